Background: an optimization exercise with open tools, aiming at small area. Do not read the settings as production practice. Function was checked by simulation only, so behaviour that the tests miss may differ from the original. The runs stand in the order in which they began. Some may have run side by side, so a run need not build on the results above it, and the first need not be the original design. The series may have gaps, and a smaller design here may also do less where the tests do not look. Power and IR drop assume default switching activity. The clock port is modelled as an ideal driver; clocking choices that lean on that would not hold on a real chip.

## config.mk

```make
export PLATFORM = sky130hd
export DESIGN_NAME = mult_mem_top
export DESIGN_NICKNAME = mult_mem_top
export VERILOG_FILES = /design/flow/design.v
export SDC_FILE = /design/flow/constraint.sdc
export NUM_CORES = 4
export LEC_CHECK = 0
export CAP_MARGIN = 20
export CORE_MARGIN = 2
export CORE_UTILIZATION = 40
export SLEW_MARGIN = 20
```

## constraint.sdc

```tcl
create_clock -name core_clock -period 4.5 [get_ports {clk}]
set_input_delay 0.9000 -clock core_clock [delete_from_list [all_inputs] [get_ports {clk}]]
set_output_delay 0.9000 -clock core_clock [all_outputs]
set_load 0.01 [all_outputs]
```

## design.v

```verilog
typedef enum logic [2:0] {
    IDLE  = 3'b000,
    WRITE = 3'b001,
    FULL =  3'b010,
    READ = 3'b011,
    DELAY = 3'b100
} state_t;
module multiplier #(    
    parameter LOGDEPTH = 6,
    parameter WIDTH = 32
) (
    input  logic                    clk, 
    input  logic                    rst,      
    input  logic                    EN_mult,  
    output logic                    EN_writeMem,  
    output logic [LOGDEPTH-1:0]     writeMem_addr,  
    input  logic [16-1:0]           mult_input0,
    input  logic [16-1:0]           mult_input1,
    (* dont_touch = "true" *) output reg [WIDTH-1:0]        writeMem_val,  
    output logic                    RDY_mult,  
    input  logic                    EN_blockRead,  
    output logic                    VALID_memVal,  
    output logic [WIDTH-1:0]        memVal_data,  
    output logic                    EN_readMem,  
    output logic [LOGDEPTH-1:0]     readMem_addr,  
    input  logic [WIDTH-1:0]        readMem_val  
);
    (* dont_touch = "true" *) state_t state, next_state;
    logic first_write;
    logic first_read;
    logic first_VALID_memVal;
    (* dont_touch = "true" *) reg [WIDTH-1: 0] product;
    logic [3:0] delay;
    logic [15:0] a_s0, b_s0;
    logic [15:0] a_s1, b_s1;   
    always_ff @(posedge clk) begin
        a_s0 <= mult_input0;
        b_s0 <= mult_input1;
    end
    logic [7:0] p00_s1, p01_s1, p02_s1, p03_s1;
    logic [7:0] p10_s1, p11_s1, p12_s1, p13_s1;
    always_ff @(posedge clk) begin
        a_s1 <= a_s0;
        b_s1 <= b_s0;
        p00_s1 <= a_s0[ 3: 0] * b_s0[ 3: 0];  
        p01_s1 <= a_s0[ 3: 0] * b_s0[ 7: 4];  
        p02_s1 <= a_s0[ 3: 0] * b_s0[11: 8];  
        p03_s1 <= a_s0[ 3: 0] * b_s0[15:12];  
        p10_s1 <= a_s0[ 7: 4] * b_s0[ 3: 0];  
        p11_s1 <= a_s0[ 7: 4] * b_s0[ 7: 4];  
        p12_s1 <= a_s0[ 7: 4] * b_s0[11: 8];  
        p13_s1 <= a_s0[ 7: 4] * b_s0[15:12];  
    end
    logic [7:0] p00, p01, p02, p03;
    logic [7:0] p10, p11, p12, p13;
    logic [7:0] p20, p21, p22, p23;
    logic [7:0] p30, p31, p32, p33;
    always_ff @(posedge clk) begin
        p00 <= p00_s1;
        p01 <= p01_s1;
        p02 <= p02_s1;
        p03 <= p03_s1;
        p10 <= p10_s1;
        p11 <= p11_s1;
        p12 <= p12_s1;
        p13 <= p13_s1;
        p20 <= a_s1[11: 8] * b_s1[ 3: 0];  
        p21 <= a_s1[11: 8] * b_s1[ 7: 4];  
        p22 <= a_s1[11: 8] * b_s1[11: 8];  
        p23 <= a_s1[11: 8] * b_s1[15:12];  
        p30 <= a_s1[15:12] * b_s1[ 3: 0];  
        p31 <= a_s1[15:12] * b_s1[ 7: 4];  
        p32 <= a_s1[15:12] * b_s1[11: 8];  
        p33 <= a_s1[15:12] * b_s1[15:12];  
    end
    logic [31:0] spp0,  spp1,  spp2,  spp3;
    logic [31:0] spp4,  spp5,  spp6,  spp7;
    logic [31:0] spp8,  spp9,  spp10, spp11;
    logic [31:0] spp12, spp13, spp14, spp15;
    logic [31:0] lvl1_0, lvl1_1, lvl1_2, lvl1_3;
    logic [31:0] lvl1_4, lvl1_5, lvl1_6, lvl1_7;
    logic [31:0] lvl2_0, lvl2_1, lvl2_2, lvl2_3;
    logic [31:0] lvl3_0, lvl3_1;
    logic [31:0] sum_comb;
    always_ff @(posedge clk) begin
        spp0  <= p00 << 0;    
        spp1  <= p01 << 4;    
        spp2  <= p02 << 8;    
        spp3  <= p03 << 12;   
        spp4  <= p10 << 4;    
        spp5  <= p11 << 8;    
        spp6  <= p12 << 12;   
        spp7  <= p13 << 16;   
        spp8  <= p20 << 8;    
        spp9  <= p21 << 12;   
        spp10 <= p22 << 16;   
        spp11 <= p23 << 20;   
        spp12 <= p30 << 12;   
        spp13 <= p31 << 16;   
        spp14 <= p32 << 20;   
        spp15 <= p33 << 24;   
    end
    always_ff @(posedge clk) begin
        lvl1_0 <= spp0  + spp1;
        lvl1_1 <= spp2  + spp3;
        lvl1_2 <= spp4  + spp5;
        lvl1_3 <= spp6  + spp7;
        lvl1_4 <= spp8  + spp9;
        lvl1_5 <= spp10 + spp11;
        lvl1_6 <= spp12 + spp13;
        lvl1_7 <= spp14 + spp15;
        lvl2_0 <= lvl1_0 + lvl1_1;
        lvl2_1 <= lvl1_2 + lvl1_3;
        lvl2_2 <= lvl1_4 + lvl1_5;
        lvl2_3 <= lvl1_6 + lvl1_7;
        lvl3_0 <= lvl2_0 + lvl2_1;
        lvl3_1 <= lvl2_2 + lvl2_3;
        sum_comb <= lvl3_0 + lvl3_1;
    end
    always_ff @(posedge clk) begin
        product <= sum_comb;
    end
    always_ff @(posedge clk) begin
        writeMem_val <= product;
    end
    always_comb begin
        memVal_data = readMem_val;   
    end
    logic                rdy_v, en_r_v, en_w_v, valid_v;
    logic [LOGDEPTH-1:0] wa_v, ra_v;
    always_ff @(posedge clk) begin
        if (rst) begin
            state = IDLE;
            next_state = IDLE;
        end
        else
            state = next_state;
        unique case (state)
            IDLE: begin
                first_write = 1'b0;  
                rdy_v = 1'b1;
                en_r_v = 1'b0;
                wa_v = 1'b0;
                en_w_v = 1'b0;
                valid_v = 1'b0; 
                delay = 4'b0;
                if (EN_mult == 1'b1) begin
                    next_state = DELAY;
                end
                else begin
                    next_state = IDLE;
                end
            end
            DELAY: begin
                if (delay > 7)
                    next_state = WRITE;
                delay = delay + 1;
            end
            WRITE: begin
                en_w_v = 1'b1;
                ra_v = 1'b0;
                valid_v = 1'b0; 
                if (wa_v < 6'd61)
                    rdy_v = 1'b1;
                else
                    rdy_v = 1'b0;
                if (wa_v <= 6'd62) begin
                    next_state = WRITE;
                    wa_v = !first_write ?  6'b0 : wa_v + 1;
                    first_write = 1'b1;
                end
                else begin
                    next_state = FULL;
                    en_w_v = 1'b0;
                    wa_v = 6'b0;
                end
            end
            FULL: begin
                rdy_v = 1'b0;
                en_w_v = 1'b0;
                wa_v = 6'b0;
                en_r_v = 1'b0;
                ra_v = 1'b0;
                first_read = 1'b0; 
                if (EN_blockRead == 1'b1) begin
                    next_state = READ;
                    en_r_v = 1'b1;
                    ra_v = 6'b0;
                end
                else 
                    next_state = FULL;
            end
            READ: begin
                if (ra_v < 6'd63) begin
                    next_state = READ;
                    en_r_v = 1'b1;
                    ra_v = ra_v + 1;
                    valid_v = 1'b1;
                    first_read = 1'b1;
                end
                else begin
                    next_state = IDLE;
                    rdy_v = 1'b1;
                    en_r_v = 1'b0;
                end
            end
            default: next_state = IDLE;
        endcase
        RDY_mult      <= rdy_v;
        EN_readMem    <= en_r_v;
        writeMem_addr <= wa_v;
        EN_writeMem   <= en_w_v;
        VALID_memVal  <= valid_v;
        readMem_addr  <= ra_v;
    end
endmodule
module registerArray #(
    parameter DEPTH = 64,
    parameter LOGDEPTH = 6,
    parameter WORDWIDTH = 16
    ) ( 
    clkA, aA, cenA, q,
    clkB, aB, cenB, d
    );
input clkA;
input clkB;
input [LOGDEPTH -1:0] aA;
input [LOGDEPTH -1:0] aB;
input cenA;
input cenB;
input [WORDWIDTH -1:0] d;
output [WORDWIDTH -1:0] q;
localparam [WORDWIDTH -1:0] ZERO_DATA = {WORDWIDTH{1'b0}};
localparam [LOGDEPTH -1:0] ZERO_ADDR = {LOGDEPTH{1'b0}};
localparam [LOGDEPTH -1:0] MAX_ADDR = {LOGDEPTH{1'b1}};
reg [WORDWIDTH -1:0] regArray [DEPTH -1:0];
reg [WORDWIDTH -1:0] rowBuffer;
always @(posedge clkA) begin
    if (~cenA) begin
        rowBuffer <= regArray[aA];
    end
end
always @(posedge clkB) begin
    if (~cenB) begin
        regArray[aB] <= d;
    end
end
assign q = rowBuffer;
endmodule: registerArray
module memory_wrapper_2port #(
    parameter DEPTH = 64,
    parameter LOGDEPTH = 6,
    parameter WIDTH = 16,
    parameter MEMTYPE = 0,
    parameter TECHNODE = 0, 
    parameter COL_MUX = 1
    ) ( 
    clkA, aA, cenA, q,
    clkB, aB, cenB, d
    );
input clkA;
input clkB;
input [LOGDEPTH -1:0] aA;
input [LOGDEPTH -1:0] aB;
input cenA;
input cenB;
input [WIDTH -1:0] d;
output [WIDTH -1:0] q;
generate
    if (MEMTYPE == 0) begin : gen_RegArr
        registerArray #( .DEPTH(DEPTH), .LOGDEPTH(LOGDEPTH), .WORDWIDTH(WIDTH)) 
            memInst ( 
                .clkA(clkA), .aA(aA), .cenA(cenA), .q(q), 
                .clkB(clkB), .aB(aB), .cenB(cenB), .d(d)
                    );
    end 
    else begin: genMemModule_Error
        $fatal("ERROR: Invalid value for parameter MEMTYPE (%d), DEPTH (%d), WIDTH (%d)", MEMTYPE, DEPTH, WIDTH);
    end
endgenerate
endmodule: memory_wrapper_2port
module mult_mem_top (
    input  logic        clk,
    input  logic        rst,
    input  logic        EN_mult,
    input  logic        EN_blockRead,
    input  logic [15:0] mult_input0,
    input  logic [15:0] mult_input1,
    output logic        RDY_mult,
    output logic        VALID_memVal,
    output logic [31:0] memVal_data
);
    logic        EN_writeMem;
    logic [5:0]  writeMem_addr;
    logic [31:0] writeMem_val;
    logic        EN_readMem;
    logic [5:0]  readMem_addr;
    logic [31:0] q;
    multiplier #(
        .WIDTH(32)
    ) multiplier_dut (
        .clk(clk),
        .rst(rst),
        .EN_mult(EN_mult),
        .EN_writeMem(EN_writeMem),
        .writeMem_addr(writeMem_addr),
        .mult_input0(mult_input0),
        .mult_input1(mult_input1),
        .writeMem_val(writeMem_val),
        .RDY_mult(RDY_mult),
        .EN_blockRead(EN_blockRead),
        .VALID_memVal(VALID_memVal),
        .memVal_data(memVal_data),
        .EN_readMem(EN_readMem),
        .readMem_addr(readMem_addr),
        .readMem_val(q)
    );
    memory_wrapper_2port #(
        .WIDTH(32)
    ) mw2p_dut (
        .clkA(clk),
        .clkB(clk),
        .aA(readMem_addr),
        .aB(writeMem_addr),
        .cenA(~EN_readMem),
        .cenB(~EN_writeMem),
        .d(writeMem_val),
        .q(q)
    );
endmodule
```

## run.sh

```bash
#!/bin/bash
# synth_recipe.tcl (not shown) runs the flow's synth.tcl, then flattens the netlist and writes it again
# the make line also repeats each setting of config.mk as NAME=value (left out here)
make -C /OpenROAD-flow-scripts/flow DESIGN_CONFIG=/design/flow/config.mk WORK_HOME=/design/flow/orfs CLKGATE_MAP_FILE= SYNTH_SCRIPT=/design/flow/synth_recipe.tcl finish
```

==> run summary, run 1 <==
status=complete, no violations; sequential-to-total area share from yosys stat=0.7258; hold depth=0; critical path type=reg2reg; DIE HEIGHT=520.3 um; Synth Instances=between 5000 and 6000; Arr. time, crit path=around 4.2 ns; Avg Inst Size Synth=19.33 um2; Relative slew margins=0.2673; CTS Buf Count=roughly 310; Crit path max-delay family=multiplexers; Final Slew Violations=0; via count=slightly above 50000; Req. time, crit path=5.14 ns; Place WS=0.9766 ns; fin area=122500 um2; Worst Skew=0.07152 ns; crit-path max FO=56; Starting Density=0.4023; GR Overflow Total=0; DRC viols=0; Final Hold Fails=0; Worst Hold Slack=around 0.29 ns; worst reg2reg endpoint=mw2p_dut.gen_RegArr.memInst.rowBuffer[8]; Setup TNS=0 ns; Final WS setup=0.9947 ns; total power=65.45 mW; Leakage=41.23 nW; hpwl dp=145500 um; vias in the first global route=52080; Buf+Inv Stages, Crit Path=3; Hold/Removal Path Class=reg2reg; Net count, final=6256; count leader, synth=edfxtp_1; final setup fails=0; Area contributors post-synth=edfxtp_1, dfxtp_1, mux4_2, ha_1, fa_1; ANT nets after route=0; Yosys top cell by area=edfxtp_1; R2R setup slack=0.99 ns; P per Cell Area=around 530 nW/um2; layout cells sized above 1=0.2137; Worst Reg2Reg Path Length in Cells=7; gr usage total=0.1773; initial antenna violation count=10; Setup Buffers After CTS=0; CP peak stage delay=between 0.5 and 0.6 ns; hold path startpoint=multiplier_dut.product[12]; CP Capture Type=register; first-pass GRT wire length=354100 um; die width=520.3 um; H-tree lvl count=5; Final period util=0.7790; Area Growth Syn to Fin=14.87%; CTS clk-pin slew, worst paths=0.06 ns; Synth Register Bits=2816; number of synthesized flops with an enable pin=2101; Async SR Flop Fraction=0; Hold-fix buffers, CTS=0; Max-Cap Viols=0; Slowest cell on crit path=mux4_2; RSZ-0062 raised after global routing=no; Hold Path Sink=multiplier_dut.writeMem_val[12]; Worst-Skew Late Latency=0.93 ns; Setup crit start kind=register; drt wl/cell=approximately 25 um; core area=265100 um2; FF-to-FF Start=multiplier_dut.readMem_addr[0]; die area=about 270000 um2; VDD IR max=0.3988 mV; Syn. warnings=2; clock root buffer=clkbuf_16; mapped cell area=around 110000 um2; Final Wtd Congestion=a little under 0.8; # rows=between 150 and 200; fillers=around 22000; min Tclk post-route=between 3 and 4 ns; fmax=roughly 290 MHz; DR iter-0 viols=approximately 4600; post-synthesis cell type count=58; CTS Buffer Depth=4; largest net degree at the start of global routing=~130; area share of the largest cell type after synthesis=0.5916; final WL=241900 um; crit-path cells=buf_4 > buf_12 > buf_12 > mux4_2 > mux4_2 > a22oi_1 > nand2_1; worst-margin pin slew=1.097 ns; vias per cell=5.349; drt pass-1 iters=5; # resized after CTS=0; # IOs=70; top_reg_cell synth=edfxtp_1; PortBufs=69; most frequent cells after synthesis=edfxtp_1, dfxtp_1, mux4_2; CTS sink cnt=2816; CTS tree=yes; area post-placement=112900 um2
-- per-stage QoR --
stage,cells,utilization
2_1_floorplan,5516,-
3_3_place_gp,9060,0.4256
3_5_place_dp,9062,0.4257
4_1_cts,9589,0.4618
5_1_grt,9590,0.4621
6_report,9590,0.4621
-- how the worst max path moves through the flow --
stage                                         start                                          end  slack (ns)  cells past startpoint
floorplan           multiplier_dut.writeMem_addr[3]  mw2p_dut.gen_RegArr.memInst.regArray[35][0]        0.89                      4
global placement     multiplier_dut.readMem_addr[0]     mw2p_dut.gen_RegArr.memInst.rowBuffer[2]        0.96                      7
detailed placement   multiplier_dut.readMem_addr[0]     mw2p_dut.gen_RegArr.memInst.rowBuffer[2]        0.98                      7
CTS                  multiplier_dut.readMem_addr[0]     mw2p_dut.gen_RegArr.memInst.rowBuffer[8]        0.95                      7
global route         multiplier_dut.readMem_addr[0]     mw2p_dut.gen_RegArr.memInst.rowBuffer[2]        0.73                      7
finish               multiplier_dut.readMem_addr[0]     mw2p_dut.gen_RegArr.memInst.rowBuffer[8]        0.99                      7
-- metal layers --
| layer | vias up | share of wire | routed length, um | GRT usage |
|---|---|---|---|---|
| li1 | 22350 | - | - | - |
| met1 | 26820 | 0.42 | 101600 | 0.2418 |
| met2 | 1728 | 0.49 | 118200 | 0.2928 |
| met3 | 391 | 0.070 | 16930 | 0.03462 |
| met4 | 2 | 0.022 | 5202 | 0.04350 |
| met5 | - | 0.000054 | 13 | 0 |
-- worst register-to-register path: stages (launching register included) --
cell and delay, ns:
edfxtp_1 0.35, buf_4 0.20, buf_12 0.39, buf_12 0.50, mux4_2 0.60, mux4_2 0.52, a22oi_1 0.55, nand2_1 0.13
-- logic make-up after synthesis --
| group | share of synthesized area |
|---|---|
| DFF | 0.7258 |
| muxes | 0.1330 |
| adders and majority gates | 0.05050 |
| and+or+nand+nor | 0.03217 |
| buffers and inverters | 0.01363 |
| xor gates and xnor gates | 0.01758 |
| AOI/OAI and AO/OA | 0.02730 |
-- flip-flops by register name (all words and copies together), names as in the netlist, 16 cells and up --
| register | flops |
|---|---|
| mw2p_dut.gen_RegArr.memInst.regArray | 2048 |
| multiplier_dut.product | 32 |
| multiplier_dut.sum_comb | 32 |
| multiplier_dut.writeMem_val | 32 |
| mw2p_dut.gen_RegArr.memInst.rowBuffer | 32 |
| multiplier_dut.lvl3_0 | 27 |
| multiplier_dut.lvl3_1 | 24 |
| multiplier_dut.lvl2_0 | 22 |
| multiplier_dut.lvl2_1 | 22 |
| multiplier_dut.lvl2_2 | 22 |
| multiplier_dut.lvl2_3 | 20 |
| multiplier_dut.a_s0 | 16 |
| multiplier_dut.b_s0 | 16 |
| multiplier_dut.b_s1 | 16 |
-- area by class of cell --
class	instances	area [um2]	share of cell area
Sequential cell	2816	77510	0.6328
Inverter	140	525.5	0.004290
Antenna cell	1	2.502	0.00002043
Multi-Input combinational cell	2364	28280	0.2308
Clock buffer	389	8292	0.06769
Timing Repair Buffer	209	2183	0.01782
Tap cell	3533	4420	0.03609
Clock inverter	138	1286	0.01050
-- placed cells by master (no fill, tap or decap), types with 17 or more instances in the layout --
cell and count:
a21o_1 60, a21oi_1 138, a22oi_1 25, and2_1 207, buf_12 35, buf_4 104
bufinv_16 19, clkbuf_1 58, clkbuf_16 313, clkbuf_8 17, clkdlybuf4s50_1 69, clkinv_1 35
clkinv_2 51, dfxtp_1 683, dfxtp_4 28, edfxtp_1 2101, fa_1 79, ha_1 304
inv_1 140, mux2i_1 31, mux4_2 616, nand2_1 135, nand2b_1 27, nand3_1 37
nand4_1 23, nor2_1 86, nor2_4 61, nor2b_1 39, o21ai_0 54, o21bai_1 30
o22ai_1 44, xnor2_1 164, xor2_1 50
-- where the power goes --
| group | total (mW) | switching (mW) | internal, mW |
|---|---|---|---|
| logic | 5.96 | 3.44 | 2.52 |
| registers | 35.6 | 3.06 | 32.5 |
| clock network | 23.9 | 9.78 | 14.1 |
| total | 65.5 | 16.3 | 49.2 |
==> inputs of run 2 (changes only) <==
==> design.v (replaced) <==
module mult_mem_top (
    input  logic        clk,
    input  logic        rst,
    input  logic        EN_mult,
    input  logic        EN_blockRead,
    input  logic [15:0] mult_input0,
    input  logic [15:0] mult_input1,
    output logic        RDY_mult,
    output logic        VALID_memVal,
    output logic [31:0] memVal_data
);
    localparam logic [1:0] S_IDLE = 2'd0, S_CAP = 2'd1, S_FULL = 2'd2, S_READ = 2'd3;
    logic [1:0]  st;
    logic [6:0]  cnt;      
    logic [2:0]  rot;      
    logic [2:0]  tsel;     
    logic [31:0] prod;
    assign prod = mult_input0 * mult_input1;
    logic idle, start, push, chain;
    assign idle  = rst || (st == S_IDLE);
    assign start = idle && EN_mult;
    assign push  = !idle && (st == S_CAP) && !cnt[6];
    assign chain = push || ((st == S_READ) && (cnt != 7'd0) && (rot == 3'd0));
    always_ff @(posedge clk) begin
        if (idle) begin
            RDY_mult     <= 1'b1;
            VALID_memVal <= 1'b0;
            cnt          <= 7'd0;
            st           <= EN_mult ? S_CAP : S_IDLE;
        end else begin
            case (st)
                S_CAP: begin
                    cnt <= cnt + 7'd1;
                    if (cnt == 7'd71) RDY_mult <= 1'b0;
                    if (cnt == 7'd73) st <= S_FULL;
                end
                S_FULL: begin
                    cnt <= 7'd0;
                    if (EN_blockRead) begin
                        st   <= S_READ;
                        tsel <= rot + 3'd1;
                    end
                end
                default: begin  
                    VALID_memVal <= 1'b1;
                    cnt <= cnt + 7'd1;
                    if (cnt == 7'd63) begin
                        RDY_mult <= 1'b1;
                        st       <= S_IDLE;
                    end
                end
            endcase
        end
    end
    always_ff @(posedge clk) begin
        if (start)      rot <= 3'd0;
        else if (!chain) rot <= rot + 3'd1;
    end
    logic [63:0][31:0] m;
    always_ff @(posedge clk) begin
        for (int g = 0; g < 8; g++) begin
            for (int j = 1; j < 8; j++)
                m[8*g+j] <= m[8*g+j-1];
        end
        m[0] <= push ? prod : m[7];
        for (int g = 1; g < 8; g++)
            m[8*g] <= chain ? m[8*g-1] : m[8*g+7];
    end
    assign memVal_data = m[{3'd7, tsel}];
endmodule
==> run 2 against run 1 <==
Against the previous run:
- routed wire length shrank 66%
- maximum frequency shrank 37%
- highest routed layer is now met4
- die area shrank 48%
- critical path type is now in2reg
- synthesized cell count shrank 35%
- area after synthesis shrank 48%
- the layout now fails its checks (negative setup slack)
- flip-flop and latch count shrank 751
==> run summary, run 2 <==
Final WS setup=-1.072 ns (was 0.9947 ns); vias per cell=4.197 (was 5.349); Yosys top cell by area=dfxtp_1 (was edfxtp_1); Req. time, crit path=5.12 ns (was 5.14 ns); mux cell area share after synthesis=0.07879 (was 0.1330); number of synthesized flops with an enable pin=5 (was 2101); Syn. warnings=1 (was 2); Synth Register Bits=2065 (was 2816); met3 WL post-DR=2737 um (was 16930 um); vias in the first global route=25660 (was 52080); fillers=11690 (was 21970); Starting Density=0.4029 (was 0.4023); PortBufs=69 (unchanged); worst-margin pin slew=0.7784 ns (was 1.097 ns); CTS sink cnt=2065 (was 2816); CTS Buf Count=173 (was 306); # IOs=70 (unchanged); drt wl/cell=13.98 um (was 25.23 um); Largest register FFs=2048 (unchanged); commonest non-fill, non-tap cell in the layout=dfxtp_1 (was edfxtp_1); area share of the largest cell type after synthesis=0.7454 (was 0.5916); Worst Skew=0.01937 ns (was 0.07152 ns); core area=137300 um2 (was 265100 um2); largest net degree at the start of global routing=61 (was 127); XOR/XNOR Fraction of Synth Area=0.005066 (was 0.01758); crit-path max FO=5 (was 56); drt pass-1 iters=7 (was 5); DRC viols=0 (unchanged); die area=141300 um2 (was 270800 um2); met2 WL=36660 um (was 118200 um); largest register by flop count=m (was mw2p_dut.gen_RegArr.memInst.regArray); H-tree lvl count=4 (was 5); sequential-to-total area share from yosys stat=0.7481 (was 0.7258); min Tclk post-route=5.572 ns (was 3.505 ns); CTS tree=yes (unchanged); Avg Inst Size Synth=15.52 um2 (was 19.33 um2); first-pass GRT wire length=135800 um (was 354100 um); most frequent cells after synthesis=dfxtp_1, mux2_2, inv_1 (was edfxtp_1, dfxtp_1, mux4_2); DR iter-0 viols=967 (was 4603); Post-Place Cells=5538 (was 9062); final setup fails=24 (was 0); die width=375.9 um (was 520.3 um); DR top layer=met4 (was met5); largest family of logic cells by synthesized area=adder cells (was multiplexers); via count=24840 (was 51290); gr usage total=0.1194 (was 0.1773); Worst-Skew Late Latency=0.74 ns (was 0.93 ns); Async SR Flop Fraction=0 (unchanged); Final Wtd Congestion=0.8259 (was 0.7948); # rows=136 (was 189); Max-Cap Viols=0 (unchanged); RSZ-0062 raised after global routing=yes (was no); critical path type=in2reg (was reg2reg); layout cells sized above 1=0.2627 (was 0.2137); Net count, final=4326 (was 6256); Final Hold Fails=0 (unchanged); CTS clk-pin slew, worst paths=0.06 ns (about the same); Adder-Cell Fraction of Synth Area=0.09575 (was 0.05050); post-synthesis simple-gate area fraction=0.03385 (was 0.03217); Relative slew margins=0.4795 (was 0.2673); ANT nets after route=0 (unchanged); count leader, synth=dfxtp_1 (was edfxtp_1); GR Overflow Total=0 (unchanged); status=complete, but fails checks (was complete, no violations); Non-Filler Instances=5918 (was 9590); wire length on met1=41530 um (was 101600 um); Arr. time, crit path=6.19 ns (was 4.15 ns); mapped cell area=55330 um2 (was 106600 um2); Final Slew Violations=0 (unchanged); most frequent cells in the layout=dfxtp_1, mux2_2, inv_1 (was edfxtp_1, dfxtp_1, mux4_2); top_reg_cell synth=dfxtp_1 (was edfxtp_1); initial antenna violation count=1 (was 10); Failed Checks=negative setup slack; Setup crit start kind=input port (was register); post-synthesis cell type count=67 (was 58); clock root buffer=clkbuf_16 (unchanged); Synth Instances=3565 (was 5516); hpwl dp=53810 um (was 145500 um); Synth Area in Compound Gates=0.01520 (was 0.02730); Area Growth Syn to Fin=21.17% (was 14.87%); DIE HEIGHT=375.9 um (was 520.3 um); Hold/Removal Path Class=reg2reg (unchanged); CP Capture Type=register (unchanged); final WL=82750 um (was 241900 um); Area contributors post-synth=dfxtp_1, fa_1, mux2_2, mux4_2, ha_1 (was edfxtp_1, dfxtp_1, mux4_2, ha_1, fa_1); CTS Buffer Depth=3 (was 4); top flop regs=m (2048), cnt (7); fmax=179.5 MHz (was 285.3 MHz); Final period util=1.238 (was 0.7790); Setup TNS=-20.43 ns (was 0 ns)
-- run 2: changes by cell type after synthesis, sizes merged, moves of 128 or more --
cell / delta
dfxtp: +1345
edfxtp: -2096
ha: -191
mux2: +257
mux4: -552
nor2: -128
xnor2: -147
-- run 2: logic make-up (layout without fill, tap and decap cells) --
logic type                 count (synthesis)  count (layout)
AOI/OAI and AO/OA                        128             128
xor gates and xnor gates                  32              32
adders and majority gates                307             307
buffers and inverters                    323             881
DFF                                     2065            2065
muxes                                    323             323
other                                      0               1
and+or+nand+nor                          387             387
-- run 2: area by class of cell --
type                       instances  area (um2)  share of cell area
antenna                            1       2.502          0.00003733
clock buffer                     257        5080             0.07577
clock inverter                    58       764.5             0.01140
inverter                         233       874.6             0.01305
multi-input combinational       1177       13500              0.2013
sequential                      2065       41390              0.6174
tap                             1794        2245             0.03348
timing repair buffer             333        3187             0.04754
-- run 2: final timing paths --
check	start	end	slack (ns)	cells after the start
setup / recovery	mult_input0[6]	m[29]	-1.07	20
hold / removal	m[33]	m[65]	0.31	0
setup reg to reg	st[0]	m[1804]	2.07	6
hold reg to reg	m[33]	m[65]	0.31	0
-- run 2: what timing repair did --
| action | in CTS | in global routing |
|---|---|---|
| gates resized for setup | 284 | 111 |
| hold buffers | 0 | 0 |
| buffers inserted | 49 | 21 |
| pin swaps | 116 | 104 |
| gates cloned | 6 | 0 |
| endpoints found under the setup margin | 26 | 24 |
-- run 2: critical path: stages --
cell     delay, ns
buf_12        0.11
buf_12        0.14
buf_6         0.11
and2_4        0.14
fa_1          0.47
fa_1          0.54
fa_1          0.58
fa_1          0.45
fa_1          0.54
inv_2         0.05
fa_1          0.56
inv_2         0.06
ha_4          0.25
buf_6         0.12
buf_4         0.15
a21o_2        0.21
a21oi_2       0.21
o22a_1        0.23
o31ai_4       0.09
mux2_4        0.29
-- run 2: metal layers --
layer | global-route usage | vias to the layer above
met2 | 0.1845 | 362
met4 | 0.04259 | 0
met1 | 0.1672 | 12080
li1 | - | 12270
met5 | 0 | -
met3 | 0.02296 | 133
-- run 2: metrics by stage --
| step | utilization | setup slack, ns | area (um2) | hold slack, ns |
|---|---|---|---|---|
| after floorplan | - | -1.412 | 55760 | 0.3096 |
| after global placement | 0.4350 | -2.274 | 59730 | 0.3097 |
| after detailed placement | 0.4350 | -2.311 | 59730 | 0.3121 |
| after CTS | 0.4858 | -0.9961 | 66710 | 0.3086 |
| after global routing | 0.4882 | -1.183 | 67040 | 0.3136 |
| final | 0.4882 | -1.072 | 67040 | 0.3112 |
Power of run 2 is not shown: the default activity estimate is doubtful for this run.
==> inputs of run 3 (changes only) <==
--- a/design.v
+++ b/design.v
@@ -1,3 +1,791 @@
+module mul_lo (input logic [15:0] a, input logic [7:0] b, output logic [23:0] l);
+    logic s1;
+    logic c2;
+    assign s1 = (a[6] & b[0]) ^ (a[5] & b[1]);
+    assign c2 = (a[6] & b[0]) & (a[5] & b[1]);
+    logic s3;
+    logic c4;
+    assign s3 = (a[7] & b[0]) ^ (a[6] & b[1]) ^ (a[5] & b[2]);
+    assign c4 = ((a[7] & b[0]) & (a[6] & b[1])) | ((a[7] & b[0]) & (a[5] & b[2])) | ((a[6] & b[1]) & (a[5] & b[2]));
+    logic s5;
+    logic c6;
+    assign s5 = (a[4] & b[3]) ^ (a[3] & b[4]);
+    assign c6 = (a[4] & b[3]) & (a[3] & b[4]);
+    logic s7;
+    logic c8;
+    assign s7 = (a[8] & b[0]) ^ (a[7] & b[1]) ^ (a[6] & b[2]);
+    assign c8 = ((a[8] & b[0]) & (a[7] & b[1])) | ((a[8] & b[0]) & (a[6] & b[2])) | ((a[7] & b[1]) & (a[6] & b[2]));
+    logic s9;
+    logic c10;
+    assign s9 = (a[5] & b[3]) ^ (a[4] & b[4]) ^ (a[3] & b[5]);
+    assign c10 = ((a[5] & b[3]) & (a[4] & b[4])) | ((a[5] & b[3]) & (a[3] & b[5])) | ((a[4] & b[4]) & (a[3] & b[5]));
+    logic s11;
+    logic c12;
+    assign s11 = (a[9] & b[0]) ^ (a[8] & b[1]) ^ (a[7] & b[2]);
+    assign c12 = ((a[9] & b[0]) & (a[8] & b[1])) | ((a[9] & b[0]) & (a[7] & b[2])) | ((a[8] & b[1]) & (a[7] & b[2]));
+    logic s13;
+    logic c14;
+    assign s13 = (a[6] & b[3]) ^ (a[5] & b[4]) ^ (a[4] & b[5]);
+    assign c14 = ((a[6] & b[3]) & (a[5] & b[4])) | ((a[6] & b[3]) & (a[4] & b[5])) | ((a[5] & b[4]) & (a[4] & b[5]));
+    logic s15;
+    logic c16;
+    assign s15 = (a[10] & b[0]) ^ (a[9] & b[1]) ^ (a[8] & b[2]);
+    assign c16 = ((a[10] & b[0]) & (a[9] & b[1])) | ((a[10] & b[0]) & (a[8] & b[2])) | ((a[9] & b[1]) & (a[8] & b[2]));
+    logic s17;
+    logic c18;
+    assign s17 = (a[7] & b[3]) ^ (a[6] & b[4]) ^ (a[5] & b[5]);
+    assign c18 = ((a[7] & b[3]) & (a[6] & b[4])) | ((a[7] & b[3]) & (a[5] & b[5])) | ((a[6] & b[4]) & (a[5] & b[5]));
+    logic s19;
+    logic c20;
+    assign s19 = (a[11] & b[0]) ^ (a[10] & b[1]) ^ (a[9] & b[2]);
+    assign c20 = ((a[11] & b[0]) & (a[10] & b[1])) | ((a[11] & b[0]) & (a[9] & b[2])) | ((a[10] & b[1]) & (a[9] & b[2]));
+    logic s21;
+    logic c22;
+    assign s21 = (a[8] & b[3]) ^ (a[7] & b[4]) ^ (a[6] & b[5]);
+    assign c22 = ((a[8] & b[3]) & (a[7] & b[4])) | ((a[8] & b[3]) & (a[6] & b[5])) | ((a[7] & b[4]) & (a[6] & b[5]));
+    logic s23;
+    logic c24;
+    assign s23 = (a[12] & b[0]) ^ (a[11] & b[1]) ^ (a[10] & b[2]);
+    assign c24 = ((a[12] & b[0]) & (a[11] & b[1])) | ((a[12] & b[0]) & (a[10] & b[2])) | ((a[11] & b[1]) & (a[10] & b[2]));
+    logic s25;
+    logic c26;
+    assign s25 = (a[9] & b[3]) ^ (a[8] & b[4]) ^ (a[7] & b[5]);
+    assign c26 = ((a[9] & b[3]) & (a[8] & b[4])) | ((a[9] & b[3]) & (a[7] & b[5])) | ((a[8] & b[4]) & (a[7] & b[5]));
+    logic s27;
+    logic c28;
+    assign s27 = (a[13] & b[0]) ^ (a[12] & b[1]) ^ (a[11] & b[2]);
+    assign c28 = ((a[13] & b[0]) & (a[12] & b[1])) | ((a[13] & b[0]) & (a[11] & b[2])) | ((a[12] & b[1]) & (a[11] & b[2]));
+    logic s29;
+    logic c30;
+    assign s29 = (a[10] & b[3]) ^ (a[9] & b[4]) ^ (a[8] & b[5]);
+    assign c30 = ((a[10] & b[3]) & (a[9] & b[4])) | ((a[10] & b[3]) & (a[8] & b[5])) | ((a[9] & b[4]) & (a[8] & b[5]));
+    logic s31;
+    logic c32;
+    assign s31 = (a[14] & b[0]) ^ (a[13] & b[1]) ^ (a[12] & b[2]);
+    assign c32 = ((a[14] & b[0]) & (a[13] & b[1])) | ((a[14] & b[0]) & (a[12] & b[2])) | ((a[13] & b[1]) & (a[12] & b[2]));
+    logic s33;
+    logic c34;
+    assign s33 = (a[11] & b[3]) ^ (a[10] & b[4]) ^ (a[9] & b[5]);
+    assign c34 = ((a[11] & b[3]) & (a[10] & b[4])) | ((a[11] & b[3]) & (a[9] & b[5])) | ((a[10] & b[4]) & (a[9] & b[5]));
+    logic s35;
+    logic c36;
+    assign s35 = (a[15] & b[0]) ^ (a[14] & b[1]) ^ (a[13] & b[2]);
+    assign c36 = ((a[15] & b[0]) & (a[14] & b[1])) | ((a[15] & b[0]) & (a[13] & b[2])) | ((a[14] & b[1]) & (a[13] & b[2]));
+    logic s37;
+    logic c38;
+    assign s37 = (a[12] & b[3]) ^ (a[11] & b[4]) ^ (a[10] & b[5]);
+    assign c38 = ((a[12] & b[3]) & (a[11] & b[4])) | ((a[12] & b[3]) & (a[10] & b[5])) | ((a[11] & b[4]) & (a[10] & b[5]));
+    logic s39;
+    logic c40;
+    assign s39 = (a[15] & b[1]) ^ (a[14] & b[2]) ^ (a[13] & b[3]);
+    assign c40 = ((a[15] & b[1]) & (a[14] & b[2])) | ((a[15] & b[1]) & (a[13] & b[3])) | ((a[14] & b[2]) & (a[13] & b[3]));
+    logic s41;
+    logic c42;
+    assign s41 = (a[12] & b[4]) ^ (a[11] & b[5]);
+    assign c42 = (a[12] & b[4]) & (a[11] & b[5]);
+    logic s43;
+    logic c44;
+    assign s43 = (a[15] & b[2]) ^ (a[14] & b[3]) ^ (a[13] & b[4]);
+    assign c44 = ((a[15] & b[2]) & (a[14] & b[3])) | ((a[15] & b[2]) & (a[13] & b[4])) | ((a[14] & b[3]) & (a[13] & b[4]));
+    logic s45;
+    logic c46;
+    assign s45 = (a[4] & b[0]) ^ (a[3] & b[1]);
+    assign c46 = (a[4] & b[0]) & (a[3] & b[1]);
+    logic s47;
+    logic c48;
+    assign s47 = (a[5] & b[0]) ^ (a[4] & b[1]) ^ (a[3] & b[2]);
+    assign c48 = ((a[5] & b[0]) & (a[4] & b[1])) | ((a[5] & b[0]) & (a[3] & b[2])) | ((a[4] & b[1]) & (a[3] & b[2]));
+    logic s49;
+    logic c50;
+    assign s49 = (a[2] & b[3]) ^ (a[1] & b[4]);
+    assign c50 = (a[2] & b[3]) & (a[1] & b[4]);
+    logic s51;
+    logic c52;
+    assign s51 = (a[4] & b[2]) ^ (a[3] & b[3]) ^ (a[2] & b[4]);
+    assign c52 = ((a[4] & b[2]) & (a[3] & b[3])) | ((a[4] & b[2]) & (a[2] & b[4])) | ((a[3] & b[3]) & (a[2] & b[4]));
+    logic s53;
+    logic c54;
+    assign s53 = (a[1] & b[5]) ^ (a[0] & b[6]) ^ s1;
+    assign c54 = ((a[1] & b[5]) & (a[0] & b[6])) | ((a[1] & b[5]) & s1) | ((a[0] & b[6]) & s1);
+    logic s55;
+    logic c56;
+    assign s55 = (a[2] & b[5]) ^ (a[1] & b[6]) ^ (a[0] & b[7]);
+    assign c56 = ((a[2] & b[5]) & (a[1] & b[6])) | ((a[2] & b[5]) & (a[0] & b[7])) | ((a[1] & b[6]) & (a[0] & b[7]));
+    logic s57;
+    logic c58;
+    assign s57 = s3 ^ s5 ^ c2;
+    assign c58 = (s3 & s5) | (s3 & c2) | (s5 & c2);
+    logic s59;
+    logic c60;
+    assign s59 = (a[2] & b[6]) ^ (a[1] & b[7]) ^ s7;
+    assign c60 = ((a[2] & b[6]) & (a[1] & b[7])) | ((a[2] & b[6]) & s7) | ((a[1] & b[7]) & s7);
+    logic s61;
+    logic c62;
+    assign s61 = s9 ^ c4 ^ c6;
+    assign c62 = (s9 & c4) | (s9 & c6) | (c4 & c6);
+    logic s63;
+    logic c64;
+    assign s63 = (a[3] & b[6]) ^ (a[2] & b[7]) ^ s11;
+    assign c64 = ((a[3] & b[6]) & (a[2] & b[7])) | ((a[3] & b[6]) & s11) | ((a[2] & b[7]) & s11);
+    logic s65;
+    logic c66;
+    assign s65 = s13 ^ c8 ^ c10;
+    assign c66 = (s13 & c8) | (s13 & c10) | (c8 & c10);
+    logic s67;
+    logic c68;
+    assign s67 = (a[4] & b[6]) ^ (a[3] & b[7]) ^ s15;
+    assign c68 = ((a[4] & b[6]) & (a[3] & b[7])) | ((a[4] & b[6]) & s15) | ((a[3] & b[7]) & s15);
+    logic s69;
+    logic c70;
+    assign s69 = s17 ^ c12 ^ c14;
+    assign c70 = (s17 & c12) | (s17 & c14) | (c12 & c14);
+    logic s71;
+    logic c72;
+    assign s71 = (a[5] & b[6]) ^ (a[4] & b[7]) ^ s19;
+    assign c72 = ((a[5] & b[6]) & (a[4] & b[7])) | ((a[5] & b[6]) & s19) | ((a[4] & b[7]) & s19);
+    logic s73;
+    logic c74;
+    assign s73 = s21 ^ c16 ^ c18;
+    assign c74 = (s21 & c16) | (s21 & c18) | (c16 & c18);
+    logic s75;
+    logic c76;
+    assign s75 = (a[6] & b[6]) ^ (a[5] & b[7]) ^ s23;
+    assign c76 = ((a[6] & b[6]) & (a[5] & b[7])) | ((a[6] & b[6]) & s23) | ((a[5] & b[7]) & s23);
+    logic s77;
+    logic c78;
+    assign s77 = s25 ^ c20 ^ c22;
+    assign c78 = (s25 & c20) | (s25 & c22) | (c20 & c22);
+    logic s79;
+    logic c80;
+    assign s79 = (a[7] & b[6]) ^ (a[6] & b[7]) ^ s27;
+    assign c80 = ((a[7] & b[6]) & (a[6] & b[7])) | ((a[7] & b[6]) & s27) | ((a[6] & b[7]) & s27);
+    logic s81;
+    logic c82;
+    assign s81 = s29 ^ c24 ^ c26;
+    assign c82 = (s29 & c24) | (s29 & c26) | (c24 & c26);
+    logic s83;
+    logic c84;
+    assign s83 = (a[8] & b[6]) ^ (a[7] & b[7]) ^ s31;
+    assign c84 = ((a[8] & b[6]) & (a[7] & b[7])) | ((a[8] & b[6]) & s31) | ((a[7] & b[7]) & s31);
+    logic s85;
+    logic c86;
+    assign s85 = s33 ^ c28 ^ c30;
+    assign c86 = (s33 & c28) | (s33 & c30) | (c28 & c30);
+    logic s87;
+    logic c88;
+    assign s87 = (a[9] & b[6]) ^ (a[8] & b[7]) ^ s35;
+    assign c88 = ((a[9] & b[6]) & (a[8] & b[7])) | ((a[9] & b[6]) & s35) | ((a[8] & b[7]) & s35);
+    logic s89;
+    logic c90;
+    assign s89 = s37 ^ c32 ^ c34;
+    assign c90 = (s37 & c32) | (s37 & c34) | (c32 & c34);
+    logic s91;
+    logic c92;
+    assign s91 = (a[10] & b[6]) ^ (a[9] & b[7]) ^ s39;
+    assign c92 = ((a[10] & b[6]) & (a[9] & b[7])) | ((a[10] & b[6]) & s39) | ((a[9] & b[7]) & s39);
+    logic s93;
+    logic c94;
+    assign s93 = s41 ^ c36 ^ c38;
+    assign c94 = (s41 & c36) | (s41 & c38) | (c36 & c38);
+    logic s95;
+    logic c96;
+    assign s95 = (a[12] & b[5]) ^ (a[11] & b[6]) ^ (a[10] & b[7]);
+    assign c96 = ((a[12] & b[5]) & (a[11] & b[6])) | ((a[12] & b[5]) & (a[10] & b[7])) | ((a[11] & b[6]) & (a[10] & b[7]));
+    logic s97;
+    logic c98;
+    assign s97 = s43 ^ c40 ^ c42;
+    assign c98 = (s43 & c40) | (s43 & c42) | (c40 & c42);
+    logic s99;
+    logic c100;
+    assign s99 = (a[15] & b[3]) ^ (a[14] & b[4]) ^ (a[13] & b[5]);
+    assign c100 = ((a[15] & b[3]) & (a[14] & b[4])) | ((a[15] & b[3]) & (a[13] & b[5])) | ((a[14] & b[4]) & (a[13] & b[5]));
+    logic s101;
+    logic c102;
+    assign s101 = (a[12] & b[6]) ^ (a[11] & b[7]) ^ c44;
+    assign c102 = ((a[12] & b[6]) & (a[11] & b[7])) | ((a[12] & b[6]) & c44) | ((a[11] & b[7]) & c44);
+    logic s103;
+    logic c104;
+    assign s103 = (a[15] & b[4]) ^ (a[14] & b[5]) ^ (a[13] & b[6]);
+    assign c104 = ((a[15] & b[4]) & (a[14] & b[5])) | ((a[15] & b[4]) & (a[13] & b[6])) | ((a[14] & b[5]) & (a[13] & b[6]));
+    logic s105;
+    logic c106;
+    assign s105 = (a[3] & b[0]) ^ (a[2] & b[1]);
+    assign c106 = (a[3] & b[0]) & (a[2] & b[1]);
+    logic s107;
+    logic c108;
+    assign s107 = (a[2] & b[2]) ^ (a[1] & b[3]) ^ (a[0] & b[4]);
+    assign c108 = ((a[2] & b[2]) & (a[1] & b[3])) | ((a[2] & b[2]) & (a[0] & b[4])) | ((a[1] & b[3]) & (a[0] & b[4]));
+    logic s109;
+    logic c110;
+    assign s109 = (a[0] & b[5]) ^ s47 ^ s49;
+    assign c110 = ((a[0] & b[5]) & s47) | ((a[0] & b[5]) & s49) | (s47 & s49);
+    logic s111;
+    logic c112;
+    assign s111 = s51 ^ s53 ^ c48;
+    assign c112 = (s51 & s53) | (s51 & c48) | (s53 & c48);
+    logic s113;
+    logic c114;
+    assign s113 = s55 ^ s57 ^ c52;
+    assign c114 = (s55 & s57) | (s55 & c52) | (s57 & c52);
+    logic s115;
+    logic c116;
+    assign s115 = s59 ^ s61 ^ c56;
+    assign c116 = (s59 & s61) | (s59 & c56) | (s61 & c56);
+    logic s117;
+    logic c118;
+    assign s117 = s63 ^ s65 ^ c60;
+    assign c118 = (s63 & s65) | (s63 & c60) | (s65 & c60);
+    logic s119;
+    logic c120;
+    assign s119 = s67 ^ s69 ^ c64;
+    assign c120 = (s67 & s69) | (s67 & c64) | (s69 & c64);
+    logic s121;
+    logic c122;
+    assign s121 = s71 ^ s73 ^ c68;
+    assign c122 = (s71 & s73) | (s71 & c68) | (s73 & c68);
+    logic s123;
+    logic c124;
+    assign s123 = s75 ^ s77 ^ c72;
+    assign c124 = (s75 & s77) | (s75 & c72) | (s77 & c72);
+    logic s125;
+    logic c126;
+    assign s125 = s79 ^ s81 ^ c76;
+    assign c126 = (s79 & s81) | (s79 & c76) | (s81 & c76);
+    logic s127;
+    logic c128;
+    assign s127 = s83 ^ s85 ^ c80;
+    assign c128 = (s83 & s85) | (s83 & c80) | (s85 & c80);
+    logic s129;
+    logic c130;
+    assign s129 = s87 ^ s89 ^ c84;
+    assign c130 = (s87 & s89) | (s87 & c84) | (s89 & c84);
+    logic s131;
+    logic c132;
+    assign s131 = s91 ^ s93 ^ c88;
+    assign c132 = (s91 & s93) | (s91 & c88) | (s93 & c88);
+    logic s133;
+    logic c134;
+    assign s133 = s95 ^ s97 ^ c92;
+    assign c134 = (s95 & s97) | (s95 & c92) | (s97 & c92);
+    logic s135;
+    logic c136;
+    assign s135 = s99 ^ s101 ^ c96;
+    assign c136 = (s99 & s101) | (s99 & c96) | (s101 & c96);
+    logic s137;
+    logic c138;
+    assign s137 = (a[12] & b[7]) ^ s103 ^ c100;
+    assign c138 = ((a[12] & b[7]) & s103) | ((a[12] & b[7]) & c100) | (s103 & c100);
+    logic s139;
+    logic c140;
+    assign s139 = (a[15] & b[5]) ^ (a[14] & b[6]) ^ (a[13] & b[7]);
+    assign c140 = ((a[15] & b[5]) & (a[14] & b[6])) | ((a[15] & b[5]) & (a[13] & b[7])) | ((a[14] & b[6]) & (a[13] & b[7]));
+    logic s141;
+    logic c142;
+    assign s141 = (a[2] & b[0]) ^ (a[1] & b[1]);
+    assign c142 = (a[2] & b[0]) & (a[1] & b[1]);
+    logic s143;
+    logic c144;
+    assign s143 = (a[1] & b[2]) ^ (a[0] & b[3]) ^ s105;
+    assign c144 = ((a[1] & b[2]) & (a[0] & b[3])) | ((a[1] & b[2]) & s105) | ((a[0] & b[3]) & s105);
+    logic s145;
+    logic c146;
+    assign s145 = s45 ^ s107 ^ c106;
+    assign c146 = (s45 & s107) | (s45 & c106) | (s107 & c106);
+    logic s147;
+    logic c148;
+    assign s147 = c46 ^ s109 ^ c108;
+    assign c148 = (c46 & s109) | (c46 & c108) | (s109 & c108);
+    logic s149;
+    logic c150;
+    assign s149 = c50 ^ s111 ^ c110;
+    assign c150 = (c50 & s111) | (c50 & c110) | (s111 & c110);
+    logic s151;
+    logic c152;
+    assign s151 = c54 ^ s113 ^ c112;
+    assign c152 = (c54 & s113) | (c54 & c112) | (s113 & c112);
+    logic s153;
+    logic c154;
+    assign s153 = c58 ^ s115 ^ c114;
+    assign c154 = (c58 & s115) | (c58 & c114) | (s115 & c114);
+    logic s155;
+    logic c156;
+    assign s155 = c62 ^ s117 ^ c116;
+    assign c156 = (c62 & s117) | (c62 & c116) | (s117 & c116);
+    logic s157;
+    logic c158;
+    assign s157 = c66 ^ s119 ^ c118;
+    assign c158 = (c66 & s119) | (c66 & c118) | (s119 & c118);
+    logic s159;
+    logic c160;
+    assign s159 = c70 ^ s121 ^ c120;
+    assign c160 = (c70 & s121) | (c70 & c120) | (s121 & c120);
+    logic s161;
+    logic c162;
+    assign s161 = c74 ^ s123 ^ c122;
+    assign c162 = (c74 & s123) | (c74 & c122) | (s123 & c122);
+    logic s163;
+    logic c164;
+    assign s163 = c78 ^ s125 ^ c124;
+    assign c164 = (c78 & s125) | (c78 & c124) | (s125 & c124);
+    logic s165;
+    logic c166;
+    assign s165 = c82 ^ s127 ^ c126;
+    assign c166 = (c82 & s127) | (c82 & c126) | (s127 & c126);
+    logic s167;
+    logic c168;
+    assign s167 = c86 ^ s129 ^ c128;
+    assign c168 = (c86 & s129) | (c86 & c128) | (s129 & c128);
+    logic s169;
+    logic c170;
+    assign s169 = c90 ^ s131 ^ c130;
+    assign c170 = (c90 & s131) | (c90 & c130) | (s131 & c130);
+    logic s171;
+    logic c172;
+    assign s171 = c94 ^ s133 ^ c132;
+    assign c172 = (c94 & s133) | (c94 & c132) | (s133 & c132);
+    logic s173;
+    logic c174;
+    assign s173 = c98 ^ s135 ^ c134;
+    assign c174 = (c98 & s135) | (c98 & c134) | (s135 & c134);
+    logic s175;
+    logic c176;
+    assign s175 = c102 ^ s137 ^ c136;
+    assign c176 = (c102 & s137) | (c102 & c136) | (s137 & c136);
+    logic s177;
+    logic c178;
+    assign s177 = c104 ^ s139 ^ c138;
+    assign c178 = (c104 & s139) | (c104 & c138) | (s139 & c138);
+    logic s179;
+    logic c180;
+    assign s179 = (a[15] & b[6]) ^ (a[14] & b[7]) ^ c140;
+    assign c180 = ((a[15] & b[6]) & (a[14] & b[7])) | ((a[15] & b[6]) & c140) | ((a[14] & b[7]) & c140);
+    assign l = {1'b0, (a[15] & b[7]), s179, s177, s175, s173, s171, s169, s167, s165, s163, s161, s159, s157, s155, s153, s151, s149, s147, s145, s143, (a[0] & b[2]), (a[1] & b[0]), (a[0] & b[0])}
+        + {1'b0, c180, c178, c176, c174, c172, c170, c168, c166, c164, c162, c160, c158, c156, c154, c152, c150, c148, c146, c144, c142, s141, (a[0] & b[1]), 1'b0};
+endmodule
+module mul_hi (input logic [15:0] a, input logic [7:0] b, input logic [23:0] l, output logic [31:0] p);
+    logic s1;
+    logic c2;
+    assign s1 = l[13] ^ (a[5] & b[0]);
+    assign c2 = l[13] & (a[5] & b[0]);
+    logic s3;
+    logic c4;
+    assign s3 = l[14] ^ (a[6] & b[0]) ^ (a[5] & b[1]);
+    assign c4 = (l[14] & (a[6] & b[0])) | (l[14] & (a[5] & b[1])) | ((a[6] & b[0]) & (a[5] & b[1]));
+    logic s5;
+    logic c6;
+    assign s5 = (a[4] & b[2]) ^ (a[3] & b[3]);
+    assign c6 = (a[4] & b[2]) & (a[3] & b[3]);
+    logic s7;
+    logic c8;
+    assign s7 = l[15] ^ (a[7] & b[0]) ^ (a[6] & b[1]);
+    assign c8 = (l[15] & (a[7] & b[0])) | (l[15] & (a[6] & b[1])) | ((a[7] & b[0]) & (a[6] & b[1]));
+    logic s9;
+    logic c10;
+    assign s9 = (a[5] & b[2]) ^ (a[4] & b[3]) ^ (a[3] & b[4]);
+    assign c10 = ((a[5] & b[2]) & (a[4] & b[3])) | ((a[5] & b[2]) & (a[3] & b[4])) | ((a[4] & b[3]) & (a[3] & b[4]));
+    logic s11;
+    logic c12;
+    assign s11 = (a[2] & b[5]) ^ (a[1] & b[6]);
+    assign c12 = (a[2] & b[5]) & (a[1] & b[6]);
+    logic s13;
+    logic c14;
+    assign s13 = l[16] ^ (a[8] & b[0]) ^ (a[7] & b[1]);
+    assign c14 = (l[16] & (a[8] & b[0])) | (l[16] & (a[7] & b[1])) | ((a[8] & b[0]) & (a[7] & b[1]));
+    logic s15;
+    logic c16;
+    assign s15 = (a[6] & b[2]) ^ (a[5] & b[3]) ^ (a[4] & b[4]);
+    assign c16 = ((a[6] & b[2]) & (a[5] & b[3])) | ((a[6] & b[2]) & (a[4] & b[4])) | ((a[5] & b[3]) & (a[4] & b[4]));
+    logic s17;
+    logic c18;
+    assign s17 = (a[3] & b[5]) ^ (a[2] & b[6]) ^ (a[1] & b[7]);
+    assign c18 = ((a[3] & b[5]) & (a[2] & b[6])) | ((a[3] & b[5]) & (a[1] & b[7])) | ((a[2] & b[6]) & (a[1] & b[7]));
+    logic s19;
+    logic c20;
+    assign s19 = l[17] ^ (a[9] & b[0]) ^ (a[8] & b[1]);
+    assign c20 = (l[17] & (a[9] & b[0])) | (l[17] & (a[8] & b[1])) | ((a[9] & b[0]) & (a[8] & b[1]));
+    logic s21;
+    logic c22;
+    assign s21 = (a[7] & b[2]) ^ (a[6] & b[3]) ^ (a[5] & b[4]);
+    assign c22 = ((a[7] & b[2]) & (a[6] & b[3])) | ((a[7] & b[2]) & (a[5] & b[4])) | ((a[6] & b[3]) & (a[5] & b[4]));
+    logic s23;
+    logic c24;
+    assign s23 = (a[4] & b[5]) ^ (a[3] & b[6]) ^ (a[2] & b[7]);
+    assign c24 = ((a[4] & b[5]) & (a[3] & b[6])) | ((a[4] & b[5]) & (a[2] & b[7])) | ((a[3] & b[6]) & (a[2] & b[7]));
+    logic s25;
+    logic c26;
+    assign s25 = l[18] ^ (a[10] & b[0]) ^ (a[9] & b[1]);
+    assign c26 = (l[18] & (a[10] & b[0])) | (l[18] & (a[9] & b[1])) | ((a[10] & b[0]) & (a[9] & b[1]));
+    logic s27;
+    logic c28;
+    assign s27 = (a[8] & b[2]) ^ (a[7] & b[3]) ^ (a[6] & b[4]);
+    assign c28 = ((a[8] & b[2]) & (a[7] & b[3])) | ((a[8] & b[2]) & (a[6] & b[4])) | ((a[7] & b[3]) & (a[6] & b[4]));
+    logic s29;
+    logic c30;
+    assign s29 = (a[5] & b[5]) ^ (a[4] & b[6]) ^ (a[3] & b[7]);
+    assign c30 = ((a[5] & b[5]) & (a[4] & b[6])) | ((a[5] & b[5]) & (a[3] & b[7])) | ((a[4] & b[6]) & (a[3] & b[7]));
+    logic s31;
+    logic c32;
+    assign s31 = l[19] ^ (a[11] & b[0]) ^ (a[10] & b[1]);
+    assign c32 = (l[19] & (a[11] & b[0])) | (l[19] & (a[10] & b[1])) | ((a[11] & b[0]) & (a[10] & b[1]));
+    logic s33;
+    logic c34;
+    assign s33 = (a[9] & b[2]) ^ (a[8] & b[3]) ^ (a[7] & b[4]);
+    assign c34 = ((a[9] & b[2]) & (a[8] & b[3])) | ((a[9] & b[2]) & (a[7] & b[4])) | ((a[8] & b[3]) & (a[7] & b[4]));
+    logic s35;
+    logic c36;
+    assign s35 = (a[6] & b[5]) ^ (a[5] & b[6]) ^ (a[4] & b[7]);
+    assign c36 = ((a[6] & b[5]) & (a[5] & b[6])) | ((a[6] & b[5]) & (a[4] & b[7])) | ((a[5] & b[6]) & (a[4] & b[7]));
+    logic s37;
+    logic c38;
+    assign s37 = l[20] ^ (a[12] & b[0]) ^ (a[11] & b[1]);
+    assign c38 = (l[20] & (a[12] & b[0])) | (l[20] & (a[11] & b[1])) | ((a[12] & b[0]) & (a[11] & b[1]));
+    logic s39;
+    logic c40;
+    assign s39 = (a[10] & b[2]) ^ (a[9] & b[3]) ^ (a[8] & b[4]);
+    assign c40 = ((a[10] & b[2]) & (a[9] & b[3])) | ((a[10] & b[2]) & (a[8] & b[4])) | ((a[9] & b[3]) & (a[8] & b[4]));
+    logic s41;
+    logic c42;
+    assign s41 = (a[7] & b[5]) ^ (a[6] & b[6]) ^ (a[5] & b[7]);
+    assign c42 = ((a[7] & b[5]) & (a[6] & b[6])) | ((a[7] & b[5]) & (a[5] & b[7])) | ((a[6] & b[6]) & (a[5] & b[7]));
+    logic s43;
+    logic c44;
+    assign s43 = l[21] ^ (a[13] & b[0]) ^ (a[12] & b[1]);
+    assign c44 = (l[21] & (a[13] & b[0])) | (l[21] & (a[12] & b[1])) | ((a[13] & b[0]) & (a[12] & b[1]));
+    logic s45;
+    logic c46;
+    assign s45 = (a[11] & b[2]) ^ (a[10] & b[3]) ^ (a[9] & b[4]);
+    assign c46 = ((a[11] & b[2]) & (a[10] & b[3])) | ((a[11] & b[2]) & (a[9] & b[4])) | ((a[10] & b[3]) & (a[9] & b[4]));
+    logic s47;
+    logic c48;
+    assign s47 = (a[8] & b[5]) ^ (a[7] & b[6]) ^ (a[6] & b[7]);
+    assign c48 = ((a[8] & b[5]) & (a[7] & b[6])) | ((a[8] & b[5]) & (a[6] & b[7])) | ((a[7] & b[6]) & (a[6] & b[7]));
+    logic s49;
+    logic c50;
+    assign s49 = l[22] ^ (a[14] & b[0]) ^ (a[13] & b[1]);
+    assign c50 = (l[22] & (a[14] & b[0])) | (l[22] & (a[13] & b[1])) | ((a[14] & b[0]) & (a[13] & b[1]));
+    logic s51;
+    logic c52;
+    assign s51 = (a[12] & b[2]) ^ (a[11] & b[3]) ^ (a[10] & b[4]);
+    assign c52 = ((a[12] & b[2]) & (a[11] & b[3])) | ((a[12] & b[2]) & (a[10] & b[4])) | ((a[11] & b[3]) & (a[10] & b[4]));
+    logic s53;
+    logic c54;
+    assign s53 = (a[9] & b[5]) ^ (a[8] & b[6]) ^ (a[7] & b[7]);
+    assign c54 = ((a[9] & b[5]) & (a[8] & b[6])) | ((a[9] & b[5]) & (a[7] & b[7])) | ((a[8] & b[6]) & (a[7] & b[7]));
+    logic s55;
+    logic c56;
+    assign s55 = l[23] ^ (a[15] & b[0]) ^ (a[14] & b[1]);
+    assign c56 = (l[23] & (a[15] & b[0])) | (l[23] & (a[14] & b[1])) | ((a[15] & b[0]) & (a[14] & b[1]));
+    logic s57;
+    logic c58;
+    assign s57 = (a[13] & b[2]) ^ (a[12] & b[3]) ^ (a[11] & b[4]);
+    assign c58 = ((a[13] & b[2]) & (a[12] & b[3])) | ((a[13] & b[2]) & (a[11] & b[4])) | ((a[12] & b[3]) & (a[11] & b[4]));
+    logic s59;
+    logic c60;
+    assign s59 = (a[10] & b[5]) ^ (a[9] & b[6]) ^ (a[8] & b[7]);
+    assign c60 = ((a[10] & b[5]) & (a[9] & b[6])) | ((a[10] & b[5]) & (a[8] & b[7])) | ((a[9] & b[6]) & (a[8] & b[7]));
+    logic s61;
+    logic c62;
+    assign s61 = (a[15] & b[1]) ^ (a[14] & b[2]) ^ (a[13] & b[3]);
+    assign c62 = ((a[15] & b[1]) & (a[14] & b[2])) | ((a[15] & b[1]) & (a[13] & b[3])) | ((a[14] & b[2]) & (a[13] & b[3]));
+    logic s63;
+    logic c64;
+    assign s63 = (a[12] & b[4]) ^ (a[11] & b[5]) ^ (a[10] & b[6]);
+    assign c64 = ((a[12] & b[4]) & (a[11] & b[5])) | ((a[12] & b[4]) & (a[10] & b[6])) | ((a[11] & b[5]) & (a[10] & b[6]));
+    logic s65;
+    logic c66;
+    assign s65 = (a[15] & b[2]) ^ (a[14] & b[3]) ^ (a[13] & b[4]);
+    assign c66 = ((a[15] & b[2]) & (a[14] & b[3])) | ((a[15] & b[2]) & (a[13] & b[4])) | ((a[14] & b[3]) & (a[13] & b[4]));
+    logic s67;
+    logic c68;
+    assign s67 = l[11] ^ (a[3] & b[0]);
+    assign c68 = l[11] & (a[3] & b[0]);
+    logic s69;
+    logic c70;
+    assign s69 = l[12] ^ (a[4] & b[0]) ^ (a[3] & b[1]);
+    assign c70 = (l[12] & (a[4] & b[0])) | (l[12] & (a[3] & b[1])) | ((a[4] & b[0]) & (a[3] & b[1]));
+    logic s71;
+    logic c72;
+    assign s71 = (a[2] & b[2]) ^ (a[1] & b[3]);
+    assign c72 = (a[2] & b[2]) & (a[1] & b[3]);
+    logic s73;
+    logic c74;
+    assign s73 = (a[4] & b[1]) ^ (a[3] & b[2]) ^ (a[2] & b[3]);
+    assign c74 = ((a[4] & b[1]) & (a[3] & b[2])) | ((a[4] & b[1]) & (a[2] & b[3])) | ((a[3] & b[2]) & (a[2] & b[3]));
+    logic s75;
+    logic c76;
+    assign s75 = (a[1] & b[4]) ^ (a[0] & b[5]) ^ s1;
+    assign c76 = ((a[1] & b[4]) & (a[0] & b[5])) | ((a[1] & b[4]) & s1) | ((a[0] & b[5]) & s1);
+    logic s77;
+    logic c78;
+    assign s77 = (a[2] & b[4]) ^ (a[1] & b[5]) ^ (a[0] & b[6]);
+    assign c78 = ((a[2] & b[4]) & (a[1] & b[5])) | ((a[2] & b[4]) & (a[0] & b[6])) | ((a[1] & b[5]) & (a[0] & b[6]));
+    logic s79;
+    logic c80;
+    assign s79 = s3 ^ s5 ^ c2;
+    assign c80 = (s3 & s5) | (s3 & c2) | (s5 & c2);
+    logic s81;
+    logic c82;
+    assign s81 = (a[0] & b[7]) ^ s7 ^ s9;
+    assign c82 = ((a[0] & b[7]) & s7) | ((a[0] & b[7]) & s9) | (s7 & s9);
+    logic s83;
+    logic c84;
+    assign s83 = s11 ^ c4 ^ c6;
+    assign c84 = (s11 & c4) | (s11 & c6) | (c4 & c6);
+    logic s85;
+    logic c86;
+    assign s85 = s13 ^ s15 ^ s17;
+    assign c86 = (s13 & s15) | (s13 & s17) | (s15 & s17);
+    logic s87;
+    logic c88;
+    assign s87 = c8 ^ c10 ^ c12;
+    assign c88 = (c8 & c10) | (c8 & c12) | (c10 & c12);
+    logic s89;
+    logic c90;
+    assign s89 = s19 ^ s21 ^ s23;
+    assign c90 = (s19 & s21) | (s19 & s23) | (s21 & s23);
+    logic s91;
+    logic c92;
+    assign s91 = c14 ^ c16 ^ c18;
+    assign c92 = (c14 & c16) | (c14 & c18) | (c16 & c18);
+    logic s93;
+    logic c94;
+    assign s93 = s25 ^ s27 ^ s29;
+    assign c94 = (s25 & s27) | (s25 & s29) | (s27 & s29);
+    logic s95;
+    logic c96;
+    assign s95 = c20 ^ c22 ^ c24;
+    assign c96 = (c20 & c22) | (c20 & c24) | (c22 & c24);
+    logic s97;
+    logic c98;
+    assign s97 = s31 ^ s33 ^ s35;
+    assign c98 = (s31 & s33) | (s31 & s35) | (s33 & s35);
+    logic s99;
+    logic c100;
+    assign s99 = c26 ^ c28 ^ c30;
+    assign c100 = (c26 & c28) | (c26 & c30) | (c28 & c30);
+    logic s101;
+    logic c102;
+    assign s101 = s37 ^ s39 ^ s41;
+    assign c102 = (s37 & s39) | (s37 & s41) | (s39 & s41);
+    logic s103;
+    logic c104;
+    assign s103 = c32 ^ c34 ^ c36;
+    assign c104 = (c32 & c34) | (c32 & c36) | (c34 & c36);
+    logic s105;
+    logic c106;
+    assign s105 = s43 ^ s45 ^ s47;
+    assign c106 = (s43 & s45) | (s43 & s47) | (s45 & s47);
+    logic s107;
+    logic c108;
+    assign s107 = c38 ^ c40 ^ c42;
+    assign c108 = (c38 & c40) | (c38 & c42) | (c40 & c42);
+    logic s109;
+    logic c110;
+    assign s109 = s49 ^ s51 ^ s53;
+    assign c110 = (s49 & s51) | (s49 & s53) | (s51 & s53);
+    logic s111;
+    logic c112;
+    assign s111 = c44 ^ c46 ^ c48;
+    assign c112 = (c44 & c46) | (c44 & c48) | (c46 & c48);
+    logic s113;
+    logic c114;
+    assign s113 = s55 ^ s57 ^ s59;
+    assign c114 = (s55 & s57) | (s55 & s59) | (s57 & s59);
+    logic s115;
+    logic c116;
+    assign s115 = c50 ^ c52 ^ c54;
+    assign c116 = (c50 & c52) | (c50 & c54) | (c52 & c54);
+    logic s117;
+    logic c118;
+    assign s117 = (a[9] & b[7]) ^ s61 ^ s63;
+    assign c118 = ((a[9] & b[7]) & s61) | ((a[9] & b[7]) & s63) | (s61 & s63);
+    logic s119;
+    logic c120;
+    assign s119 = c56 ^ c58 ^ c60;
+    assign c120 = (c56 & c58) | (c56 & c60) | (c58 & c60);
+    logic s121;
+    logic c122;
+    assign s121 = (a[12] & b[5]) ^ (a[11] & b[6]) ^ (a[10] & b[7]);
+    assign c122 = ((a[12] & b[5]) & (a[11] & b[6])) | ((a[12] & b[5]) & (a[10] & b[7])) | ((a[11] & b[6]) & (a[10] & b[7]));
+    logic s123;
+    logic c124;
+    assign s123 = s65 ^ c62 ^ c64;
+    assign c124 = (s65 & c62) | (s65 & c64) | (c62 & c64);
+    logic s125;
+    logic c126;
+    assign s125 = (a[15] & b[3]) ^ (a[14] & b[4]) ^ (a[13] & b[5]);
+    assign c126 = ((a[15] & b[3]) & (a[14] & b[4])) | ((a[15] & b[3]) & (a[13] & b[5])) | ((a[14] & b[4]) & (a[13] & b[5]));
+    logic s127;
+    logic c128;
+    assign s127 = (a[12] & b[6]) ^ (a[11] & b[7]) ^ c66;
+    assign c128 = ((a[12] & b[6]) & (a[11] & b[7])) | ((a[12] & b[6]) & c66) | ((a[11] & b[7]) & c66);
+    logic s129;
+    logic c130;
+    assign s129 = (a[15] & b[4]) ^ (a[14] & b[5]) ^ (a[13] & b[6]);
+    assign c130 = ((a[15] & b[4]) & (a[14] & b[5])) | ((a[15] & b[4]) & (a[13] & b[6])) | ((a[14] & b[5]) & (a[13] & b[6]));
+    logic s131;
+    logic c132;
+    assign s131 = l[10] ^ (a[2] & b[0]);
+    assign c132 = l[10] & (a[2] & b[0]);
+    logic s133;
+    logic c134;
+    assign s133 = (a[2] & b[1]) ^ (a[1] & b[2]) ^ (a[0] & b[3]);
+    assign c134 = ((a[2] & b[1]) & (a[1] & b[2])) | ((a[2] & b[1]) & (a[0] & b[3])) | ((a[1] & b[2]) & (a[0] & b[3]));
+    logic s135;
+    logic c136;
+    assign s135 = (a[0] & b[4]) ^ s69 ^ s71;
+    assign c136 = ((a[0] & b[4]) & s69) | ((a[0] & b[4]) & s71) | (s69 & s71);
+    logic s137;
+    logic c138;
+    assign s137 = s73 ^ s75 ^ c70;
+    assign c138 = (s73 & s75) | (s73 & c70) | (s75 & c70);
+    logic s139;
+    logic c140;
+    assign s139 = s77 ^ s79 ^ c74;
+    assign c140 = (s77 & s79) | (s77 & c74) | (s79 & c74);
+    logic s141;
+    logic c142;
+    assign s141 = s81 ^ s83 ^ c78;
+    assign c142 = (s81 & s83) | (s81 & c78) | (s83 & c78);
+    logic s143;
+    logic c144;
+    assign s143 = s85 ^ s87 ^ c82;
+    assign c144 = (s85 & s87) | (s85 & c82) | (s87 & c82);
+    logic s145;
+    logic c146;
+    assign s145 = s89 ^ s91 ^ c86;
+    assign c146 = (s89 & s91) | (s89 & c86) | (s91 & c86);
+    logic s147;
+    logic c148;
+    assign s147 = s93 ^ s95 ^ c90;
+    assign c148 = (s93 & s95) | (s93 & c90) | (s95 & c90);
+    logic s149;
+    logic c150;
+    assign s149 = s97 ^ s99 ^ c94;
+    assign c150 = (s97 & s99) | (s97 & c94) | (s99 & c94);
+    logic s151;
+    logic c152;
+    assign s151 = s101 ^ s103 ^ c98;
+    assign c152 = (s101 & s103) | (s101 & c98) | (s103 & c98);
+    logic s153;
+    logic c154;
+    assign s153 = s105 ^ s107 ^ c102;
+    assign c154 = (s105 & s107) | (s105 & c102) | (s107 & c102);
+    logic s155;
+    logic c156;
+    assign s155 = s109 ^ s111 ^ c106;
+    assign c156 = (s109 & s111) | (s109 & c106) | (s111 & c106);
+    logic s157;
+    logic c158;
+    assign s157 = s113 ^ s115 ^ c110;
+    assign c158 = (s113 & s115) | (s113 & c110) | (s115 & c110);
+    logic s159;
+    logic c160;
+    assign s159 = s117 ^ s119 ^ c114;
+    assign c160 = (s117 & s119) | (s117 & c114) | (s119 & c114);
+    logic s161;
+    logic c162;
+    assign s161 = s121 ^ s123 ^ c118;
+    assign c162 = (s121 & s123) | (s121 & c118) | (s123 & c118);
+    logic s163;
+    logic c164;
+    assign s163 = s125 ^ s127 ^ c122;
+    assign c164 = (s125 & s127) | (s125 & c122) | (s127 & c122);
+    logic s165;
+    logic c166;
+    assign s165 = (a[12] & b[7]) ^ s129 ^ c126;
+    assign c166 = ((a[12] & b[7]) & s129) | ((a[12] & b[7]) & c126) | (s129 & c126);
+    logic s167;
+    logic c168;
+    assign s167 = (a[15] & b[5]) ^ (a[14] & b[6]) ^ (a[13] & b[7]);
+    assign c168 = ((a[15] & b[5]) & (a[14] & b[6])) | ((a[15] & b[5]) & (a[13] & b[7])) | ((a[14] & b[6]) & (a[13] & b[7]));
+    logic s169;
+    logic c170;
+    assign s169 = l[9] ^ (a[1] & b[0]);
+    assign c170 = l[9] & (a[1] & b[0]);
+    logic s171;
+    logic c172;
+    assign s171 = (a[1] & b[1]) ^ (a[0] & b[2]) ^ s131;
+    assign c172 = ((a[1] & b[1]) & (a[0] & b[2])) | ((a[1] & b[1]) & s131) | ((a[0] & b[2]) & s131);
+    logic s173;
+    logic c174;
+    assign s173 = s67 ^ s133 ^ c132;
+    assign c174 = (s67 & s133) | (s67 & c132) | (s133 & c132);
+    logic s175;
+    logic c176;
+    assign s175 = c68 ^ s135 ^ c134;
+    assign c176 = (c68 & s135) | (c68 & c134) | (s135 & c134);
+    logic s177;
+    logic c178;
+    assign s177 = c72 ^ s137 ^ c136;
+    assign c178 = (c72 & s137) | (c72 & c136) | (s137 & c136);
+    logic s179;
+    logic c180;
+    assign s179 = c76 ^ s139 ^ c138;
+    assign c180 = (c76 & s139) | (c76 & c138) | (s139 & c138);
+    logic s181;
+    logic c182;
+    assign s181 = c80 ^ s141 ^ c140;
+    assign c182 = (c80 & s141) | (c80 & c140) | (s141 & c140);
+    logic s183;
+    logic c184;
+    assign s183 = c84 ^ s143 ^ c142;
+    assign c184 = (c84 & s143) | (c84 & c142) | (s143 & c142);
+    logic s185;
+    logic c186;
+    assign s185 = c88 ^ s145 ^ c144;
+    assign c186 = (c88 & s145) | (c88 & c144) | (s145 & c144);
+    logic s187;
+    logic c188;
+    assign s187 = c92 ^ s147 ^ c146;
+    assign c188 = (c92 & s147) | (c92 & c146) | (s147 & c146);
+    logic s189;
+    logic c190;
+    assign s189 = c96 ^ s149 ^ c148;
+    assign c190 = (c96 & s149) | (c96 & c148) | (s149 & c148);
+    logic s191;
+    logic c192;
+    assign s191 = c100 ^ s151 ^ c150;
+    assign c192 = (c100 & s151) | (c100 & c150) | (s151 & c150);
+    logic s193;
+    logic c194;
+    assign s193 = c104 ^ s153 ^ c152;
+    assign c194 = (c104 & s153) | (c104 & c152) | (s153 & c152);
+    logic s195;
+    logic c196;
+    assign s195 = c108 ^ s155 ^ c154;
+    assign c196 = (c108 & s155) | (c108 & c154) | (s155 & c154);
+    logic s197;
+    logic c198;
+    assign s197 = c112 ^ s157 ^ c156;
+    assign c198 = (c112 & s157) | (c112 & c156) | (s157 & c156);
+    logic s199;
+    logic c200;
+    assign s199 = c116 ^ s159 ^ c158;
+    assign c200 = (c116 & s159) | (c116 & c158) | (s159 & c158);
+    logic s201;
+    logic c202;
+    assign s201 = c120 ^ s161 ^ c160;
+    assign c202 = (c120 & s161) | (c120 & c160) | (s161 & c160);
+    logic s203;
+    logic c204;
+    assign s203 = c124 ^ s163 ^ c162;
+    assign c204 = (c124 & s163) | (c124 & c162) | (s163 & c162);
+    logic s205;
+    logic c206;
+    assign s205 = c128 ^ s165 ^ c164;
+    assign c206 = (c128 & s165) | (c128 & c164) | (s165 & c164);
+    logic s207;
+    logic c208;
+    assign s207 = c130 ^ s167 ^ c166;
+    assign c208 = (c130 & s167) | (c130 & c166) | (s167 & c166);
+    logic s209;
+    logic c210;
+    assign s209 = (a[15] & b[6]) ^ (a[14] & b[7]) ^ c168;
+    assign c210 = ((a[15] & b[6]) & (a[14] & b[7])) | ((a[15] & b[6]) & c168) | ((a[14] & b[7]) & c168);
+    assign p = {1'b0, (a[15] & b[7]), s209, s207, s205, s203, s201, s199, s197, s195, s193, s191, s189, s187, s185, s183, s181, s179, s177, s175, s173, s171, (a[0] & b[1]), l[8], l[7], l[6], l[5], l[4], l[3], l[2], l[1], l[0]}
+        + {1'b0, c210, c208, c206, c204, c202, c200, c198, c196, c194, c192, c190, c188, c186, c184, c182, c180, c178, c176, c174, c172, c170, s169, (a[0] & b[0]), 1'b0, 1'b0, 1'b0, 1'b0, 1'b0, 1'b0, 1'b0, 1'b0};
+endmodule
 module mult_mem_top (
     input  logic        clk,
     input  logic        rst,
@@ -14,8 +802,13 @@
     logic [6:0]  cnt;      
     logic [2:0]  rot;      
     logic [2:0]  tsel;     
+    logic [63:0][31:0] m;  
+    logic [23:0] lo;
+    logic [15:0] a0;
     logic [31:0] prod;
-    assign prod = mult_input0 * mult_input1;
+    logic        conv;
+    mul_lo u_lo (.a(mult_input0), .b(mult_input1[7:0]), .l(lo));
+    mul_hi u_hi (.a(a0), .b(m[0][31:24]), .l(m[0][23:0]), .p(prod));
     logic idle, start, push, chain;
     assign idle  = rst || (st == S_IDLE);
     assign start = idle && EN_mult;
@@ -56,13 +849,15 @@
         if (start)      rot <= 3'd0;
         else if (!chain) rot <= rot + 3'd1;
     end
-    logic [63:0][31:0] m;
     always_ff @(posedge clk) begin
+        a0   <= mult_input0;
+        conv <= push;
         for (int g = 0; g < 8; g++) begin
-            for (int j = 1; j < 8; j++)
+            for (int j = (g == 0) ? 2 : 1; j < 8; j++)
                 m[8*g+j] <= m[8*g+j-1];
         end
-        m[0] <= push ? prod : m[7];
+        m[0] <= push ? {mult_input1[15:8], lo} : m[7];
+        m[1] <= conv ? prod : m[0];
         for (int g = 1; g < 8; g++)
             m[8*g] <= chain ? m[8*g-1] : m[8*g+7];
     end
==> run 3 against run 2 <==
Against the previous run:
- non-clock buffer count fell by 12
- register-to-register slack got worse by 2.2 ns
- the layout still fails its checks (negative setup slack)
- routed wire length rose by 4.2%
- critical endpoint is now m[59]
==> run summary, run 3 <==
status=complete, but fails checks (unchanged); Failed Checks=negative setup slack (unchanged); area share of the largest cell type after synthesis=0.7486 (was 0.7454); post-synthesis cell type count=78 (was 67); # diodes=0 (was 1); crit-path most repeated cell=fa_1 (unchanged); CP peak stage delay=0.54 ns (was 0.58 ns); Largest register FFs=2048 (unchanged); Slowest cell on crit path=fa_1 (unchanged); final setup fails=5 (was 24); Hold-fix buffers, CTS=0 (unchanged); count leader, synth=dfxtp_1 (unchanged); clock root buffer=clkbuf_16 (unchanged); RSZ-0062 raised after global routing=yes (unchanged); Relative slew margins=0.5294 (was 0.4795); first-pass GRT wire length=138700 um (was 135800 um); CTS Buf Count=177 (was 173); number of synthesized flops with an enable pin=5 (unchanged); commonest non-fill, non-tap cell in the layout=dfxtp_1 (unchanged); most frequent cells in the layout=dfxtp_1, mux2_2, nand2_1 (was dfxtp_1, mux2_2, inv_1); initial antenna violation count=1 (unchanged); hold depth=0 (unchanged); worst-margin pin slew=0.7059 ns (was 0.7784 ns); Area contributors post-synth=dfxtp_1, fa_1, mux2_2, mux4_2, ha_1 (unchanged); fin area=67140 um2 (was 67040 um2); vias per cell=4.239 (was 4.197); drt pass-1 iters=5 (was 7); via count=25330 (was 24840); Final WS setup=-0.09648 ns (was -1.072 ns); die width=376.6 um (was 375.9 um); drt wl/cell=14.42 um (was 13.98 um); GR Overflow Total=0 (unchanged); mapped cell area=55540 um2 (was 55330 um2); CTS Buffer Depth=3 (unchanged); top flop regs=m (2048), a0 (16), cnt (7) (was m (2048), cnt (7)); Final Wtd Congestion=0.8103 (was 0.8259); gr usage total=0.1235 (was 0.1194); core area=137700 um2 (was 137300 um2); # IOs=70 (unchanged); Req. time, crit path=5.15 ns (was 5.12 ns); Arr. time, crit path=5.24 ns (was 6.19 ns); CTS sink cnt=2082 (was 2065); crit-path cells=buf_12 > buf_4 > buf_12 > buf_4 > nand2_2 > fa_1 > inv_1 > fa_1 > fa_1 > inv_1 > fa_1 > inv_2 > ha_4 > and4_4 > and3_4 > a221oi_4 > o31ai_4 > xor2_1 > mux2_4 (was buf_12 > buf_12 > buf_6 > and2_4 > fa_1 > fa_1 > fa_1 > fa_1 > fa_1 > inv_2 > fa_1 > inv_2 > ha_4 > buf_6 > buf_4 > a21o_2 > a21oi_2 > o22a_1 > o31ai_4 > mux2_4); CP Capture Type=register (unchanged); largest net degree at the start of global routing=93 (was 61); layout cells sized above 1=0.2372 (was 0.2627); Starting Density=0.4035 (was 0.4029); fillers=11730 (was 11690); hpwl dp=56400 um (was 53810 um); largest register by flop count=m (unchanged); most frequent cells after synthesis=dfxtp_1, mux2_2, nand2_1 (was dfxtp_1, mux2_2, inv_1); Final period util=1.021 (was 1.238); # rows=136 (unchanged); ANT nets after route=0 (unchanged); die area=141900 um2 (was 141300 um2); CTS clk-pin slew, worst paths=0.06 ns (about the same); final WL=86210 um (was 82750 um); Area Growth Syn to Fin=20.87% (was 21.17%); Worst-Skew Late Latency=0.77 ns (was 0.74 ns); DIE HEIGHT=376.6 um (was 375.9 um); Avg Inst Size Synth=15.33 um2 (was 15.52 um2); Yosys top cell by area=dfxtp_1 (unchanged); area post-placement=60080 um2 (was 59730 um2); DRC viols=0 (unchanged); Synth Register Bits=2082 (was 2065); sequential-to-total area share from yosys stat=0.7513 (was 0.7481); Max-Cap Viols=0 (unchanged); vias in the first global route=25940 (was 25660); Syn. warnings=1 (unchanged); crit-path max FO=4 (was 5); min Tclk post-route=4.596 ns (was 5.572 ns); PortBufs=69 (unchanged); H-tree lvl count=4 (unchanged); Final Hold Fails=0 (unchanged); top_reg_cell synth=dfxtp_1 (unchanged); DR iter-0 viols=1033 (was 967); critical path type=reg2reg (was in2reg); Worst Reg2Reg Path Length in Cells=19 (was 6); Final Slew Violations=0 (unchanged); fmax=217.6 MHz (was 179.5 MHz); CTS tree=yes (unchanged); Hold/Removal Path Class=reg2reg (unchanged); Synth Instances=3623 (was 3565); Worst Skew=0.05452 ns (was 0.01937 ns); Net count, final=4324 (was 4326); Setup crit start kind=register (was input port); Async SR Flop Fraction=0 (unchanged)
-- run 3: changes by cell type in the layout (fill, tap and decap cells not counted), moves of 15 or more --
cell	previous run	this run
and2_1	89	108
and2_4	28	11
buf_4	188	205
buf_6	63	16
ha_1	96	47
inv_1	200	185
inv_2	33	9
nand2_1	170	215
nand2_2	28	9
nor2_1	16	41
o21ai_0	9	37
-- run 3: path summary, 6_finish.rpt --
check          from  slack, ns     end
max           m[24]       -0.1   m[59]
min          m[424]       0.28  m[456]
max reg2reg   m[24]       -0.1   m[59]
min reg2reg  m[424]       0.28  m[456]
-- run 3: per-layer routing --
layer  vias up  part of all wire  track usage
met5         -                 0            0
met4         0             0.024      0.04294
met3       154             0.037      0.02607
met2       347              0.44       0.1904
met1     12240              0.50       0.1721
li1      12590                 -            -
-- run 3: timing repair --
action,4_1_cts,5_1_grt
setup endpoints to repair,28,28
resized for setup,83,96
gates cloned,2,2
buffers inserted,16,22
pin swaps,59,50
-- run 3: final cells by class --
| class | count | area [um2] | area share |
|---|---|---|---|
| repair buffers | 321 | 3018 | 0.04495 |
| clock buffers | 260 | 5071 | 0.07554 |
| flip-flops and latches | 2082 | 41750 | 0.6219 |
| inverters | 195 | 732.0 | 0.01090 |
| multi-input cells | 1260 | 13390 | 0.1994 |
| clock inverters | 65 | 932.1 | 0.01388 |
| well taps | 1794 | 2245 | 0.03343 |
-- run 3: logic make-up (layout without fill, tap and decap cells) --
kind of cell | after synthesis | after routing | synth area share
compound gates | 178 | 178 | 0.02136
xor+xnor | 30 | 30 | 0.004730
fa+ha+maj | 251 | 251 | 0.08127
buf+inv | 281 | 841 | 0.02025
flops | 2082 | 2082 | 0.7513
mux | 332 | 332 | 0.08019
simple gates | 469 | 469 | 0.04091
-- run 3: through the flow --
step | worst slack, ns | utilization | setup TNS (ns) | hold WS, ns | cells
6_report | -0.09648 | 0.4877 | -0.2981 | 0.2793 | 5977
5_1_grt | -0.2106 | 0.4877 | -1.358 | 0.2741 | 5977
4_1_cts | -0.04775 | 0.4840 | -0.1415 | 0.2711 | 5955
3_5_place_dp | -1.006 | 0.4365 | -22.45 | 0.3121 | 5613
3_3_place_gp | -0.9429 | 0.4365 | -20.98 | 0.3095 | 5613
2_1_floorplan | -0.2567 | - | -0.4144 | 0.3096 | 3623
-- run 3: worst max-delay path: cells and delay by family, from the launching register on --
family | cells | cell delay [ns]
xor+xnor | 1 | 0.18
fa+ha+maj | 5 | 2.12
simple gates | 3 | 0.39
buf+inv | 7 | 0.67
mux | 1 | 0.26
flops | 1 | 0.36
compound gates | 2 | 0.49
Power of run 3 is not shown: the default activity estimate is doubtful for this run.
==> inputs of run 4 (changes only) <==
--- a/design.v
+++ b/design.v
@@ -801,14 +801,15 @@
     logic [1:0]  st;
     logic [6:0]  cnt;      
     logic [2:0]  rot;      
-    logic [2:0]  tsel;     
+    logic [7:0]  tsel;     
     logic [63:0][31:0] m;  
     logic [23:0] lo;
     logic [15:0] a0;
     logic [31:0] prod;
     logic        conv;
     mul_lo u_lo (.a(mult_input0), .b(mult_input1[7:0]), .l(lo));
-    mul_hi u_hi (.a(a0), .b(m[0][31:24]), .l(m[0][23:0]), .p(prod));
+    logic [7:4]  b0;       
+    mul_hi u_hi (.a(a0), .b({b0[7:4], m[0][27:24]}), .l(m[0][23:0]), .p(prod));
     logic idle, start, push, chain;
     assign idle  = rst || (st == S_IDLE);
     assign start = idle && EN_mult;
@@ -831,7 +832,7 @@
                     cnt <= 7'd0;
                     if (EN_blockRead) begin
                         st   <= S_READ;
-                        tsel <= rot + 3'd1;
+                        tsel <= 8'd1 << (rot + 3'd1);
                     end
                 end
                 default: begin  
@@ -851,6 +852,7 @@
     end
     always_ff @(posedge clk) begin
         a0   <= mult_input0;
+        b0   <= mult_input1[15:12];
         conv <= push;
         for (int g = 0; g < 8; g++) begin
             for (int j = (g == 0) ? 2 : 1; j < 8; j++)
@@ -861,5 +863,9 @@
         for (int g = 1; g < 8; g++)
             m[8*g] <= chain ? m[8*g-1] : m[8*g+7];
     end
-    assign memVal_data = m[{3'd7, tsel}];
+    always_comb begin
+        memVal_data = '0;
+        for (int i = 0; i < 8; i++)
+            memVal_data = memVal_data | (m[56+i] & {32{tsel[i]}});
+    end
 endmodule
==> run 4 against run 3 <==
Against the previous run:
- still fails the layout checks on negative setup slack
- sequential share of layout area increased by 1.1 points
- non-clock buffer count decreased by 30
- synthesized cell count increased by 1.7%
==> run summary, run 4 <==
status=complete, but fails checks (unchanged); Failed Checks=negative setup slack (unchanged); DR top layer=met4 (unchanged); post-synthesis cell type count=67 (was 78); Synth Register Bits=2091 (was 2082); Relative slew margins=0.3330 (was 0.5294); first-pass GRT wire length=139900 um (was 138700 um); Hold/Removal Path Class=reg2reg (unchanged); Final WS setup=-0.02037 ns (was -0.09648 ns); Area contributors post-synth=dfxtp_1, fa_1, mux2_2, a22oi_1, ha_1 (was dfxtp_1, fa_1, mux2_2, mux4_2, ha_1); largest net degree at the start of global routing=86 (was 93); gr usage total=0.1242 (was 0.1235); min Tclk post-route=4.520 ns (was 4.596 ns); commonest non-fill, non-tap cell in the layout=dfxtp_1 (unchanged); critical path type=reg2reg (unchanged); sequential-to-total area share from yosys stat=0.7613 (was 0.7513); fmax=221.2 MHz (was 217.6 MHz); Max-Cap Viols=0 (unchanged); most frequent cells in the layout=dfxtp_1, mux2_2, nand2_1 (unchanged); met3 WL post-DR=3299 um (was 3147 um); die width=375.2 um (was 376.6 um); CTS sink cnt=2091 (was 2082); Final Hold Fails=0 (unchanged); Arr. time, crit path=5.17 ns (was 5.24 ns); CTS tree=yes (unchanged); drt wl/cell=14.39 um (was 14.42 um); Starting Density=0.4019 (was 0.4035); FF-to-FF Start=b0[5] (was m[24]); # rows=136 (unchanged); Yosys top cell by area=dfxtp_1 (unchanged); Setup crit start kind=register (unchanged); worst reg2reg endpoint=m[60] (was m[59]); worst-margin pin slew=1.000 ns (was 0.7059 ns); Final period util=1.005 (was 1.021); number of synthesized flops with an enable pin=10 (was 5); crit-path max FO=7 (was 4); largest register by flop count=m (unchanged); Final Util=0.4841 (was 0.4877); R2R setup slack=-0.02 ns (was -0.1 ns); Avg Inst Size Synth=14.97 um2 (was 15.33 um2); met2 WL=37930 um (was 37580 um); GR Overflow Total=0 (unchanged); top_reg_cell synth=dfxtp_1 (unchanged); CP Capture Type=register (unchanged); clock root buffer=clkbuf_16 (unchanged); vias in the first global route=26210 (was 25940); drt pass-1 iters=5 (unchanged); Hold-fix buffers, CTS=0 (unchanged); DRC viols=0 (unchanged); core area=137200 um2 (was 137700 um2); hpwl dp=56980 um (was 56400 um); # diodes=0 (unchanged); Net count, final=4358 (was 4324); CTS clk-pin slew, worst paths=0.06 ns (about the same); area share of the largest cell type after synthesis=0.7558 (was 0.7486); ANT nets after route=0 (unchanged); mapped cell area=55120 um2 (was 55540 um2); H-tree lvl count=4 (unchanged); hold depth=0 (unchanged); Final Slew Violations=0 (unchanged); PortBufs=69 (unchanged); DIE HEIGHT=375.2 um (was 376.6 um); via count=25770 (was 25330); count leader, synth=dfxtp_1 (unchanged); layout cells sized above 1=0.2071 (was 0.2372); vias per cell=4.293 (was 4.239); CTS Buf Count=178 (was 177); Worst Reg2Reg Path Length in Cells=17 (was 19); Largest register FFs=2048 (unchanged); initial antenna violation count=0 (was 1); # IOs=70 (unchanged); Async SR Flop Fraction=0 (unchanged); final WL=86390 um (was 86210 um); Hold Path Sink=m[1317] (was m[456]); final setup fails=3 (was 5); CTS Buffer Depth=3 (unchanged); most frequent cells after synthesis=dfxtp_1, mux2_2, nand2_1 (unchanged); DR iter-0 viols=1296 (was 1033); Worst-Skew Late Latency=0.76 ns (was 0.77 ns); wire length on met1=42770 um (was 43410 um); Req. time, crit path=5.15 ns (about the same); Area Growth Syn to Fin=20.47% (was 20.87%); Worst Skew=0.03900 ns (was 0.05452 ns); hold path startpoint=m[1285] (was m[424]); top flop regs=m (2048), a0 (16), tsel (8) (was m (2048), a0 (16), cnt (7)); Synth Instances=3683 (was 3623); RSZ-0062 raised after global routing=yes (unchanged); die area=140800 um2 (was 141900 um2); Syn. warnings=1 (unchanged); Final Wtd Congestion=0.8143 (was 0.8103)
-- run 4: per-layer routing --
layer,global-route usage,vias up
li1,-,12760
met5,0,-
met2,0.1923,432
met3,0.02548,176
met4,0.04577,0
met1,0.1721,12410
-- run 4: cell type report --
type                       count  area [um2]
sequential                  2091       42000
multi-input combinational   1308       12670
fill                       11800       70750
inverter                     198       743.2
clock inverter                63       903.4
clock buffer                 259        5273
timing repair buffer         291        2559
tap                         1794        2245
-- run 4: worst max path at each step --
stage | depth (start not counted) | to | slack, ns | from
global route | 18 | m[52] | -0.21 | b0[5]
global placement | 15 | m[18] | -0.80 | mult_input0[5]
detailed placement | 15 | m[18] | -0.89 | mult_input0[5]
floorplan | 17 | m[22] | -0.03 | mult_input1[0]
finish | 17 | m[60] | -0.02 | b0[5]
CTS | 17 | m[18] | -0.001 | mult_input1[2]
-- run 4: metrics by stage --
| step | worst slack [ns] | setup TNS, ns | hold slack, ns | cells | cell area, um2 |
|---|---|---|---|---|---|
| finish | -0.02037 | -0.05083 | 0.3055 | 6004 | 66400 |
| global route | -0.2101 | -1.451 | 0.3049 | 6004 | 66400 |
| CTS | -0.0009903 | -0.0009903 | 0.3037 | 5991 | 65980 |
| detailed placement | -0.8905 | -19.17 | 0.3121 | 5655 | 59450 |
| global placement | -0.7953 | -17.70 | 0.3096 | 5655 | 59450 |
| floorplan | -0.02915 | -0.08037 | 0.3096 | 3683 | 55470 |
-- run 4: critical path, cell delays in order (launching register included) --
cell,delay [ns]
dfxtp_4,0.35
buf_12,0.13
and2_4,0.13
fa_1,0.47
fa_1,0.49
inv_1,0.05
fa_1,0.45
fa_1,0.53
inv_2,0.05
ha_4,0.24
buf_6,0.12
a2111oi_4,0.33
o21ai_1,0.11
a21oi_1,0.13
a21o_1,0.24
nor3_2,0.07
or4_1,0.42
o311ai_2,0.09
-- run 4: kinds of logic (layout without fill, tap and decap cells) --
| group | after synthesis | after routing | share of synthesized area |
|---|---|---|---|
| buf+inv | 284 | 811 | 0.02138 |
| fa+ha+maj | 254 | 254 | 0.08258 |
| simple gates | 480 | 480 | 0.04281 |
| mux | 236 | 236 | 0.04810 |
| compound gates | 302 | 302 | 0.03811 |
| flops | 2091 | 2091 | 0.7613 |
| xor+xnor | 36 | 36 | 0.005720 |
-- run 4: what timing repair did --
action	in CTS	in global routing
pin swaps	46	59
endpoints found under the hold margin	0	0
setup buffers	14	11
gates cloned	0	4
resized for setup	70	78
setup endpoints to repair	22	29
Power of run 4 is not shown: the default activity estimate is doubtful for this run.
==> inputs of run 5 (changes only) <==
--- a/config.mk
+++ b/config.mk
@@ -7,5 +7,7 @@
 export LEC_CHECK = 0
 export CAP_MARGIN = 20
 export CORE_MARGIN = 2
-export CORE_UTILIZATION = 40
+export CORE_UTILIZATION = 65
+export CTS_BUF_LIST = sky130_fd_sc_hd__clkbuf_8
+export CTS_CLUSTER_SIZE = 30
 export SLEW_MARGIN = 20
==> run 5 against run 4 <==
Against the previous run:
- the layout still fails its checks (negative setup slack)
- worst hold slack lost 0.085 ns
- sequential share of layout area grew 1.2 points
- global-route usage grew 12 points
==> run summary, run 5 <==
status=complete, but fails checks (unchanged); Failed Checks=negative setup slack (unchanged); Relative slew margins=0.5074 (was 0.3330); Syn. warnings=1 (unchanged); final setup fails=1 (was 3); Post-Place Cells=4984 (was 5655); drt pass-1 iters=5 (unchanged); min Tclk post-route=4.501 ns (was 4.520 ns); Avg Inst Size Synth=14.97 um2 (unchanged); Worst Skew=0.1033 ns (was 0.03900 ns); drt wl/cell=18.54 um (was 14.39 um); DR top layer=met4 (unchanged); area share of the largest cell type after synthesis=0.7558 (unchanged); PortBufs=69 (unchanged); core area=83820 um2 (was 137200 um2); ANT nets after route=0 (unchanged); Setup crit start kind=register (unchanged); hpwl dp=61480 um (was 56980 um); initial antenna violation count=1 (was 0); top_reg_cell synth=dfxtp_1 (unchanged); CTS sink cnt=2091 (unchanged); via count=27080 (was 25770); Synth Instances=3683 (unchanged); # IOs=70 (unchanged); Synth Register Bits=2091 (unchanged); Final Slew Violations=0 (unchanged); post-synthesis cell type count=67 (unchanged); crit-path max FO=6 (was 7); gr usage total=0.2424 (was 0.1242); CP Capture Type=register (unchanged); fillers=4557 (was 11800); H-tree lvl count=5 (was 4); Largest register FFs=2048 (unchanged); largest register by flop count=m (unchanged); Net count, final=4464 (was 4358); largest net degree at the start of global routing=106 (was 86); Req. time, crit path=5.28 ns (was 5.15 ns); CTS Buffer Depth=4 (was 3); most frequent cells in the layout=dfxtp_1, clkbuf_8, inv_1 (was dfxtp_1, mux2_2, nand2_1); die area=87140 um2 (was 140800 um2); layout cells sized above 1=0.2229 (was 0.2071); vias in the first global route=30370 (was 26210); DIE HEIGHT=295.2 um (was 375.2 um); count leader, synth=dfxtp_1 (unchanged); mapped cell area=55120 um2 (unchanged); fmax=222.2 MHz (was 221.2 MHz); Area contributors post-synth=dfxtp_1, fa_1, mux2_2, a22oi_1, ha_1 (unchanged); met3 WL post-DR=3734 um (was 3299 um); top flop regs=m (2048), a0 (16), tsel (8) (unchanged); Final Hold Fails=0 (unchanged); Arr. time, crit path=5.28 ns (was 5.17 ns); DRC viols=0 (unchanged); final WL=102000 um (was 86390 um); worst-margin pin slew=0.7389 ns (was 1.000 ns); CTS clk-pin slew, worst paths=0.07 ns (was 0.06 ns); Max-Cap Viols=0 (unchanged); critical path type=reg2reg (unchanged); Hold/Removal Path Class=reg2reg (unchanged); die width=295.2 um (was 375.2 um); most frequent cells after synthesis=dfxtp_1, mux2_2, nand2_1 (unchanged); Place WS=-0.9764 ns (was -0.8905 ns); Worst-Skew Late Latency=0.93 ns (was 0.76 ns); Non-Filler Instances=5505 (was 6004); CTS Buf Count=301 (was 178); CTS tree=yes (unchanged); Final WS setup=-0.001160 ns (was -0.02037 ns); sequential-to-total area share from yosys stat=0.7613 (unchanged); met2 WL=51160 um (was 37930 um); Final Util=0.7769 (was 0.4841); Area Growth Syn to Fin=18.14% (was 20.47%); # rows=106 (was 136); vias per cell=4.920 (was 4.293); Yosys top cell by area=dfxtp_1 (unchanged); Starting Density=0.6576 (was 0.4019); commonest non-fill, non-tap cell in the layout=dfxtp_1 (unchanged); RSZ-0062 raised after global routing=yes (unchanged); Async SR Flop Fraction=0 (unchanged); clock root buffer=clkbuf_8 (was clkbuf_16); first-pass GRT wire length=163700 um (was 139900 um); DR iter-0 viols=1152 (was 1296); number of synthesized flops with an enable pin=10 (unchanged); Setup TNS=-0.001160 ns (was -0.05083 ns); Final Wtd Congestion=0.8359 (was 0.8143); wire length on met1=43490 um (was 42770 um); Final period util=1.000 (was 1.005); GR Overflow Total=0 (unchanged)
run 5: area by class of cell:
| class | instances | area, um2 | area share |
|---|---|---|---|
| antenna | 1 | 2.502 | 0.00003843 |
| clock buffer | 375 | 5161 | 0.07926 |
| clock inverter | 124 | 681.9 | 0.01047 |
| inverter | 198 | 743.2 | 0.01141 |
| multi-input combinational | 1308 | 12690 | 0.1950 |
| sequential | 2091 | 42000 | 0.6450 |
| tap | 1134 | 1419 | 0.02179 |
| timing repair buffer | 274 | 2412 | 0.03705 |
run 5: layer usage:
layer | vias to the layer above | global-route usage
met1 | 13300 | 0.2960
met2 | 588 | 0.4193
met5 | - | 0
li1 | 12980 | -
met3 | 217 | 0.04548
met4 | 0 | 0.1091
run 5: what timing repair did:
item                       4_1_cts  5_1_grt
cloned                           0        1
hold buffers                     0        0
setup endpoints to repair       14       26
setup buffers                   10       11
pin swaps                       41       40
gates resized for setup         66       74
run 5: cell families after synthesis:
| group | after synthesis | share of synthesized area |
|---|---|---|
| multiplexers | 236 | 0.04810 |
| buffers and inverters | 284 | 0.02138 |
| flip-flops | 2091 | 0.7613 |
| AO/OA/AOI/OAI | 302 | 0.03811 |
| adder cells (fa/ha/maj) | 254 | 0.08258 |
| AND/OR/NAND/NOR | 480 | 0.04281 |
| XOR/XNOR | 36 | 0.005720 |
run 5: critical path, cell delays in order (launching register included):
cell,delay (ns)
dfxtp_4,0.39
buf_6,0.13
buf_6,0.10
nand2_4,0.04
fa_1,0.48
inv_2,0.04
fa_1,0.47
inv_1,0.05
fa_1,0.45
fa_1,0.51
inv_2,0.05
ha_4,0.28
and4_4,0.24
nand2_4,0.05
a21oi_4,0.15
o41ai_4,0.10
buf_6,0.14
or4_1,0.53
a41oi_2,0.20
run 5: worst paths after layout:
kind / cells after the start / startpoint / slack (ns) / end
hold / removal: 0 / m[294] / 0.22 / m[326]
setup / recovery: 18 / m[24] / -0.001 / m[59]
hold reg to reg: 0 / m[294] / 0.22 / m[326]
setup reg to reg: 18 / m[24] / -0.001 / m[59]
run 5: through the flow:
step | hold slack [ns] | cell area [um2]
after floorplan | 0.3096 | 55470
after global placement | 0.3095 | 58530
final | 0.2203 | 65120
after detailed placement | 0.3121 | 58530
after global routing | 0.2132 | 65120
after CTS | 0.2171 | 64680
Power of run 5 is not shown: the default activity estimate is doubtful for this run.
==> inputs of run 6 (changes only) <==
==> design.v (replaced) <==
module mul_s0 (input logic [15:0] a, input logic [5:0] b, output logic [21:0] p);
    logic s1;
    logic c2;
    assign s1 = (a[4] & b[0]) ^ (a[3] & b[1]);
    assign c2 = (a[4] & b[0]) & (a[3] & b[1]);
    logic s3;
    logic c4;
    assign s3 = (a[5] & b[0]) ^ (a[4] & b[1]) ^ (a[3] & b[2]);
    assign c4 = ((a[5] & b[0]) & (a[4] & b[1])) | ((a[5] & b[0]) & (a[3] & b[2])) | ((a[4] & b[1]) & (a[3] & b[2]));
    logic s5;
    logic c6;
    assign s5 = (a[2] & b[3]) ^ (a[1] & b[4]);
    assign c6 = (a[2] & b[3]) & (a[1] & b[4]);
    logic s7;
    logic c8;
    assign s7 = (a[6] & b[0]) ^ (a[5] & b[1]) ^ (a[4] & b[2]);
    assign c8 = ((a[6] & b[0]) & (a[5] & b[1])) | ((a[6] & b[0]) & (a[4] & b[2])) | ((a[5] & b[1]) & (a[4] & b[2]));
    logic s9;
    logic c10;
    assign s9 = (a[3] & b[3]) ^ (a[2] & b[4]) ^ (a[1] & b[5]);
    assign c10 = ((a[3] & b[3]) & (a[2] & b[4])) | ((a[3] & b[3]) & (a[1] & b[5])) | ((a[2] & b[4]) & (a[1] & b[5]));
    logic s11;
    logic c12;
    assign s11 = (a[7] & b[0]) ^ (a[6] & b[1]) ^ (a[5] & b[2]);
    assign c12 = ((a[7] & b[0]) & (a[6] & b[1])) | ((a[7] & b[0]) & (a[5] & b[2])) | ((a[6] & b[1]) & (a[5] & b[2]));
    logic s13;
    logic c14;
    assign s13 = (a[4] & b[3]) ^ (a[3] & b[4]) ^ (a[2] & b[5]);
    assign c14 = ((a[4] & b[3]) & (a[3] & b[4])) | ((a[4] & b[3]) & (a[2] & b[5])) | ((a[3] & b[4]) & (a[2] & b[5]));
    logic s15;
    logic c16;
    assign s15 = (a[8] & b[0]) ^ (a[7] & b[1]) ^ (a[6] & b[2]);
    assign c16 = ((a[8] & b[0]) & (a[7] & b[1])) | ((a[8] & b[0]) & (a[6] & b[2])) | ((a[7] & b[1]) & (a[6] & b[2]));
    logic s17;
    logic c18;
    assign s17 = (a[5] & b[3]) ^ (a[4] & b[4]) ^ (a[3] & b[5]);
    assign c18 = ((a[5] & b[3]) & (a[4] & b[4])) | ((a[5] & b[3]) & (a[3] & b[5])) | ((a[4] & b[4]) & (a[3] & b[5]));
    logic s19;
    logic c20;
    assign s19 = (a[9] & b[0]) ^ (a[8] & b[1]) ^ (a[7] & b[2]);
    assign c20 = ((a[9] & b[0]) & (a[8] & b[1])) | ((a[9] & b[0]) & (a[7] & b[2])) | ((a[8] & b[1]) & (a[7] & b[2]));
    logic s21;
    logic c22;
    assign s21 = (a[6] & b[3]) ^ (a[5] & b[4]) ^ (a[4] & b[5]);
    assign c22 = ((a[6] & b[3]) & (a[5] & b[4])) | ((a[6] & b[3]) & (a[4] & b[5])) | ((a[5] & b[4]) & (a[4] & b[5]));
    logic s23;
    logic c24;
    assign s23 = (a[10] & b[0]) ^ (a[9] & b[1]) ^ (a[8] & b[2]);
    assign c24 = ((a[10] & b[0]) & (a[9] & b[1])) | ((a[10] & b[0]) & (a[8] & b[2])) | ((a[9] & b[1]) & (a[8] & b[2]));
    logic s25;
    logic c26;
    assign s25 = (a[7] & b[3]) ^ (a[6] & b[4]) ^ (a[5] & b[5]);
    assign c26 = ((a[7] & b[3]) & (a[6] & b[4])) | ((a[7] & b[3]) & (a[5] & b[5])) | ((a[6] & b[4]) & (a[5] & b[5]));
    logic s27;
    logic c28;
    assign s27 = (a[11] & b[0]) ^ (a[10] & b[1]) ^ (a[9] & b[2]);
    assign c28 = ((a[11] & b[0]) & (a[10] & b[1])) | ((a[11] & b[0]) & (a[9] & b[2])) | ((a[10] & b[1]) & (a[9] & b[2]));
    logic s29;
    logic c30;
    assign s29 = (a[8] & b[3]) ^ (a[7] & b[4]) ^ (a[6] & b[5]);
    assign c30 = ((a[8] & b[3]) & (a[7] & b[4])) | ((a[8] & b[3]) & (a[6] & b[5])) | ((a[7] & b[4]) & (a[6] & b[5]));
    logic s31;
    logic c32;
    assign s31 = (a[12] & b[0]) ^ (a[11] & b[1]) ^ (a[10] & b[2]);
    assign c32 = ((a[12] & b[0]) & (a[11] & b[1])) | ((a[12] & b[0]) & (a[10] & b[2])) | ((a[11] & b[1]) & (a[10] & b[2]));
    logic s33;
    logic c34;
    assign s33 = (a[9] & b[3]) ^ (a[8] & b[4]) ^ (a[7] & b[5]);
    assign c34 = ((a[9] & b[3]) & (a[8] & b[4])) | ((a[9] & b[3]) & (a[7] & b[5])) | ((a[8] & b[4]) & (a[7] & b[5]));
    logic s35;
    logic c36;
    assign s35 = (a[13] & b[0]) ^ (a[12] & b[1]) ^ (a[11] & b[2]);
    assign c36 = ((a[13] & b[0]) & (a[12] & b[1])) | ((a[13] & b[0]) & (a[11] & b[2])) | ((a[12] & b[1]) & (a[11] & b[2]));
    logic s37;
    logic c38;
    assign s37 = (a[10] & b[3]) ^ (a[9] & b[4]) ^ (a[8] & b[5]);
    assign c38 = ((a[10] & b[3]) & (a[9] & b[4])) | ((a[10] & b[3]) & (a[8] & b[5])) | ((a[9] & b[4]) & (a[8] & b[5]));
    logic s39;
    logic c40;
    assign s39 = (a[14] & b[0]) ^ (a[13] & b[1]) ^ (a[12] & b[2]);
    assign c40 = ((a[14] & b[0]) & (a[13] & b[1])) | ((a[14] & b[0]) & (a[12] & b[2])) | ((a[13] & b[1]) & (a[12] & b[2]));
    logic s41;
    logic c42;
    assign s41 = (a[11] & b[3]) ^ (a[10] & b[4]) ^ (a[9] & b[5]);
    assign c42 = ((a[11] & b[3]) & (a[10] & b[4])) | ((a[11] & b[3]) & (a[9] & b[5])) | ((a[10] & b[4]) & (a[9] & b[5]));
    logic s43;
    logic c44;
    assign s43 = (a[15] & b[0]) ^ (a[14] & b[1]) ^ (a[13] & b[2]);
    assign c44 = ((a[15] & b[0]) & (a[14] & b[1])) | ((a[15] & b[0]) & (a[13] & b[2])) | ((a[14] & b[1]) & (a[13] & b[2]));
    logic s45;
    logic c46;
    assign s45 = (a[12] & b[3]) ^ (a[11] & b[4]) ^ (a[10] & b[5]);
    assign c46 = ((a[12] & b[3]) & (a[11] & b[4])) | ((a[12] & b[3]) & (a[10] & b[5])) | ((a[11] & b[4]) & (a[10] & b[5]));
    logic s47;
    logic c48;
    assign s47 = (a[15] & b[1]) ^ (a[14] & b[2]) ^ (a[13] & b[3]);
    assign c48 = ((a[15] & b[1]) & (a[14] & b[2])) | ((a[15] & b[1]) & (a[13] & b[3])) | ((a[14] & b[2]) & (a[13] & b[3]));
    logic s49;
    logic c50;
    assign s49 = (a[12] & b[4]) ^ (a[11] & b[5]);
    assign c50 = (a[12] & b[4]) & (a[11] & b[5]);
    logic s51;
    logic c52;
    assign s51 = (a[15] & b[2]) ^ (a[14] & b[3]) ^ (a[13] & b[4]);
    assign c52 = ((a[15] & b[2]) & (a[14] & b[3])) | ((a[15] & b[2]) & (a[13] & b[4])) | ((a[14] & b[3]) & (a[13] & b[4]));
    logic s53;
    logic c54;
    assign s53 = (a[3] & b[0]) ^ (a[2] & b[1]);
    assign c54 = (a[3] & b[0]) & (a[2] & b[1]);
    logic s55;
    logic c56;
    assign s55 = (a[2] & b[2]) ^ (a[1] & b[3]) ^ (a[0] & b[4]);
    assign c56 = ((a[2] & b[2]) & (a[1] & b[3])) | ((a[2] & b[2]) & (a[0] & b[4])) | ((a[1] & b[3]) & (a[0] & b[4]));
    logic s57;
    logic c58;
    assign s57 = (a[0] & b[5]) ^ s3 ^ s5;
    assign c58 = ((a[0] & b[5]) & s3) | ((a[0] & b[5]) & s5) | (s3 & s5);
    logic s59;
    logic c60;
    assign s59 = s7 ^ s9 ^ c4;
    assign c60 = (s7 & s9) | (s7 & c4) | (s9 & c4);
    logic s61;
    logic c62;
    assign s61 = s11 ^ s13 ^ c8;
    assign c62 = (s11 & s13) | (s11 & c8) | (s13 & c8);
    logic s63;
    logic c64;
    assign s63 = s15 ^ s17 ^ c12;
    assign c64 = (s15 & s17) | (s15 & c12) | (s17 & c12);
    logic s65;
    logic c66;
    assign s65 = s19 ^ s21 ^ c16;
    assign c66 = (s19 & s21) | (s19 & c16) | (s21 & c16);
    logic s67;
    logic c68;
    assign s67 = s23 ^ s25 ^ c20;
    assign c68 = (s23 & s25) | (s23 & c20) | (s25 & c20);
    logic s69;
    logic c70;
    assign s69 = s27 ^ s29 ^ c24;
    assign c70 = (s27 & s29) | (s27 & c24) | (s29 & c24);
    logic s71;
    logic c72;
    assign s71 = s31 ^ s33 ^ c28;
    assign c72 = (s31 & s33) | (s31 & c28) | (s33 & c28);
    logic s73;
    logic c74;
    assign s73 = s35 ^ s37 ^ c32;
    assign c74 = (s35 & s37) | (s35 & c32) | (s37 & c32);
    logic s75;
    logic c76;
    assign s75 = s39 ^ s41 ^ c36;
    assign c76 = (s39 & s41) | (s39 & c36) | (s41 & c36);
    logic s77;
    logic c78;
    assign s77 = s43 ^ s45 ^ c40;
    assign c78 = (s43 & s45) | (s43 & c40) | (s45 & c40);
    logic s79;
    logic c80;
    assign s79 = s47 ^ s49 ^ c44;
    assign c80 = (s47 & s49) | (s47 & c44) | (s49 & c44);
    logic s81;
    logic c82;
    assign s81 = (a[12] & b[5]) ^ s51 ^ c48;
    assign c82 = ((a[12] & b[5]) & s51) | ((a[12] & b[5]) & c48) | (s51 & c48);
    logic s83;
    logic c84;
    assign s83 = (a[15] & b[3]) ^ (a[14] & b[4]) ^ (a[13] & b[5]);
    assign c84 = ((a[15] & b[3]) & (a[14] & b[4])) | ((a[15] & b[3]) & (a[13] & b[5])) | ((a[14] & b[4]) & (a[13] & b[5]));
    logic s85;
    logic c86;
    assign s85 = (a[2] & b[0]) ^ (a[1] & b[1]);
    assign c86 = (a[2] & b[0]) & (a[1] & b[1]);
    logic s87;
    logic c88;
    assign s87 = (a[1] & b[2]) ^ (a[0] & b[3]) ^ s53;
    assign c88 = ((a[1] & b[2]) & (a[0] & b[3])) | ((a[1] & b[2]) & s53) | ((a[0] & b[3]) & s53);
    logic s89;
    logic c90;
    assign s89 = s1 ^ s55 ^ c54;
    assign c90 = (s1 & s55) | (s1 & c54) | (s55 & c54);
    logic s91;
    logic c92;
    assign s91 = c2 ^ s57 ^ c56;
    assign c92 = (c2 & s57) | (c2 & c56) | (s57 & c56);
    logic s93;
    logic c94;
    assign s93 = c6 ^ s59 ^ c58;
    assign c94 = (c6 & s59) | (c6 & c58) | (s59 & c58);
    logic s95;
    logic c96;
    assign s95 = c10 ^ s61 ^ c60;
    assign c96 = (c10 & s61) | (c10 & c60) | (s61 & c60);
    logic s97;
    logic c98;
    assign s97 = c14 ^ s63 ^ c62;
    assign c98 = (c14 & s63) | (c14 & c62) | (s63 & c62);
    logic s99;
    logic c100;
    assign s99 = c18 ^ s65 ^ c64;
    assign c100 = (c18 & s65) | (c18 & c64) | (s65 & c64);
    logic s101;
    logic c102;
    assign s101 = c22 ^ s67 ^ c66;
    assign c102 = (c22 & s67) | (c22 & c66) | (s67 & c66);
    logic s103;
    logic c104;
    assign s103 = c26 ^ s69 ^ c68;
    assign c104 = (c26 & s69) | (c26 & c68) | (s69 & c68);
    logic s105;
    logic c106;
    assign s105 = c30 ^ s71 ^ c70;
    assign c106 = (c30 & s71) | (c30 & c70) | (s71 & c70);
    logic s107;
    logic c108;
    assign s107 = c34 ^ s73 ^ c72;
    assign c108 = (c34 & s73) | (c34 & c72) | (s73 & c72);
    logic s109;
    logic c110;
    assign s109 = c38 ^ s75 ^ c74;
    assign c110 = (c38 & s75) | (c38 & c74) | (s75 & c74);
    logic s111;
    logic c112;
    assign s111 = c42 ^ s77 ^ c76;
    assign c112 = (c42 & s77) | (c42 & c76) | (s77 & c76);
    logic s113;
    logic c114;
    assign s113 = c46 ^ s79 ^ c78;
    assign c114 = (c46 & s79) | (c46 & c78) | (s79 & c78);
    logic s115;
    logic c116;
    assign s115 = c50 ^ s81 ^ c80;
    assign c116 = (c50 & s81) | (c50 & c80) | (s81 & c80);
    logic s117;
    logic c118;
    assign s117 = c52 ^ s83 ^ c82;
    assign c118 = (c52 & s83) | (c52 & c82) | (s83 & c82);
    logic s119;
    logic c120;
    assign s119 = (a[15] & b[4]) ^ (a[14] & b[5]) ^ c84;
    assign c120 = ((a[15] & b[4]) & (a[14] & b[5])) | ((a[15] & b[4]) & c84) | ((a[14] & b[5]) & c84);
    assign p = {1'b0, (a[15] & b[5]), s119, s117, s115, s113, s111, s109, s107, s105, s103, s101, s99, s97, s95, s93, s91, s89, s87, (a[0] & b[2]), (a[1] & b[0]), (a[0] & b[0])}
        + {1'b0, c120, c118, c116, c114, c112, c110, c108, c106, c104, c102, c100, c98, c96, c94, c92, c90, c88, c86, s85, (a[0] & b[1]), 1'b0};
endmodule
module mul_s1 (input logic [15:0] a, input logic [4:0] b, input logic [21:0] l, output logic [26:0] p);
    logic s1;
    logic c2;
    assign s1 = l[9] ^ (a[3] & b[0]);
    assign c2 = l[9] & (a[3] & b[0]);
    logic s3;
    logic c4;
    assign s3 = l[10] ^ (a[4] & b[0]) ^ (a[3] & b[1]);
    assign c4 = (l[10] & (a[4] & b[0])) | (l[10] & (a[3] & b[1])) | ((a[4] & b[0]) & (a[3] & b[1]));
    logic s5;
    logic c6;
    assign s5 = (a[2] & b[2]) ^ (a[1] & b[3]);
    assign c6 = (a[2] & b[2]) & (a[1] & b[3]);
    logic s7;
    logic c8;
    assign s7 = l[11] ^ (a[5] & b[0]) ^ (a[4] & b[1]);
    assign c8 = (l[11] & (a[5] & b[0])) | (l[11] & (a[4] & b[1])) | ((a[5] & b[0]) & (a[4] & b[1]));
    logic s9;
    logic c10;
    assign s9 = (a[3] & b[2]) ^ (a[2] & b[3]) ^ (a[1] & b[4]);
    assign c10 = ((a[3] & b[2]) & (a[2] & b[3])) | ((a[3] & b[2]) & (a[1] & b[4])) | ((a[2] & b[3]) & (a[1] & b[4]));
    logic s11;
    logic c12;
    assign s11 = l[12] ^ (a[6] & b[0]) ^ (a[5] & b[1]);
    assign c12 = (l[12] & (a[6] & b[0])) | (l[12] & (a[5] & b[1])) | ((a[6] & b[0]) & (a[5] & b[1]));
    logic s13;
    logic c14;
    assign s13 = (a[4] & b[2]) ^ (a[3] & b[3]) ^ (a[2] & b[4]);
    assign c14 = ((a[4] & b[2]) & (a[3] & b[3])) | ((a[4] & b[2]) & (a[2] & b[4])) | ((a[3] & b[3]) & (a[2] & b[4]));
    logic s15;
    logic c16;
    assign s15 = l[13] ^ (a[7] & b[0]) ^ (a[6] & b[1]);
    assign c16 = (l[13] & (a[7] & b[0])) | (l[13] & (a[6] & b[1])) | ((a[7] & b[0]) & (a[6] & b[1]));
    logic s17;
    logic c18;
    assign s17 = (a[5] & b[2]) ^ (a[4] & b[3]) ^ (a[3] & b[4]);
    assign c18 = ((a[5] & b[2]) & (a[4] & b[3])) | ((a[5] & b[2]) & (a[3] & b[4])) | ((a[4] & b[3]) & (a[3] & b[4]));
    logic s19;
    logic c20;
    assign s19 = l[14] ^ (a[8] & b[0]) ^ (a[7] & b[1]);
    assign c20 = (l[14] & (a[8] & b[0])) | (l[14] & (a[7] & b[1])) | ((a[8] & b[0]) & (a[7] & b[1]));
    logic s21;
    logic c22;
    assign s21 = (a[6] & b[2]) ^ (a[5] & b[3]) ^ (a[4] & b[4]);
    assign c22 = ((a[6] & b[2]) & (a[5] & b[3])) | ((a[6] & b[2]) & (a[4] & b[4])) | ((a[5] & b[3]) & (a[4] & b[4]));
    logic s23;
    logic c24;
    assign s23 = l[15] ^ (a[9] & b[0]) ^ (a[8] & b[1]);
    assign c24 = (l[15] & (a[9] & b[0])) | (l[15] & (a[8] & b[1])) | ((a[9] & b[0]) & (a[8] & b[1]));
    logic s25;
    logic c26;
    assign s25 = (a[7] & b[2]) ^ (a[6] & b[3]) ^ (a[5] & b[4]);
    assign c26 = ((a[7] & b[2]) & (a[6] & b[3])) | ((a[7] & b[2]) & (a[5] & b[4])) | ((a[6] & b[3]) & (a[5] & b[4]));
    logic s27;
    logic c28;
    assign s27 = l[16] ^ (a[10] & b[0]) ^ (a[9] & b[1]);
    assign c28 = (l[16] & (a[10] & b[0])) | (l[16] & (a[9] & b[1])) | ((a[10] & b[0]) & (a[9] & b[1]));
    logic s29;
    logic c30;
    assign s29 = (a[8] & b[2]) ^ (a[7] & b[3]) ^ (a[6] & b[4]);
    assign c30 = ((a[8] & b[2]) & (a[7] & b[3])) | ((a[8] & b[2]) & (a[6] & b[4])) | ((a[7] & b[3]) & (a[6] & b[4]));
    logic s31;
    logic c32;
    assign s31 = l[17] ^ (a[11] & b[0]) ^ (a[10] & b[1]);
    assign c32 = (l[17] & (a[11] & b[0])) | (l[17] & (a[10] & b[1])) | ((a[11] & b[0]) & (a[10] & b[1]));
    logic s33;
    logic c34;
    assign s33 = (a[9] & b[2]) ^ (a[8] & b[3]) ^ (a[7] & b[4]);
    assign c34 = ((a[9] & b[2]) & (a[8] & b[3])) | ((a[9] & b[2]) & (a[7] & b[4])) | ((a[8] & b[3]) & (a[7] & b[4]));
    logic s35;
    logic c36;
    assign s35 = l[18] ^ (a[12] & b[0]) ^ (a[11] & b[1]);
    assign c36 = (l[18] & (a[12] & b[0])) | (l[18] & (a[11] & b[1])) | ((a[12] & b[0]) & (a[11] & b[1]));
    logic s37;
    logic c38;
    assign s37 = (a[10] & b[2]) ^ (a[9] & b[3]) ^ (a[8] & b[4]);
    assign c38 = ((a[10] & b[2]) & (a[9] & b[3])) | ((a[10] & b[2]) & (a[8] & b[4])) | ((a[9] & b[3]) & (a[8] & b[4]));
    logic s39;
    logic c40;
    assign s39 = l[19] ^ (a[13] & b[0]) ^ (a[12] & b[1]);
    assign c40 = (l[19] & (a[13] & b[0])) | (l[19] & (a[12] & b[1])) | ((a[13] & b[0]) & (a[12] & b[1]));
    logic s41;
    logic c42;
    assign s41 = (a[11] & b[2]) ^ (a[10] & b[3]) ^ (a[9] & b[4]);
    assign c42 = ((a[11] & b[2]) & (a[10] & b[3])) | ((a[11] & b[2]) & (a[9] & b[4])) | ((a[10] & b[3]) & (a[9] & b[4]));
    logic s43;
    logic c44;
    assign s43 = l[20] ^ (a[14] & b[0]) ^ (a[13] & b[1]);
    assign c44 = (l[20] & (a[14] & b[0])) | (l[20] & (a[13] & b[1])) | ((a[14] & b[0]) & (a[13] & b[1]));
    logic s45;
    logic c46;
    assign s45 = (a[12] & b[2]) ^ (a[11] & b[3]) ^ (a[10] & b[4]);
    assign c46 = ((a[12] & b[2]) & (a[11] & b[3])) | ((a[12] & b[2]) & (a[10] & b[4])) | ((a[11] & b[3]) & (a[10] & b[4]));
    logic s47;
    logic c48;
    assign s47 = l[21] ^ (a[15] & b[0]) ^ (a[14] & b[1]);
    assign c48 = (l[21] & (a[15] & b[0])) | (l[21] & (a[14] & b[1])) | ((a[15] & b[0]) & (a[14] & b[1]));
    logic s49;
    logic c50;
    assign s49 = (a[13] & b[2]) ^ (a[12] & b[3]) ^ (a[11] & b[4]);
    assign c50 = ((a[13] & b[2]) & (a[12] & b[3])) | ((a[13] & b[2]) & (a[11] & b[4])) | ((a[12] & b[3]) & (a[11] & b[4]));
    logic s51;
    logic c52;
    assign s51 = (a[15] & b[1]) ^ (a[14] & b[2]) ^ (a[13] & b[3]);
    assign c52 = ((a[15] & b[1]) & (a[14] & b[2])) | ((a[15] & b[1]) & (a[13] & b[3])) | ((a[14] & b[2]) & (a[13] & b[3]));
    logic s53;
    logic c54;
    assign s53 = l[8] ^ (a[2] & b[0]);
    assign c54 = l[8] & (a[2] & b[0]);
    logic s55;
    logic c56;
    assign s55 = (a[2] & b[1]) ^ (a[1] & b[2]) ^ (a[0] & b[3]);
    assign c56 = ((a[2] & b[1]) & (a[1] & b[2])) | ((a[2] & b[1]) & (a[0] & b[3])) | ((a[1] & b[2]) & (a[0] & b[3]));
    logic s57;
    logic c58;
    assign s57 = (a[0] & b[4]) ^ s3 ^ s5;
    assign c58 = ((a[0] & b[4]) & s3) | ((a[0] & b[4]) & s5) | (s3 & s5);
    logic s59;
    logic c60;
    assign s59 = s7 ^ s9 ^ c4;
    assign c60 = (s7 & s9) | (s7 & c4) | (s9 & c4);
    logic s61;
    logic c62;
    assign s61 = s11 ^ s13 ^ c8;
    assign c62 = (s11 & s13) | (s11 & c8) | (s13 & c8);
    logic s63;
    logic c64;
    assign s63 = s15 ^ s17 ^ c12;
    assign c64 = (s15 & s17) | (s15 & c12) | (s17 & c12);
    logic s65;
    logic c66;
    assign s65 = s19 ^ s21 ^ c16;
    assign c66 = (s19 & s21) | (s19 & c16) | (s21 & c16);
    logic s67;
    logic c68;
    assign s67 = s23 ^ s25 ^ c20;
    assign c68 = (s23 & s25) | (s23 & c20) | (s25 & c20);
    logic s69;
    logic c70;
    assign s69 = s27 ^ s29 ^ c24;
    assign c70 = (s27 & s29) | (s27 & c24) | (s29 & c24);
    logic s71;
    logic c72;
    assign s71 = s31 ^ s33 ^ c28;
    assign c72 = (s31 & s33) | (s31 & c28) | (s33 & c28);
    logic s73;
    logic c74;
    assign s73 = s35 ^ s37 ^ c32;
    assign c74 = (s35 & s37) | (s35 & c32) | (s37 & c32);
    logic s75;
    logic c76;
    assign s75 = s39 ^ s41 ^ c36;
    assign c76 = (s39 & s41) | (s39 & c36) | (s41 & c36);
    logic s77;
    logic c78;
    assign s77 = s43 ^ s45 ^ c40;
    assign c78 = (s43 & s45) | (s43 & c40) | (s45 & c40);
    logic s79;
    logic c80;
    assign s79 = s47 ^ s49 ^ c44;
    assign c80 = (s47 & s49) | (s47 & c44) | (s49 & c44);
    logic s81;
    logic c82;
    assign s81 = (a[12] & b[4]) ^ s51 ^ c48;
    assign c82 = ((a[12] & b[4]) & s51) | ((a[12] & b[4]) & c48) | (s51 & c48);
    logic s83;
    logic c84;
    assign s83 = (a[15] & b[2]) ^ (a[14] & b[3]) ^ (a[13] & b[4]);
    assign c84 = ((a[15] & b[2]) & (a[14] & b[3])) | ((a[15] & b[2]) & (a[13] & b[4])) | ((a[14] & b[3]) & (a[13] & b[4]));
    logic s85;
    logic c86;
    assign s85 = l[7] ^ (a[1] & b[0]);
    assign c86 = l[7] & (a[1] & b[0]);
    logic s87;
    logic c88;
    assign s87 = (a[1] & b[1]) ^ (a[0] & b[2]) ^ s53;
    assign c88 = ((a[1] & b[1]) & (a[0] & b[2])) | ((a[1] & b[1]) & s53) | ((a[0] & b[2]) & s53);
    logic s89;
    logic c90;
    assign s89 = s1 ^ s55 ^ c54;
    assign c90 = (s1 & s55) | (s1 & c54) | (s55 & c54);
    logic s91;
    logic c92;
    assign s91 = c2 ^ s57 ^ c56;
    assign c92 = (c2 & s57) | (c2 & c56) | (s57 & c56);
    logic s93;
    logic c94;
    assign s93 = c6 ^ s59 ^ c58;
    assign c94 = (c6 & s59) | (c6 & c58) | (s59 & c58);
    logic s95;
    logic c96;
    assign s95 = c10 ^ s61 ^ c60;
    assign c96 = (c10 & s61) | (c10 & c60) | (s61 & c60);
    logic s97;
    logic c98;
    assign s97 = c14 ^ s63 ^ c62;
    assign c98 = (c14 & s63) | (c14 & c62) | (s63 & c62);
    logic s99;
    logic c100;
    assign s99 = c18 ^ s65 ^ c64;
    assign c100 = (c18 & s65) | (c18 & c64) | (s65 & c64);
    logic s101;
    logic c102;
    assign s101 = c22 ^ s67 ^ c66;
    assign c102 = (c22 & s67) | (c22 & c66) | (s67 & c66);
    logic s103;
    logic c104;
    assign s103 = c26 ^ s69 ^ c68;
    assign c104 = (c26 & s69) | (c26 & c68) | (s69 & c68);
    logic s105;
    logic c106;
    assign s105 = c30 ^ s71 ^ c70;
    assign c106 = (c30 & s71) | (c30 & c70) | (s71 & c70);
    logic s107;
    logic c108;
    assign s107 = c34 ^ s73 ^ c72;
    assign c108 = (c34 & s73) | (c34 & c72) | (s73 & c72);
    logic s109;
    logic c110;
    assign s109 = c38 ^ s75 ^ c74;
    assign c110 = (c38 & s75) | (c38 & c74) | (s75 & c74);
    logic s111;
    logic c112;
    assign s111 = c42 ^ s77 ^ c76;
    assign c112 = (c42 & s77) | (c42 & c76) | (s77 & c76);
    logic s113;
    logic c114;
    assign s113 = c46 ^ s79 ^ c78;
    assign c114 = (c46 & s79) | (c46 & c78) | (s79 & c78);
    logic s115;
    logic c116;
    assign s115 = c50 ^ s81 ^ c80;
    assign c116 = (c50 & s81) | (c50 & c80) | (s81 & c80);
    logic s117;
    logic c118;
    assign s117 = c52 ^ s83 ^ c82;
    assign c118 = (c52 & s83) | (c52 & c82) | (s83 & c82);
    logic s119;
    logic c120;
    assign s119 = (a[15] & b[3]) ^ (a[14] & b[4]) ^ c84;
    assign c120 = ((a[15] & b[3]) & (a[14] & b[4])) | ((a[15] & b[3]) & c84) | ((a[14] & b[4]) & c84);
    assign p = {1'b0, (a[15] & b[4]), s119, s117, s115, s113, s111, s109, s107, s105, s103, s101, s99, s97, s95, s93, s91, s89, s87, (a[0] & b[1]), l[6], l[5], l[4], l[3], l[2], l[1], l[0]}
        + {1'b0, c120, c118, c116, c114, c112, c110, c108, c106, c104, c102, c100, c98, c96, c94, c92, c90, c88, c86, s85, (a[0] & b[0]), 1'b0, 1'b0, 1'b0, 1'b0, 1'b0, 1'b0};
endmodule
module mul_s2 (input logic [15:0] a, input logic [4:0] b, input logic [26:0] l, output logic [31:0] p);
    logic s1;
    logic c2;
    assign s1 = l[14] ^ (a[3] & b[0]);
    assign c2 = l[14] & (a[3] & b[0]);
    logic s3;
    logic c4;
    assign s3 = l[15] ^ (a[4] & b[0]) ^ (a[3] & b[1]);
    assign c4 = (l[15] & (a[4] & b[0])) | (l[15] & (a[3] & b[1])) | ((a[4] & b[0]) & (a[3] & b[1]));
    logic s5;
    logic c6;
    assign s5 = (a[2] & b[2]) ^ (a[1] & b[3]);
    assign c6 = (a[2] & b[2]) & (a[1] & b[3]);
    logic s7;
    logic c8;
    assign s7 = l[16] ^ (a[5] & b[0]) ^ (a[4] & b[1]);
    assign c8 = (l[16] & (a[5] & b[0])) | (l[16] & (a[4] & b[1])) | ((a[5] & b[0]) & (a[4] & b[1]));
    logic s9;
    logic c10;
    assign s9 = (a[3] & b[2]) ^ (a[2] & b[3]) ^ (a[1] & b[4]);
    assign c10 = ((a[3] & b[2]) & (a[2] & b[3])) | ((a[3] & b[2]) & (a[1] & b[4])) | ((a[2] & b[3]) & (a[1] & b[4]));
    logic s11;
    logic c12;
    assign s11 = l[17] ^ (a[6] & b[0]) ^ (a[5] & b[1]);
    assign c12 = (l[17] & (a[6] & b[0])) | (l[17] & (a[5] & b[1])) | ((a[6] & b[0]) & (a[5] & b[1]));
    logic s13;
    logic c14;
    assign s13 = (a[4] & b[2]) ^ (a[3] & b[3]) ^ (a[2] & b[4]);
    assign c14 = ((a[4] & b[2]) & (a[3] & b[3])) | ((a[4] & b[2]) & (a[2] & b[4])) | ((a[3] & b[3]) & (a[2] & b[4]));
    logic s15;
    logic c16;
    assign s15 = l[18] ^ (a[7] & b[0]) ^ (a[6] & b[1]);
    assign c16 = (l[18] & (a[7] & b[0])) | (l[18] & (a[6] & b[1])) | ((a[7] & b[0]) & (a[6] & b[1]));
    logic s17;
    logic c18;
    assign s17 = (a[5] & b[2]) ^ (a[4] & b[3]) ^ (a[3] & b[4]);
    assign c18 = ((a[5] & b[2]) & (a[4] & b[3])) | ((a[5] & b[2]) & (a[3] & b[4])) | ((a[4] & b[3]) & (a[3] & b[4]));
    logic s19;
    logic c20;
    assign s19 = l[19] ^ (a[8] & b[0]) ^ (a[7] & b[1]);
    assign c20 = (l[19] & (a[8] & b[0])) | (l[19] & (a[7] & b[1])) | ((a[8] & b[0]) & (a[7] & b[1]));
    logic s21;
    logic c22;
    assign s21 = (a[6] & b[2]) ^ (a[5] & b[3]) ^ (a[4] & b[4]);
    assign c22 = ((a[6] & b[2]) & (a[5] & b[3])) | ((a[6] & b[2]) & (a[4] & b[4])) | ((a[5] & b[3]) & (a[4] & b[4]));
    logic s23;
    logic c24;
    assign s23 = l[20] ^ (a[9] & b[0]) ^ (a[8] & b[1]);
    assign c24 = (l[20] & (a[9] & b[0])) | (l[20] & (a[8] & b[1])) | ((a[9] & b[0]) & (a[8] & b[1]));
    logic s25;
    logic c26;
    assign s25 = (a[7] & b[2]) ^ (a[6] & b[3]) ^ (a[5] & b[4]);
    assign c26 = ((a[7] & b[2]) & (a[6] & b[3])) | ((a[7] & b[2]) & (a[5] & b[4])) | ((a[6] & b[3]) & (a[5] & b[4]));
    logic s27;
    logic c28;
    assign s27 = l[21] ^ (a[10] & b[0]) ^ (a[9] & b[1]);
    assign c28 = (l[21] & (a[10] & b[0])) | (l[21] & (a[9] & b[1])) | ((a[10] & b[0]) & (a[9] & b[1]));
    logic s29;
    logic c30;
    assign s29 = (a[8] & b[2]) ^ (a[7] & b[3]) ^ (a[6] & b[4]);
    assign c30 = ((a[8] & b[2]) & (a[7] & b[3])) | ((a[8] & b[2]) & (a[6] & b[4])) | ((a[7] & b[3]) & (a[6] & b[4]));
    logic s31;
    logic c32;
    assign s31 = l[22] ^ (a[11] & b[0]) ^ (a[10] & b[1]);
    assign c32 = (l[22] & (a[11] & b[0])) | (l[22] & (a[10] & b[1])) | ((a[11] & b[0]) & (a[10] & b[1]));
    logic s33;
    logic c34;
    assign s33 = (a[9] & b[2]) ^ (a[8] & b[3]) ^ (a[7] & b[4]);
    assign c34 = ((a[9] & b[2]) & (a[8] & b[3])) | ((a[9] & b[2]) & (a[7] & b[4])) | ((a[8] & b[3]) & (a[7] & b[4]));
    logic s35;
    logic c36;
    assign s35 = l[23] ^ (a[12] & b[0]) ^ (a[11] & b[1]);
    assign c36 = (l[23] & (a[12] & b[0])) | (l[23] & (a[11] & b[1])) | ((a[12] & b[0]) & (a[11] & b[1]));
    logic s37;
    logic c38;
    assign s37 = (a[10] & b[2]) ^ (a[9] & b[3]) ^ (a[8] & b[4]);
    assign c38 = ((a[10] & b[2]) & (a[9] & b[3])) | ((a[10] & b[2]) & (a[8] & b[4])) | ((a[9] & b[3]) & (a[8] & b[4]));
    logic s39;
    logic c40;
    assign s39 = l[24] ^ (a[13] & b[0]) ^ (a[12] & b[1]);
    assign c40 = (l[24] & (a[13] & b[0])) | (l[24] & (a[12] & b[1])) | ((a[13] & b[0]) & (a[12] & b[1]));
    logic s41;
    logic c42;
    assign s41 = (a[11] & b[2]) ^ (a[10] & b[3]) ^ (a[9] & b[4]);
    assign c42 = ((a[11] & b[2]) & (a[10] & b[3])) | ((a[11] & b[2]) & (a[9] & b[4])) | ((a[10] & b[3]) & (a[9] & b[4]));
    logic s43;
    logic c44;
    assign s43 = l[25] ^ (a[14] & b[0]) ^ (a[13] & b[1]);
    assign c44 = (l[25] & (a[14] & b[0])) | (l[25] & (a[13] & b[1])) | ((a[14] & b[0]) & (a[13] & b[1]));
    logic s45;
    logic c46;
    assign s45 = (a[12] & b[2]) ^ (a[11] & b[3]) ^ (a[10] & b[4]);
    assign c46 = ((a[12] & b[2]) & (a[11] & b[3])) | ((a[12] & b[2]) & (a[10] & b[4])) | ((a[11] & b[3]) & (a[10] & b[4]));
    logic s47;
    logic c48;
    assign s47 = l[26] ^ (a[15] & b[0]) ^ (a[14] & b[1]);
    assign c48 = (l[26] & (a[15] & b[0])) | (l[26] & (a[14] & b[1])) | ((a[15] & b[0]) & (a[14] & b[1]));
    logic s49;
    logic c50;
    assign s49 = (a[13] & b[2]) ^ (a[12] & b[3]) ^ (a[11] & b[4]);
    assign c50 = ((a[13] & b[2]) & (a[12] & b[3])) | ((a[13] & b[2]) & (a[11] & b[4])) | ((a[12] & b[3]) & (a[11] & b[4]));
    logic s51;
    logic c52;
    assign s51 = (a[15] & b[1]) ^ (a[14] & b[2]) ^ (a[13] & b[3]);
    assign c52 = ((a[15] & b[1]) & (a[14] & b[2])) | ((a[15] & b[1]) & (a[13] & b[3])) | ((a[14] & b[2]) & (a[13] & b[3]));
    logic s53;
    logic c54;
    assign s53 = l[13] ^ (a[2] & b[0]);
    assign c54 = l[13] & (a[2] & b[0]);
    logic s55;
    logic c56;
    assign s55 = (a[2] & b[1]) ^ (a[1] & b[2]) ^ (a[0] & b[3]);
    assign c56 = ((a[2] & b[1]) & (a[1] & b[2])) | ((a[2] & b[1]) & (a[0] & b[3])) | ((a[1] & b[2]) & (a[0] & b[3]));
    logic s57;
    logic c58;
    assign s57 = (a[0] & b[4]) ^ s3 ^ s5;
    assign c58 = ((a[0] & b[4]) & s3) | ((a[0] & b[4]) & s5) | (s3 & s5);
    logic s59;
    logic c60;
    assign s59 = s7 ^ s9 ^ c4;
    assign c60 = (s7 & s9) | (s7 & c4) | (s9 & c4);
    logic s61;
    logic c62;
    assign s61 = s11 ^ s13 ^ c8;
    assign c62 = (s11 & s13) | (s11 & c8) | (s13 & c8);
    logic s63;
    logic c64;
    assign s63 = s15 ^ s17 ^ c12;
    assign c64 = (s15 & s17) | (s15 & c12) | (s17 & c12);
    logic s65;
    logic c66;
    assign s65 = s19 ^ s21 ^ c16;
    assign c66 = (s19 & s21) | (s19 & c16) | (s21 & c16);
    logic s67;
    logic c68;
    assign s67 = s23 ^ s25 ^ c20;
    assign c68 = (s23 & s25) | (s23 & c20) | (s25 & c20);
    logic s69;
    logic c70;
    assign s69 = s27 ^ s29 ^ c24;
    assign c70 = (s27 & s29) | (s27 & c24) | (s29 & c24);
    logic s71;
    logic c72;
    assign s71 = s31 ^ s33 ^ c28;
    assign c72 = (s31 & s33) | (s31 & c28) | (s33 & c28);
    logic s73;
    logic c74;
    assign s73 = s35 ^ s37 ^ c32;
    assign c74 = (s35 & s37) | (s35 & c32) | (s37 & c32);
    logic s75;
    logic c76;
    assign s75 = s39 ^ s41 ^ c36;
    assign c76 = (s39 & s41) | (s39 & c36) | (s41 & c36);
    logic s77;
    logic c78;
    assign s77 = s43 ^ s45 ^ c40;
    assign c78 = (s43 & s45) | (s43 & c40) | (s45 & c40);
    logic s79;
    logic c80;
    assign s79 = s47 ^ s49 ^ c44;
    assign c80 = (s47 & s49) | (s47 & c44) | (s49 & c44);
    logic s81;
    logic c82;
    assign s81 = (a[12] & b[4]) ^ s51 ^ c48;
    assign c82 = ((a[12] & b[4]) & s51) | ((a[12] & b[4]) & c48) | (s51 & c48);
    logic s83;
    logic c84;
    assign s83 = (a[15] & b[2]) ^ (a[14] & b[3]) ^ (a[13] & b[4]);
    assign c84 = ((a[15] & b[2]) & (a[14] & b[3])) | ((a[15] & b[2]) & (a[13] & b[4])) | ((a[14] & b[3]) & (a[13] & b[4]));
    logic s85;
    logic c86;
    assign s85 = l[12] ^ (a[1] & b[0]);
    assign c86 = l[12] & (a[1] & b[0]);
    logic s87;
    logic c88;
    assign s87 = (a[1] & b[1]) ^ (a[0] & b[2]) ^ s53;
    assign c88 = ((a[1] & b[1]) & (a[0] & b[2])) | ((a[1] & b[1]) & s53) | ((a[0] & b[2]) & s53);
    logic s89;
    logic c90;
    assign s89 = s1 ^ s55 ^ c54;
    assign c90 = (s1 & s55) | (s1 & c54) | (s55 & c54);
    logic s91;
    logic c92;
    assign s91 = c2 ^ s57 ^ c56;
    assign c92 = (c2 & s57) | (c2 & c56) | (s57 & c56);
    logic s93;
    logic c94;
    assign s93 = c6 ^ s59 ^ c58;
    assign c94 = (c6 & s59) | (c6 & c58) | (s59 & c58);
    logic s95;
    logic c96;
    assign s95 = c10 ^ s61 ^ c60;
    assign c96 = (c10 & s61) | (c10 & c60) | (s61 & c60);
    logic s97;
    logic c98;
    assign s97 = c14 ^ s63 ^ c62;
    assign c98 = (c14 & s63) | (c14 & c62) | (s63 & c62);
    logic s99;
    logic c100;
    assign s99 = c18 ^ s65 ^ c64;
    assign c100 = (c18 & s65) | (c18 & c64) | (s65 & c64);
    logic s101;
    logic c102;
    assign s101 = c22 ^ s67 ^ c66;
    assign c102 = (c22 & s67) | (c22 & c66) | (s67 & c66);
    logic s103;
    logic c104;
    assign s103 = c26 ^ s69 ^ c68;
    assign c104 = (c26 & s69) | (c26 & c68) | (s69 & c68);
    logic s105;
    logic c106;
    assign s105 = c30 ^ s71 ^ c70;
    assign c106 = (c30 & s71) | (c30 & c70) | (s71 & c70);
    logic s107;
    logic c108;
    assign s107 = c34 ^ s73 ^ c72;
    assign c108 = (c34 & s73) | (c34 & c72) | (s73 & c72);
    logic s109;
    logic c110;
    assign s109 = c38 ^ s75 ^ c74;
    assign c110 = (c38 & s75) | (c38 & c74) | (s75 & c74);
    logic s111;
    logic c112;
    assign s111 = c42 ^ s77 ^ c76;
    assign c112 = (c42 & s77) | (c42 & c76) | (s77 & c76);
    logic s113;
    logic c114;
    assign s113 = c46 ^ s79 ^ c78;
    assign c114 = (c46 & s79) | (c46 & c78) | (s79 & c78);
    logic s115;
    logic c116;
    assign s115 = c50 ^ s81 ^ c80;
    assign c116 = (c50 & s81) | (c50 & c80) | (s81 & c80);
    logic s117;
    logic c118;
    assign s117 = c52 ^ s83 ^ c82;
    assign c118 = (c52 & s83) | (c52 & c82) | (s83 & c82);
    logic s119;
    logic c120;
    assign s119 = (a[15] & b[3]) ^ (a[14] & b[4]) ^ c84;
    assign c120 = ((a[15] & b[3]) & (a[14] & b[4])) | ((a[15] & b[3]) & c84) | ((a[14] & b[4]) & c84);
    assign p = {1'b0, (a[15] & b[4]), s119, s117, s115, s113, s111, s109, s107, s105, s103, s101, s99, s97, s95, s93, s91, s89, s87, (a[0] & b[1]), l[11], l[10], l[9], l[8], l[7], l[6], l[5], l[4], l[3], l[2], l[1], l[0]}
        + {1'b0, c120, c118, c116, c114, c112, c110, c108, c106, c104, c102, c100, c98, c96, c94, c92, c90, c88, c86, s85, (a[0] & b[0]), 1'b0, 1'b0, 1'b0, 1'b0, 1'b0, 1'b0, 1'b0, 1'b0, 1'b0, 1'b0, 1'b0};
endmodule
module mult_mem_top (
    input  logic        clk,
    input  logic        rst,
    input  logic        EN_mult,
    input  logic        EN_blockRead,
    input  logic [15:0] mult_input0,
    input  logic [15:0] mult_input1,
    output logic        RDY_mult,
    output logic        VALID_memVal,
    output logic [31:0] memVal_data
);
    localparam logic [1:0] S_IDLE = 2'd0, S_CAP = 2'd1, S_FULL = 2'd2, S_READ = 2'd3;
    logic [1:0]  st;
    logic [6:0]  cnt;      
    logic [2:0]  rot;      
    logic [7:0]  tsel;     
    logic [63:0][31:0] m;  
    logic [21:0] l0;
    logic [26:0] l1;
    logic [31:0] prod;
    logic [15:0] a0, a1;
    logic        conv1, conv2;
    mul_s0 u_s0 (.a(mult_input0), .b(mult_input1[5:0]), .p(l0));
    mul_s1 u_s1 (.a(a0), .b(m[0][26:22]), .l(m[0][21:0]), .p(l1));
    mul_s2 u_s2 (.a(a1), .b(m[1][31:27]), .l(m[1][26:0]), .p(prod));
    logic idle, start, push, chain;
    assign idle  = rst || (st == S_IDLE);
    assign start = idle && EN_mult;
    assign push  = !idle && (st == S_CAP) && !cnt[6];
    assign chain = push || ((st == S_READ) && (cnt != 7'd0) && (rot == 3'd0));
    always_ff @(posedge clk) begin
        if (idle) begin
            RDY_mult     <= 1'b1;
            VALID_memVal <= 1'b0;
            cnt          <= 7'd0;
            st           <= EN_mult ? S_CAP : S_IDLE;
        end else begin
            case (st)
                S_CAP: begin
                    cnt <= cnt + 7'd1;
                    if (cnt == 7'd71) RDY_mult <= 1'b0;
                    if (cnt == 7'd73) st <= S_FULL;
                end
                S_FULL: begin
                    cnt <= 7'd0;
                    if (EN_blockRead) begin
                        st   <= S_READ;
                        tsel <= 8'd1 << (rot + 3'd1);
                    end
                end
                default: begin  
                    VALID_memVal <= 1'b1;
                    cnt <= cnt + 7'd1;
                    if (cnt == 7'd63) begin
                        RDY_mult <= 1'b1;
                        st       <= S_IDLE;
                    end
                end
            endcase
        end
    end
    always_ff @(posedge clk) begin
        if (start)      rot <= 3'd0;
        else if (!chain) rot <= rot + 3'd1;
    end
    always_ff @(posedge clk) begin
        a0    <= mult_input0;
        a1    <= a0;
        conv1 <= push;
        conv2 <= conv1;
        for (int g = 0; g < 8; g++) begin
            for (int j = (g == 0) ? 3 : 1; j < 8; j++)
                m[8*g+j] <= m[8*g+j-1];
        end
        m[0] <= push ? {mult_input1[15:6], l0} : m[7];
        m[1] <= conv1 ? {m[0][31:27], l1} : m[0];
        m[2] <= conv2 ? prod : m[1];
        for (int g = 1; g < 8; g++)
            m[8*g] <= chain ? m[8*g-1] : m[8*g+7];
    end
    always_comb begin
        memVal_data = '0;
        for (int i = 0; i < 8; i++)
            memVal_data = memVal_data | (m[56+i] & {32{tsel[i]}});
    end
endmodule
==> config.mk (replaced) <==
export PLATFORM = sky130hd
export DESIGN_NAME = mult_mem_top
export DESIGN_NICKNAME = mult_mem_top
export VERILOG_FILES = /design/flow/design.v
export SDC_FILE = /design/flow/constraint.sdc
export NUM_CORES = 4
export LEC_CHECK = 0
export CAP_MARGIN = 0
export CORE_MARGIN = 2
export CORE_UTILIZATION = 65
export CTS_CLUSTER_DIAMETER = 100
export CTS_CLUSTER_SIZE = 30
export SLEW_MARGIN = 0
==> run 6 against run 5 <==
Against the previous run:
- now clean on timing, DRC and antenna
- sequential share of layout area rose by 4.3 points
- routed wire length fell by 17%
- clock skew fell by 0.063 ns
- utilization fell by 5.8 points
- global-route usage fell by 4.8 points
- die area rose by 1.9%
- flip-flop and latch count rose by 13
- cell count fell by 6.2%
- maximum frequency rose by 3.3%
- worst setup slack improved by 0.14 ns
- non-clock buffer count fell by 86
- critical path depth fell by 3
==> run summary, run 6 <==
status=complete, no violations (was complete, but fails checks); Avg Inst Size Synth=14.72 um2 (was 14.97 um2); hpwl dp=58110 um (was 61480 um); crit-path max FO=8 (was 6); Req. time, crit path=5.02 ns (was 5.28 ns); drt wl/cell=16.46 um (was 18.54 um); final setup fails=0 (was 1); Largest register FFs=2048 (unchanged); clock root buffer=clkbuf_16 (was clkbuf_8); area post-placement=58980 um2 (was 58530 um2); CTS tree=yes (unchanged); VDD IR max=0.5376 mV; Yosys top cell by area=dfxtp_1 (unchanged); # rows=107 (was 106); DR iter-0 viols=1359 (was 1152); gr usage total=0.1947 (was 0.2424); via count=25710 (was 27080); Worst Reg2Reg Path Length in Cells=14 (was 18); top_reg_cell synth=dfxtp_1 (unchanged); die width=298.0 um (was 295.2 um); Hold Path Sink=m[1521] (was m[326]); worst reg2reg endpoint=m[54] (was m[59]); mapped cell area=56170 um2 (was 55120 um2); Starting Density=0.6576 (about the same); Leakage=25.91 nW; Synth Register Bits=2104 (was 2091); initial antenna violation count=1 (unchanged); first-pass GRT wire length=139600 um (was 163700 um); vias in the first global route=27220 (was 30370); sequential-to-total area share from yosys stat=0.7517 (was 0.7613); Final Hold Fails=0 (unchanged); DR top layer=met4 (unchanged); final WL=84970 um (was 102000 um); Net count, final=4295 (was 4464); die area=88780 um2 (was 87140 um2); wire length on met1=39820 um (was 43490 um); Setup crit start kind=input port (was register); Area contributors post-synth=dfxtp_1, fa_1, mux2_1, and2_1, ha_1 (was dfxtp_1, fa_1, mux2_2, a22oi_1, ha_1); CTS clk-pin slew, worst paths=0.11 ns (was 0.07 ns); FF-to-FF Start=a0[2] (was m[24]); met2 WL=39850 um (was 51160 um); commonest non-fill, non-tap cell in the layout=dfxtp_1 (unchanged); fmax=229.5 MHz (was 222.2 MHz); DIE HEIGHT=298.0 um (was 295.2 um); most frequent cells in the layout=dfxtp_1, inv_1, mux2_1, and2_1, fa_1 (was dfxtp_1, clkbuf_8, inv_1); CTS Buf Count=82 (was 301); # IOs=70 (unchanged); count leader, synth=dfxtp_1 (unchanged); core area=85410 um2 (was 83820 um2); drt pass-1 iters=5 (unchanged); Synth Instances=3816 (was 3683); Max-Cap Viols=0 (unchanged); CTS sink cnt=2104 (was 2091); Async SR Flop Fraction=0 (unchanged); hold depth=0 (unchanged); PortBufs=69 (unchanged); post-synthesis cell type count=65 (was 67); fin area=61370 um2 (was 65120 um2); area share of the largest cell type after synthesis=0.7464 (was 0.7558); critical path type=in2reg (was reg2reg); GR Overflow Total=0 (unchanged); largest net degree at the start of global routing=64 (was 106); Relative slew margins=0.4107 (was 0.5074); CP Capture Type=register (unchanged); Final Slew Violations=0 (unchanged); ANT nets after route=0 (unchanged); met3 WL post-DR=2998 um (was 3734 um); vias per cell=4.980 (was 4.920); largest register by flop count=m (unchanged); CTS Buffer Depth=3 (was 4); Syn. warnings=1 (unchanged); R2R setup slack=0.16 ns (was -0.001 ns); Final Wtd Congestion=0.8642 (was 0.8359); H-tree lvl count=3 (was 5); Worst-Skew Late Latency=0.68 ns (was 0.93 ns); Final WS setup=0.1420 ns (was -0.001160 ns); Worst Skew=0.04012 ns (was 0.1033 ns); worst-margin pin slew=0.8840 ns (was 0.7389 ns); Arr. time, crit path=4.88 ns (was 5.28 ns); Place WS=-0.6346 ns (was -0.9764 ns); fillers=5689 (was 4557); number of synthesized flops with an enable pin=10 (unchanged); Hold/Removal Path Class=reg2reg (unchanged); top flop regs=m (2048), a0 (16), a1 (16) (was m (2048), a0 (16), tsel (8)); P per Cell Area=677.1 nW/um2; most frequent cells after synthesis=dfxtp_1, inv_1, and2_1, mux2_1, fa_1 (was dfxtp_1, mux2_2, nand2_1); Final period util=0.9684 (was 1.000); DRC viols=0 (unchanged); min Tclk post-route=4.358 ns (was 4.501 ns); layout cells sized above 1=0.06645 (was 0.2229); Area Growth Syn to Fin=9.260% (was 18.14%); hold path startpoint=m[1489] (was m[294])
-- run 6: layout make-up --
type                       instances  area (um2)  share of cell area
antenna                            1       2.502          0.00004078
clock buffer                      87        2092             0.03409
clock inverter                    11       217.7            0.003548
inverter                         246       923.4             0.01505
multi-input combinational       1382       12730              0.2074
sequential                      2104       42240              0.6883
tap                             1144        1431             0.02332
timing repair buffer             188        1737             0.02830
-- run 6: kinds of logic after synthesis --
| kind of cell | after synthesis | share of synthesized area |
|---|---|---|
| flip-flops | 2104 | 0.7517 |
| AND/OR/NAND/NOR | 502 | 0.04785 |
| buffers and inverters | 330 | 0.02259 |
| AO/OA/AOI/OAI | 320 | 0.03941 |
| multiplexers | 256 | 0.05128 |
| adder cells (fa/ha/maj) | 255 | 0.07953 |
| XOR/XNOR | 49 | 0.007641 |
-- run 6: worst max-delay path by stage --
stage | start | end | slack (ns)
floorplan | mult_input1[3] | m[18] | 0.0007
global placement | mult_input1[3] | m[21] | -0.53
detailed placement | mult_input1[3] | m[21] | -0.63
CTS | m[26] | m[52] | 0.05
global route | mult_input1[0] | m[14] | -0.002
finish | mult_input1[0] | m[16] | 0.14
-- run 6: critical path, stage by stage --
cell and delay (ns):
clkdlybuf4s50_1 0.53, buf_4 0.19, nand2_1 0.08, fa_1 0.53
fa_1 0.51, fa_1 0.52, inv_1 0.04, ha_1 0.34
nand4_1 0.11, or3_1 0.37, a31oi_2 0.25, o21ai_1 0.12
o21ai_1 0.18, xnor2_1 0.14, o21ai_1 0.07
-- run 6: power by group --
group	internal, mW	total [mW]	leakage (nW)	switching [mW]
clock network	3.45	8.66	1.12	5.21
registers	20.8	21.6	17.1	0.884
logic	5.06	11.2	7.71	6.19
-- run 6: timing repair --
item,in CTS,in global routing
hold endpoints to repair,0,0
buffers inserted,0,0
endpoints found under the setup margin,13,17
gates resized for setup,5,19
hold buffers,0,0
-- run 6: routing by layer --
layer | vias up | track usage
li1 | 12600 | -
met1 | 12510 | 0.2591
met2 | 440 | 0.3296
met3 | 160 | 0.03026
met4 | 0 | 0.06102
met5 | - | 0
-- run 6: per-stage QoR --
stage,TNS (ns),std cells,hold WS [ns],utilization,power (mW)
6_report,0,5163,0.3053,0.7185,41.55
5_1_grt,-0.002491,5162,0.3193,0.7184,44.23
2_1_floorplan,0,3816,0.3096,-,29.83
4_1_cts,0,5162,0.3124,0.7176,41.86
3_5_place_dp,-7.377,5064,0.3121,0.6905,33.26
3_3_place_gp,-5.749,5064,0.3095,0.6905,32.89
==> inputs of run 7 (changes only) <==
==> flow/run.sh (new file) <==
#!/bin/bash
# The standard layout, with clock tree synthesis told not to add dummy loads.
# All tool output goes to standard.log in the work folder (ORFS also keeps
# each step's log under orfs/logs/).
set -euo pipefail
export CTS_ARGS="-sink_clustering_enable -repair_clock_nets -dont_use_dummy_load -sink_clustering_size 30 -sink_clustering_max_diameter 100"
bash standard.sh finish > standard.log 2>&1
==> standard.sh (new file) <==
#!/bin/bash
# synth_recipe.tcl (not shown) runs the flow's synth.tcl, then flattens the netlist and writes it again
# the make line also repeats each setting of config.mk as NAME=value (left out here)
make -C /OpenROAD-flow-scripts/flow DESIGN_CONFIG=/design/flow/config.mk WORK_HOME=/design/flow/orfs CLKGATE_MAP_FILE= SYNTH_SCRIPT=/design/flow/synth_recipe.tcl "${@:-finish}"
removed: run.sh
==> run 7 against run 6 <==
Against the previous run:
- cell area fell by 0.37%
- die area did not move
- largest power group unchanged
- sequential power barely moved
- total power fell by 0.95%
- utilization fell by 0.27 points
- global-route usage barely moved
- non-clock buffer count did not move
- register-to-register slack barely moved
- flip-flop and latch count did not move
- routed wire length fell by 0.14%
- count of clock-buffer cells in the layout fell by 5
- largest cell class unchanged
==> run summary, run 7 <==
mapped cell area=56170 um2 (unchanged); Setup crit start kind=register (was input port); Area contributors post-synth=dfxtp_1, fa_1, mux2_1, and2_1, ha_1 (unchanged); PortBufs=69 (unchanged); met1 GRT Util=0.2594 (was 0.2591); final setup fails=0 (unchanged); top flop regs=m (2048), a0 (16), a1 (16) (unchanged); Final Wtd Congestion=0.8642 (unchanged); via count=25630 (was 25710); status=complete, no violations (unchanged); # rows=107 (unchanged); first-pass GRT wire length=139500 um (was 139600 um); largest net degree at the start of global routing=64 (unchanged); Synth Register Bits=2104 (unchanged); Yosys top cell by area=dfxtp_1 (unchanged); Setup TNS=0 ns (unchanged); vias per cell=4.979 (was 4.980); final WL=84850 um (was 84970 um); Setup Buffers After CTS=0 (unchanged); CTS clk-pin slew, worst paths=0.10 ns (was 0.11 ns); min Tclk post-route=4.352 ns (was 4.358 ns); top_reg_cell synth=dfxtp_1 (unchanged); count leader, synth=dfxtp_1 (unchanged); CTS Buffer Depth=3 (unchanged); post-synthesis cell type count=65 (unchanged); VDD IR max=0.5356 mV (was 0.5376 mV); Starting Density=0.6576 (unchanged); DIE HEIGHT=298.0 um (unchanged); Max-Cap Viols=0 (unchanged); Async SR Flop Fraction=0 (unchanged); critical path type=reg2reg (was in2reg); hpwl dp=58110 um (unchanged); largest register by flop count=m (unchanged); Non-Filler Instances=5147 (was 5163); drt wl/cell=16.49 um (was 16.46 um); Slowest cell on crit path=dfxtp_1 (was clkdlybuf4s50_1); layout cells sized above 1=0.06397 (was 0.06645); fmax=229.8 MHz (was 229.5 MHz); Crit path max-delay family=adder cells (unchanged); Largest register FFs=2048 (unchanged); Hold/Removal Path Class=reg2reg (unchanged); gr usage total=0.1942 (was 0.1947); CTS sink cnt=2104 (unchanged); GRT Max-Usage Layer=met2 (unchanged); vias in the first global route=27160 (was 27220); most frequent cells after synthesis=dfxtp_1, inv_1, and2_1, mux2_1, fa_1 (unchanged); CTS tree=yes (unchanged); number of synthesized flops with an enable pin=10 (unchanged); die area=88780 um2 (unchanged); met3 usage=0.03026 (unchanged); Relative slew margins=0.3974 (was 0.4107); CP peak stage delay=0.58 ns (was 0.53 ns); commonest non-fill, non-tap cell in the layout=dfxtp_1 (unchanged); worst-margin pin slew=0.9039 ns (was 0.8840 ns); Final Slew Violations=0 (unchanged); Worst-Skew Late Latency=0.66 ns (was 0.68 ns); crit-path max FO=6 (was 8); Area Growth Syn to Fin=8.855% (was 9.260%); crit-path most repeated cell=fa_1; Arr. time, crit path=4.84 ns (was 4.88 ns); drt pass-1 iters=6 (was 5); CTS Buf Count=82 (unchanged); Final period util=0.9670 (was 0.9684); H-tree lvl count=3 (unchanged); P per Cell Area=673.2 nW/um2 (was 677.1 nW/um2); # IOs=70 (unchanged); die width=298.0 um (unchanged); met2 Use GR=0.3285 (was 0.3296); Buf+Inv Stages, Crit Path=3 (unchanged); Net count, final=4295 (unchanged); Req. time, crit path=4.98 ns (was 5.02 ns); Avg Inst Size Synth=14.72 um2 (unchanged); crit-path cells=and2_1 > fa_1 > inv_1 > fa_1 > fa_1 > inv_1 > ha_1 > nor2b_1 > or4_4 > a221oi_4 > buf_4 > o31ai_2 > xor2_1 > mux2_2 (was clkdlybuf4s50_1 > buf_4 > nand2_1 > fa_1 > fa_1 > fa_1 > inv_1 > ha_1 > nand4_1 > or3_1 > a31oi_2 > o21ai_1 > o21ai_1 > xnor2_1 > o21ai_1); DR iter-0 viols=1327 (was 1359); area share of the largest cell type after synthesis=0.7464 (unchanged); sequential-to-total area share from yosys stat=0.7517 (unchanged); initial antenna violation count=1 (unchanged); Post-Place Cells=5064 (unchanged); CP Capture Type=register (unchanged); core area=85410 um2 (unchanged); ANT nets after route=0 (unchanged); fillers=5720 (was 5689); most frequent cells in the layout=dfxtp_1, inv_1, mux2_1, and2_1, fa_1 (unchanged); DRC viols=0 (unchanged); GR Overflow Total=0 (unchanged); Final Hold Fails=0 (unchanged); Syn. warnings=1 (unchanged); RSZ-0062 raised after global routing=no; Worst Skew=0.1039 ns (was 0.04012 ns); Synth Instances=3816 (unchanged); Hold-fix buffers, CTS=0 (unchanged); clock root buffer=clkbuf_16 (unchanged); Leakage=25.84 nW (was 25.91 nW)
==> run 7: cell types whose count changed in the layout (fill, tap and decap cells not counted), moves of 2 or more <==
cell	previous run	this run
clkinv_8	2	0
clkdlybuf4s50_1	63	59
dlymetal6s2s_1	6	10
buf_4	108	106
clkbuf_1	4	0
buf_6	0	2
clkinv_16	4	0
inv_6	2	0
==> run 7: stage by stage <==
stage	total power, mW	utilization	setup WS, ns	area (um2)	hold slack [ns]
final	41.16	0.7158	0.1485	61140	0.2828
after floorplan	29.83	-	0.0007399	56170	0.3096
after CTS	41.45	0.7146	0.006509	61040	0.2809
after global routing	43.83	0.7158	0.005866	61140	0.2891
after global placement	32.89	0.6905	-0.5292	58980	0.3095
after detailed placement	33.26	0.6905	-0.6346	58980	0.3121
==> run 7: layout make-up <==
type	count	area, um2	area share
antenna	1	2.502	0.00004093
tap	1144	1431	0.02341
sequential	2104	42240	0.6908
timing repair buffer	188	1754	0.02869
inverter	246	923.4	0.01510
multi-input combinational	1382	12740	0.2084
clock buffer	82	2052	0.03356
==> run 7: logic make-up (layout without fill, tap and decap cells) <==
family	count (synthesis)	in the layout	synth area share
flip-flops	2104	2104	0.7517
AND/OR/NAND/NOR	502	502	0.04785
buffers and inverters	330	516	0.02259
AO/OA/AOI/OAI	320	320	0.03941
multiplexers	256	256	0.05128
adder cells (fa/ha/maj)	255	255	0.07953
XOR/XNOR	49	49	0.007641
other	0	1	0
==> run 7: report_power, final <==
group / switching [mW] / leakage (nW) / total (mW) / internal [mW]
clock network: 4.97 / 1.01 / 8.26 / 3.29
registers: 0.885 / 17.1 / 21.6 / 20.8
logic: 6.19 / 7.75 / 11.2 / 5.06
total: 12.0 / 25.8 / 41.2 / 29.1
==> run 7: final timing paths <==
kind / from / slack (ns) / cells past startpoint / to
hold reg to reg: m[714] / 0.28 / 0 / m[746]
setup reg to reg: a0[2] / 0.15 / 14 / m[54]
hold / removal: m[714] / 0.28 / 0 / m[746]
setup / recovery: a0[2] / 0.15 / 14 / m[54]
==> run 7: what timing repair did <==
action	CTS	global route
setup endpoints to repair	14	21
pin swaps	0	2
gates resized for setup	5	27
==> run 7: per-layer routing <==
layer | part of all wire | vias to the layer above | routed length, um
met5 | 0 | - | 0
met4 | 0.028 | 0 | 2368
met3 | 0.036 | 164 | 3048
met2 | 0.47 | 443 | 39570
met1 | 0.47 | 12440 | 39870
li1 | - | 12580 | -
==> inputs of run 8 (changes only) <==
==> design.v (replaced) <==
module mul_s0 (input logic [15:0] a, input logic [7:0] b, output logic [23:0] p);
    logic pp1;
    assign pp1 = a[0] & b[0];
    logic pp2;
    assign pp2 = a[1] & b[0];
    logic pp3;
    assign pp3 = a[2] & b[0];
    logic pp4;
    assign pp4 = a[3] & b[0];
    logic pp5;
    assign pp5 = a[4] & b[0];
    logic pp6;
    assign pp6 = a[5] & b[0];
    logic pp7;
    assign pp7 = a[6] & b[0];
    logic pp8;
    assign pp8 = a[7] & b[0];
    logic pp9;
    assign pp9 = a[8] & b[0];
    logic pp10;
    assign pp10 = a[9] & b[0];
    logic pp11;
    assign pp11 = a[10] & b[0];
    logic pp12;
    assign pp12 = a[11] & b[0];
    logic pp13;
    assign pp13 = a[12] & b[0];
    logic pp14;
    assign pp14 = a[13] & b[0];
    logic pp15;
    assign pp15 = a[14] & b[0];
    logic pp16;
    assign pp16 = a[15] & b[0];
    logic pp17;
    assign pp17 = a[0] & b[1];
    logic pp18;
    assign pp18 = a[1] & b[1];
    logic pp19;
    assign pp19 = a[2] & b[1];
    logic pp20;
    assign pp20 = a[3] & b[1];
    logic pp21;
    assign pp21 = a[4] & b[1];
    logic pp22;
    assign pp22 = a[5] & b[1];
    logic pp23;
    assign pp23 = a[6] & b[1];
    logic pp24;
    assign pp24 = a[7] & b[1];
    logic pp25;
    assign pp25 = a[8] & b[1];
    logic pp26;
    assign pp26 = a[9] & b[1];
    logic pp27;
    assign pp27 = a[10] & b[1];
    logic pp28;
    assign pp28 = a[11] & b[1];
    logic pp29;
    assign pp29 = a[12] & b[1];
    logic pp30;
    assign pp30 = a[13] & b[1];
    logic pp31;
    assign pp31 = a[14] & b[1];
    logic pp32;
    assign pp32 = a[15] & b[1];
    logic pp33;
    assign pp33 = a[0] & b[2];
    logic pp34;
    assign pp34 = a[1] & b[2];
    logic pp35;
    assign pp35 = a[2] & b[2];
    logic pp36;
    assign pp36 = a[3] & b[2];
    logic pp37;
    assign pp37 = a[4] & b[2];
    logic pp38;
    assign pp38 = a[5] & b[2];
    logic pp39;
    assign pp39 = a[6] & b[2];
    logic pp40;
    assign pp40 = a[7] & b[2];
    logic pp41;
    assign pp41 = a[8] & b[2];
    logic pp42;
    assign pp42 = a[9] & b[2];
    logic pp43;
    assign pp43 = a[10] & b[2];
    logic pp44;
    assign pp44 = a[11] & b[2];
    logic pp45;
    assign pp45 = a[12] & b[2];
    logic pp46;
    assign pp46 = a[13] & b[2];
    logic pp47;
    assign pp47 = a[14] & b[2];
    logic pp48;
    assign pp48 = a[15] & b[2];
    logic pp49;
    assign pp49 = a[0] & b[3];
    logic pp50;
    assign pp50 = a[1] & b[3];
    logic pp51;
    assign pp51 = a[2] & b[3];
    logic pp52;
    assign pp52 = a[3] & b[3];
    logic pp53;
    assign pp53 = a[4] & b[3];
    logic pp54;
    assign pp54 = a[5] & b[3];
    logic pp55;
    assign pp55 = a[6] & b[3];
    logic pp56;
    assign pp56 = a[7] & b[3];
    logic pp57;
    assign pp57 = a[8] & b[3];
    logic pp58;
    assign pp58 = a[9] & b[3];
    logic pp59;
    assign pp59 = a[10] & b[3];
    logic pp60;
    assign pp60 = a[11] & b[3];
    logic pp61;
    assign pp61 = a[12] & b[3];
    logic pp62;
    assign pp62 = a[13] & b[3];
    logic pp63;
    assign pp63 = a[14] & b[3];
    logic pp64;
    assign pp64 = a[15] & b[3];
    logic pp65;
    assign pp65 = a[0] & b[4];
    logic pp66;
    assign pp66 = a[1] & b[4];
    logic pp67;
    assign pp67 = a[2] & b[4];
    logic pp68;
    assign pp68 = a[3] & b[4];
    logic pp69;
    assign pp69 = a[4] & b[4];
    logic pp70;
    assign pp70 = a[5] & b[4];
    logic pp71;
    assign pp71 = a[6] & b[4];
    logic pp72;
    assign pp72 = a[7] & b[4];
    logic pp73;
    assign pp73 = a[8] & b[4];
    logic pp74;
    assign pp74 = a[9] & b[4];
    logic pp75;
    assign pp75 = a[10] & b[4];
    logic pp76;
    assign pp76 = a[11] & b[4];
    logic pp77;
    assign pp77 = a[12] & b[4];
    logic pp78;
    assign pp78 = a[13] & b[4];
    logic pp79;
    assign pp79 = a[14] & b[4];
    logic pp80;
    assign pp80 = a[15] & b[4];
    logic pp81;
    assign pp81 = a[0] & b[5];
    logic pp82;
    assign pp82 = a[1] & b[5];
    logic pp83;
    assign pp83 = a[2] & b[5];
    logic pp84;
    assign pp84 = a[3] & b[5];
    logic pp85;
    assign pp85 = a[4] & b[5];
    logic pp86;
    assign pp86 = a[5] & b[5];
    logic pp87;
    assign pp87 = a[6] & b[5];
    logic pp88;
    assign pp88 = a[7] & b[5];
    logic pp89;
    assign pp89 = a[8] & b[5];
    logic pp90;
    assign pp90 = a[9] & b[5];
    logic pp91;
    assign pp91 = a[10] & b[5];
    logic pp92;
    assign pp92 = a[11] & b[5];
    logic pp93;
    assign pp93 = a[12] & b[5];
    logic pp94;
    assign pp94 = a[13] & b[5];
    logic pp95;
    assign pp95 = a[14] & b[5];
    logic pp96;
    assign pp96 = a[15] & b[5];
    logic pp97;
    assign pp97 = a[0] & b[6];
    logic pp98;
    assign pp98 = a[1] & b[6];
    logic pp99;
    assign pp99 = a[2] & b[6];
    logic pp100;
    assign pp100 = a[3] & b[6];
    logic pp101;
    assign pp101 = a[4] & b[6];
    logic pp102;
    assign pp102 = a[5] & b[6];
    logic pp103;
    assign pp103 = a[6] & b[6];
    logic pp104;
    assign pp104 = a[7] & b[6];
    logic pp105;
    assign pp105 = a[8] & b[6];
    logic pp106;
    assign pp106 = a[9] & b[6];
    logic pp107;
    assign pp107 = a[10] & b[6];
    logic pp108;
    assign pp108 = a[11] & b[6];
    logic pp109;
    assign pp109 = a[12] & b[6];
    logic pp110;
    assign pp110 = a[13] & b[6];
    logic pp111;
    assign pp111 = a[14] & b[6];
    logic pp112;
    assign pp112 = a[15] & b[6];
    logic pp113;
    assign pp113 = a[0] & b[7];
    logic pp114;
    assign pp114 = a[1] & b[7];
    logic pp115;
    assign pp115 = a[2] & b[7];
    logic pp116;
    assign pp116 = a[3] & b[7];
    logic pp117;
    assign pp117 = a[4] & b[7];
    logic pp118;
    assign pp118 = a[5] & b[7];
    logic pp119;
    assign pp119 = a[6] & b[7];
    logic pp120;
    assign pp120 = a[7] & b[7];
    logic pp121;
    assign pp121 = a[8] & b[7];
    logic pp122;
    assign pp122 = a[9] & b[7];
    logic pp123;
    assign pp123 = a[10] & b[7];
    logic pp124;
    assign pp124 = a[11] & b[7];
    logic pp125;
    assign pp125 = a[12] & b[7];
    logic pp126;
    assign pp126 = a[13] & b[7];
    logic pp127;
    assign pp127 = a[14] & b[7];
    logic pp128;
    assign pp128 = a[15] & b[7];
    logic s129;
    logic c130;
    ha_cell u_s129 (.x(pp7), .y(pp22), .s(s129), .c(c130));
    logic s131;
    logic c132;
    fa_cell u_s131 (.x(pp8), .y(pp23), .z(pp38), .s(s131), .c(c132));
    logic s133;
    logic c134;
    ha_cell u_s133 (.x(pp53), .y(pp68), .s(s133), .c(c134));
    logic s135;
    logic c136;
    fa_cell u_s135 (.x(pp9), .y(pp24), .z(pp39), .s(s135), .c(c136));
    logic s137;
    logic c138;
    fa_cell u_s137 (.x(pp54), .y(pp69), .z(pp84), .s(s137), .c(c138));
    logic s139;
    logic c140;
    fa_cell u_s139 (.x(pp10), .y(pp25), .z(pp40), .s(s139), .c(c140));
    logic s141;
    logic c142;
    fa_cell u_s141 (.x(pp55), .y(pp70), .z(pp85), .s(s141), .c(c142));
    logic s143;
    logic c144;
    fa_cell u_s143 (.x(pp11), .y(pp26), .z(pp41), .s(s143), .c(c144));
    logic s145;
    logic c146;
    fa_cell u_s145 (.x(pp56), .y(pp71), .z(pp86), .s(s145), .c(c146));
    logic s147;
    logic c148;
    fa_cell u_s147 (.x(pp12), .y(pp27), .z(pp42), .s(s147), .c(c148));
    logic s149;
    logic c150;
    fa_cell u_s149 (.x(pp57), .y(pp72), .z(pp87), .s(s149), .c(c150));
    logic s151;
    logic c152;
    fa_cell u_s151 (.x(pp13), .y(pp28), .z(pp43), .s(s151), .c(c152));
    logic s153;
    logic c154;
    fa_cell u_s153 (.x(pp58), .y(pp73), .z(pp88), .s(s153), .c(c154));
    logic s155;
    logic c156;
    fa_cell u_s155 (.x(pp14), .y(pp29), .z(pp44), .s(s155), .c(c156));
    logic s157;
    logic c158;
    fa_cell u_s157 (.x(pp59), .y(pp74), .z(pp89), .s(s157), .c(c158));
    logic s159;
    logic c160;
    fa_cell u_s159 (.x(pp15), .y(pp30), .z(pp45), .s(s159), .c(c160));
    logic s161;
    logic c162;
    fa_cell u_s161 (.x(pp60), .y(pp75), .z(pp90), .s(s161), .c(c162));
    logic s163;
    logic c164;
    fa_cell u_s163 (.x(pp16), .y(pp31), .z(pp46), .s(s163), .c(c164));
    logic s165;
    logic c166;
    fa_cell u_s165 (.x(pp61), .y(pp76), .z(pp91), .s(s165), .c(c166));
    logic s167;
    logic c168;
    fa_cell u_s167 (.x(pp32), .y(pp47), .z(pp62), .s(s167), .c(c168));
    logic s169;
    logic c170;
    ha_cell u_s169 (.x(pp77), .y(pp92), .s(s169), .c(c170));
    logic s171;
    logic c172;
    fa_cell u_s171 (.x(pp48), .y(pp63), .z(pp78), .s(s171), .c(c172));
    logic s173;
    logic c174;
    ha_cell u_s173 (.x(pp5), .y(pp20), .s(s173), .c(c174));
    logic s175;
    logic c176;
    fa_cell u_s175 (.x(pp6), .y(pp21), .z(pp36), .s(s175), .c(c176));
    logic s177;
    logic c178;
    ha_cell u_s177 (.x(pp51), .y(pp66), .s(s177), .c(c178));
    logic s179;
    logic c180;
    fa_cell u_s179 (.x(pp37), .y(pp52), .z(pp67), .s(s179), .c(c180));
    logic s181;
    logic c182;
    fa_cell u_s181 (.x(pp82), .y(pp97), .z(s129), .s(s181), .c(c182));
    logic s183;
    logic c184;
    fa_cell u_s183 (.x(pp83), .y(pp98), .z(pp113), .s(s183), .c(c184));
    logic s185;
    logic c186;
    fa_cell u_s185 (.x(s131), .y(s133), .z(c130), .s(s185), .c(c186));
    logic s187;
    logic c188;
    fa_cell u_s187 (.x(pp99), .y(pp114), .z(s135), .s(s187), .c(c188));
    logic s189;
    logic c190;
    fa_cell u_s189 (.x(s137), .y(c132), .z(c134), .s(s189), .c(c190));
    logic s191;
    logic c192;
    fa_cell u_s191 (.x(pp100), .y(pp115), .z(s139), .s(s191), .c(c192));
    logic s193;
    logic c194;
    fa_cell u_s193 (.x(s141), .y(c136), .z(c138), .s(s193), .c(c194));
    logic s195;
    logic c196;
    fa_cell u_s195 (.x(pp101), .y(pp116), .z(s143), .s(s195), .c(c196));
    logic s197;
    logic c198;
    fa_cell u_s197 (.x(s145), .y(c140), .z(c142), .s(s197), .c(c198));
    logic s199;
    logic c200;
    fa_cell u_s199 (.x(pp102), .y(pp117), .z(s147), .s(s199), .c(c200));
    logic s201;
    logic c202;
    fa_cell u_s201 (.x(s149), .y(c144), .z(c146), .s(s201), .c(c202));
    logic s203;
    logic c204;
    fa_cell u_s203 (.x(pp103), .y(pp118), .z(s151), .s(s203), .c(c204));
    logic s205;
    logic c206;
    fa_cell u_s205 (.x(s153), .y(c148), .z(c150), .s(s205), .c(c206));
    logic s207;
    logic c208;
    fa_cell u_s207 (.x(pp104), .y(pp119), .z(s155), .s(s207), .c(c208));
    logic s209;
    logic c210;
    fa_cell u_s209 (.x(s157), .y(c152), .z(c154), .s(s209), .c(c210));
    logic s211;
    logic c212;
    fa_cell u_s211 (.x(pp105), .y(pp120), .z(s159), .s(s211), .c(c212));
    logic s213;
    logic c214;
    fa_cell u_s213 (.x(s161), .y(c156), .z(c158), .s(s213), .c(c214));
    logic s215;
    logic c216;
    fa_cell u_s215 (.x(pp106), .y(pp121), .z(s163), .s(s215), .c(c216));
    logic s217;
    logic c218;
    fa_cell u_s217 (.x(s165), .y(c160), .z(c162), .s(s217), .c(c218));
    logic s219;
    logic c220;
    fa_cell u_s219 (.x(pp107), .y(pp122), .z(s167), .s(s219), .c(c220));
    logic s221;
    logic c222;
    fa_cell u_s221 (.x(s169), .y(c164), .z(c166), .s(s221), .c(c222));
    logic s223;
    logic c224;
    fa_cell u_s223 (.x(pp93), .y(pp108), .z(pp123), .s(s223), .c(c224));
    logic s225;
    logic c226;
    fa_cell u_s225 (.x(s171), .y(c168), .z(c170), .s(s225), .c(c226));
    logic s227;
    logic c228;
    fa_cell u_s227 (.x(pp64), .y(pp79), .z(pp94), .s(s227), .c(c228));
    logic s229;
    logic c230;
    fa_cell u_s229 (.x(pp109), .y(pp124), .z(c172), .s(s229), .c(c230));
    logic s231;
    logic c232;
    fa_cell u_s231 (.x(pp80), .y(pp95), .z(pp110), .s(s231), .c(c232));
    logic s233;
    logic c234;
    ha_cell u_s233 (.x(pp4), .y(pp19), .s(s233), .c(c234));
    logic s235;
    logic c236;
    fa_cell u_s235 (.x(pp35), .y(pp50), .z(pp65), .s(s235), .c(c236));
    logic s237;
    logic c238;
    fa_cell u_s237 (.x(pp81), .y(s175), .z(s177), .s(s237), .c(c238));
    logic s239;
    logic c240;
    fa_cell u_s239 (.x(s179), .y(s181), .z(c176), .s(s239), .c(c240));
    logic s241;
    logic c242;
    fa_cell u_s241 (.x(s183), .y(s185), .z(c180), .s(s241), .c(c242));
    logic s243;
    logic c244;
    fa_cell u_s243 (.x(s187), .y(s189), .z(c184), .s(s243), .c(c244));
    logic s245;
    logic c246;
    fa_cell u_s245 (.x(s191), .y(s193), .z(c188), .s(s245), .c(c246));
    logic s247;
    logic c248;
    fa_cell u_s247 (.x(s195), .y(s197), .z(c192), .s(s247), .c(c248));
    logic s249;
    logic c250;
    fa_cell u_s249 (.x(s199), .y(s201), .z(c196), .s(s249), .c(c250));
    logic s251;
    logic c252;
    fa_cell u_s251 (.x(s203), .y(s205), .z(c200), .s(s251), .c(c252));
    logic s253;
    logic c254;
    fa_cell u_s253 (.x(s207), .y(s209), .z(c204), .s(s253), .c(c254));
    logic s255;
    logic c256;
    fa_cell u_s255 (.x(s211), .y(s213), .z(c208), .s(s255), .c(c256));
    logic s257;
    logic c258;
    fa_cell u_s257 (.x(s215), .y(s217), .z(c212), .s(s257), .c(c258));
    logic s259;
    logic c260;
    fa_cell u_s259 (.x(s219), .y(s221), .z(c216), .s(s259), .c(c260));
    logic s261;
    logic c262;
    fa_cell u_s261 (.x(s223), .y(s225), .z(c220), .s(s261), .c(c262));
    logic s263;
    logic c264;
    fa_cell u_s263 (.x(s227), .y(s229), .z(c224), .s(s263), .c(c264));
    logic s265;
    logic c266;
    fa_cell u_s265 (.x(pp125), .y(s231), .z(c228), .s(s265), .c(c266));
    logic s267;
    logic c268;
    fa_cell u_s267 (.x(pp96), .y(pp111), .z(pp126), .s(s267), .c(c268));
    logic s269;
    logic c270;
    ha_cell u_s269 (.x(pp3), .y(pp18), .s(s269), .c(c270));
    logic s271;
    logic c272;
    fa_cell u_s271 (.x(pp34), .y(pp49), .z(s233), .s(s271), .c(c272));
    logic s273;
    logic c274;
    fa_cell u_s273 (.x(s173), .y(s235), .z(c234), .s(s273), .c(c274));
    logic s275;
    logic c276;
    fa_cell u_s275 (.x(c174), .y(s237), .z(c236), .s(s275), .c(c276));
    logic s277;
    logic c278;
    fa_cell u_s277 (.x(c178), .y(s239), .z(c238), .s(s277), .c(c278));
    logic s279;
    logic c280;
    fa_cell u_s279 (.x(c182), .y(s241), .z(c240), .s(s279), .c(c280));
    logic s281;
    logic c282;
    fa_cell u_s281 (.x(c186), .y(s243), .z(c242), .s(s281), .c(c282));
    logic s283;
    logic c284;
    fa_cell u_s283 (.x(c190), .y(s245), .z(c244), .s(s283), .c(c284));
    logic s285;
    logic c286;
    fa_cell u_s285 (.x(c194), .y(s247), .z(c246), .s(s285), .c(c286));
    logic s287;
    logic c288;
    fa_cell u_s287 (.x(c198), .y(s249), .z(c248), .s(s287), .c(c288));
    logic s289;
    logic c290;
    fa_cell u_s289 (.x(c202), .y(s251), .z(c250), .s(s289), .c(c290));
    logic s291;
    logic c292;
    fa_cell u_s291 (.x(c206), .y(s253), .z(c252), .s(s291), .c(c292));
    logic s293;
    logic c294;
    fa_cell u_s293 (.x(c210), .y(s255), .z(c254), .s(s293), .c(c294));
    logic s295;
    logic c296;
    fa_cell u_s295 (.x(c214), .y(s257), .z(c256), .s(s295), .c(c296));
    logic s297;
    logic c298;
    fa_cell u_s297 (.x(c218), .y(s259), .z(c258), .s(s297), .c(c298));
    logic s299;
    logic c300;
    fa_cell u_s299 (.x(c222), .y(s261), .z(c260), .s(s299), .c(c300));
    logic s301;
    logic c302;
    fa_cell u_s301 (.x(c226), .y(s263), .z(c262), .s(s301), .c(c302));
    logic s303;
    logic c304;
    fa_cell u_s303 (.x(c230), .y(s265), .z(c264), .s(s303), .c(c304));
    logic s305;
    logic c306;
    fa_cell u_s305 (.x(c232), .y(s267), .z(c266), .s(s305), .c(c306));
    logic s307;
    logic c308;
    fa_cell u_s307 (.x(pp112), .y(pp127), .z(c268), .s(s307), .c(c308));
    logic p309;
    logic g310;
    ha_cell u_p309 (.x(pp2), .y(pp17), .s(p309), .c(g310));
    logic p311;
    logic g312;
    ha_cell u_p311 (.x(pp33), .y(s269), .s(p311), .c(g312));
    logic p313;
    logic g314;
    ha_cell u_p313 (.x(s271), .y(c270), .s(p313), .c(g314));
    logic p315;
    logic g316;
    ha_cell u_p315 (.x(s273), .y(c272), .s(p315), .c(g316));
    logic p317;
    logic g318;
    ha_cell u_p317 (.x(s275), .y(c274), .s(p317), .c(g318));
    logic p319;
    logic g320;
    ha_cell u_p319 (.x(s277), .y(c276), .s(p319), .c(g320));
    logic p321;
    logic g322;
    ha_cell u_p321 (.x(s279), .y(c278), .s(p321), .c(g322));
    logic p323;
    logic g324;
    ha_cell u_p323 (.x(s281), .y(c280), .s(p323), .c(g324));
    logic p325;
    logic g326;
    ha_cell u_p325 (.x(s283), .y(c282), .s(p325), .c(g326));
    logic p327;
    logic g328;
    ha_cell u_p327 (.x(s285), .y(c284), .s(p327), .c(g328));
    logic p329;
    logic g330;
    ha_cell u_p329 (.x(s287), .y(c286), .s(p329), .c(g330));
    logic p331;
    logic g332;
    ha_cell u_p331 (.x(s289), .y(c288), .s(p331), .c(g332));
    logic p333;
    logic g334;
    ha_cell u_p333 (.x(s291), .y(c290), .s(p333), .c(g334));
    logic p335;
    logic g336;
    ha_cell u_p335 (.x(s293), .y(c292), .s(p335), .c(g336));
    logic p337;
    logic g338;
    ha_cell u_p337 (.x(s295), .y(c294), .s(p337), .c(g338));
    logic p339;
    logic g340;
    ha_cell u_p339 (.x(s297), .y(c296), .s(p339), .c(g340));
    logic p341;
    logic g342;
    ha_cell u_p341 (.x(s299), .y(c298), .s(p341), .c(g342));
    logic p343;
    logic g344;
    ha_cell u_p343 (.x(s301), .y(c300), .s(p343), .c(g344));
    logic p345;
    logic g346;
    ha_cell u_p345 (.x(s303), .y(c302), .s(p345), .c(g346));
    logic p347;
    logic g348;
    ha_cell u_p347 (.x(s305), .y(c304), .s(p347), .c(g348));
    logic p349;
    logic g350;
    ha_cell u_p349 (.x(s307), .y(c306), .s(p349), .c(g350));
    logic p351;
    logic g352;
    ha_cell u_p351 (.x(pp128), .y(c308), .s(p351), .c(g352));
    logic G353;
    assign G353 = g312 | (p311 & g310);
    logic P354;
    assign P354 = p311 & p309;
    logic G355;
    assign G355 = g316 | (p315 & g314);
    logic P356;
    assign P356 = p315 & p313;
    logic G357;
    assign G357 = g320 | (p319 & g318);
    logic P358;
    assign P358 = p319 & p317;
    logic G359;
    assign G359 = g324 | (p323 & g322);
    logic P360;
    assign P360 = p323 & p321;
    logic G361;
    assign G361 = g328 | (p327 & g326);
    logic P362;
    assign P362 = p327 & p325;
    logic G363;
    assign G363 = g332 | (p331 & g330);
    logic P364;
    assign P364 = p331 & p329;
    logic G365;
    assign G365 = g336 | (p335 & g334);
    logic P366;
    assign P366 = p335 & p333;
    logic G367;
    assign G367 = g340 | (p339 & g338);
    logic P368;
    assign P368 = p339 & p337;
    logic G369;
    assign G369 = g344 | (p343 & g342);
    logic P370;
    assign P370 = p343 & p341;
    logic G371;
    assign G371 = g348 | (p347 & g346);
    logic P372;
    assign P372 = p347 & p345;
    logic G373;
    assign G373 = g352 | (p351 & g350);
    logic P374;
    assign P374 = p351 & p349;
    logic G375;
    assign G375 = G355 | (P356 & G353);
    logic P376;
    assign P376 = P356 & P354;
    logic G377;
    assign G377 = G359 | (P360 & G357);
    logic P378;
    assign P378 = P360 & P358;
    logic G379;
    assign G379 = G363 | (P364 & G361);
    logic P380;
    assign P380 = P364 & P362;
    logic G381;
    assign G381 = G367 | (P368 & G365);
    logic P382;
    assign P382 = P368 & P366;
    logic G383;
    assign G383 = G371 | (P372 & G369);
    logic P384;
    assign P384 = P372 & P370;
    logic G385;
    assign G385 = G377 | (P378 & G375);
    logic P386;
    assign P386 = P378 & P376;
    logic G387;
    assign G387 = G381 | (P382 & G379);
    logic P388;
    assign P388 = P382 & P380;
    logic G389;
    assign G389 = G387 | (P388 & G385);
    logic P390;
    assign P390 = P388 & P386;
    logic G391;
    assign G391 = G379 | (P380 & G385);
    logic P392;
    assign P392 = P380 & P386;
    logic G393;
    assign G393 = G383 | (P384 & G389);
    logic P394;
    assign P394 = P384 & P390;
    logic G395;
    assign G395 = G357 | (P358 & G375);
    logic P396;
    assign P396 = P358 & P376;
    logic G397;
    assign G397 = G361 | (P362 & G385);
    logic P398;
    assign P398 = P362 & P386;
    logic G399;
    assign G399 = G365 | (P366 & G391);
    logic P400;
    assign P400 = P366 & P392;
    logic G401;
    assign G401 = G369 | (P370 & G389);
    logic P402;
    assign P402 = P370 & P390;
    logic G403;
    assign G403 = G373 | (P374 & G393);
    logic P404;
    assign P404 = P374 & P394;
    logic G405;
    assign G405 = g314 | (p313 & G353);
    logic P406;
    assign P406 = p313 & P354;
    logic G407;
    assign G407 = g318 | (p317 & G375);
    logic P408;
    assign P408 = p317 & P376;
    logic G409;
    assign G409 = g322 | (p321 & G395);
    logic P410;
    assign P410 = p321 & P396;
    logic G411;
    assign G411 = g326 | (p325 & G385);
    logic P412;
    assign P412 = p325 & P386;
    logic G413;
    assign G413 = g330 | (p329 & G397);
    logic P414;
    assign P414 = p329 & P398;
    logic G415;
    assign G415 = g334 | (p333 & G391);
    logic P416;
    assign P416 = p333 & P392;
    logic G417;
    assign G417 = g338 | (p337 & G399);
    logic P418;
    assign P418 = p337 & P400;
    logic G419;
    assign G419 = g342 | (p341 & G389);
    logic P420;
    assign P420 = p341 & P390;
    logic G421;
    assign G421 = g346 | (p345 & G401);
    logic P422;
    assign P422 = p345 & P402;
    logic G423;
    assign G423 = g350 | (p349 & G393);
    logic P424;
    assign P424 = p349 & P394;
    logic G425;
    assign G425 = 1'b0 | (1'b0 & G403);
    logic P426;
    assign P426 = 1'b0 & P404;
    logic o427;
    assign o427 = p311 ^ g310;
    logic o428;
    assign o428 = p313 ^ G353;
    logic o429;
    assign o429 = p315 ^ G405;
    logic o430;
    assign o430 = p317 ^ G375;
    logic o431;
    assign o431 = p319 ^ G407;
    logic o432;
    assign o432 = p321 ^ G395;
    logic o433;
    assign o433 = p323 ^ G409;
    logic o434;
    assign o434 = p325 ^ G385;
    logic o435;
    assign o435 = p327 ^ G411;
    logic o436;
    assign o436 = p329 ^ G397;
    logic o437;
    assign o437 = p331 ^ G413;
    logic o438;
    assign o438 = p333 ^ G391;
    logic o439;
    assign o439 = p335 ^ G415;
    logic o440;
    assign o440 = p337 ^ G399;
    logic o441;
    assign o441 = p339 ^ G417;
    logic o442;
    assign o442 = p341 ^ G389;
    logic o443;
    assign o443 = p343 ^ G419;
    logic o444;
    assign o444 = p345 ^ G401;
    logic o445;
    assign o445 = p347 ^ G421;
    logic o446;
    assign o446 = p349 ^ G393;
    logic o447;
    assign o447 = p351 ^ G423;
    logic o448;
    assign o448 = 1'b0 ^ G403;
    assign p = {o448, o447, o446, o445, o444, o443, o442, o441, o440, o439, o438, o437, o436, o435, o434, o433, o432, o431, o430, o429, o428, o427, p309, pp1};
endmodule
module mul_s1 (input logic [15:0] a, input logic [7:0] b, input logic [23:0] l, output logic [31:0] p);
    logic pp1;
    assign pp1 = a[0] & b[0];
    logic pp2;
    assign pp2 = a[1] & b[0];
    logic pp3;
    assign pp3 = a[2] & b[0];
    logic pp4;
    assign pp4 = a[3] & b[0];
    logic pp5;
    assign pp5 = a[4] & b[0];
    logic pp6;
    assign pp6 = a[5] & b[0];
    logic pp7;
    assign pp7 = a[6] & b[0];
    logic pp8;
    assign pp8 = a[7] & b[0];
    logic pp9;
    assign pp9 = a[8] & b[0];
    logic pp10;
    assign pp10 = a[9] & b[0];
    logic pp11;
    assign pp11 = a[10] & b[0];
    logic pp12;
    assign pp12 = a[11] & b[0];
    logic pp13;
    assign pp13 = a[12] & b[0];
    logic pp14;
    assign pp14 = a[13] & b[0];
    logic pp15;
    assign pp15 = a[14] & b[0];
    logic pp16;
    assign pp16 = a[15] & b[0];
    logic pp17;
    assign pp17 = a[0] & b[1];
    logic pp18;
    assign pp18 = a[1] & b[1];
    logic pp19;
    assign pp19 = a[2] & b[1];
    logic pp20;
    assign pp20 = a[3] & b[1];
    logic pp21;
    assign pp21 = a[4] & b[1];
    logic pp22;
    assign pp22 = a[5] & b[1];
    logic pp23;
    assign pp23 = a[6] & b[1];
    logic pp24;
    assign pp24 = a[7] & b[1];
    logic pp25;
    assign pp25 = a[8] & b[1];
    logic pp26;
    assign pp26 = a[9] & b[1];
    logic pp27;
    assign pp27 = a[10] & b[1];
    logic pp28;
    assign pp28 = a[11] & b[1];
    logic pp29;
    assign pp29 = a[12] & b[1];
    logic pp30;
    assign pp30 = a[13] & b[1];
    logic pp31;
    assign pp31 = a[14] & b[1];
    logic pp32;
    assign pp32 = a[15] & b[1];
    logic pp33;
    assign pp33 = a[0] & b[2];
    logic pp34;
    assign pp34 = a[1] & b[2];
    logic pp35;
    assign pp35 = a[2] & b[2];
    logic pp36;
    assign pp36 = a[3] & b[2];
    logic pp37;
    assign pp37 = a[4] & b[2];
    logic pp38;
    assign pp38 = a[5] & b[2];
    logic pp39;
    assign pp39 = a[6] & b[2];
    logic pp40;
    assign pp40 = a[7] & b[2];
    logic pp41;
    assign pp41 = a[8] & b[2];
    logic pp42;
    assign pp42 = a[9] & b[2];
    logic pp43;
    assign pp43 = a[10] & b[2];
    logic pp44;
    assign pp44 = a[11] & b[2];
    logic pp45;
    assign pp45 = a[12] & b[2];
    logic pp46;
    assign pp46 = a[13] & b[2];
    logic pp47;
    assign pp47 = a[14] & b[2];
    logic pp48;
    assign pp48 = a[15] & b[2];
    logic pp49;
    assign pp49 = a[0] & b[3];
    logic pp50;
    assign pp50 = a[1] & b[3];
    logic pp51;
    assign pp51 = a[2] & b[3];
    logic pp52;
    assign pp52 = a[3] & b[3];
    logic pp53;
    assign pp53 = a[4] & b[3];
    logic pp54;
    assign pp54 = a[5] & b[3];
    logic pp55;
    assign pp55 = a[6] & b[3];
    logic pp56;
    assign pp56 = a[7] & b[3];
    logic pp57;
    assign pp57 = a[8] & b[3];
    logic pp58;
    assign pp58 = a[9] & b[3];
    logic pp59;
    assign pp59 = a[10] & b[3];
    logic pp60;
    assign pp60 = a[11] & b[3];
    logic pp61;
    assign pp61 = a[12] & b[3];
    logic pp62;
    assign pp62 = a[13] & b[3];
    logic pp63;
    assign pp63 = a[14] & b[3];
    logic pp64;
    assign pp64 = a[15] & b[3];
    logic pp65;
    assign pp65 = a[0] & b[4];
    logic pp66;
    assign pp66 = a[1] & b[4];
    logic pp67;
    assign pp67 = a[2] & b[4];
    logic pp68;
    assign pp68 = a[3] & b[4];
    logic pp69;
    assign pp69 = a[4] & b[4];
    logic pp70;
    assign pp70 = a[5] & b[4];
    logic pp71;
    assign pp71 = a[6] & b[4];
    logic pp72;
    assign pp72 = a[7] & b[4];
    logic pp73;
    assign pp73 = a[8] & b[4];
    logic pp74;
    assign pp74 = a[9] & b[4];
    logic pp75;
    assign pp75 = a[10] & b[4];
    logic pp76;
    assign pp76 = a[11] & b[4];
    logic pp77;
    assign pp77 = a[12] & b[4];
    logic pp78;
    assign pp78 = a[13] & b[4];
    logic pp79;
    assign pp79 = a[14] & b[4];
    logic pp80;
    assign pp80 = a[15] & b[4];
    logic pp81;
    assign pp81 = a[0] & b[5];
    logic pp82;
    assign pp82 = a[1] & b[5];
    logic pp83;
    assign pp83 = a[2] & b[5];
    logic pp84;
    assign pp84 = a[3] & b[5];
    logic pp85;
    assign pp85 = a[4] & b[5];
    logic pp86;
    assign pp86 = a[5] & b[5];
    logic pp87;
    assign pp87 = a[6] & b[5];
    logic pp88;
    assign pp88 = a[7] & b[5];
    logic pp89;
    assign pp89 = a[8] & b[5];
    logic pp90;
    assign pp90 = a[9] & b[5];
    logic pp91;
    assign pp91 = a[10] & b[5];
    logic pp92;
    assign pp92 = a[11] & b[5];
    logic pp93;
    assign pp93 = a[12] & b[5];
    logic pp94;
    assign pp94 = a[13] & b[5];
    logic pp95;
    assign pp95 = a[14] & b[5];
    logic pp96;
    assign pp96 = a[15] & b[5];
    logic pp97;
    assign pp97 = a[0] & b[6];
    logic pp98;
    assign pp98 = a[1] & b[6];
    logic pp99;
    assign pp99 = a[2] & b[6];
    logic pp100;
    assign pp100 = a[3] & b[6];
    logic pp101;
    assign pp101 = a[4] & b[6];
    logic pp102;
    assign pp102 = a[5] & b[6];
    logic pp103;
    assign pp103 = a[6] & b[6];
    logic pp104;
    assign pp104 = a[7] & b[6];
    logic pp105;
    assign pp105 = a[8] & b[6];
    logic pp106;
    assign pp106 = a[9] & b[6];
    logic pp107;
    assign pp107 = a[10] & b[6];
    logic pp108;
    assign pp108 = a[11] & b[6];
    logic pp109;
    assign pp109 = a[12] & b[6];
    logic pp110;
    assign pp110 = a[13] & b[6];
    logic pp111;
    assign pp111 = a[14] & b[6];
    logic pp112;
    assign pp112 = a[15] & b[6];
    logic pp113;
    assign pp113 = a[0] & b[7];
    logic pp114;
    assign pp114 = a[1] & b[7];
    logic pp115;
    assign pp115 = a[2] & b[7];
    logic pp116;
    assign pp116 = a[3] & b[7];
    logic pp117;
    assign pp117 = a[4] & b[7];
    logic pp118;
    assign pp118 = a[5] & b[7];
    logic pp119;
    assign pp119 = a[6] & b[7];
    logic pp120;
    assign pp120 = a[7] & b[7];
    logic pp121;
    assign pp121 = a[8] & b[7];
    logic pp122;
    assign pp122 = a[9] & b[7];
    logic pp123;
    assign pp123 = a[10] & b[7];
    logic pp124;
    assign pp124 = a[11] & b[7];
    logic pp125;
    assign pp125 = a[12] & b[7];
    logic pp126;
    assign pp126 = a[13] & b[7];
    logic pp127;
    assign pp127 = a[14] & b[7];
    logic pp128;
    assign pp128 = a[15] & b[7];
    logic s129;
    logic c130;
    ha_cell u_s129 (.x(l[13]), .y(pp6), .s(s129), .c(c130));
    logic s131;
    logic c132;
    fa_cell u_s131 (.x(l[14]), .y(pp7), .z(pp22), .s(s131), .c(c132));
    logic s133;
    logic c134;
    ha_cell u_s133 (.x(pp37), .y(pp52), .s(s133), .c(c134));
    logic s135;
    logic c136;
    fa_cell u_s135 (.x(l[15]), .y(pp8), .z(pp23), .s(s135), .c(c136));
    logic s137;
    logic c138;
    fa_cell u_s137 (.x(pp38), .y(pp53), .z(pp68), .s(s137), .c(c138));
    logic s139;
    logic c140;
    ha_cell u_s139 (.x(pp83), .y(pp98), .s(s139), .c(c140));
    logic s141;
    logic c142;
    fa_cell u_s141 (.x(l[16]), .y(pp9), .z(pp24), .s(s141), .c(c142));
    logic s143;
    logic c144;
    fa_cell u_s143 (.x(pp39), .y(pp54), .z(pp69), .s(s143), .c(c144));
    logic s145;
    logic c146;
    fa_cell u_s145 (.x(pp84), .y(pp99), .z(pp114), .s(s145), .c(c146));
    logic s147;
    logic c148;
    fa_cell u_s147 (.x(l[17]), .y(pp10), .z(pp25), .s(s147), .c(c148));
    logic s149;
    logic c150;
    fa_cell u_s149 (.x(pp40), .y(pp55), .z(pp70), .s(s149), .c(c150));
    logic s151;
    logic c152;
    fa_cell u_s151 (.x(pp85), .y(pp100), .z(pp115), .s(s151), .c(c152));
    logic s153;
    logic c154;
    fa_cell u_s153 (.x(l[18]), .y(pp11), .z(pp26), .s(s153), .c(c154));
    logic s155;
    logic c156;
    fa_cell u_s155 (.x(pp41), .y(pp56), .z(pp71), .s(s155), .c(c156));
    logic s157;
    logic c158;
    fa_cell u_s157 (.x(pp86), .y(pp101), .z(pp116), .s(s157), .c(c158));
    logic s159;
    logic c160;
    fa_cell u_s159 (.x(l[19]), .y(pp12), .z(pp27), .s(s159), .c(c160));
    logic s161;
    logic c162;
    fa_cell u_s161 (.x(pp42), .y(pp57), .z(pp72), .s(s161), .c(c162));
    logic s163;
    logic c164;
    fa_cell u_s163 (.x(pp87), .y(pp102), .z(pp117), .s(s163), .c(c164));
    logic s165;
    logic c166;
    fa_cell u_s165 (.x(l[20]), .y(pp13), .z(pp28), .s(s165), .c(c166));
    logic s167;
    logic c168;
    fa_cell u_s167 (.x(pp43), .y(pp58), .z(pp73), .s(s167), .c(c168));
    logic s169;
    logic c170;
    fa_cell u_s169 (.x(pp88), .y(pp103), .z(pp118), .s(s169), .c(c170));
    logic s171;
    logic c172;
    fa_cell u_s171 (.x(l[21]), .y(pp14), .z(pp29), .s(s171), .c(c172));
    logic s173;
    logic c174;
    fa_cell u_s173 (.x(pp44), .y(pp59), .z(pp74), .s(s173), .c(c174));
    logic s175;
    logic c176;
    fa_cell u_s175 (.x(pp89), .y(pp104), .z(pp119), .s(s175), .c(c176));
    logic s177;
    logic c178;
    fa_cell u_s177 (.x(l[22]), .y(pp15), .z(pp30), .s(s177), .c(c178));
    logic s179;
    logic c180;
    fa_cell u_s179 (.x(pp45), .y(pp60), .z(pp75), .s(s179), .c(c180));
    logic s181;
    logic c182;
    fa_cell u_s181 (.x(pp90), .y(pp105), .z(pp120), .s(s181), .c(c182));
    logic s183;
    logic c184;
    fa_cell u_s183 (.x(l[23]), .y(pp16), .z(pp31), .s(s183), .c(c184));
    logic s185;
    logic c186;
    fa_cell u_s185 (.x(pp46), .y(pp61), .z(pp76), .s(s185), .c(c186));
    logic s187;
    logic c188;
    fa_cell u_s187 (.x(pp91), .y(pp106), .z(pp121), .s(s187), .c(c188));
    logic s189;
    logic c190;
    fa_cell u_s189 (.x(pp32), .y(pp47), .z(pp62), .s(s189), .c(c190));
    logic s191;
    logic c192;
    fa_cell u_s191 (.x(pp77), .y(pp92), .z(pp107), .s(s191), .c(c192));
    logic s193;
    logic c194;
    fa_cell u_s193 (.x(pp48), .y(pp63), .z(pp78), .s(s193), .c(c194));
    logic s195;
    logic c196;
    ha_cell u_s195 (.x(l[11]), .y(pp4), .s(s195), .c(c196));
    logic s197;
    logic c198;
    fa_cell u_s197 (.x(l[12]), .y(pp5), .z(pp20), .s(s197), .c(c198));
    logic s199;
    logic c200;
    ha_cell u_s199 (.x(pp35), .y(pp50), .s(s199), .c(c200));
    logic s201;
    logic c202;
    fa_cell u_s201 (.x(pp21), .y(pp36), .z(pp51), .s(s201), .c(c202));
    logic s203;
    logic c204;
    fa_cell u_s203 (.x(pp66), .y(pp81), .z(s129), .s(s203), .c(c204));
    logic s205;
    logic c206;
    fa_cell u_s205 (.x(pp67), .y(pp82), .z(pp97), .s(s205), .c(c206));
    logic s207;
    logic c208;
    fa_cell u_s207 (.x(s131), .y(s133), .z(c130), .s(s207), .c(c208));
    logic s209;
    logic c210;
    fa_cell u_s209 (.x(pp113), .y(s135), .z(s137), .s(s209), .c(c210));
    logic s211;
    logic c212;
    fa_cell u_s211 (.x(s139), .y(c132), .z(c134), .s(s211), .c(c212));
    logic s213;
    logic c214;
    fa_cell u_s213 (.x(s141), .y(s143), .z(s145), .s(s213), .c(c214));
    logic s215;
    logic c216;
    fa_cell u_s215 (.x(c136), .y(c138), .z(c140), .s(s215), .c(c216));
    logic s217;
    logic c218;
    fa_cell u_s217 (.x(s147), .y(s149), .z(s151), .s(s217), .c(c218));
    logic s219;
    logic c220;
    fa_cell u_s219 (.x(c142), .y(c144), .z(c146), .s(s219), .c(c220));
    logic s221;
    logic c222;
    fa_cell u_s221 (.x(s153), .y(s155), .z(s157), .s(s221), .c(c222));
    logic s223;
    logic c224;
    fa_cell u_s223 (.x(c148), .y(c150), .z(c152), .s(s223), .c(c224));
    logic s225;
    logic c226;
    fa_cell u_s225 (.x(s159), .y(s161), .z(s163), .s(s225), .c(c226));
    logic s227;
    logic c228;
    fa_cell u_s227 (.x(c154), .y(c156), .z(c158), .s(s227), .c(c228));
    logic s229;
    logic c230;
    fa_cell u_s229 (.x(s165), .y(s167), .z(s169), .s(s229), .c(c230));
    logic s231;
    logic c232;
    fa_cell u_s231 (.x(c160), .y(c162), .z(c164), .s(s231), .c(c232));
    logic s233;
    logic c234;
    fa_cell u_s233 (.x(s171), .y(s173), .z(s175), .s(s233), .c(c234));
    logic s235;
    logic c236;
    fa_cell u_s235 (.x(c166), .y(c168), .z(c170), .s(s235), .c(c236));
    logic s237;
    logic c238;
    fa_cell u_s237 (.x(s177), .y(s179), .z(s181), .s(s237), .c(c238));
    logic s239;
    logic c240;
    fa_cell u_s239 (.x(c172), .y(c174), .z(c176), .s(s239), .c(c240));
    logic s241;
    logic c242;
    fa_cell u_s241 (.x(s183), .y(s185), .z(s187), .s(s241), .c(c242));
    logic s243;
    logic c244;
    fa_cell u_s243 (.x(c178), .y(c180), .z(c182), .s(s243), .c(c244));
    logic s245;
    logic c246;
    fa_cell u_s245 (.x(pp122), .y(s189), .z(s191), .s(s245), .c(c246));
    logic s247;
    logic c248;
    fa_cell u_s247 (.x(c184), .y(c186), .z(c188), .s(s247), .c(c248));
    logic s249;
    logic c250;
    fa_cell u_s249 (.x(pp93), .y(pp108), .z(pp123), .s(s249), .c(c250));
    logic s251;
    logic c252;
    fa_cell u_s251 (.x(s193), .y(c190), .z(c192), .s(s251), .c(c252));
    logic s253;
    logic c254;
    fa_cell u_s253 (.x(pp64), .y(pp79), .z(pp94), .s(s253), .c(c254));
    logic s255;
    logic c256;
    fa_cell u_s255 (.x(pp109), .y(pp124), .z(c194), .s(s255), .c(c256));
    logic s257;
    logic c258;
    fa_cell u_s257 (.x(pp80), .y(pp95), .z(pp110), .s(s257), .c(c258));
    logic s259;
    logic c260;
    ha_cell u_s259 (.x(l[10]), .y(pp3), .s(s259), .c(c260));
    logic s261;
    logic c262;
    fa_cell u_s261 (.x(pp19), .y(pp34), .z(pp49), .s(s261), .c(c262));
    logic s263;
    logic c264;
    fa_cell u_s263 (.x(pp65), .y(s197), .z(s199), .s(s263), .c(c264));
    logic s265;
    logic c266;
    fa_cell u_s265 (.x(s201), .y(s203), .z(c198), .s(s265), .c(c266));
    logic s267;
    logic c268;
    fa_cell u_s267 (.x(s205), .y(s207), .z(c202), .s(s267), .c(c268));
    logic s269;
    logic c270;
    fa_cell u_s269 (.x(s209), .y(s211), .z(c206), .s(s269), .c(c270));
    logic s271;
    logic c272;
    fa_cell u_s271 (.x(s213), .y(s215), .z(c210), .s(s271), .c(c272));
    logic s273;
    logic c274;
    fa_cell u_s273 (.x(s217), .y(s219), .z(c214), .s(s273), .c(c274));
    logic s275;
    logic c276;
    fa_cell u_s275 (.x(s221), .y(s223), .z(c218), .s(s275), .c(c276));
    logic s277;
    logic c278;
    fa_cell u_s277 (.x(s225), .y(s227), .z(c222), .s(s277), .c(c278));
    logic s279;
    logic c280;
    fa_cell u_s279 (.x(s229), .y(s231), .z(c226), .s(s279), .c(c280));
    logic s281;
    logic c282;
    fa_cell u_s281 (.x(s233), .y(s235), .z(c230), .s(s281), .c(c282));
    logic s283;
    logic c284;
    fa_cell u_s283 (.x(s237), .y(s239), .z(c234), .s(s283), .c(c284));
    logic s285;
    logic c286;
    fa_cell u_s285 (.x(s241), .y(s243), .z(c238), .s(s285), .c(c286));
    logic s287;
    logic c288;
    fa_cell u_s287 (.x(s245), .y(s247), .z(c242), .s(s287), .c(c288));
    logic s289;
    logic c290;
    fa_cell u_s289 (.x(s249), .y(s251), .z(c246), .s(s289), .c(c290));
    logic s291;
    logic c292;
    fa_cell u_s291 (.x(s253), .y(s255), .z(c250), .s(s291), .c(c292));
    logic s293;
    logic c294;
    fa_cell u_s293 (.x(pp125), .y(s257), .z(c254), .s(s293), .c(c294));
    logic s295;
    logic c296;
    fa_cell u_s295 (.x(pp96), .y(pp111), .z(pp126), .s(s295), .c(c296));
    logic s297;
    logic c298;
    ha_cell u_s297 (.x(l[9]), .y(pp2), .s(s297), .c(c298));
    logic s299;
    logic c300;
    fa_cell u_s299 (.x(pp18), .y(pp33), .z(s259), .s(s299), .c(c300));
    logic s301;
    logic c302;
    fa_cell u_s301 (.x(s195), .y(s261), .z(c260), .s(s301), .c(c302));
    logic s303;
    logic c304;
    fa_cell u_s303 (.x(c196), .y(s263), .z(c262), .s(s303), .c(c304));
    logic s305;
    logic c306;
    fa_cell u_s305 (.x(c200), .y(s265), .z(c264), .s(s305), .c(c306));
    logic s307;
    logic c308;
    fa_cell u_s307 (.x(c204), .y(s267), .z(c266), .s(s307), .c(c308));
    logic s309;
    logic c310;
    fa_cell u_s309 (.x(c208), .y(s269), .z(c268), .s(s309), .c(c310));
    logic s311;
    logic c312;
    fa_cell u_s311 (.x(c212), .y(s271), .z(c270), .s(s311), .c(c312));
    logic s313;
    logic c314;
    fa_cell u_s313 (.x(c216), .y(s273), .z(c272), .s(s313), .c(c314));
    logic s315;
    logic c316;
    fa_cell u_s315 (.x(c220), .y(s275), .z(c274), .s(s315), .c(c316));
    logic s317;
    logic c318;
    fa_cell u_s317 (.x(c224), .y(s277), .z(c276), .s(s317), .c(c318));
    logic s319;
    logic c320;
    fa_cell u_s319 (.x(c228), .y(s279), .z(c278), .s(s319), .c(c320));
    logic s321;
    logic c322;
    fa_cell u_s321 (.x(c232), .y(s281), .z(c280), .s(s321), .c(c322));
    logic s323;
    logic c324;
    fa_cell u_s323 (.x(c236), .y(s283), .z(c282), .s(s323), .c(c324));
    logic s325;
    logic c326;
    fa_cell u_s325 (.x(c240), .y(s285), .z(c284), .s(s325), .c(c326));
    logic s327;
    logic c328;
    fa_cell u_s327 (.x(c244), .y(s287), .z(c286), .s(s327), .c(c328));
    logic s329;
    logic c330;
    fa_cell u_s329 (.x(c248), .y(s289), .z(c288), .s(s329), .c(c330));
    logic s331;
    logic c332;
    fa_cell u_s331 (.x(c252), .y(s291), .z(c290), .s(s331), .c(c332));
    logic s333;
    logic c334;
    fa_cell u_s333 (.x(c256), .y(s293), .z(c292), .s(s333), .c(c334));
    logic s335;
    logic c336;
    fa_cell u_s335 (.x(c258), .y(s295), .z(c294), .s(s335), .c(c336));
    logic s337;
    logic c338;
    fa_cell u_s337 (.x(pp112), .y(pp127), .z(c296), .s(s337), .c(c338));
    logic p339;
    logic g340;
    ha_cell u_p339 (.x(l[8]), .y(pp1), .s(p339), .c(g340));
    logic p341;
    logic g342;
    ha_cell u_p341 (.x(pp17), .y(s297), .s(p341), .c(g342));
    logic p343;
    logic g344;
    ha_cell u_p343 (.x(s299), .y(c298), .s(p343), .c(g344));
    logic p345;
    logic g346;
    ha_cell u_p345 (.x(s301), .y(c300), .s(p345), .c(g346));
    logic p347;
    logic g348;
    ha_cell u_p347 (.x(s303), .y(c302), .s(p347), .c(g348));
    logic p349;
    logic g350;
    ha_cell u_p349 (.x(s305), .y(c304), .s(p349), .c(g350));
    logic p351;
    logic g352;
    ha_cell u_p351 (.x(s307), .y(c306), .s(p351), .c(g352));
    logic p353;
    logic g354;
    ha_cell u_p353 (.x(s309), .y(c308), .s(p353), .c(g354));
    logic p355;
    logic g356;
    ha_cell u_p355 (.x(s311), .y(c310), .s(p355), .c(g356));
    logic p357;
    logic g358;
    ha_cell u_p357 (.x(s313), .y(c312), .s(p357), .c(g358));
    logic p359;
    logic g360;
    ha_cell u_p359 (.x(s315), .y(c314), .s(p359), .c(g360));
    logic p361;
    logic g362;
    ha_cell u_p361 (.x(s317), .y(c316), .s(p361), .c(g362));
    logic p363;
    logic g364;
    ha_cell u_p363 (.x(s319), .y(c318), .s(p363), .c(g364));
    logic p365;
    logic g366;
    ha_cell u_p365 (.x(s321), .y(c320), .s(p365), .c(g366));
    logic p367;
    logic g368;
    ha_cell u_p367 (.x(s323), .y(c322), .s(p367), .c(g368));
    logic p369;
    logic g370;
    ha_cell u_p369 (.x(s325), .y(c324), .s(p369), .c(g370));
    logic p371;
    logic g372;
    ha_cell u_p371 (.x(s327), .y(c326), .s(p371), .c(g372));
    logic p373;
    logic g374;
    ha_cell u_p373 (.x(s329), .y(c328), .s(p373), .c(g374));
    logic p375;
    logic g376;
    ha_cell u_p375 (.x(s331), .y(c330), .s(p375), .c(g376));
    logic p377;
    logic g378;
    ha_cell u_p377 (.x(s333), .y(c332), .s(p377), .c(g378));
    logic p379;
    logic g380;
    ha_cell u_p379 (.x(s335), .y(c334), .s(p379), .c(g380));
    logic p381;
    logic g382;
    ha_cell u_p381 (.x(s337), .y(c336), .s(p381), .c(g382));
    logic p383;
    logic g384;
    ha_cell u_p383 (.x(pp128), .y(c338), .s(p383), .c(g384));
    logic G385;
    assign G385 = g342 | (p341 & g340);
    logic P386;
    assign P386 = p341 & p339;
    logic G387;
    assign G387 = g346 | (p345 & g344);
    logic P388;
    assign P388 = p345 & p343;
    logic G389;
    assign G389 = g350 | (p349 & g348);
    logic P390;
    assign P390 = p349 & p347;
    logic G391;
    assign G391 = g354 | (p353 & g352);
    logic P392;
    assign P392 = p353 & p351;
    logic G393;
    assign G393 = g358 | (p357 & g356);
    logic P394;
    assign P394 = p357 & p355;
    logic G395;
    assign G395 = g362 | (p361 & g360);
    logic P396;
    assign P396 = p361 & p359;
    logic G397;
    assign G397 = g366 | (p365 & g364);
    logic P398;
    assign P398 = p365 & p363;
    logic G399;
    assign G399 = g370 | (p369 & g368);
    logic P400;
    assign P400 = p369 & p367;
    logic G401;
    assign G401 = g374 | (p373 & g372);
    logic P402;
    assign P402 = p373 & p371;
    logic G403;
    assign G403 = g378 | (p377 & g376);
    logic P404;
    assign P404 = p377 & p375;
    logic G405;
    assign G405 = g382 | (p381 & g380);
    logic P406;
    assign P406 = p381 & p379;
    logic G407;
    assign G407 = 1'b0 | (1'b0 & g384);
    logic P408;
    assign P408 = 1'b0 & p383;
    logic G409;
    assign G409 = G387 | (P388 & G385);
    logic P410;
    assign P410 = P388 & P386;
    logic G411;
    assign G411 = G391 | (P392 & G389);
    logic P412;
    assign P412 = P392 & P390;
    logic G413;
    assign G413 = G395 | (P396 & G393);
    logic P414;
    assign P414 = P396 & P394;
    logic G415;
    assign G415 = G399 | (P400 & G397);
    logic P416;
    assign P416 = P400 & P398;
    logic G417;
    assign G417 = G403 | (P404 & G401);
    logic P418;
    assign P418 = P404 & P402;
    logic G419;
    assign G419 = G407 | (P408 & G405);
    logic P420;
    assign P420 = P408 & P406;
    logic G421;
    assign G421 = G411 | (P412 & G409);
    logic P422;
    assign P422 = P412 & P410;
    logic G423;
    assign G423 = G415 | (P416 & G413);
    logic P424;
    assign P424 = P416 & P414;
    logic G425;
    assign G425 = G419 | (P420 & G417);
    logic P426;
    assign P426 = P420 & P418;
    logic G427;
    assign G427 = G423 | (P424 & G421);
    logic P428;
    assign P428 = P424 & P422;
    logic G429;
    assign G429 = G425 | (P426 & G427);
    logic P430;
    assign P430 = P426 & P428;
    logic G431;
    assign G431 = G413 | (P414 & G421);
    logic P432;
    assign P432 = P414 & P422;
    logic G433;
    assign G433 = G417 | (P418 & G427);
    logic P434;
    assign P434 = P418 & P428;
    logic G435;
    assign G435 = G389 | (P390 & G409);
    logic P436;
    assign P436 = P390 & P410;
    logic G437;
    assign G437 = G393 | (P394 & G421);
    logic P438;
    assign P438 = P394 & P422;
    logic G439;
    assign G439 = G397 | (P398 & G431);
    logic P440;
    assign P440 = P398 & P432;
    logic G441;
    assign G441 = G401 | (P402 & G427);
    logic P442;
    assign P442 = P402 & P428;
    logic G443;
    assign G443 = G405 | (P406 & G433);
    logic P444;
    assign P444 = P406 & P434;
    logic G445;
    assign G445 = g344 | (p343 & G385);
    logic P446;
    assign P446 = p343 & P386;
    logic G447;
    assign G447 = g348 | (p347 & G409);
    logic P448;
    assign P448 = p347 & P410;
    logic G449;
    assign G449 = g352 | (p351 & G435);
    logic P450;
    assign P450 = p351 & P436;
    logic G451;
    assign G451 = g356 | (p355 & G421);
    logic P452;
    assign P452 = p355 & P422;
    logic G453;
    assign G453 = g360 | (p359 & G437);
    logic P454;
    assign P454 = p359 & P438;
    logic G455;
    assign G455 = g364 | (p363 & G431);
    logic P456;
    assign P456 = p363 & P432;
    logic G457;
    assign G457 = g368 | (p367 & G439);
    logic P458;
    assign P458 = p367 & P440;
    logic G459;
    assign G459 = g372 | (p371 & G427);
    logic P460;
    assign P460 = p371 & P428;
    logic G461;
    assign G461 = g376 | (p375 & G441);
    logic P462;
    assign P462 = p375 & P442;
    logic G463;
    assign G463 = g380 | (p379 & G433);
    logic P464;
    assign P464 = p379 & P434;
    logic G465;
    assign G465 = g384 | (p383 & G443);
    logic P466;
    assign P466 = p383 & P444;
    logic o467;
    assign o467 = p341 ^ g340;
    logic o468;
    assign o468 = p343 ^ G385;
    logic o469;
    assign o469 = p345 ^ G445;
    logic o470;
    assign o470 = p347 ^ G409;
    logic o471;
    assign o471 = p349 ^ G447;
    logic o472;
    assign o472 = p351 ^ G435;
    logic o473;
    assign o473 = p353 ^ G449;
    logic o474;
    assign o474 = p355 ^ G421;
    logic o475;
    assign o475 = p357 ^ G451;
    logic o476;
    assign o476 = p359 ^ G437;
    logic o477;
    assign o477 = p361 ^ G453;
    logic o478;
    assign o478 = p363 ^ G431;
    logic o479;
    assign o479 = p365 ^ G455;
    logic o480;
    assign o480 = p367 ^ G439;
    logic o481;
    assign o481 = p369 ^ G457;
    logic o482;
    assign o482 = p371 ^ G427;
    logic o483;
    assign o483 = p373 ^ G459;
    logic o484;
    assign o484 = p375 ^ G441;
    logic o485;
    assign o485 = p377 ^ G461;
    logic o486;
    assign o486 = p379 ^ G433;
    logic o487;
    assign o487 = p381 ^ G463;
    logic o488;
    assign o488 = p383 ^ G443;
    logic o489;
    assign o489 = 1'b0 ^ G465;
    assign p = {o489, o488, o487, o486, o485, o484, o483, o482, o481, o480, o479, o478, o477, o476, o475, o474, o473, o472, o471, o470, o469, o468, o467, p339, l[7], l[6], l[5], l[4], l[3], l[2], l[1], l[0]};
endmodule
module fa_cell (input logic x, input logic y, input logic z, output logic s, output logic c);
    assign s = x ^ y ^ z;
    assign c = (x & y) | (x & z) | (y & z);
endmodule
module ha_cell (input logic x, input logic y, output logic s, output logic c);
    assign s = x ^ y;
    assign c = x & y;
endmodule
module mult_mem_top (
    input  logic        clk,
    input  logic        rst,
    input  logic        EN_mult,
    input  logic        EN_blockRead,
    input  logic [15:0] mult_input0,
    input  logic [15:0] mult_input1,
    output logic        RDY_mult,
    output logic        VALID_memVal,
    output logic [31:0] memVal_data
);
    localparam logic [1:0] S_IDLE = 2'd0, S_CAP = 2'd1, S_FULL = 2'd2, S_READ = 2'd3;
    logic [1:0]  st;
    logic [6:0]  cnt;      
    logic [2:0]  rot;      
    logic [7:0]  tsel;     
    logic [63:0][31:0] m;  
    logic [23:0] lo;
    logic [15:0] a0;
    logic [31:0] prod;
    logic        conv;
    mul_s0 u_lo (.a(mult_input0), .b(mult_input1[7:0]), .p(lo));
    logic [7:4]  b0;       
    mul_s1 u_hi (.a(a0), .b({b0[7:4], m[0][27:24]}), .l(m[0][23:0]), .p(prod));
    logic idle, start, push, chain;
    assign idle  = rst || (st == S_IDLE);
    assign start = idle && EN_mult;
    assign push  = !idle && (st == S_CAP) && !cnt[6];
    assign chain = push || ((st == S_READ) && (cnt != 7'd0) && (rot == 3'd0));
    always_ff @(posedge clk) begin
        if (idle) begin
            RDY_mult     <= 1'b1;
            VALID_memVal <= 1'b0;
            cnt          <= 7'd0;
            st           <= EN_mult ? S_CAP : S_IDLE;
        end else begin
            case (st)
                S_CAP: begin
                    cnt <= cnt + 7'd1;
                    if (cnt == 7'd71) RDY_mult <= 1'b0;
                    if (cnt == 7'd73) st <= S_FULL;
                end
                S_FULL: begin
                    cnt <= 7'd0;
                    if (EN_blockRead) begin
                        st   <= S_READ;
                        tsel <= 8'd1 << (rot + 3'd1);
                    end
                end
                default: begin  
                    VALID_memVal <= 1'b1;
                    cnt <= cnt + 7'd1;
                    if (cnt == 7'd63) begin
                        RDY_mult <= 1'b1;
                        st       <= S_IDLE;
                    end
                end
            endcase
        end
    end
    always_ff @(posedge clk) begin
        if (start)      rot <= 3'd0;
        else if (!chain) rot <= rot + 3'd1;
    end
    always_ff @(posedge clk) begin
        a0   <= mult_input0;
        b0   <= mult_input1[15:12];
        conv <= push;
        for (int g = 0; g < 8; g++) begin
            for (int j = (g == 0) ? 2 : 1; j < 8; j++)
                m[8*g+j] <= m[8*g+j-1];
        end
        m[0] <= push ? {mult_input1[15:8], lo} : m[7];
        m[1] <= conv ? prod : m[0];
        for (int g = 1; g < 8; g++)
            m[8*g] <= chain ? m[8*g-1] : m[8*g+7];
    end
    always_comb begin
        memVal_data = '0;
        for (int i = 0; i < 8; i++)
            memVal_data = memVal_data | (m[56+i] & {32{tsel[i]}});
    end
endmodule
==> run.sh (new file) <==
#!/bin/bash
# synth_recipe.tcl (not shown) runs the flow's synth.tcl, then flattens the netlist and writes it again
# the make line also repeats each setting of config.mk as NAME=value (left out here)
make -C /OpenROAD-flow-scripts/flow DESIGN_CONFIG=/design/flow/config.mk WORK_HOME=/design/flow/orfs CLKGATE_MAP_FILE= SYNTH_SCRIPT=/design/flow/synth_recipe.tcl finish
--- a/config.mk
+++ b/config.mk
@@ -11,3 +11,5 @@
 export CTS_CLUSTER_DIAMETER = 100
 export CTS_CLUSTER_SIZE = 30
 export SLEW_MARGIN = 0
+export SYNTH_HIERARCHICAL = 1
+export SYNTH_MINIMUM_KEEP_SIZE = 0
removed: flow/run.sh
removed: standard.sh
==> run 8 against run 7 <==
Against the previous run:
- now fails the layout checks on negative setup slack
- register-to-register slack lost 0.24 ns
- worst setup slack worse by 0.24 ns
- first-iteration DRC count down 28%
- combinational power up 7%
- routed wire length shrank 3.4%
- non-clock buffer count grew 29
- count of clock-buffer cells in the layout is 2 higher
- via count shrank 8.4%
- critical path depth up 1
- critical endpoint is now m[62]
==> run summary, run 8 <==
Synth Register Bits=2091 (was 2104); clock root buffer=clkbuf_16 (unchanged); Hold Path Sink=m[739] (was m[746]); first-pass GRT wire length=130800 um (was 139500 um); status=complete, but fails checks (was complete, no violations); Hold-fix buffers, CTS=0 (unchanged); vias in the first global route=24810 (was 27160); min Tclk post-route=4.588 ns (was 4.352 ns); most frequent cells after synthesis=dfxtp_1, and2_1, fa_1 (was dfxtp_1, inv_1, and2_1, mux2_1, fa_1); vias per cell=4.894 (was 4.979); Worst-Skew Late Latency=0.66 ns (about the same); hold depth=0 (unchanged); Slowest cell on crit path=fa_1 (was dfxtp_1); CTS clk-pin slew, worst paths=0.11 ns (was 0.10 ns); drt pass-1 iters=5 (was 6); RSZ-0062 raised after global routing=yes (was no); Max-Cap Viols=0 (unchanged); worst reg2reg endpoint=m[62] (was m[54]); Async SR Flop Fraction=0 (unchanged); CP peak stage delay=0.58 ns (about the same); P per Cell Area=685.5 nW/um2 (was 673.2 nW/um2); Area Growth Syn to Fin=9.863% (was 8.855%); hpwl dp=53250 um (was 58110 um); core area=84880 um2 (was 85410 um2); GR Overflow Total=0 (unchanged); final setup fails=6 (was 0); # diodes=0 (was 1); Final WS setup=-0.08835 ns (was 0.1485 ns); largest net degree at the start of global routing=120 (was 64); drt wl/cell=17.09 um (was 16.49 um); fin area=60930 um2 (was 61140 um2); crit-path most repeated cell=fa_1 (unchanged); Final Slew Violations=0 (unchanged); Final Wtd Congestion=0.8340 (was 0.8642); crit-path max FO=5 (was 6); Post-Place Cells=4687 (was 5064); Syn. warnings=7 (was 1); Yosys top cell by area=dfxtp_1 (unchanged); Hold/Removal Path Class=reg2reg (unchanged); gr usage total=0.1881 (was 0.1942); Setup TNS=-0.2392 ns (was 0 ns); area post-placement=58020 um2 (was 58980 um2); DRC viols=0 (unchanged); largest register by flop count=m (unchanged); DIE HEIGHT=296.1 um (was 298.0 um); Avg Inst Size Synth=15.94 um2 (was 14.72 um2); Leakage=25.32 nW (was 25.84 nW); Final Util=0.7179 (was 0.7158); Non-Filler Instances=4797 (was 5147); hold path startpoint=m[707] (was m[714]); Net count, final=3955 (was 4295); Final period util=1.020 (was 0.9670); Worst Skew=0.03586 ns (was 0.1039 ns); commonest non-fill, non-tap cell in the layout=dfxtp_1 (unchanged); Req. time, crit path=5.05 ns (was 4.98 ns); final WL=81970 um (was 84850 um); CP Capture Type=register (unchanged); DR iter-0 viols=953 (was 1327); # rows=107 (unchanged); die width=296.1 um (was 298.0 um); worst-margin pin slew=1.034 ns (was 0.9039 ns); count leader, synth=dfxtp_1 (unchanged); most frequent cells in the layout=dfxtp_1, and2_1, fa_1 (was dfxtp_1, inv_1, mux2_1, and2_1, fa_1); die area=87680 um2 (was 88780 um2); area share of the largest cell type after synthesis=0.7511 (was 0.7464); R2R setup slack=-0.09 ns (was 0.15 ns); post-synthesis cell type count=59 (was 65); critical path type=reg2reg (unchanged); number of synthesized flops with an enable pin=10 (unchanged); ANT nets after route=0 (unchanged); via count=23480 (was 25630); Place WS=-1.320 ns (was -0.6346 ns); fillers=5543 (was 5720); CTS Buf Count=80 (was 82); sequential-to-total area share from yosys stat=0.7566 (was 0.7517); Starting Density=0.6534 (was 0.6576); CTS tree=yes (unchanged); Synth Instances=3479 (was 3816); layout cells sized above 1=0.1820 (was 0.06397); fmax=217.9 MHz (was 229.8 MHz); mapped cell area=55460 um2 (was 56170 um2); Worst Reg2Reg Path Length in Cells=15 (was 14); Area contributors post-synth=dfxtp_1, fa_1, mux2_4, and2_1, mux2_2 (was dfxtp_1, fa_1, mux2_1, and2_1, ha_1); top_reg_cell synth=dfxtp_1 (unchanged); crit-path cells=buf_8 > and2_4 > fa_1 > fa_1 > fa_1 > fa_1 > ha_4 > nand2_2 > buf_4 > nor3_2 > buf_4 > a41oi_2 > a31oi_1 > ha_2 > mux2_2 (was and2_1 > fa_1 > inv_1 > fa_1 > fa_1 > inv_1 > ha_1 > nor2b_1 > or4_4 > a221oi_4 > buf_4 > o31ai_2 > xor2_1 > mux2_2); Largest register FFs=2048 (unchanged); VDD IR max=1.105 mV (was 0.5356 mV); H-tree lvl count=3 (unchanged); Arr. time, crit path=5.14 ns (was 4.84 ns); initial antenna violation count=1 (unchanged); Failed Checks=negative setup slack; PortBufs=69 (unchanged); Final Hold Fails=0 (unchanged); FF-to-FF Start=m[24] (was a0[2]); Relative slew margins=0.3110 (was 0.3974); CTS Buffer Depth=3 (unchanged); Setup crit start kind=register (unchanged); # IOs=70 (unchanged); top flop regs=m (2048), a0 (16), tsel (8) (was m (2048), a0 (16), a1 (16)); CTS sink cnt=2091 (was 2104)
-- run 8: report_power, final --
| part | internal, mW | leakage, nW | switching, mW |
|---|---|---|---|
| combinational | 6.26 | 7.30 | 5.70 |
| sequential | 20.6 | 17.0 | 0.737 |
| clock | 3.33 | 1.06 | 5.10 |
-- run 8: layer usage --
metal  part of all wire  up-vias  GRT usage
met2               0.46      338     0.3064
li1                   -    11510          -
met1               0.49    11510     0.2680
met4              0.020        0    0.04890
met5                  0        -          0
met3              0.033      122    0.02556
-- run 8: worst max path at each step --
stage | from | cells past startpoint | end | slack, ns
4_1_cts | m[25] | 16 | m[63] | -0.1
2_1_floorplan | mult_input1[0] | 18 | m[22] | -0.49
3_3_place_gp | mult_input1[5] | 19 | m[22] | -1.34
5_1_grt | m[24] | 17 | m[61] | -0.21
3_5_place_dp | mult_input1[5] | 21 | m[16] | -1.32
6_report | m[24] | 15 | m[62] | -0.09
-- run 8: kinds of logic (layout without fill, tap and decap cells) --
kind of cell | Yosys count | in the layout | share of synthesized area
mux | 257 | 257 | 0.06224
flops | 2091 | 2091 | 0.7566
fa+ha+maj | 275 | 275 | 0.08654
compound gates | 190 | 190 | 0.02529
simple gates | 491 | 491 | 0.04871
xor+xnor | 27 | 27 | 0.004264
buf+inv | 148 | 322 | 0.01640
-- run 8: final cells by class --
class,instances,area (um2),share of cell area
clock buffer,84,2038,0.03345
timing repair buffer,217,1909,0.03134
multi-input combinational,1240,13370,0.2194
clock inverter,7,140.1,0.002300
inverter,14,60.06,0.0009856
sequential,2091,41990,0.6890
tap,1144,1431,0.02349
-- run 8: repair_timing --
item / in CTS / in global routing
gates cloned: 1 / 0
gates resized for setup: 141 / 89
endpoints found under the setup margin: 30 / 27
pin swaps: 84 / 119
setup buffers: 13 / 6
hold endpoints to repair: 0 / 0
-- run 8: Yosys stat by module, one instance, submodules excluded --
module | times used | cells inside | cell area [um2] | flip-flops and latches
mul_s1 | 1 | 248 | 1635 | 0
ha_cell | 59 | 1 | 12.51 | 0
mult_mem_top | 1 | 2751 | 47880 | 2091
fa_cell | 181 | 1 | 20.02 | 0
mul_s0 | 1 | 240 | 1583 | 0
-- run 8: worst max-delay path, delay by kind of cell, from the launching register on --
kind	cells	cell delay, ns
adders and majority gates	6	2.63
buffers and inverters	3	0.43
and+or+nand+nor	3	0.40
DFF	1	0.39
AOI/OAI and AO/OA	2	0.36
muxes	1	0.26
-- run 8: stage by stage --
stage / hold WS [ns] / total power, mW
after global placement: 0.3095 / 31.16
after detailed placement: 0.3121 / 31.60
after CTS: 0.3095 / 40.80
after global routing: 0.3208 / 44.03
after floorplan: 0.3096 / 30.04
final: 0.3078 / 41.77
## Run 9: large edit since run 8, in outline
design.v: 1731 -> 1863 lines; modules unchanged: 2
  mul_s0: edited, 787 -> 611 lines, shown in part
  mul_s1: edited, 853 -> 579 lines, not shown
  mul_s2: new, 579 lines, not shown
  mult_mem_top: edited, 83 -> 86 lines
==> module mul_s0 as of run 9, first 74 of 611 lines <==
module mul_s0 (input logic [15:0] a, input logic [5:0] b, output logic [21:0] p);
    logic pp1;
    assign pp1 = a[0] & b[0];
    logic pp2;
    assign pp2 = a[1] & b[0];
    logic pp3;
    assign pp3 = a[2] & b[0];
    logic pp4;
    assign pp4 = a[3] & b[0];
    logic pp5;
    assign pp5 = a[4] & b[0];
    logic pp6;
    assign pp6 = a[5] & b[0];
    logic pp7;
    assign pp7 = a[6] & b[0];
    logic pp8;
    assign pp8 = a[7] & b[0];
    logic pp9;
    assign pp9 = a[8] & b[0];
    logic pp10;
    assign pp10 = a[9] & b[0];
    logic pp11;
    assign pp11 = a[10] & b[0];
    logic pp12;
    assign pp12 = a[11] & b[0];
    logic pp13;
    assign pp13 = a[12] & b[0];
    logic pp14;
    assign pp14 = a[13] & b[0];
    logic pp15;
    assign pp15 = a[14] & b[0];
    logic pp16;
    assign pp16 = a[15] & b[0];
    logic pp17;
    assign pp17 = a[0] & b[1];
    logic pp18;
    assign pp18 = a[1] & b[1];
    logic pp19;
    assign pp19 = a[2] & b[1];
    logic pp20;
    assign pp20 = a[3] & b[1];
    logic pp21;
    assign pp21 = a[4] & b[1];
    logic pp22;
    assign pp22 = a[5] & b[1];
    logic pp23;
    assign pp23 = a[6] & b[1];
    logic pp24;
    assign pp24 = a[7] & b[1];
    logic pp25;
    assign pp25 = a[8] & b[1];
    logic pp26;
    assign pp26 = a[9] & b[1];
    logic pp27;
    assign pp27 = a[10] & b[1];
    logic pp28;
    assign pp28 = a[11] & b[1];
    logic pp29;
    assign pp29 = a[12] & b[1];
    logic pp30;
    assign pp30 = a[13] & b[1];
    logic pp31;
    assign pp31 = a[14] & b[1];
    logic pp32;
    assign pp32 = a[15] & b[1];
    logic pp33;
    assign pp33 = a[0] & b[2];
    logic pp34;
    assign pp34 = a[1] & b[2];
    logic pp35;
    assign pp35 = a[2] & b[2];
    logic pp36;
    assign pp36 = a[3] & b[2];
    logic pp37;
==> module mult_mem_top, changes in run 9 <==
@@ -15,13 +15,14 @@
     logic [2:0]  rot;      
     logic [7:0]  tsel;     
     logic [63:0][31:0] m;  
-    logic [23:0] lo;
-    logic [15:0] a0;
+    logic [21:0] l0;
+    logic [26:0] l1;
     logic [31:0] prod;
-    logic        conv;
-    mul_s0 u_lo (.a(mult_input0), .b(mult_input1[7:0]), .p(lo));
-    logic [7:4]  b0;       
-    mul_s1 u_hi (.a(a0), .b({b0[7:4], m[0][27:24]}), .l(m[0][23:0]), .p(prod));
+    logic [15:0] a0, a1;
+    logic        conv1, conv2;
+    mul_s0 u_s0 (.a(mult_input0), .b(mult_input1[5:0]), .p(l0));
+    mul_s1 u_s1 (.a(a0), .b(m[0][26:22]), .l(m[0][21:0]), .p(l1));
+    mul_s2 u_s2 (.a(a1), .b(m[1][31:27]), .l(m[1][26:0]), .p(prod));
     logic idle, start, push, chain;
     assign idle  = rst || (st == S_IDLE);
     assign start = idle && EN_mult;
@@ -63,15 +64,17 @@
         else if (!chain) rot <= rot + 3'd1;
     end
     always_ff @(posedge clk) begin
-        a0   <= mult_input0;
-        b0   <= mult_input1[15:12];
-        conv <= push;
+        a0    <= mult_input0;
+        a1    <= a0;
+        conv1 <= push;
+        conv2 <= conv1;
         for (int g = 0; g < 8; g++) begin
-            for (int j = (g == 0) ? 2 : 1; j < 8; j++)
+            for (int j = (g == 0) ? 3 : 1; j < 8; j++)
                 m[8*g+j] <= m[8*g+j-1];
         end
-        m[0] <= push ? {mult_input1[15:8], lo} : m[7];
-        m[1] <= conv ? prod : m[0];
+        m[0] <= push ? {mult_input1[15:6], l0} : m[7];
+        m[1] <= conv1 ? {m[0][31:27], l1} : m[0];
+        m[2] <= conv2 ? prod : m[1];
         for (int g = 1; g < 8; g++)
             m[8*g] <= chain ? m[8*g-1] : m[8*g+7];
     end
==> run 9 against run 8 <==
Against the previous run:
- now clean on timing, DRC and antenna
- area after synthesis rose by 1.9%
- cell area fell by 0.27%
- non-clock buffer count fell by 54
- sequential share of layout area rose by 0.58 points
- routed wire length fell by 0.73%
- flip-flop and latch count rose by 13
- utilization fell by 1.5 points
- combinational power fell by 31%
- critical path type unchanged
- critical endpoint is now m[57]
==> run summary, run 9 <==
Setup Buffers After CTS=0 (was 13); fin area=60770 um2 (was 60930 um2); Post-Place Cells=4762 (was 4687); # rows=108 (was 107); Non-Filler Instances=4859 (was 4797); PortBufs=69 (unchanged); count leader, synth=dfxtp_1 (unchanged); mapped cell area=56500 um2 (was 55460 um2); Hold-fix buffers, CTS=0 (unchanged); CTS tree=yes (unchanged); XOR/XNOR Fraction of Synth Area=0.005270 (was 0.004264); crit-path most repeated cell=fa_1 (unchanged); most frequent cells after synthesis=dfxtp_1, and2_1, fa_1 (unchanged); status=complete, no violations (was complete, but fails checks); Hold/Removal Path Class=reg2reg (unchanged); Synth Register Bits=2104 (was 2091); core area=86480 um2 (was 84880 um2); Req. time, crit path=5.07 ns (was 5.05 ns); Yosys top cell by area=dfxtp_1 (unchanged); DR iter-0 viols=1087 (was 953); sequential-to-total area share from yosys stat=0.7472 (was 0.7566); Starting Density=0.6534 (about the same); top_reg_cell synth=dfxtp_1 (unchanged); Setup crit start kind=register (unchanged); Relative slew margins=0.3936 (was 0.3110); ANT nets after route=0 (unchanged); first-pass GRT wire length=132900 um (was 130800 um); post-synthesis simple-gate area fraction=0.04958 (was 0.04871); Adder-Cell Fraction of Synth Area=0.08463 (was 0.08654); Synth Area in Compound Gates=0.02715 (was 0.02529); # resized after CTS=0 (was 141); Area Growth Syn to Fin=7.544% (was 9.863%); largest register by flop count=m (unchanged); Final Wtd Congestion=0.8099 (was 0.8340); largest net degree at the start of global routing=87 (was 120); drt wl/cell=16.75 um (was 17.09 um); H-tree lvl count=3 (unchanged); crit-path cells=buf_4 > buf_4 > and2_1 > fa_1 > fa_1 > fa_1 > ha_1 > a211oi_2 > nor2_2 > o41ai_4 > nand3_2 > a31o_1 > ha_1 > nor2_2 > xnor2_1 > mux2_2 (was buf_8 > and2_4 > fa_1 > fa_1 > fa_1 > fa_1 > ha_4 > nand2_2 > buf_4 > nor3_2 > buf_4 > a41oi_2 > a31oi_1 > ha_2 > mux2_2); min Tclk post-route=4.332 ns (was 4.588 ns); # diodes=0 (unchanged); Crit path max-delay family=adder cells (unchanged); CP peak stage delay=0.48 ns (was 0.58 ns); Worst-Skew Late Latency=0.67 ns (was 0.66 ns); VDD IR max=0.5063 mV (was 1.105 mV); GR Overflow Total=0 (unchanged); CTS sink cnt=2104 (was 2091); Async SR Flop Fraction=0 (unchanged); area post-placement=58410 um2 (was 58020 um2); Avg Inst Size Synth=15.67 um2 (was 15.94 um2); CTS Buf Count=82 (was 80); drt pass-1 iters=4 (was 5); P per Cell Area=631.0 nW/um2 (was 685.5 nW/um2); critical path type=reg2reg (unchanged); fmax=230.9 MHz (was 217.9 MHz); layout cells sized above 1=0.1342 (was 0.1820); die width=298.8 um (was 296.1 um); Arr. time, crit path=4.90 ns (was 5.14 ns); number of synthesized flops with an enable pin=10 (unchanged); DIE HEIGHT=298.8 um (was 296.1 um); final WL=81370 um (was 81970 um); Syn. warnings=7 (unchanged); Final period util=0.9626 (was 1.020); sequential cell area=42230 um2 (was 41990 um2); crit-path max FO=14 (was 5); vias per cell=4.930 (was 4.894); total power=38.34 mW (was 41.77 mW); commonest non-fill, non-tap cell in the layout=dfxtp_1 (unchanged); Net count, final=4009 (was 3955); Final Util=0.7026 (was 0.7179); largest family of logic cells by synthesized area=adder cells (unchanged); Final Hold Fails=0 (unchanged); fillers=5741 (was 5543); Worst Skew=0.04696 ns (was 0.03586 ns); Buf+Inv Stages, Crit Path=2 (was 3); via count=23950 (was 23480); Largest register FFs=2048 (unchanged); CTS clk-pin slew, worst paths=0.10 ns (was 0.11 ns); DRC viols=0 (unchanged); die area=89310 um2 (was 87680 um2); Multi-input gate area=13210 um2 (was 13370 um2); clock root buffer=clkbuf_16 (unchanged); Final Slew Violations=0 (unchanged); initial antenna violation count=1 (unchanged); CTS Buffer Depth=3 (unchanged); Leakage=25.68 nW (was 25.32 nW); final setup fails=0 (was 6); area share of the largest cell type after synthesis=0.7419 (was 0.7511); Max-Cap Viols=0 (unchanged); gr usage total=0.1847 (was 0.1881); post-synthesis cell type count=51 (was 59); Slowest cell on crit path=fa_1 (unchanged); mux cell area share after synthesis=0.06647 (was 0.06224); Area contributors post-synth=dfxtp_1, fa_1, mux2_4, and2_1, mux2_2 (unchanged); CP Capture Type=register (unchanged); most frequent cells in the layout=dfxtp_1, and2_1, fa_1 (unchanged); # IOs=70 (unchanged); vias in the first global route=25510 (was 24810); worst-margin pin slew=0.9097 ns (was 1.034 ns); top flop regs=m (2048), a0 (16), a1 (16) (was m (2048), a0 (16), tsel (8)); Synth Instances=3606 (was 3479); Setup TNS=0 ns (was -0.2392 ns); hpwl dp=54700 um (was 53250 um)
==> run 9: area by class of cell <==
cell class | count | share of cell area
Tap cell | 1155 | 0.02378
Inverter | 15 | 0.001009
Sequential cell | 2104 | 0.6949
Multi-Input combinational cell | 1325 | 0.2175
Timing Repair Buffer | 163 | 0.02514
Clock buffer | 85 | 0.03395
Clock inverter | 12 | 0.003768
==> run 9: power by group <==
part,internal (mW),switching [mW],leakage [nW]
registers,20.7,0.793,17.1
clock network,3.41,5.22,1.11
logic,4.03,4.23,7.52
total,28.1,10.2,25.7
==> run 9: final timing paths <==
| check | start | endpoint | slack [ns] | cells past startpoint |
|---|---|---|---|---|
| setup / recovery | m[26] | m[57] | 0.17 | 16 |
| hold reg to reg | m[840] | m[872] | 0.31 | 0 |
| setup reg to reg | m[26] | m[57] | 0.17 | 16 |
| hold / removal | m[840] | m[872] | 0.31 | 0 |
==> run 9: worst register-to-register path, cell delays in order (launching register included) <==
cell,delay [ns]
dfxtp_1,0.31
buf_4,0.18
buf_4,0.17
and2_1,0.17
fa_1,0.48
fa_1,0.46
fa_1,0.41
ha_1,0.25
a211oi_2,0.27
nor2_2,0.09
o41ai_4,0.37
nand3_2,0.20
a31o_1,0.26
ha_1,0.19
nor2_2,0.10
xnor2_1,0.07
mux2_2,0.25
==> run 9: per-module statistics from Yosys, one instance, submodules excluded <==
module	times used	flops+latches	cells
mult_mem_top	1	2104	2794
mul_s0	1	0	197
mul_s2	1	0	190
mul_s1	1	0	185
fa_cell	167	0	1
ha_cell	73	0	1
==> run 9: metal layers <==
metal  part of all wire  vias up  global-route usage
met1               0.48    11740              0.2557
met4              0.030        0             0.05881
met5                  0        -                   0
met3              0.030      136             0.02712
li1                   -    11780                   -
met2               0.46      299              0.3025
==> run 9: kinds of logic after synthesis <==
family                   count (synthesis)
buffers and inverters                  177
multiplexers                           284
AO/OA/AOI/OAI                          204
adder cells (fa/ha/maj)                282
XOR/XNOR                                34
AND/OR/NAND/NOR                        521
flip-flops                            2104
==> run 9: through the flow <==
stage	hold WS, ns	worst slack [ns]
2_1_floorplan	0.3096	0.03577
3_3_place_gp	0.3095	-0.6173
3_5_place_dp	0.3121	-0.6684
4_1_cts	0.3075	0.04047
5_1_grt	0.3139	-0.03840
6_report	0.3119	0.1683
==> inputs of run 10 (changes only) <==
==> design.v (replaced) <==
module mul_s0 (input logic [15:0] a, input logic [7:0] b, output logic [23:0] p);
    logic pp1;
    assign pp1 = a[0] & b[0];
    logic pp2;
    assign pp2 = a[1] & b[0];
    logic pp3;
    assign pp3 = a[2] & b[0];
    logic pp4;
    assign pp4 = a[3] & b[0];
    logic pp5;
    assign pp5 = a[4] & b[0];
    logic pp6;
    assign pp6 = a[5] & b[0];
    logic pp7;
    assign pp7 = a[6] & b[0];
    logic pp8;
    assign pp8 = a[7] & b[0];
    logic pp9;
    assign pp9 = a[8] & b[0];
    logic pp10;
    assign pp10 = a[9] & b[0];
    logic pp11;
    assign pp11 = a[10] & b[0];
    logic pp12;
    assign pp12 = a[11] & b[0];
    logic pp13;
    assign pp13 = a[12] & b[0];
    logic pp14;
    assign pp14 = a[13] & b[0];
    logic pp15;
    assign pp15 = a[14] & b[0];
    logic pp16;
    assign pp16 = a[15] & b[0];
    logic pp17;
    assign pp17 = a[0] & b[1];
    logic pp18;
    assign pp18 = a[1] & b[1];
    logic pp19;
    assign pp19 = a[2] & b[1];
    logic pp20;
    assign pp20 = a[3] & b[1];
    logic pp21;
    assign pp21 = a[4] & b[1];
    logic pp22;
    assign pp22 = a[5] & b[1];
    logic pp23;
    assign pp23 = a[6] & b[1];
    logic pp24;
    assign pp24 = a[7] & b[1];
    logic pp25;
    assign pp25 = a[8] & b[1];
    logic pp26;
    assign pp26 = a[9] & b[1];
    logic pp27;
    assign pp27 = a[10] & b[1];
    logic pp28;
    assign pp28 = a[11] & b[1];
    logic pp29;
    assign pp29 = a[12] & b[1];
    logic pp30;
    assign pp30 = a[13] & b[1];
    logic pp31;
    assign pp31 = a[14] & b[1];
    logic pp32;
    assign pp32 = a[15] & b[1];
    logic pp33;
    assign pp33 = a[0] & b[2];
    logic pp34;
    assign pp34 = a[1] & b[2];
    logic pp35;
    assign pp35 = a[2] & b[2];
    logic pp36;
    assign pp36 = a[3] & b[2];
    logic pp37;
    assign pp37 = a[4] & b[2];
    logic pp38;
    assign pp38 = a[5] & b[2];
    logic pp39;
    assign pp39 = a[6] & b[2];
    logic pp40;
    assign pp40 = a[7] & b[2];
    logic pp41;
    assign pp41 = a[8] & b[2];
    logic pp42;
    assign pp42 = a[9] & b[2];
    logic pp43;
    assign pp43 = a[10] & b[2];
    logic pp44;
    assign pp44 = a[11] & b[2];
    logic pp45;
    assign pp45 = a[12] & b[2];
    logic pp46;
    assign pp46 = a[13] & b[2];
    logic pp47;
    assign pp47 = a[14] & b[2];
    logic pp48;
    assign pp48 = a[15] & b[2];
    logic pp49;
    assign pp49 = a[0] & b[3];
    logic pp50;
    assign pp50 = a[1] & b[3];
    logic pp51;
    assign pp51 = a[2] & b[3];
    logic pp52;
    assign pp52 = a[3] & b[3];
    logic pp53;
    assign pp53 = a[4] & b[3];
    logic pp54;
    assign pp54 = a[5] & b[3];
    logic pp55;
    assign pp55 = a[6] & b[3];
    logic pp56;
    assign pp56 = a[7] & b[3];
    logic pp57;
    assign pp57 = a[8] & b[3];
    logic pp58;
    assign pp58 = a[9] & b[3];
    logic pp59;
    assign pp59 = a[10] & b[3];
    logic pp60;
    assign pp60 = a[11] & b[3];
    logic pp61;
    assign pp61 = a[12] & b[3];
    logic pp62;
    assign pp62 = a[13] & b[3];
    logic pp63;
    assign pp63 = a[14] & b[3];
    logic pp64;
    assign pp64 = a[15] & b[3];
    logic pp65;
    assign pp65 = a[0] & b[4];
    logic pp66;
    assign pp66 = a[1] & b[4];
    logic pp67;
    assign pp67 = a[2] & b[4];
    logic pp68;
    assign pp68 = a[3] & b[4];
    logic pp69;
    assign pp69 = a[4] & b[4];
    logic pp70;
    assign pp70 = a[5] & b[4];
    logic pp71;
    assign pp71 = a[6] & b[4];
    logic pp72;
    assign pp72 = a[7] & b[4];
    logic pp73;
    assign pp73 = a[8] & b[4];
    logic pp74;
    assign pp74 = a[9] & b[4];
    logic pp75;
    assign pp75 = a[10] & b[4];
    logic pp76;
    assign pp76 = a[11] & b[4];
    logic pp77;
    assign pp77 = a[12] & b[4];
    logic pp78;
    assign pp78 = a[13] & b[4];
    logic pp79;
    assign pp79 = a[14] & b[4];
    logic pp80;
    assign pp80 = a[15] & b[4];
    logic pp81;
    assign pp81 = a[0] & b[5];
    logic pp82;
    assign pp82 = a[1] & b[5];
    logic pp83;
    assign pp83 = a[2] & b[5];
    logic pp84;
    assign pp84 = a[3] & b[5];
    logic pp85;
    assign pp85 = a[4] & b[5];
    logic pp86;
    assign pp86 = a[5] & b[5];
    logic pp87;
    assign pp87 = a[6] & b[5];
    logic pp88;
    assign pp88 = a[7] & b[5];
    logic pp89;
    assign pp89 = a[8] & b[5];
    logic pp90;
    assign pp90 = a[9] & b[5];
    logic pp91;
    assign pp91 = a[10] & b[5];
    logic pp92;
    assign pp92 = a[11] & b[5];
    logic pp93;
    assign pp93 = a[12] & b[5];
    logic pp94;
    assign pp94 = a[13] & b[5];
    logic pp95;
    assign pp95 = a[14] & b[5];
    logic pp96;
    assign pp96 = a[15] & b[5];
    logic pp97;
    assign pp97 = a[0] & b[6];
    logic pp98;
    assign pp98 = a[1] & b[6];
    logic pp99;
    assign pp99 = a[2] & b[6];
    logic pp100;
    assign pp100 = a[3] & b[6];
    logic pp101;
    assign pp101 = a[4] & b[6];
    logic pp102;
    assign pp102 = a[5] & b[6];
    logic pp103;
    assign pp103 = a[6] & b[6];
    logic pp104;
    assign pp104 = a[7] & b[6];
    logic pp105;
    assign pp105 = a[8] & b[6];
    logic pp106;
    assign pp106 = a[9] & b[6];
    logic pp107;
    assign pp107 = a[10] & b[6];
    logic pp108;
    assign pp108 = a[11] & b[6];
    logic pp109;
    assign pp109 = a[12] & b[6];
    logic pp110;
    assign pp110 = a[13] & b[6];
    logic pp111;
    assign pp111 = a[14] & b[6];
    logic pp112;
    assign pp112 = a[15] & b[6];
    logic pp113;
    assign pp113 = a[0] & b[7];
    logic pp114;
    assign pp114 = a[1] & b[7];
    logic pp115;
    assign pp115 = a[2] & b[7];
    logic pp116;
    assign pp116 = a[3] & b[7];
    logic pp117;
    assign pp117 = a[4] & b[7];
    logic pp118;
    assign pp118 = a[5] & b[7];
    logic pp119;
    assign pp119 = a[6] & b[7];
    logic pp120;
    assign pp120 = a[7] & b[7];
    logic pp121;
    assign pp121 = a[8] & b[7];
    logic pp122;
    assign pp122 = a[9] & b[7];
    logic pp123;
    assign pp123 = a[10] & b[7];
    logic pp124;
    assign pp124 = a[11] & b[7];
    logic pp125;
    assign pp125 = a[12] & b[7];
    logic pp126;
    assign pp126 = a[13] & b[7];
    logic pp127;
    assign pp127 = a[14] & b[7];
    logic pp128;
    assign pp128 = a[15] & b[7];
    logic s129;
    logic c130;
    ha_cell u_s129 (.x(pp7), .y(pp22), .s(s129), .c(c130));
    logic s131;
    logic c132;
    fa_cell u_s131 (.x(pp8), .y(pp23), .z(pp38), .s(s131), .c(c132));
    logic s133;
    logic c134;
    ha_cell u_s133 (.x(pp53), .y(pp68), .s(s133), .c(c134));
    logic s135;
    logic c136;
    fa_cell u_s135 (.x(pp9), .y(pp24), .z(pp39), .s(s135), .c(c136));
    logic s137;
    logic c138;
    fa_cell u_s137 (.x(pp54), .y(pp69), .z(pp84), .s(s137), .c(c138));
    logic s139;
    logic c140;
    fa_cell u_s139 (.x(pp10), .y(pp25), .z(pp40), .s(s139), .c(c140));
    logic s141;
    logic c142;
    fa_cell u_s141 (.x(pp55), .y(pp70), .z(pp85), .s(s141), .c(c142));
    logic s143;
    logic c144;
    fa_cell u_s143 (.x(pp11), .y(pp26), .z(pp41), .s(s143), .c(c144));
    logic s145;
    logic c146;
    fa_cell u_s145 (.x(pp56), .y(pp71), .z(pp86), .s(s145), .c(c146));
    logic s147;
    logic c148;
    fa_cell u_s147 (.x(pp12), .y(pp27), .z(pp42), .s(s147), .c(c148));
    logic s149;
    logic c150;
    fa_cell u_s149 (.x(pp57), .y(pp72), .z(pp87), .s(s149), .c(c150));
    logic s151;
    logic c152;
    fa_cell u_s151 (.x(pp13), .y(pp28), .z(pp43), .s(s151), .c(c152));
    logic s153;
    logic c154;
    fa_cell u_s153 (.x(pp58), .y(pp73), .z(pp88), .s(s153), .c(c154));
    logic s155;
    logic c156;
    fa_cell u_s155 (.x(pp14), .y(pp29), .z(pp44), .s(s155), .c(c156));
    logic s157;
    logic c158;
    fa_cell u_s157 (.x(pp59), .y(pp74), .z(pp89), .s(s157), .c(c158));
    logic s159;
    logic c160;
    fa_cell u_s159 (.x(pp15), .y(pp30), .z(pp45), .s(s159), .c(c160));
    logic s161;
    logic c162;
    fa_cell u_s161 (.x(pp60), .y(pp75), .z(pp90), .s(s161), .c(c162));
    logic s163;
    logic c164;
    fa_cell u_s163 (.x(pp16), .y(pp31), .z(pp46), .s(s163), .c(c164));
    logic s165;
    logic c166;
    fa_cell u_s165 (.x(pp61), .y(pp76), .z(pp91), .s(s165), .c(c166));
    logic s167;
    logic c168;
    fa_cell u_s167 (.x(pp32), .y(pp47), .z(pp62), .s(s167), .c(c168));
    logic s169;
    logic c170;
    ha_cell u_s169 (.x(pp77), .y(pp92), .s(s169), .c(c170));
    logic s171;
    logic c172;
    fa_cell u_s171 (.x(pp48), .y(pp63), .z(pp78), .s(s171), .c(c172));
    logic s173;
    logic c174;
    ha_cell u_s173 (.x(pp5), .y(pp20), .s(s173), .c(c174));
    logic s175;
    logic c176;
    fa_cell u_s175 (.x(pp6), .y(pp21), .z(pp36), .s(s175), .c(c176));
    logic s177;
    logic c178;
    ha_cell u_s177 (.x(pp51), .y(pp66), .s(s177), .c(c178));
    logic s179;
    logic c180;
    fa_cell u_s179 (.x(pp37), .y(pp52), .z(pp67), .s(s179), .c(c180));
    logic s181;
    logic c182;
    fa_cell u_s181 (.x(pp82), .y(pp97), .z(s129), .s(s181), .c(c182));
    logic s183;
    logic c184;
    fa_cell u_s183 (.x(pp83), .y(pp98), .z(pp113), .s(s183), .c(c184));
    logic s185;
    logic c186;
    fa_cell u_s185 (.x(s131), .y(s133), .z(c130), .s(s185), .c(c186));
    logic s187;
    logic c188;
    fa_cell u_s187 (.x(pp99), .y(pp114), .z(s135), .s(s187), .c(c188));
    logic s189;
    logic c190;
    fa_cell u_s189 (.x(s137), .y(c132), .z(c134), .s(s189), .c(c190));
    logic s191;
    logic c192;
    fa_cell u_s191 (.x(pp100), .y(pp115), .z(s139), .s(s191), .c(c192));
    logic s193;
    logic c194;
    fa_cell u_s193 (.x(s141), .y(c136), .z(c138), .s(s193), .c(c194));
    logic s195;
    logic c196;
    fa_cell u_s195 (.x(pp101), .y(pp116), .z(s143), .s(s195), .c(c196));
    logic s197;
    logic c198;
    fa_cell u_s197 (.x(s145), .y(c140), .z(c142), .s(s197), .c(c198));
    logic s199;
    logic c200;
    fa_cell u_s199 (.x(pp102), .y(pp117), .z(s147), .s(s199), .c(c200));
    logic s201;
    logic c202;
    fa_cell u_s201 (.x(s149), .y(c144), .z(c146), .s(s201), .c(c202));
    logic s203;
    logic c204;
    fa_cell u_s203 (.x(pp103), .y(pp118), .z(s151), .s(s203), .c(c204));
    logic s205;
    logic c206;
    fa_cell u_s205 (.x(s153), .y(c148), .z(c150), .s(s205), .c(c206));
    logic s207;
    logic c208;
    fa_cell u_s207 (.x(pp104), .y(pp119), .z(s155), .s(s207), .c(c208));
    logic s209;
    logic c210;
    fa_cell u_s209 (.x(s157), .y(c152), .z(c154), .s(s209), .c(c210));
    logic s211;
    logic c212;
    fa_cell u_s211 (.x(pp105), .y(pp120), .z(s159), .s(s211), .c(c212));
    logic s213;
    logic c214;
    fa_cell u_s213 (.x(s161), .y(c156), .z(c158), .s(s213), .c(c214));
    logic s215;
    logic c216;
    fa_cell u_s215 (.x(pp106), .y(pp121), .z(s163), .s(s215), .c(c216));
    logic s217;
    logic c218;
    fa_cell u_s217 (.x(s165), .y(c160), .z(c162), .s(s217), .c(c218));
    logic s219;
    logic c220;
    fa_cell u_s219 (.x(pp107), .y(pp122), .z(s167), .s(s219), .c(c220));
    logic s221;
    logic c222;
    fa_cell u_s221 (.x(s169), .y(c164), .z(c166), .s(s221), .c(c222));
    logic s223;
    logic c224;
    fa_cell u_s223 (.x(pp93), .y(pp108), .z(pp123), .s(s223), .c(c224));
    logic s225;
    logic c226;
    fa_cell u_s225 (.x(s171), .y(c168), .z(c170), .s(s225), .c(c226));
    logic s227;
    logic c228;
    fa_cell u_s227 (.x(pp64), .y(pp79), .z(pp94), .s(s227), .c(c228));
    logic s229;
    logic c230;
    fa_cell u_s229 (.x(pp109), .y(pp124), .z(c172), .s(s229), .c(c230));
    logic s231;
    logic c232;
    fa_cell u_s231 (.x(pp80), .y(pp95), .z(pp110), .s(s231), .c(c232));
    logic s233;
    logic c234;
    ha_cell u_s233 (.x(pp4), .y(pp19), .s(s233), .c(c234));
    logic s235;
    logic c236;
    fa_cell u_s235 (.x(pp35), .y(pp50), .z(pp65), .s(s235), .c(c236));
    logic s237;
    logic c238;
    fa_cell u_s237 (.x(pp81), .y(s175), .z(s177), .s(s237), .c(c238));
    logic s239;
    logic c240;
    fa_cell u_s239 (.x(s179), .y(s181), .z(c176), .s(s239), .c(c240));
    logic s241;
    logic c242;
    fa_cell u_s241 (.x(s183), .y(s185), .z(c180), .s(s241), .c(c242));
    logic s243;
    logic c244;
    fa_cell u_s243 (.x(s187), .y(s189), .z(c184), .s(s243), .c(c244));
    logic s245;
    logic c246;
    fa_cell u_s245 (.x(s191), .y(s193), .z(c188), .s(s245), .c(c246));
    logic s247;
    logic c248;
    fa_cell u_s247 (.x(s195), .y(s197), .z(c192), .s(s247), .c(c248));
    logic s249;
    logic c250;
    fa_cell u_s249 (.x(s199), .y(s201), .z(c196), .s(s249), .c(c250));
    logic s251;
    logic c252;
    fa_cell u_s251 (.x(s203), .y(s205), .z(c200), .s(s251), .c(c252));
    logic s253;
    logic c254;
    fa_cell u_s253 (.x(s207), .y(s209), .z(c204), .s(s253), .c(c254));
    logic s255;
    logic c256;
    fa_cell u_s255 (.x(s211), .y(s213), .z(c208), .s(s255), .c(c256));
    logic s257;
    logic c258;
    fa_cell u_s257 (.x(s215), .y(s217), .z(c212), .s(s257), .c(c258));
    logic s259;
    logic c260;
    fa_cell u_s259 (.x(s219), .y(s221), .z(c216), .s(s259), .c(c260));
    logic s261;
    logic c262;
    fa_cell u_s261 (.x(s223), .y(s225), .z(c220), .s(s261), .c(c262));
    logic s263;
    logic c264;
    fa_cell u_s263 (.x(s227), .y(s229), .z(c224), .s(s263), .c(c264));
    logic s265;
    logic c266;
    fa_cell u_s265 (.x(pp125), .y(s231), .z(c228), .s(s265), .c(c266));
    logic s267;
    logic c268;
    fa_cell u_s267 (.x(pp96), .y(pp111), .z(pp126), .s(s267), .c(c268));
    logic s269;
    logic c270;
    ha_cell u_s269 (.x(pp3), .y(pp18), .s(s269), .c(c270));
    logic s271;
    logic c272;
    fa_cell u_s271 (.x(pp34), .y(pp49), .z(s233), .s(s271), .c(c272));
    logic s273;
    logic c274;
    fa_cell u_s273 (.x(s173), .y(s235), .z(c234), .s(s273), .c(c274));
    logic s275;
    logic c276;
    fa_cell u_s275 (.x(c174), .y(s237), .z(c236), .s(s275), .c(c276));
    logic s277;
    logic c278;
    fa_cell u_s277 (.x(c178), .y(s239), .z(c238), .s(s277), .c(c278));
    logic s279;
    logic c280;
    fa_cell u_s279 (.x(c182), .y(s241), .z(c240), .s(s279), .c(c280));
    logic s281;
    logic c282;
    fa_cell u_s281 (.x(c186), .y(s243), .z(c242), .s(s281), .c(c282));
    logic s283;
    logic c284;
    fa_cell u_s283 (.x(c190), .y(s245), .z(c244), .s(s283), .c(c284));
    logic s285;
    logic c286;
    fa_cell u_s285 (.x(c194), .y(s247), .z(c246), .s(s285), .c(c286));
    logic s287;
    logic c288;
    fa_cell u_s287 (.x(c198), .y(s249), .z(c248), .s(s287), .c(c288));
    logic s289;
    logic c290;
    fa_cell u_s289 (.x(c202), .y(s251), .z(c250), .s(s289), .c(c290));
    logic s291;
    logic c292;
    fa_cell u_s291 (.x(c206), .y(s253), .z(c252), .s(s291), .c(c292));
    logic s293;
    logic c294;
    fa_cell u_s293 (.x(c210), .y(s255), .z(c254), .s(s293), .c(c294));
    logic s295;
    logic c296;
    fa_cell u_s295 (.x(c214), .y(s257), .z(c256), .s(s295), .c(c296));
    logic s297;
    logic c298;
    fa_cell u_s297 (.x(c218), .y(s259), .z(c258), .s(s297), .c(c298));
    logic s299;
    logic c300;
    fa_cell u_s299 (.x(c222), .y(s261), .z(c260), .s(s299), .c(c300));
    logic s301;
    logic c302;
    fa_cell u_s301 (.x(c226), .y(s263), .z(c262), .s(s301), .c(c302));
    logic s303;
    logic c304;
    fa_cell u_s303 (.x(c230), .y(s265), .z(c264), .s(s303), .c(c304));
    logic s305;
    logic c306;
    fa_cell u_s305 (.x(c232), .y(s267), .z(c266), .s(s305), .c(c306));
    logic s307;
    logic c308;
    fa_cell u_s307 (.x(pp112), .y(pp127), .z(c268), .s(s307), .c(c308));
    logic [23:0] sum309;
    assign sum309 = {1'b0, pp128, s307, s305, s303, s301, s299, s297, s295, s293, s291, s289, s287, s285, s283, s281, s279, s277, s275, s273, s271, pp33, pp2, pp1}
        + {1'b0, c308, c306, c304, c302, c300, c298, c296, c294, c292, c290, c288, c286, c284, c282, c280, c278, c276, c274, c272, c270, s269, pp17, 1'b0};
    assign p = {sum309[23], sum309[22], sum309[21], sum309[20], sum309[19], sum309[18], sum309[17], sum309[16], sum309[15], sum309[14], sum309[13], sum309[12], sum309[11], sum309[10], sum309[9], sum309[8], sum309[7], sum309[6], sum309[5], sum309[4], sum309[3], sum309[2], sum309[1], sum309[0]};
endmodule
module mul_s1 (input logic [15:0] a, input logic [7:0] b, input logic [31:0] l, output logic [31:0] p);
    logic pp1;
    assign pp1 = a[0] & b[0];
    logic pp2;
    assign pp2 = a[1] & b[0];
    logic pp3;
    assign pp3 = a[2] & b[0];
    logic pp4;
    assign pp4 = a[3] & b[0];
    logic pp5;
    assign pp5 = a[4] & b[0];
    logic pp6;
    assign pp6 = a[5] & b[0];
    logic pp7;
    assign pp7 = a[6] & b[0];
    logic pp8;
    assign pp8 = a[7] & b[0];
    logic pp9;
    assign pp9 = a[8] & b[0];
    logic pp10;
    assign pp10 = a[9] & b[0];
    logic pp11;
    assign pp11 = a[10] & b[0];
    logic pp12;
    assign pp12 = a[11] & b[0];
    logic pp13;
    assign pp13 = a[12] & b[0];
    logic pp14;
    assign pp14 = a[13] & b[0];
    logic pp15;
    assign pp15 = a[14] & b[0];
    logic pp16;
    assign pp16 = a[15] & b[0];
    logic pp17;
    assign pp17 = a[0] & b[1];
    logic pp18;
    assign pp18 = a[1] & b[1];
    logic pp19;
    assign pp19 = a[2] & b[1];
    logic pp20;
    assign pp20 = a[3] & b[1];
    logic pp21;
    assign pp21 = a[4] & b[1];
    logic pp22;
    assign pp22 = a[5] & b[1];
    logic pp23;
    assign pp23 = a[6] & b[1];
    logic pp24;
    assign pp24 = a[7] & b[1];
    logic pp25;
    assign pp25 = a[8] & b[1];
    logic pp26;
    assign pp26 = a[9] & b[1];
    logic pp27;
    assign pp27 = a[10] & b[1];
    logic pp28;
    assign pp28 = a[11] & b[1];
    logic pp29;
    assign pp29 = a[12] & b[1];
    logic pp30;
    assign pp30 = a[13] & b[1];
    logic pp31;
    assign pp31 = a[14] & b[1];
    logic pp32;
    assign pp32 = a[15] & b[1];
    logic pp33;
    assign pp33 = a[0] & b[2];
    logic pp34;
    assign pp34 = a[1] & b[2];
    logic pp35;
    assign pp35 = a[2] & b[2];
    logic pp36;
    assign pp36 = a[3] & b[2];
    logic pp37;
    assign pp37 = a[4] & b[2];
    logic pp38;
    assign pp38 = a[5] & b[2];
    logic pp39;
    assign pp39 = a[6] & b[2];
    logic pp40;
    assign pp40 = a[7] & b[2];
    logic pp41;
    assign pp41 = a[8] & b[2];
    logic pp42;
    assign pp42 = a[9] & b[2];
    logic pp43;
    assign pp43 = a[10] & b[2];
    logic pp44;
    assign pp44 = a[11] & b[2];
    logic pp45;
    assign pp45 = a[12] & b[2];
    logic pp46;
    assign pp46 = a[13] & b[2];
    logic pp47;
    assign pp47 = a[14] & b[2];
    logic pp48;
    assign pp48 = a[15] & b[2];
    logic pp49;
    assign pp49 = a[0] & b[3];
    logic pp50;
    assign pp50 = a[1] & b[3];
    logic pp51;
    assign pp51 = a[2] & b[3];
    logic pp52;
    assign pp52 = a[3] & b[3];
    logic pp53;
    assign pp53 = a[4] & b[3];
    logic pp54;
    assign pp54 = a[5] & b[3];
    logic pp55;
    assign pp55 = a[6] & b[3];
    logic pp56;
    assign pp56 = a[7] & b[3];
    logic pp57;
    assign pp57 = a[8] & b[3];
    logic pp58;
    assign pp58 = a[9] & b[3];
    logic pp59;
    assign pp59 = a[10] & b[3];
    logic pp60;
    assign pp60 = a[11] & b[3];
    logic pp61;
    assign pp61 = a[12] & b[3];
    logic pp62;
    assign pp62 = a[13] & b[3];
    logic pp63;
    assign pp63 = a[14] & b[3];
    logic pp64;
    assign pp64 = a[15] & b[3];
    logic pp65;
    assign pp65 = a[0] & b[4];
    logic pp66;
    assign pp66 = a[1] & b[4];
    logic pp67;
    assign pp67 = a[2] & b[4];
    logic pp68;
    assign pp68 = a[3] & b[4];
    logic pp69;
    assign pp69 = a[4] & b[4];
    logic pp70;
    assign pp70 = a[5] & b[4];
    logic pp71;
    assign pp71 = a[6] & b[4];
    logic pp72;
    assign pp72 = a[7] & b[4];
    logic pp73;
    assign pp73 = a[8] & b[4];
    logic pp74;
    assign pp74 = a[9] & b[4];
    logic pp75;
    assign pp75 = a[10] & b[4];
    logic pp76;
    assign pp76 = a[11] & b[4];
    logic pp77;
    assign pp77 = a[12] & b[4];
    logic pp78;
    assign pp78 = a[13] & b[4];
    logic pp79;
    assign pp79 = a[14] & b[4];
    logic pp80;
    assign pp80 = a[15] & b[4];
    logic pp81;
    assign pp81 = a[0] & b[5];
    logic pp82;
    assign pp82 = a[1] & b[5];
    logic pp83;
    assign pp83 = a[2] & b[5];
    logic pp84;
    assign pp84 = a[3] & b[5];
    logic pp85;
    assign pp85 = a[4] & b[5];
    logic pp86;
    assign pp86 = a[5] & b[5];
    logic pp87;
    assign pp87 = a[6] & b[5];
    logic pp88;
    assign pp88 = a[7] & b[5];
    logic pp89;
    assign pp89 = a[8] & b[5];
    logic pp90;
    assign pp90 = a[9] & b[5];
    logic pp91;
    assign pp91 = a[10] & b[5];
    logic pp92;
    assign pp92 = a[11] & b[5];
    logic pp93;
    assign pp93 = a[12] & b[5];
    logic pp94;
    assign pp94 = a[13] & b[5];
    logic pp95;
    assign pp95 = a[14] & b[5];
    logic pp96;
    assign pp96 = a[15] & b[5];
    logic pp97;
    assign pp97 = a[0] & b[6];
    logic pp98;
    assign pp98 = a[1] & b[6];
    logic pp99;
    assign pp99 = a[2] & b[6];
    logic pp100;
    assign pp100 = a[3] & b[6];
    logic pp101;
    assign pp101 = a[4] & b[6];
    logic pp102;
    assign pp102 = a[5] & b[6];
    logic pp103;
    assign pp103 = a[6] & b[6];
    logic pp104;
    assign pp104 = a[7] & b[6];
    logic pp105;
    assign pp105 = a[8] & b[6];
    logic pp106;
    assign pp106 = a[9] & b[6];
    logic pp107;
    assign pp107 = a[10] & b[6];
    logic pp108;
    assign pp108 = a[11] & b[6];
    logic pp109;
    assign pp109 = a[12] & b[6];
    logic pp110;
    assign pp110 = a[13] & b[6];
    logic pp111;
    assign pp111 = a[14] & b[6];
    logic pp112;
    assign pp112 = a[15] & b[6];
    logic pp113;
    assign pp113 = a[0] & b[7];
    logic pp114;
    assign pp114 = a[1] & b[7];
    logic pp115;
    assign pp115 = a[2] & b[7];
    logic pp116;
    assign pp116 = a[3] & b[7];
    logic pp117;
    assign pp117 = a[4] & b[7];
    logic pp118;
    assign pp118 = a[5] & b[7];
    logic pp119;
    assign pp119 = a[6] & b[7];
    logic pp120;
    assign pp120 = a[7] & b[7];
    logic pp121;
    assign pp121 = a[8] & b[7];
    logic pp122;
    assign pp122 = a[9] & b[7];
    logic pp123;
    assign pp123 = a[10] & b[7];
    logic pp124;
    assign pp124 = a[11] & b[7];
    logic pp125;
    assign pp125 = a[12] & b[7];
    logic pp126;
    assign pp126 = a[13] & b[7];
    logic pp127;
    assign pp127 = a[14] & b[7];
    logic pp128;
    assign pp128 = a[15] & b[7];
    logic s129;
    logic c130;
    ha_cell u_s129 (.x(l[13]), .y(pp6), .s(s129), .c(c130));
    logic s131;
    logic c132;
    fa_cell u_s131 (.x(l[14]), .y(pp7), .z(pp22), .s(s131), .c(c132));
    logic s133;
    logic c134;
    ha_cell u_s133 (.x(pp37), .y(pp52), .s(s133), .c(c134));
    logic s135;
    logic c136;
    fa_cell u_s135 (.x(l[15]), .y(pp8), .z(pp23), .s(s135), .c(c136));
    logic s137;
    logic c138;
    fa_cell u_s137 (.x(pp38), .y(pp53), .z(pp68), .s(s137), .c(c138));
    logic s139;
    logic c140;
    ha_cell u_s139 (.x(pp83), .y(pp98), .s(s139), .c(c140));
    logic s141;
    logic c142;
    fa_cell u_s141 (.x(l[16]), .y(pp9), .z(pp24), .s(s141), .c(c142));
    logic s143;
    logic c144;
    fa_cell u_s143 (.x(pp39), .y(pp54), .z(pp69), .s(s143), .c(c144));
    logic s145;
    logic c146;
    fa_cell u_s145 (.x(pp84), .y(pp99), .z(pp114), .s(s145), .c(c146));
    logic s147;
    logic c148;
    fa_cell u_s147 (.x(l[17]), .y(pp10), .z(pp25), .s(s147), .c(c148));
    logic s149;
    logic c150;
    fa_cell u_s149 (.x(pp40), .y(pp55), .z(pp70), .s(s149), .c(c150));
    logic s151;
    logic c152;
    fa_cell u_s151 (.x(pp85), .y(pp100), .z(pp115), .s(s151), .c(c152));
    logic s153;
    logic c154;
    fa_cell u_s153 (.x(l[18]), .y(pp11), .z(pp26), .s(s153), .c(c154));
    logic s155;
    logic c156;
    fa_cell u_s155 (.x(pp41), .y(pp56), .z(pp71), .s(s155), .c(c156));
    logic s157;
    logic c158;
    fa_cell u_s157 (.x(pp86), .y(pp101), .z(pp116), .s(s157), .c(c158));
    logic s159;
    logic c160;
    fa_cell u_s159 (.x(l[19]), .y(pp12), .z(pp27), .s(s159), .c(c160));
    logic s161;
    logic c162;
    fa_cell u_s161 (.x(pp42), .y(pp57), .z(pp72), .s(s161), .c(c162));
    logic s163;
    logic c164;
    fa_cell u_s163 (.x(pp87), .y(pp102), .z(pp117), .s(s163), .c(c164));
    logic s165;
    logic c166;
    fa_cell u_s165 (.x(l[20]), .y(pp13), .z(pp28), .s(s165), .c(c166));
    logic s167;
    logic c168;
    fa_cell u_s167 (.x(pp43), .y(pp58), .z(pp73), .s(s167), .c(c168));
    logic s169;
    logic c170;
    fa_cell u_s169 (.x(pp88), .y(pp103), .z(pp118), .s(s169), .c(c170));
    logic s171;
    logic c172;
    fa_cell u_s171 (.x(l[21]), .y(pp14), .z(pp29), .s(s171), .c(c172));
    logic s173;
    logic c174;
    fa_cell u_s173 (.x(pp44), .y(pp59), .z(pp74), .s(s173), .c(c174));
    logic s175;
    logic c176;
    fa_cell u_s175 (.x(pp89), .y(pp104), .z(pp119), .s(s175), .c(c176));
    logic s177;
    logic c178;
    fa_cell u_s177 (.x(l[22]), .y(pp15), .z(pp30), .s(s177), .c(c178));
    logic s179;
    logic c180;
    fa_cell u_s179 (.x(pp45), .y(pp60), .z(pp75), .s(s179), .c(c180));
    logic s181;
    logic c182;
    fa_cell u_s181 (.x(pp90), .y(pp105), .z(pp120), .s(s181), .c(c182));
    logic s183;
    logic c184;
    fa_cell u_s183 (.x(l[23]), .y(pp16), .z(pp31), .s(s183), .c(c184));
    logic s185;
    logic c186;
    fa_cell u_s185 (.x(pp46), .y(pp61), .z(pp76), .s(s185), .c(c186));
    logic s187;
    logic c188;
    fa_cell u_s187 (.x(pp91), .y(pp106), .z(pp121), .s(s187), .c(c188));
    logic s189;
    logic c190;
    fa_cell u_s189 (.x(l[24]), .y(pp32), .z(pp47), .s(s189), .c(c190));
    logic s191;
    logic c192;
    fa_cell u_s191 (.x(pp62), .y(pp77), .z(pp92), .s(s191), .c(c192));
    logic s193;
    logic c194;
    ha_cell u_s193 (.x(pp107), .y(pp122), .s(s193), .c(c194));
    logic s195;
    logic c196;
    fa_cell u_s195 (.x(l[25]), .y(pp48), .z(pp63), .s(s195), .c(c196));
    logic s197;
    logic c198;
    fa_cell u_s197 (.x(pp78), .y(pp93), .z(pp108), .s(s197), .c(c198));
    logic s199;
    logic c200;
    fa_cell u_s199 (.x(l[26]), .y(pp64), .z(pp79), .s(s199), .c(c200));
    logic s201;
    logic c202;
    ha_cell u_s201 (.x(l[11]), .y(pp4), .s(s201), .c(c202));
    logic s203;
    logic c204;
    fa_cell u_s203 (.x(l[12]), .y(pp5), .z(pp20), .s(s203), .c(c204));
    logic s205;
    logic c206;
    ha_cell u_s205 (.x(pp35), .y(pp50), .s(s205), .c(c206));
    logic s207;
    logic c208;
    fa_cell u_s207 (.x(pp21), .y(pp36), .z(pp51), .s(s207), .c(c208));
    logic s209;
    logic c210;
    fa_cell u_s209 (.x(pp66), .y(pp81), .z(s129), .s(s209), .c(c210));
    logic s211;
    logic c212;
    fa_cell u_s211 (.x(pp67), .y(pp82), .z(pp97), .s(s211), .c(c212));
    logic s213;
    logic c214;
    fa_cell u_s213 (.x(s131), .y(s133), .z(c130), .s(s213), .c(c214));
    logic s215;
    logic c216;
    fa_cell u_s215 (.x(pp113), .y(s135), .z(s137), .s(s215), .c(c216));
    logic s217;
    logic c218;
    fa_cell u_s217 (.x(s139), .y(c132), .z(c134), .s(s217), .c(c218));
    logic s219;
    logic c220;
    fa_cell u_s219 (.x(s141), .y(s143), .z(s145), .s(s219), .c(c220));
    logic s221;
    logic c222;
    fa_cell u_s221 (.x(c136), .y(c138), .z(c140), .s(s221), .c(c222));
    logic s223;
    logic c224;
    fa_cell u_s223 (.x(s147), .y(s149), .z(s151), .s(s223), .c(c224));
    logic s225;
    logic c226;
    fa_cell u_s225 (.x(c142), .y(c144), .z(c146), .s(s225), .c(c226));
    logic s227;
    logic c228;
    fa_cell u_s227 (.x(s153), .y(s155), .z(s157), .s(s227), .c(c228));
    logic s229;
    logic c230;
    fa_cell u_s229 (.x(c148), .y(c150), .z(c152), .s(s229), .c(c230));
    logic s231;
    logic c232;
    fa_cell u_s231 (.x(s159), .y(s161), .z(s163), .s(s231), .c(c232));
    logic s233;
    logic c234;
    fa_cell u_s233 (.x(c154), .y(c156), .z(c158), .s(s233), .c(c234));
    logic s235;
    logic c236;
    fa_cell u_s235 (.x(s165), .y(s167), .z(s169), .s(s235), .c(c236));
    logic s237;
    logic c238;
    fa_cell u_s237 (.x(c160), .y(c162), .z(c164), .s(s237), .c(c238));
    logic s239;
    logic c240;
    fa_cell u_s239 (.x(s171), .y(s173), .z(s175), .s(s239), .c(c240));
    logic s241;
    logic c242;
    fa_cell u_s241 (.x(c166), .y(c168), .z(c170), .s(s241), .c(c242));
    logic s243;
    logic c244;
    fa_cell u_s243 (.x(s177), .y(s179), .z(s181), .s(s243), .c(c244));
    logic s245;
    logic c246;
    fa_cell u_s245 (.x(c172), .y(c174), .z(c176), .s(s245), .c(c246));
    logic s247;
    logic c248;
    fa_cell u_s247 (.x(s183), .y(s185), .z(s187), .s(s247), .c(c248));
    logic s249;
    logic c250;
    fa_cell u_s249 (.x(c178), .y(c180), .z(c182), .s(s249), .c(c250));
    logic s251;
    logic c252;
    fa_cell u_s251 (.x(s189), .y(s191), .z(s193), .s(s251), .c(c252));
    logic s253;
    logic c254;
    fa_cell u_s253 (.x(c184), .y(c186), .z(c188), .s(s253), .c(c254));
    logic s255;
    logic c256;
    fa_cell u_s255 (.x(pp123), .y(s195), .z(s197), .s(s255), .c(c256));
    logic s257;
    logic c258;
    fa_cell u_s257 (.x(c190), .y(c192), .z(c194), .s(s257), .c(c258));
    logic s259;
    logic c260;
    fa_cell u_s259 (.x(pp94), .y(pp109), .z(pp124), .s(s259), .c(c260));
    logic s261;
    logic c262;
    fa_cell u_s261 (.x(s199), .y(c196), .z(c198), .s(s261), .c(c262));
    logic s263;
    logic c264;
    fa_cell u_s263 (.x(l[27]), .y(pp80), .z(pp95), .s(s263), .c(c264));
    logic s265;
    logic c266;
    fa_cell u_s265 (.x(pp110), .y(pp125), .z(c200), .s(s265), .c(c266));
    logic s267;
    logic c268;
    fa_cell u_s267 (.x(l[28]), .y(pp96), .z(pp111), .s(s267), .c(c268));
    logic s269;
    logic c270;
    ha_cell u_s269 (.x(l[10]), .y(pp3), .s(s269), .c(c270));
    logic s271;
    logic c272;
    fa_cell u_s271 (.x(pp19), .y(pp34), .z(pp49), .s(s271), .c(c272));
    logic s273;
    logic c274;
    fa_cell u_s273 (.x(pp65), .y(s203), .z(s205), .s(s273), .c(c274));
    logic s275;
    logic c276;
    fa_cell u_s275 (.x(s207), .y(s209), .z(c204), .s(s275), .c(c276));
    logic s277;
    logic c278;
    fa_cell u_s277 (.x(s211), .y(s213), .z(c208), .s(s277), .c(c278));
    logic s279;
    logic c280;
    fa_cell u_s279 (.x(s215), .y(s217), .z(c212), .s(s279), .c(c280));
    logic s281;
    logic c282;
    fa_cell u_s281 (.x(s219), .y(s221), .z(c216), .s(s281), .c(c282));
    logic s283;
    logic c284;
    fa_cell u_s283 (.x(s223), .y(s225), .z(c220), .s(s283), .c(c284));
    logic s285;
    logic c286;
    fa_cell u_s285 (.x(s227), .y(s229), .z(c224), .s(s285), .c(c286));
    logic s287;
    logic c288;
    fa_cell u_s287 (.x(s231), .y(s233), .z(c228), .s(s287), .c(c288));
    logic s289;
    logic c290;
    fa_cell u_s289 (.x(s235), .y(s237), .z(c232), .s(s289), .c(c290));
    logic s291;
    logic c292;
    fa_cell u_s291 (.x(s239), .y(s241), .z(c236), .s(s291), .c(c292));
    logic s293;
    logic c294;
    fa_cell u_s293 (.x(s243), .y(s245), .z(c240), .s(s293), .c(c294));
    logic s295;
    logic c296;
    fa_cell u_s295 (.x(s247), .y(s249), .z(c244), .s(s295), .c(c296));
    logic s297;
    logic c298;
    fa_cell u_s297 (.x(s251), .y(s253), .z(c248), .s(s297), .c(c298));
    logic s299;
    logic c300;
    fa_cell u_s299 (.x(s255), .y(s257), .z(c252), .s(s299), .c(c300));
    logic s301;
    logic c302;
    fa_cell u_s301 (.x(s259), .y(s261), .z(c256), .s(s301), .c(c302));
    logic s303;
    logic c304;
    fa_cell u_s303 (.x(s263), .y(s265), .z(c260), .s(s303), .c(c304));
    logic s305;
    logic c306;
    fa_cell u_s305 (.x(pp126), .y(s267), .z(c264), .s(s305), .c(c306));
    logic s307;
    logic c308;
    fa_cell u_s307 (.x(l[29]), .y(pp112), .z(pp127), .s(s307), .c(c308));
    logic s309;
    logic c310;
    ha_cell u_s309 (.x(l[9]), .y(pp2), .s(s309), .c(c310));
    logic s311;
    logic c312;
    fa_cell u_s311 (.x(pp18), .y(pp33), .z(s269), .s(s311), .c(c312));
    logic s313;
    logic c314;
    fa_cell u_s313 (.x(s201), .y(s271), .z(c270), .s(s313), .c(c314));
    logic s315;
    logic c316;
    fa_cell u_s315 (.x(c202), .y(s273), .z(c272), .s(s315), .c(c316));
    logic s317;
    logic c318;
    fa_cell u_s317 (.x(c206), .y(s275), .z(c274), .s(s317), .c(c318));
    logic s319;
    logic c320;
    fa_cell u_s319 (.x(c210), .y(s277), .z(c276), .s(s319), .c(c320));
    logic s321;
    logic c322;
    fa_cell u_s321 (.x(c214), .y(s279), .z(c278), .s(s321), .c(c322));
    logic s323;
    logic c324;
    fa_cell u_s323 (.x(c218), .y(s281), .z(c280), .s(s323), .c(c324));
    logic s325;
    logic c326;
    fa_cell u_s325 (.x(c222), .y(s283), .z(c282), .s(s325), .c(c326));
    logic s327;
    logic c328;
    fa_cell u_s327 (.x(c226), .y(s285), .z(c284), .s(s327), .c(c328));
    logic s329;
    logic c330;
    fa_cell u_s329 (.x(c230), .y(s287), .z(c286), .s(s329), .c(c330));
    logic s331;
    logic c332;
    fa_cell u_s331 (.x(c234), .y(s289), .z(c288), .s(s331), .c(c332));
    logic s333;
    logic c334;
    fa_cell u_s333 (.x(c238), .y(s291), .z(c290), .s(s333), .c(c334));
    logic s335;
    logic c336;
    fa_cell u_s335 (.x(c242), .y(s293), .z(c292), .s(s335), .c(c336));
    logic s337;
    logic c338;
    fa_cell u_s337 (.x(c246), .y(s295), .z(c294), .s(s337), .c(c338));
    logic s339;
    logic c340;
    fa_cell u_s339 (.x(c250), .y(s297), .z(c296), .s(s339), .c(c340));
    logic s341;
    logic c342;
    fa_cell u_s341 (.x(c254), .y(s299), .z(c298), .s(s341), .c(c342));
    logic s343;
    logic c344;
    fa_cell u_s343 (.x(c258), .y(s301), .z(c300), .s(s343), .c(c344));
    logic s345;
    logic c346;
    fa_cell u_s345 (.x(c262), .y(s303), .z(c302), .s(s345), .c(c346));
    logic s347;
    logic c348;
    fa_cell u_s347 (.x(c266), .y(s305), .z(c304), .s(s347), .c(c348));
    logic s349;
    logic c350;
    fa_cell u_s349 (.x(c268), .y(s307), .z(c306), .s(s349), .c(c350));
    logic s351;
    logic c352;
    fa_cell u_s351 (.x(l[30]), .y(pp128), .z(c308), .s(s351), .c(c352));
    logic [31:0] sum353;
    assign sum353 = {l[31], s351, s349, s347, s345, s343, s341, s339, s337, s335, s333, s331, s329, s327, s325, s323, s321, s319, s317, s315, s313, s311, pp17, l[8], l[7], l[6], l[5], l[4], l[3], l[2], l[1], l[0]}
        + {c352, c350, c348, c346, c344, c342, c340, c338, c336, c334, c332, c330, c328, c326, c324, c322, c320, c318, c316, c314, c312, c310, s309, pp1, 1'b0, 1'b0, 1'b0, 1'b0, 1'b0, 1'b0, 1'b0, 1'b0};
    assign p = {sum353[31], sum353[30], sum353[29], sum353[28], sum353[27], sum353[26], sum353[25], sum353[24], sum353[23], sum353[22], sum353[21], sum353[20], sum353[19], sum353[18], sum353[17], sum353[16], sum353[15], sum353[14], sum353[13], sum353[12], sum353[11], sum353[10], sum353[9], sum353[8], sum353[7], sum353[6], sum353[5], sum353[4], sum353[3], sum353[2], sum353[1], sum353[0]};
endmodule
module fa_cell (input logic x, input logic y, input logic z, output logic s, output logic c);
    assign s = x ^ y ^ z;
    assign c = (x & y) | (x & z) | (y & z);
endmodule
module ha_cell (input logic x, input logic y, output logic s, output logic c);
    assign s = x ^ y;
    assign c = x & y;
endmodule
module mult_mem_top (
    input  logic        clk,
    input  logic        rst,
    input  logic        EN_mult,
    input  logic        EN_blockRead,
    input  logic [15:0] mult_input0,
    input  logic [15:0] mult_input1,
    output logic        RDY_mult,
    output logic        VALID_memVal,
    output logic [31:0] memVal_data
);
    localparam logic [1:0] S_IDLE = 2'd0, S_CAP = 2'd1, S_FULL = 2'd2, S_READ = 2'd3;
    logic [1:0]  st;
    logic [6:0]  cnt;      
    logic [2:0]  rot;      
    logic [7:0]  tsel;     
    logic [63:0][31:0] m;  
    logic [23:0] lo;
    logic [15:0] a0;
    logic [7:4]  b0;       
    logic [31:0] prod;
    logic        conv;
    mul_s0 u_lo (.a(mult_input0), .b(mult_input1[7:0]), .p(lo));
    mul_s1 u_hi (.a(a0), .b({b0[7:4], m[0][27:24]}),
                 .l({m[0][31:24] & {8{!conv}}, m[0][23:0]}), .p(prod));
    logic idle, start, push, chain;
    assign idle  = rst || (st == S_IDLE);
    assign start = idle && EN_mult;
    assign push  = !idle && (st == S_CAP) && !cnt[6];
    assign chain = push || ((st == S_READ) && (cnt != 7'd0) && (rot == 3'd0));
    always_ff @(posedge clk) begin
        if (idle) begin
            RDY_mult     <= 1'b1;
            VALID_memVal <= 1'b0;
            cnt          <= 7'd0;
            st           <= EN_mult ? S_CAP : S_IDLE;
        end else begin
            case (st)
                S_CAP: begin
                    cnt <= cnt + 7'd1;
                    if (cnt == 7'd71) RDY_mult <= 1'b0;
                    if (cnt == 7'd73) st <= S_FULL;
                end
                S_FULL: begin
                    cnt <= 7'd0;
                    if (EN_blockRead) begin
                        st   <= S_READ;
                        tsel <= 8'd1 << (rot + 3'd1);
                    end
                end
                default: begin  
                    VALID_memVal <= 1'b1;
                    cnt <= cnt + 7'd1;
                    if (cnt == 7'd63) begin
                        RDY_mult <= 1'b1;
                        st       <= S_IDLE;
                    end
                end
            endcase
        end
    end
    always_ff @(posedge clk) begin
        if (start)      rot <= 3'd0;
        else if (!chain) rot <= rot + 3'd1;
    end
    always_ff @(posedge clk) begin
        a0   <= push ? mult_input0 : 16'd0;
        b0   <= mult_input1[15:12];
        conv <= push;
        for (int g = 0; g < 8; g++) begin
            for (int j = (g == 0) ? 2 : 1; j < 8; j++)
                m[8*g+j] <= m[8*g+j-1];
        end
        m[0] <= push ? {mult_input1[15:8], lo} : m[7];
        m[1] <= prod;
        for (int g = 1; g < 8; g++)
            m[8*g] <= chain ? m[8*g-1] : m[8*g+7];
    end
    always_comb begin
        memVal_data = '0;
        for (int i = 0; i < 8; i++)
            memVal_data = memVal_data | (m[56+i] & {32{tsel[i]}});
    end
endmodule
==> run 10 against run 9 <==
Against the previous run:
- die area shrank 1.5%
- worst hold slack lost 0.0037 ns
- routed wire length grew 3.9%
- worst setup slack lost 0.081 ns
- cell count grew 0.84%
- first-iteration DRC count shrank 2.5%
- cell area grew 0.25%
- sequential power is essentially flat
- critical endpoint is now m[56]
- largest cell class unchanged
- largest power group unchanged
==> run summary, run 10 <==
GR Overflow Total=0 (unchanged); DR iter-0 viols=1060 (was 1087); Area Growth Syn to Fin=9.446% (was 7.544%); number of synthesized flops with an enable pin=10 (unchanged); Final Hold Fails=0 (unchanged); post-synthesis cell type count=73 (was 51); Final Slew Violations=0 (unchanged); Net Sw Power=9.245 mW (was 10.25 mW); status=complete, no violations (unchanged); total power=36.55 mW (was 38.34 mW); # rows=107 (was 108); FF-to-FF Start=m[27] (was m[26]); PortBufs=69 (unchanged); XOR/XNOR Fraction of Synth Area=0.007238 (was 0.005270); ANT nets after route=0 (unchanged); Sequential Power Share=0.583 (was 0.559); CTS Buf Count=80 (was 82); final WL=84570 um (was 81370 um); first-pass GRT wire length=135900 um (was 132900 um); die area=87990 um2 (was 89310 um2); final setup fails=0 (unchanged); Relative slew margins=0.2634 (was 0.3936); Worst Reg2Reg Path Length in Cells=13 (was 16); worst reg2reg endpoint=m[56] (was m[57]); post-synthesis simple-gate area fraction=0.05287 (was 0.04958); Place WS=-0.9514 ns (was -0.6684 ns); Syn. warnings=7 (unchanged); Async SR Flop Fraction=0 (unchanged); worst-margin pin slew=1.105 ns (was 0.9097 ns); R2R setup slack=0.09 ns (was 0.17 ns); CTS sink cnt=2091 (was 2104); Hold Path Sink=m[342] (was m[872]); Arr. time, crit path=4.94 ns (was 4.90 ns); Worst Skew=0.03732 ns (was 0.04696 ns); combinational power share=0.185 (was 0.215); Setup TNS=0 ns (unchanged); Max-Cap Viols=0 (unchanged); Clk pwr share=0.233 (was 0.225); Final Wtd Congestion=0.8438 (was 0.8099); Net count, final=4041 (was 4009); hold depth=0 (unchanged); VDD IR max=0.5786 mV (was 0.5063 mV); core area=85010 um2 (was 86480 um2); Final period util=0.9807 (was 0.9626); largest family of logic cells by synthesized area=adder cells (unchanged); Synth Instances=3540 (was 3606); critical path type=reg2reg (unchanged); DIE HEIGHT=296.6 um (was 298.8 um); H-tree lvl count=3 (unchanged); P per Cell Area=600.0 nW/um2 (was 631.0 nW/um2); top_reg_cell synth=dfxtp_1 (unchanged); Synth Area in Compound Gates=0.03520 (was 0.02715); hpwl dp=55830 um (was 54700 um); cell internal pwr=27.31 mW (was 28.09 mW); Hold/Removal Path Class=reg2reg (unchanged); Worst-Skew Late Latency=0.66 ns (was 0.67 ns); vias in the first global route=25710 (was 25510); CTS tree=yes (unchanged); top flop regs=m (2048), a0 (16), tsel (8) (was m (2048), a0 (16), a1 (16)); largest register by flop count=m (unchanged); Leakage=25.63 nW (was 25.68 nW); CTS clk-pin slew, worst paths=0.11 ns (was 0.10 ns); die width=296.6 um (was 298.8 um); via count=24440 (was 23950); Synth Register Bits=2091 (was 2104); Hold-fix buffers, CTS=0 (unchanged); vias per cell=4.987 (was 4.930); Req. time, crit path=5.03 ns (was 5.07 ns); sequential-to-total area share from yosys stat=0.7539 (was 0.7472); initial antenna violation count=1 (unchanged); crit-path max FO=17 (was 14); most frequent cells in the layout=dfxtp_1, and2_1, fa_1 (unchanged); largest net degree at the start of global routing=121 (was 87); most frequent cells after synthesis=dfxtp_1, and2_1, fa_1 (unchanged); # diodes=0 (unchanged); Largest register FFs=2048 (unchanged); Setup crit start kind=register (unchanged); Adder-Cell Fraction of Synth Area=0.08416 (was 0.08463); drt pass-1 iters=5 (was 4); Starting Density=0.6547 (was 0.6534); CP Capture Type=register (unchanged); clock root buffer=clkbuf_16 (unchanged); commonest non-fill, non-tap cell in the layout=dfxtp_1 (unchanged); # IOs=70 (unchanged); fmax=226.6 MHz (was 230.9 MHz); count leader, synth=dfxtp_1 (unchanged); Yosys top cell by area=dfxtp_1 (unchanged); gr usage total=0.1955 (was 0.1847); min Tclk post-route=4.413 ns (was 4.332 ns); Area contributors post-synth=dfxtp_1, fa_1, mux2_4, and2_1, a22oi_1 (was dfxtp_1, fa_1, mux2_4, and2_1, mux2_2); Sw Ratio=0.2529 (was 0.2673); layout cells sized above 1=0.1422 (was 0.1342); DRC viols=0 (unchanged); Avg Inst Size Synth=15.72 um2 (was 15.67 um2); hold path startpoint=m[310] (was m[840]); mux cell area share after synthesis=0.05575 (was 0.06647); area share of the largest cell type after synthesis=0.7485 (was 0.7419); Final WS setup=0.08682 ns (was 0.1683 ns); drt wl/cell=17.26 um (was 16.75 um); mapped cell area=55660 um2 (was 56500 um2); CTS Buffer Depth=3 (unchanged)
==> run 10: cell types whose count changed after synthesis, moves of 8 or more <==
cell | before | now
xor2_1 | 5 | 18
dfxtp_1 | 2094 | 2081
fa_1 | 167 | 189
buf_4 | 81 | 9
nor2b_1 | 3 | 15
and2_1 | 264 | 280
mux2_2 | 134 | 76
nand3_1 | 4 | 12
inv_1 | 14 | 22
a21o_1 | 6 | 14
a21oi_1 | 20 | 40
nor2_1 | 57 | 30
ha_1 | 115 | 72
==> run 10: power groups by stage <==
stage	clock network [mW]	registers (mW)	logic, mW
3_3_place_gp	0	21.7	6.28
3_5_place_dp	0	21.7	6.41
4_1_cts	8.75	21.3	6.57
2_1_floorplan	0	21.4	4.36
6_report	8.50	21.3	6.75
5_1_grt	9.38	21.5	7.47
==> run 10: repair_timing <==
action | in CTS | in global routing
setup buffers | 5 | 1
gates resized for setup | 27 | 61
endpoints found under the setup margin | 25 | 23
pin swaps | 15 | 41
==> run 10: worst max path at each step <==
stage | from | to | slack [ns] | depth (start not counted)
after floorplan | mult_input1[0] | m[19] | -0.17 | 16
after global placement | mult_input1[4] | m[22] | -0.93 | 15
after detailed placement | mult_input1[1] | m[19] | -0.95 | 15
after CTS | m[27] | m[56] | -0.005 | 14
after global routing | m[26] | m[57] | -0.01 | 14
final | m[27] | m[56] | 0.09 | 13
==> run 10: cell families (layout without fill, tap and decap cells) <==
kind of cell,after synthesis,count (layout)
xor+xnor,46,46
mux,226,226
compound gates,267,267
simple gates,536,536
fa+ha+maj,261,261
flops,2091,2091
buf+inv,113,329
==> run 10: worst max-delay path, stage by stage (launching register included) <==
cell and delay (ns):
dfxtp_1 0.35, buf_12 0.16, and2_1 0.18, fa_1 0.52
fa_1 0.59, fa_1 0.46, fa_1 0.56, ha_2 0.31
a21oi_4 0.18, o211ai_1 0.13, a32oi_1 0.21, o21ai_2 0.15
and3_1 0.20, a211o_1 0.26
==> run 10: area by class of cell <==
class / count / area (um2)
Fill cell: 5522 / 24090
Timing Repair Buffer: 211 / 1838
Sequential cell: 2091 / 41970
Clock inverter: 9 / 148.9
Clock buffer: 85 / 2063
Tap cell: 1144 / 1431
Inverter: 24 / 91.34
Multi-Input combinational cell: 1336 / 13380
==> run 10: per-stage QoR <==
| stage | std cells | utilization | area, um2 | hold WS (ns) |
|---|---|---|---|---|
| global route | 4900 | 0.7166 | 60920 | 0.2899 |
| finish | 4900 | 0.7166 | 60920 | 0.3082 |
| detailed placement | 4801 | 0.6877 | 58460 | 0.3121 |
| global placement | 4801 | 0.6877 | 58460 | 0.3095 |
| floorplan | 3540 | - | 55750 | 0.3096 |
| CTS | 4900 | 0.7148 | 60770 | 0.2903 |
==> run 10: Yosys stat by module, one instance, submodules excluded <==
module,times used,cell area [um2],flops+latches,cells
mult_mem_top,1,47660,2091,2741
mul_s1,1,2158,0,319
mul_s0,1,1911,0,278
fa_cell,187,20.02,0,1
ha_cell,15,12.51,0,1
==> run 10: routing by layer <==
| layer | vias up | wire length (um) | GRT usage |
|---|---|---|---|
| li1 | 11880 | - | - |
| met1 | 12100 | 39770 | 0.2685 |
| met2 | 327 | 40210 | 0.3261 |
| met3 | 124 | 2642 | 0.02660 |
| met4 | 0 | 1948 | 0.05851 |
| met5 | - | 0 | 0 |
==> inputs of run 11 (changes only) <==
==> design.v: back to that of run 9 <==
--- a/config.mk
+++ b/config.mk
@@ -5,6 +5,7 @@
 export SDC_FILE = /design/flow/constraint.sdc
 export NUM_CORES = 4
 export LEC_CHECK = 0
+export ABC_AREA = 1
 export CAP_MARGIN = 0
 export CORE_MARGIN = 2
 export CORE_UTILIZATION = 65
==> run 11 against run 10 <==
Against the previous run:
- sequential share of layout area grew 0.45 points
- count of clock-buffer cells in the layout grew 1
- die area grew 2.5%
- synthesized cell count grew 27%
- area after synthesis grew 2.5%
- largest power group unchanged
==> run summary, run 11 <==
Worst Hold Slack=0.3176 ns (was 0.3082 ns); CTS Buffer Depth=3 (unchanged); DIE HEIGHT=300.3 um (was 296.6 um); CTS sink cnt=2104 (was 2091); Arr. time, crit path=4.76 ns (was 4.94 ns); gr usage total=0.1788 (was 0.1955); Slowest cell on crit path=clkdlybuf4s50_1 (was fa_1); Final Slew Violations=0 (unchanged); crit-path most repeated cell=nand2_1 (was fa_1); Avg Inst Size Synth=12.73 um2 (was 15.72 um2); Req. time, crit path=5.09 ns (was 5.03 ns); min Tclk post-route=4.169 ns (was 4.413 ns); Setup Buffers After CTS=0 (was 5); most frequent cells after synthesis=dfxtp_1, nand2_1, inv_1 (was dfxtp_1, and2_1, fa_1); sequential-to-total area share from yosys stat=0.7400 (was 0.7539); Hold-fix buffers, CTS=0 (unchanged); CTS Buf Count=81 (was 80); critical path type=in2reg (was reg2reg); Largest register FFs=2048 (unchanged); vias in the first global route=26200 (was 25710); CP peak stage delay=0.59 ns (about the same); Synth Instances=4482 (was 3540); DRC viols=0 (unchanged); fmax=239.9 MHz (was 226.6 MHz); Worst-Skew Late Latency=0.66 ns (about the same); H-tree lvl count=3 (unchanged); largest register by flop count=m (unchanged); die width=300.3 um (was 296.6 um); Async SR Flop Fraction=0 (unchanged); Syn. warnings=7 (unchanged); worst-margin pin slew=1.153 ns (was 1.105 ns); CTS tree=yes (unchanged); GR Overflow Total=0 (unchanged); Setup crit start kind=input port (was register); DR iter-0 viols=1164 (was 1060); post-synthesis cell type count=36 (was 73); VDD IR max=0.5940 mV (was 0.5786 mV); Starting Density=0.6567 (was 0.6547); top_reg_cell synth=dfxtp_1 (unchanged); CTS clk-pin slew, worst paths=0.10 ns (was 0.11 ns); crit-path cells=clkdlybuf4s50_1 > nand2_1 > inv_1 > fa_1 > fa_1 > fa_1 > ha_1 > nand2_1 > inv_1 > a21oi_2 > nand2_4 > nand2_2 > nand2_2 > nand2_1 > nand2_1 > ha_1 > nor2_1 > xor2_1 > nand2_1 > nand2_1 (was buf_12 > and2_1 > fa_1 > fa_1 > fa_1 > fa_1 > ha_2 > a21oi_4 > o211ai_1 > a32oi_1 > o21ai_2 > and3_1 > a211o_1); # rows=108 (was 107); Max-Cap Viols=0 (unchanged); vias per cell=4.657 (was 4.987); Post-Place Cells=5590 (was 4801); ANT nets after route=0 (unchanged); # IOs=70 (unchanged); Non-Filler Instances=5687 (was 4900); R2R setup slack=0.50 ns (was 0.09 ns); status=complete, no violations (unchanged); PortBufs=69 (unchanged); fillers=6230 (was 5522); crit-path max FO=7 (was 17); Area contributors post-synth=dfxtp_1, fa_1, nand2_1, inv_1, ha_1 (was dfxtp_1, fa_1, mux2_4, and2_1, a22oi_1); commonest non-fill, non-tap cell in the layout=dfxtp_1 (unchanged); drt wl/cell=13.88 um (was 17.26 um); Synth Register Bits=2104 (was 2091); # diodes=0 (unchanged); final setup fails=0 (unchanged); layout cells sized above 1=0.07171 (was 0.1422); mapped cell area=57060 um2 (was 55660 um2); area share of the largest cell type after synthesis=0.7347 (was 0.7485); largest net degree at the start of global routing=75 (was 121); via count=26480 (was 24440); Setup TNS=0 ns (unchanged); Final Util=0.7008 (was 0.7166); final WL=78960 um (was 84570 um); drt pass-1 iters=5 (unchanged); Relative slew margins=0.2317 (was 0.2634); Final Hold Fails=0 (unchanged); RSZ-0062 raised after global routing=no; Final period util=0.9265 (was 0.9807); first-pass GRT wire length=131100 um (was 135900 um); Leakage=28.35 nW (was 25.63 nW); die area=90170 um2 (was 87990 um2); count leader, synth=dfxtp_1 (unchanged); # resized after CTS=0 (was 27); Worst Skew=0.02464 ns (was 0.03732 ns); Hold/Removal Path Class=reg2reg (unchanged); Net count, final=4836 (was 4041); clock root buffer=clkbuf_16 (unchanged); number of synthesized flops with an enable pin=10 (unchanged); top flop regs=m (2048), a0 (16), a1 (16) (was m (2048), a0 (16), tsel (8)); P per Cell Area=795.2 nW/um2 (was 600.0 nW/um2); Yosys top cell by area=dfxtp_1 (unchanged); initial antenna violation count=0 (was 1); Final Wtd Congestion=0.8272 (was 0.8438); hpwl dp=52630 um (was 55830 um); core area=86890 um2 (was 85010 um2); CP Capture Type=register (unchanged); most frequent cells in the layout=dfxtp_1, nand2_1, inv_1 (was dfxtp_1, and2_1, fa_1); Area Growth Syn to Fin=6.710% (was 9.446%)
run 11: worst max-delay path, delay by kind of cell:
kind | cells | cell delay, ns
fa+ha+maj | 5 | 2.02
simple gates | 10 | 0.78
buf+inv | 3 | 0.71
compound gates | 1 | 0.17
xor+xnor | 1 | 0.15
run 11: logic make-up (layout without fill, tap and decap cells):
logic type      count (synthesis)  in the layout  synth area share
flops                        2104           2104            0.7400
simple gates                 1093           1093           0.07578
buf+inv                       628            678           0.05068
compound gates                289            289           0.03399
fa+ha+maj                     282            282           0.08381
mux                            59             59           0.01164
xor+xnor                       27             27          0.004145
run 11: cell type report:
cell class | instances | area [um2] | share of cell area
sequential | 2104 | 42220 | 0.6934
multi-input combinational | 1750 | 11960 | 0.1965
clock buffer | 86 | 2056 | 0.03376
inverter | 424 | 1592 | 0.02614
tap | 1155 | 1445 | 0.02373
timing repair buffer | 157 | 1414 | 0.02322
clock inverter | 11 | 197.7 | 0.003247
run 11: path summary, 6_finish.rpt:
| check | from | to | cells after the start |
|---|---|---|---|
| max | mult_input0[4] | m[20] | 20 |
| min | m[692] | m[724] | 0 |
| max reg2reg | m[24] | m[57] | 19 |
| min reg2reg | m[692] | m[724] | 0 |
run 11: report_power, final:
group | switching (mW) | internal (mW)
Clock | 5.16 | 3.38
Combinational | 5.70 | 4.37
Sequential | 2.47 | 27.3
run 11: per-stage QoR:
stage	setup slack [ns]	instance area [um2]	total power, mW
finish	0.3310	60890	48.41
global route	0.1025	60890	51.93
CTS	0.3389	60890	49.06
detailed placement	-0.3717	58630	40.49
global placement	-0.2608	58630	39.93
floorplan	0.06823	57060	38.90
run 11: modules after synthesis, one instance, submodules excluded:
module | area (um2) | times used
fa_cell | 20.02 | 167
ha_cell | 12.51 | 73
mul_s0 | 1488 | 1
mul_s1 | 1396 | 1
mul_s2 | 1434 | 1
mult_mem_top | 48480 | 1
run 11: routing by layer:
metal / global-route usage / vias up / wire (um)
li1: - / 13650 / -
met1: 0.2598 / 12520 / 40220
met4: 0.04417 / 0 / 1197
met5: 0 / - / 0
met2: 0.2868 / 229 / 35460
met3: 0.02356 / 87 / 2078
==> inputs of run 12 (changes only) <==
==> design.v: back to that of run 10 <==
==> run 12 against run 11 <==
Against the previous run:
- area after synthesis down 0.29%
- worst hold slack worse by 0.0038 ns
- critical path type unchanged
- flip-flop and latch count down 13
- critical path depth down 1
- first-iteration DRC count up 28%
- synthesized cell count up 6.0%
- count of clock-buffer cells in the layout down 3
- die area down 0.29%
- register-to-register slack worse by 0.20 ns
- critical endpoint unchanged
- cell count up 5.7%
- clock skew up 0.0020 ns
- via count up 6.7%
==> run summary, run 12 <==
critical path type=in2reg (unchanged); Net count, final=5141 (was 4836); Area contributors post-synth=dfxtp_1, nand2_1, fa_1, inv_1, ha_1 (was dfxtp_1, fa_1, nand2_1, inv_1, ha_1); Worst Setup SP=mult_input1[3] (was mult_input0[4]); CTS tree=yes (unchanged); via count=28250 (was 26480); Final period util=0.9571 (was 0.9265); DIE HEIGHT=299.8 um (was 300.3 um); H-tree lvl count=3 (unchanged); fin area=61400 um2 (was 60890 um2); Worst Hold Slack=0.3138 ns (was 0.3176 ns); Setup crit start kind=input port (unchanged); top flop regs=m (2048), a0 (16), tsel (8) (was m (2048), a0 (16), a1 (16)); Area Growth Syn to Fin=7.931% (was 6.710%); vias per cell=4.700 (was 4.657); CTS Buffer Depth=3 (unchanged); mapped cell area=56890 um2 (was 57060 um2); Place WS=-0.5411 ns (was -0.3717 ns); final WL=87620 um (was 78960 um); Arr. time, crit path=4.90 ns (was 4.76 ns); most frequent cells in the layout=dfxtp_1, nand2_1, inv_1 (unchanged); Req. time, crit path=5.09 ns (about the same); FF-to-FF Start=a0[9] (was m[24]); Final Hold Fails=0 (unchanged); Yosys top cell by area=dfxtp_1 (unchanged); Hold Path Sink=m[751] (was m[724]); hold depth=0 (unchanged); crit-path max FO=16 (was 7); core area=86750 um2 (was 86890 um2); Worst-Skew Late Latency=0.66 ns (about the same); Final Slew Violations=0 (unchanged); Starting Density=0.6558 (was 0.6567); Final WS setup=0.1930 ns (was 0.3310 ns); die width=299.8 um (was 300.3 um); min Tclk post-route=4.307 ns (was 4.169 ns); # rows=108 (unchanged); VDD IR max=0.5845 mV (was 0.5940 mV); sequential-to-total area share from yosys stat=0.7376 (was 0.7400); clock root buffer=clkbuf_16 (unchanged); P per Cell Area=765.2 nW/um2 (was 795.2 nW/um2); number of synthesized flops with an enable pin=10 (unchanged); PortBufs=69 (unchanged); fmax=232.2 MHz (was 239.9 MHz); area post-placement=59100 um2 (was 58630 um2); top_reg_cell synth=dfxtp_1 (unchanged); Largest register FFs=2048 (unchanged); count leader, synth=dfxtp_1 (unchanged); CTS Buf Count=80 (was 81); status=complete, no violations (unchanged); CTS clk-pin slew, worst paths=0.11 ns (was 0.10 ns); CP Capture Type=register (unchanged); Hold/Removal Path Class=reg2reg (unchanged); Final Wtd Congestion=0.8986 (was 0.8272); Worst Skew=0.02664 ns (was 0.02464 ns); Setup TNS=0 ns (unchanged); area share of the largest cell type after synthesis=0.7323 (was 0.7347); Leakage=29.24 nW (was 28.35 nW); post-synthesis cell type count=39 (was 36); hpwl dp=60260 um (was 52630 um); Syn. warnings=7 (unchanged); CTS sink cnt=2091 (was 2104); commonest non-fill, non-tap cell in the layout=dfxtp_1 (unchanged); vias in the first global route=28440 (was 26200); DR iter-0 viols=1489 (was 1164); GR Overflow Total=0 (unchanged); layout cells sized above 1=0.05025 (was 0.07171); drt wl/cell=14.58 um (was 13.88 um); Worst Reg2Reg Path Length in Cells=14 (was 19); most frequent cells after synthesis=dfxtp_1, nand2_1, inv_1 (unchanged); Synth Register Bits=2091 (was 2104); # diodes=0 (unchanged); Avg Inst Size Synth=11.97 um2 (was 12.73 um2); largest net degree at the start of global routing=78 (was 75); hold path startpoint=m[719] (was m[692]); # IOs=70 (unchanged); Relative slew margins=0.4545 (was 0.2317); worst reg2reg endpoint=m[52] (was m[57]); worst-margin pin slew=0.8183 ns (was 1.153 ns); gr usage total=0.2000 (was 0.1788); largest register by flop count=m (unchanged); R2R setup slack=0.30 ns (was 0.50 ns); drt pass-1 iters=4 (was 5); Synth Instances=4753 (was 4482); Async SR Flop Fraction=0 (unchanged); die area=89910 um2 (was 90170 um2); first-pass GRT wire length=144700 um (was 131100 um); ANT nets after route=0 (unchanged); initial antenna violation count=0 (unchanged); DRC viols=0 (unchanged); Max-Cap Viols=0 (unchanged); final setup fails=0 (unchanged)
==> run 12: changes by cell type after synthesis, moves of 51 or more <==
cell,change
clkbuf_1,+51
nand2_1,+166
a21oi_1,+79
inv_1,+129
a21oi_2,-62
buf_4,-69
==> run 12: logic make-up after synthesis <==
family / share of synthesized area
flip-flops: 0.7376
AND/OR/NAND/NOR: 0.09490
buffers and inverters: 0.05030
AO/OA/AOI/OAI: 0.03136
adder cells (fa/ha/maj): 0.08234
XOR/XNOR: 0.003541
==> run 12: modules after synthesis, one instance, submodules excluded <==
module | flip-flops and latches | cells
mult_mem_top | 2091 | 3305
mul_s1 | 0 | 649
mul_s0 | 0 | 597
fa_cell | 0 | 1
ha_cell | 0 | 1
==> run 12: power breakdown <==
group | switching, mW | internal (mW) | leakage (nW)
combinational | 5.28 | 3.39 | 10.6
clock | 5.11 | 3.34 | 1.08
sequential | 2.54 | 27.3 | 17.6
total | 12.9 | 34.0 | 29.2
==> run 12: worst max-delay path: stages <==
cell,delay [ns]
clkdlybuf4s50_1,0.45
buf_12,0.17
nand2_1,0.06
inv_1,0.06
fa_1,0.55
fa_1,0.44
fa_1,0.53
fa_1,0.49
ha_1,0.35
nand2_1,0.12
nor2_1,0.20
inv_1,0.08
nor2_2,0.10
nand3b_1,0.10
nand3_1,0.09
nand2_1,0.05
nand2_1,0.05
nand2_1,0.05
nand2_1,0.07
==> run 12: worst max path at each step <==
stage,to,slack [ns],cells past startpoint
floorplan,m[16],0.006,19
finish,m[20],0.19,19
detailed placement,m[19],-0.54,18
global placement,m[20],-0.51,18
global route,m[21],-0.007,21
CTS,m[20],0.17,19
==> run 12: per-stage QoR <==
stage / utilization / std cells / power, mW
final: 0.7078 / 6011 / 46.98
after global routing: 0.7078 / 6011 / 50.05
after CTS: 0.7067 / 6011 / 47.36
after detailed placement: 0.6812 / 5917 / 38.89
after global placement: 0.6812 / 5917 / 38.37
after floorplan: - / 4753 / 35.28
==> run 12: layout make-up <==
type | instances | area (um2)
tap | 1155 | 1445
inverter | 553 | 2076
fill | 6328 | 25350
clock inverter | 11 | 171.4
sequential | 2091 | 41960
multi-input combinational | 1950 | 12170
clock buffer | 83 | 2034
timing repair buffer | 168 | 1541
==> run 12: routing by layer <==
layer / vias to the layer above / global-route usage / wire [um]
met3: 121 / 0.02356 / 2822
met1: 13340 / 0.2863 / 43120
met2: 346 / 0.3251 / 39810
li1: 14450 / - / -
met4: 0 / 0.05619 / 1858
met5: - / 0 / 0
==> run 12: timing repair <==
action                     CTS  global route
hold buffers                 0             0
setup endpoints to repair    0            13
hold endpoints to repair     0             0
setup buffers                0             0
gates resized for setup      0            18
--- run 13: outline of the changes from run 12 ---
design.v: 1222 -> 1900 lines; modules unchanged: 2
  mul_s0: edited, 532 -> 611 lines, shown in part
  mul_s1: edited, 598 -> 579 lines, not shown
  mul_s2: new, 579 lines, not shown
  mult_mem_top: edited, 84 -> 114 lines
  mux2: new, 9 lines
==> module mul_s0 as of run 13, first 74 of 611 lines <==
module mul_s0 (input logic [15:0] a, input logic [5:0] b, output logic [21:0] p);
    logic pp1;
    assign pp1 = a[0] & b[0];
    logic pp2;
    assign pp2 = a[1] & b[0];
    logic pp3;
    assign pp3 = a[2] & b[0];
    logic pp4;
    assign pp4 = a[3] & b[0];
    logic pp5;
    assign pp5 = a[4] & b[0];
    logic pp6;
    assign pp6 = a[5] & b[0];
    logic pp7;
    assign pp7 = a[6] & b[0];
    logic pp8;
    assign pp8 = a[7] & b[0];
    logic pp9;
    assign pp9 = a[8] & b[0];
    logic pp10;
    assign pp10 = a[9] & b[0];
    logic pp11;
    assign pp11 = a[10] & b[0];
    logic pp12;
    assign pp12 = a[11] & b[0];
    logic pp13;
    assign pp13 = a[12] & b[0];
    logic pp14;
    assign pp14 = a[13] & b[0];
    logic pp15;
    assign pp15 = a[14] & b[0];
    logic pp16;
    assign pp16 = a[15] & b[0];
    logic pp17;
    assign pp17 = a[0] & b[1];
    logic pp18;
    assign pp18 = a[1] & b[1];
    logic pp19;
    assign pp19 = a[2] & b[1];
    logic pp20;
    assign pp20 = a[3] & b[1];
    logic pp21;
    assign pp21 = a[4] & b[1];
    logic pp22;
    assign pp22 = a[5] & b[1];
    logic pp23;
    assign pp23 = a[6] & b[1];
    logic pp24;
    assign pp24 = a[7] & b[1];
    logic pp25;
    assign pp25 = a[8] & b[1];
    logic pp26;
    assign pp26 = a[9] & b[1];
    logic pp27;
    assign pp27 = a[10] & b[1];
    logic pp28;
    assign pp28 = a[11] & b[1];
    logic pp29;
    assign pp29 = a[12] & b[1];
    logic pp30;
    assign pp30 = a[13] & b[1];
    logic pp31;
    assign pp31 = a[14] & b[1];
    logic pp32;
    assign pp32 = a[15] & b[1];
    logic pp33;
    assign pp33 = a[0] & b[2];
    logic pp34;
    assign pp34 = a[1] & b[2];
    logic pp35;
    assign pp35 = a[2] & b[2];
    logic pp36;
    assign pp36 = a[3] & b[2];
    logic pp37;
==> module mult_mem_top as of run 13 <==
module mult_mem_top (
    input  logic        clk,
    input  logic        rst,
    input  logic        EN_mult,
    input  logic        EN_blockRead,
    input  logic [15:0] mult_input0,
    input  logic [15:0] mult_input1,
    output logic        RDY_mult,
    output logic        VALID_memVal,
    output logic [31:0] memVal_data
);
    localparam logic [1:0] S_IDLE = 2'd0, S_CAP = 2'd1, S_FULL = 2'd2, S_READ = 2'd3;
    logic [1:0]  st;
    logic [6:0]  cnt;      
    logic [2:0]  rot;      
    logic [7:0]  tsel;     
    logic [63:0][31:0] m;  
    logic [21:0] l0;
    logic [26:0] l1;
    logic [31:0] prod;
    logic [15:0] a0, a1;
    logic        conv1, conv2;
    mul_s0 u_s0 (.a(mult_input0), .b(mult_input1[5:0]), .p(l0));
    mul_s1 u_s1 (.a(a0), .b(m[0][26:22]), .l(m[0][21:0]), .p(l1));
    mul_s2 u_s2 (.a(a1), .b(m[1][31:27]), .l(m[1][26:0]), .p(prod));
    logic idle, start, push, chain;
    assign idle  = rst || (st == S_IDLE);
    assign start = idle && EN_mult;
    assign push  = !idle && (st == S_CAP) && !cnt[6];
    assign chain = push || ((st == S_READ) && (cnt != 7'd0) && (rot == 3'd0));
    always_ff @(posedge clk) begin
        if (idle) begin
            RDY_mult     <= 1'b1;
            VALID_memVal <= 1'b0;
            cnt          <= 7'd0;
            st           <= EN_mult ? S_CAP : S_IDLE;
        end else begin
            case (st)
                S_CAP: begin
                    cnt <= cnt + 7'd1;
                    if (cnt == 7'd71) RDY_mult <= 1'b0;
                    if (cnt == 7'd73) st <= S_FULL;
                end
                S_FULL: begin
                    cnt <= 7'd0;
                    if (EN_blockRead) begin
                        st   <= S_READ;
                        tsel <= 8'd1 << (rot + 3'd1);
                    end
                end
                default: begin  
                    VALID_memVal <= 1'b1;
                    cnt <= cnt + 7'd1;
                    if (cnt == 7'd63) begin
                        RDY_mult <= 1'b1;
                        st       <= S_IDLE;
                    end
                end
            endcase
        end
    end
    always_ff @(posedge clk) begin
        if (start)      rot <= 3'd0;
        else if (!chain) rot <= rot + 3'd1;
    end
    logic [63:0][31:0] d;   
    logic [7:0][31:0]  dj;    
    logic [7:0]        sj;    
    logic [7:0][31:0]  aj;    
    logic [7:0][31:0]  bj;
    logic [31:0] d1, d2;
    assign sj[0] = push;
    assign aj[0] = {mult_input1[15:6], l0};
    assign bj[0] = m[7];
    for (genvar g = 1; g < 8; g++) begin : grp
        assign sj[g] = chain;
        assign aj[g] = m[8*g-1];
        assign bj[g] = m[8*g+7];
    end
    for (genvar g = 0; g < 8; g++) begin : gw
        for (genvar k = 0; k < 32; k++) begin : gb
            mux2 u_j (.s(sj[g]), .sn(!sj[g]), .a(aj[g][k]), .b(bj[g][k]), .y(dj[g][k]));
        end
    end
    for (genvar k = 0; k < 32; k++) begin : cb
        if (k < 27)
            mux2 u_c1 (.s(conv1), .sn(!conv1), .a(l1[k]), .b(m[0][k]), .y(d1[k]));
        else
            assign d1[k] = m[0][k];
        mux2 u_c2 (.s(conv2), .sn(!conv2), .a(prod[k]), .b(m[1][k]), .y(d2[k]));
    end
    for (genvar w = 0; w < 64; w++) begin : wd
        if (w == 1)
            assign d[w] = d1;
        else if (w == 2)
            assign d[w] = d2;
        else if (w % 8 == 0)
            assign d[w] = dj[w/8];
        else
            assign d[w] = m[w-1];
    end
    always_ff @(posedge clk) begin
        a0    <= mult_input0;
        a1    <= a0;
        conv1 <= push;
        conv2 <= conv1;
        m     <= d;
    end
    always_comb begin
        memVal_data = '0;
        for (int i = 0; i < 8; i++)
            memVal_data = memVal_data | (m[56+i] & {32{tsel[i]}});
    end
endmodule
==> module mux2 as of run 13 <==
module mux2 (
    input  logic s,
    input  logic sn,
    input  logic a,
    input  logic b,
    output logic y
);
    assign y = (s & a) | (sn & b);
endmodule
--- a/config.mk
+++ b/config.mk
@@ -5,7 +5,6 @@
 export SDC_FILE = /design/flow/constraint.sdc
 export NUM_CORES = 4
 export LEC_CHECK = 0
-export ABC_AREA = 1
 export CAP_MARGIN = 0
 export CORE_MARGIN = 2
 export CORE_UTILIZATION = 65
==> run 13 against run 12 <==
Against the previous run:
- maximum frequency down 0.90%
- still clean
- cell area down 3.3%
- worst setup slack got worse by 0.039 ns
- first-iteration DRC count down 16%
- clock skew shrank 0.0031 ns
- synthesized cell count is 26% lower
- combinational power decreased by 14%
- total power down 20%
==> run summary, run 13 <==
critical path type=in2reg (unchanged); CTS sink cnt=2104 (was 2091); Setup crit start kind=input port (unchanged); Final WS setup=0.1536 ns (was 0.1930 ns); VDD IR max=0.5204 mV (was 0.5845 mV); Slowest cell on crit path=fa_1 (unchanged); CP Capture Type=register (unchanged); combinational power share=0.198 (was 0.185); area share of the largest cell type after synthesis=0.7637 (was 0.7323); Max-Cap Viols=0 (unchanged); ANT nets after route=0 (unchanged); CTS Buffer Depth=3 (unchanged); vias in the first global route=26070 (was 28440); first-pass GRT wire length=141000 um (was 144700 um); CP peak stage delay=0.57 ns (was 0.55 ns); Avg Inst Size Synth=15.67 um2 (was 11.97 um2); Hold-fix buffers, CTS=0 (unchanged); Net Sw Power=10.19 mW (was 12.93 mW); die width=294.6 um (was 299.8 um); Setup TNS=0 ns (unchanged); layout cells sized above 1=0.06570 (was 0.05025); Post-Place Cells=4674 (was 5917); crit-path most repeated cell=fa_1 (was nand2_1); Buf+Inv Stages, Crit Path=2 (was 4); crit-path max FO=7 (was 16); final setup fails=0 (unchanged); worst-margin pin slew=0.9352 ns (was 0.8183 ns); hold path startpoint=m[1638] (was m[719]); FF-to-FF Start=m[63] (was a0[9]); # IOs=70 (unchanged); Worst Skew=0.02350 ns (was 0.02664 ns); via count=24830 (was 28250); cell internal pwr=27.38 mW (was 34.05 mW); min Tclk post-route=4.346 ns (was 4.307 ns); sequential-to-total area share from yosys stat=0.7691 (was 0.7376); hold depth=0 (unchanged); largest net degree at the start of global routing=138 (was 78); gr usage total=0.2072 (was 0.2000); Crit path max-delay family=adder cells (unchanged); drt pass-1 iters=5 (was 4); Area contributors post-synth=dfxtp_1, fa_1, a22o_1, and2_1, ha_1 (was dfxtp_1, nand2_1, fa_1, inv_1, ha_1); Worst Reg2Reg Path Length in Cells=15 (was 14); Req. time, crit path=5.06 ns (was 5.09 ns); Sequential Power Share=0.574 (was 0.636); mapped cell area=54890 um2 (was 56890 um2); most frequent cells in the layout=dfxtp_1, a22o_1, and2_1 (was dfxtp_1, nand2_1, inv_1); Final Util=0.7094 (was 0.7078); Yosys top cell by area=dfxtp_1 (unchanged); CTS Buf Count=81 (was 80); die area=86790 um2 (was 89910 um2); count leader, synth=dfxtp_1 (unchanged); sequential cell area=42230 um2 (was 41960 um2); DRC viols=0 (unchanged); fillers=5519 (was 6328); Final Slew Violations=0 (unchanged); worst reg2reg endpoint=m[94] (was m[52]); Leakage=24.44 nW (was 29.24 nW); Multi-input gate area=11930 um2 (was 12170 um2); Sw Ratio=0.2713 (was 0.2753); largest register by flop count=m (unchanged); R2R setup slack=0.24 ns (was 0.30 ns); most frequent cells after synthesis=dfxtp_1, a22o_1, and2_1 (was dfxtp_1, nand2_1, inv_1); fin area=59370 um2 (was 61400 um2); commonest non-fill, non-tap cell in the layout=dfxtp_1 (unchanged); post-synthesis cell type count=45 (was 39); H-tree lvl count=3 (unchanged); hpwl dp=57900 um (was 60260 um); Area Growth Syn to Fin=8.160% (was 7.931%); core area=83690 um2 (was 86750 um2); Starting Density=0.6559 (was 0.6558); # diodes=0 (unchanged); Synth Instances=3503 (was 4753); P per Cell Area=632.8 nW/um2 (was 765.2 nW/um2); number of synthesized flops with an enable pin=10 (unchanged); total power=37.57 mW (was 46.98 mW); Final Hold Fails=0 (unchanged); Syn. warnings=7 (unchanged); clock root buffer=clkbuf_16 (unchanged); GR Overflow Total=0 (unchanged); top_reg_cell synth=dfxtp_1 (unchanged); final WL=88310 um (was 87620 um); Synth Register Bits=2104 (was 2091); status=complete, no violations (unchanged); Net count, final=3947 (was 5141); PortBufs=69 (unchanged); Largest register FFs=2048 (unchanged); Hold/Removal Path Class=reg2reg (unchanged); Non-Filler Instances=4772 (was 6011); Hold Path Sink=m[1670] (was m[751]); area post-placement=57020 um2 (was 59100 um2); Final period util=0.9659 (was 0.9571); fmax=230.1 MHz (was 232.2 MHz); Relative slew margins=0.3765 (was 0.4545); CTS tree=yes (unchanged); Final Wtd Congestion=0.8512 (was 0.8986); Arr. time, crit path=4.90 ns (about the same); initial antenna violation count=2 (was 0); vias per cell=5.202 (was 4.700); drt wl/cell=18.51 um (was 14.58 um); Worst-Skew Late Latency=0.67 ns (was 0.66 ns); CTS clk-pin slew, worst paths=0.10 ns (was 0.11 ns); DR iter-0 viols=1249 (was 1489); Worst Hold Slack=0.3134 ns (was 0.3138 ns); crit-path cells=clkdlybuf4s50_1 > buf_6 > and2_4 > fa_1 > fa_1 > fa_1 > ha_4 > a211oi_2 > nor2_2 > o41ai_4 > nand3_2 > a31o_1 > ha_1 > nor2_2 > xnor2_1 > a22o_1 (was clkdlybuf4s50_1 > buf_12 > nand2_1 > inv_1 > fa_1 > fa_1 > fa_1 > fa_1 > ha_1 > nand2_1 > nor2_1 > inv_1 > nor2_2 > nand3b_1 > nand3_1 > nand2_1 > nand2_1 > nand2_1 > nand2_1); RSZ-0062 raised after global routing=no; Async SR Flop Fraction=0 (unchanged); top flop regs=m (2048), a0 (16), a1 (16) (was m (2048), a0 (16), tsel (8)); Place WS=-0.7591 ns (was -0.5411 ns); Clk pwr share=0.228 (was 0.180); DIE HEIGHT=294.6 um (was 299.8 um); # rows=106 (was 108)
run 13: changes by cell type after synthesis, sizes merged, moves of 25 or more:
| cell | previous run | this run |
|---|---|---|
| a21oi | 141 | 21 |
| nand3 | 94 | 6 |
| clkbuf | 101 | 41 |
| a221oi | 41 | 0 |
| a22o | 12 | 316 |
| and2 | 2 | 264 |
| nand2 | 1028 | 32 |
| xnor2 | 4 | 30 |
| buf | 58 | 83 |
| inv | 552 | 19 |
| ha | 72 | 115 |
| o21ai | 113 | 20 |
| a22oi | 0 | 128 |
| nor2 | 205 | 58 |
run 13: what timing repair did:
action	CTS	global route
setup endpoints to repair	3	22
pin swaps	0	13
hold endpoints to repair	0	0
buffers inserted	0	6
gates resized for setup	1	36
run 13: how the worst max path moves through the flow:
stage / endpoint / cells past startpoint / slack (ns) / from
2_1_floorplan: m[1024] / 5 / -2.20 / rst
3_3_place_gp: m[20] / 16 / -0.64 / mult_input1[1]
3_5_place_dp: m[14] / 15 / -0.76 / mult_input1[1]
4_1_cts: m[94] / 14 / 0.05 / m[59]
5_1_grt: m[20] / 16 / 0.0007 / mult_input1[3]
6_report: m[20] / 16 / 0.15 / mult_input1[3]
run 13: routing by layer:
layer	wire length, um	up-vias	global-route usage
li1	-	11950	-
met1	40480	12290	0.2801
met2	41670	435	0.3446
met3	3150	145	0.02933
met4	2990	4	0.07280
met5	21	-	0
run 13: power by group through the flow:
stage | Sequential, mW | Clock (mW) | Combinational (mW)
2_1_floorplan | 21.4 | 0 | 6.96
4_1_cts | 21.6 | 8.79 | 7.42
5_1_grt | 21.8 | 9.43 | 8.41
3_5_place_dp | 22.0 | 0 | 7.37
6_report | 21.6 | 8.56 | 7.45
3_3_place_gp | 21.9 | 0 | 7.19
run 13: kinds of logic (layout without fill, tap and decap cells):
family	count (synthesis)	count (layout)	synth area share
DFF	2104	2104	0.7691
and+or+nand+nor	417	417	0.04411
xor gates and xnor gates	34	34	0.005425
buffers and inverters	143	278	0.01548
AOI/OAI and AO/OA	523	523	0.07873
adders and majority gates	282	282	0.08712
run 13: worst register-to-register path, stage by stage, from the launching register on:
cell and delay (ns):
dfxtp_2 0.50, buf_4 0.20, and2_1 0.16, fa_1 0.45, fa_1 0.52, fa_1 0.51
ha_1 0.34, o21ai_0 0.09, nor2_1 0.10, o41ai_4 0.24, nand3_2 0.17, a31o_1 0.26
ha_1 0.19, nor2_1 0.13, xnor2_1 0.08, a22o_1 0.23
run 13: final cells by class:
| cell class | count | area share |
|---|---|---|
| Clock buffer | 82 | 0.03420 |
| Clock inverter | 10 | 0.002971 |
| Inverter | 19 | 0.001391 |
| Multi-Input combinational cell | 1256 | 0.2009 |
| Sequential cell | 2104 | 0.7113 |
| Tap cell | 1134 | 0.02390 |
| Timing Repair Buffer | 167 | 0.02531 |
run 13: per-module statistics from Yosys (local to each module, per instance):
module        flip-flops and latches  copies in the design  cell area, um2
mux2                               0                   315           8.758
mult_mem_top                    2104                     1           44090
fa_cell                            0                   167           20.02
mul_s1                             0                     1            1229
mul_s0                             0                     1            1295
ha_cell                            0                    73           12.51
mul_s2                             0                     1            1266
==> inputs of run 14 (changes only) <==
==> design.v (replaced) <==
module mul_s0 (input logic [15:0] a, input logic [7:0] b, output logic [23:0] p);
    logic pp1;
    assign pp1 = a[0] & b[0];
    logic pp2;
    assign pp2 = a[1] & b[0];
    logic pp3;
    assign pp3 = a[2] & b[0];
    logic pp4;
    assign pp4 = a[3] & b[0];
    logic pp5;
    assign pp5 = a[4] & b[0];
    logic pp6;
    assign pp6 = a[5] & b[0];
    logic pp7;
    assign pp7 = a[6] & b[0];
    logic pp8;
    assign pp8 = a[7] & b[0];
    logic pp9;
    assign pp9 = a[8] & b[0];
    logic pp10;
    assign pp10 = a[9] & b[0];
    logic pp11;
    assign pp11 = a[10] & b[0];
    logic pp12;
    assign pp12 = a[11] & b[0];
    logic pp13;
    assign pp13 = a[12] & b[0];
    logic pp14;
    assign pp14 = a[13] & b[0];
    logic pp15;
    assign pp15 = a[14] & b[0];
    logic pp16;
    assign pp16 = a[15] & b[0];
    logic pp17;
    assign pp17 = a[0] & b[1];
    logic pp18;
    assign pp18 = a[1] & b[1];
    logic pp19;
    assign pp19 = a[2] & b[1];
    logic pp20;
    assign pp20 = a[3] & b[1];
    logic pp21;
    assign pp21 = a[4] & b[1];
    logic pp22;
    assign pp22 = a[5] & b[1];
    logic pp23;
    assign pp23 = a[6] & b[1];
    logic pp24;
    assign pp24 = a[7] & b[1];
    logic pp25;
    assign pp25 = a[8] & b[1];
    logic pp26;
    assign pp26 = a[9] & b[1];
    logic pp27;
    assign pp27 = a[10] & b[1];
    logic pp28;
    assign pp28 = a[11] & b[1];
    logic pp29;
    assign pp29 = a[12] & b[1];
    logic pp30;
    assign pp30 = a[13] & b[1];
    logic pp31;
    assign pp31 = a[14] & b[1];
    logic pp32;
    assign pp32 = a[15] & b[1];
    logic pp33;
    assign pp33 = a[0] & b[2];
    logic pp34;
    assign pp34 = a[1] & b[2];
    logic pp35;
    assign pp35 = a[2] & b[2];
    logic pp36;
    assign pp36 = a[3] & b[2];
    logic pp37;
    assign pp37 = a[4] & b[2];
    logic pp38;
    assign pp38 = a[5] & b[2];
    logic pp39;
    assign pp39 = a[6] & b[2];
    logic pp40;
    assign pp40 = a[7] & b[2];
    logic pp41;
    assign pp41 = a[8] & b[2];
    logic pp42;
    assign pp42 = a[9] & b[2];
    logic pp43;
    assign pp43 = a[10] & b[2];
    logic pp44;
    assign pp44 = a[11] & b[2];
    logic pp45;
    assign pp45 = a[12] & b[2];
    logic pp46;
    assign pp46 = a[13] & b[2];
    logic pp47;
    assign pp47 = a[14] & b[2];
    logic pp48;
    assign pp48 = a[15] & b[2];
    logic pp49;
    assign pp49 = a[0] & b[3];
    logic pp50;
    assign pp50 = a[1] & b[3];
    logic pp51;
    assign pp51 = a[2] & b[3];
    logic pp52;
    assign pp52 = a[3] & b[3];
    logic pp53;
    assign pp53 = a[4] & b[3];
    logic pp54;
    assign pp54 = a[5] & b[3];
    logic pp55;
    assign pp55 = a[6] & b[3];
    logic pp56;
    assign pp56 = a[7] & b[3];
    logic pp57;
    assign pp57 = a[8] & b[3];
    logic pp58;
    assign pp58 = a[9] & b[3];
    logic pp59;
    assign pp59 = a[10] & b[3];
    logic pp60;
    assign pp60 = a[11] & b[3];
    logic pp61;
    assign pp61 = a[12] & b[3];
    logic pp62;
    assign pp62 = a[13] & b[3];
    logic pp63;
    assign pp63 = a[14] & b[3];
    logic pp64;
    assign pp64 = a[15] & b[3];
    logic pp65;
    assign pp65 = a[0] & b[4];
    logic pp66;
    assign pp66 = a[1] & b[4];
    logic pp67;
    assign pp67 = a[2] & b[4];
    logic pp68;
    assign pp68 = a[3] & b[4];
    logic pp69;
    assign pp69 = a[4] & b[4];
    logic pp70;
    assign pp70 = a[5] & b[4];
    logic pp71;
    assign pp71 = a[6] & b[4];
    logic pp72;
    assign pp72 = a[7] & b[4];
    logic pp73;
    assign pp73 = a[8] & b[4];
    logic pp74;
    assign pp74 = a[9] & b[4];
    logic pp75;
    assign pp75 = a[10] & b[4];
    logic pp76;
    assign pp76 = a[11] & b[4];
    logic pp77;
    assign pp77 = a[12] & b[4];
    logic pp78;
    assign pp78 = a[13] & b[4];
    logic pp79;
    assign pp79 = a[14] & b[4];
    logic pp80;
    assign pp80 = a[15] & b[4];
    logic pp81;
    assign pp81 = a[0] & b[5];
    logic pp82;
    assign pp82 = a[1] & b[5];
    logic pp83;
    assign pp83 = a[2] & b[5];
    logic pp84;
    assign pp84 = a[3] & b[5];
    logic pp85;
    assign pp85 = a[4] & b[5];
    logic pp86;
    assign pp86 = a[5] & b[5];
    logic pp87;
    assign pp87 = a[6] & b[5];
    logic pp88;
    assign pp88 = a[7] & b[5];
    logic pp89;
    assign pp89 = a[8] & b[5];
    logic pp90;
    assign pp90 = a[9] & b[5];
    logic pp91;
    assign pp91 = a[10] & b[5];
    logic pp92;
    assign pp92 = a[11] & b[5];
    logic pp93;
    assign pp93 = a[12] & b[5];
    logic pp94;
    assign pp94 = a[13] & b[5];
    logic pp95;
    assign pp95 = a[14] & b[5];
    logic pp96;
    assign pp96 = a[15] & b[5];
    logic pp97;
    assign pp97 = a[0] & b[6];
    logic pp98;
    assign pp98 = a[1] & b[6];
    logic pp99;
    assign pp99 = a[2] & b[6];
    logic pp100;
    assign pp100 = a[3] & b[6];
    logic pp101;
    assign pp101 = a[4] & b[6];
    logic pp102;
    assign pp102 = a[5] & b[6];
    logic pp103;
    assign pp103 = a[6] & b[6];
    logic pp104;
    assign pp104 = a[7] & b[6];
    logic pp105;
    assign pp105 = a[8] & b[6];
    logic pp106;
    assign pp106 = a[9] & b[6];
    logic pp107;
    assign pp107 = a[10] & b[6];
    logic pp108;
    assign pp108 = a[11] & b[6];
    logic pp109;
    assign pp109 = a[12] & b[6];
    logic pp110;
    assign pp110 = a[13] & b[6];
    logic pp111;
    assign pp111 = a[14] & b[6];
    logic pp112;
    assign pp112 = a[15] & b[6];
    logic pp113;
    assign pp113 = a[0] & b[7];
    logic pp114;
    assign pp114 = a[1] & b[7];
    logic pp115;
    assign pp115 = a[2] & b[7];
    logic pp116;
    assign pp116 = a[3] & b[7];
    logic pp117;
    assign pp117 = a[4] & b[7];
    logic pp118;
    assign pp118 = a[5] & b[7];
    logic pp119;
    assign pp119 = a[6] & b[7];
    logic pp120;
    assign pp120 = a[7] & b[7];
    logic pp121;
    assign pp121 = a[8] & b[7];
    logic pp122;
    assign pp122 = a[9] & b[7];
    logic pp123;
    assign pp123 = a[10] & b[7];
    logic pp124;
    assign pp124 = a[11] & b[7];
    logic pp125;
    assign pp125 = a[12] & b[7];
    logic pp126;
    assign pp126 = a[13] & b[7];
    logic pp127;
    assign pp127 = a[14] & b[7];
    logic pp128;
    assign pp128 = a[15] & b[7];
    logic s129;
    logic c130;
    ha_cell u_s129 (.x(pp7), .y(pp22), .s(s129), .c(c130));
    logic s131;
    logic c132;
    fa_cell u_s131 (.x(pp8), .y(pp23), .z(pp38), .s(s131), .c(c132));
    logic s133;
    logic c134;
    ha_cell u_s133 (.x(pp53), .y(pp68), .s(s133), .c(c134));
    logic s135;
    logic c136;
    fa_cell u_s135 (.x(pp9), .y(pp24), .z(pp39), .s(s135), .c(c136));
    logic s137;
    logic c138;
    fa_cell u_s137 (.x(pp54), .y(pp69), .z(pp84), .s(s137), .c(c138));
    logic s139;
    logic c140;
    fa_cell u_s139 (.x(pp10), .y(pp25), .z(pp40), .s(s139), .c(c140));
    logic s141;
    logic c142;
    fa_cell u_s141 (.x(pp55), .y(pp70), .z(pp85), .s(s141), .c(c142));
    logic s143;
    logic c144;
    fa_cell u_s143 (.x(pp11), .y(pp26), .z(pp41), .s(s143), .c(c144));
    logic s145;
    logic c146;
    fa_cell u_s145 (.x(pp56), .y(pp71), .z(pp86), .s(s145), .c(c146));
    logic s147;
    logic c148;
    fa_cell u_s147 (.x(pp12), .y(pp27), .z(pp42), .s(s147), .c(c148));
    logic s149;
    logic c150;
    fa_cell u_s149 (.x(pp57), .y(pp72), .z(pp87), .s(s149), .c(c150));
    logic s151;
    logic c152;
    fa_cell u_s151 (.x(pp13), .y(pp28), .z(pp43), .s(s151), .c(c152));
    logic s153;
    logic c154;
    fa_cell u_s153 (.x(pp58), .y(pp73), .z(pp88), .s(s153), .c(c154));
    logic s155;
    logic c156;
    fa_cell u_s155 (.x(pp14), .y(pp29), .z(pp44), .s(s155), .c(c156));
    logic s157;
    logic c158;
    fa_cell u_s157 (.x(pp59), .y(pp74), .z(pp89), .s(s157), .c(c158));
    logic s159;
    logic c160;
    fa_cell u_s159 (.x(pp15), .y(pp30), .z(pp45), .s(s159), .c(c160));
    logic s161;
    logic c162;
    fa_cell u_s161 (.x(pp60), .y(pp75), .z(pp90), .s(s161), .c(c162));
    logic s163;
    logic c164;
    fa_cell u_s163 (.x(pp16), .y(pp31), .z(pp46), .s(s163), .c(c164));
    logic s165;
    logic c166;
    fa_cell u_s165 (.x(pp61), .y(pp76), .z(pp91), .s(s165), .c(c166));
    logic s167;
    logic c168;
    fa_cell u_s167 (.x(pp32), .y(pp47), .z(pp62), .s(s167), .c(c168));
    logic s169;
    logic c170;
    ha_cell u_s169 (.x(pp77), .y(pp92), .s(s169), .c(c170));
    logic s171;
    logic c172;
    fa_cell u_s171 (.x(pp48), .y(pp63), .z(pp78), .s(s171), .c(c172));
    logic s173;
    logic c174;
    ha_cell u_s173 (.x(pp5), .y(pp20), .s(s173), .c(c174));
    logic s175;
    logic c176;
    fa_cell u_s175 (.x(pp6), .y(pp21), .z(pp36), .s(s175), .c(c176));
    logic s177;
    logic c178;
    ha_cell u_s177 (.x(pp51), .y(pp66), .s(s177), .c(c178));
    logic s179;
    logic c180;
    fa_cell u_s179 (.x(pp37), .y(pp52), .z(pp67), .s(s179), .c(c180));
    logic s181;
    logic c182;
    fa_cell u_s181 (.x(pp82), .y(pp97), .z(s129), .s(s181), .c(c182));
    logic s183;
    logic c184;
    fa_cell u_s183 (.x(pp83), .y(pp98), .z(pp113), .s(s183), .c(c184));
    logic s185;
    logic c186;
    fa_cell u_s185 (.x(s131), .y(s133), .z(c130), .s(s185), .c(c186));
    logic s187;
    logic c188;
    fa_cell u_s187 (.x(pp99), .y(pp114), .z(s135), .s(s187), .c(c188));
    logic s189;
    logic c190;
    fa_cell u_s189 (.x(s137), .y(c132), .z(c134), .s(s189), .c(c190));
    logic s191;
    logic c192;
    fa_cell u_s191 (.x(pp100), .y(pp115), .z(s139), .s(s191), .c(c192));
    logic s193;
    logic c194;
    fa_cell u_s193 (.x(s141), .y(c136), .z(c138), .s(s193), .c(c194));
    logic s195;
    logic c196;
    fa_cell u_s195 (.x(pp101), .y(pp116), .z(s143), .s(s195), .c(c196));
    logic s197;
    logic c198;
    fa_cell u_s197 (.x(s145), .y(c140), .z(c142), .s(s197), .c(c198));
    logic s199;
    logic c200;
    fa_cell u_s199 (.x(pp102), .y(pp117), .z(s147), .s(s199), .c(c200));
    logic s201;
    logic c202;
    fa_cell u_s201 (.x(s149), .y(c144), .z(c146), .s(s201), .c(c202));
    logic s203;
    logic c204;
    fa_cell u_s203 (.x(pp103), .y(pp118), .z(s151), .s(s203), .c(c204));
    logic s205;
    logic c206;
    fa_cell u_s205 (.x(s153), .y(c148), .z(c150), .s(s205), .c(c206));
    logic s207;
    logic c208;
    fa_cell u_s207 (.x(pp104), .y(pp119), .z(s155), .s(s207), .c(c208));
    logic s209;
    logic c210;
    fa_cell u_s209 (.x(s157), .y(c152), .z(c154), .s(s209), .c(c210));
    logic s211;
    logic c212;
    fa_cell u_s211 (.x(pp105), .y(pp120), .z(s159), .s(s211), .c(c212));
    logic s213;
    logic c214;
    fa_cell u_s213 (.x(s161), .y(c156), .z(c158), .s(s213), .c(c214));
    logic s215;
    logic c216;
    fa_cell u_s215 (.x(pp106), .y(pp121), .z(s163), .s(s215), .c(c216));
    logic s217;
    logic c218;
    fa_cell u_s217 (.x(s165), .y(c160), .z(c162), .s(s217), .c(c218));
    logic s219;
    logic c220;
    fa_cell u_s219 (.x(pp107), .y(pp122), .z(s167), .s(s219), .c(c220));
    logic s221;
    logic c222;
    fa_cell u_s221 (.x(s169), .y(c164), .z(c166), .s(s221), .c(c222));
    logic s223;
    logic c224;
    fa_cell u_s223 (.x(pp93), .y(pp108), .z(pp123), .s(s223), .c(c224));
    logic s225;
    logic c226;
    fa_cell u_s225 (.x(s171), .y(c168), .z(c170), .s(s225), .c(c226));
    logic s227;
    logic c228;
    fa_cell u_s227 (.x(pp64), .y(pp79), .z(pp94), .s(s227), .c(c228));
    logic s229;
    logic c230;
    fa_cell u_s229 (.x(pp109), .y(pp124), .z(c172), .s(s229), .c(c230));
    logic s231;
    logic c232;
    fa_cell u_s231 (.x(pp80), .y(pp95), .z(pp110), .s(s231), .c(c232));
    logic s233;
    logic c234;
    ha_cell u_s233 (.x(pp4), .y(pp19), .s(s233), .c(c234));
    logic s235;
    logic c236;
    fa_cell u_s235 (.x(pp35), .y(pp50), .z(pp65), .s(s235), .c(c236));
    logic s237;
    logic c238;
    fa_cell u_s237 (.x(pp81), .y(s175), .z(s177), .s(s237), .c(c238));
    logic s239;
    logic c240;
    fa_cell u_s239 (.x(s179), .y(s181), .z(c176), .s(s239), .c(c240));
    logic s241;
    logic c242;
    fa_cell u_s241 (.x(s183), .y(s185), .z(c180), .s(s241), .c(c242));
    logic s243;
    logic c244;
    fa_cell u_s243 (.x(s187), .y(s189), .z(c184), .s(s243), .c(c244));
    logic s245;
    logic c246;
    fa_cell u_s245 (.x(s191), .y(s193), .z(c188), .s(s245), .c(c246));
    logic s247;
    logic c248;
    fa_cell u_s247 (.x(s195), .y(s197), .z(c192), .s(s247), .c(c248));
    logic s249;
    logic c250;
    fa_cell u_s249 (.x(s199), .y(s201), .z(c196), .s(s249), .c(c250));
    logic s251;
    logic c252;
    fa_cell u_s251 (.x(s203), .y(s205), .z(c200), .s(s251), .c(c252));
    logic s253;
    logic c254;
    fa_cell u_s253 (.x(s207), .y(s209), .z(c204), .s(s253), .c(c254));
    logic s255;
    logic c256;
    fa_cell u_s255 (.x(s211), .y(s213), .z(c208), .s(s255), .c(c256));
    logic s257;
    logic c258;
    fa_cell u_s257 (.x(s215), .y(s217), .z(c212), .s(s257), .c(c258));
    logic s259;
    logic c260;
    fa_cell u_s259 (.x(s219), .y(s221), .z(c216), .s(s259), .c(c260));
    logic s261;
    logic c262;
    fa_cell u_s261 (.x(s223), .y(s225), .z(c220), .s(s261), .c(c262));
    logic s263;
    logic c264;
    fa_cell u_s263 (.x(s227), .y(s229), .z(c224), .s(s263), .c(c264));
    logic s265;
    logic c266;
    fa_cell u_s265 (.x(pp125), .y(s231), .z(c228), .s(s265), .c(c266));
    logic s267;
    logic c268;
    fa_cell u_s267 (.x(pp96), .y(pp111), .z(pp126), .s(s267), .c(c268));
    logic s269;
    logic c270;
    ha_cell u_s269 (.x(pp3), .y(pp18), .s(s269), .c(c270));
    logic s271;
    logic c272;
    fa_cell u_s271 (.x(pp34), .y(pp49), .z(s233), .s(s271), .c(c272));
    logic s273;
    logic c274;
    fa_cell u_s273 (.x(s173), .y(s235), .z(c234), .s(s273), .c(c274));
    logic s275;
    logic c276;
    fa_cell u_s275 (.x(c174), .y(s237), .z(c236), .s(s275), .c(c276));
    logic s277;
    logic c278;
    fa_cell u_s277 (.x(c178), .y(s239), .z(c238), .s(s277), .c(c278));
    logic s279;
    logic c280;
    fa_cell u_s279 (.x(c182), .y(s241), .z(c240), .s(s279), .c(c280));
    logic s281;
    logic c282;
    fa_cell u_s281 (.x(c186), .y(s243), .z(c242), .s(s281), .c(c282));
    logic s283;
    logic c284;
    fa_cell u_s283 (.x(c190), .y(s245), .z(c244), .s(s283), .c(c284));
    logic s285;
    logic c286;
    fa_cell u_s285 (.x(c194), .y(s247), .z(c246), .s(s285), .c(c286));
    logic s287;
    logic c288;
    fa_cell u_s287 (.x(c198), .y(s249), .z(c248), .s(s287), .c(c288));
    logic s289;
    logic c290;
    fa_cell u_s289 (.x(c202), .y(s251), .z(c250), .s(s289), .c(c290));
    logic s291;
    logic c292;
    fa_cell u_s291 (.x(c206), .y(s253), .z(c252), .s(s291), .c(c292));
    logic s293;
    logic c294;
    fa_cell u_s293 (.x(c210), .y(s255), .z(c254), .s(s293), .c(c294));
    logic s295;
    logic c296;
    fa_cell u_s295 (.x(c214), .y(s257), .z(c256), .s(s295), .c(c296));
    logic s297;
    logic c298;
    fa_cell u_s297 (.x(c218), .y(s259), .z(c258), .s(s297), .c(c298));
    logic s299;
    logic c300;
    fa_cell u_s299 (.x(c222), .y(s261), .z(c260), .s(s299), .c(c300));
    logic s301;
    logic c302;
    fa_cell u_s301 (.x(c226), .y(s263), .z(c262), .s(s301), .c(c302));
    logic s303;
    logic c304;
    fa_cell u_s303 (.x(c230), .y(s265), .z(c264), .s(s303), .c(c304));
    logic s305;
    logic c306;
    fa_cell u_s305 (.x(c232), .y(s267), .z(c266), .s(s305), .c(c306));
    logic s307;
    logic c308;
    fa_cell u_s307 (.x(pp112), .y(pp127), .z(c268), .s(s307), .c(c308));
    logic [23:0] sum309;
    assign sum309 = {1'b0, pp128, s307, s305, s303, s301, s299, s297, s295, s293, s291, s289, s287, s285, s283, s281, s279, s277, s275, s273, s271, pp33, pp2, pp1}
        + {1'b0, c308, c306, c304, c302, c300, c298, c296, c294, c292, c290, c288, c286, c284, c282, c280, c278, c276, c274, c272, c270, s269, pp17, 1'b0};
    assign p = {sum309[23], sum309[22], sum309[21], sum309[20], sum309[19], sum309[18], sum309[17], sum309[16], sum309[15], sum309[14], sum309[13], sum309[12], sum309[11], sum309[10], sum309[9], sum309[8], sum309[7], sum309[6], sum309[5], sum309[4], sum309[3], sum309[2], sum309[1], sum309[0]};
endmodule
module mul_s1 (input logic [15:0] a, input logic [7:0] b, input logic [31:0] l, output logic [31:0] p);
    logic pp1;
    assign pp1 = a[0] & b[0];
    logic pp2;
    assign pp2 = a[1] & b[0];
    logic pp3;
    assign pp3 = a[2] & b[0];
    logic pp4;
    assign pp4 = a[3] & b[0];
    logic pp5;
    assign pp5 = a[4] & b[0];
    logic pp6;
    assign pp6 = a[5] & b[0];
    logic pp7;
    assign pp7 = a[6] & b[0];
    logic pp8;
    assign pp8 = a[7] & b[0];
    logic pp9;
    assign pp9 = a[8] & b[0];
    logic pp10;
    assign pp10 = a[9] & b[0];
    logic pp11;
    assign pp11 = a[10] & b[0];
    logic pp12;
    assign pp12 = a[11] & b[0];
    logic pp13;
    assign pp13 = a[12] & b[0];
    logic pp14;
    assign pp14 = a[13] & b[0];
    logic pp15;
    assign pp15 = a[14] & b[0];
    logic pp16;
    assign pp16 = a[15] & b[0];
    logic pp17;
    assign pp17 = a[0] & b[1];
    logic pp18;
    assign pp18 = a[1] & b[1];
    logic pp19;
    assign pp19 = a[2] & b[1];
    logic pp20;
    assign pp20 = a[3] & b[1];
    logic pp21;
    assign pp21 = a[4] & b[1];
    logic pp22;
    assign pp22 = a[5] & b[1];
    logic pp23;
    assign pp23 = a[6] & b[1];
    logic pp24;
    assign pp24 = a[7] & b[1];
    logic pp25;
    assign pp25 = a[8] & b[1];
    logic pp26;
    assign pp26 = a[9] & b[1];
    logic pp27;
    assign pp27 = a[10] & b[1];
    logic pp28;
    assign pp28 = a[11] & b[1];
    logic pp29;
    assign pp29 = a[12] & b[1];
    logic pp30;
    assign pp30 = a[13] & b[1];
    logic pp31;
    assign pp31 = a[14] & b[1];
    logic pp32;
    assign pp32 = a[15] & b[1];
    logic pp33;
    assign pp33 = a[0] & b[2];
    logic pp34;
    assign pp34 = a[1] & b[2];
    logic pp35;
    assign pp35 = a[2] & b[2];
    logic pp36;
    assign pp36 = a[3] & b[2];
    logic pp37;
    assign pp37 = a[4] & b[2];
    logic pp38;
    assign pp38 = a[5] & b[2];
    logic pp39;
    assign pp39 = a[6] & b[2];
    logic pp40;
    assign pp40 = a[7] & b[2];
    logic pp41;
    assign pp41 = a[8] & b[2];
    logic pp42;
    assign pp42 = a[9] & b[2];
    logic pp43;
    assign pp43 = a[10] & b[2];
    logic pp44;
    assign pp44 = a[11] & b[2];
    logic pp45;
    assign pp45 = a[12] & b[2];
    logic pp46;
    assign pp46 = a[13] & b[2];
    logic pp47;
    assign pp47 = a[14] & b[2];
    logic pp48;
    assign pp48 = a[15] & b[2];
    logic pp49;
    assign pp49 = a[0] & b[3];
    logic pp50;
    assign pp50 = a[1] & b[3];
    logic pp51;
    assign pp51 = a[2] & b[3];
    logic pp52;
    assign pp52 = a[3] & b[3];
    logic pp53;
    assign pp53 = a[4] & b[3];
    logic pp54;
    assign pp54 = a[5] & b[3];
    logic pp55;
    assign pp55 = a[6] & b[3];
    logic pp56;
    assign pp56 = a[7] & b[3];
    logic pp57;
    assign pp57 = a[8] & b[3];
    logic pp58;
    assign pp58 = a[9] & b[3];
    logic pp59;
    assign pp59 = a[10] & b[3];
    logic pp60;
    assign pp60 = a[11] & b[3];
    logic pp61;
    assign pp61 = a[12] & b[3];
    logic pp62;
    assign pp62 = a[13] & b[3];
    logic pp63;
    assign pp63 = a[14] & b[3];
    logic pp64;
    assign pp64 = a[15] & b[3];
    logic pp65;
    assign pp65 = a[0] & b[4];
    logic pp66;
    assign pp66 = a[1] & b[4];
    logic pp67;
    assign pp67 = a[2] & b[4];
    logic pp68;
    assign pp68 = a[3] & b[4];
    logic pp69;
    assign pp69 = a[4] & b[4];
    logic pp70;
    assign pp70 = a[5] & b[4];
    logic pp71;
    assign pp71 = a[6] & b[4];
    logic pp72;
    assign pp72 = a[7] & b[4];
    logic pp73;
    assign pp73 = a[8] & b[4];
    logic pp74;
    assign pp74 = a[9] & b[4];
    logic pp75;
    assign pp75 = a[10] & b[4];
    logic pp76;
    assign pp76 = a[11] & b[4];
    logic pp77;
    assign pp77 = a[12] & b[4];
    logic pp78;
    assign pp78 = a[13] & b[4];
    logic pp79;
    assign pp79 = a[14] & b[4];
    logic pp80;
    assign pp80 = a[15] & b[4];
    logic pp81;
    assign pp81 = a[0] & b[5];
    logic pp82;
    assign pp82 = a[1] & b[5];
    logic pp83;
    assign pp83 = a[2] & b[5];
    logic pp84;
    assign pp84 = a[3] & b[5];
    logic pp85;
    assign pp85 = a[4] & b[5];
    logic pp86;
    assign pp86 = a[5] & b[5];
    logic pp87;
    assign pp87 = a[6] & b[5];
    logic pp88;
    assign pp88 = a[7] & b[5];
    logic pp89;
    assign pp89 = a[8] & b[5];
    logic pp90;
    assign pp90 = a[9] & b[5];
    logic pp91;
    assign pp91 = a[10] & b[5];
    logic pp92;
    assign pp92 = a[11] & b[5];
    logic pp93;
    assign pp93 = a[12] & b[5];
    logic pp94;
    assign pp94 = a[13] & b[5];
    logic pp95;
    assign pp95 = a[14] & b[5];
    logic pp96;
    assign pp96 = a[15] & b[5];
    logic pp97;
    assign pp97 = a[0] & b[6];
    logic pp98;
    assign pp98 = a[1] & b[6];
    logic pp99;
    assign pp99 = a[2] & b[6];
    logic pp100;
    assign pp100 = a[3] & b[6];
    logic pp101;
    assign pp101 = a[4] & b[6];
    logic pp102;
    assign pp102 = a[5] & b[6];
    logic pp103;
    assign pp103 = a[6] & b[6];
    logic pp104;
    assign pp104 = a[7] & b[6];
    logic pp105;
    assign pp105 = a[8] & b[6];
    logic pp106;
    assign pp106 = a[9] & b[6];
    logic pp107;
    assign pp107 = a[10] & b[6];
    logic pp108;
    assign pp108 = a[11] & b[6];
    logic pp109;
    assign pp109 = a[12] & b[6];
    logic pp110;
    assign pp110 = a[13] & b[6];
    logic pp111;
    assign pp111 = a[14] & b[6];
    logic pp112;
    assign pp112 = a[15] & b[6];
    logic pp113;
    assign pp113 = a[0] & b[7];
    logic pp114;
    assign pp114 = a[1] & b[7];
    logic pp115;
    assign pp115 = a[2] & b[7];
    logic pp116;
    assign pp116 = a[3] & b[7];
    logic pp117;
    assign pp117 = a[4] & b[7];
    logic pp118;
    assign pp118 = a[5] & b[7];
    logic pp119;
    assign pp119 = a[6] & b[7];
    logic pp120;
    assign pp120 = a[7] & b[7];
    logic pp121;
    assign pp121 = a[8] & b[7];
    logic pp122;
    assign pp122 = a[9] & b[7];
    logic pp123;
    assign pp123 = a[10] & b[7];
    logic pp124;
    assign pp124 = a[11] & b[7];
    logic pp125;
    assign pp125 = a[12] & b[7];
    logic pp126;
    assign pp126 = a[13] & b[7];
    logic pp127;
    assign pp127 = a[14] & b[7];
    logic pp128;
    assign pp128 = a[15] & b[7];
    logic s129;
    logic c130;
    ha_cell u_s129 (.x(l[13]), .y(pp6), .s(s129), .c(c130));
    logic s131;
    logic c132;
    fa_cell u_s131 (.x(l[14]), .y(pp7), .z(pp22), .s(s131), .c(c132));
    logic s133;
    logic c134;
    ha_cell u_s133 (.x(pp37), .y(pp52), .s(s133), .c(c134));
    logic s135;
    logic c136;
    fa_cell u_s135 (.x(l[15]), .y(pp8), .z(pp23), .s(s135), .c(c136));
    logic s137;
    logic c138;
    fa_cell u_s137 (.x(pp38), .y(pp53), .z(pp68), .s(s137), .c(c138));
    logic s139;
    logic c140;
    ha_cell u_s139 (.x(pp83), .y(pp98), .s(s139), .c(c140));
    logic s141;
    logic c142;
    fa_cell u_s141 (.x(l[16]), .y(pp9), .z(pp24), .s(s141), .c(c142));
    logic s143;
    logic c144;
    fa_cell u_s143 (.x(pp39), .y(pp54), .z(pp69), .s(s143), .c(c144));
    logic s145;
    logic c146;
    fa_cell u_s145 (.x(pp84), .y(pp99), .z(pp114), .s(s145), .c(c146));
    logic s147;
    logic c148;
    fa_cell u_s147 (.x(l[17]), .y(pp10), .z(pp25), .s(s147), .c(c148));
    logic s149;
    logic c150;
    fa_cell u_s149 (.x(pp40), .y(pp55), .z(pp70), .s(s149), .c(c150));
    logic s151;
    logic c152;
    fa_cell u_s151 (.x(pp85), .y(pp100), .z(pp115), .s(s151), .c(c152));
    logic s153;
    logic c154;
    fa_cell u_s153 (.x(l[18]), .y(pp11), .z(pp26), .s(s153), .c(c154));
    logic s155;
    logic c156;
    fa_cell u_s155 (.x(pp41), .y(pp56), .z(pp71), .s(s155), .c(c156));
    logic s157;
    logic c158;
    fa_cell u_s157 (.x(pp86), .y(pp101), .z(pp116), .s(s157), .c(c158));
    logic s159;
    logic c160;
    fa_cell u_s159 (.x(l[19]), .y(pp12), .z(pp27), .s(s159), .c(c160));
    logic s161;
    logic c162;
    fa_cell u_s161 (.x(pp42), .y(pp57), .z(pp72), .s(s161), .c(c162));
    logic s163;
    logic c164;
    fa_cell u_s163 (.x(pp87), .y(pp102), .z(pp117), .s(s163), .c(c164));
    logic s165;
    logic c166;
    fa_cell u_s165 (.x(l[20]), .y(pp13), .z(pp28), .s(s165), .c(c166));
    logic s167;
    logic c168;
    fa_cell u_s167 (.x(pp43), .y(pp58), .z(pp73), .s(s167), .c(c168));
    logic s169;
    logic c170;
    fa_cell u_s169 (.x(pp88), .y(pp103), .z(pp118), .s(s169), .c(c170));
    logic s171;
    logic c172;
    fa_cell u_s171 (.x(l[21]), .y(pp14), .z(pp29), .s(s171), .c(c172));
    logic s173;
    logic c174;
    fa_cell u_s173 (.x(pp44), .y(pp59), .z(pp74), .s(s173), .c(c174));
    logic s175;
    logic c176;
    fa_cell u_s175 (.x(pp89), .y(pp104), .z(pp119), .s(s175), .c(c176));
    logic s177;
    logic c178;
    fa_cell u_s177 (.x(l[22]), .y(pp15), .z(pp30), .s(s177), .c(c178));
    logic s179;
    logic c180;
    fa_cell u_s179 (.x(pp45), .y(pp60), .z(pp75), .s(s179), .c(c180));
    logic s181;
    logic c182;
    fa_cell u_s181 (.x(pp90), .y(pp105), .z(pp120), .s(s181), .c(c182));
    logic s183;
    logic c184;
    fa_cell u_s183 (.x(l[23]), .y(pp16), .z(pp31), .s(s183), .c(c184));
    logic s185;
    logic c186;
    fa_cell u_s185 (.x(pp46), .y(pp61), .z(pp76), .s(s185), .c(c186));
    logic s187;
    logic c188;
    fa_cell u_s187 (.x(pp91), .y(pp106), .z(pp121), .s(s187), .c(c188));
    logic s189;
    logic c190;
    fa_cell u_s189 (.x(l[24]), .y(pp32), .z(pp47), .s(s189), .c(c190));
    logic s191;
    logic c192;
    fa_cell u_s191 (.x(pp62), .y(pp77), .z(pp92), .s(s191), .c(c192));
    logic s193;
    logic c194;
    ha_cell u_s193 (.x(pp107), .y(pp122), .s(s193), .c(c194));
    logic s195;
    logic c196;
    fa_cell u_s195 (.x(l[25]), .y(pp48), .z(pp63), .s(s195), .c(c196));
    logic s197;
    logic c198;
    fa_cell u_s197 (.x(pp78), .y(pp93), .z(pp108), .s(s197), .c(c198));
    logic s199;
    logic c200;
    fa_cell u_s199 (.x(l[26]), .y(pp64), .z(pp79), .s(s199), .c(c200));
    logic s201;
    logic c202;
    ha_cell u_s201 (.x(l[11]), .y(pp4), .s(s201), .c(c202));
    logic s203;
    logic c204;
    fa_cell u_s203 (.x(l[12]), .y(pp5), .z(pp20), .s(s203), .c(c204));
    logic s205;
    logic c206;
    ha_cell u_s205 (.x(pp35), .y(pp50), .s(s205), .c(c206));
    logic s207;
    logic c208;
    fa_cell u_s207 (.x(pp21), .y(pp36), .z(pp51), .s(s207), .c(c208));
    logic s209;
    logic c210;
    fa_cell u_s209 (.x(pp66), .y(pp81), .z(s129), .s(s209), .c(c210));
    logic s211;
    logic c212;
    fa_cell u_s211 (.x(pp67), .y(pp82), .z(pp97), .s(s211), .c(c212));
    logic s213;
    logic c214;
    fa_cell u_s213 (.x(s131), .y(s133), .z(c130), .s(s213), .c(c214));
    logic s215;
    logic c216;
    fa_cell u_s215 (.x(pp113), .y(s135), .z(s137), .s(s215), .c(c216));
    logic s217;
    logic c218;
    fa_cell u_s217 (.x(s139), .y(c132), .z(c134), .s(s217), .c(c218));
    logic s219;
    logic c220;
    fa_cell u_s219 (.x(s141), .y(s143), .z(s145), .s(s219), .c(c220));
    logic s221;
    logic c222;
    fa_cell u_s221 (.x(c136), .y(c138), .z(c140), .s(s221), .c(c222));
    logic s223;
    logic c224;
    fa_cell u_s223 (.x(s147), .y(s149), .z(s151), .s(s223), .c(c224));
    logic s225;
    logic c226;
    fa_cell u_s225 (.x(c142), .y(c144), .z(c146), .s(s225), .c(c226));
    logic s227;
    logic c228;
    fa_cell u_s227 (.x(s153), .y(s155), .z(s157), .s(s227), .c(c228));
    logic s229;
    logic c230;
    fa_cell u_s229 (.x(c148), .y(c150), .z(c152), .s(s229), .c(c230));
    logic s231;
    logic c232;
    fa_cell u_s231 (.x(s159), .y(s161), .z(s163), .s(s231), .c(c232));
    logic s233;
    logic c234;
    fa_cell u_s233 (.x(c154), .y(c156), .z(c158), .s(s233), .c(c234));
    logic s235;
    logic c236;
    fa_cell u_s235 (.x(s165), .y(s167), .z(s169), .s(s235), .c(c236));
    logic s237;
    logic c238;
    fa_cell u_s237 (.x(c160), .y(c162), .z(c164), .s(s237), .c(c238));
    logic s239;
    logic c240;
    fa_cell u_s239 (.x(s171), .y(s173), .z(s175), .s(s239), .c(c240));
    logic s241;
    logic c242;
    fa_cell u_s241 (.x(c166), .y(c168), .z(c170), .s(s241), .c(c242));
    logic s243;
    logic c244;
    fa_cell u_s243 (.x(s177), .y(s179), .z(s181), .s(s243), .c(c244));
    logic s245;
    logic c246;
    fa_cell u_s245 (.x(c172), .y(c174), .z(c176), .s(s245), .c(c246));
    logic s247;
    logic c248;
    fa_cell u_s247 (.x(s183), .y(s185), .z(s187), .s(s247), .c(c248));
    logic s249;
    logic c250;
    fa_cell u_s249 (.x(c178), .y(c180), .z(c182), .s(s249), .c(c250));
    logic s251;
    logic c252;
    fa_cell u_s251 (.x(s189), .y(s191), .z(s193), .s(s251), .c(c252));
    logic s253;
    logic c254;
    fa_cell u_s253 (.x(c184), .y(c186), .z(c188), .s(s253), .c(c254));
    logic s255;
    logic c256;
    fa_cell u_s255 (.x(pp123), .y(s195), .z(s197), .s(s255), .c(c256));
    logic s257;
    logic c258;
    fa_cell u_s257 (.x(c190), .y(c192), .z(c194), .s(s257), .c(c258));
    logic s259;
    logic c260;
    fa_cell u_s259 (.x(pp94), .y(pp109), .z(pp124), .s(s259), .c(c260));
    logic s261;
    logic c262;
    fa_cell u_s261 (.x(s199), .y(c196), .z(c198), .s(s261), .c(c262));
    logic s263;
    logic c264;
    fa_cell u_s263 (.x(l[27]), .y(pp80), .z(pp95), .s(s263), .c(c264));
    logic s265;
    logic c266;
    fa_cell u_s265 (.x(pp110), .y(pp125), .z(c200), .s(s265), .c(c266));
    logic s267;
    logic c268;
    fa_cell u_s267 (.x(l[28]), .y(pp96), .z(pp111), .s(s267), .c(c268));
    logic s269;
    logic c270;
    ha_cell u_s269 (.x(l[10]), .y(pp3), .s(s269), .c(c270));
    logic s271;
    logic c272;
    fa_cell u_s271 (.x(pp19), .y(pp34), .z(pp49), .s(s271), .c(c272));
    logic s273;
    logic c274;
    fa_cell u_s273 (.x(pp65), .y(s203), .z(s205), .s(s273), .c(c274));
    logic s275;
    logic c276;
    fa_cell u_s275 (.x(s207), .y(s209), .z(c204), .s(s275), .c(c276));
    logic s277;
    logic c278;
    fa_cell u_s277 (.x(s211), .y(s213), .z(c208), .s(s277), .c(c278));
    logic s279;
    logic c280;
    fa_cell u_s279 (.x(s215), .y(s217), .z(c212), .s(s279), .c(c280));
    logic s281;
    logic c282;
    fa_cell u_s281 (.x(s219), .y(s221), .z(c216), .s(s281), .c(c282));
    logic s283;
    logic c284;
    fa_cell u_s283 (.x(s223), .y(s225), .z(c220), .s(s283), .c(c284));
    logic s285;
    logic c286;
    fa_cell u_s285 (.x(s227), .y(s229), .z(c224), .s(s285), .c(c286));
    logic s287;
    logic c288;
    fa_cell u_s287 (.x(s231), .y(s233), .z(c228), .s(s287), .c(c288));
    logic s289;
    logic c290;
    fa_cell u_s289 (.x(s235), .y(s237), .z(c232), .s(s289), .c(c290));
    logic s291;
    logic c292;
    fa_cell u_s291 (.x(s239), .y(s241), .z(c236), .s(s291), .c(c292));
    logic s293;
    logic c294;
    fa_cell u_s293 (.x(s243), .y(s245), .z(c240), .s(s293), .c(c294));
    logic s295;
    logic c296;
    fa_cell u_s295 (.x(s247), .y(s249), .z(c244), .s(s295), .c(c296));
    logic s297;
    logic c298;
    fa_cell u_s297 (.x(s251), .y(s253), .z(c248), .s(s297), .c(c298));
    logic s299;
    logic c300;
    fa_cell u_s299 (.x(s255), .y(s257), .z(c252), .s(s299), .c(c300));
    logic s301;
    logic c302;
    fa_cell u_s301 (.x(s259), .y(s261), .z(c256), .s(s301), .c(c302));
    logic s303;
    logic c304;
    fa_cell u_s303 (.x(s263), .y(s265), .z(c260), .s(s303), .c(c304));
    logic s305;
    logic c306;
    fa_cell u_s305 (.x(pp126), .y(s267), .z(c264), .s(s305), .c(c306));
    logic s307;
    logic c308;
    fa_cell u_s307 (.x(l[29]), .y(pp112), .z(pp127), .s(s307), .c(c308));
    logic s309;
    logic c310;
    ha_cell u_s309 (.x(l[9]), .y(pp2), .s(s309), .c(c310));
    logic s311;
    logic c312;
    fa_cell u_s311 (.x(pp18), .y(pp33), .z(s269), .s(s311), .c(c312));
    logic s313;
    logic c314;
    fa_cell u_s313 (.x(s201), .y(s271), .z(c270), .s(s313), .c(c314));
    logic s315;
    logic c316;
    fa_cell u_s315 (.x(c202), .y(s273), .z(c272), .s(s315), .c(c316));
    logic s317;
    logic c318;
    fa_cell u_s317 (.x(c206), .y(s275), .z(c274), .s(s317), .c(c318));
    logic s319;
    logic c320;
    fa_cell u_s319 (.x(c210), .y(s277), .z(c276), .s(s319), .c(c320));
    logic s321;
    logic c322;
    fa_cell u_s321 (.x(c214), .y(s279), .z(c278), .s(s321), .c(c322));
    logic s323;
    logic c324;
    fa_cell u_s323 (.x(c218), .y(s281), .z(c280), .s(s323), .c(c324));
    logic s325;
    logic c326;
    fa_cell u_s325 (.x(c222), .y(s283), .z(c282), .s(s325), .c(c326));
    logic s327;
    logic c328;
    fa_cell u_s327 (.x(c226), .y(s285), .z(c284), .s(s327), .c(c328));
    logic s329;
    logic c330;
    fa_cell u_s329 (.x(c230), .y(s287), .z(c286), .s(s329), .c(c330));
    logic s331;
    logic c332;
    fa_cell u_s331 (.x(c234), .y(s289), .z(c288), .s(s331), .c(c332));
    logic s333;
    logic c334;
    fa_cell u_s333 (.x(c238), .y(s291), .z(c290), .s(s333), .c(c334));
    logic s335;
    logic c336;
    fa_cell u_s335 (.x(c242), .y(s293), .z(c292), .s(s335), .c(c336));
    logic s337;
    logic c338;
    fa_cell u_s337 (.x(c246), .y(s295), .z(c294), .s(s337), .c(c338));
    logic s339;
    logic c340;
    fa_cell u_s339 (.x(c250), .y(s297), .z(c296), .s(s339), .c(c340));
    logic s341;
    logic c342;
    fa_cell u_s341 (.x(c254), .y(s299), .z(c298), .s(s341), .c(c342));
    logic s343;
    logic c344;
    fa_cell u_s343 (.x(c258), .y(s301), .z(c300), .s(s343), .c(c344));
    logic s345;
    logic c346;
    fa_cell u_s345 (.x(c262), .y(s303), .z(c302), .s(s345), .c(c346));
    logic s347;
    logic c348;
    fa_cell u_s347 (.x(c266), .y(s305), .z(c304), .s(s347), .c(c348));
    logic s349;
    logic c350;
    fa_cell u_s349 (.x(c268), .y(s307), .z(c306), .s(s349), .c(c350));
    logic s351;
    logic c352;
    fa_cell u_s351 (.x(l[30]), .y(pp128), .z(c308), .s(s351), .c(c352));
    logic [31:0] sum353;
    assign sum353 = {l[31], s351, s349, s347, s345, s343, s341, s339, s337, s335, s333, s331, s329, s327, s325, s323, s321, s319, s317, s315, s313, s311, pp17, l[8], l[7], l[6], l[5], l[4], l[3], l[2], l[1], l[0]}
        + {c352, c350, c348, c346, c344, c342, c340, c338, c336, c334, c332, c330, c328, c326, c324, c322, c320, c318, c316, c314, c312, c310, s309, pp1, 1'b0, 1'b0, 1'b0, 1'b0, 1'b0, 1'b0, 1'b0, 1'b0};
    assign p = {sum353[31], sum353[30], sum353[29], sum353[28], sum353[27], sum353[26], sum353[25], sum353[24], sum353[23], sum353[22], sum353[21], sum353[20], sum353[19], sum353[18], sum353[17], sum353[16], sum353[15], sum353[14], sum353[13], sum353[12], sum353[11], sum353[10], sum353[9], sum353[8], sum353[7], sum353[6], sum353[5], sum353[4], sum353[3], sum353[2], sum353[1], sum353[0]};
endmodule
module fa_cell (input logic x, input logic y, input logic z, output logic s, output logic c);
    assign s = x ^ y ^ z;
    assign c = (x & y) | (x & z) | (y & z);
endmodule
module ha_cell (input logic x, input logic y, output logic s, output logic c);
    assign s = x ^ y;
    assign c = x & y;
endmodule
module mult_mem_top (
    input  logic        clk,
    input  logic        rst,
    input  logic        EN_mult,
    input  logic        EN_blockRead,
    input  logic [15:0] mult_input0,
    input  logic [15:0] mult_input1,
    output logic        RDY_mult,
    output logic        VALID_memVal,
    output logic [31:0] memVal_data
);
    localparam logic [1:0] S_IDLE = 2'd0, S_CAP = 2'd1, S_FULL = 2'd2, S_READ = 2'd3;
    logic [1:0]  st;
    logic [6:0]  cnt;      
    logic [2:0]  rot;      
    logic [7:0]  tsel;     
    logic [63:0][31:0] m;  
    logic [23:0] lo;
    logic [15:0] a0;
    logic [7:4]  b0;       
    logic [31:0] prod;
    logic        conv;
    mul_s0 u_lo (.a(mult_input0), .b(mult_input1[7:0]), .p(lo));
    mul_s1 u_hi (.a(a0), .b({b0[7:4], m[0][27:24]}),
                 .l({m[0][31:24] & {8{!conv}}, m[0][23:0]}), .p(prod));
    logic idle, start, push, chain;
    assign idle  = rst || (st == S_IDLE);
    assign start = idle && EN_mult;
    assign push  = !idle && (st == S_CAP) && !cnt[6];
    assign chain = push || ((st == S_READ) && (cnt != 7'd0) && (rot == 3'd0));
    always_ff @(posedge clk) begin
        if (idle) begin
            RDY_mult     <= 1'b1;
            VALID_memVal <= 1'b0;
            cnt          <= 7'd0;
            st           <= EN_mult ? S_CAP : S_IDLE;
        end else begin
            case (st)
                S_CAP: begin
                    cnt <= cnt + 7'd1;
                    if (cnt == 7'd71) RDY_mult <= 1'b0;
                    if (cnt == 7'd73) st <= S_FULL;
                end
                S_FULL: begin
                    cnt <= 7'd0;
                    if (EN_blockRead) begin
                        st   <= S_READ;
                        tsel <= 8'd1 << (rot + 3'd1);
                    end
                end
                default: begin  
                    VALID_memVal <= 1'b1;
                    cnt <= cnt + 7'd1;
                    if (cnt == 7'd63) begin
                        RDY_mult <= 1'b1;
                        st       <= S_IDLE;
                    end
                end
            endcase
        end
    end
    always_ff @(posedge clk) begin
        if (start)      rot <= 3'd0;
        else if (!chain) rot <= rot + 3'd1;
    end
    logic [63:0][31:0] d;   
    logic [7:0][31:0]  dj;    
    logic [7:0]        sj;    
    logic [7:0][31:0]  aj;    
    logic [7:0][31:0]  bj;
    assign sj[0] = push;
    assign aj[0] = {mult_input1[15:8], lo};
    assign bj[0] = m[7];
    for (genvar g = 1; g < 8; g++) begin : grp
        assign sj[g] = chain;
        assign aj[g] = m[8*g-1];
        assign bj[g] = m[8*g+7];
    end
    for (genvar g = 0; g < 8; g++) begin : gw
        for (genvar k = 0; k < 32; k++) begin : gb
            mux2 u_j (.s(sj[g]), .sn(!sj[g]), .a(aj[g][k]), .b(bj[g][k]), .y(dj[g][k]));
        end
    end
    for (genvar w = 0; w < 64; w++) begin : wd
        if (w == 1)
            assign d[w] = prod;
        else if (w % 8 == 0)
            assign d[w] = dj[w/8];
        else
            assign d[w] = m[w-1];
    end
    always_ff @(posedge clk) begin
        a0   <= push ? mult_input0 : 16'd0;
        b0   <= mult_input1[15:12];
        conv <= push;
        m    <= d;
    end
    always_comb begin
        memVal_data = '0;
        for (int i = 0; i < 8; i++)
            memVal_data = memVal_data | (m[56+i] & {32{tsel[i]}});
    end
endmodule
module mux2 (
    input  logic s,
    input  logic sn,
    input  logic a,
    input  logic b,
    output logic y
);
    assign y = (s & a) | (sn & b);
endmodule
==> run 14 against run 13 <==
Against the previous run:
- still clean
- combinational power is 9.0% lower
- first-iteration DRC count shrank 7.6%
- global-route usage up 0.55 points
- critical endpoint is now m[17]
- largest cell class unchanged
- largest power group unchanged
==> run summary, run 14 <==
status=complete, no violations (unchanged); vias in the first global route=26780 (was 26070); Syn. warnings=7 (unchanged); clock root buffer=clkbuf_16 (unchanged); CP Capture Type=register (unchanged); Area Growth Syn to Fin=10.67% (was 8.160%); Net count, final=3993 (was 3947); largest register by flop count=m (unchanged); VDD IR max=0.4524 mV (was 0.5204 mV); R2R setup slack=0.11 ns (was 0.24 ns); Setup crit start kind=input port (unchanged); CTS Buf Count=81 (unchanged); mapped cell area=54220 um2 (was 54890 um2); top_reg_cell synth=dfxtp_1 (unchanged); final setup fails=0 (unchanged); DRC viols=0 (unchanged); H-tree lvl count=3 (unchanged); Starting Density=0.6583 (was 0.6559); # rows=105 (was 106); DIE HEIGHT=292.8 um (was 294.6 um); Leakage=24.58 nW (was 24.44 nW); post-synthesis cell type count=70 (was 45); DR iter-0 viols=1154 (was 1249); Final Wtd Congestion=0.8435 (was 0.8512); largest net degree at the start of global routing=99 (was 138); die width=292.8 um (was 294.6 um); gr usage total=0.2127 (was 0.2072); via count=24930 (was 24830); Avg Inst Size Synth=15.74 um2 (was 15.67 um2); area share of the largest cell type after synthesis=0.7683 (was 0.7637); CTS clk-pin slew, worst paths=0.10 ns (about the same); critical path type=in2reg (unchanged); Area contributors post-synth=dfxtp_1, fa_1, a22o_1, and2_1, a22oi_1 (was dfxtp_1, fa_1, a22o_1, and2_1, ha_1); # IOs=70 (unchanged); worst-margin pin slew=0.7593 ns (was 0.9352 ns); most frequent cells after synthesis=dfxtp_1, and2_1, a22o_1 (was dfxtp_1, a22o_1, and2_1); vias per cell=5.218 (was 5.202); drt pass-1 iters=5 (unchanged); core area=82370 um2 (was 83690 um2); min Tclk post-route=4.405 ns (was 4.346 ns); CTS Buffer Depth=3 (unchanged); layout cells sized above 1=0.09334 (was 0.06570); drt wl/cell=18.64 um (was 18.51 um); Relative slew margins=0.4938 (was 0.3765); # diodes=0 (unchanged); Final WS setup=0.09459 ns (was 0.1536 ns); crit-path max FO=5 (was 7); Largest register FFs=2048 (unchanged); count leader, synth=dfxtp_1 (unchanged); number of synthesized flops with an enable pin=10 (unchanged); Multi-input gate area=12270 um2 (was 11930 um2); Req. time, crit path=5.06 ns (about the same); Max-Cap Viols=0 (unchanged); Synth Register Bits=2091 (was 2104); Worst Skew=0.04335 ns (was 0.02350 ns); most frequent cells in the layout=dfxtp_1, and2_1, a22o_1 (was dfxtp_1, a22o_1, and2_1); commonest non-fill, non-tap cell in the layout=dfxtp_1 (unchanged); CTS sink cnt=2091 (was 2104); Final Slew Violations=0 (unchanged); Final period util=0.9790 (was 0.9659); final WL=89030 um (was 88310 um); Yosys top cell by area=dfxtp_1 (unchanged); initial antenna violation count=0 (was 2); top flop regs=m (2048), a0 (16), tsel (8) (was m (2048), a0 (16), a1 (16)); die area=85750 um2 (was 86790 um2); Synth Instances=3444 (was 3503); fmax=227.0 MHz (was 230.1 MHz); GR Overflow Total=0 (unchanged); Final Hold Fails=0 (unchanged); total power=36.83 mW (was 37.57 mW); Arr. time, crit path=4.96 ns (was 4.90 ns); Place WS=-0.9500 ns (was -0.7591 ns); first-pass GRT wire length=144900 um (was 141000 um); ANT nets after route=0 (unchanged); Async SR Flop Fraction=0 (unchanged); Hold/Removal Path Class=reg2reg (unchanged); RSZ-0062 raised after global routing=yes (was no); Worst-Skew Late Latency=0.66 ns (was 0.67 ns); PortBufs=69 (unchanged); sequential cell area=41970 um2 (was 42230 um2); P per Cell Area=613.7 nW/um2 (was 632.8 nW/um2); Hold-fix buffers, CTS=0 (unchanged); fillers=5159 (was 5519); hpwl dp=56860 um (was 57900 um); Final Util=0.7285 (was 0.7094); sequential-to-total area share from yosys stat=0.7738 (was 0.7691); CTS tree=yes (unchanged)
-- run 14: stage by stage --
step / setup TNS (ns) / hold slack [ns] / std cells / instance area [um2]
global placement: -12.62 / 0.3097 / 4673 / 57380
detailed placement: -13.59 / 0.3121 / 4673 / 57380
CTS: 0 / 0.3182 / 4775 / 59820
global route: -0.01724 / 0.3201 / 4777 / 60010
floorplan: -433.90 / 0.3096 / 3444 / 54370
finish: 0 / 0.3144 / 4777 / 60010
-- run 14: metal layers --
metal | vias to the layer above | track usage | part of all wire
li1 | 12020 | - | -
met1 | 12390 | 0.2955 | 0.47
met2 | 395 | 0.3570 | 0.48
met3 | 121 | 0.02595 | 0.031
met4 | 0 | 0.05704 | 0.023
met5 | - | 0 | 0
-- run 14: final timing paths --
path,startpoint,endpoint,cells past startpoint
setup reg to reg,m[25],m[61],13
hold / removal,m[1462],m[1494],0
hold reg to reg,m[1462],m[1494],0
setup / recovery,mult_input0[3],m[17],15
-- run 14: power breakdown --
| part | switching [mW] | internal, mW |
|---|---|---|
| Clock | 5.15 | 3.44 |
| Combinational | 3.53 | 3.25 |
| Sequential | 0.839 | 20.6 |
-- run 14: cell families (layout without fill, tap and decap cells) --
| group | Yosys count | in the layout | synth area share |
|---|---|---|---|
| AO/OA/AOI/OAI | 526 | 526 | 0.07779 |
| XOR/XNOR | 45 | 45 | 0.007269 |
| adder cells (fa/ha/maj) | 261 | 261 | 0.08639 |
| buffers and inverters | 84 | 347 | 0.006945 |
| flip-flops | 2091 | 2091 | 0.7738 |
| multiplexers | 1 | 1 | 0.0002077 |
| AND/OR/NAND/NOR | 436 | 436 | 0.04756 |
-- run 14: critical path, stage by stage --
cell,delay [ns]
clkdlybuf4s50_1,0.48
and2_1,0.15
fa_1,0.44
fa_1,0.51
fa_1,0.43
fa_1,0.53
ha_4,0.22
a21oi_4,0.14
o21ai_2,0.07
a21o_1,0.18
a211oi_4,0.33
buf_4,0.19
o31ai_4,0.05
xnor2_1,0.13
a22o_1,0.20
-- run 14: per-module statistics from Yosys, one instance, submodules excluded --
module | cell area [um2] | flops+latches | copies in the design | cells
mult_mem_top | 43980 | 2091 | 1 | 2389
fa_cell | 20.02 | 0 | 187 | 1
mux2 | 8.758 | 0 | 256 | 1
mul_s1 | 2158 | 0 | 1 | 319
mul_s0 | 1911 | 0 | 1 | 278
ha_cell | 12.51 | 0 | 15 | 1
-- run 14: timing repair --
action / in CTS / in global routing
cloned: 1 / 0
setup buffers: 7 / 2
pin swaps: 24 / 52
resized for setup: 43 / 54
hold endpoints to repair: 0 / 0
endpoints found under the setup margin: 17 / 17
-- run 14: layout make-up --
cell class | instances | area share
Clock buffer | 85 | 0.03490
Clock inverter | 9 | 0.003294
Inverter | 26 | 0.001835
Multi-Input combinational cell | 1269 | 0.2045
Sequential cell | 2091 | 0.6993
Tap cell | 1070 | 0.02231
Timing Repair Buffer | 227 | 0.03380
==> inputs of run 15 (changes only) <==
==> design.v: back to that of run 13 <==
==> flow/run.sh (new file) <==
#!/bin/bash
# The standard layout (standard.sh), with two changes: clock tree synthesis
# adds no dummy loads, and the port buffers are the smallest buffer cell
# (the resizer still sizes them up where timing or slew needs it).
# All tool output goes to standard.log in the work folder; ORFS also keeps
# each step's own log under orfs/logs/.
set -euo pipefail
export CTS_ARGS="-sink_clustering_enable -repair_clock_nets -dont_use_dummy_load -sink_clustering_size 30 -sink_clustering_max_diameter 100"
export BUFFER_PORTS_ARGS="-buffer_cell sky130_fd_sc_hd__buf_1"
bash standard.sh finish > standard.log 2>&1
==> standard.sh (new file) <==
#!/bin/bash
# synth_recipe.tcl (not shown) runs the flow's synth.tcl, then flattens the netlist and writes it again
# the make line also repeats each setting of config.mk as NAME=value (left out here)
make -C /OpenROAD-flow-scripts/flow DESIGN_CONFIG=/design/flow/config.mk WORK_HOME=/design/flow/orfs CLKGATE_MAP_FILE= SYNTH_SCRIPT=/design/flow/synth_recipe.tcl "${@:-finish}"
removed: run.sh
==> run 15 against run 14 <==
Against the previous run:
- still clean on timing, DRC and antenna
- synthesized cell count grew 1.7%
- sequential share of layout area is 2.2 points higher
- cell count fell by 0.71%
- flip-flop and latch count up 13
- sequential power barely moved
- die area rose by 1.2%
- cell area fell by 2.5%
- via count decreased by 1.1%
- register-to-register slack better by 0.08 ns
- routed wire length down 1.8%
- global-route usage fell by 0.69 points
- first-iteration DRC count rose by 11%
- largest cell class unchanged
==> run summary, run 15 <==
DR iter-0 viols=1284 (was 1154); Avg Inst Size Synth=15.67 um2 (was 15.74 um2); top flop regs=m (2048), a0 (16), a1 (16) (was m (2048), a0 (16), tsel (8)); area share of the largest cell type after synthesis=0.7637 (was 0.7683); Hold/Removal Path Class=reg2reg (unchanged); combinational power share=0.196 (was 0.184); Synth Instances=3503 (was 3444); RSZ-0062 raised after global routing=no (was yes); hold depth=0 (unchanged); mapped cell area=54890 um2 (was 54220 um2); gr usage total=0.2058 (was 0.2127); CP Capture Type=register (unchanged); H-tree lvl count=3 (unchanged); PortBufs=69 (unchanged); area post-placement=56470 um2 (was 57380 um2); CTS Buf Count=81 (unchanged); crit-path cells=and2_1 > fa_1 > fa_1 > fa_1 > ha_1 > a21o_1 > or2_1 > a31oi_1 > o21ai_0 > ha_1 > nor2_1 > xnor2_1 > a22o_1 (was clkdlybuf4s50_1 > and2_1 > fa_1 > fa_1 > fa_1 > fa_1 > ha_4 > a21oi_4 > o21ai_2 > a21o_1 > a211oi_4 > buf_4 > o31ai_4 > xnor2_1 > a22o_1); crit-path most repeated cell=fa_1 (unchanged); FF-to-FF Start=m[61] (was m[25]); largest net degree at the start of global routing=111 (was 99); worst-margin pin slew=1.247 ns (was 0.7593 ns); Net count, final=3929 (was 3993); Synth Register Bits=2104 (was 2091); count leader, synth=dfxtp_1 (unchanged); critical path type=reg2reg (was in2reg); Slowest cell on crit path=dfxtp_1 (was fa_1); Starting Density=0.6559 (was 0.6583); sequential-to-total area share from yosys stat=0.7691 (was 0.7738); vias per cell=5.198 (was 5.218); hold path startpoint=m[885] (was m[1462]); Non-Filler Instances=4743 (was 4777); Largest register FFs=2048 (unchanged); post-synthesis cell type count=45 (was 70); Final period util=0.9578 (was 0.9790); largest register by flop count=m (unchanged); final setup fails=0 (unchanged); CTS tree=yes (unchanged); min Tclk post-route=4.310 ns (was 4.405 ns); # rows=106 (was 105); DRC viols=0 (unchanged); # IOs=70 (unchanged); Setup crit start kind=register (was input port); Async SR Flop Fraction=0 (unchanged); status=complete, no violations (unchanged); crit-path max FO=12 (was 5); number of synthesized flops with an enable pin=10 (unchanged); commonest non-fill, non-tap cell in the layout=dfxtp_1 (unchanged); first-pass GRT wire length=139900 um (was 144900 um); most frequent cells in the layout=dfxtp_1, a22o_1, and2_1 (was dfxtp_1, and2_1, a22o_1); Clk pwr share=0.222 (was 0.233); Net Sw Power=9.908 mW (was 9.525 mW); die width=294.6 um (was 292.8 um); Final Hold Fails=0 (unchanged); Worst Hold Slack=0.2903 ns (was 0.3144 ns); Max-Cap Viols=0 (unchanged); CTS Buffer Depth=3 (unchanged); Sw Ratio=0.2671 (was 0.2586); Relative slew margins=0.1684 (was 0.4938); top_reg_cell synth=dfxtp_1 (unchanged); # diodes=0 (unchanged); total power=37.10 mW (was 36.83 mW); R2R setup slack=0.19 ns (was 0.11 ns); Req. time, crit path=5.03 ns (was 5.06 ns); Final Wtd Congestion=0.8478 (was 0.8435); Sequential Power Share=0.582 (about the same); Post-Place Cells=4662 (was 4673); Arr. time, crit path=4.84 ns (was 4.96 ns); drt pass-1 iters=5 (unchanged); layout cells sized above 1=0.05653 (was 0.09334); Worst-Skew Late Latency=0.67 ns (was 0.66 ns); Final Util=0.6992 (was 0.7285); drt wl/cell=18.44 um (was 18.64 um); Yosys top cell by area=dfxtp_1 (unchanged); VDD IR max=0.4459 mV (was 0.4524 mV); fin area=58520 um2 (was 60010 um2); CTS clk-pin slew, worst paths=0.11 ns (was 0.10 ns); final WL=87450 um (was 89030 um); Area contributors post-synth=dfxtp_1, fa_1, a22o_1, and2_1, ha_1 (was dfxtp_1, fa_1, a22o_1, and2_1, a22oi_1); Syn. warnings=7 (unchanged); GR Overflow Total=0 (unchanged); CTS sink cnt=2104 (was 2091); vias in the first global route=25710 (was 26780); initial antenna violation count=2 (was 0); Hold Path Sink=m[917] (was m[1494]); P per Cell Area=633.9 nW/um2 (was 613.7 nW/um2); Worst Skew=0.06538 ns (was 0.04335 ns); most frequent cells after synthesis=dfxtp_1, a22o_1, and2_1 (was dfxtp_1, and2_1, a22o_1); clock root buffer=clkbuf_16 (unchanged); Final Slew Violations=0 (unchanged); hpwl dp=57420 um (was 56860 um); cell internal pwr=27.19 mW (was 27.30 mW); core area=83690 um2 (was 82370 um2); Worst Reg2Reg Path Length in Cells=13 (unchanged); Area Growth Syn to Fin=6.606% (was 10.67%); worst reg2reg endpoint=m[90] (was m[61]); CP peak stage delay=0.63 ns (was 0.53 ns); fmax=232.0 MHz (was 227.0 MHz); ANT nets after route=0 (unchanged); via count=24660 (was 24930); Leakage=24.01 nW (was 24.58 nW); die area=86790 um2 (was 85750 um2); DIE HEIGHT=294.6 um (was 292.8 um)
## run 15: changes by cell type in the layout (fill, tap and decap cells not counted), moves of 10 or more
cell,change
fa_1,-19
clkdlybuf4s50_1,-51
nor2_1,+29
buf_4,-58
a21oi_2,-12
ha_1,+55
buf_1,+67
ha_4,-13
buf_12,-13
a22o_1,+60
xor2_1,-13
and2_4,-10
nor2b_1,-14
## run 15: cell type report
cell class,instances,area (um2)
flip-flops and latches,2104,42230
fillers,5615,25170
multi-input cells,1256,11880
clock buffers,81,2027
well taps,1134,1419
repair buffers,149,874.6
inverters,19,82.58
## run 15: power by group through the flow
stage               logic, mW  clock network (mW)  registers [mW]
floorplan                6.96                   0            21.4
global placement         7.08                   0            22.0
detailed placement       7.26                   0            22.0
CTS                      7.32                8.45            21.6
global route             8.29                9.09            21.8
finish                   7.28                8.22            21.6
## run 15: cell families after synthesis
group                      after synthesis  synth area share
adders and majority gates              282           0.08712
buffers and inverters                  143           0.01548
AOI/OAI and AO/OA                      523           0.07873
DFF                                   2104            0.7691
xor gates and xnor gates                34          0.005425
and+or+nand+nor                        417           0.04411
## run 15: routing by layer
layer  global-route usage  wire length [um]  vias to the layer above
met5                    0                 7                        -
met4              0.07130              2893                        2
met3              0.03107              3369                      136
met2               0.3357             40660                      434
met1               0.2834             40530                    12200
li1                     -                 -                    11890
## run 15: timing repair
action / CTS / global route
endpoints found under the hold margin: 0 / 0
endpoints found under the setup margin: 0 / 16
gates resized for setup: 0 / 12
hold buffers: 0 / 0
setup buffers: 0 / 0
## run 15: worst max-delay path, delay by kind of cell, from the launching register on
family                   cells  cell delay (ns)
AO/OA/AOI/OAI                4             0.89
AND/OR/NAND/NOR              3             0.60
adder cells (fa/ha/maj)      5             2.00
flip-flops                   1             0.63
XOR/XNOR                     1             0.08
## run 15: worst max path at each step
stage                         from  endpoint  slack [ns]  depth (start not counted)
global route                 m[61]     m[90]        0.03                         14
CTS                          m[59]     m[90]        0.04                         13
detailed placement  mult_input1[5]     m[20]       -0.47                         16
finish                       m[61]     m[90]        0.19                         13
floorplan                      rst   m[1024]       -2.20                          5
global placement    mult_input1[5]     m[20]       -0.37                         16
## run 15: through the flow
stage / TNS [ns] / setup slack, ns
after global routing: 0 / 0.03019
after floorplan: -492.03 / -2.197
after CTS: 0 / 0.04040
after detailed placement: -4.019 / -0.4674
final: 0 / 0.1899
after global placement: -3.070 / -0.3678
## run 15: Yosys stat by module (local to each module, per instance)
module        flip-flops and latches  area [um2]  cells inside
fa_cell                            0       20.02             1
mul_s0                             0        1295           197
mul_s2                             0        1266           190
ha_cell                            0       12.51             1
mul_s1                             0        1229           185
mult_mem_top                    2104       44090          2376
mux2                               0       8.758             1
==> inputs of run 16 (changes only) <==
==> run.sh (new file) <==
#!/bin/bash
# synth_recipe.tcl (not shown) runs the flow's synth.tcl, then flattens the netlist and writes it again
# the make line also repeats each setting of config.mk as NAME=value (left out here)
make -C /OpenROAD-flow-scripts/flow DESIGN_CONFIG=/design/flow/config.mk WORK_HOME=/design/flow/orfs CLKGATE_MAP_FILE= SYNTH_SCRIPT=/design/flow/synth_recipe.tcl finish
--- a/config.mk
+++ b/config.mk
@@ -7,7 +7,7 @@
 export LEC_CHECK = 0
 export CAP_MARGIN = 0
 export CORE_MARGIN = 2
-export CORE_UTILIZATION = 65
+export CORE_UTILIZATION = 75
 export CTS_CLUSTER_DIAMETER = 100
 export CTS_CLUSTER_SIZE = 30
 export SLEW_MARGIN = 0
removed: flow/run.sh
removed: standard.sh
==> run 16 against run 15 <==
Against the previous run:
- cell count is 3.5% lower
- global-route usage up 7.6 points
- routed wire length increased by 19%
- synthesized cell count unchanged
- non-clock buffer count is 1 higher
- sequential power barely moved
- critical endpoint is now m[12]
- largest cell class unchanged
- highest routed layer is now met4
==> run summary, run 16 <==
most frequent cells after synthesis=dfxtp_1, a22o_1, and2_1 (unchanged); crit-path max FO=7 (was 12); Final period util=0.9732 (was 0.9578); Async SR Flop Fraction=0 (unchanged); drt pass-1 iters=8 (was 5); layout cells sized above 1=0.06050 (was 0.05653); Max-Cap Viols=0 (unchanged); CTS Buf Count=80 (was 81); Yosys top cell by area=dfxtp_1 (unchanged); CTS clk-pin slew, worst paths=0.11 ns (about the same); critical path type=in2reg (was reg2reg); top_reg_cell synth=dfxtp_1 (unchanged); H-tree lvl count=3 (unchanged); Post-Place Cells=4487 (was 4662); number of synthesized flops with an enable pin=10 (unchanged); Worst Skew=0.02944 ns (was 0.06538 ns); die area=75370 um2 (was 86790 um2); sequential-to-total area share from yosys stat=0.7691 (unchanged); via count=25830 (was 24660); Largest register FFs=2048 (unchanged); DIE HEIGHT=274.5 um (was 294.6 um); largest net degree at the start of global routing=143 (was 111); Hold Path Sink=m[1692] (was m[917]); Hold/Removal Path Class=reg2reg (unchanged); top flop regs=m (2048), a0 (16), a1 (16) (unchanged); Final Util=0.8114 (was 0.6992); Setup TNS=0 ns (unchanged); # diodes=0 (unchanged); CTS sink cnt=2104 (unchanged); DRC viols=0 (unchanged); PortBufs=69 (unchanged); min Tclk post-route=4.379 ns (was 4.310 ns); Starting Density=0.7549 (was 0.6559); Final Wtd Congestion=0.8566 (was 0.8478); most frequent cells in the layout=dfxtp_1, a22o_1, and2_1 (unchanged); Worst-Skew Late Latency=0.67 ns (about the same); R2R setup slack=0.13 ns (was 0.19 ns); cell internal pwr=27.52 mW (was 27.19 mW); worst-margin pin slew=1.080 ns (was 1.247 ns); post-synthesis cell type count=45 (unchanged); final setup fails=0 (unchanged); Area contributors post-synth=dfxtp_1, fa_1, a22o_1, and2_1, ha_1 (unchanged); gr usage total=0.2821 (was 0.2058); count leader, synth=dfxtp_1 (unchanged); DR iter-0 viols=1709 (was 1284); ANT nets after route=0 (unchanged); core area=72710 um2 (was 83690 um2); # IOs=70 (unchanged); Synth Register Bits=2104 (unchanged); Sw Ratio=0.2819 (was 0.2671); Req. time, crit path=5.06 ns (was 5.03 ns); die width=274.5 um (was 294.6 um); worst reg2reg endpoint=m[94] (was m[90]); combinational power share=0.208 (was 0.196); largest register by flop count=m (unchanged); Worst Reg2Reg Path Length in Cells=14 (was 13); Avg Inst Size Synth=15.67 um2 (unchanged); clock root buffer=clkbuf_16 (unchanged); VDD IR max=0.5045 mV (was 0.4459 mV); vias in the first global route=28170 (was 25710); Net Sw Power=10.80 mW (was 9.908 mW); Arr. time, crit path=4.94 ns (was 4.84 ns); total power=38.32 mW (was 37.10 mW); vias per cell=5.640 (was 5.198); Sequential Power Share=0.565 (was 0.582); Final Hold Fails=0 (unchanged); Area Growth Syn to Fin=7.481% (was 6.606%); Final Slew Violations=0 (unchanged); drt wl/cell=22.70 um (was 18.44 um); hpwl dp=59560 um (was 57420 um); first-pass GRT wire length=163600 um (was 139900 um); fmax=228.4 MHz (was 232.0 MHz); initial antenna violation count=1 (was 2); Hold-fix buffers, CTS=0 (unchanged); P per Cell Area=649.5 nW/um2 (was 633.9 nW/um2); final WL=103900 um (was 87450 um); CP Capture Type=register (unchanged); commonest non-fill, non-tap cell in the layout=dfxtp_1 (unchanged); FF-to-FF Start=m[62] (was m[61]); Leakage=24.33 nW (was 24.01 nW); Clk pwr share=0.227 (was 0.222); status=complete, no violations (unchanged); Non-Filler Instances=4579 (was 4743); # rows=99 (was 106); Setup crit start kind=input port (was register); Relative slew margins=0.2801 (was 0.1684); hold path startpoint=m[1660] (was m[885]); Net count, final=3929 (unchanged); Syn. warnings=7 (unchanged); CTS Buffer Depth=3 (unchanged); area share of the largest cell type after synthesis=0.7637 (unchanged); mapped cell area=54890 um2 (unchanged); Worst Hold Slack=0.3109 ns (was 0.2903 ns); CTS tree=yes (unchanged); GR Overflow Total=0 (unchanged); hold depth=0 (unchanged); Synth Instances=3503 (unchanged)
-- run 16: cell count changes in the layout (fill, tap and decap cells not counted), moves of 3 or more --
cell,previous run,this run
clkdlybuf4s50_1,0,62
dlymetal6s2s_1,0,7
buf_1,67,0
dfxtp_2,9,6
a21oi_1,21,18
a21oi_2,0,3
-- run 16: repair_timing --
action | in CTS | in global routing
pin swaps | 0 | 2
setup endpoints to repair | 8 | 17
hold endpoints to repair | 0 | 0
gates resized for setup | 2 | 28
buffers inserted | 0 | 1
-- run 16: final cells by class --
cell class,count,area (um2)
flip-flops and latches,2104,42230
fillers,3406,13710
multi-input cells,1256,11950
clock buffers,85,2085
repair buffers,150,1345
well taps,959,1200
clock inverters,6,106.4
inverters,19,82.58
-- run 16: power by group through the flow --
stage	clock, mW	sequential (mW)	combinational (mW)
detailed placement	0	22.0	7.39
CTS	8.79	21.7	7.76
global placement	0	21.8	7.08
global route	9.37	21.8	8.81
floorplan	0	21.4	6.96
finish	8.71	21.7	7.96
-- run 16: per-stage QoR --
step	setup WS [ns]	area (um2)
final	0.1208	59000
after global routing	-0.005305	59000
after CTS	0.02280	58890
after detailed placement	-0.6186	56700
after global placement	-0.6209	56700
after floorplan	-2.197	54960
-- run 16: kinds of logic after synthesis --
| kind of cell | after synthesis | share of synthesized area |
|---|---|---|
| fa+ha+maj | 282 | 0.08712 |
| xor+xnor | 34 | 0.005425 |
| simple gates | 417 | 0.04411 |
| flops | 2104 | 0.7691 |
| buf+inv | 143 | 0.01548 |
| compound gates | 523 | 0.07873 |
-- run 16: per-module statistics from Yosys, one instance, submodules excluded --
module,copies in the design,cells inside,flops+latches,cell area [um2]
mul_s1,1,185,0,1229
fa_cell,167,1,0,20.02
mul_s2,1,190,0,1266
mux2,315,1,0,8.758
ha_cell,73,1,0,12.51
mul_s0,1,197,0,1295
mult_mem_top,1,2376,2104,44090
-- run 16: how the worst max path moves through the flow --
stage | slack [ns] | end | from
finish | 0.12 | m[12] | mult_input0[4]
global route | -0.005 | m[20] | mult_input1[0]
CTS | 0.02 | m[90] | m[61]
detailed placement | -0.62 | m[20] | mult_input1[2]
global placement | -0.62 | m[20] | mult_input1[2]
floorplan | -2.20 | m[1024] | rst
-- run 16: critical path: stages --
cell and delay (ns):
clkdlybuf4s50_1 0.57, and2_1 0.24, fa_1 0.53, fa_1 0.52
fa_1 0.49, ha_4 0.27, a21o_1 0.19, or2_1 0.26
a31oi_2 0.23, buf_4 0.15, inv_1 0.03, ha_1 0.17
nor2_1 0.11, xnor2_1 0.07, a22o_1 0.20
-- run 16: metal layers --
layer / up-vias / global-route usage / part of all wire
li1: 11880 / - / -
met2: 690 / 0.5038 / 0.52
met4: 0 / 0.08309 / 0.030
met5: - / 0 / 0
met1: 13040 / 0.3640 / 0.42
met3: 211 / 0.03352 / 0.037
--- run 17: outline of the changes from run 16 ---
design.v: 1900 -> 1912 lines; modules unchanged: 3
  mul_s0: edited, 611 -> 615 lines, shown in part
  mul_s1: edited, 579 -> 583 lines, not shown
  mul_s2: edited, 579 -> 583 lines, not shown
  mult_mem_top: edited, 114 -> 114 lines
==> module mul_s0 as of run 17, first 67 of 615 lines <==
module mul_s0 (input logic [15:0] a, input logic [5:0] b, output logic [21:0] pn);
    logic ppn1;
    assign ppn1 = ~(a[0] & b[0]);
    logic ppn2;
    assign ppn2 = ~(a[1] & b[0]);
    logic ppn3;
    assign ppn3 = ~(a[2] & b[0]);
    logic ppn4;
    assign ppn4 = ~(a[3] & b[0]);
    logic ppn5;
    assign ppn5 = ~(a[4] & b[0]);
    logic ppn6;
    assign ppn6 = ~(a[5] & b[0]);
    logic ppn7;
    assign ppn7 = ~(a[6] & b[0]);
    logic ppn8;
    assign ppn8 = ~(a[7] & b[0]);
    logic ppn9;
    assign ppn9 = ~(a[8] & b[0]);
    logic ppn10;
    assign ppn10 = ~(a[9] & b[0]);
    logic ppn11;
    assign ppn11 = ~(a[10] & b[0]);
    logic ppn12;
    assign ppn12 = ~(a[11] & b[0]);
    logic ppn13;
    assign ppn13 = ~(a[12] & b[0]);
    logic ppn14;
    assign ppn14 = ~(a[13] & b[0]);
    logic ppn15;
    assign ppn15 = ~(a[14] & b[0]);
    logic ppn16;
    assign ppn16 = ~(a[15] & b[0]);
    logic ppn17;
    assign ppn17 = ~(a[0] & b[1]);
    logic ppn18;
    assign ppn18 = ~(a[1] & b[1]);
    logic ppn19;
    assign ppn19 = ~(a[2] & b[1]);
    logic ppn20;
    assign ppn20 = ~(a[3] & b[1]);
    logic ppn21;
    assign ppn21 = ~(a[4] & b[1]);
    logic ppn22;
    assign ppn22 = ~(a[5] & b[1]);
    logic ppn23;
    assign ppn23 = ~(a[6] & b[1]);
    logic ppn24;
    assign ppn24 = ~(a[7] & b[1]);
    logic ppn25;
    assign ppn25 = ~(a[8] & b[1]);
    logic ppn26;
    assign ppn26 = ~(a[9] & b[1]);
    logic ppn27;
    assign ppn27 = ~(a[10] & b[1]);
    logic ppn28;
    assign ppn28 = ~(a[11] & b[1]);
    logic ppn29;
    assign ppn29 = ~(a[12] & b[1]);
    logic ppn30;
    assign ppn30 = ~(a[13] & b[1]);
    logic ppn31;
    assign ppn31 = ~(a[14] & b[1]);
    logic ppn32;
    assign ppn32 = ~(a[15] & b[1]);
    logic ppn33;
    assign ppn33 = ~(a[0] & b[2]);
==> module mult_mem_top, changes in run 17 <==
@@ -15,14 +15,14 @@
     logic [2:0]  rot;      
     logic [7:0]  tsel;     
     logic [63:0][31:0] m;  
-    logic [21:0] l0;
-    logic [26:0] l1;
+    logic [21:0] l0;       
+    logic [26:0] l1;       
     logic [31:0] prod;
     logic [15:0] a0, a1;
     logic        conv1, conv2;
-    mul_s0 u_s0 (.a(mult_input0), .b(mult_input1[5:0]), .p(l0));
-    mul_s1 u_s1 (.a(a0), .b(m[0][26:22]), .l(m[0][21:0]), .p(l1));
-    mul_s2 u_s2 (.a(a1), .b(m[1][31:27]), .l(m[1][26:0]), .p(prod));
+    mul_s0 u_s0 (.a(mult_input0), .b(mult_input1[5:0]), .pn(l0));
+    mul_s1 u_s1 (.a(a0), .b(m[0][26:22]), .ln(m[0][21:0]), .pn(l1));
+    mul_s2 u_s2 (.a(a1), .b(m[1][31:27]), .ln(m[1][26:0]), .p(prod));
     logic idle, start, push, chain;
     assign idle  = rst || (st == S_IDLE);
     assign start = idle && EN_mult;
removed: run.sh
==> flow/run.sh (new file) <==
#!/bin/bash
# The standard layout (standard.sh), with two changes: clock tree synthesis
# adds no dummy loads, and the port buffers are the smallest buffer cell
# (the resizer still sizes them up where timing or slew needs it).
# All tool output goes to standard.log in the work folder; ORFS also keeps
# each step's own log under orfs/logs/.
set -euo pipefail
export CTS_ARGS="-sink_clustering_enable -repair_clock_nets -dont_use_dummy_load -sink_clustering_size 30 -sink_clustering_max_diameter 100"
export BUFFER_PORTS_ARGS="-buffer_cell sky130_fd_sc_hd__buf_1"
bash standard.sh finish > standard.log 2>&1
==> standard.sh (new file) <==
#!/bin/bash
# synth_recipe.tcl (not shown) runs the flow's synth.tcl, then flattens the netlist and writes it again
# the make line also repeats each setting of config.mk as NAME=value (left out here)
make -C /OpenROAD-flow-scripts/flow DESIGN_CONFIG=/design/flow/config.mk WORK_HOME=/design/flow/orfs CLKGATE_MAP_FILE= SYNTH_SCRIPT=/design/flow/synth_recipe.tcl "${@:-finish}"
--- a/config.mk
+++ b/config.mk
@@ -7,7 +7,7 @@
 export LEC_CHECK = 0
 export CAP_MARGIN = 0
 export CORE_MARGIN = 2
-export CORE_UTILIZATION = 75
+export CORE_UTILIZATION = 65
 export CTS_CLUSTER_DIAMETER = 100
 export CTS_CLUSTER_SIZE = 30
 export SLEW_MARGIN = 0
==> run 17 against run 16 <==
Against the previous run:
- first-iteration DRC count fell by 20%
- still clean on timing, DRC and antenna
- die area rose by 14%
- worst setup slack better by 0.091 ns
- count of clock-buffer cells in the layout down 4
- clock skew grew 0.088 ns
- maximum frequency is 2.1% higher
- area after synthesis decreased by 0.83%
- via count fell by 3.4%
- utilization shrank 11 points
==> run summary, run 17 <==
status=complete, no violations (unchanged); worst-margin pin slew=0.9596 ns (was 1.080 ns); via count=24940 (was 25830); Synth Register Bits=2104 (unchanged); largest register by flop count=m (unchanged); Buf+Inv Stages, Crit Path=1 (was 3); # rows=106 (was 99); CTS Buf Count=81 (was 80); vias per cell=5.265 (was 5.640); Final Wtd Congestion=0.8703 (was 0.8566); crit-path cells=buf_12 > nand2_1 > fa_1 > fa_1 > fa_1 > ha_2 > a211oi_2 > nor2_1 > o41ai_4 > nand3_2 > a31o_1 > ha_1 > nor2_1 > xor2_1 > a22o_1 (was clkdlybuf4s50_1 > and2_1 > fa_1 > fa_1 > fa_1 > ha_4 > a21o_1 > or2_1 > a31oi_2 > buf_4 > inv_1 > ha_1 > nor2_1 > xnor2_1 > a22o_1); Worst-Skew Late Latency=0.69 ns (was 0.67 ns); crit path capture=m[94] (was m[12]); Area contributors post-synth=dfxtp_1, fa_1, a22o_1, ha_1, nand2_1 (was dfxtp_1, fa_1, a22o_1, and2_1, ha_1); critical path type=reg2reg (was in2reg); # IOs=70 (unchanged); final setup fails=0 (unchanged); min Tclk post-route=4.288 ns (was 4.379 ns); Synth Instances=3540 (was 3503); Arr. time, crit path=4.81 ns (was 4.94 ns); Final period util=0.9528 (was 0.9732); largest net degree at the start of global routing=130 (was 143); vias in the first global route=26120 (was 28170); Worst path depth=15 (unchanged); drt wl/cell=18.87 um (was 22.70 um); CTS sink cnt=2104 (unchanged); drt pass-1 iters=5 (was 8); most frequent cells in the layout=dfxtp_1, a22o_1, nand2_1 (was dfxtp_1, a22o_1, and2_1); Net count, final=3977 (was 3929); Worst Reg2Reg Path Length in Cells=15 (was 14); post-synthesis cell type count=50 (was 45); Syn. warnings=7 (unchanged); fillers=5540 (was 3406); Worst Hold Slack=0.2469 ns (was 0.3109 ns); fmax=233.2 MHz (was 228.4 MHz); mapped cell area=54440 um2 (was 54890 um2); Yosys top cell by area=dfxtp_1 (unchanged); Final Slew Violations=0 (unchanged); Req. time, crit path=5.02 ns (was 5.06 ns); Crit path max-delay family=adder cells (unchanged); Avg Inst Size Synth=15.38 um2 (was 15.67 um2); count leader, synth=dfxtp_1 (unchanged); FF-to-FF Start=m[62] (unchanged); Async SR Flop Fraction=0 (unchanged); ANT nets after route=0 (unchanged); DR iter-0 viols=1369 (was 1709); CP peak stage delay=0.55 ns (was 0.57 ns); CTS clk-pin slew, worst paths=0.11 ns (about the same); Area Growth Syn to Fin=7.212% (was 7.481%); gr usage total=0.2110 (was 0.2821); Setup crit start kind=register (was input port); top_reg_cell synth=dfxtp_1 (unchanged); core area=83290 um2 (was 72710 um2); H-tree lvl count=3 (unchanged); crit-path max FO=17 (was 7); hpwl dp=56790 um (was 59560 um); clock root buffer=clkbuf_16 (unchanged); commonest non-fill, non-tap cell in the layout=dfxtp_1 (unchanged); DIE HEIGHT=293.4 um (was 274.5 um); CTS Buffer Depth=3 (unchanged); layout cells sized above 1=0.06125 (was 0.06050); sequential-to-total area share from yosys stat=0.7755 (was 0.7691); sequential cell area=42220 um2 (was 42230 um2); GR Overflow Total=0 (unchanged); Worst Skew=0.1171 ns (was 0.02944 ns); Hold-fix buffers, CTS=0 (unchanged); area share of the largest cell type after synthesis=0.7700 (was 0.7637); Largest register FFs=2048 (unchanged); Slowest cell on crit path=fa_1 (was clkdlybuf4s50_1); die area=86080 um2 (was 75370 um2); Multi-input gate area=11510 um2 (was 11950 um2); R2R setup slack=0.21 ns (was 0.13 ns); Hold/Removal Path Class=reg2reg (unchanged); initial antenna violation count=3 (was 1); crit-path most repeated cell=fa_1 (unchanged); Starting Density=0.6536 (was 0.7549); top flop regs=m (2048), a0 (16), a1 (16) (unchanged); Final Hold Fails=0 (unchanged); CTS tree=yes (unchanged); worst reg2reg endpoint=m[94] (unchanged); most frequent cells after synthesis=dfxtp_1, a22o_1, nand2_1 (was dfxtp_1, a22o_1, and2_1); DRC viols=0 (unchanged); first-pass GRT wire length=142900 um (was 163600 um); CP Capture Type=register (unchanged); final WL=89400 um (was 103900 um); die width=293.4 um (was 274.5 um); Max-Cap Viols=0 (unchanged); number of synthesized flops with an enable pin=10 (unchanged); PortBufs=69 (unchanged); Relative slew margins=0.3595 (was 0.2801); Worst Setup SP=m[62] (was mult_input0[4])
## run 17: worst min-delay path by stage
stage               endpoint  depth (start not counted)    start
floorplan            m[1000]                          0   m[968]
detailed placement   m[1202]                          0  m[1170]
global placement     m[1190]                          0  m[1158]
CTS                   m[418]                          0   m[386]
global route          m[418]                          0   m[386]
finish                m[418]                          0   m[386]
## run 17: kinds of logic (layout without fill, tap and decap cells)
logic type,after synthesis,in the layout,share of synthesized area
other cells,3,14,0.0002068
xor+xnor,34,34,0.005470
flops,2104,2104,0.7755
buf+inv,168,275,0.01657
compound gates,525,525,0.07911
fa+ha+maj,282,282,0.08963
simple gates,424,424,0.03346
## run 17: stage by stage
stage	instances	cell area (um2)	utilization	worst slack (ns)	setup TNS, ns
after global routing	4737	58360	0.7007	-0.01990	-0.01990
final	4738	58370	0.7008	0.2123	0
after floorplan	3550	54760	-	-2.197	-492.06
after CTS	4736	58330	0.7003	0.09141	0
after detailed placement	4655	56300	0.6759	-0.1998	-0.8344
after global placement	4655	56300	0.6759	-0.1405	-0.3084
## run 17: repair_timing
item / in CTS / in global routing
setup endpoints to repair: 0 / 6
gates resized for setup: 0 / 8
setup buffers: 0 / 1
## run 17: Yosys stat by module (local to each module, per instance)
| module | cells inside | cell area (um2) |
|---|---|---|
| mul_s0 | 208 | 1090 |
| fa_cell | 1 | 20.02 |
| ha_cell | 1 | 12.51 |
| mul_s2 | 206 | 1090 |
| mul_s1 | 195 | 1060 |
| mux2 | 1 | 8.758 |
| mult_mem_top | 2376 | 44090 |
## run 17: metal layers
layer,track usage,wire length (um),up-vias
met5,0,26,-
met4,0.06770,2495,4
met3,0.03094,3214,148
met2,0.3355,40490,467
met1,0.3015,43170,12370
li1,-,-,11960
## run 17: area by class of cell
type | instances | share of cell area
flip-flops and latches | 2104 | 0.7234
multi-input cells | 1278 | 0.1972
clock buffers | 81 | 0.03473
well taps | 1080 | 0.02315
repair buffers | 155 | 0.01871
inverters | 39 | 0.002701
diodes | 1 | 0.00004287
## run 17: worst register-to-register path: cells and delay by family (launching register included)
| family | cells | cell delay [ns] |
|---|---|---|
| buf+inv | 1 | 0.18 |
| flops | 1 | 0.41 |
| simple gates | 4 | 0.48 |
| xor+xnor | 1 | 0.08 |
| compound gates | 4 | 0.89 |
| fa+ha+maj | 5 | 2.06 |
Power of run 17 is not shown: the default activity estimate is doubtful for this run.
==> inputs of run 18 (changes only) <==
--- a/config.mk
+++ b/config.mk
@@ -7,7 +7,7 @@
 export LEC_CHECK = 0
 export CAP_MARGIN = 0
 export CORE_MARGIN = 2
-export CORE_UTILIZATION = 65
+export CORE_UTILIZATION = 72
 export CTS_CLUSTER_DIAMETER = 100
 export CTS_CLUSTER_SIZE = 30
 export SLEW_MARGIN = 0
==> run 18 against run 17 <==
Against the previous run:
- worst setup slack got worse by 0.048 ns
- register-to-register slack lost 0.05 ns
- critical path type unchanged
- highest routed layer is now met4
- critical path depth unchanged
- non-clock buffer count grew 2
- still clean
==> run summary, run 18 <==
status=complete, no violations (unchanged); top_reg_cell synth=dfxtp_1 (unchanged); CTS Buffer Depth=3 (unchanged); Syn. warnings=7 (unchanged); Final Slew Violations=0 (unchanged); clock root buffer=clkbuf_16 (unchanged); core area=74700 um2 (was 83290 um2); first-pass GRT wire length=151600 um (was 142900 um); met2 Use GR=0.4269 (was 0.3355); Hold-fix buffers, CTS=0 (unchanged); mapped cell area=54440 um2 (unchanged); GR Overflow Total=0 (unchanged); hold path startpoint=m[311] (was m[386]); Worst Setup SP=m[62] (unchanged); largest register by flop count=m (unchanged); Req. time, crit path=5.02 ns (about the same); Max-Cap Viols=0 (unchanged); GRT Max-Usage Layer=met2 (unchanged); post-synthesis cell type count=50 (unchanged); Final WS setup=0.1646 ns (was 0.2123 ns); vias per cell=5.471 (was 5.265); final setup fails=0 (unchanged); DIE HEIGHT=279.0 um (was 293.4 um); met1 GRT Util=0.3367 (was 0.3015); commonest non-fill, non-tap cell in the layout=dfxtp_1 (unchanged); layout cells sized above 1=0.06178 (was 0.06125); via count=25320 (was 24940); min Tclk post-route=4.335 ns (was 4.288 ns); Setup crit start kind=register (unchanged); fmax=230.7 MHz (was 233.2 MHz); FF-to-FF Start=m[62] (unchanged); # rows=100 (was 106); number of synthesized flops with an enable pin=10 (unchanged); Largest register FFs=2048 (unchanged); most frequent cells after synthesis=dfxtp_1, a22o_1, nand2_1 (unchanged); H-tree lvl count=3 (unchanged); hpwl dp=57560 um (was 56790 um); critical path type=reg2reg (unchanged); crit-path max FO=17 (unchanged); CTS tree=yes (unchanged); CP Capture Type=register (unchanged); # IOs=70 (unchanged); largest net degree at the start of global routing=186 (was 130); CTS sink cnt=2104 (unchanged); top flop regs=m (2048), a0 (16), a1 (16) (unchanged); final WL=95290 um (was 89400 um); Area contributors post-synth=dfxtp_1, fa_1, a22o_1, ha_1, nand2_1 (unchanged); Worst Skew=0.05984 ns (was 0.1171 ns); drt wl/cell=20.59 um (was 18.87 um); sequential-to-total area share from yosys stat=0.7755 (unchanged); ANT nets after route=0 (unchanged); Net count, final=3978 (was 3977); CTS Buf Count=80 (was 81); Avg Inst Size Synth=15.38 um2 (unchanged); Area Growth Syn to Fin=6.814% (was 7.212%); PortBufs=69 (unchanged); gr usage total=0.2493 (was 0.2110); Synth Instances=3540 (unchanged); Final Wtd Congestion=0.8873 (was 0.8703); Async SR Flop Fraction=0 (unchanged); Final Hold Fails=0 (unchanged); Yosys top cell by area=dfxtp_1 (unchanged); Arr. time, crit path=4.86 ns (was 4.81 ns); initial antenna violation count=1 (was 3); CTS clk-pin slew, worst paths=0.11 ns (about the same); vias in the first global route=27210 (was 26120); die area=77830 um2 (was 86080 um2); DR iter-0 viols=1677 (was 1369); count leader, synth=dfxtp_1 (unchanged); most frequent cells in the layout=dfxtp_1, a22o_1, nand2_1 (unchanged); area share of the largest cell type after synthesis=0.7700 (unchanged); met3 usage=0.03263 (was 0.03094); Hold/Removal Path Class=reg2reg (unchanged); Place WS=-0.2305 ns (was -0.1998 ns); Synth Register Bits=2104 (unchanged); Final period util=0.9634 (was 0.9528); R2R setup slack=0.16 ns (was 0.21 ns); Worst-Skew Late Latency=0.66 ns (was 0.69 ns); Relative slew margins=0.2461 (was 0.3595); drt pass-1 iters=5 (unchanged); die width=279.0 um (was 293.4 um); DRC viols=0 (unchanged); Starting Density=0.7288 (was 0.6536); worst-margin pin slew=1.131 ns (was 0.9596 ns)
==> run 18: cell type report <==
| cell class | instances | area, um2 |
|---|---|---|
| Fill cell | 4098 | 16550 |
| Tap cell | 969 | 1212 |
| Antenna cell | 1 | 2.502 |
| Timing Repair Buffer | 157 | 1045 |
| Sequential cell | 2104 | 42230 |
| Multi-Input combinational cell | 1278 | 11500 |
| Inverter | 39 | 157.7 |
| Clock buffer | 80 | 2002 |
==> run 18: cells by family (layout without fill, tap and decap cells) <==
logic type	count (synthesis)	count (layout)	synth area share
xor+xnor	34	34	0.005470
buf+inv	168	276	0.01657
compound gates	525	525	0.07911
other cells	3	14	0.0002068
fa+ha+maj	282	282	0.08963
flops	2104	2104	0.7755
simple gates	424	424	0.03346
==> run 18: repair_timing <==
action	CTS	global route
gates resized for setup	0	6
buffers inserted	0	0
endpoints found under the setup margin	0	6
==> run 18: path summary, 6_finish.rpt <==
| kind | end | cells after the start |
|---|---|---|
| setup reg to reg | m[90] | 15 |
| setup / recovery | m[90] | 15 |
| hold reg to reg | m[343] | 0 |
| hold / removal | m[343] | 0 |
==> run 18: critical path: stages, from the launching register on <==
cell and delay (ns):
dfxtp_1 0.35, buf_4 0.26, nand2_1 0.13, fa_1 0.52, fa_1 0.52, fa_1 0.50, ha_1 0.34, a21o_1 0.23
or2_1 0.27, a31oi_1 0.21, buf_4 0.16, o21ai_0 0.11, ha_1 0.22, nor2_1 0.14, xor2_1 0.09, a22o_1 0.21
==> run 18: metrics by stage <==
| step | cells | TNS [ns] | hold WS [ns] | utilization | cell area (um2) |
|---|---|---|---|---|---|
| 4_1_cts | 4627 | 0 | 0.2790 | 0.7783 | 58130 |
| 3_3_place_gp | 4547 | -0.1991 | 0.3095 | 0.7515 | 56130 |
| 6_report | 4628 | 0 | 0.2789 | 0.7785 | 58150 |
| 2_1_floorplan | 3550 | -492.06 | 0.3096 | - | 54760 |
| 3_5_place_dp | 4547 | -0.8268 | 0.3121 | 0.7515 | 56130 |
| 5_1_grt | 4627 | -0.01763 | 0.2814 | 0.7784 | 58150 |
==> run 18: metal layers <==
layer | part of all wire | up-vias
li1 | - | 11960
met1 | 0.44 | 12720
met2 | 0.49 | 498
met3 | 0.038 | 145
met4 | 0.026 | 0
met5 | 0 | -
==> run 18: per-module statistics from Yosys (local to each module, per instance) <==
| module | times used | cells inside |
|---|---|---|
| mult_mem_top | 1 | 2376 |
| mux2 | 315 | 1 |
| ha_cell | 60 | 1 |
| mul_s1 | 1 | 195 |
| mul_s2 | 1 | 206 |
| mul_s0 | 1 | 208 |
| fa_cell | 180 | 1 |
Power of run 18 is not shown: the default activity estimate is doubtful for this run.
==> run 19: too many edits to list; what changed since run 18 <==
design.v: 1912 -> 1771 lines; modules unchanged: 3
  mul_s0: edited, 615 -> 791 lines, not shown
  mul_s1: edited, 583 -> 857 lines, shown in part
  mult_mem_top: edited, 114 -> 106 lines
  removed: mul_s2
==> module mul_s1 as of run 19, first 66 of 857 lines <==
module mul_s1 (input logic [15:0] a, input logic [7:0] b, input logic [23:0] ln, output logic [31:0] p);
    logic ppn1;
    assign ppn1 = ~(a[0] & b[0]);
    logic ppn2;
    assign ppn2 = ~(a[1] & b[0]);
    logic ppn3;
    assign ppn3 = ~(a[2] & b[0]);
    logic ppn4;
    assign ppn4 = ~(a[3] & b[0]);
    logic ppn5;
    assign ppn5 = ~(a[4] & b[0]);
    logic ppn6;
    assign ppn6 = ~(a[5] & b[0]);
    logic ppn7;
    assign ppn7 = ~(a[6] & b[0]);
    logic ppn8;
    assign ppn8 = ~(a[7] & b[0]);
    logic ppn9;
    assign ppn9 = ~(a[8] & b[0]);
    logic ppn10;
    assign ppn10 = ~(a[9] & b[0]);
    logic ppn11;
    assign ppn11 = ~(a[10] & b[0]);
    logic ppn12;
    assign ppn12 = ~(a[11] & b[0]);
    logic ppn13;
    assign ppn13 = ~(a[12] & b[0]);
    logic ppn14;
    assign ppn14 = ~(a[13] & b[0]);
    logic ppn15;
    assign ppn15 = ~(a[14] & b[0]);
    logic ppn16;
    assign ppn16 = ~(a[15] & b[0]);
    logic ppn17;
    assign ppn17 = ~(a[0] & b[1]);
    logic ppn18;
    assign ppn18 = ~(a[1] & b[1]);
    logic ppn19;
    assign ppn19 = ~(a[2] & b[1]);
    logic ppn20;
    assign ppn20 = ~(a[3] & b[1]);
    logic ppn21;
    assign ppn21 = ~(a[4] & b[1]);
    logic ppn22;
    assign ppn22 = ~(a[5] & b[1]);
    logic ppn23;
    assign ppn23 = ~(a[6] & b[1]);
    logic ppn24;
    assign ppn24 = ~(a[7] & b[1]);
    logic ppn25;
    assign ppn25 = ~(a[8] & b[1]);
    logic ppn26;
    assign ppn26 = ~(a[9] & b[1]);
    logic ppn27;
    assign ppn27 = ~(a[10] & b[1]);
    logic ppn28;
    assign ppn28 = ~(a[11] & b[1]);
    logic ppn29;
    assign ppn29 = ~(a[12] & b[1]);
    logic ppn30;
    assign ppn30 = ~(a[13] & b[1]);
    logic ppn31;
    assign ppn31 = ~(a[14] & b[1]);
    logic ppn32;
    assign ppn32 = ~(a[15] & b[1]);
    logic ppn33;
==> module mult_mem_top, changes in run 19 <==
@@ -15,14 +15,13 @@
     logic [2:0]  rot;      
     logic [7:0]  tsel;     
     logic [63:0][31:0] m;  
-    logic [21:0] l0;       
-    logic [26:0] l1;       
+    logic [23:0] l0;       
     logic [31:0] prod;
-    logic [15:0] a0, a1;
-    logic        conv1, conv2;
-    mul_s0 u_s0 (.a(mult_input0), .b(mult_input1[5:0]), .pn(l0));
-    mul_s1 u_s1 (.a(a0), .b(m[0][26:22]), .ln(m[0][21:0]), .pn(l1));
-    mul_s2 u_s2 (.a(a1), .b(m[1][31:27]), .ln(m[1][26:0]), .p(prod));
+    logic [15:0] a0;
+    logic [7:4]  b0;       
+    logic        conv;
+    mul_s0 u_s0 (.a(mult_input0), .b(mult_input1[7:0]), .pn(l0));
+    mul_s1 u_s1 (.a(a0), .b({b0, m[0][27:24]}), .ln(m[0][23:0]), .p(prod));
     logic idle, start, push, chain;
     assign idle  = rst || (st == S_IDLE);
     assign start = idle && EN_mult;
@@ -68,9 +67,9 @@
     logic [7:0]        sj;    
     logic [7:0][31:0]  aj;    
     logic [7:0][31:0]  bj;
-    logic [31:0] d1, d2;
+    logic [31:0] d1;
     assign sj[0] = push;
-    assign aj[0] = {mult_input1[15:6], l0};
+    assign aj[0] = {mult_input1[15:8], l0};
     assign bj[0] = m[7];
     for (genvar g = 1; g < 8; g++) begin : grp
         assign sj[g] = chain;
@@ -83,28 +82,21 @@
         end
     end
     for (genvar k = 0; k < 32; k++) begin : cb
-        if (k < 27)
-            mux2 u_c1 (.s(conv1), .sn(!conv1), .a(l1[k]), .b(m[0][k]), .y(d1[k]));
-        else
-            assign d1[k] = m[0][k];
-        mux2 u_c2 (.s(conv2), .sn(!conv2), .a(prod[k]), .b(m[1][k]), .y(d2[k]));
+        mux2 u_c (.s(conv), .sn(!conv), .a(prod[k]), .b(m[0][k]), .y(d1[k]));
     end
     for (genvar w = 0; w < 64; w++) begin : wd
         if (w == 1)
             assign d[w] = d1;
-        else if (w == 2)
-            assign d[w] = d2;
         else if (w % 8 == 0)
             assign d[w] = dj[w/8];
         else
             assign d[w] = m[w-1];
     end
     always_ff @(posedge clk) begin
-        a0    <= mult_input0;
-        a1    <= a0;
-        conv1 <= push;
-        conv2 <= conv1;
-        m     <= d;
+        a0   <= mult_input0;
+        b0   <= mult_input1[15:12];
+        conv <= push;
+        m    <= d;
     end
     always_comb begin
         memVal_data = '0;
--- a/flow/run.sh
+++ b/flow/run.sh
@@ -5,6 +5,6 @@
 # All tool output goes to standard.log in the work folder; ORFS also keeps
 # each step's own log under orfs/logs/.
 set -euo pipefail
-export CTS_ARGS="-sink_clustering_enable -repair_clock_nets -dont_use_dummy_load -sink_clustering_size 30 -sink_clustering_max_diameter 100"
+export CTS_ARGS="-sink_clustering_enable -repair_clock_nets -dont_use_dummy_load -sink_clustering_size 34 -sink_clustering_max_diameter 100"
 export BUFFER_PORTS_ARGS="-buffer_cell sky130_fd_sc_hd__buf_1"
 bash standard.sh finish > standard.log 2>&1
==> run 19 against run 18 <==
Against the previous run:
- now fails the layout checks on negative setup slack
- flip-flop and latch count is 13 lower
- global-route usage grew 1.6 points
- worst setup slack worse by 0.33 ns
- maximum frequency shrank 7.1%
- die area decreased by 1.6%
==> run summary, run 19 <==
status=complete, but fails checks (was complete, no violations); Failed Checks=negative setup slack; CTS Buffer Depth=3 (unchanged); number of synthesized flops with an enable pin=10 (unchanged); largest net degree at the start of global routing=173 (was 186); Worst-Skew Late Latency=0.65 ns (was 0.66 ns); CP Capture Type=register (unchanged); initial antenna violation count=2 (was 1); Final Hold Fails=0 (unchanged); critical path type=reg2reg (unchanged); final setup fails=12 (was 0); Final Slew Violations=0 (unchanged); drt wl/cell=21.82 um (was 20.59 um); vias per cell=5.430 (was 5.471); Area Growth Syn to Fin=10.13% (was 6.814%); ANT nets after route=0 (unchanged); top_reg_cell synth=dfxtp_1 (unchanged); layout cells sized above 1=0.1165 (was 0.06178); Hold-fix buffers, CTS=0 (unchanged); clock root buffer=clkbuf_16 (unchanged); Avg Inst Size Synth=15.55 um2 (was 15.38 um2); Place WS=-1.014 ns (was -0.2305 ns); DR iter-0 viols=1589 (was 1677); drt pass-1 iters=5 (unchanged); commonest non-fill, non-tap cell in the layout=dfxtp_1 (unchanged); first-pass GRT wire length=157200 um (was 151600 um); CTS clk-pin slew, worst paths=0.12 ns (was 0.11 ns); Max-Cap Viols=0 (unchanged); Area contributors post-synth=dfxtp_1, fa_1, a22o_1, nand2_1, ha_1 (was dfxtp_1, fa_1, a22o_1, ha_1, nand2_1); core area=74070 um2 (was 74700 um2); gr usage total=0.2648 (was 0.2493); fillers=3823 (was 4098); Syn. warnings=7 (unchanged); Starting Density=0.7234 (was 0.7288); hpwl dp=59760 um (was 57560 um); Async SR Flop Fraction=0 (unchanged); Synth Instances=3446 (was 3540); GR Overflow Total=0 (unchanged); Multi-input gate area=11770 um2 (was 11500 um2); final WL=100900 um (was 95290 um); Worst Hold Slack=0.2651 ns (was 0.2789 ns); largest register by flop count=m (unchanged); DIE HEIGHT=276.8 um (was 279.0 um); Hold/Removal Path Class=reg2reg (unchanged); post-synthesis cell type count=50 (unchanged); most frequent cells in the layout=dfxtp_1, a22o_1, nand2_1 (unchanged); die width=276.8 um (was 279.0 um); Largest register FFs=2048 (unchanged); PortBufs=69 (unchanged); Worst Skew=0.09734 ns (was 0.05984 ns); RSZ-0062 raised after global routing=yes; # rows=100 (unchanged); count leader, synth=dfxtp_1 (unchanged); Final period util=1.038 (was 0.9634); Yosys top cell by area=dfxtp_1 (unchanged); vias in the first global route=27080 (was 27210); H-tree lvl count=3 (unchanged); CTS tree=yes (unchanged); most frequent cells after synthesis=dfxtp_1, a22o_1, nand2_1 (unchanged); top flop regs=m (2048), a0 (16), tsel (8) (was m (2048), a0 (16), a1 (16)); Net count, final=3970 (was 3978); worst-margin pin slew=1.047 ns (was 1.131 ns); Final Wtd Congestion=0.8474 (was 0.8873); die area=76620 um2 (was 77830 um2); # IOs=70 (unchanged); Relative slew margins=0.3017 (was 0.2461); Req. time, crit path=5.03 ns (was 5.02 ns); # diodes=0 (was 1); min Tclk post-route=4.669 ns (was 4.335 ns); CTS sink cnt=2091 (was 2104); Synth Register Bits=2091 (was 2104); CTS Buf Count=73 (was 80); sequential-to-total area share from yosys stat=0.7831 (was 0.7755); Arr. time, crit path=5.20 ns (was 4.86 ns); crit-path max FO=6 (was 17); DRC viols=0 (unchanged); sequential cell area=41970 um2 (was 42230 um2); Final WS setup=-0.1690 ns (was 0.1646 ns); mapped cell area=53580 um2 (was 54440 um2); via count=25120 (was 25320); Setup crit start kind=register (unchanged); area share of the largest cell type after synthesis=0.7775 (was 0.7700); fmax=214.2 MHz (was 230.7 MHz)
==> run 19: changes by cell type after synthesis, sizes merged, moves of 15 or more <==
cell / delta
clkbuf: +25
a22o: -28
nor2: -18
buf: -16
fa: +15
ha: -22
==> run 19: final timing paths <==
kind	start	to	slack, ns	cells after the start
max	m[24]	m[55]	-0.17	17
min	m[59]	m[91]	0.27	0
max reg2reg	m[24]	m[55]	-0.17	17
min reg2reg	m[59]	m[91]	0.27	0
==> run 19: per-module statistics from Yosys, one instance, submodules excluded <==
| module | times used | cells inside | area, um2 | flip-flops and latches |
|---|---|---|---|---|
| fa_cell | 195 | 1 | 20.02 | 0 |
| ha_cell | 45 | 1 | 12.51 | 0 |
| mul_s0 | 1 | 267 | 1366 | 0 |
| mul_s1 | 1 | 289 | 1436 | 0 |
| mult_mem_top | 1 | 2362 | 43790 | 2091 |
| mux2 | 288 | 1 | 8.758 | 0 |
==> run 19: per-layer routing <==
metal | wire length [um] | track usage | vias up
met5 | 31 | 0 | -
met4 | 2737 | 0.07929 | 4
met3 | 3372 | 0.02902 | 150
met2 | 51620 | 0.4670 | 515
met1 | 43170 | 0.3483 | 12700
li1 | - | - | 11760
==> run 19: area by class of cell <==
cell class / instances / area share
clock buffer: 73 / 0.03096
tap: 969 / 0.02055
inverter: 35 / 0.002523
multi-input combinational: 1194 / 0.1994
sequential: 2091 / 0.7113
timing repair buffer: 264 / 0.03522
==> run 19: repair_timing <==
item / CTS / global route
resized for setup: 89 / 77
pin swaps: 112 / 76
setup endpoints to repair: 21 / 30
cloned: 2 / 1
buffers inserted: 15 / 9
==> run 19: cell families (layout without fill, tap and decap cells) <==
family | after synthesis | in the layout | synth area share
AO/OA/AOI/OAI | 479 | 479 | 0.07288
XOR/XNOR | 27 | 27 | 0.004414
adder cells (fa/ha/maj) | 275 | 275 | 0.09154
buffers and inverters | 173 | 372 | 0.01553
flip-flops | 2091 | 2091 | 0.7831
other | 2 | 14 | 0.0001402
AND/OR/NAND/NOR | 399 | 399 | 0.03237
==> run 19: worst max-delay path: stages, from the launching register on <==
cell and delay (ns):
dfxtp_4 0.44, buf_12 0.15, nand2_1 0.08, fa_1 0.56, fa_1 0.44, fa_1 0.52, fa_1 0.47, ha_4 0.32
nand3_4 0.09, a211oi_4 0.29, buf_4 0.17, nor3_2 0.05, a2bb2oi_2 0.19, a21oi_2 0.23, ha_4 0.17, nor2_2 0.04
xor2_1 0.13, a22o_1 0.21
==> run 19: through the flow <==
| step | cell area, um2 | instances | setup TNS, ns | utilization |
|---|---|---|---|---|
| finish | 59010 | 4626 | -0.8340 | 0.7966 |
| global route | 59010 | 4626 | -2.710 | 0.7966 |
| CTS | 58640 | 4618 | -0.7165 | 0.7917 |
| detailed placement | 56260 | 4531 | -14.13 | 0.7596 |
| global placement | 56260 | 4531 | -13.06 | 0.7596 |
| floorplan | 54300 | 3458 | -451.02 | - |
Power of run 19 is not shown: the default activity estimate is doubtful for this run.
==> inputs of run 20 (changes only) <==
==> design.v: back to that of run 17 <==
==> run 20 against run 19 <==
Against the previous run:
- the run now finishes clean
- flip-flop and latch count up 13
- worst setup slack better by 0.37 ns
- first-iteration DRC count down 7.0%
- die area up 1.6%
- cell count down 0.13%
- count of clock-buffer cells in the layout unchanged
- critical endpoint is now m[89]
- highest routed layer unchanged
==> run summary, run 20 <==
status=complete, no violations (was complete, but fails checks); Synth Instances=3540 (was 3446); most frequent cells after synthesis=dfxtp_1, a22o_1, nand2_1 (unchanged); CTS sink cnt=2104 (was 2091); die width=279.0 um (was 276.8 um); fmax=232.3 MHz (was 214.2 MHz); area share of the largest cell type after synthesis=0.7700 (was 0.7775); # IOs=70 (unchanged); Area Growth Syn to Fin=6.511% (was 10.13%); ANT nets after route=0 (unchanged); top_reg_cell synth=dfxtp_1 (unchanged); min Tclk post-route=4.304 ns (was 4.669 ns); vias per cell=5.479 (was 5.430); CTS Buffer Depth=3 (unchanged); R2R setup slack=0.20 ns (was -0.17 ns); worst-margin pin slew=1.084 ns (was 1.047 ns); vias in the first global route=27120 (was 27080); Arr. time, crit path=4.81 ns (was 5.20 ns); drt wl/cell=20.43 um (was 21.82 um); top flop regs=m (2048), a0 (16), a1 (16) (was m (2048), a0 (16), tsel (8)); gr usage total=0.2476 (was 0.2648); sequential-to-total area share from yosys stat=0.7755 (was 0.7831); count leader, synth=dfxtp_1 (unchanged); Final Wtd Congestion=0.8873 (was 0.8474); GR Overflow Total=0 (unchanged); Syn. warnings=7 (unchanged); met2 WL=46320 um (was 51620 um); Yosys top cell by area=dfxtp_1 (unchanged); commonest non-fill, non-tap cell in the layout=dfxtp_1 (unchanged); core area=74700 um2 (was 74070 um2); final WL=94370 um (was 100900 um); mapped cell area=54440 um2 (was 53580 um2); drt pass-1 iters=5 (unchanged); most frequent cells in the layout=dfxtp_1, a22o_1, nand2_1 (unchanged); area post-placement=56130 um2 (was 56260 um2); # diodes=0 (unchanged); # resized after CTS=0 (was 89); CTS tree=yes (unchanged); Worst-Skew Late Latency=0.67 ns (was 0.65 ns); Final Slew Violations=0 (unchanged); H-tree lvl count=3 (unchanged); CTS clk-pin slew, worst paths=0.11 ns (was 0.12 ns); Final period util=0.9564 (was 1.038); first-pass GRT wire length=151200 um (was 157200 um); met3 WL post-DR=3303 um (was 3372 um); Setup crit start kind=register (unchanged); post-synthesis cell type count=50 (unchanged); CTS Buf Count=73 (unchanged); Synth Register Bits=2104 (was 2091); Final Hold Fails=0 (unchanged); Setup Buffers After CTS=0 (was 15); via count=25310 (was 25120); Relative slew margins=0.2775 (was 0.3017); Starting Density=0.7288 (was 0.7234); crit-path max FO=17 (was 6); layout cells sized above 1=0.06053 (was 0.1165); Async SR Flop Fraction=0 (unchanged); clock root buffer=clkbuf_16 (unchanged); Avg Inst Size Synth=15.38 um2 (was 15.55 um2); Hold/Removal Path Class=reg2reg (unchanged); largest register by flop count=m (unchanged); Req. time, crit path=5.01 ns (was 5.03 ns); Hold-fix buffers, CTS=0 (unchanged); # rows=100 (unchanged); DR top layer=met5 (unchanged); DR iter-0 viols=1477 (was 1589); CP Capture Type=register (unchanged); final setup fails=0 (was 12); fillers=4165 (was 3823); Worst Skew=0.09705 ns (was 0.09734 ns); Max-Cap Viols=0 (unchanged); DIE HEIGHT=279.0 um (was 276.8 um); DRC viols=0 (unchanged); fin area=57980 um2 (was 59010 um2); initial antenna violation count=1 (was 2); largest net degree at the start of global routing=186 (was 173); die area=77830 um2 (was 76620 um2); Net count, final=3971 (was 3970); number of synthesized flops with an enable pin=10 (unchanged); wire length on met1=42500 um (was 43170 um); critical path type=reg2reg (unchanged); PortBufs=69 (unchanged); Largest register FFs=2048 (unchanged); Area contributors post-synth=dfxtp_1, fa_1, a22o_1, ha_1, nand2_1 (was dfxtp_1, fa_1, a22o_1, nand2_1, ha_1); hpwl dp=57560 um (was 59760 um)
[run 20: final timing paths]
| kind | from | to | depth (start not counted) |
|---|---|---|---|
| worst max-delay path | m[62] | m[89] | 14 |
| worst min-delay path | m[419] | m[451] | 0 |
| worst min register to register | m[419] | m[451] | 0 |
| worst max register to register | m[62] | m[89] | 14 |
[run 20: cell type report]
| cell class | count | area, um2 | share of cell area |
|---|---|---|---|
| multi-input cells | 1278 | 11510 | 0.1986 |
| flip-flops and latches | 2104 | 42230 | 0.7282 |
| inverters | 39 | 157.7 | 0.002719 |
| repair buffers | 157 | 1049 | 0.01808 |
| well taps | 969 | 1212 | 0.02091 |
| clock buffers | 73 | 1827 | 0.03150 |
[run 20: metrics by stage]
stage | cells | setup TNS, ns | hold WS (ns) | setup WS [ns] | utilization
after detailed placement | 4547 | -0.8268 | 0.3121 | -0.2305 | 0.7515
after CTS | 4620 | 0 | 0.2766 | 0.09539 | 0.7759
after global routing | 4620 | -0.0005742 | 0.2713 | -0.0005742 | 0.7763
final | 4620 | 0 | 0.2730 | 0.1961 | 0.7763
after global placement | 4547 | -0.1991 | 0.3095 | -0.1101 | 0.7515
after floorplan | 3550 | -492.06 | 0.3096 | -2.197 | -
[run 20: routing by layer]
metal  global-route usage  vias to the layer above
met3              0.03196                      149
met1               0.3382                    12700
met2               0.4234                      514
met5                    0                        -
li1                     -                    11950
met4              0.06465                        2
[run 20: logic make-up (layout without fill, tap and decap cells)]
family,Yosys count,after routing,share of synthesized area
DFF,2104,2104,0.7755
other,3,13,0.0002068
AOI/OAI and AO/OA,525,525,0.07911
and+or+nand+nor,424,424,0.03346
adders and majority gates,282,282,0.08963
buffers and inverters,168,269,0.01657
xor gates and xnor gates,34,34,0.005470
[run 20: Yosys stat by module (local to each module, per instance)]
| module | flops+latches | cell area, um2 |
|---|---|---|
| mult_mem_top | 2104 | 44090 |
| mul_s0 | 0 | 1090 |
| mul_s2 | 0 | 1090 |
| mul_s1 | 0 | 1060 |
| fa_cell | 0 | 20.02 |
| ha_cell | 0 | 12.51 |
| mux2 | 0 | 8.758 |
[run 20: worst max-delay path, stage by stage (launching register included)]
cell and delay [ns]:
dfxtp_1 0.38, buf_6 0.21, nand2_1 0.11, fa_1 0.52, fa_1 0.52, fa_1 0.50, ha_1 0.33, a21o_1 0.22
or2_1 0.27, a31oi_1 0.20, buf_4 0.15, o21ai_0 0.11, ha_1 0.37, inv_1 0.05, a22o_1 0.21
Power of run 20 is not shown: the default activity estimate is doubtful for this run.
==> inputs of run 21 (changes only) <==
--- a/config.mk
+++ b/config.mk
@@ -9,7 +9,8 @@
 export CORE_MARGIN = 2
 export CORE_UTILIZATION = 72
 export CTS_CLUSTER_DIAMETER = 100
-export CTS_CLUSTER_SIZE = 30
+export CTS_CLUSTER_SIZE = 34
+export GPL_TIMING_DRIVEN = 0
 export SLEW_MARGIN = 0
 export SYNTH_HIERARCHICAL = 1
 export SYNTH_MINIMUM_KEEP_SIZE = 0
==> run 21 against run 20 <==
Against the previous run:
- worst setup slack worse by 0.089 ns
- via count up 1.4%
- non-clock buffer count up 40
- maximum frequency down 2.0%
==> run summary, run 21 <==
count leader, synth=dfxtp_1 (unchanged); min Tclk post-route=4.393 ns (was 4.304 ns); CP peak stage delay=0.58 ns (was 0.52 ns); fin area=58540 um2 (was 57980 um2); # IOs=70 (unchanged); Crit path max-delay family=adder cells (unchanged); Synth Register Bits=2104 (unchanged); Synth Instances=3540 (unchanged); die area=77830 um2 (unchanged); CTS Buf Count=71 (was 73); CTS sink cnt=2104 (unchanged); top flop regs=m (2048), a0 (16), a1 (16) (unchanged); post-synthesis cell type count=50 (unchanged); die width=279.0 um (unchanged); Hold/Removal Path Class=reg2reg (unchanged); Req. time, crit path=5.02 ns (was 5.01 ns); DRC viols=0 (unchanged); core area=74700 um2 (unchanged); GR Overflow Total=0 (unchanged); crit-path most repeated cell=fa_1 (unchanged); Area Growth Syn to Fin=7.541% (was 6.511%); worst-margin pin slew=1.350 ns (was 1.084 ns); Buf+Inv Stages, Crit Path=3 (unchanged); initial antenna violation count=2 (was 1); Max-Cap Viols=0 (unchanged); first-pass GRT wire length=157200 um (was 151200 um); vias in the first global route=27380 (was 27120); sequential-to-total area share from yosys stat=0.7755 (unchanged); Slowest cell on crit path=fa_1 (unchanged); final WL=100100 um (was 94370 um); ANT nets after route=0 (unchanged); via count=25670 (was 25310); CP Capture Type=register (unchanged); Avg Inst Size Synth=15.38 um2 (unchanged); clock root buffer=clkbuf_16 (unchanged); largest net degree at the start of global routing=127 (was 186); Starting Density=0.7288 (unchanged); Final Hold Fails=0 (unchanged); Final Wtd Congestion=0.8958 (was 0.8873); critical path type=reg2reg (unchanged); CTS clk-pin slew, worst paths=0.12 ns (was 0.11 ns); vias per cell=5.507 (was 5.479); status=complete, no violations (unchanged); Arr. time, crit path=4.92 ns (was 4.81 ns); Setup crit start kind=register (unchanged); Area contributors post-synth=dfxtp_1, fa_1, a22o_1, ha_1, nand2_1 (unchanged); CTS tree=yes (unchanged); DR iter-0 viols=1646 (was 1477); Final period util=0.9762 (was 0.9564); Net count, final=4010 (was 3971); Final Slew Violations=0 (unchanged); Place WS=-0.8927 ns (was -0.2305 ns); area share of the largest cell type after synthesis=0.7700 (unchanged); hpwl dp=61550 um (was 57560 um); CTS Buffer Depth=3 (unchanged); top_reg_cell synth=dfxtp_1 (unchanged); crit-path cells=clkbuf_8 > clkbuf_8 > nand2_1 > fa_1 > fa_1 > fa_1 > ha_4 > a211oi_2 > o21ai_1 > a22oi_2 > o21ai_4 > a31o_2 > ha_1 > nor2_1 > xnor2_1 > buf_4 > a22o_1 (was buf_6 > nand2_1 > fa_1 > fa_1 > fa_1 > ha_1 > a21o_1 > or2_1 > a31oi_1 > buf_4 > o21ai_0 > ha_1 > inv_1 > a22o_1); number of synthesized flops with an enable pin=10 (unchanged); H-tree lvl count=3 (unchanged); PortBufs=63 (was 69); Worst Hold Slack=0.3001 ns (was 0.2730 ns); Worst-Skew Late Latency=0.65 ns (was 0.67 ns); crit-path max FO=10 (was 17); # rows=100 (unchanged); Worst Skew=0.04421 ns (was 0.09705 ns); most frequent cells in the layout=dfxtp_1, a22o_1, nand2_1 (unchanged); area post-placement=56350 um2 (was 56130 um2); mapped cell area=54440 um2 (unchanged); commonest non-fill, non-tap cell in the layout=dfxtp_1 (unchanged); Yosys top cell by area=dfxtp_1 (unchanged); final setup fails=0 (unchanged); drt pass-1 iters=5 (unchanged); DIE HEIGHT=279.0 um (unchanged); Final WS setup=0.1070 ns (was 0.1961 ns); Relative slew margins=0.09857 (was 0.2775); fmax=227.6 MHz (was 232.3 MHz); Setup TNS=0 ns (unchanged); gr usage total=0.2611 (was 0.2476); RSZ-0062 raised after global routing=yes; most frequent cells after synthesis=dfxtp_1, a22o_1, nand2_1 (unchanged); drt wl/cell=21.47 um (was 20.43 um); Largest register FFs=2048 (unchanged); largest register by flop count=m (unchanged); Syn. warnings=7 (unchanged); Hold-fix buffers, CTS=0 (unchanged); Async SR Flop Fraction=0 (unchanged); layout cells sized above 1=0.07317 (was 0.06053)
==> run 21: cell counts after synthesis <==
Identical to the previous run, type by type.
==> run 21: repair_timing <==
item | in CTS | in global routing
resized for setup | 79 | 37
setup buffers | 4 | 0
pin swaps | 8 | 22
setup endpoints to repair | 215 | 21
gates cloned | 1 | 0
==> run 21: Yosys stat by module (local to each module, per instance) <==
| module | cell area (um2) | copies in the design | flops+latches | cells inside |
|---|---|---|---|---|
| mul_s1 | 1060 | 1 | 0 | 195 |
| ha_cell | 12.51 | 60 | 0 | 1 |
| mul_s2 | 1090 | 1 | 0 | 206 |
| mul_s0 | 1090 | 1 | 0 | 208 |
| mult_mem_top | 44090 | 1 | 2104 | 2376 |
| mux2 | 8.758 | 315 | 0 | 1 |
| fa_cell | 20.02 | 180 | 0 | 1 |
==> run 21: worst paths after layout <==
kind                from      to  slack [ns]  cells after the start
setup / recovery   m[22]   m[57]        0.11                     17
hold / removal    m[570]  m[602]        0.30                      0
setup reg to reg   m[22]   m[57]        0.11                     17
hold reg to reg   m[570]  m[602]        0.30                      0
==> run 21: kinds of logic (layout without fill, tap and decap cells) <==
family,after synthesis,in the layout,share of synthesized area
compound gates,525,525,0.07911
xor+xnor,34,34,0.005470
fa+ha+maj,282,282,0.08963
buf+inv,168,308,0.01657
flops,2104,2104,0.7755
other cells,3,15,0.0002068
simple gates,424,424,0.03346
==> run 21: area by class of cell <==
| type | instances | area (um2) |
|---|---|---|
| Timing Repair Buffer | 73 | 431.7 |
| Tap cell | 969 | 1212 |
| Inverter | 39 | 157.7 |
| Fill cell | 4001 | 16150 |
| Clock buffer | 71 | 1777 |
| Timing Repair inverter | 1 | 7.507 |
| Buffer | 124 | 1026 |
| Antenna cell | 2 | 5.005 |
| Sequential cell | 2104 | 42240 |
| Multi-Input combinational cell | 1278 | 11690 |
==> run 21: worst register-to-register path: stages, from the launching register on <==
cell	delay, ns
dfxtp_2	0.38
clkbuf_8	0.19
clkbuf_8	0.18
nand2_1	0.09
fa_1	0.50
fa_1	0.58
fa_1	0.46
ha_4	0.26
a211oi_2	0.26
o21ai_1	0.12
a22oi_2	0.22
o21ai_4	0.11
a31o_2	0.26
ha_1	0.18
nor2_1	0.12
xnor2_1	0.07
buf_4	0.13
a22o_1	0.20
==> run 21: routing by layer <==
| metal | vias up | share of wire | track usage |
|---|---|---|---|
| li1 | 12060 | - | - |
| met1 | 12890 | 0.44 | 0.3499 |
| met2 | 582 | 0.50 | 0.4550 |
| met3 | 137 | 0.036 | 0.02862 |
| met4 | 0 | 0.027 | 0.07403 |
| met5 | - | 0 | 0 |
==> run 21: through the flow <==
step           cells  utilization
2_1_floorplan   3550            -
6_report        4661       0.7838
3_3_place_gp    4582       0.7525
5_1_grt         4659       0.7837
4_1_cts         4663       0.7822
3_5_place_dp    4587       0.7544
Power of run 21 is not shown: the default activity estimate is doubtful for this run.
==> inputs of run 22 (changes only) <==
--- a/config.mk
+++ b/config.mk
@@ -5,12 +5,12 @@
 export SDC_FILE = /design/flow/constraint.sdc
 export NUM_CORES = 4
 export LEC_CHECK = 0
+export ABC_AREA = 1
 export CAP_MARGIN = 0
 export CORE_MARGIN = 2
 export CORE_UTILIZATION = 72
 export CTS_CLUSTER_DIAMETER = 100
 export CTS_CLUSTER_SIZE = 34
-export GPL_TIMING_DRIVEN = 0
 export SLEW_MARGIN = 0
 export SYNTH_HIERARCHICAL = 1
 export SYNTH_MINIMUM_KEEP_SIZE = 0
==> run 22 against run 21 <==
Against the previous run:
- maximum frequency rose by 9.3%
- count of clock-buffer cells in the layout rose by 2
- utilization fell by 1.2 points
- area after synthesis rose by 2.3%
- clock skew rose by 0.044 ns
- global-route usage fell by 4.4 points
- highest routed layer unchanged
- die area rose by 2.2%
- cell count rose by 18%
- first-iteration DRC count fell by 18%
- sequential share of layout area fell by 0.35 points
- synthesized cell count rose by 24%
- worst hold slack got worse by 0.0016 ns
==> run summary, run 22 <==
status=complete, no violations (unchanged); met2 WL=38520 um (was 49910 um); Synth Instances=4393 (was 3540); # diodes=0 (was 2); die area=79560 um2 (was 77830 um2); number of synthesized flops with an enable pin=10 (unchanged); Slowest cell on crit path=dfxtp_1 (was fa_1); P per Cell Area=739.4 nW/um2; VDD IR max=between 0.6 and 0.7 mV; Leakage=25.08 nW; Req. time, crit path=5.08 ns (was 5.02 ns); Worst Reg2Reg Path Length in Cells=18 (was 17); post-synthesis cell type count=36 (was 50); Area Growth Syn to Fin=5.614% (was 7.541%); H-tree lvl count=3 (unchanged); Setup Buffers After CTS=0 (was 4); core area=76200 um2 (was 74700 um2); Synth Register Bits=2104 (unchanged); crit-path most repeated cell=nand2_1 (was fa_1); CTS Buffer Depth=3 (unchanged); Final Wtd Congestion=0.8486 (was 0.8958); final WL=83670 um (was 100100 um); final setup fails=0 (unchanged); die width=282.1 um (was 279.0 um); RSZ-0062 raised after global routing=no (was yes); vias in the first global route=27270 (was 27380); sequential-to-total area share from yosys stat=0.7584 (was 0.7755); Largest register FFs=2048 (unchanged); layout cells sized above 1=0.03744 (was 0.07317); drt pass-1 iters=5 (unchanged); Final Hold Fails=0 (unchanged); Starting Density=0.7306 (was 0.7288); Hold-fix buffers, CTS=0 (unchanged); hold depth=0 (unchanged); Max-Cap Viols=0 (unchanged); crit-path max FO=13 (was 10); Net count, final=4781 (was 4010); Worst path depth=18 (was 17); Worst Skew=0.08801 ns (was 0.04421 ns); DRC viols=0 (unchanged); most frequent cells in the layout=dfxtp_1, nand2_1, fa_1 (was dfxtp_1, a22o_1, nand2_1); largest net degree at the start of global routing=91 (was 127); first-pass GRT wire length=137800 um (was 157200 um); CP Capture Type=register (unchanged); Place WS=0.05438 ns (was -0.8927 ns); Yosys top cell by area=dfxtp_1 (unchanged); top flop regs=m (2048), a0 (16), a1 (16) (unchanged); Final Slew Violations=0 (unchanged); # resized after CTS=0 (was 79); top_reg_cell synth=dfxtp_1 (unchanged); Avg Inst Size Synth=12.67 um2 (was 15.38 um2); GR Overflow Total=0 (unchanged); fmax=248.9 MHz (was 227.6 MHz); CTS sink cnt=2104 (unchanged); CTS clk-pin slew, worst paths=0.12 ns (about the same); # rows=101 (was 100); CP peak stage delay=0.70 ns (was 0.58 ns); Final period util=0.8929 (was 0.9762); min Tclk post-route=4.018 ns (was 4.393 ns); Crit path max-delay family=adder cells (unchanged); critical path type=reg2reg (unchanged); met3 WL post-DR=2474 um (was 3633 um); gr usage total=0.2172 (was 0.2611); Setup crit start kind=register (unchanged); vias per cell=4.860 (was 5.507); via count=26690 (was 25670); Syn. warnings=7 (unchanged); Arr. time, crit path=4.59 ns (was 4.92 ns); ANT nets after route=0 (unchanged); mapped cell area=55670 um2 (was 54440 um2); count leader, synth=dfxtp_1 (unchanged); crit-path cells=nand2_1 > fa_1 > fa_1 > fa_1 > ha_1 > nand2_1 > nand2_1 > a21oi_2 > nand2_4 > nand2_2 > nand2_2 > nand2_1 > nand2_1 > ha_1 > nor2_1 > xor2_1 > nand2_1 > nand2_1 (was clkbuf_8 > clkbuf_8 > nand2_1 > fa_1 > fa_1 > fa_1 > ha_4 > a211oi_2 > o21ai_1 > a22oi_2 > o21ai_4 > a31o_2 > ha_1 > nor2_1 > xnor2_1 > buf_4 > a22o_1); Final WS setup=0.4817 ns (was 0.1070 ns); DR top layer=met4 (unchanged); drt wl/cell=15.24 um (was 21.47 um); DR iter-0 viols=1357 (was 1646); Worst-Skew Late Latency=0.64 ns (was 0.65 ns); commonest non-fill, non-tap cell in the layout=dfxtp_1 (unchanged); Relative slew margins=0.2486 (was 0.09857); Buf+Inv Stages, Crit Path=0 (was 3); worst-margin pin slew=1.127 ns (was 1.350 ns); largest register by flop count=m (unchanged); Area contributors post-synth=dfxtp_1, nand2_1, fa_1, ha_1, a221oi_1 (was dfxtp_1, fa_1, a22o_1, ha_1, nand2_1); hpwl dp=53320 um (was 61550 um); area share of the largest cell type after synthesis=0.7530 (was 0.7700); clock root buffer=clkbuf_16 (unchanged); CTS Buf Count=73 (was 71); wire length on met1=41060 um (was 43870 um); # IOs=70 (unchanged); Setup TNS=0 ns (unchanged); DIE HEIGHT=282.1 um (was 279.0 um); initial antenna violation count=0 (was 2); PortBufs=69 (was 63); Async SR Flop Fraction=0 (unchanged); CTS tree=yes (unchanged); Hold/Removal Path Class=reg2reg (unchanged); most frequent cells after synthesis=dfxtp_1, nand2_1, fa_1 (was dfxtp_1, a22o_1, nand2_1)
[run 22: power breakdown]
group | leakage (nW) | switching, mW | internal, mW
Combinational | 7.08 | 7.95 | 5.64
Clock | 0.900 | 4.93 | 2.96
Sequential | 17.1 | 0.870 | 21.1
[run 22: routing by layer]
metal | up-vias | global-route usage
met5 | - | 0
met4 | 0 | 0.05046
met3 | 103 | 0.02808
met2 | 374 | 0.3628
met1 | 12700 | 0.3064
li1 | 13510 | -
[run 22: cell type report]
cell class                 count  area (um2)
sequential                  2104       42220
fill                        4752       17400
multi-input combinational   2069       12340
clock buffer                  73        1827
tap                         1030        1289
timing repair buffer         111       724.4
inverter                     104       397.9
[run 22: logic make-up (layout without fill, tap and decap cells)]
family / after synthesis / count (layout) / synth area share
AOI/OAI and AO/OA: 97 / 97 / 0.01396
xor gates and xnor gates: 29 / 29 / 0.004562
adders and majority gates: 282 / 282 / 0.08765
buffers and inverters: 230 / 288 / 0.02090
DFF: 2104 / 2104 / 0.7584
other: 3 / 13 / 0.0002023
and+or+nand+nor: 1648 / 1648 / 0.1143
[run 22: path summary, 6_finish.rpt]
path | startpoint | end | slack (ns)
hold / removal | m[806] | m[838] | 0.30
setup reg to reg | m[26] | m[57] | 0.48
setup / recovery | m[26] | m[57] | 0.48
hold reg to reg | m[806] | m[838] | 0.30
[run 22: stage by stage]
| step | hold slack [ns] | cells | cell area [um2] | utilization | power (mW) |
|---|---|---|---|---|---|
| final | 0.2984 | 5491 | 58800 | 0.7716 | 43.47 |
| after global routing | 0.3135 | 5491 | 58800 | 0.7716 | 46.84 |
| after CTS | 0.3022 | 5491 | 58800 | 0.7716 | 43.84 |
| after detailed placement | 0.3121 | 5418 | 56970 | 0.7476 | 36.03 |
| after global placement | 0.3095 | 5418 | 56970 | 0.7476 | 35.60 |
| after floorplan | 0.3096 | 4403 | 55720 | - | 36.65 |
[run 22: Yosys stat by module, one instance, submodules excluded]
| module | flops+latches | cells | copies in the design |
|---|---|---|---|
| mul_s2 | 0 | 228 | 1 |
| mul_s1 | 0 | 215 | 1 |
| fa_cell | 0 | 1 | 180 |
| mul_s0 | 0 | 228 | 1 |
| mult_mem_top | 2104 | 2537 | 1 |
| mux2 | 0 | 3 | 315 |
| ha_cell | 0 | 1 | 60 |

[separate check: timing with driven ports]
The results above use ideal ports. As a check the final layouts listed here were re-extracted and re-timed, cells and wires unchanged.
Step 1: set_driving_cell puts a clkbuf_16 on clk and a buf_2 on each other input, an assumption about the parent block.
Step 2 also shifts input and output timing later by t, the mid clock arrival at the registers, as if the neighbouring blocks saw the same clock.
a / b / c = no drivers / after step 1 / after step 2; a / b = the first two.
run | t (ns) | setup WS [ns] | hold WS [ns] | worst slew at a driven data input, ns
run 1 | 0.987 | 0.995 / 0.995 / 0.995 | 0.294 / 0.294 / 0.294 | 0.09
run 2 | 0.791 | -1.072 / -1.054 / -1.845 | 0.311 / 0.311 / 0.311 | 0.06
run 3 | 0.817 | -0.096 / -0.096 / -0.521 | 0.279 / 0.279 / 0.279 | 0.19
run 4 | 0.807 | -0.020 / -0.020 / -0.645 | 0.306 / 0.306 / 0.306 | 0.06
run 5 | 0.934 | -0.001 / -0.001 / -0.833 | 0.220 / 0.220 / 0.220 | 0.04
run 6 | 0.722 | 0.142 / 0.163 / -0.536 | 0.305 / 0.305 / 0.305 | 0.04
run 7 | 0.677 | 0.148 / 0.148 / -0.460 | 0.283 / 0.283 / 0.283 | 0.04
run 8 | 0.714 | -0.088 / -0.088 / -0.712 | 0.308 / 0.308 / 0.308 | 0.06
run 9 | 0.710 | 0.168 / 0.168 / -0.433 | 0.312 / 0.312 / 0.312 | 0.04
run 10 | 0.711 | 0.087 / 0.087 / -0.526 | 0.308 / 0.308 / 0.308 | 0.04
run 11 | 0.712 | 0.331 / 0.373 / -0.339 | 0.318 / 0.318 / 0.318 | 0.04
run 12 | 0.715 | 0.193 / 0.234 / -0.481 | 0.314 / 0.314 / 0.314 | 0.04
run 13 | 0.720 | 0.154 / 0.191 / -0.530 | 0.313 / 0.313 / 0.313 | 0.06
run 14 | 0.712 | 0.095 / 0.108 / -0.581 | 0.314 / 0.314 / 0.314 | 0.04
run 15 | 0.699 | 0.190 / 0.190 / -0.432 | 0.290 / 0.290 / 0.290 | 0.06
run 16 | 0.724 | 0.121 / 0.135 / -0.563 | 0.311 / 0.311 / 0.311 | 0.06
run 17 | 0.694 | 0.212 / 0.212 / -0.221 | 0.247 / 0.247 / 0.247 | 0.14
run 18 | 0.704 | 0.165 / 0.165 / -0.236 | 0.279 / 0.279 / 0.279 | 0.14
run 19 | 0.680 | -0.169 / -0.169 / -0.698 | 0.265 / 0.265 / 0.265 | 0.08
run 20 | 0.688 | 0.196 / 0.196 / -0.250 | 0.273 / 0.273 / 0.273 | 0.14
run 21 | 0.701 | 0.107 / 0.107 / -0.442 | 0.300 / 0.300 / 0.300 | 0.14
run 22 | 0.667 | 0.482 / 0.482 / -0.002 | 0.298 / 0.298 / 0.298 | 0.04
With both steps, setup timing fails in 15 of these runs, where it was met with ideal ports. For run 5, which loses most, drivers alone change the setup slack by 0.000 ns; drivers and shift together by -0.832 ns.
